Context: an optimization exercise on an open-source flow, tuned for small area and a short achievable clock period. The choices shown serve that exercise and are no tape-out recipe.
At most, simulation tests tie the RTL to the original design; equivalence was not proved.
Runs are listed by start time; runs that overlapped did not see each other's results, and the first one shown may already differ from the original design.
Not every run is shown, and edits may drop behaviour that the tests do not exercise.
The RTL of runs 5, 6, 8, 9, 13, 14, 16 to 22, 25, 26, 28, 30, 33, 34, 36, 39, 40, 43, 44, 46 and 50 was laid out without a check of its function.
No activity file was given, so power comes from the tool's default toggle rates.

==> design/flow/design.v <==
module pipeline_sum #(DATA_WIDTH = 16) (
    input clk,
    input [DATA_WIDTH-1:0] a, b,
    output [2*DATA_WIDTH-1:0] r
);
logic [DATA_WIDTH-1:0] r_or, r_xor, r_div, r_slb;
assign r_or = a | b;
assign r_xor = a ^ b;
assign r_div = (b == '0) ? '1 : a / b;
assign r_slb = a << b;
logic [DATA_WIDTH-1:0] or_reg, xor_reg, div_reg, slb_reg;
always_ff @(posedge clk) begin
	  or_reg <= r_or;
	  xor_reg <= r_xor;
	  div_reg <= r_div;
	  slb_reg <= r_slb;
end
logic [2*DATA_WIDTH-1:0] partial_sum1, partial_sum2;
always_ff @(posedge clk) begin
	  partial_sum1 <= or_reg + div_reg;
	  partial_sum2 <= xor_reg + slb_reg;
end
logic [2*DATA_WIDTH-1:0] full_sum;
always_ff @(posedge clk) begin
     full_sum <= partial_sum1 + partial_sum2;
end
assign r = full_sum;
endmodule
==> design/flow/run.sh <==
#!/bin/bash
# synth_recipe.tcl (not shown) runs the flow's synth.tcl, then flattens the netlist and writes it again
# the make line also repeats each setting of config.mk as NAME=value (left out here)
make -C /OpenROAD-flow-scripts/flow DESIGN_CONFIG=/design/flow/config.mk WORK_HOME=/design/flow/orfs CLKGATE_MAP_FILE= SYNTH_SCRIPT=/design/flow/synth_recipe.tcl finish
==> design/flow/config.mk <==
export PLATFORM = sky130hd
export DESIGN_NAME = pipeline_sum
export DESIGN_NICKNAME = pipeline_sum
export VERILOG_FILES = /design/flow/design.v
export SDC_FILE = /design/flow/constraint.sdc
export NUM_CORES = 4
export LEC_CHECK = 0
export CAP_MARGIN = 20
export CORE_MARGIN = 2
export CORE_UTILIZATION = 40
export SLEW_MARGIN = 20
==> design/flow/constraint.sdc <==
create_clock -name core_clock -period 36.0 [get_ports {clk}]
set_input_delay 7.2000 -clock core_clock [delete_from_list [all_inputs] [get_ports {clk}]]
set_output_delay 7.2000 -clock core_clock [all_outputs]
set_load 0.01 [all_outputs]
==> results of run 1 <==
worst max path at each step:
| stage | end | start | slack, ns |
|---|---|---|---|
| 4_1_cts | div_reg[0] | b[15] | 0.22 |
| 2_1_floorplan | div_reg[0] | b[0] | 3.43 |
| 6_report | div_reg[0] | b[15] | 1.91 |
| 3_3_place_gp | div_reg[0] | b[15] | 0.06 |
| 5_1_grt | div_reg[0] | b[15] | -0.04 |
| 3_5_place_dp | div_reg[0] | b[15] | -0.58 |
final cells by class:
| cell class | count | share of cell area |
|---|---|---|
| Sequential cell | 116 | 0.162 |
| Tap cell | 396 | 0.0346 |
| Clock inverter | 9 | 0.00699 |
| Multi-Input combinational cell | 1309 | 0.687 |
| Inverter | 102 | 0.0267 |
| Timing Repair Buffer | 75 | 0.0480 |
| Clock buffer | 23 | 0.0348 |
repair_timing:
item / 4_1_cts / 5_1_grt
cloned: 0 / 1
resized for setup: 1 / 30
pin swaps: 0 / 2
endpoints found under the setup margin: 1 / 2
setup buffers: 0 / 3
hold buffers: 0 / 0
hold endpoints to repair: 0 / 0
worst max-delay path, delay by kind of cell:
kind	cells	cell delay [ns]
adders and majority gates	15	4.78
muxes	4	1.39
and+or+nand+nor	24	5.82
AOI/OAI and AO/OA	58	13.53
buffers and inverters	6	1.54
kinds of logic after synthesis:
kind of cell | count (synthesis) | share of synthesized area
muxes | 47 | 0.0457
buffers and inverters | 157 | 0.0520
xor gates and xnor gates | 94 | 0.0654
other | 1 | 0.000298
and+or+nand+nor | 473 | 0.186
adders and majority gates | 205 | 0.206
DFF | 116 | 0.185
AOI/OAI and AO/OA | 475 | 0.261
through the flow:
step	cell area [um2]	TNS [ns]	power [mW]	worst slack, ns	hold WS (ns)
finish	14300	0	0.566	1.91	0.445
global route	14300	-0.0381	0.602	-0.0381	0.473
CTS	14100	0	0.562	0.215	0.451
detailed placement	13500	-0.579	0.394	-0.579	0.432
global placement	13500	0	0.391	0.0564	0.437
floorplan	12600	0	0.329	3.43	0.420
cells in the final DEF (no fill, tap or decap), types with 50 or more instances in the layout:
| master | instances |
|---|---|
| ha_1 | 202 |
| dfxtp_1 | 116 |
| nor2_1 | 119 |
| a21oi_1 | 113 |
| nand2_1 | 128 |
| clkdlybuf4s50_1 | 50 |
| xnor2_1 | 63 |
| nor3_1 | 50 |
| o21ai_0 | 75 |
| inv_1 | 101 |
metal layers:
| layer | global-route usage | wire length (um) | vias up |
|---|---|---|---|
| met1 | 0.291 | 17400 | 5524 |
| met5 | 0 | 0 | - |
| met4 | 0.106 | 1790 | 0 |
| li1 | - | - | 5890 |
| met2 | 0.361 | 16700 | 364 |
| met3 | 0.0282 | 1620 | 95 |
where the power goes:
group | total, mW | internal [mW] | leakage [nW] | switching [mW]
logic | 0.246 | 0.111 | 5.12 | 0.135
clock network | 0.166 | 0.110 | 0.295 | 0.0555
registers | 0.154 | 0.149 | 0.964 | 0.00520
total | 0.566 | 0.370 | 6.38 | 0.196
==> flow_metrics.py, run 1 <==
metrics = {
    "run_status": {
        "run_status": "timing/DRC/antenna clean",
    },
    "global_route": {
        "grt_max_degree": 27,
        "grt_pass1_wl_mm": 58.2,
        "grt_pass1_vias": 11090,
        "grt-ovfl-total": 0,
        "grt_use_total": 0.222,
        "antenna_found_initial": 1,
    },
    "finish": {
        "fillers": 2981,
        "post-route-util": 0.466,
        "n_antenna_cell": 0,
        "largest_reg_flops": 18,
        "regArea_mm2": 0.00232,
        "drive_gt1_frac": 0.0924,
        "top_register": "full_sum",
        "area_growth_pct": 13.8,
        "final_cells": 2030,
        "finalNetCount": 1859,
        "multi_input_area_mm2": 0.00984,
        "reg_top3": "full_sum (18), partial_sum1 (17), partial_sum2 (17)",
    },
    "worst_setup_path": {
        "critPathSlowestCell": "or4_4",
        "ff2ff_setup_slack_ns": 33.04,
        "cp-end-kind": "register",
        "path_max_fanout": 20,
        "critical_path_arrival_ns": 34.35,
        "regToRegEndpoint": "partial_sum1[15]",
        "timing.rr.start": "or_reg[1]",
        "cpMostUsedCell": "ha_1",
        "r2r_cells": 9,
        "slowest_delay_ns": 0.73,
        "critPathKind": "input pin to register",
        "crit_path_start_kind": "input pin",
        "required_ns": 36.25,
    },
    "timing": {
        "slew_headroom": 0.352,
        "setup_violations": 0,
        "max_freq_ghz": 0.0293,
        "clock-skew-final_ns": 0.00722,
        "finalCriticalPeriod_ns": 34.09,
        "finalHoldViolations": 0,
        "period_share": 0.947,
        "drv_slew": 0,
        "tightest_slew_ns": 0.963,
    },
    "worst_hold_path": {
        "worst_hold_path.endpoint": "full_sum[0]",
        "whs_path_depth": 1,
        "min_from": "partial_sum2[0]",
        "hp-class": "register to register",
    },
    "synth": {
        "ys_ff_latch": 116,
        "ys.flop_type": "dfxtp_1",
        "ys_warn_count": 1,
        "netlist.area_leader.share": 0.201,
        "synthCells": 1568,
        "async_reset_ff_frac": 0,
        "synth-edff-count": 0,
        "synth.most_common_cell": "ha_1",
        "seq_area_frac_synth": 0.185,
        "synth.cell_area_mm2": 0.0126,
        "synthDistinctLibCells": 95,
        "avgSynthCellArea_um2": 8.02,
        "ys_top_cells_by_count": "ha_1 (202), nand2_1 (129), nor2_1 (120), a21oi_1 (117), dfxtp_1 (116)",
        "synthTopCellsByArea": "ha_1 (20%), dfxtp_1 (18%), a21oi_1 (4.7%)",
        "synth_top_area_cell": "ha_1",
    },
    "clock_network": {
        "tritoncts": "built",
        "cts_sinks": 116,
        "clock_path_buffers": 2,
        "htree_levels": 4,
        "cts_made_buffers": 17,
        "path_clk_slew_ns": 0.05,
        "cts_root_buffer": "clkbuf_16",
        "clock_latency_ns": 0.41,
    },
    "drt": {
        "drcViolationCount": 0,
        "via_count": 11873,
        "wire_per_inst_um": 18.5,
        "wirelength_mm": 37.6,
        "firstDrtPassIters": 5,
        "routed_via_density": 5.85,
        "drt_iter0_drc": 831,
        "final_antenna_net_count": 0,
    },
    "floorplan": {
        "chipWidth_um": 181,
        "die-area_mm2": 0.0329,
        "rows": 64,
        "die_y_um": 181,
        "start_util": 0.409,
        "core_mm2": 0.0307,
        "io-pin-count": 65,
    },
    "place": {
        "hpwlAfterDp_mm": 29.5,
        "routabilityCongestion": 0.937,
        "io_buffer_count": 50,
        "place_inst": 1994,
    },
    "power": {
        "pwr_density_cell_mw_per_mm2": 39.5,
        "ir_drop_v": 0.0000198,
        "power.leakage_nw": 6.38,
    },
    "run": {
        "drv_cap": 0,
    },
}
--- run 2: outline of the changes from run 1 ---
design/flow/design.v: 28 -> 462 lines; modules unchanged: 0
  pipeline_sum: edited, 28 -> 462 lines, shown in part
==> module pipeline_sum, changes in run 2, first 24 of 488 lines <==
@@ -1,28 +1,462 @@
-module pipeline_sum #(DATA_WIDTH = 16) (
+module pipeline_sum (
     input clk,
-    input [DATA_WIDTH-1:0] a, b,
-    output [2*DATA_WIDTH-1:0] r
+    input [15:0] a, b,
+    output [31:0] r
 );
-logic [DATA_WIDTH-1:0] r_or, r_xor, r_div, r_slb;
-assign r_or = a | b;
-assign r_xor = a ^ b;
-assign r_div = (b == '0) ? '1 : a / b;
-assign r_slb = a << b;
-logic [DATA_WIDTH-1:0] or_reg, xor_reg, div_reg, slb_reg;
-always_ff @(posedge clk) begin
-	  or_reg <= r_or;
-	  xor_reg <= r_xor;
-	  div_reg <= r_div;
-	  slb_reg <= r_slb;
-end
-logic [2*DATA_WIDTH-1:0] partial_sum1, partial_sum2;
-always_ff @(posedge clk) begin
-	  partial_sum1 <= or_reg + div_reg;
--- a/design/flow/config.mk
+++ b/design/flow/config.mk
@@ -7,2 +7,3 @@
 export LEC_CHECK = 0
+export ABC_AREA = 1
 export CAP_MARGIN = 20
==> flow_metrics.py, run 2 <==
metrics = {
    "finish": {
        "drive_gt1_frac": 0.116,
        "final_cell_mix": "nand2_1 (395), inv_1 (215), nand3_1 (123)",
        "finalNetCount": 1706,
        "area_growth_pct": 10.7,
        "fin_area_mm2": 0.0120,
        "mostFrequentLayoutCell": "nand2_1",
        "n_antenna_cell": 0,
        "multi_input_area_mm2": 0.00717,
        "regArea_mm2": 0.00232,
        "reg_top3": "y_c2 (18), y_c3 (18)",
        "fillers": 2760,
    },
    "drt": {
        "final_antenna_net_count": 0,
        "drt_iter0_drc": 586,
        "drcViolationCount": 0,
        "wirelength_mm": 27.0,
        "wire_per_inst_um": 13.7,
        "via_count": 9459,
        "firstDrtPassIters": 5,
        "routed_via_density": 4.82,
    },
    "clock_network": {
        "path_clk_slew_ns": 0.07,
        "ctsResizeCount": 0,
        "post_cts_buffers": 0,
        "clock_latency_ns": 0.42,
        "clock_path_buffers": 2,
        "cts_sinks": 116,
        "tritoncts": "built",
        "holdBufCountCts": 0,
        "cts_root_buffer": "clkbuf_16",
        "cts_made_buffers": 17,
        "htree_levels": 4,
    },
    "timing": {
        "clock-skew-final_ns": 0.0132,
        "finalHoldViolations": 0,
        "drv_slew": 0,
        "setup_violations": 0,
        "tightest_slew_ns": 0.959,
        "finalCriticalPeriod_ns": 13.23,
        "grt_setup_unrepaired": "no",
        "period_share": 0.368,
        "max_freq_ghz": 0.0756,
        "slew_headroom": 0.360,
        "timing.setup.tns_ns": 0,
    },
    "place": {
        "place_area_mm2": 0.0114,
        "routabilityCongestion": 0.863,
        "hpwlAfterDp_mm": 21.6,
        "io_buffer_count": 50,
    },
    "power": {
        "ir_drop_v": 0.0000282,
        "power.leakage_nw": 5.93,
        "pwr_density_cell_mw_per_mm2": 44.0,
        "total_power_mw": 0.527,
    },
    "synth": {
        "seq_area_frac_synth": 0.215,
        "netlist.area_leader.share": 0.215,
        "synth.most_common_cell": "nand2_1",
        "ys.flop_type": "dfxtp_1",
        "synthDistinctLibCells": 62,
        "synth-edff-count": 0,
        "avgSynthCellArea_um2": 6.88,
        "synth.cell_area_mm2": 0.0108,
        "synthCells": 1571,
        "ys_ff_latch": 116,
        "synthTopCellsByArea": "dfxtp_1 (21%), nand2_1 (14%), xor2_1 (9.2%)",
        "ys_warn_count": 1,
        "synth_top_area_cell": "dfxtp_1",
        "ys_top_cells_by_count": "nand2_1 (395), inv_1 (215), nand3_1 (123), dfxtp_1 (116), xor2_1 (113)",
        "async_reset_ff_frac": 0,
    },
    "run": {
        "drv_cap": 0,
    },
    "floorplan": {
        "io-pin-count": 65,
        "chipWidth_um": 168,
        "core_mm2": 0.0267,
        "start_util": 0.404,
        "die-area_mm2": 0.0283,
        "rows": 60,
        "die_y_um": 168,
    },
    "global_route": {
        "grt_max_degree": 28,
        "grt_pass1_wl_mm": 44.5,
        "grt-ovfl-total": 0,
        "grt_pass1_vias": 8941,
        "antenna_found_initial": 0,
        "grt_use_total": 0.195,
    },
    "worst_setup_path": {
        "crit_path_start_kind": "register",
        "cp.depth": 121,
        "cpMostUsedCell": "nand3_2",
        "crit_family": "simple AND/OR/NAND/NOR gates",
        "path_buf_inv": 7,
        "path_max_fanout": 19,
        "r2r_cells": 121,
        "critical_path_arrival_ns": 13.54,
        "critPathSlowestCell": "dfxtp_1",
        "slowest_delay_ns": 0.95,
        "cp-end-kind": "register",
        "required_ns": 36.31,
        "critPathKind": "register to register",
    },
    "worst_hold_path": {
        "whs_path_depth": 0,
        "hp-class": "register to register",
    },
    "run_status": {
        "run_status": "timing/DRC/antenna clean",
    },
}
## run 2: cell types whose count changed after synthesis, sizes merged, moves of 34 or more
| cell | delta |
|---|---|
| xor2 | +91 |
| inv | +135 |
| o21a | -34 |
| nand2 | +310 |
| nor3 | -50 |
| a21oi | -69 |
| nand3 | +143 |
| ha | -154 |
## run 2: area by class of cell
class                   count  area share
multi-input cells        1165       0.599
flip-flops and latches    116       0.194
inverters                 254      0.0806
repair buffers             53      0.0437
well taps                 341      0.0357
clock buffers              17      0.0356
clock inverters            15      0.0113
## run 2: layer usage
| layer | global-route usage | up-vias | share of wire |
|---|---|---|---|
| met5 | 0 | - | 0 |
| met4 | 0.0708 | 0 | 0.031 |
| met3 | 0.0249 | 44 | 0.026 |
| met2 | 0.343 | 168 | 0.48 |
| met1 | 0.245 | 4295 | 0.46 |
| li1 | - | 4952 | - |
## run 2: power by group
group	internal, mW	total [mW]	switching (mW)
Sequential	0.151	0.168	0.0166
Clock	0.0910	0.163	0.0715
Combinational	0.0842	0.196	0.112
## run 2: metrics by stage
step | setup slack (ns) | instances | utilization | hold WS (ns)
floorplan | 25.57 | 1584 | - | 0.310
global placement | 23.07 | 1929 | 0.427 | 0.312
detailed placement | 22.79 | 1929 | 0.427 | 0.312
CTS | 22.73 | 1961 | 0.448 | 0.323
global route | 21.04 | 1961 | 0.448 | 0.329
finish | 22.77 | 1961 | 0.448 | 0.322
## run 2: worst paths after layout
check | to | startpoint | slack (ns)
worst min-delay path | y_c3[1] | y_c2[1] | 0.32
worst max-delay path | q0_c3 | bb_c2[3] | 22.77
worst max register to register | q0_c3 | bb_c2[3] | 22.77
worst min register to register | y_c3[1] | y_c2[1] | 0.32
## run 2: kinds of logic after synthesis
group           synth area share
simple gates               0.335
buf+inv                    0.126
xor+xnor                   0.153
compound gates            0.0799
flops                      0.215
fa+ha+maj                 0.0889
mux                      0.00185
other cells             0.000347
## run 2: worst register-to-register path: cells and delay by family, from the launching register on
family / cells / cell delay (ns)
XOR/XNOR: 5 / 1.08
flip-flops: 1 / 0.95
AND/OR/NAND/NOR: 106 / 9.54
AO/OA/AOI/OAI: 3 / 0.60
buffers and inverters: 7 / 0.98
--- run 3: outline of the changes from run 2 ---
design/flow/design.v: 462 -> 436 lines; modules unchanged: 0
  pipeline_sum: edited, 462 -> 436 lines, not shown
--- a/design/flow/config.mk
+++ b/design/flow/config.mk
@@ -10,3 +10,3 @@
 export CORE_MARGIN = 2
-export CORE_UTILIZATION = 40
+export CORE_UTILIZATION = 65
 export SLEW_MARGIN = 20
==> flow_metrics.py, run 3 <==
metrics = {
    "clock_network": {
        "htree_levels": 4,
        "path_clk_slew_ns": 0.06,
        "tritoncts": "built",
        "clock_path_buffers": 2,
        "ctsResizeCount": 0,
        "cts_sinks": 114,
        "cts_made_buffers": 17,
        "clock_latency_ns": 0.42,
        "cts_root_buffer": "clkbuf_16",
        "post_cts_buffers": 0,
        "holdBufCountCts": 0,
    },
    "timing": {
        "finalHoldViolations": 0,
        "worst_slack_ns": 24.50,
        "slew_headroom": 0.386,
        "clock-skew-final_ns": 0.0102,
        "max_freq_ghz": 0.0870,
        "drv_slew": 0,
        "grt_setup_unrepaired": "no",
        "whs_ns": 0.326,
        "period_share": 0.319,
        "finalCriticalPeriod_ns": 11.50,
        "setup_violations": 0,
        "tightest_slew_ns": 0.920,
        "timing.setup.tns_ns": 0,
    },
    "floorplan": {
        "io-pin-count": 65,
        "core_mm2": 0.0165,
        "die-area_mm2": 0.0178,
        "start_util": 0.660,
        "rows": 47,
        "die_y_um": 133,
        "chipWidth_um": 133,
    },
    "finish": {
        "drive_gt1_frac": 0.0795,
        "n_antenna_cell": 0,
        "top_register": "y_c3",
        "final_cells": 1919,
        "final_cell_mix": "nand2_1 (484), inv_1 (274), nand3_1 (159)",
        "mostFrequentLayoutCell": "nand2_1",
        "largest_reg_flops": 18,
        "area_growth_pct": 9.16,
        "finalNetCount": 1790,
    },
    "drt": {
        "drcViolationCount": 0,
        "final_antenna_net_count": 0,
        "firstDrtPassIters": 5,
        "drt_iter0_drc": 639,
        "wire_per_inst_um": 13.1,
        "wirelength_mm": 25.1,
        "routed_via_density": 5.13,
        "via_count": 9841,
    },
    "power": {
        "p_int_mw": 0.325,
        "comb_power_share": 0.352,
        "p_sw_frac": 0.361,
        "p_switching_mw": 0.183,
        "power.leakage_nw": 6.23,
        "pwr-share-seq": 0.305,
        "ir_drop_v": 0.0000382,
        "pwr_density_cell_mw_per_mm2": 42.8,
        "clkPwrFrac": 0.342,
        "total_power_mw": 0.508,
    },
    "place": {
        "routabilityCongestion": 0.920,
        "io_buffer_count": 50,
        "dp_worst_setup_slack_ns": 24.62,
        "hpwlAfterDp_mm": 19.9,
        "place_inst": 1887,
    },
    "synth": {
        "synthCells": 1660,
        "synthTopCellsByArea": "dfxtp_1 (21%), nand2_1 (17%), xor2_1 (9.9%)",
        "synthDistinctLibCells": 55,
        "avgSynthCellArea_um2": 6.55,
        "async_reset_ff_frac": 0,
        "synth.cell_area_mm2": 0.0109,
        "synth_top_area_cell": "dfxtp_1",
        "synth.most_common_cell": "nand2_1",
        "seq_area_frac_synth": 0.210,
        "ys.flop_type": "dfxtp_1",
        "ys_warn_count": 1,
        "netlist.area_leader.share": 0.210,
        "ys_top_cells_by_count": "nand2_1 (484), inv_1 (274), nand3_1 (159), xor2_1 (123), dfxtp_1 (114)",
        "synth-edff-count": 0,
        "ys_ff_latch": 114,
    },
    "global_route": {
        "grt-ovfl-total": 0,
        "grt_max_degree": 30,
        "grt_use_total": 0.292,
        "antenna_found_initial": 0,
        "grt_pass1_vias": 9174,
        "grt_pass1_wl_mm": 41.9,
    },
    "worst_hold_path": {
        "hp-class": "register to register",
    },
    "worst_setup_path": {
        "critPathSlowestCell": "dfxtp_1",
        "cp-end-kind": "register",
        "critical_path_arrival_ns": 11.82,
        "critPathKind": "register to register",
        "crit_path_start_kind": "register",
        "cpMostUsedCell": "nand2_1",
        "slowest_delay_ns": 0.92,
        "required_ns": 36.32,
        "path_max_fanout": 29,
    },
    "run_status": {
        "run_status": "timing/DRC/antenna clean",
    },
    "run": {
        "drv_cap": 0,
    },
}
-- run 3: cell families (layout without fill, tap and decap cells) --
| kind of cell | count (synthesis) | count (layout) | share of synthesized area |
|---|---|---|---|
| and+or+nand+nor | 831 | 831 | 0.338 |
| adders and majority gates | 72 | 72 | 0.101 |
| AOI/OAI and AO/OA | 130 | 130 | 0.0740 |
| buffers and inverters | 355 | 381 | 0.144 |
| other | 1 | 14 | 0.000345 |
| xor gates and xnor gates | 156 | 156 | 0.131 |
| muxes | 1 | 1 | 0.000921 |
| DFF | 114 | 114 | 0.210 |
-- run 3: final timing paths --
kind	start	to	slack, ns	cells after the start
max	bb_c2[2]	q0_c3	24.50	105
min	ra_c1[0]	ra_c2[0]	0.33	0
max reg2reg	bb_c2[2]	q0_c3	24.50	105
min reg2reg	ra_c1[0]	ra_c2[0]	0.33	0
-- run 3: cell type report --
type / count / area [um2]
Clock inverter: 14 / 169
Fill cell: 1396 / 4600
Inverter: 297 / 1110
Timing Repair Buffer: 52 / 515
Sequential cell: 114 / 2280
Tap cell: 220 / 275
Clock buffer: 18 / 439
Multi-Input combinational cell: 1204 / 7070
-- run 3: through the flow --
| step | util | cell area, um2 |
|---|---|---|
| 6_report | 0.721 | 11900 |
| 5_1_grt | 0.721 | 11900 |
| 4_1_cts | 0.721 | 11900 |
| 3_5_place_dp | 0.684 | 11300 |
| 3_3_place_gp | 0.684 | 11300 |
| 2_1_floorplan | - | 10900 |
-- run 3: critical path: cells and delay by family, from the launching register on --
family	cells	cell delay, ns
simple gates	95	8.70
buf+inv	7	1.17
flops	1	0.92
xor+xnor	2	0.44
compound gates	1	0.14
-- run 3: per-layer routing --
layer | part of all wire | global-route usage | vias up
met5 | 0 | 0 | -
met4 | 0.036 | 0.126 | 0
met3 | 0.046 | 0.0586 | 55
met2 | 0.49 | 0.512 | 187
met1 | 0.43 | 0.347 | 4460
li1 | - | - | 5139
-- run 3: power groups by stage --
stage	combinational [mW]	clock, mW	sequential (mW)
after detailed placement	0.178	0	0.158
after global placement	0.175	0	0.158
after CTS	0.180	0.176	0.155
after global routing	0.203	0.182	0.157
final	0.179	0.174	0.155
after floorplan	0.136	0	0.151
==> inputs of run 4 (changes only) <==
--- a/design/flow/config.mk
+++ b/design/flow/config.mk
@@ -10,3 +10,3 @@
 export CORE_MARGIN = 2
-export CORE_UTILIZATION = 65
+export CORE_UTILIZATION = 40
 export SLEW_MARGIN = 20
==> flow_metrics.py, run 4 <==
metrics = {
    "run_status": {
        "run_status": "timing/DRC/antenna clean",
    },
    "timing": {
        "finalCriticalPeriod_ns": 11.06,
        "tightest_slew_ns": 0.853,
        "timing.setup.tns_ns": 0,
        "setup_violations": 0,
        "period_share": 0.307,
        "finalHoldViolations": 0,
        "drv_slew": 0,
        "slew_headroom": 0.431,
        "whs_ns": 0.326,
        "grt_setup_unrepaired": "no",
        "max_freq_ghz": 0.0904,
        "clock-skew-final_ns": 0.0144,
    },
    "clock_network": {
        "holdBufCountCts": 0,
        "cts_sinks": 114,
        "cts_made_buffers": 17,
        "clock_latency_ns": 0.43,
        "path_clk_slew_ns": 0.06,
        "post_cts_buffers": 0,
        "ctsResizeCount": 0,
        "cts_root_buffer": "clkbuf_16",
        "clock_path_buffers": 2,
        "tritoncts": "built",
        "htree_levels": 4,
    },
    "worst_setup_path": {
        "critPathSlowestCell": "dfxtp_1",
        "path_buf_inv": 8,
        "cpMostUsedCell": "nand2_1",
        "slowest_delay_ns": 0.87,
        "critPathKind": "register to register",
        "crit_path_start_kind": "register",
        "timing.rr.start": "bb_c2[1]",
        "crit_family": "simple AND/OR/NAND/NOR gates",
        "cp-end-kind": "register",
        "critical_path_arrival_ns": 11.37,
        "path_max_fanout": 24,
        "crit_start": "bb_c2[1]",
        "required_ns": 36.31,
    },
    "finish": {
        "top_register": "y_c3",
        "area_growth_pct": 10.3,
        "drive_gt1_frac": 0.0795,
        "largest_reg_flops": 18,
        "finalNetCount": 1790,
        "final_cells": 2040,
        "n_antenna_cell": 0,
        "final_cell_mix": "nand2_1 (484), inv_1 (274), nand3_1 (159)",
        "mostFrequentLayoutCell": "nand2_1",
        "fin_area_mm2": 0.0120,
    },
    "synth": {
        "ys_ff_latch": 114,
        "synth.cell_area_mm2": 0.0109,
        "netlist.area_leader.share": 0.210,
        "synth-edff-count": 0,
        "synth.most_common_cell": "nand2_1",
        "seq_area_frac_synth": 0.210,
        "ys_warn_count": 1,
        "ys_top_cells_by_count": "nand2_1 (484), inv_1 (274), nand3_1 (159), xor2_1 (123), dfxtp_1 (114)",
        "ys.flop_type": "dfxtp_1",
        "synth_top_area_cell": "dfxtp_1",
        "async_reset_ff_frac": 0,
        "synthCells": 1660,
        "synthDistinctLibCells": 55,
        "synthTopCellsByArea": "dfxtp_1 (21%), nand2_1 (17%), xor2_1 (9.9%)",
        "avgSynthCellArea_um2": 6.55,
    },
    "power": {
        "pwr_density_cell_mw_per_mm2": 41.6,
        "ir_drop_v": 0.0000333,
        "power.leakage_nw": 6.21,
    },
    "global_route": {
        "antenna_found_initial": 0,
        "grtUsageMet1": 0.238,
        "grt_pass1_vias": 9121,
        "globalRouteMet2Util": 0.324,
        "grt_pass1_wl_mm": 43.3,
        "grt_use_total": 0.188,
        "grt-ovfl-total": 0,
        "grt_most_used_layer": "met2",
        "grt_max_degree": 29,
        "met3_usage": 0.0276,
    },
    "run": {
        "drv_cap": 0,
    },
    "drt": {
        "via_count": 9640,
        "firstDrtPassIters": 6,
        "drt_iter0_drc": 563,
        "drcViolationCount": 0,
        "wire_per_inst_um": 12.6,
        "routed_via_density": 4.73,
        "final_antenna_net_count": 0,
        "wirelength_mm": 25.7,
    },
    "place": {
        "place_inst": 2008,
        "hpwlAfterDp_mm": 20.8,
        "io_buffer_count": 50,
        "routabilityCongestion": 0.891,
        "place_area_mm2": 0.0114,
    },
    "floorplan": {
        "die_y_um": 169,
        "start_util": 0.406,
        "die-area_mm2": 0.0285,
        "rows": 60,
        "chipWidth_um": 169,
        "core_mm2": 0.0268,
        "io-pin-count": 65,
    },
    "worst_hold_path": {
        "min_from": "ra_c1[5]",
        "hp-class": "register to register",
    },
}
run 4: kinds of logic after synthesis:
family          after synthesis  share of synthesized area
simple gates                831                      0.338
fa+ha+maj                    72                      0.101
xor+xnor                    156                      0.131
mux                           1                   0.000921
flops                       114                      0.210
buf+inv                     355                      0.144
compound gates              130                     0.0740
other cells                   1                   0.000345
run 4: area by class of cell:
class,instances,area (um2)
fillers,2793,14800
well taps,341,427
repair buffers,52,515
flip-flops and latches,114,2280
inverters,297,1110
clock buffers,17,425
clock inverters,15,151
multi-input cells,1204,7070
run 4: stage by stage:
stage	total power [mW]	utilization	setup WS (ns)
detailed placement	0.337	0.426	24.96
finish	0.499	0.447	24.94
global route	0.537	0.447	23.09
floorplan	0.287	-	26.51
CTS	0.506	0.447	24.90
global placement	0.335	0.426	25.16
run 4: final timing paths:
kind              cells past startpoint  endpoint  slack, ns
setup / recovery                    102     q0_c3      24.94
hold / removal                        0  ra_c2[5]       0.33
setup reg to reg                    102     q0_c3      24.94
hold reg to reg                       0  ra_c2[5]       0.33
run 4: power by group:
group,leakage (nW),switching [mW],total [mW],internal [mW]
clock,0.284,0.0696,0.167,0.0970
sequential,0.955,0.0139,0.155,0.141
combinational,4.98,0.0999,0.177,0.0776
total,6.21,0.183,0.499,0.316
run 4: layer usage:
layer | wire length, um | part of all wire
met5 | 0 | 0
met4 | 709 | 0.028
met3 | 888 | 0.035
met1 | 12000 | 0.46
met2 | 12200 | 0.47
run 4: worst reg2reg max path: cells and delay by family, from the launching register on:
| kind | cells | cell delay, ns |
|---|---|---|
| simple gates | 87 | 7.82 |
| buf+inv | 8 | 0.88 |
| flops | 1 | 0.87 |
| xor+xnor | 4 | 0.84 |
| compound gates | 3 | 0.54 |
--- run 5: outline of the changes from run 4 ---
design/flow/design.v: 436 -> 436 lines; modules unchanged: 0
  pipeline_sum: edited, 436 -> 436 lines, not shown
--- a/design/flow/config.mk
+++ b/design/flow/config.mk
@@ -10,3 +10,4 @@
 export CORE_MARGIN = 2
-export CORE_UTILIZATION = 40
+export CORE_UTILIZATION = 55
+export CTS_BUF_LIST = sky130_fd_sc_hd__clkbuf_8
 export SLEW_MARGIN = 20
==> flow_metrics.py, run 5 <==
metrics = {
    "timing": {
        "finalCriticalPeriod_ns": 10.75,
        "slew_headroom": 0.414,
        "setup_violations": 0,
        "finalHoldViolations": 0,
        "timing.setup.tns_ns": 0,
        "grt_setup_unrepaired": "no",
        "period_share": 0.299,
        "tightest_slew_ns": 0.876,
        "clock-skew-final_ns": 0.0125,
        "drv_slew": 0,
        "whs_ns": 0.340,
        "max_freq_ghz": 0.0930,
    },
    "run": {
        "drv_cap": 0,
    },
    "clock_network": {
        "htree_levels": 3,
        "ctsResizeCount": 0,
        "clock_path_buffers": 2,
        "cts_sinks": 110,
        "cts_root_buffer": "clkbuf_8",
        "tritoncts": "built",
        "path_clk_slew_ns": 0.12,
        "clock_latency_ns": 0.40,
        "post_cts_buffers": 0,
        "cts_made_buffers": 9,
        "holdBufCountCts": 0,
    },
    "synth": {
        "synthDistinctLibCells": 67,
        "async_reset_ff_frac": 0,
        "avgSynthCellArea_um2": 6.72,
        "netlist.area_leader.share": 0.190,
        "synth_top_area_cell": "dfxtp_1",
        "ys_top_cells_by_count": "nand2_1 (479), inv_1 (260), nand3_1 (132), xor2_1 (126), dfxtp_1 (110)",
        "synth.most_common_cell": "nand2_1",
        "synthCells": 1724,
        "synthTopCellsByArea": "dfxtp_1 (19%), nand2_1 (16%), xor2_1 (9.5%)",
        "synth.cell_area_mm2": 0.0116,
        "ys_ff_latch": 110,
        "ys.flop_type": "dfxtp_1",
        "seq_area_frac_synth": 0.190,
        "ys_warn_count": 1,
        "synth-edff-count": 0,
    },
    "worst_setup_path": {
        "cpMostUsedCell": "nand2_1",
        "slowest_delay_ns": 0.83,
        "critPathSlowestCell": "dfxtp_1",
        "crit_path_start_kind": "register",
        "critPathKind": "register to register",
        "cp-end-kind": "register",
        "path_max_fanout": 22,
        "critical_path_arrival_ns": 11.11,
        "required_ns": 36.35,
    },
    "power": {
        "p_int_mw": 0.260,
        "power.leakage_nw": 6.29,
        "p_sw_frac": 0.416,
        "pwr-share-seq": 0.332,
        "comb_power_share": 0.478,
        "pwr_density_cell_mw_per_mm2": 36.2,
        "ir_drop_v": 0.0000203,
        "clkPwrFrac": 0.190,
        "p_switching_mw": 0.185,
    },
    "global_route": {
        "grt_max_degree": 32,
        "antenna_found_initial": 0,
        "grt_use_total": 0.256,
        "grt-ovfl-total": 0,
        "grt_pass1_wl_mm": 45.3,
        "grt_pass1_vias": 9295,
    },
    "finish": {
        "final_cell_mix": "nand2_1 (479), inv_1 (260), nand3_1 (132)",
        "drive_gt1_frac": 0.115,
        "area_growth_pct": 6.05,
        "finalNetCount": 1852,
        "top_register": "rr_c3",
        "mostFrequentLayoutCell": "nand2_1",
        "post-route-util": 0.590,
        "fin_area_mm2": 0.0123,
        "largest_reg_flops": 18,
        "n_antenna_cell": 0,
    },
    "place": {
        "hpwlAfterDp_mm": 22.8,
        "io_buffer_count": 50,
        "place_area_mm2": 0.0121,
        "routabilityCongestion": 0.946,
    },
    "worst_hold_path": {
        "hp-class": "register to register",
    },
    "drt": {
        "wirelength_mm": 27.5,
        "drt_iter0_drc": 474,
        "routed_via_density": 4.95,
        "drcViolationCount": 0,
        "via_count": 10027,
        "final_antenna_net_count": 0,
        "firstDrtPassIters": 5,
        "wire_per_inst_um": 13.6,
    },
    "floorplan": {
        "rows": 53,
        "io-pin-count": 65,
        "chipWidth_um": 149,
        "die-area_mm2": 0.0222,
        "start_util": 0.556,
        "core_mm2": 0.0208,
        "die_y_um": 149,
    },
    "run_status": {
        "run_status": "timing/DRC/antenna clean",
    },
}
-- run 5: changes by cell type after synthesis, moves of 5 or more --
cell / change
inv_1: -14
a21oi_1: -8
nand3_2: +13
a31oi_1: -6
buf_6: -9
nand3_1: -27
or2_2: +10
xor2_2: +5
clkbuf_8: +9
nand2_1: -5
nor2_1: +16
nand2_2: +32
-- run 5: stage by stage --
stage                     instances  worst slack, ns  power, mW
after global routing           2027            23.81      0.483
final                          2027            25.25      0.444
after global placement         2011            25.64      0.363
after CTS                      2027            25.33      0.449
after detailed placement       2011            25.38      0.364
after floorplan                1737            26.93      0.310
-- run 5: cell type report --
type / instances / area, um2
Fill cell: 2088 / 8540
Multi-Input combinational cell: 1280 / 7860
Sequential cell: 110 / 2200
Inverter: 292 / 1120
Timing Repair Buffer: 54 / 531
Tap cell: 275 / 344
Clock buffer: 9 / 124
Clock inverter: 7 / 106
-- run 5: layer usage --
layer	vias up	part of all wire	wire length (um)	track usage
met3	42	0.044	1210	0.0343
met2	206	0.46	12500	0.425
met1	4445	0.47	12900	0.342
met4	0	0.029	803	0.0895
li1	5334	-	-	-
met5	-	0	0	0
-- run 5: cells by family (layout without fill, tap and decap cells) --
| logic type | after synthesis | in the layout | share of synthesized area |
|---|---|---|---|
| fa+ha+maj | 72 | 72 | 0.0959 |
| other cells | 1 | 14 | 0.000324 |
| flops | 110 | 110 | 0.190 |
| mux | 2 | 2 | 0.00173 |
| compound gates | 130 | 130 | 0.0722 |
| simple gates | 890 | 890 | 0.359 |
| buf+inv | 347 | 362 | 0.136 |
| xor+xnor | 172 | 172 | 0.145 |
-- run 5: power groups by stage --
stage                     Clock (mW)  Combinational [mW]  Sequential, mW
after floorplan                    0               0.159           0.151
after global placement             0               0.212           0.151
after detailed placement           0               0.213           0.151
after CTS                     0.0869               0.214           0.148
after global routing          0.0908               0.243           0.149
final                         0.0843               0.213           0.148
-- run 5: path summary, 6_finish.rpt --
kind | startpoint | to | slack [ns] | cells past startpoint
worst max register to register | bb_c2[2] | rr_c3[7] | 25.25 | 84
worst max-delay path | bb_c2[2] | rr_c3[7] | 25.25 | 84
worst min-delay path | q14_c1 | q14_c2 | 0.34 | 0
worst min register to register | q14_c1 | q14_c2 | 0.34 | 0
-- run 5: worst max-delay path: cells and delay by family (launching register included) --
kind | cells | cell delay [ns]
XOR/XNOR | 3 | 0.53
flip-flops | 1 | 0.83
adder cells (fa/ha/maj) | 2 | 0.67
buffers and inverters | 7 | 1.15
AND/OR/NAND/NOR | 67 | 6.54
AO/OA/AOI/OAI | 5 | 0.97
==> inputs of run 6 (changes only) <==
--- a/design/flow/design.v
+++ b/design/flow/design.v
@@ -38,5 +38,20 @@
   wire [15:0] s0_r13_ra = {s0_r13_d, s0_r14_ra[12:0]};
+  wire [3:0] s0_r12_t = s0_r13_ra[15:12];
+  wire s0_r12_hz = ~(|b[15:4]);
+  wire [4:0] s0_r12_bo;
+  assign s0_r12_bo[0] = 1'b0;
+  assign s0_r12_bo[1] = (s0_r12_t[0] ^ b[0]) ? b[0] : s0_r12_bo[0];
+  assign s0_r12_bo[2] = (s0_r12_t[1] ^ b[1]) ? b[1] : s0_r12_bo[1];
+  assign s0_r12_bo[3] = (s0_r12_t[2] ^ b[2]) ? b[2] : s0_r12_bo[2];
+  assign s0_r12_bo[4] = (s0_r12_t[3] ^ b[3]) ? b[3] : s0_r12_bo[3];
+  wire s0_r12_q = s0_r12_hz & ~s0_r12_bo[4];
+  wire [3:0] s0_r12_d;
+  assign s0_r12_d[0] = s0_r12_t[0] ^ (s0_r12_q & (b[0] ^ s0_r12_bo[0]));
+  assign s0_r12_d[1] = s0_r12_t[1] ^ (s0_r12_q & (b[1] ^ s0_r12_bo[1]));
+  assign s0_r12_d[2] = s0_r12_t[2] ^ (s0_r12_q & (b[2] ^ s0_r12_bo[2]));
+  assign s0_r12_d[3] = s0_r12_t[3] ^ (s0_r12_q & (b[3] ^ s0_r12_bo[3]));
+  wire [15:0] s0_r12_ra = {s0_r12_d, s0_r13_ra[11:0]};
   reg [15:0] ra_c1;
   reg [15:0] bb_c1;
-  reg [2:0] ah_c1;
+  reg [3:0] ah_c1;
   reg q15_c1;
@@ -44,6 +59,7 @@
   reg q13_c1;
+  reg q12_c1;
   always_ff @(posedge clk) begin
-    ra_c1 <= s0_r13_ra;
+    ra_c1 <= s0_r12_ra;
     bb_c1 <= b;
-    ah_c1 <= a[15:13];
+    ah_c1 <= a[15:12];
     q15_c1 <= s0_r15_q;
@@ -51,19 +67,5 @@
     q13_c1 <= s0_r13_q;
+    q12_c1 <= s0_r12_q;
   end
-  wire [3:0] s1_r12_t = ra_c1[15:12];
-  wire s1_r12_hz = ~(|bb_c1[15:4]);
-  wire [4:0] s1_r12_bo;
-  assign s1_r12_bo[0] = 1'b0;
-  assign s1_r12_bo[1] = (s1_r12_t[0] ^ bb_c1[0]) ? bb_c1[0] : s1_r12_bo[0];
-  assign s1_r12_bo[2] = (s1_r12_t[1] ^ bb_c1[1]) ? bb_c1[1] : s1_r12_bo[1];
-  assign s1_r12_bo[3] = (s1_r12_t[2] ^ bb_c1[2]) ? bb_c1[2] : s1_r12_bo[2];
-  assign s1_r12_bo[4] = (s1_r12_t[3] ^ bb_c1[3]) ? bb_c1[3] : s1_r12_bo[3];
-  wire s1_r12_q = s1_r12_hz & ~s1_r12_bo[4];
-  wire [3:0] s1_r12_d;
-  assign s1_r12_d[0] = s1_r12_t[0] ^ (s1_r12_q & (bb_c1[0] ^ s1_r12_bo[0]));
-  assign s1_r12_d[1] = s1_r12_t[1] ^ (s1_r12_q & (bb_c1[1] ^ s1_r12_bo[1]));
-  assign s1_r12_d[2] = s1_r12_t[2] ^ (s1_r12_q & (bb_c1[2] ^ s1_r12_bo[2]));
-  assign s1_r12_d[3] = s1_r12_t[3] ^ (s1_r12_q & (bb_c1[3] ^ s1_r12_bo[3]));
-  wire [15:0] s1_r12_ra = {s1_r12_d, ra_c1[11:0]};
-  wire [4:0] s1_r11_t = s1_r12_ra[15:11];
+  wire [4:0] s1_r11_t = ra_c1[15:11];
   wire s1_r11_hz = ~(|bb_c1[15:5]);
@@ -83,3 +85,3 @@
   assign s1_r11_d[4] = s1_r11_t[4] ^ (s1_r11_q & (bb_c1[4] ^ s1_r11_bo[4]));
-  wire [15:0] s1_r11_ra = {s1_r11_d, s1_r12_ra[10:0]};
+  wire [15:0] s1_r11_ra = {s1_r11_d, ra_c1[10:0]};
   wire [5:0] s1_r10_t = s1_r11_ra[15:10];
@@ -245,3 +247,3 @@
     bb_c2 <= bb_c1;
-    ah_c2 <= {ah_c1, ra_c1[12:5]};
+    ah_c2 <= {ah_c1, ra_c1[11:5]};
     q15_c2 <= q15_c1;
@@ -249,3 +251,3 @@
     q13_c2 <= q13_c1;
-    q12_c2 <= s1_r12_q;
+    q12_c2 <= q12_c1;
     q11_c2 <= s1_r11_q;
==> flow_metrics.py, run 6 <==
metrics = {
    "worst_setup_path": {
        "crit_path_start_kind": "input pin",
        "required_ns": 36.30,
        "critPathKind": "input pin to register",
        "cp-end-kind": "register",
        "path_max_fanout": 5,
        "critical_path_arrival_ns": 11.95,
    },
    "finish": {
        "drive_gt1_frac": 0.120,
        "top_register": "rr_c3",
        "mostFrequentLayoutCell": "nand2_1",
        "finalNetCount": 1895,
        "area_growth_pct": 5.11,
        "largest_reg_flops": 18,
        "fin_area_mm2": 0.0125,
        "final_cell_mix": "nand2_1 (500), inv_1 (275), nand3_1 (165)",
        "n_antenna_cell": 0,
    },
    "place": {
        "routabilityCongestion": 0.886,
        "io_buffer_count": 50,
        "dp_worst_setup_slack_ns": 23.95,
        "hpwlAfterDp_mm": 22.2,
        "place_area_mm2": 0.0123,
    },
    "timing": {
        "tightest_slew_ns": 0.857,
        "setup_violations": 0,
        "finalCriticalPeriod_ns": 11.65,
        "timing.setup.tns_ns": 0,
        "period_share": 0.324,
        "grt_setup_unrepaired": "no",
        "max_freq_ghz": 0.0859,
        "slew_headroom": 0.427,
        "finalHoldViolations": 0,
        "clock-skew-final_ns": 0.0215,
        "worst_slack_ns": 24.35,
        "drv_slew": 0,
    },
    "clock_network": {
        "htree_levels": 3,
        "cts_made_buffers": 9,
        "holdBufCountCts": 0,
        "path_clk_slew_ns": 0.12,
        "clock_path_buffers": 2,
        "ctsResizeCount": 0,
        "clock_latency_ns": 0.41,
        "tritoncts": "built",
        "cts_sinks": 112,
        "post_cts_buffers": 0,
        "cts_root_buffer": "clkbuf_8",
    },
    "drt": {
        "top_layer_used": "met4",
        "firstDrtPassIters": 5,
        "final_antenna_net_count": 0,
        "drcViolationCount": 0,
        "via_count": 10347,
        "routed_via_density": 5.00,
        "route.met2.wl_mm": 12.5,
        "route.met3.wl_um": 826,
        "wl_met1_mm": 12.8,
        "wirelength_mm": 26.6,
        "wire_per_inst_um": 12.8,
        "drt_iter0_drc": 418,
    },
    "worst_hold_path": {
        "hp-class": "register to register",
    },
    "global_route": {
        "antenna_found_initial": 0,
        "grt-ovfl-total": 0,
        "grt_max_degree": 33,
        "grt_use_total": 0.242,
        "grt_pass1_wl_mm": 44.2,
        "grt_pass1_vias": 9262,
    },
    "synth": {
        "synthTopCellsByArea": "dfxtp_1 (19%), nand2_1 (16%), inv_1 (8.7%)",
        "synthDistinctLibCells": 59,
        "ys_top_cells_by_count": "nand2_1 (500), inv_1 (275), nand3_1 (165), dfxtp_1 (112), xor2_1 (112)",
        "ys_warn_count": 1,
        "ys.flop_type": "dfxtp_1",
        "async_reset_ff_frac": 0,
        "ys_ff_latch": 112,
        "avgSynthCellArea_um2": 6.69,
        "synthCells": 1777,
        "synth-edff-count": 0,
        "netlist.area_leader.share": 0.189,
        "seq_area_frac_synth": 0.189,
        "synth.most_common_cell": "nand2_1",
        "synth.cell_area_mm2": 0.0119,
        "synth_top_area_cell": "dfxtp_1",
    },
    "power": {
        "power.leakage_nw": 6.51,
        "total_power_mw": 0.440,
        "ir_drop_v": 0.0000212,
        "pwr_density_cell_mw_per_mm2": 35.3,
    },
    "floorplan": {
        "die-area_mm2": 0.0228,
        "die_y_um": 151,
        "chipWidth_um": 151,
        "rows": 53,
        "start_util": 0.564,
        "io-pin-count": 65,
        "core_mm2": 0.0211,
    },
    "run": {
        "drv_cap": 0,
    },
    "run_status": {
        "run_status": "timing/DRC/antenna clean",
    },
}
## run 6: changes by cell type after synthesis, moves of 9 or more
cell	delta
inv_1	+15
nand2_1	+21
buf_4	+9
o21ai_0	+9
nor2_1	-24
nand2_4	+15
xor2_1	-14
nand3_1	+33
## run 6: logic make-up after synthesis
family,Yosys count,synth area share
AO/OA/AOI/OAI,118,0.0594
XOR/XNOR,160,0.129
buffers and inverters,371,0.143
multiplexers,2,0.00168
other,1,0.000316
adder cells (fa/ha/maj),71,0.0924
flip-flops,112,0.189
AND/OR/NAND/NOR,942,0.385
## run 6: final timing paths
| check | from | cells past startpoint | to | slack [ns] |
|---|---|---|---|---|
| worst min-delay path | ah_c1[0] | 0 | ah_c2[7] | 0.34 |
| worst max-delay path | b[4] | 27 | ra_c1[14] | 24.35 |
| worst max register to register | bb_c2[3] | 80 | rr_c3[7] | 25.27 |
| worst min register to register | ah_c1[0] | 0 | ah_c2[7] | 0.34 |
## run 6: critical path: stages
cell             delay, ns
clkdlybuf4s50_1       0.41
nor4_1                0.53
nand3_1               0.13
nor3_1                0.52
inv_1                 0.08
nor2_1                0.14
inv_1                 0.08
nor2_1                0.13
nand2_1               0.08
o21ai_0               0.22
a21boi_0              0.19
nand2_1               0.09
nand2_1               0.08
a21oi_1               0.17
o21ai_0               0.13
a21oi_1               0.26
nand2_1               0.10
xor2_1                0.17
nand2_1               0.06
nand2_1               0.05
inv_1                 0.07
nand2_1               0.06
a21oi_1               0.18
nand2_1               0.10
a22oi_1               0.39
nand3b_1              0.15
xor2_1                0.17
## run 6: cell type report
cell class	count	area, um2
Tap cell	275	344
Fill cell	2141	8600
Multi-Input combinational cell	1307	7990
Clock buffer	10	138
Sequential cell	112	2240
Inverter	306	1170
Timing Repair Buffer	55	538
Clock inverter	6	68.8
## run 6: power by group
| group | switching, mW | total, mW | internal (mW) |
|---|---|---|---|
| sequential | 0.00983 | 0.149 | 0.139 |
| clock | 0.0487 | 0.0783 | 0.0296 |
| combinational | 0.125 | 0.213 | 0.0876 |
## run 6: layer usage
| metal | GRT usage | up-vias |
|---|---|---|
| li1 | - | 5473 |
| met1 | 0.326 | 4677 |
| met2 | 0.415 | 168 |
| met3 | 0.0271 | 29 |
| met4 | 0.0593 | 0 |
| met5 | 0 | - |
## run 6: per-stage QoR
| stage | utilization | hold slack, ns | std cells |
|---|---|---|---|
| global placement | 0.583 | 0.312 | 2055 |
| floorplan | - | 0.310 | 1790 |
| CTS | 0.592 | 0.340 | 2071 |
| finish | 0.592 | 0.335 | 2071 |
| global route | 0.592 | 0.341 | 2071 |
| detailed placement | 0.583 | 0.314 | 2055 |
==> inputs of run 7 (changes only) <==
==> design/flow/design.v: back to that of run 3 <==
==> flow_metrics.py, run 7 <==
metrics = {
    "power": {
        "power.leakage_nw": 6.14,
        "ir_drop_v": 0.0000241,
        "pwr_density_cell_mw_per_mm2": 39.0,
    },
    "timing": {
        "grt_setup_unrepaired": "no",
        "drv_slew": 0,
        "max_freq_ghz": 0.0908,
        "finalCriticalPeriod_ns": 11.01,
        "worst_slack_ns": 24.99,
        "finalHoldViolations": 0,
        "period_share": 0.306,
        "slew_headroom": 0.499,
        "setup_violations": 0,
        "tightest_slew_ns": 0.750,
        "timing.setup.tns_ns": 0,
        "clock-skew-final_ns": 0.0143,
    },
    "worst_setup_path": {
        "crit_start": "bb_c2[3]",
        "critical_path_arrival_ns": 11.37,
        "r2r_cells": 105,
        "slowest_delay_ns": 0.77,
        "critPathKind": "register to register",
        "critPathSlowestCell": "dfxtp_1",
        "timing.rr.start": "bb_c2[3]",
        "crit_path_end": "q0_c3",
        "regToRegEndpoint": "q0_c3",
        "cpMostUsedCell": "nand2_1",
        "required_ns": 36.36,
        "crit_path_start_kind": "register",
        "ff2ff_setup_slack_ns": 24.99,
        "cp-end-kind": "register",
        "path_max_fanout": 14,
    },
    "place": {
        "dp_worst_setup_slack_ns": 24.94,
        "hpwlAfterDp_mm": 20.8,
        "io_buffer_count": 50,
        "routabilityCongestion": 0.932,
    },
    "clock_network": {
        "htree_levels": 4,
        "cts_made_buffers": 17,
        "tritoncts": "built",
        "ctsResizeCount": 0,
        "path_clk_slew_ns": 0.08,
        "clock_path_buffers": 2,
        "post_cts_buffers": 0,
        "clock_latency_ns": 0.46,
        "cts_root_buffer": "clkbuf_8",
        "cts_sinks": 114,
        "holdBufCountCts": 0,
    },
    "finish": {
        "largest_reg_flops": 18,
        "drive_gt1_frac": 0.0805,
        "area_growth_pct": 7.84,
        "final_cell_mix": "nand2_1 (484), inv_1 (274), nand3_1 (159)",
        "n_antenna_cell": 0,
        "fillers": 1980,
        "top_register": "y_c3",
        "finalNetCount": 1792,
        "post-route-util": 0.604,
        "mostFrequentLayoutCell": "nand2_1",
    },
    "drt": {
        "final_antenna_net_count": 0,
        "firstDrtPassIters": 5,
        "routed_via_density": 4.95,
        "drt_iter0_drc": 344,
        "wirelength_mm": 25.8,
        "wire_per_inst_um": 13.1,
        "drcViolationCount": 0,
        "via_count": 9731,
    },
    "synth": {
        "synth-edff-count": 0,
        "seq_area_frac_synth": 0.210,
        "ys.flop_type": "dfxtp_1",
        "netlist.area_leader.share": 0.210,
        "synthTopCellsByArea": "dfxtp_1 (21%), nand2_1 (17%), xor2_1 (9.9%)",
        "synth.most_common_cell": "nand2_1",
        "ys_ff_latch": 114,
        "ys_warn_count": 1,
        "synth.cell_area_mm2": 0.0109,
        "avgSynthCellArea_um2": 6.55,
        "synth_top_area_cell": "dfxtp_1",
        "ys_top_cells_by_count": "nand2_1 (484), inv_1 (274), nand3_1 (159), xor2_1 (123), dfxtp_1 (114)",
        "synthCells": 1660,
        "synthDistinctLibCells": 55,
        "async_reset_ff_frac": 0,
    },
    "global_route": {
        "antenna_found_initial": 0,
        "grt_pass1_wl_mm": 42.6,
        "grt_max_degree": 29,
        "grt_use_total": 0.260,
        "grt_pass1_vias": 9032,
        "grt-ovfl-total": 0,
    },
    "floorplan": {
        "core_mm2": 0.0194,
        "start_util": 0.560,
        "die_y_um": 145,
        "rows": 51,
        "chipWidth_um": 145,
        "io-pin-count": 65,
        "die-area_mm2": 0.0209,
    },
    "worst_hold_path": {
        "hp-class": "register to register",
        "min_from": "ra_c1[1]",
    },
    "run_status": {
        "run_status": "timing/DRC/antenna clean",
    },
    "run": {
        "drv_cap": 0,
    },
}
==> run 7: cell count changes after synthesis, moves of 8 or more <==
cell | before | now
nand2_2 | 61 | 33
nand2_4 | 24 | 6
or2_2 | 16 | 8
o21ai_0 | 58 | 49
nand2_1 | 500 | 484
a21oi_1 | 28 | 36
buf_6 | 11 | 20
nand4_1 | 28 | 19
nor2_1 | 76 | 84
nand3_2 | 35 | 16
buf_4 | 27 | 16
xor2_1 | 112 | 123
clkbuf_8 | 9 | 0
==> run 7: per-stage QoR <==
stage	total power [mW]	std cells	hold slack, ns	instance area [um2]
3_5_place_dp	0.337	1934	0.312	11300
2_1_floorplan	0.287	1673	0.310	10900
3_3_place_gp	0.335	1934	0.311	11300
4_1_cts	0.461	1966	0.332	11700
6_report	0.457	1966	0.331	11700
5_1_grt	0.492	1966	0.339	11700
==> run 7: worst min path at each step <==
stage	to	slack, ns	cells past startpoint
detailed placement	q13_c2	0.31	0
finish	ra_c2[1]	0.33	0
CTS	ra_c2[5]	0.33	0
global route	ra_c2[0]	0.34	0
global placement	q13_c2	0.31	0
floorplan	ah_c2[7]	0.31	0
==> run 7: routing by layer <==
layer	vias to the layer above	global-route usage	part of all wire
met4	0	0.0899	0.023
met5	-	0	0
met3	37	0.0328	0.031
met1	4387	0.326	0.46
met2	164	0.459	0.49
li1	5143	-	-
==> run 7: cells by family (layout without fill, tap and decap cells) <==
family | Yosys count | after routing | share of synthesized area
compound gates | 130 | 130 | 0.0740
xor+xnor | 156 | 156 | 0.131
fa+ha+maj | 72 | 72 | 0.101
buf+inv | 355 | 383 | 0.144
flops | 114 | 114 | 0.210
mux | 1 | 1 | 0.000921
other cells | 1 | 14 | 0.000345
simple gates | 831 | 831 | 0.338
==> run 7: final cells by class <==
cell class,count,area (um2),share of cell area
timing repair buffer,54,531,0.0453
sequential,114,2280,0.195
clock inverter,15,159,0.0136
clock buffer,17,234,0.0200
inverter,297,1110,0.0951
multi-input combinational,1204,7070,0.603
tap,265,332,0.0283
==> run 7: power breakdown <==
group	internal, mW	total [mW]	leakage [nW]	switching [mW]
Clock	0.0576	0.124	0.199	0.0660
Sequential	0.141	0.154	0.955	0.0133
Combinational	0.0776	0.179	4.99	0.101
==> run 7: worst max-delay path, delay by kind of cell (launching register included) <==
kind                      cells  cell delay [ns]
buffers and inverters         7             0.85
xor gates and xnor gates      1             0.31
DFF                           1             0.77
and+or+nand+nor              97             8.98
==> inputs of run 8 (changes only) <==
--- a/design/flow/design.v
+++ b/design/flow/design.v
@@ -38,5 +38,20 @@
   wire [15:0] s0_r13_ra = {s0_r13_d, s0_r14_ra[12:0]};
+  wire [3:0] s0_r12_t = s0_r13_ra[15:12];
+  wire s0_r12_hz = ~(|b[15:4]);
+  wire [4:0] s0_r12_bo;
+  assign s0_r12_bo[0] = 1'b0;
+  assign s0_r12_bo[1] = (s0_r12_t[0] ^ b[0]) ? b[0] : s0_r12_bo[0];
+  assign s0_r12_bo[2] = (s0_r12_t[1] ^ b[1]) ? b[1] : s0_r12_bo[1];
+  assign s0_r12_bo[3] = (s0_r12_t[2] ^ b[2]) ? b[2] : s0_r12_bo[2];
+  assign s0_r12_bo[4] = (s0_r12_t[3] ^ b[3]) ? b[3] : s0_r12_bo[3];
+  wire s0_r12_q = s0_r12_hz & ~s0_r12_bo[4];
+  wire [3:0] s0_r12_d;
+  assign s0_r12_d[0] = s0_r12_t[0] ^ (s0_r12_q & (b[0] ^ s0_r12_bo[0]));
+  assign s0_r12_d[1] = s0_r12_t[1] ^ (s0_r12_q & (b[1] ^ s0_r12_bo[1]));
+  assign s0_r12_d[2] = s0_r12_t[2] ^ (s0_r12_q & (b[2] ^ s0_r12_bo[2]));
+  assign s0_r12_d[3] = s0_r12_t[3] ^ (s0_r12_q & (b[3] ^ s0_r12_bo[3]));
+  wire [15:0] s0_r12_ra = {s0_r12_d, s0_r13_ra[11:0]};
   reg [15:0] ra_c1;
   reg [15:0] bb_c1;
-  reg [2:0] ah_c1;
+  reg [3:0] ah_c1;
   reg q15_c1;
@@ -44,6 +59,7 @@
   reg q13_c1;
+  reg q12_c1;
   always_ff @(posedge clk) begin
-    ra_c1 <= s0_r13_ra;
+    ra_c1 <= s0_r12_ra;
     bb_c1 <= b;
-    ah_c1 <= a[15:13];
+    ah_c1 <= a[15:12];
     q15_c1 <= s0_r15_q;
@@ -51,19 +67,5 @@
     q13_c1 <= s0_r13_q;
+    q12_c1 <= s0_r12_q;
   end
-  wire [3:0] s1_r12_t = ra_c1[15:12];
-  wire s1_r12_hz = ~(|bb_c1[15:4]);
-  wire [4:0] s1_r12_bo;
-  assign s1_r12_bo[0] = 1'b0;
-  assign s1_r12_bo[1] = (s1_r12_t[0] ^ bb_c1[0]) ? bb_c1[0] : s1_r12_bo[0];
-  assign s1_r12_bo[2] = (s1_r12_t[1] ^ bb_c1[1]) ? bb_c1[1] : s1_r12_bo[1];
-  assign s1_r12_bo[3] = (s1_r12_t[2] ^ bb_c1[2]) ? bb_c1[2] : s1_r12_bo[2];
-  assign s1_r12_bo[4] = (s1_r12_t[3] ^ bb_c1[3]) ? bb_c1[3] : s1_r12_bo[3];
-  wire s1_r12_q = s1_r12_hz & ~s1_r12_bo[4];
-  wire [3:0] s1_r12_d;
-  assign s1_r12_d[0] = s1_r12_t[0] ^ (s1_r12_q & (bb_c1[0] ^ s1_r12_bo[0]));
-  assign s1_r12_d[1] = s1_r12_t[1] ^ (s1_r12_q & (bb_c1[1] ^ s1_r12_bo[1]));
-  assign s1_r12_d[2] = s1_r12_t[2] ^ (s1_r12_q & (bb_c1[2] ^ s1_r12_bo[2]));
-  assign s1_r12_d[3] = s1_r12_t[3] ^ (s1_r12_q & (bb_c1[3] ^ s1_r12_bo[3]));
-  wire [15:0] s1_r12_ra = {s1_r12_d, ra_c1[11:0]};
-  wire [4:0] s1_r11_t = s1_r12_ra[15:11];
+  wire [4:0] s1_r11_t = ra_c1[15:11];
   wire s1_r11_hz = ~(|bb_c1[15:5]);
@@ -83,3 +85,3 @@
   assign s1_r11_d[4] = s1_r11_t[4] ^ (s1_r11_q & (bb_c1[4] ^ s1_r11_bo[4]));
-  wire [15:0] s1_r11_ra = {s1_r11_d, s1_r12_ra[10:0]};
+  wire [15:0] s1_r11_ra = {s1_r11_d, ra_c1[10:0]};
   wire [5:0] s1_r10_t = s1_r11_ra[15:10];
@@ -215,3 +217,3 @@
     bb_c2 <= bb_c1;
-    ah_c2 <= {ah_c1, ra_c1[12:6]};
+    ah_c2 <= {ah_c1, ra_c1[11:6]};
     q15_c2 <= q15_c1;
@@ -219,3 +221,3 @@
     q13_c2 <= q13_c1;
-    q12_c2 <= s1_r12_q;
+    q12_c2 <= q12_c1;
     q11_c2 <= s1_r11_q;
==> flow_metrics.py, run 8 <==
metrics = {
    "run_status": {
        "run_status": "timing/DRC/antenna clean",
    },
    "global_route": {
        "grt_pass1_vias": 8666,
        "grt_pass1_wl_mm": 40.1,
        "antenna_found_initial": 0,
        "grt_use_total": 0.245,
        "grt-ovfl-total": 0,
        "grt_max_degree": 31,
    },
    "synth": {
        "avgSynthCellArea_um2": 6.57,
        "synth-edff-count": 0,
        "seq_area_frac_synth": 0.220,
        "async_reset_ff_frac": 0,
        "synthTopCellsByArea": "dfxtp_1 (22%), nand2_1 (16%), xor2_1 (10%)",
        "synthDistinctLibCells": 58,
        "synth_top_family_by_area": "simple AND/OR/NAND/NOR gates",
        "ys.flop_type": "dfxtp_1",
        "ys_warn_count": 1,
        "synth.most_common_cell": "nand2_1",
        "synth.cell_area_mm2": 0.0106,
        "netlist.area_leader.share": 0.220,
        "synth_mux_area_frac": 0.000948,
        "synthCells": 1608,
        "ys_ff_latch": 116,
        "synthAdderAreaFrac": 0.105,
        "synthSimpleGateAreaFrac": 0.334,
        "synth_compound_area_frac": 0.0802,
        "synth_top_area_cell": "dfxtp_1",
        "synth_xor_area_frac": 0.129,
        "ys_top_cells_by_count": "nand2_1 (457), inv_1 (270), nand3_1 (149), xor2_1 (124), dfxtp_1 (116)",
    },
    "clock_network": {
        "ctsResizeCount": 0,
        "clock_path_buffers": 2,
        "cts_root_buffer": "clkbuf_8",
        "path_clk_slew_ns": 0.07,
        "htree_levels": 4,
        "tritoncts": "built",
        "post_cts_buffers": 0,
        "holdBufCountCts": 0,
        "cts_sinks": 116,
        "cts_made_buffers": 17,
        "clock_latency_ns": 0.44,
    },
    "finish": {
        "area_growth_pct": 9.23,
        "drive_gt1_frac": 0.0773,
        "final_cell_mix": "nand2_1 (457), inv_1 (271), nand3_1 (149)",
        "n_antenna_cell": 0,
        "post-route-util": 0.615,
        "largest_reg_flops": 18,
        "mostFrequentLayoutCell": "nand2_1",
        "finalNetCount": 1746,
        "final_cells": 1889,
        "top_register": "y_c3",
        "fin_area_mm2": 0.0115,
    },
    "timing": {
        "worst_slack_ns": 24.67,
        "tightest_slew_ns": 0.808,
        "timing.setup.tns_ns": 0,
        "setup_violations": 0,
        "clock-skew-final_ns": 0.0104,
        "whs_ns": 0.325,
        "grt_setup_unrepaired": "no",
        "period_share": 0.315,
        "finalHoldViolations": 0,
        "slew_headroom": 0.460,
        "max_freq_ghz": 0.0882,
        "drv_slew": 0,
        "finalCriticalPeriod_ns": 11.33,
    },
    "power": {
        "pwr-share-seq": 0.346,
        "p_sw_frac": 0.375,
        "power.leakage_nw": 6.01,
        "clkPwrFrac": 0.270,
        "ir_drop_v": 0.0000287,
        "p_int_mw": 0.284,
        "p_switching_mw": 0.170,
        "comb_power_share": 0.385,
        "pwr_density_cell_mw_per_mm2": 39.3,
        "total_power_mw": 0.454,
    },
    "floorplan": {
        "rows": 50,
        "start_util": 0.563,
        "die_y_um": 143,
        "chipWidth_um": 143,
        "die-area_mm2": 0.0203,
        "core_mm2": 0.0188,
        "io-pin-count": 65,
    },
    "worst_hold_path": {
        "min_from": "ra_c1[4]",
        "hp-class": "register to register",
    },
    "drt": {
        "via_count": 9378,
        "wirelength_mm": 23.5,
        "firstDrtPassIters": 5,
        "routed_via_density": 4.96,
        "drt_iter0_drc": 342,
        "final_antenna_net_count": 0,
        "drcViolationCount": 0,
        "wire_per_inst_um": 12.4,
    },
    "worst_setup_path": {
        "required_ns": 36.32,
        "critical_path_arrival_ns": 11.66,
        "crit_path_start_kind": "input pin",
        "path_max_fanout": 5,
        "critPathSlowestCell": "nor3_1",
        "slowest_delay_ns": 0.54,
        "cpMostUsedCell": "nand2_1",
        "cp-end-kind": "register",
        "crit_start": "b[10]",
        "timing.rr.start": "bb_c2[2]",
        "critPathKind": "input pin to register",
    },
    "place": {
        "place_area_mm2": 0.0111,
        "routabilityCongestion": 0.863,
        "io_buffer_count": 50,
        "dp_worst_setup_slack_ns": 24.22,
        "hpwlAfterDp_mm": 19.2,
        "place_inst": 1857,
    },
    "run": {
        "drv_cap": 0,
    },
}
-- run 8: cell type report --
cell class,instances,area (um2)
clock inverter,15,170
sequential,116,2320
tap,234,293
fill,1844,7230
clock buffer,17,234
timing repair buffer,53,523
multi-input combinational,1168,6920
inverter,286,1080
-- run 8: logic make-up (layout without fill, tap and decap cells) --
family,count (synthesis),count (layout)
DFF,116,116
adders and majority gates,73,73
other,1,14
muxes,1,1
buffers and inverters,337,371
xor gates and xnor gates,152,152
and+or+nand+nor,790,790
AOI/OAI and AO/OA,138,138
-- run 8: path summary, 6_finish.rpt --
check / endpoint / slack [ns] / depth (start not counted)
worst max-delay path: ra_c1[14] / 24.67 / 27
worst min-delay path: ra_c2[4] / 0.32 / 0
worst max register to register: q0_c3 / 24.78 / 99
worst min register to register: ra_c2[4] / 0.32 / 0
-- run 8: per-layer routing --
layer	track usage	share of wire	vias to the layer above
met2	0.427	0.48	125
met1	0.314	0.47	4200
met4	0.0578	0.017	0
met5	0	0	-
li1	-	-	5026
met3	0.0464	0.032	27
-- run 8: power groups by stage --
| stage | logic, mW | registers [mW] | clock network [mW] |
|---|---|---|---|
| after global placement | 0.173 | 0.159 | 0 |
| after global routing | 0.199 | 0.159 | 0.132 |
| after CTS | 0.176 | 0.157 | 0.126 |
| final | 0.175 | 0.157 | 0.122 |
| after detailed placement | 0.175 | 0.160 | 0 |
| after floorplan | 0.131 | 0.154 | 0 |
-- run 8: critical path, delay by kind of cell --
kind / cells / cell delay, ns
buffers and inverters: 4 / 0.64
AO/OA/AOI/OAI: 7 / 1.40
AND/OR/NAND/NOR: 14 / 2.08
XOR/XNOR: 2 / 0.34
--- run 9: outline of the changes from run 8 ---
design/flow/design.v: 438 -> 438 lines; modules unchanged: 0
  pipeline_sum: edited, 438 -> 438 lines, not shown
==> flow_metrics.py, run 9 <==
metrics = {
    "power": {
        "power.leakage_nw": 6.16,
        "ir_drop_v": 0.0000208,
        "clkPwrFrac": 0.258,
        "pwr-share-seq": 0.346,
        "p_sw_frac": 0.397,
        "pwr_density_cell_mw_per_mm2": 38.1,
        "p_int_mw": 0.277,
        "comb_power_share": 0.397,
        "p_switching_mw": 0.183,
    },
    "floorplan": {
        "rows": 51,
        "start_util": 0.565,
        "die-area_mm2": 0.0213,
        "die_y_um": 146,
        "core_mm2": 0.0196,
        "io-pin-count": 65,
        "chipWidth_um": 146,
    },
    "finish": {
        "drive_gt1_frac": 0.101,
        "multi_input_area_mm2": 0.00746,
        "area_growth_pct": 9.02,
        "finalNetCount": 1792,
        "final_cell_mix": "nand2_1 (467), inv_1 (240), nand3_1 (150)",
        "mostFrequentLayoutCell": "nand2_1",
        "regArea_mm2": 0.00234,
        "top_register": "y_c3",
        "fillers": 1904,
        "largest_reg_flops": 18,
    },
    "drt": {
        "final_antenna_net_count": 0,
        "drt_iter0_drc": 458,
        "drcViolationCount": 0,
        "via_count": 9833,
        "firstDrtPassIters": 7,
        "wire_per_inst_um": 13.1,
        "wirelength_mm": 25.8,
        "routed_via_density": 5.00,
    },
    "timing": {
        "period_share": 0.318,
        "clock-skew-final_ns": 0.0235,
        "finalHoldViolations": 0,
        "whs_ns": 0.325,
        "tightest_slew_ns": 0.892,
        "grt_setup_unrepaired": "no",
        "timing.setup.tns_ns": 0,
        "setup_violations": 0,
        "max_freq_ghz": 0.0873,
        "worst_slack_ns": 24.55,
        "slew_headroom": 0.404,
        "finalCriticalPeriod_ns": 11.45,
        "drv_slew": 0,
    },
    "worst_setup_path": {
        "path_max_fanout": 4,
        "ff2ff_setup_slack_ns": 25.58,
        "cp-end-kind": "register",
        "crit_family": "simple AND/OR/NAND/NOR gates",
        "r2r_cells": 90,
        "critPathKind": "input pin to register",
        "critical_path_arrival_ns": 11.79,
        "required_ns": 36.33,
        "regToRegEndpoint": "q0_c3",
        "crit_path_start_kind": "input pin",
        "cpMostUsedCell": "nand2_1",
        "critPathSlowestCell": "nor3_1",
        "path_buf_inv": 4,
        "slowest_delay_ns": 0.49,
        "timing.rr.start": "bb_c2[1]",
    },
    "synth": {
        "seq_area_frac_synth": 0.212,
        "netlist.area_leader.share": 0.212,
        "synth_xor_area_frac": 0.158,
        "synth_compound_area_frac": 0.0643,
        "ys.flop_type": "dfxtp_1",
        "ys_ff_latch": 117,
        "ys_warn_count": 1,
        "ys_top_cells_by_count": "nand2_1 (467), inv_1 (240), nand3_1 (150), xor2_1 (126), dfxtp_1 (117)",
        "synth.cell_area_mm2": 0.0111,
        "async_reset_ff_frac": 0,
        "synthCells": 1654,
        "avgSynthCellArea_um2": 6.69,
        "synth-edff-count": 0,
        "synthDistinctLibCells": 57,
        "synth_top_family_by_area": "simple AND/OR/NAND/NOR gates",
        "synth.most_common_cell": "nand2_1",
        "synthSimpleGateAreaFrac": 0.347,
        "synth_mux_area_frac": 0.00181,
        "synthAdderAreaFrac": 0.0981,
        "synthTopCellsByArea": "dfxtp_1 (21%), nand2_1 (16%), xor2_1 (10%)",
        "synth_top_area_cell": "dfxtp_1",
    },
    "clock_network": {
        "holdBufCountCts": 0,
        "ctsResizeCount": 0,
        "tritoncts": "built",
        "cts_sinks": 117,
        "post_cts_buffers": 0,
        "cts_root_buffer": "clkbuf_8",
        "path_clk_slew_ns": 0.09,
        "cts_made_buffers": 17,
        "clock_path_buffers": 2,
        "htree_levels": 4,
        "clock_latency_ns": 0.45,
    },
    "global_route": {
        "antenna_found_initial": 1,
        "grt_max_degree": 33,
        "grt_pass1_wl_mm": 43.0,
        "grt_use_total": 0.246,
        "grt_pass1_vias": 9117,
        "grt-ovfl-total": 0,
    },
    "worst_hold_path": {
        "hp-class": "register to register",
        "worst_hold_path.endpoint": "q13_c2",
        "whs_path_depth": 0,
        "min_from": "q13_c1",
    },
    "run_status": {
        "run_status": "timing/DRC/antenna clean",
    },
    "run": {
        "drv_cap": 0,
    },
    "place": {
        "hpwlAfterDp_mm": 20.8,
        "dp_worst_setup_slack_ns": 24.09,
        "io_buffer_count": 50,
        "routabilityCongestion": 0.905,
    },
}
-- run 9: cell count changes after synthesis, sizes merged, moves of 7 or more --
cell and change:
inv -23, xor2 +7, nand2 +30, a31oi -8, nor2 +7, xnor2 +19, nand4 +11
-- run 9: final cells by class --
cell class / count / area share
Tap cell: 265 / 0.0275
Antenna cell: 1 / 0.000207
Inverter: 269 / 0.0841
Clock inverter: 14 / 0.0114
Multi-Input combinational cell: 1229 / 0.618
Timing Repair Buffer: 55 / 0.0446
Sequential cell: 117 / 0.194
Clock buffer: 18 / 0.0205
-- run 9: layer usage --
metal / wire length [um] / GRT usage
met3: 822 / 0.0348
met4: 532 / 0.0770
met2: 12300 / 0.426
met1: 12100 / 0.318
met5: 0 / 0
-- run 9: power by group through the flow --
stage	Clock, mW	Combinational (mW)	Sequential, mW
floorplan	0	0.138	0.156
global placement	0	0.180	0.162
detailed placement	0	0.183	0.162
CTS	0.121	0.184	0.159
global route	0.127	0.207	0.161
finish	0.119	0.182	0.159
-- run 9: cells by family (layout without fill, tap and decap cells) --
kind of cell	after synthesis	in the layout
xor gates and xnor gates	182	182
DFF	117	117
and+or+nand+nor	840	840
adders and majority gates	70	70
AOI/OAI and AO/OA	121	121
other	1	15
muxes	2	2
buffers and inverters	321	356
-- run 9: worst register-to-register path, delay by kind of cell, from the launching register on --
family,cells,cell delay [ns]
DFF,1,0.85
buffers and inverters,5,0.75
xor gates and xnor gates,5,1.08
and+or+nand+nor,78,6.84
AOI/OAI and AO/OA,2,0.81
-- run 9: through the flow --
step	util	cell area [um2]	power [mW]	instances
floorplan	-	11100	0.294	1667
finish	0.616	12100	0.460	1968
CTS	0.616	12100	0.464	1967
global route	0.616	12100	0.496	1967
detailed placement	0.596	11700	0.345	1935
global placement	0.596	11700	0.342	1935
-- run 9: worst max path at each step --
stage / startpoint / to / slack [ns] / cells past startpoint
6_report: b[10] / ra_c1[14] / 24.55 / 28
5_1_grt: b[5] / ra_c1[14] / 23.92 / 28
4_1_cts: b[11] / ra_c1[14] / 24.52 / 28
2_1_floorplan: b[10] / ra_c1[14] / 25.59 / 27
3_3_place_gp: b[10] / ra_c1[14] / 24.20 / 28
3_5_place_dp: b[11] / ra_c1[14] / 24.09 / 28
==> run 10: too many edits to list; what changed since run 9 <==
design/flow/design.v: 438 -> 443 lines; modules unchanged: 0
  pipeline_sum: edited, 438 -> 443 lines, not shown
removed: design/flow/run.sh
==> design/flow/flow/run.sh (new file) <==
#!/bin/bash
# Own layout flow: the standard ORFS flow (standard.sh, unchanged synthesis),
# with the timing repair steps asked to reach a setup slack of SETUP_SLACK_MARGIN
# ns (against the design's own clock and constraints) using gate sizing and pin
# swaps only, so that the few high-fanout drivers on the critical paths are sized
# for their real wire load.
set -euo pipefail
MARGIN=25
bash standard.sh SETUP_SLACK_MARGIN=$MARGIN SETUP_MOVE_SEQUENCE=sizeup,swap SKIP_GATE_CLONING=1 finish > make_finish.log 2>&1
==> design/flow/standard.sh (new file) <==
#!/bin/bash
# synth_recipe.tcl (not shown) runs the flow's synth.tcl, then flattens the netlist and writes it again
# the make line also repeats each setting of config.mk as NAME=value (left out here)
make -C /OpenROAD-flow-scripts/flow DESIGN_CONFIG=/design/flow/config.mk WORK_HOME=/design/flow/orfs CLKGATE_MAP_FILE= SYNTH_SCRIPT=/design/flow/synth_recipe.tcl "${@:-finish}"
--- a/design/flow/config.mk
+++ b/design/flow/config.mk
@@ -11,3 +11,2 @@
 export CORE_UTILIZATION = 55
-export CTS_BUF_LIST = sky130_fd_sc_hd__clkbuf_8
 export SLEW_MARGIN = 20
==> flow_metrics.py, run 10 <==
metrics = {
    "timing": {
        "slew_headroom": 0.556,
        "setup_violations": 0,
        "grt_setup_unrepaired": "no",
        "tightest_slew_ns": 0.665,
        "finalHoldViolations": 0,
        "clock-skew-final_ns": 0.0123,
        "timing.setup.tns_ns": 0,
        "max_freq_ghz": 0.100,
        "drv_slew": 0,
        "whs_ns": 0.326,
        "period_share": 0.277,
        "finalCriticalPeriod_ns": 9.98,
    },
    "finish": {
        "area_growth_pct": 10.2,
        "n_antenna_cell": 0,
        "final_cell_mix": "nand2_1 (495), inv_1 (274), nand3_1 (171)",
        "drive_gt1_frac": 0.101,
        "finalNetCount": 1928,
        "mostFrequentLayoutCell": "nand2_1",
    },
    "power": {
        "pwr_density_cell_mw_per_mm2": 35.1,
        "ir_drop_v": 0.0000259,
        "power.leakage_nw": 6.69,
    },
    "drt": {
        "wire_per_inst_um": 14.0,
        "drt_iter0_drc": 475,
        "wirelength_mm": 29.0,
        "via_count": 10707,
        "firstDrtPassIters": 5,
        "final_antenna_net_count": 0,
        "drcViolationCount": 0,
        "routed_via_density": 5.17,
    },
    "run_status": {
        "run_status": "timing/DRC/antenna clean",
    },
    "floorplan": {
        "die-area_mm2": 0.0221,
        "rows": 52,
        "die_y_um": 149,
        "io-pin-count": 65,
        "chipWidth_um": 149,
        "start_util": 0.564,
        "core_mm2": 0.0204,
    },
    "clock_network": {
        "cts_made_buffers": 9,
        "cts_root_buffer": "clkbuf_16",
        "clock_path_buffers": 2,
        "tritoncts": "built",
        "cts_sinks": 109,
        "ctsResizeCount": 0,
        "htree_levels": 3,
        "holdBufCountCts": 0,
        "post_cts_buffers": 0,
        "path_clk_slew_ns": 0.08,
        "clock_latency_ns": 0.37,
    },
    "synth": {
        "async_reset_ff_frac": 0,
        "synthDistinctLibCells": 59,
        "synth.most_common_cell": "nand2_1",
        "synthTopCellsByArea": "dfxtp_1 (19%), nand2_1 (17%), inv_1 (9.0%)",
        "seq_area_frac_synth": 0.190,
        "synth_top_area_cell": "dfxtp_1",
        "synth.cell_area_mm2": 0.0115,
        "ys_top_cells_by_count": "nand2_1 (506), inv_1 (276), nand3_1 (180), dfxtp_1 (109), xor2_1 (100)",
        "avgSynthCellArea_um2": 6.46,
        "netlist.area_leader.share": 0.190,
        "ys_warn_count": 1,
        "synth-edff-count": 0,
        "ys.flop_type": "dfxtp_1",
        "synthCells": 1778,
        "ys_ff_latch": 109,
    },
    "worst_hold_path": {
        "hp-class": "register to register",
        "min_from": "q15_c1",
        "worst_hold_path.endpoint": "q15_c2",
        "whs_path_depth": 0,
    },
    "global_route": {
        "antenna_found_initial": 0,
        "grt_pass1_wl_mm": 47.6,
        "grt_use_total": 0.269,
        "grt_pass1_vias": 9978,
        "grt_max_degree": 32,
        "grt-ovfl-total": 0,
    },
    "worst_setup_path": {
        "crit_family": "simple AND/OR/NAND/NOR gates",
        "ff2ff_setup_slack_ns": 26.02,
        "r2r_cells": 93,
        "cp-end-kind": "register",
        "critical_path_arrival_ns": 10.22,
        "timing.rr.start": "bb_c2[3]",
        "regToRegEndpoint": "lo_c3[5]",
        "slowest_delay_ns": 0.59,
        "critPathSlowestCell": "dfxtp_2",
        "crit_path_start_kind": "register",
        "path_max_fanout": 15,
        "critPathKind": "register to register",
        "cpMostUsedCell": "nand2_1",
        "required_ns": 36.24,
        "path_buf_inv": 4,
    },
    "place": {
        "routabilityCongestion": 0.910,
        "io_buffer_count": 50,
        "hpwlAfterDp_mm": 23.4,
    },
    "run": {
        "drv_cap": 0,
    },
}
-- run 10: changes by cell type in the layout (fill, tap and decap cells not counted), moves of 10 or more --
cell,before,now
o22ai_1,4,18
xor2_1,126,92
nand3_1,150,171
ha_1,42,71
a21oi_1,33,57
nand2_1,467,495
clkbuf_8,18,0
xnor2_1,41,23
o21ai_0,55,69
nand2_4,2,13
nor2_1,81,58
dfxtp_1,117,107
inv_1,240,274
-- run 10: power by group --
group / switching (mW) / total, mW / leakage, nW / internal [mW]
logic: 0.112 / 0.193 / 5.63 / 0.0805
registers: 0.0131 / 0.149 / 0.914 / 0.136
clock network: 0.0534 / 0.103 / 0.148 / 0.0494
-- run 10: kinds of logic after synthesis --
group,synth area share
and+or+nand+nor,0.346
xor gates and xnor gates,0.112
AOI/OAI and AO/OA,0.0905
DFF,0.190
muxes,0.00174
other,0.000327
buffers and inverters,0.130
adders and majority gates,0.129
-- run 10: stage by stage --
stage               instance area (um2)  power (mW)   util  cells  worst slack, ns
finish                            12700       0.444  0.622   2070            26.02
global placement                  12100       0.337  0.593   2054            25.50
detailed placement                12100       0.338  0.593   2054            25.27
CTS                               12400       0.441  0.608   2070            25.20
global route                      12700       0.478  0.622   2070            24.91
floorplan                         11500       0.287      -   1791            26.92
-- run 10: worst max-delay path by stage --
stage / startpoint / endpoint / depth (start not counted)
2_1_floorplan: b[9] / ra_c1[14] / 14
3_3_place_gp: bb_c2[4] / lo_c3[6] / 84
3_5_place_dp: bb_c2[4] / lo_c3[6] / 83
4_1_cts: bb_c2[2] / lo_c3[6] / 92
5_1_grt: bb_c2[0] / lo_c3[5] / 93
6_report: bb_c2[3] / lo_c3[5] / 93
-- run 10: area by class of cell --
cell class,instances,area [um2]
clock inverters,7,75.1
fillers,2017,7700
multi-input cells,1310,8080
clock buffers,9,225
repair buffers,53,556
flip-flops and latches,109,2180
inverters,312,1200
well taps,270,338
-- run 10: layer usage --
| layer | part of all wire | wire [um] | GRT usage | up-vias |
|---|---|---|---|---|
| met5 | 0 | 0 | 0 | - |
| met4 | 0.030 | 872 | 0.0919 | 0 |
| met3 | 0.042 | 1220 | 0.0334 | 52 |
| met2 | 0.49 | 14200 | 0.485 | 225 |
| met1 | 0.44 | 12700 | 0.330 | 4865 |
| li1 | - | - | - | 5565 |
==> inputs of run 11 (changes only) <==
==> design/flow/flow/run.sh (replaced) <==
#!/bin/bash
set -euo pipefail
MARGIN=25
bash standard.sh SETUP_SLACK_MARGIN=$MARGIN SETUP_MOVE_SEQUENCE=sizeup,swap SKIP_GATE_CLONING=1 \
  "BUFFER_PORTS_ARGS=-buffer_cell sky130_fd_sc_hd__buf_1" finish > make_finish.log 2>&1
==> flow_metrics.py, run 11 <==
metrics = {
    "floorplan": {
        "die-area_mm2": 0.0221,
        "chipWidth_um": 149,
        "io-pin-count": 65,
        "start_util": 0.564,
        "die_y_um": 149,
        "rows": 52,
        "core_mm2": 0.0204,
    },
    "finish": {
        "post-route-util": 0.606,
        "drive_gt1_frac": 0.103,
        "finalNetCount": 1928,
        "final_cell_mix": "nand2_1 (495), inv_1 (274), nand3_1 (169)",
        "fillers": 2003,
        "mostFrequentLayoutCell": "nand2_1",
        "n_antenna_cell": 0,
        "area_growth_pct": 7.44,
    },
    "global_route": {
        "grt_max_degree": 32,
        "antenna_found_initial": 0,
        "grt_pass1_wl_mm": 46.3,
        "grt_pass1_vias": 9824,
        "grt_use_total": 0.262,
        "grt-ovfl-total": 0,
    },
    "synth": {
        "synthDistinctLibCells": 59,
        "synthCells": 1778,
        "ys_ff_latch": 109,
        "synth.most_common_cell": "nand2_1",
        "seq_area_frac_synth": 0.190,
        "synth-edff-count": 0,
        "avgSynthCellArea_um2": 6.46,
        "ys.flop_type": "dfxtp_1",
        "synth.cell_area_mm2": 0.0115,
        "ys_warn_count": 1,
        "synthTopCellsByArea": "dfxtp_1 (19%), nand2_1 (17%), inv_1 (9.0%)",
        "async_reset_ff_frac": 0,
        "synth_top_area_cell": "dfxtp_1",
        "netlist.area_leader.share": 0.190,
        "ys_top_cells_by_count": "nand2_1 (506), inv_1 (276), nand3_1 (180), dfxtp_1 (109), xor2_1 (100)",
    },
    "timing": {
        "period_share": 0.277,
        "finalHoldViolations": 0,
        "slew_headroom": 0.561,
        "clock-skew-final_ns": 0.0110,
        "finalCriticalPeriod_ns": 9.97,
        "grt_setup_unrepaired": "no",
        "drv_slew": 0,
        "setup_violations": 0,
        "timing.setup.tns_ns": 0,
        "tightest_slew_ns": 0.657,
        "max_freq_ghz": 0.100,
    },
    "drt": {
        "route.met3.wl_mm": 1.13,
        "drcViolationCount": 0,
        "drt_iter0_drc": 544,
        "firstDrtPassIters": 5,
        "wirelength_mm": 28.7,
        "via_count": 10665,
        "routed_via_density": 5.15,
        "final_antenna_net_count": 0,
        "wire_per_inst_um": 13.8,
        "route.met2.wl_mm": 14.0,
        "top_layer_used": "met4",
        "wl_met1_mm": 12.4,
    },
    "run_status": {
        "run_status": "timing/DRC/antenna clean",
    },
    "worst_setup_path": {
        "required_ns": 36.23,
        "cp-end-kind": "register",
        "path_max_fanout": 26,
        "critPathSlowestCell": "a21boi_4",
        "critPathKind": "register to register",
        "critical_path_arrival_ns": 10.20,
        "slowest_delay_ns": 0.40,
        "crit_path_start_kind": "register",
        "cpMostUsedCell": "nand2_1",
    },
    "clock_network": {
        "htree_levels": 3,
        "cts_made_buffers": 9,
        "clock_latency_ns": 0.36,
        "cts_sinks": 109,
        "cts_root_buffer": "clkbuf_16",
        "post_cts_buffers": 0,
        "clock_path_buffers": 2,
        "path_clk_slew_ns": 0.08,
        "tritoncts": "built",
        "holdBufCountCts": 0,
    },
    "power": {
        "pwr_density_cell_mw_per_mm2": 34.7,
        "power.leakage_nw": 6.56,
        "ir_drop_v": 0.0000222,
    },
    "run": {
        "drv_cap": 0,
    },
    "place": {
        "io_buffer_count": 50,
        "routabilityCongestion": 0.910,
        "hpwlAfterDp_mm": 23.2,
    },
    "worst_hold_path": {
        "hp-class": "register to register",
    },
}
-- run 11: changes by cell type in the layout (fill, tap and decap cells not counted), sizes merged --
cell | before | now
buf | 3 | 53
clkdlybuf4s50 | 50 | 0
-- run 11: final cells by class --
class                           instances  area [um2]  share of cell area
Tap cell                              270         338              0.0274
Sequential cell                       109        2190               0.177
Timing Repair Buffer                   53         243              0.0197
Clock inverter                          7        80.1             0.00649
Clock buffer                            9         225              0.0183
Inverter                              312        1190              0.0968
Multi-Input combinational cell       1310        8070               0.654
-- run 11: repair_timing --
item | in CTS | in global routing
setup endpoints to repair | 0 | 7
resized for setup | 0 | 66
hold endpoints to repair | 0 | 0
-- run 11: per-stage QoR --
stage               hold slack [ns]  instances  power (mW)  worst slack (ns)  cell area [um2]
floorplan                     0.310       1791       0.287             26.92            11500
global placement              0.310       2054       0.321             25.37            11800
detailed placement            0.312       2054       0.324             25.11            11800
CTS                           0.324       2070       0.427             25.08            12100
global route                  0.338       2070       0.461             24.96            12300
finish                        0.330       2070       0.428             26.03            12300
-- run 11: kinds of logic (layout without fill, tap and decap cells) --
family	count (synthesis)	count (layout)	share of synthesized area
fa+ha+maj	101	101	0.129
buf+inv	372	381	0.130
other cells	1	14	0.000327
simple gates	877	877	0.346
flops	109	109	0.190
compound gates	180	180	0.0905
mux	2	2	0.00174
xor+xnor	136	136	0.112
-- run 11: worst paths after layout --
kind | slack, ns | endpoint | start | cells after the start
hold / removal | 0.33 | ah_c2[7] | ah_c1[0] | 0
setup reg to reg | 26.03 | lo_c3[6] | bb_c2[1] | 95
setup / recovery | 26.03 | lo_c3[6] | bb_c2[1] | 95
hold reg to reg | 0.33 | ah_c2[7] | ah_c1[0] | 0
-- run 11: layer usage --
metal,vias up,GRT usage
met5,-,0
met4,0,0.109
met3,46,0.0304
met2,189,0.465
met1,4869,0.322
li1,5561,-
-- run 11: worst max-delay path, delay by kind of cell, from the launching register on --
| kind | cells | cell delay [ns] |
|---|---|---|
| xor gates and xnor gates | 3 | 0.54 |
| AOI/OAI and AO/OA | 4 | 0.94 |
| adders and majority gates | 2 | 0.36 |
| DFF | 1 | 0.36 |
| and+or+nand+nor | 80 | 6.91 |
| buffers and inverters | 6 | 0.67 |
-- run 11: power by group --
group / switching [mW] / leakage [nW] / internal, mW / total [mW]
Combinational: 0.111 / 5.49 / 0.0658 / 0.177
Clock: 0.0530 / 0.149 / 0.0495 / 0.103
Sequential: 0.0129 / 0.914 / 0.136 / 0.149
--- run 12: outline of the changes from run 11 ---
design/flow/design.v: 443 -> 445 lines; modules unchanged: 0
  pipeline_sum: edited, 443 -> 445 lines, not shown
==> flow_metrics.py, run 12 <==
metrics = {
    "floorplan": {
        "start_util": 0.559,
        "core_mm2": 0.0210,
        "die_y_um": 150,
        "rows": 53,
        "io-pin-count": 65,
        "chipWidth_um": 150,
        "die-area_mm2": 0.0225,
    },
    "synth": {
        "async_reset_ff_frac": 0,
        "ys_warn_count": 1,
        "synth.cell_area_mm2": 0.0117,
        "synthDistinctLibCells": 63,
        "synthTopCellsByArea": "dfxtp_1 (19%), nand2_1 (14%), inv_1 (7.7%)",
        "netlist.area_leader.share": 0.190,
        "synth_top_area_cell": "dfxtp_1",
        "avgSynthCellArea_um2": 6.84,
        "synth-edff-count": 0,
        "synth.most_common_cell": "nand2_1",
        "ys_top_cells_by_count": "nand2_1 (432), inv_1 (241), nand3_1 (140), dfxtp_1 (111), xor2_1 (97)",
        "synthCells": 1712,
        "ys.flop_type": "dfxtp_1",
        "ys_ff_latch": 111,
        "seq_area_frac_synth": 0.190,
    },
    "worst_setup_path": {
        "crit_start": "b[4]",
        "r2r_cells": 91,
        "crit_path_start_kind": "input pin",
        "timing.rr.start": "bb_c2[2]",
        "ff2ff_setup_slack_ns": 26.03,
        "required_ns": 36.25,
        "path_max_fanout": 3,
        "critical_path_arrival_ns": 10.24,
        "crit_path_end": "ra_c1[14]",
        "cp-end-kind": "register",
        "critPathKind": "input pin to register",
        "regToRegEndpoint": "lo_c3[5]",
    },
    "clock_network": {
        "cts_root_buffer": "clkbuf_16",
        "tritoncts": "built",
        "clock_path_buffers": 2,
        "path_clk_slew_ns": 0.08,
        "cts_made_buffers": 9,
        "htree_levels": 3,
        "cts_sinks": 111,
        "post_cts_buffers": 0,
        "clock_latency_ns": 0.36,
    },
    "power": {
        "ir_drop_v": 0.0000241,
        "pwr_density_cell_mw_per_mm2": 34.4,
        "p_sw_frac": 0.407,
        "pwr-share-seq": 0.355,
        "clkPwrFrac": 0.237,
        "comb_power_share": 0.407,
        "p_int_mw": 0.252,
        "power.leakage_nw": 6.29,
        "p_switching_mw": 0.173,
        "total_power_mw": 0.426,
    },
    "drt": {
        "wire_per_inst_um": 13.9,
        "via_count": 10169,
        "firstDrtPassIters": 5,
        "drt_iter0_drc": 462,
        "wirelength_mm": 28.1,
        "routed_via_density": 5.05,
        "drcViolationCount": 0,
        "final_antenna_net_count": 0,
    },
    "place": {
        "place_inst": 1997,
        "routabilityCongestion": 0.924,
        "hpwlAfterDp_mm": 22.8,
        "dp_worst_setup_slack_ns": 25.36,
        "io_buffer_count": 50,
    },
    "finish": {
        "post-route-util": 0.590,
        "drive_gt1_frac": 0.145,
        "regArea_mm2": 0.00223,
        "area_growth_pct": 5.53,
        "multi_input_area_mm2": 0.00814,
        "fillers": 2115,
        "final_cell_mix": "nand2_1 (421), inv_1 (239), nand3_1 (136)",
        "n_antenna_cell": 0,
        "mostFrequentLayoutCell": "nand2_1",
        "final_cells": 2013,
        "finalNetCount": 1864,
    },
    "timing": {
        "worst_slack_ns": 26.01,
        "finalHoldViolations": 0,
        "tightest_slew_ns": 0.789,
        "drv_slew": 0,
        "clock-skew-final_ns": 0.0122,
        "finalCriticalPeriod_ns": 9.99,
        "grt_setup_unrepaired": "no",
        "setup_violations": 0,
        "timing.setup.tns_ns": 0,
        "max_freq_ghz": 0.100,
        "slew_headroom": 0.473,
        "period_share": 0.278,
    },
    "global_route": {
        "antenna_found_initial": 0,
        "grt_use_total": 0.254,
        "grt_max_degree": 32,
        "grt_pass1_vias": 9224,
        "grt-ovfl-total": 0,
        "grt_pass1_wl_mm": 45.1,
    },
    "worst_hold_path": {
        "hp-class": "register to register",
    },
    "run_status": {
        "run_status": "timing/DRC/antenna clean",
    },
    "run": {
        "drv_cap": 0,
    },
}
run 12: changes by cell type after synthesis, moves of 6 or more:
cell,previous run,this run
buf_2,3,9
xor2_2,5,12
nand3_1,180,140
nor2_1,62,73
buf_6,1,7
clkbuf_1,32,6
nor3_1,2,9
nand2_1,506,432
nand3_2,13,26
a21oi_1,58,44
inv_1,276,241
nand2_2,39,80
xnor2_1,25,17
run 12: logic make-up after synthesis:
logic type,synth area share
flip-flops,0.190
multiplexers,0.00171
other,0.000320
adder cells (fa/ha/maj),0.126
AO/OA/AOI/OAI,0.0818
AND/OR/NAND/NOR,0.355
buffers and inverters,0.132
XOR/XNOR,0.114
run 12: layer usage:
| layer | GRT usage | wire length [um] | up-vias |
|---|---|---|---|
| li1 | - | - | 5366 |
| met5 | 0 | 0 | - |
| met1 | 0.325 | 12800 | 4597 |
| met2 | 0.451 | 13700 | 165 |
| met4 | 0.0769 | 729 | 0 |
| met3 | 0.0256 | 869 | 41 |
run 12: power groups by stage:
stage	Clock, mW	Combinational, mW	Sequential [mW]
floorplan	0	0.145	0.148
global placement	0	0.169	0.154
detailed placement	0	0.171	0.154
CTS	0.103	0.172	0.151
global route	0.107	0.197	0.153
finish	0.101	0.173	0.151
run 12: how the worst min path moves through the flow:
stage                      to  cells past startpoint  slack, ns      from
floorplan           ah_c2[10]                      0       0.31  ah_c1[2]
global placement     ra_c2[1]                      0       0.31  ra_c1[1]
detailed placement   ah_c2[8]                      0       0.31  ah_c1[0]
CTS                    q13_c2                      0       0.32    q13_c1
global route           q13_c2                      0       0.33    q13_c1
finish                 q13_c2                      0       0.33    q13_c1
run 12: repair_timing:
item | CTS | global route
endpoints found under the setup margin | 0 | 7
hold buffers | 0 | 0
resized for setup | 0 | 47
run 12: final cells by class:
cell class | instances | area share
repair buffers | 52 | 0.0174
clock inverters | 6 | 0.00587
inverters | 289 | 0.0912
well taps | 275 | 0.0278
flip-flops and latches | 111 | 0.180
multi-input cells | 1270 | 0.659
clock buffers | 10 | 0.0185
run 12: metrics by stage:
step	hold slack (ns)	instance area, um2
2_1_floorplan	0.310	11800
3_3_place_gp	0.310	11900
3_5_place_dp	0.312	11900
4_1_cts	0.323	12200
5_1_grt	0.331	12400
6_report	0.330	12400
run 12: critical path: stages:
cell and delay [ns]:
buf_1 0.08, nor3_1 0.57, nand4_1 0.46, nor2_1 0.26
nand2_1 0.10, o21ai_0 0.15, inv_1 0.07, nor2_1 0.08
nor2_1 0.06, nand2_1 0.06, nand2_1 0.08, a21oi_1 0.13
inv_1 0.06, or2_2 0.28, a21boi_0 0.30, nand3b_1 0.13
xor2_1 0.16
==> inputs of run 13 (changes only) <==
--- a/design/flow/design.v
+++ b/design/flow/design.v
@@ -25,30 +25,28 @@
   wire [15:0] s0_r14_ra = {s0_r14_d, s0_r15_ra[13:0]};
-  wire [2:0] s0_r13_t = s0_r14_ra[15:13];
-  wire s0_r13_hz = ~(|b[15:3]);
-  wire [3:0] s0_r13_bo;
-  assign s0_r13_bo[0] = 1'b0;
-  assign s0_r13_bo[1] = (s0_r13_t[0] ^ b[0]) ? b[0] : s0_r13_bo[0];
-  assign s0_r13_bo[2] = (s0_r13_t[1] ^ b[1]) ? b[1] : s0_r13_bo[1];
-  assign s0_r13_bo[3] = (s0_r13_t[2] ^ b[2]) ? b[2] : s0_r13_bo[2];
-  wire s0_r13_q = s0_r13_hz & ~s0_r13_bo[3];
-  wire [2:0] s0_r13_d;
-  assign s0_r13_d[0] = s0_r13_t[0] ^ (s0_r13_q & (b[0] ^ s0_r13_bo[0]));
-  assign s0_r13_d[1] = s0_r13_t[1] ^ (s0_r13_q & (b[1] ^ s0_r13_bo[1]));
-  assign s0_r13_d[2] = s0_r13_t[2] ^ (s0_r13_q & (b[2] ^ s0_r13_bo[2]));
-  wire [15:0] s0_r13_ra = {s0_r13_d, s0_r14_ra[12:0]};
   reg [15:0] ra_c1;
   reg [15:0] bb_c1;
-  reg [2:0] ah_c1;
+  reg [1:0] ah_c1;
   reg q15_c1;
   reg q14_c1;
-  reg q13_c1;
   always_ff @(posedge clk) begin
-    ra_c1 <= s0_r13_ra;
+    ra_c1 <= s0_r14_ra;
     bb_c1 <= b;
-    ah_c1 <= a[15:13];
+    ah_c1 <= a[15:14];
     q15_c1 <= s0_r15_q;
     q14_c1 <= s0_r14_q;
-    q13_c1 <= s0_r13_q;
   end
-  wire [3:0] s1_r12_t = ra_c1[15:12];
+  wire [2:0] s1_r13_t = ra_c1[15:13];
+  wire s1_r13_hz = ~(|bb_c1[15:3]);
+  wire [3:0] s1_r13_bo;
+  assign s1_r13_bo[0] = 1'b0;
+  assign s1_r13_bo[1] = (s1_r13_t[0] ^ bb_c1[0]) ? bb_c1[0] : s1_r13_bo[0];
+  assign s1_r13_bo[2] = (s1_r13_t[1] ^ bb_c1[1]) ? bb_c1[1] : s1_r13_bo[1];
+  assign s1_r13_bo[3] = (s1_r13_t[2] ^ bb_c1[2]) ? bb_c1[2] : s1_r13_bo[2];
+  wire s1_r13_q = s1_r13_hz & ~s1_r13_bo[3];
+  wire [2:0] s1_r13_d;
+  assign s1_r13_d[0] = s1_r13_t[0] ^ (s1_r13_q & (bb_c1[0] ^ s1_r13_bo[0]));
+  assign s1_r13_d[1] = s1_r13_t[1] ^ (s1_r13_q & (bb_c1[1] ^ s1_r13_bo[1]));
+  assign s1_r13_d[2] = s1_r13_t[2] ^ (s1_r13_q & (bb_c1[2] ^ s1_r13_bo[2]));
+  wire [15:0] s1_r13_ra = {s1_r13_d, ra_c1[12:0]};
+  wire [3:0] s1_r12_t = s1_r13_ra[15:12];
   wire s1_r12_hz = ~(|bb_c1[15:4]);
@@ -66,3 +64,3 @@
   assign s1_r12_d[3] = s1_r12_t[3] ^ (s1_r12_q & (bb_c1[3] ^ s1_r12_bo[3]));
-  wire [15:0] s1_r12_ra = {s1_r12_d, ra_c1[11:0]};
+  wire [15:0] s1_r12_ra = {s1_r12_d, s1_r13_ra[11:0]};
   wire [4:0] s1_r11_t = s1_r12_ra[15:11];
@@ -245,6 +243,6 @@
     bb_c2 <= bb_c1;
-    ah_c2 <= {ah_c1, ra_c1[12:5]};
+    ah_c2 <= {ah_c1, ra_c1[13:5]};
     q15_c2 <= q15_c1;
     q14_c2 <= q14_c1;
-    q13_c2 <= q13_c1;
+    q13_c2 <= s1_r13_q;
     q12_c2 <= s1_r12_q;
==> flow_metrics.py, run 13 <==
metrics = {
    "run_status": {
        "run_status": "timing/DRC/antenna clean",
    },
    "global_route": {
        "grt_use_total": 0.263,
        "antenna_found_initial": 0,
        "grt_pass1_vias": 9410,
        "grt_max_degree": 31,
        "grt_pass1_wl_mm": 46.9,
        "grt-ovfl-total": 0,
    },
    "worst_setup_path": {
        "cpMostUsedCell": "nand2_2",
        "cp.depth": 102,
        "critPathSlowestCell": "dfxtp_4",
        "r2r_cells": 102,
        "timing.rr.start": "bb_c2[1]",
        "regToRegEndpoint": "lo_c3[5]",
        "path_buf_inv": 7,
        "critPathKind": "register to register",
        "slowest_delay_ns": 0.44,
        "crit_path_start_kind": "register",
        "crit_family": "simple AND/OR/NAND/NOR gates",
        "cp-end-kind": "register",
        "critical_path_arrival_ns": 10.85,
        "crit_start": "bb_c2[1]",
        "path_max_fanout": 22,
        "crit_path_end": "lo_c3[5]",
        "required_ns": 36.24,
        "ff2ff_setup_slack_ns": 25.39,
    },
    "finish": {
        "final_cell_mix": "nand2_1 (373), inv_1 (203), nand3_1 (117)",
        "finalNetCount": 1854,
        "mostFrequentLayoutCell": "nand2_1",
        "area_growth_pct": 9.71,
        "post-route-util": 0.615,
        "drive_gt1_frac": 0.216,
        "n_antenna_cell": 0,
    },
    "drt": {
        "drcViolationCount": 0,
        "routed_via_density": 5.13,
        "drt_iter0_drc": 548,
        "wirelength_mm": 29.5,
        "firstDrtPassIters": 5,
        "final_antenna_net_count": 0,
        "via_count": 10270,
        "wire_per_inst_um": 14.7,
    },
    "timing": {
        "period_share": 0.295,
        "slew_headroom": 0.549,
        "drv_slew": 0,
        "clock-skew-final_ns": 0.0154,
        "max_freq_ghz": 0.0943,
        "tightest_slew_ns": 0.673,
        "finalCriticalPeriod_ns": 10.61,
        "timing.setup.tns_ns": 0,
        "finalHoldViolations": 0,
        "grt_setup_unrepaired": "yes",
        "setup_violations": 0,
    },
    "synth": {
        "ys_ff_latch": 109,
        "netlist.area_leader.share": 0.185,
        "synthTopCellsByArea": "dfxtp_1 (18%), nand2_1 (13%), ha_1 (7.2%)",
        "ys_warn_count": 1,
        "synth_top_area_cell": "dfxtp_1",
        "seq_area_frac_synth": 0.185,
        "avgSynthCellArea_um2": 6.97,
        "synth.most_common_cell": "nand2_1",
        "ys.flop_type": "dfxtp_1",
        "async_reset_ff_frac": 0,
        "ys_top_cells_by_count": "nand2_1 (420), inv_1 (211), nand3_1 (127), dfxtp_1 (109), xor2_1 (94)",
        "synthCells": 1695,
        "synth-edff-count": 0,
        "synthDistinctLibCells": 67,
        "synth.cell_area_mm2": 0.0118,
    },
    "power": {
        "total_power_mw": 0.446,
        "ir_drop_v": 0.0000240,
        "pwr_density_cell_mw_per_mm2": 34.4,
        "power.leakage_nw": 6.37,
    },
    "floorplan": {
        "core_mm2": 0.0211,
        "io-pin-count": 65,
        "chipWidth_um": 151,
        "die-area_mm2": 0.0227,
        "rows": 53,
        "start_util": 0.561,
        "die_y_um": 151,
    },
    "worst_hold_path": {
        "min_from": "ra_c1[4]",
        "hp-class": "register to register",
    },
    "clock_network": {
        "clock_path_buffers": 2,
        "post_cts_buffers": 0,
        "cts_made_buffers": 9,
        "tritoncts": "built",
        "clock_latency_ns": 0.37,
        "cts_root_buffer": "clkbuf_16",
        "path_clk_slew_ns": 0.09,
        "htree_levels": 3,
        "cts_sinks": 109,
        "holdBufCountCts": 0,
    },
    "place": {
        "hpwlAfterDp_mm": 23.7,
        "io_buffer_count": 50,
        "routabilityCongestion": 0.940,
    },
    "run": {
        "drv_cap": 0,
    },
}
-- run 13: cell types whose count changed in the layout (fill, tap and decap cells not counted), sizes merged, moves of 4 or more --
cell / before / now
xor2: 109 / 114
buf: 52 / 56
nor2: 86 / 100
nor3: 10 / 6
a21oi: 50 / 55
nand2: 528 / 513
o21ai: 81 / 75
nand3: 170 / 161
nand3b: 10 / 15
xnor2: 17 / 11
o22ai: 15 / 20
-- run 13: worst min-delay path by stage --
stage	end	slack (ns)	cells past startpoint
final	ra_c2[4]	0.33	0
after global routing	ra_c2[4]	0.34	0
after CTS	ra_c2[4]	0.33	0
after detailed placement	ah_c2[10]	0.31	0
after global placement	ah_c2[10]	0.31	0
after floorplan	ah_c2[10]	0.31	0
-- run 13: logic make-up after synthesis --
kind of cell               Yosys count  share of synthesized area
AOI/OAI and AO/OA                  173                     0.0866
xor gates and xnor gates           130                      0.115
adders and majority gates           99                      0.124
buffers and inverters              339                      0.132
DFF                                109                      0.185
muxes                                2                    0.00169
other                                1                   0.000317
and+or+nand+nor                    842                      0.356
-- run 13: layout make-up --
class	count	area (um2)
clock buffers	9	225
well taps	275	344
inverters	287	1190
clock inverters	7	103
flip-flops and latches	109	2200
fillers	2102	8120
multi-input cells	1260	8680
repair buffers	56	236
-- run 13: layer usage --
layer	share of wire	global-route usage
met4	0.012	0.0477
met2	0.50	0.473
met1	0.46	0.344
met3	0.030	0.0264
met5	0	0
-- run 13: where the power goes --
part / switching, mW / total [mW] / leakage, nW / internal, mW
Combinational: 0.119 / 0.189 / 5.30 / 0.0702
Sequential: 0.0123 / 0.148 / 0.915 / 0.136
Clock: 0.0571 / 0.109 / 0.160 / 0.0520
Total: 0.188 / 0.446 / 6.37 / 0.258
-- run 13: worst reg2reg max path: cells and delay by family, from the launching register on --
| family | cells | cell delay (ns) |
|---|---|---|
| compound gates | 15 | 2.32 |
| xor+xnor | 4 | 0.75 |
| fa+ha+maj | 2 | 0.56 |
| buf+inv | 7 | 0.55 |
| flops | 1 | 0.44 |
| simple gates | 74 | 5.88 |
-- run 13: timing repair --
action | CTS | global route
gates resized for setup | 1 | 162
endpoints found under the setup margin | 1 | 19
pin swaps | 0 | 63
cloned | 0 | 0
-- run 13: through the flow --
step	area, um2	setup WS [ns]	hold slack [ns]	cells
final	13000	25.39	0.332	2003
after floorplan	11900	26.70	0.310	1708
after global routing	13000	24.48	0.336	2003
after detailed placement	12000	25.03	0.312	1987
after CTS	12300	25.01	0.335	2003
after global placement	12000	25.31	0.313	1987
--- run 14: outline of the changes from run 13 ---
design/flow/design.v: 443 -> 441 lines; modules unchanged: 0
  pipeline_sum: edited, 443 -> 441 lines, not shown
==> flow_metrics.py, run 14 <==
metrics = {
    "drt": {
        "via_count": 10469,
        "drt_iter0_drc": 582,
        "firstDrtPassIters": 5,
        "routed_via_density": 5.16,
        "final_antenna_net_count": 0,
        "wirelength_mm": 29.7,
        "drcViolationCount": 0,
        "wire_per_inst_um": 14.6,
    },
    "clock_network": {
        "clock_latency_ns": 0.38,
        "htree_levels": 3,
        "tritoncts": "built",
        "cts_made_buffers": 9,
        "cts_root_buffer": "clkbuf_16",
        "clock_path_buffers": 2,
        "cts_sinks": 107,
        "holdBufCountCts": 0,
        "post_cts_buffers": 0,
        "path_clk_slew_ns": 0.09,
    },
    "finish": {
        "area_growth_pct": 7.18,
        "regArea_mm2": 0.00215,
        "final_cell_mix": "nand2_1 (452), inv_1 (254), nand3_1 (141)",
        "post-route-util": 0.600,
        "n_antenna_cell": 0,
        "multi_input_area_mm2": 0.00837,
        "mostFrequentLayoutCell": "nand2_1",
        "fin_area_mm2": 0.0126,
        "finalNetCount": 1882,
        "fillers": 2068,
        "drive_gt1_frac": 0.125,
    },
    "timing": {
        "setup_violations": 0,
        "finalHoldViolations": 0,
        "grt_setup_unrepaired": "no",
        "clock-skew-final_ns": 0.0162,
        "max_freq_ghz": 0.101,
        "timing.setup.tns_ns": 0,
        "drv_slew": 0,
        "tightest_slew_ns": 0.868,
        "slew_headroom": 0.416,
        "period_share": 0.275,
        "finalCriticalPeriod_ns": 9.91,
    },
    "global_route": {
        "grt_use_total": 0.271,
        "grt_pass1_wl_mm": 47.9,
        "grt_pass1_vias": 9806,
        "grt_max_degree": 32,
        "grt-ovfl-total": 0,
        "antenna_found_initial": 0,
    },
    "worst_setup_path": {
        "critical_path_arrival_ns": 10.15,
        "regToRegEndpoint": "lo_c3[5]",
        "slowest_delay_ns": 0.71,
        "cp-end-kind": "register",
        "ff2ff_setup_slack_ns": 26.09,
        "path_buf_inv": 5,
        "cpMostUsedCell": "nand2_1",
        "critPathKind": "register to register",
        "required_ns": 36.24,
        "r2r_cells": 76,
        "crit_start": "bb_c2[7]",
        "critPathSlowestCell": "dfxtp_1",
        "timing.rr.start": "bb_c2[7]",
        "crit_family": "simple AND/OR/NAND/NOR gates",
        "path_max_fanout": 12,
        "crit_path_start_kind": "register",
    },
    "synth": {
        "synth.cell_area_mm2": 0.0117,
        "ys_ff_latch": 107,
        "async_reset_ff_frac": 0,
        "synth.most_common_cell": "nand2_1",
        "synthCells": 1726,
        "synthTopCellsByArea": "dfxtp_1 (18%), nand2_1 (15%), xor2_1 (8.3%)",
        "netlist.area_leader.share": 0.182,
        "synthDistinctLibCells": 68,
        "ys.flop_type": "dfxtp_1",
        "synth_top_area_cell": "dfxtp_1",
        "ys_warn_count": 1,
        "avgSynthCellArea_um2": 6.80,
        "seq_area_frac_synth": 0.182,
        "ys_top_cells_by_count": "nand2_1 (465), inv_1 (254), nand3_1 (157), xor2_1 (111), dfxtp_1 (107)",
        "synth-edff-count": 0,
    },
    "power": {
        "power.leakage_nw": 6.47,
        "pwr_density_cell_mw_per_mm2": 34.5,
        "ir_drop_v": 0.0000227,
    },
    "floorplan": {
        "io-pin-count": 65,
        "start_util": 0.560,
        "rows": 53,
        "core_mm2": 0.0210,
        "chipWidth_um": 150,
        "die-area_mm2": 0.0225,
        "die_y_um": 150,
    },
    "worst_hold_path": {
        "min_from": "ah_c1[1]",
        "whs_path_depth": 0,
        "worst_hold_path.endpoint": "ah_c2[9]",
        "hp-class": "register to register",
    },
    "run": {
        "drv_cap": 0,
    },
    "run_status": {
        "run_status": "timing/DRC/antenna clean",
    },
    "place": {
        "routabilityCongestion": 0.910,
        "hpwlAfterDp_mm": 24.0,
        "io_buffer_count": 50,
        "place_area_mm2": 0.0120,
    },
}
[run 14: power breakdown]
group	switching [mW]	internal, mW	leakage (nW)
combinational	0.113	0.0678	5.42
sequential	0.0134	0.134	0.898
clock	0.0551	0.0507	0.154
total	0.182	0.252	6.47
[run 14: routing by layer]
| metal | wire length [um] | vias up | global-route usage |
|---|---|---|---|
| li1 | - | 5441 | - |
| met3 | 1140 | 48 | 0.0315 |
| met2 | 14900 | 205 | 0.495 |
| met5 | 0 | - | 0 |
| met4 | 720 | 0 | 0.0844 |
| met1 | 12900 | 4775 | 0.332 |
[run 14: logic make-up after synthesis]
group	count (synthesis)	synth area share
AO/OA/AOI/OAI	170	0.0847
adder cells (fa/ha/maj)	101	0.126
other	1	0.000319
XOR/XNOR	159	0.137
flip-flops	107	0.182
buffers and inverters	341	0.129
multiplexers	1	0.000853
AND/OR/NAND/NOR	846	0.340
[run 14: layout make-up]
type / instances / area share
inverters: 284 / 0.0902
clock buffers: 9 / 0.0179
multi-input cells: 1291 / 0.665
repair buffers: 56 / 0.0211
well taps: 275 / 0.0273
flip-flops and latches: 107 / 0.171
clock inverters: 7 / 0.00746
[run 14: worst register-to-register path, delay by kind of cell (launching register included)]
family | cells | cell delay [ns]
and+or+nand+nor | 61 | 5.87
AOI/OAI and AO/OA | 5 | 1.15
adders and majority gates | 2 | 0.53
xor gates and xnor gates | 3 | 0.77
DFF | 1 | 0.71
buffers and inverters | 5 | 0.76
[run 14: through the flow]
step,cells,power (mW),hold slack [ns],setup slack (ns)
2_1_floorplan,1739,0.289,0.310,27.35
3_3_place_gp,2013,0.324,0.310,24.96
3_5_place_dp,2013,0.326,0.312,24.65
4_1_cts,2029,0.432,0.335,25.02
5_1_grt,2029,0.468,0.337,24.90
6_report,2029,0.434,0.334,26.09
[run 14: timing repair]
action / 4_1_cts / 5_1_grt
gates cloned: 0 / 0
gates resized for setup: 2 / 73
pin swaps: 0 / 10
endpoints found under the setup margin: 6 / 7
[run 14: worst max path at each step]
stage / endpoint / slack [ns] / cells after the start
after global placement: lo_c3[5] / 24.96 / 87
after global routing: lo_c3[5] / 24.90 / 98
after detailed placement: lo_c3[5] / 24.65 / 85
after CTS: lo_c3[5] / 25.02 / 85
after floorplan: lo_c3[5] / 27.35 / 94
final: lo_c3[5] / 26.09 / 76
==> run 15: too many edits to list; what changed since run 14 <==
design/flow/design.v: 441 -> 510 lines; modules unchanged: 0
  pipeline_sum: edited, 441 -> 510 lines, not shown
==> flow_metrics.py, run 15 <==
metrics = {
    "run_status": {
        "run_status": "timing/DRC/antenna clean",
    },
    "timing": {
        "clock-skew-final_ns": 0.0101,
        "period_share": 0.277,
        "max_freq_ghz": 0.100,
        "tightest_slew_ns": 0.647,
        "grt_setup_unrepaired": "no",
        "drv_slew": 0,
        "timing.setup.tns_ns": 0,
        "finalCriticalPeriod_ns": 9.97,
        "setup_violations": 0,
        "slew_headroom": 0.567,
        "finalHoldViolations": 0,
    },
    "synth": {
        "netlist.area_leader.share": 0.199,
        "synthCells": 1646,
        "ys_top_cells_by_count": "nand2_1 (381), inv_1 (234), nor2_1 (124), nand3_1 (116), xor2_1 (113)",
        "synthDistinctLibCells": 64,
        "synth_top_area_cell": "dfxtp_1",
        "ys.flop_type": "dfxtp_1",
        "synthTopCellsByArea": "dfxtp_1 (20%), nand2_1 (13%), xor2_1 (8.8%)",
        "avgSynthCellArea_um2": 6.80,
        "async_reset_ff_frac": 0,
        "ys_warn_count": 1,
        "synth.most_common_cell": "nand2_1",
        "seq_area_frac_synth": 0.199,
        "synth.cell_area_mm2": 0.0112,
        "synth-edff-count": 0,
        "ys_ff_latch": 111,
    },
    "clock_network": {
        "path_clk_slew_ns": 0.08,
        "tritoncts": "built",
        "htree_levels": 3,
        "clock_path_buffers": 2,
        "cts_made_buffers": 9,
        "holdBufCountCts": 0,
        "cts_sinks": 111,
        "ctsResizeCount": 0,
        "clock_latency_ns": 0.37,
        "cts_root_buffer": "clkbuf_16",
        "post_cts_buffers": 0,
    },
    "floorplan": {
        "start_util": 0.557,
        "die_y_um": 147,
        "rows": 52,
        "chipWidth_um": 147,
        "core_mm2": 0.0201,
        "die-area_mm2": 0.0215,
        "io-pin-count": 65,
    },
    "finish": {
        "final_cell_mix": "nand2_1 (378), inv_1 (232), nor2_1 (124)",
        "drive_gt1_frac": 0.0961,
        "fin_area_mm2": 0.0119,
        "n_antenna_cell": 0,
        "area_growth_pct": 5.90,
        "regArea_mm2": 0.00223,
        "finalNetCount": 1808,
        "fillers": 1980,
        "multi_input_area_mm2": 0.00778,
        "mostFrequentLayoutCell": "nand2_1",
    },
    "global_route": {
        "grt-ovfl-total": 0,
        "grt_pass1_wl_mm": 45.7,
        "grt_pass1_vias": 9353,
        "grt_max_degree": 34,
        "antenna_found_initial": 0,
        "grt_use_total": 0.267,
    },
    "power": {
        "power.leakage_nw": 5.87,
        "clkPwrFrac": 0.241,
        "pwr-share-seq": 0.360,
        "p_switching_mw": 0.170,
        "p_sw_frac": 0.403,
        "pwr_density_cell_mw_per_mm2": 35.5,
        "ir_drop_v": 0.0000267,
        "p_int_mw": 0.251,
        "comb_power_share": 0.399,
    },
    "worst_hold_path": {
        "whs_path_depth": 0,
        "worst_hold_path.endpoint": "q15_c2",
        "min_from": "q15_c1",
        "hp-class": "register to register",
    },
    "worst_setup_path": {
        "crit_path_end": "lo_c3[5]",
        "path_max_fanout": 25,
        "cpMostUsedCell": "nand2_1",
        "crit_start": "bb_c2[2]",
        "ff2ff_setup_slack_ns": 26.03,
        "timing.rr.start": "bb_c2[2]",
        "regToRegEndpoint": "lo_c3[5]",
        "critPathSlowestCell": "or4_1",
        "r2r_cells": 64,
        "critical_path_arrival_ns": 10.23,
        "crit_path_start_kind": "register",
        "required_ns": 36.26,
        "critPathKind": "register to register",
        "slowest_delay_ns": 0.54,
        "cp-end-kind": "register",
    },
    "place": {
        "routabilityCongestion": 0.930,
        "hpwlAfterDp_mm": 22.6,
        "place_area_mm2": 0.0115,
        "io_buffer_count": 50,
    },
    "drt": {
        "drt_iter0_drc": 551,
        "via_count": 10000,
        "wire_per_inst_um": 14.3,
        "drcViolationCount": 0,
        "firstDrtPassIters": 6,
        "routed_via_density": 5.14,
        "wirelength_mm": 27.8,
        "final_antenna_net_count": 0,
    },
    "run": {
        "drv_cap": 0,
    },
}
-- run 15: cell types whose count changed in the layout (fill, tap and decap cells not counted), moves of 11 or more --
cell,previous run,this run
nor2_1,75,124
nand3_2,33,13
a21oi_1,50,61
nand2_1,452,378
inv_1,254,232
nand3_1,141,114
-- run 15: kinds of logic after synthesis --
family	share of synthesized area
and+or+nand+nor	0.318
buffers and inverters	0.117
AOI/OAI and AO/OA	0.100
xor gates and xnor gates	0.125
DFF	0.199
adders and majority gates	0.140
muxes	0.00179
other	0.000335
-- run 15: layer usage --
| metal | vias to the layer above | GRT usage | share of wire |
|---|---|---|---|
| met5 | - | 0 | 0 |
| met4 | 0 | 0.102 | 0.030 |
| met3 | 39 | 0.0344 | 0.040 |
| met2 | 199 | 0.445 | 0.45 |
| met1 | 4534 | 0.352 | 0.48 |
| li1 | 5228 | - | - |
-- run 15: through the flow --
stage          hold WS [ns]  std cells  power [mW]   util  setup slack [ns]
4_1_cts               0.331       1946       0.423  0.585             25.23
6_report              0.327       1946       0.421  0.590             26.03
2_1_floorplan         0.310       1659       0.287      -             26.93
5_1_grt               0.338       1946       0.454  0.590             24.97
3_3_place_gp          0.311       1930       0.319  0.571             25.56
3_5_place_dp          0.313       1930       0.320  0.571             25.28
-- run 15: area by class of cell --
type                            instances  area share
Inverter                              261      0.0845
Clock buffer                           10      0.0193
Sequential cell                       111       0.188
Clock inverter                          6     0.00517
Timing Repair Buffer                   54      0.0184
Multi-Input combinational cell       1234       0.656
Tap cell                              270      0.0285
-- run 15: critical path, delay by kind of cell (launching register included) --
kind | cells | cell delay (ns)
adders and majority gates | 5 | 1.79
DFF | 1 | 0.49
and+or+nand+nor | 39 | 4.13
xor gates and xnor gates | 3 | 0.59
AOI/OAI and AO/OA | 13 | 1.95
buffers and inverters | 4 | 0.89
-- run 15: power by group through the flow --
| stage | logic (mW) | registers (mW) | clock network [mW] |
|---|---|---|---|
| 3_3_place_gp | 0.164 | 0.154 | 0 |
| 6_report | 0.168 | 0.151 | 0.101 |
| 2_1_floorplan | 0.138 | 0.149 | 0 |
| 5_1_grt | 0.192 | 0.154 | 0.108 |
| 3_5_place_dp | 0.166 | 0.155 | 0 |
| 4_1_cts | 0.167 | 0.152 | 0.104 |
## Run 16: large edit since run 15, in outline
design/flow/design.v: 510 -> 441 lines; modules unchanged: 0
  pipeline_sum: edited, 510 -> 441 lines, not shown
==> flow_metrics.py, run 16 <==
metrics = {
    "run_status": {
        "run_status": "timing/DRC/antenna clean",
    },
    "clock_network": {
        "cts_sinks": 107,
        "path_clk_slew_ns": 0.08,
        "htree_levels": 3,
        "clock_latency_ns": 0.36,
        "clock_path_buffers": 2,
        "holdBufCountCts": 0,
        "tritoncts": "built",
        "cts_made_buffers": 9,
        "cts_root_buffer": "clkbuf_16",
    },
    "timing": {
        "period_share": 0.306,
        "whs_ns": 0.325,
        "drv_slew": 0,
        "tightest_slew_ns": 0.814,
        "setup_violations": 0,
        "finalCriticalPeriod_ns": 11.01,
        "finalHoldViolations": 0,
        "slew_headroom": 0.458,
        "max_freq_ghz": 0.0909,
        "clock-skew-final_ns": 0.0137,
        "timing.setup.tns_ns": 0,
        "worst_slack_ns": 24.99,
        "grt_setup_unrepaired": "yes",
    },
    "worst_setup_path": {
        "critical_path_arrival_ns": 11.25,
        "slowest_delay_ns": 0.45,
        "cp-end-kind": "register",
        "crit_path_start_kind": "register",
        "path_max_fanout": 12,
        "critPathSlowestCell": "inv_1",
        "critPathKind": "register to register",
        "r2r_cells": 89,
        "required_ns": 36.24,
    },
    "finish": {
        "finalNetCount": 1823,
        "final_cells": 1962,
        "area_growth_pct": 12.6,
        "mostFrequentLayoutCell": "nand2_1",
        "fin_area_mm2": 0.0126,
        "n_antenna_cell": 0,
        "drive_gt1_frac": 0.160,
        "final_cell_mix": "nand2_1 (367), inv_1 (264), xor2_1 (115)",
        "post-route-util": 0.628,
    },
    "place": {
        "dp_worst_setup_slack_ns": 23.68,
        "place_inst": 1947,
        "hpwlAfterDp_mm": 22.2,
        "place_area_mm2": 0.0113,
        "routabilityCongestion": 0.861,
        "io_buffer_count": 50,
    },
    "drt": {
        "drt_iter0_drc": 635,
        "drcViolationCount": 0,
        "routed_via_density": 5.13,
        "final_antenna_net_count": 0,
        "via_count": 10068,
        "wire_per_inst_um": 14.3,
        "firstDrtPassIters": 5,
        "wirelength_mm": 28.0,
    },
    "synth": {
        "async_reset_ff_frac": 0,
        "ys_ff_latch": 107,
        "synth_top_area_cell": "dfxtp_1",
        "netlist.area_leader.share": 0.191,
        "synthTopCellsByArea": "dfxtp_1 (19%), nand2_1 (15%), xor2_1 (10%)",
        "seq_area_frac_synth": 0.191,
        "ys_warn_count": 1,
        "synth.most_common_cell": "nand2_1",
        "synthCells": 1664,
        "synth-edff-count": 0,
        "ys.flop_type": "dfxtp_1",
        "synthDistinctLibCells": 61,
        "avgSynthCellArea_um2": 6.73,
        "synth.cell_area_mm2": 0.0112,
        "ys_top_cells_by_count": "nand2_1 (441), inv_1 (270), nand3_1 (134), xor2_1 (128), dfxtp_1 (107)",
    },
    "global_route": {
        "grt_use_total": 0.260,
        "grt-ovfl-total": 0,
        "grt_max_degree": 31,
        "antenna_found_initial": 0,
        "grt_pass1_wl_mm": 45.1,
        "grt_pass1_vias": 9359,
    },
    "power": {
        "ir_drop_v": 0.0000247,
        "total_power_mw": 0.448,
        "power.leakage_nw": 6.28,
        "pwr_density_cell_mw_per_mm2": 35.5,
    },
    "floorplan": {
        "start_util": 0.557,
        "rows": 52,
        "die-area_mm2": 0.0215,
        "io-pin-count": 65,
        "die_y_um": 147,
        "chipWidth_um": 147,
        "core_mm2": 0.0201,
    },
    "worst_hold_path": {
        "whs_path_depth": 0,
        "hp-class": "register to register",
    },
    "run": {
        "drv_cap": 0,
    },
}
[run 16: changes by cell type in the layout (fill, tap and decap cells not counted), sizes merged, moves of 8 or more]
| cell | before | now |
|---|---|---|
| nor2 | 130 | 93 |
| xor2 | 120 | 129 |
| o211ai | 11 | 1 |
| inv | 253 | 282 |
| xnor2 | 18 | 32 |
| o22ai | 8 | 17 |
| nor3 | 13 | 4 |
| o221ai | 8 | 0 |
| nand2 | 438 | 457 |
| nand3 | 130 | 152 |
[run 16: per-layer routing]
metal / up-vias / global-route usage / part of all wire
met1: 4601 / 0.331 / 0.44
li1: 5217 / - / -
met5: - / 0 / 0
met2: 203 / 0.462 / 0.50
met3: 47 / 0.0323 / 0.035
met4: 0 / 0.0738 / 0.027
[run 16: area by class of cell]
| class | instances | area (um2) |
|---|---|---|
| clock buffer | 10 | 239 |
| clock inverter | 5 | 67.6 |
| fill | 1940 | 7480 |
| inverter | 284 | 1080 |
| multi-input combinational | 1231 | 8510 |
| sequential | 107 | 2150 |
| tap | 270 | 338 |
| timing repair buffer | 55 | 238 |
[run 16: power breakdown]
| group | internal (mW) | switching (mW) |
|---|---|---|
| registers | 0.134 | 0.0125 |
| clock network | 0.0566 | 0.0466 |
| logic | 0.0752 | 0.124 |
| total | 0.265 | 0.183 |
[run 16: critical path: cells and delay by family (launching register included)]
kind	cells	cell delay [ns]
buf+inv	6	0.92
simple gates	72	6.89
xor+xnor	4	0.86
fa+ha+maj	3	0.65
compound gates	4	1.12
flops	1	0.43
[run 16: worst paths after layout]
| kind | end | startpoint | slack, ns |
|---|---|---|---|
| max | lo_c3[6] | bb_c2[15] | 24.99 |
| min | q13_c2 | q13_c1 | 0.32 |
| max reg2reg | lo_c3[6] | bb_c2[15] | 24.99 |
| min reg2reg | q13_c2 | q13_c1 | 0.32 |
[run 16: logic make-up after synthesis]
| kind of cell | after synthesis | synth area share |
|---|---|---|
| other cells | 1 | 0.000335 |
| flops | 107 | 0.191 |
| compound gates | 189 | 0.101 |
| buf+inv | 339 | 0.139 |
| xor+xnor | 163 | 0.131 |
| mux | 1 | 0.000893 |
| fa+ha+maj | 104 | 0.135 |
| simple gates | 760 | 0.303 |
[run 16: timing repair]
| item | CTS | global route |
|---|---|---|
| gates resized for setup | 57 | 178 |
| pin swaps | 13 | 82 |
| endpoints found under the setup margin | 7 | 17 |
| setup buffers | 0 | 0 |
## Run 17: large edit since run 16, in outline
design/flow/design.v: 441 -> 546 lines; modules unchanged: 0
  pipeline_sum: edited, 441 -> 546 lines, not shown
==> flow_metrics.py, run 17 <==
metrics = {
    "clock_network": {
        "post_cts_buffers": 0,
        "htree_levels": 3,
        "clock_path_buffers": 2,
        "tritoncts": "built",
        "cts_root_buffer": "clkbuf_16",
        "clock_latency_ns": 0.37,
        "cts_made_buffers": 9,
        "cts_sinks": 111,
        "path_clk_slew_ns": 0.10,
    },
    "finish": {
        "fin_area_mm2": 0.0130,
        "finalNetCount": 2047,
        "area_growth_pct": 4.57,
        "drive_gt1_frac": 0.113,
        "final_cell_mix": "nand2_1 (482), inv_1 (267), nand3_1 (183)",
        "mostFrequentLayoutCell": "nand2_1",
        "n_antenna_cell": 0,
        "post-route-util": 0.591,
    },
    "timing": {
        "tightest_slew_ns": 0.750,
        "finalHoldViolations": 0,
        "drv_slew": 0,
        "grt_setup_unrepaired": "no",
        "finalCriticalPeriod_ns": 9.91,
        "clock-skew-final_ns": 0.0223,
        "worst_slack_ns": 26.09,
        "max_freq_ghz": 0.101,
        "timing.setup.tns_ns": 0,
        "period_share": 0.275,
        "setup_violations": 0,
        "slew_headroom": 0.498,
        "whs_ns": 0.329,
    },
    "floorplan": {
        "chipWidth_um": 154,
        "start_util": 0.565,
        "die-area_mm2": 0.0238,
        "core_mm2": 0.0220,
        "io-pin-count": 65,
        "rows": 54,
        "die_y_um": 154,
    },
    "drt": {
        "drcViolationCount": 0,
        "firstDrtPassIters": 7,
        "drt_iter0_drc": 648,
        "final_antenna_net_count": 0,
        "wire_per_inst_um": 14.5,
        "routed_via_density": 5.24,
        "via_count": 11481,
        "wirelength_mm": 31.7,
    },
    "worst_hold_path": {
        "worst_hold_path.endpoint": "q13_c2",
        "hp-class": "register to register",
        "min_from": "q13_c1",
        "whs_path_depth": 0,
    },
    "synth": {
        "netlist.area_leader.share": 0.179,
        "synthDistinctLibCells": 72,
        "synthCells": 1887,
        "synth_top_area_cell": "dfxtp_1",
        "synth.most_common_cell": "nand2_1",
        "seq_area_frac_synth": 0.179,
        "ys_warn_count": 1,
        "avgSynthCellArea_um2": 6.57,
        "ys_top_cells_by_count": "nand2_1 (482), inv_1 (270), nand3_1 (184), nor2_1 (116), dfxtp_1 (111)",
        "ys_ff_latch": 111,
        "ys.flop_type": "dfxtp_1",
        "async_reset_ff_frac": 0,
        "synth.cell_area_mm2": 0.0124,
        "synth-edff-count": 0,
        "synthTopCellsByArea": "dfxtp_1 (18%), nand2_1 (15%), inv_1 (8.2%)",
    },
    "place": {
        "io_buffer_count": 50,
        "routabilityCongestion": 0.927,
        "dp_worst_setup_slack_ns": 25.08,
        "hpwlAfterDp_mm": 25.6,
        "place_area_mm2": 0.0126,
    },
    "global_route": {
        "grt-ovfl-total": 0,
        "grt_max_degree": 30,
        "grt_pass1_wl_mm": 52.6,
        "antenna_found_initial": 0,
        "grt_pass1_vias": 10725,
        "grt_use_total": 0.272,
        "grt_most_used_layer": "met2",
        "globalRouteMet2Util": 0.462,
        "met3_usage": 0.0261,
        "grtUsageMet1": 0.365,
    },
    "worst_setup_path": {
        "regToRegEndpoint": "lo_c3[5]",
        "ff2ff_setup_slack_ns": 26.09,
        "cpMostUsedCell": "nand2_1",
        "cp.depth": 66,
        "cp-end-kind": "register",
        "crit_path_start_kind": "register",
        "required_ns": 36.23,
        "critical_path_arrival_ns": 10.15,
        "r2r_cells": 66,
        "critPathKind": "register to register",
        "path_max_fanout": 21,
        "slowest_delay_ns": 0.51,
        "critPathSlowestCell": "dfxtp_4",
        "path_buf_inv": 6,
        "timing.rr.start": "bb_c2[1]",
        "crit_family": "simple AND/OR/NAND/NOR gates",
    },
    "power": {
        "pwr_density_cell_mw_per_mm2": 33.5,
        "power.leakage_nw": 6.63,
        "ir_drop_v": 0.0000208,
    },
    "run_status": {
        "run_status": "timing/DRC/antenna clean",
    },
    "run": {
        "drv_cap": 0,
    },
}
[run 17: metrics by stage]
stage               total power, mW  cells
finish                        0.435   2191
global route                  0.471   2191
CTS                           0.436   2191
detailed placement            0.334   2175
global placement              0.332   2175
floorplan                     0.300   1900
[run 17: final cells by class]
cell class                      count  area (um2)
Timing Repair Buffer               54         218
Sequential cell                   111        2240
Clock inverter                      6        60.1
Inverter                          303        1180
Tap cell                          280         350
Clock buffer                       10         229
Multi-Input combinational cell   1427        8700
Fill cell                        2191        8980
[run 17: worst max-delay path by stage]
stage / startpoint / endpoint
after floorplan: b[10] / ra_c1[14]
after global placement: bb_c2[1] / lo_c3[6]
after detailed placement: bb_c2[1] / lo_c3[6]
after CTS: bb_c2[1] / lo_c3[6]
after global routing: bb_c2[1] / lo_c3[5]
final: bb_c2[1] / lo_c3[5]
[run 17: logic make-up (layout without fill, tap and decap cells)]
group,count (synthesis),count (layout),synth area share
DFF,111,111,0.179
xor gates and xnor gates,120,120,0.0923
AOI/OAI and AO/OA,189,189,0.0879
adders and majority gates,112,112,0.130
and+or+nand+nor,990,990,0.381
buffers and inverters,362,373,0.128
muxes,2,2,0.00161
other,1,14,0.000302
[run 17: layer usage]
metal  wire [um]  part of all wire
met4         815             0.026
met5           0                 0
met3        1450             0.046
met1       14800              0.47
met2       14600              0.46
[run 17: power by group]
group / internal (mW) / switching [mW]
combinational: 0.0675 / 0.114
sequential: 0.138 / 0.0132
clock: 0.0491 / 0.0530
total: 0.255 / 0.180
[run 17: what timing repair did]
item	in CTS	in global routing
pin swaps	0	3
gates cloned	0	0
resized for setup	1	25
endpoints found under the setup margin	1	19
hold buffers	0	0
==> run 18: too many edits to list; what changed since run 17 <==
design/flow/design.v: 546 -> 459 lines; modules unchanged: 0
  pipeline_sum: edited, 546 -> 459 lines, not shown
==> flow_metrics.py, run 18 <==
metrics = {
    "synth": {
        "synthTopCellsByArea": "dfxtp_1 (20%), nand2_1 (15%), ha_1 (9.3%)",
        "seq_area_frac_synth": 0.201,
        "ys_ff_latch": 111,
        "synth.most_common_cell": "nand2_1",
        "ys_warn_count": 1,
        "synthCells": 1675,
        "synth_top_area_cell": "dfxtp_1",
        "synth.cell_area_mm2": 0.0111,
        "synthDistinctLibCells": 56,
        "synth-edff-count": 0,
        "ys.flop_type": "dfxtp_1",
        "ys_top_cells_by_count": "nand2_1 (449), inv_1 (238), nand3_1 (178), dfxtp_1 (111), o21ai_0 (100)",
        "async_reset_ff_frac": 0,
        "netlist.area_leader.share": 0.201,
        "avgSynthCellArea_um2": 6.61,
    },
    "drt": {
        "final_antenna_net_count": 0,
        "routed_via_density": 5.21,
        "firstDrtPassIters": 7,
        "drt_iter0_drc": 691,
        "via_count": 10287,
        "drcViolationCount": 0,
        "wire_per_inst_um": 14.5,
        "wirelength_mm": 28.6,
    },
    "worst_setup_path": {
        "critPathSlowestCell": "fa_2",
        "ff2ff_setup_slack_ns": 25.46,
        "crit_path_start_kind": "register",
        "timing.rr.start": "bb_c2[0]",
        "r2r_cells": 104,
        "path_max_fanout": 34,
        "slowest_delay_ns": 0.44,
        "critPathKind": "register to register",
        "crit_start": "bb_c2[0]",
        "cpMostUsedCell": "nand2_2",
        "required_ns": 36.25,
        "cp-end-kind": "register",
        "critical_path_arrival_ns": 10.79,
        "regToRegEndpoint": "lo_c3[3]",
    },
    "timing": {
        "whs_ns": 0.329,
        "worst_slack_ns": 25.46,
        "tightest_slew_ns": 0.763,
        "drv_slew": 0,
        "max_freq_ghz": 0.0949,
        "period_share": 0.293,
        "setup_violations": 0,
        "finalCriticalPeriod_ns": 10.54,
        "clock-skew-final_ns": 0.00771,
        "finalHoldViolations": 0,
        "timing.setup.tns_ns": 0,
        "slew_headroom": 0.490,
        "grt_setup_unrepaired": "yes",
    },
    "power": {
        "total_power_mw": 0.437,
        "ir_drop_v": 0.0000233,
        "pwr_density_cell_mw_per_mm2": 33.8,
        "power.leakage_nw": 6.50,
    },
    "clock_network": {
        "tritoncts": "built",
        "path_clk_slew_ns": 0.08,
        "cts_made_buffers": 9,
        "htree_levels": 3,
        "clock_path_buffers": 2,
        "post_cts_buffers": 0,
        "cts_sinks": 111,
        "holdBufCountCts": 0,
        "clock_latency_ns": 0.37,
        "cts_root_buffer": "clkbuf_16",
    },
    "finish": {
        "multi_input_area_mm2": 0.00872,
        "area_growth_pct": 16.7,
        "final_cells": 1973,
        "fillers": 1839,
        "n_antenna_cell": 0,
        "fin_area_mm2": 0.0129,
        "post-route-util": 0.660,
        "finalNetCount": 1848,
        "drive_gt1_frac": 0.217,
        "final_cell_mix": "nand2_1 (336), inv_1 (227), nand3_1 (149)",
        "mostFrequentLayoutCell": "nand2_1",
        "regArea_mm2": 0.00225,
    },
    "global_route": {
        "grt_pass1_wl_mm": 44.1,
        "antenna_found_initial": 0,
        "grt_max_degree": 35,
        "grt_pass1_vias": 9088,
        "grt-ovfl-total": 0,
        "grt_use_total": 0.256,
    },
    "worst_hold_path": {
        "min_from": "q14_c1",
        "hp-class": "register to register",
        "whs_path_depth": 0,
        "worst_hold_path.endpoint": "q14_c2",
    },
    "floorplan": {
        "io-pin-count": 65,
        "die_y_um": 146,
        "rows": 51,
        "chipWidth_um": 146,
        "core_mm2": 0.0196,
        "start_util": 0.566,
        "die-area_mm2": 0.0213,
    },
    "place": {
        "place_area_mm2": 0.0114,
        "hpwlAfterDp_mm": 22.6,
        "dp_worst_setup_slack_ns": 23.76,
        "place_inst": 1957,
        "io_buffer_count": 50,
        "routabilityCongestion": 0.911,
    },
    "run": {
        "drv_cap": 0,
    },
    "run_status": {
        "run_status": "timing/DRC/antenna clean",
    },
}
run 18: cell types whose count changed after synthesis, moves of 9 or more:
cell	previous run	this run
o21ai_0	89	100
nor2_2	16	0
xor2_1	95	49
nand2_2	57	46
nor2_1	116	52
or2_2	16	35
nand2_1	482	449
nand4_1	37	11
o21ai_1	1	10
inv_1	270	238
run 18: worst max path at each step:
| stage | end | slack, ns |
|---|---|---|
| finish | lo_c3[3] | 25.46 |
| global route | lo_c3[5] | 24.33 |
| CTS | lo_c3[5] | 25.01 |
| detailed placement | lo_c3[5] | 23.76 |
| global placement | lo_c3[5] | 24.30 |
| floorplan | ra_c1[13] | 26.31 |
run 18: timing repair:
item | in CTS | in global routing
setup endpoints to repair | 7 | 19
gates resized for setup | 25 | 323
pin swaps | 6 | 124
run 18: critical path, delay by kind of cell, from the launching register on:
family / cells / cell delay, ns
xor+xnor: 1 / 0.15
flops: 1 / 0.34
compound gates: 22 / 2.25
simple gates: 70 / 5.75
fa+ha+maj: 4 / 0.95
buf+inv: 7 / 0.90
run 18: kinds of logic after synthesis:
kind of cell | Yosys count | share of synthesized area
buf+inv | 317 | 0.118
xor+xnor | 71 | 0.0561
mux | 8 | 0.00723
fa+ha+maj | 114 | 0.149
compound gates | 216 | 0.111
simple gates | 837 | 0.358
other cells | 1 | 0.000338
flops | 111 | 0.201
run 18: layer usage:
layer	vias up	wire length, um	global-route usage
met5	-	0	0
met4	0	803	0.0848
met3	44	1230	0.0270
met2	247	13500	0.435
met1	4607	13100	0.341
li1	5389	-	-
run 18: where the power goes:
part / switching (mW) / internal [mW] / total (mW)
Sequential: 0.0130 / 0.138 / 0.151
Combinational: 0.114 / 0.0703 / 0.184
Clock: 0.0524 / 0.0498 / 0.102
run 18: area by class of cell:
class,instances,area share
Tap cell,265,0.0256
Sequential cell,111,0.174
Inverter,270,0.0856
Clock buffer,9,0.0174
Multi-Input combinational cell,1260,0.674
Timing Repair Buffer,51,0.0161
Clock inverter,7,0.00677
==> run 19: too many edits to list; what changed since run 18 <==
design/flow/design.v: 459 -> 527 lines; modules unchanged: 0
  pipeline_sum: edited, 459 -> 527 lines, not shown
==> flow_metrics.py, run 19 <==
metrics = {
    "run_status": {
        "run_status": "timing/DRC/antenna clean",
    },
    "drt": {
        "drcViolationCount": 0,
        "drt_iter0_drc": 718,
        "routed_via_density": 5.18,
        "wire_per_inst_um": 13.9,
        "via_count": 10954,
        "firstDrtPassIters": 6,
        "final_antenna_net_count": 0,
        "wirelength_mm": 29.4,
    },
    "synth": {
        "synth-edff-count": 0,
        "ys_top_cells_by_count": "nand2_1 (515), inv_1 (256), nand3_1 (170), xor2_1 (112), dfxtp_1 (109)",
        "netlist.area_leader.share": 0.183,
        "seq_area_frac_synth": 0.183,
        "synth.cell_area_mm2": 0.0119,
        "synthCells": 1818,
        "synthDistinctLibCells": 60,
        "ys.flop_type": "dfxtp_1",
        "ys_ff_latch": 109,
        "async_reset_ff_frac": 0,
        "avgSynthCellArea_um2": 6.55,
        "ys_warn_count": 1,
        "synth_top_area_cell": "dfxtp_1",
        "synth.most_common_cell": "nand2_1",
        "synthTopCellsByArea": "dfxtp_1 (18%), nand2_1 (16%), ha_1 (8.3%)",
    },
    "timing": {
        "grt_setup_unrepaired": "no",
        "slew_headroom": 0.283,
        "clock-skew-final_ns": 0.0148,
        "finalCriticalPeriod_ns": 9.92,
        "period_share": 0.276,
        "finalHoldViolations": 0,
        "timing.setup.tns_ns": 0,
        "max_freq_ghz": 0.101,
        "tightest_slew_ns": 1.07,
        "worst_slack_ns": 26.08,
        "drv_slew": 0,
        "setup_violations": 0,
        "whs_ns": 0.329,
    },
    "power": {
        "power.leakage_nw": 6.44,
        "ir_drop_v": 0.0000219,
        "total_power_mw": 0.436,
        "pwr_density_cell_mw_per_mm2": 35.0,
    },
    "floorplan": {
        "rows": 53,
        "chipWidth_um": 151,
        "io-pin-count": 65,
        "start_util": 0.563,
        "core_mm2": 0.0212,
        "die-area_mm2": 0.0228,
        "die_y_um": 151,
    },
    "worst_setup_path": {
        "slowest_delay_ns": 0.51,
        "crit_family": "simple AND/OR/NAND/NOR gates",
        "cpMostUsedCell": "nand2_1",
        "cp-end-kind": "register",
        "r2r_cells": 67,
        "critPathKind": "register to register",
        "regToRegEndpoint": "lo_c3[5]",
        "path_max_fanout": 24,
        "critical_path_arrival_ns": 10.16,
        "crit_path_start_kind": "register",
        "required_ns": 36.24,
        "ff2ff_setup_slack_ns": 26.08,
        "critPathSlowestCell": "dfxtp_4",
        "path_buf_inv": 7,
        "timing.rr.start": "bb_c2[1]",
    },
    "global_route": {
        "antenna_found_initial": 0,
        "grt_use_total": 0.266,
        "grt_pass1_vias": 9782,
        "grt-ovfl-total": 0,
        "grt_pass1_wl_mm": 47.8,
        "grt_max_degree": 30,
    },
    "place": {
        "hpwlAfterDp_mm": 24.0,
        "routabilityCongestion": 0.905,
        "place_area_mm2": 0.0121,
        "dp_worst_setup_slack_ns": 25.54,
        "io_buffer_count": 50,
        "place_inst": 2097,
    },
    "clock_network": {
        "cts_sinks": 109,
        "cts_made_buffers": 9,
        "tritoncts": "built",
        "clock_latency_ns": 0.38,
        "htree_levels": 3,
        "post_cts_buffers": 0,
        "clock_path_buffers": 2,
        "cts_root_buffer": "clkbuf_16",
        "path_clk_slew_ns": 0.09,
    },
    "worst_hold_path": {
        "worst_hold_path.endpoint": "q15_c2",
        "min_from": "q15_c1",
        "whs_path_depth": 0,
        "hp-class": "register to register",
    },
    "finish": {
        "fin_area_mm2": 0.0125,
        "post-route-util": 0.589,
        "finalNetCount": 1974,
        "n_antenna_cell": 0,
        "final_cell_mix": "nand2_1 (510), inv_1 (254), nand3_1 (168)",
        "area_growth_pct": 4.65,
        "mostFrequentLayoutCell": "nand2_1",
        "final_cells": 2113,
        "drive_gt1_frac": 0.0827,
    },
    "run": {
        "drv_cap": 0,
    },
}
[run 19: what timing repair did]
action / CTS / global route
setup endpoints to repair: 0 / 6
gates resized for setup: 0 / 20
hold buffers: 0 / 0
endpoints found under the hold margin: 0 / 0
[run 19: final cells by class]
cell class                      count  area, um2
Tap cell                          275        344
Timing Repair Buffer               52        203
Fill cell                        2122       8690
Multi-Input combinational cell   1378       8330
Clock buffer                        9        225
Clock inverter                      7       93.8
Inverter                          283       1080
Sequential cell                   109       2190
[run 19: report_power, final]
| part | internal [mW] | total [mW] | switching, mW | leakage, nW |
|---|---|---|---|---|
| logic | 0.0665 | 0.180 | 0.114 | 5.37 |
| clock network | 0.0508 | 0.107 | 0.0564 | 0.154 |
| registers | 0.136 | 0.149 | 0.0133 | 0.915 |
[run 19: cells by family after synthesis]
kind of cell	count (synthesis)	synth area share
adder cells (fa/ha/maj)	111	0.134
other	1	0.000315
XOR/XNOR	142	0.116
flip-flops	109	0.183
AO/OA/AOI/OAI	160	0.0760
multiplexers	1	0.000840
buffers and inverters	344	0.127
AND/OR/NAND/NOR	950	0.362
[run 19: per-layer routing]
metal | part of all wire | up-vias | GRT usage
met2 | 0.48 | 208 | 0.470
met3 | 0.033 | 37 | 0.0325
li1 | - | 5740 | -
met1 | 0.46 | 4969 | 0.344
met4 | 0.019 | 0 | 0.0664
met5 | 0 | - | 0
[run 19: how the worst max path moves through the flow]
stage          slack (ns)      from  cells after the start        end
3_5_place_dp        25.54  bb_c2[1]                     67   lo_c3[5]
2_1_floorplan       26.92      b[9]                     14  ra_c1[14]
5_1_grt             25.00  bb_c2[1]                     79   lo_c3[6]
4_1_cts             25.50  bb_c2[1]                     67   lo_c3[5]
6_report            26.08  bb_c2[1]                     67   lo_c3[5]
3_3_place_gp        25.76  bb_c2[1]                     67   lo_c3[5]
--- run 20: outline of the changes from run 19 ---
design/flow/design.v: 527 -> 447 lines; modules unchanged: 0
  pipeline_sum: edited, 527 -> 447 lines, not shown
--- a/design/flow/flow/run.sh
+++ b/design/flow/flow/run.sh
@@ -2,3 +2,3 @@
 set -euo pipefail
-MARGIN=25
+MARGIN=${MARGIN:-25}
 bash standard.sh SETUP_SLACK_MARGIN=$MARGIN SETUP_MOVE_SEQUENCE=sizeup,swap SKIP_GATE_CLONING=1 \
==> flow_metrics.py, run 20 <==
metrics = {
    "synth": {
        "synth_top_area_cell": "dfxtp_1",
        "netlist.area_leader.share": 0.190,
        "synth-edff-count": 0,
        "seq_area_frac_synth": 0.190,
        "ys_top_cells_by_count": "nand2_1 (441), inv_1 (244), nand3_1 (143), dfxtp_1 (111), xor2_1 (98)",
        "ys_ff_latch": 111,
        "synth.cell_area_mm2": 0.0117,
        "ys_warn_count": 1,
        "synthTopCellsByArea": "dfxtp_1 (19%), nand2_1 (14%), inv_1 (7.8%)",
        "avgSynthCellArea_um2": 6.83,
        "synth.most_common_cell": "nand2_1",
        "ys.flop_type": "dfxtp_1",
        "synthDistinctLibCells": 68,
        "async_reset_ff_frac": 0,
        "synthCells": 1710,
    },
    "run_status": {
        "run_status": "timing/DRC/antenna clean",
    },
    "worst_setup_path": {
        "regToRegEndpoint": "lo_c3[8]",
        "crit_start": "bb_c2[0]",
        "critPathKind": "register to register",
        "critical_path_arrival_ns": 10.25,
        "required_ns": 36.27,
        "timing.rr.start": "bb_c2[0]",
        "cp-end-kind": "register",
        "critPathSlowestCell": "xor2_1",
        "path_max_fanout": 33,
        "slowest_delay_ns": 0.36,
        "crit_path_end": "lo_c3[8]",
        "crit_path_start_kind": "register",
        "r2r_cells": 101,
        "cpMostUsedCell": "nand2_2",
        "ff2ff_setup_slack_ns": 26.02,
    },
    "finish": {
        "fillers": 2074,
        "regArea_mm2": 0.00223,
        "area_growth_pct": 6.71,
        "multi_input_area_mm2": 0.00819,
        "final_cell_mix": "nand2_1 (425), inv_1 (244), nand3_1 (139)",
        "n_antenna_cell": 0,
        "mostFrequentLayoutCell": "nand2_1",
        "finalNetCount": 1865,
        "drive_gt1_frac": 0.143,
        "final_cells": 2014,
    },
    "global_route": {
        "grt_use_total": 0.255,
        "grt_max_degree": 34,
        "grt_pass1_wl_mm": 45.5,
        "grt-ovfl-total": 0,
        "grt_pass1_vias": 9459,
        "antenna_found_initial": 1,
    },
    "timing": {
        "finalHoldViolations": 0,
        "slew_headroom": 0.495,
        "timing.setup.tns_ns": 0,
        "max_freq_ghz": 0.100,
        "grt_setup_unrepaired": "no",
        "period_share": 0.277,
        "drv_slew": 0,
        "finalCriticalPeriod_ns": 9.98,
        "clock-skew-final_ns": 0.0135,
        "setup_violations": 0,
        "tightest_slew_ns": 0.755,
    },
    "floorplan": {
        "chipWidth_um": 150,
        "core_mm2": 0.0210,
        "io-pin-count": 65,
        "die-area_mm2": 0.0224,
        "rows": 53,
        "die_y_um": 150,
        "start_util": 0.557,
    },
    "power": {
        "clkPwrFrac": 0.250,
        "p_switching_mw": 0.178,
        "comb_power_share": 0.408,
        "power.leakage_nw": 6.34,
        "total_power_mw": 0.435,
        "p_sw_frac": 0.410,
        "ir_drop_v": 0.0000223,
        "pwr-share-seq": 0.342,
        "pwr_density_cell_mw_per_mm2": 34.9,
        "p_int_mw": 0.256,
    },
    "drt": {
        "firstDrtPassIters": 5,
        "drcViolationCount": 0,
        "wire_per_inst_um": 13.7,
        "routed_via_density": 5.03,
        "wirelength_mm": 27.6,
        "drt_iter0_drc": 403,
        "via_count": 10132,
        "final_antenna_net_count": 0,
    },
    "clock_network": {
        "cts_root_buffer": "clkbuf_16",
        "path_clk_slew_ns": 0.09,
        "cts_sinks": 111,
        "htree_levels": 3,
        "tritoncts": "built",
        "cts_made_buffers": 9,
        "clock_path_buffers": 2,
        "clock_latency_ns": 0.37,
    },
    "run": {
        "drv_cap": 0,
    },
    "place": {
        "routabilityCongestion": 0.903,
        "io_buffer_count": 50,
        "hpwlAfterDp_mm": 22.7,
        "place_inst": 1998,
    },
    "worst_hold_path": {
        "hp-class": "register to register",
    },
}
[run 20: metrics by stage]
| stage | setup slack, ns | util | hold slack [ns] | cell area, um2 |
|---|---|---|---|---|
| floorplan | 26.92 | - | 0.310 | 11700 |
| global placement | 25.55 | 0.567 | 0.309 | 11900 |
| detailed placement | 25.28 | 0.567 | 0.312 | 11900 |
| CTS | 25.23 | 0.583 | 0.335 | 12200 |
| global route | 24.97 | 0.595 | 0.338 | 12500 |
| finish | 26.02 | 0.595 | 0.333 | 12500 |
[run 20: cell type report]
cell class | count | area share
Tap cell | 275 | 0.0276
Inverter | 289 | 0.0907
Sequential cell | 111 | 0.179
Multi-Input combinational cell | 1268 | 0.657
Clock inverter | 7 | 0.00823
Clock buffer | 9 | 0.0181
Timing Repair Buffer | 55 | 0.0194
[run 20: worst max-delay path, delay by kind of cell, from the launching register on]
kind | cells | cell delay (ns)
flip-flops | 1 | 0.33
XOR/XNOR | 2 | 0.46
AND/OR/NAND/NOR | 76 | 5.95
buffers and inverters | 8 | 0.69
AO/OA/AOI/OAI | 12 | 1.84
adder cells (fa/ha/maj) | 3 | 0.58
[run 20: power by group through the flow]
| stage | Combinational, mW | Sequential (mW) | Clock, mW |
|---|---|---|---|
| after detailed placement | 0.174 | 0.152 | 0 |
| after global routing | 0.202 | 0.151 | 0.117 |
| after CTS | 0.174 | 0.149 | 0.111 |
| after floorplan | 0.147 | 0.147 | 0 |
| after global placement | 0.172 | 0.152 | 0 |
| final | 0.177 | 0.149 | 0.109 |
[run 20: worst min-delay path by stage]
| stage | startpoint | endpoint | cells past startpoint |
|---|---|---|---|
| floorplan | ah_c1[2] | ah_c2[10] | 0 |
| global placement | ra_c1[0] | ra_c2[0] | 0 |
| detailed placement | ah_c1[0] | ah_c2[8] | 0 |
| CTS | ah_c1[0] | ah_c2[8] | 0 |
| global route | ra_c1[0] | ra_c2[0] | 0 |
| finish | ra_c1[4] | ra_c2[4] | 0 |
[run 20: what timing repair did]
action                                  CTS  global route
endpoints found under the setup margin    0             9
hold buffers                              0             0
setup buffers                             0             0
resized for setup                         0            68
[run 20: logic make-up after synthesis]
logic type,Yosys count,share of synthesized area
fa+ha+maj,100,0.126
compound gates,165,0.0824
other cells,1,0.000321
mux,5,0.00429
buf+inv,344,0.129
simple gates,851,0.353
flops,111,0.190
xor+xnor,133,0.115
[run 20: routing by layer]
layer / GRT usage / up-vias / part of all wire
li1: - / 5363 / -
met2: 0.452 / 116 / 0.48
met3: 0.0302 / 38 / 0.028
met1: 0.322 / 4613 / 0.46
met4: 0.0863 / 2 / 0.026
met5: 0 / - / 0.00043
--- run 21: outline of the changes from run 20 ---
design/flow/design.v: 447 -> 544 lines; modules unchanged: 0
  pipeline_sum: edited, 447 -> 544 lines, not shown
==> flow_metrics.py, run 21 <==
metrics = {
    "run_status": {
        "run_status": "timing/DRC/antenna clean",
    },
    "worst_hold_path": {
        "hp-class": "register to register",
    },
    "drt": {
        "wire_per_inst_um": 13.2,
        "wirelength_mm": 30.4,
        "final_antenna_net_count": 0,
        "routed_via_density": 5.20,
        "drt_iter0_drc": 621,
        "drcViolationCount": 0,
        "via_count": 11975,
        "firstDrtPassIters": 5,
    },
    "power": {
        "p_int_mw": 0.254,
        "ir_drop_v": 0.0000247,
        "power.leakage_nw": 7.03,
        "clkPwrFrac": 0.239,
        "pwr_density_cell_mw_per_mm2": 33.7,
        "p_switching_mw": 0.182,
        "pwr-share-seq": 0.341,
        "p_sw_frac": 0.418,
        "comb_power_share": 0.420,
    },
    "global_route": {
        "grt-ovfl-total": 0,
        "grt_pass1_vias": 11108,
        "grt_pass1_wl_mm": 51.3,
        "antenna_found_initial": 2,
        "grt_max_degree": 31,
        "grt_use_total": 0.262,
    },
    "worst_setup_path": {
        "critPathSlowestCell": "nor2b_4",
        "required_ns": 36.24,
        "path_max_fanout": 23,
        "cpMostUsedCell": "nand2_1",
        "path_buf_inv": 10,
        "cp-end-kind": "register",
        "crit_family": "simple AND/OR/NAND/NOR gates",
        "critical_path_arrival_ns": 9.99,
        "crit_path_start_kind": "register",
        "critPathKind": "register to register",
        "slowest_delay_ns": 0.41,
    },
    "timing": {
        "drv_slew": 0,
        "finalHoldViolations": 0,
        "setup_violations": 0,
        "max_freq_ghz": 0.103,
        "grt_setup_unrepaired": "no",
        "tightest_slew_ns": 0.779,
        "finalCriticalPeriod_ns": 9.75,
        "timing.setup.tns_ns": 0,
        "whs_ns": 0.332,
        "slew_headroom": 0.480,
        "clock-skew-final_ns": 0.0187,
        "period_share": 0.271,
    },
    "synth": {
        "synth.cell_area_mm2": 0.0124,
        "seq_area_frac_synth": 0.176,
        "ys_warn_count": 1,
        "ys_top_cells_by_count": "nand2_1 (652), inv_1 (284), nand3_1 (218), dfxtp_1 (109), nor2_1 (106)",
        "synthCells": 2003,
        "synth.most_common_cell": "nand2_1",
        "synthDistinctLibCells": 62,
        "ys_ff_latch": 109,
        "synthTopCellsByArea": "nand2_1 (20%), dfxtp_1 (18%), nand3_1 (8.8%)",
        "ys.flop_type": "dfxtp_1",
        "synth_top_area_cell": "nand2_1",
        "synth-edff-count": 0,
        "netlist.area_leader.share": 0.198,
        "avgSynthCellArea_um2": 6.18,
        "async_reset_ff_frac": 0,
    },
    "finish": {
        "drive_gt1_frac": 0.0678,
        "area_growth_pct": 4.44,
        "final_cell_mix": "nand2_1 (652), inv_1 (284), nand3_1 (218)",
        "n_antenna_cell": 0,
        "finalNetCount": 2160,
        "mostFrequentLayoutCell": "nand2_1",
    },
    "clock_network": {
        "clock_path_buffers": 2,
        "post_cts_buffers": 0,
        "holdBufCountCts": 0,
        "ctsResizeCount": 0,
        "cts_root_buffer": "clkbuf_16",
        "tritoncts": "built",
        "path_clk_slew_ns": 0.09,
        "clock_latency_ns": 0.37,
        "htree_levels": 3,
        "cts_sinks": 109,
        "cts_made_buffers": 9,
    },
    "floorplan": {
        "core_mm2": 0.0220,
        "die_y_um": 154,
        "io-pin-count": 65,
        "start_util": 0.564,
        "rows": 54,
        "die-area_mm2": 0.0237,
        "chipWidth_um": 154,
    },
    "place": {
        "io_buffer_count": 50,
        "hpwlAfterDp_mm": 25.1,
        "routabilityCongestion": 0.898,
    },
    "run": {
        "drv_cap": 0,
    },
}
## run 21: cell count changes in the layout (fill, tap and decap cells not counted), moves of 19 or more
| cell | change |
|---|---|
| nand4_1 | +36 |
| nand2_1 | +227 |
| xor2_1 | -19 |
| inv_1 | +40 |
| nor2_1 | +33 |
| nand2_2 | -56 |
| nand3_1 | +79 |
## run 21: layout make-up
class / count / area [um2]
Clock inverter: 7 / 93.8
Tap cell: 280 / 350
Clock buffer: 9 / 225
Multi-Input combinational cell: 1528 / 8680
Sequential cell: 109 / 2180
Fill cell: 2239 / 9020
Inverter: 315 / 1190
Timing Repair Buffer: 54 / 218
## run 21: power groups by stage
| stage | combinational, mW | clock (mW) | sequential (mW) |
|---|---|---|---|
| 5_1_grt | 0.212 | 0.111 | 0.151 |
| 3_5_place_dp | 0.182 | 0 | 0.151 |
| 2_1_floorplan | 0.153 | 0 | 0.146 |
| 3_3_place_gp | 0.180 | 0 | 0.151 |
| 4_1_cts | 0.184 | 0.108 | 0.149 |
| 6_report | 0.183 | 0.104 | 0.149 |
## run 21: path summary, 6_finish.rpt
path	start	end	slack, ns	cells past startpoint
setup / recovery	bb_c2[1]	lo_c3[5]	26.25	70
hold / removal	q13_c1	q13_c2	0.33	0
hold reg to reg	q13_c1	q13_c2	0.33	0
setup reg to reg	bb_c2[1]	lo_c3[5]	26.25	70
## run 21: logic make-up after synthesis
kind of cell               share of synthesized area
and+or+nand+nor                                0.406
DFF                                            0.176
other                                       0.000303
muxes                                        0.00162
buffers and inverters                          0.127
adders and majority gates                      0.131
AOI/OAI and AO/OA                             0.0751
xor gates and xnor gates                      0.0825
## run 21: worst reg2reg max path, delay by kind of cell, from the launching register on
family,cells,cell delay (ns)
AOI/OAI and AO/OA,4,0.52
xor gates and xnor gates,4,0.83
adders and majority gates,6,1.76
buffers and inverters,10,1.31
DFF,1,0.31
and+or+nand+nor,46,4.94
## run 21: stage by stage
step | cell area [um2] | instances | util | setup WS [ns] | power, mW
after global placement | 12600 | 2286 | 0.575 | 26.34 | 0.331
after detailed placement | 12600 | 2286 | 0.575 | 26.28 | 0.334
after CTS | 12900 | 2302 | 0.589 | 26.24 | 0.440
after floorplan | 12400 | 2016 | - | 26.93 | 0.299
after global routing | 12900 | 2302 | 0.589 | 25.14 | 0.474
final | 12900 | 2302 | 0.589 | 26.25 | 0.436
## run 21: metal layers
metal  vias up  track usage  part of all wire
met5         -            0           0.00076
met4         4       0.0961             0.032
met3        55       0.0310             0.040
met2       228        0.464              0.47
met1      5358        0.327              0.46
li1       6330            -                 -
--- run 22: outline of the changes from run 21 ---
design/flow/design.v: 544 -> 447 lines; modules unchanged: 0
  pipeline_sum: edited, 544 -> 447 lines, not shown
==> flow_metrics.py, run 22 <==
metrics = {
    "finish": {
        "mostFrequentLayoutCell": "nand2_1",
        "area_growth_pct": 6.93,
        "final_cell_mix": "nand2_1 (427), inv_1 (235), nand3_1 (126)",
        "final_cells": 2052,
        "post-route-util": 0.594,
        "drive_gt1_frac": 0.167,
        "finalNetCount": 1889,
    },
    "synth": {
        "synthTopCellsByArea": "dfxtp_1 (19%), nand2_1 (13%), inv_1 (7.4%)",
        "ys_ff_latch": 113,
        "ys_warn_count": 1,
        "synth.cell_area_mm2": 0.0120,
        "synth_top_area_cell": "dfxtp_1",
        "ys_top_cells_by_count": "nand2_1 (427), inv_1 (236), nand3_1 (127), dfxtp_1 (113), xor2_1 (96)",
        "avgSynthCellArea_um2": 6.98,
        "netlist.area_leader.share": 0.188,
        "synthDistinctLibCells": 74,
        "seq_area_frac_synth": 0.188,
        "ys.flop_type": "dfxtp_1",
        "async_reset_ff_frac": 0,
        "synth.most_common_cell": "nand2_1",
        "synthCells": 1725,
        "synth-edff-count": 0,
    },
    "timing": {
        "setup_violations": 0,
        "finalHoldViolations": 0,
        "max_freq_ghz": 0.0947,
        "grt_setup_unrepaired": "no",
        "period_share": 0.293,
        "tightest_slew_ns": 0.770,
        "clock-skew-final_ns": 0.0117,
        "finalCriticalPeriod_ns": 10.56,
        "slew_headroom": 0.485,
        "drv_slew": 0,
        "whs_ns": 0.328,
        "timing.setup.tns_ns": 0,
    },
    "drt": {
        "routed_via_density": 4.97,
        "final_antenna_net_count": 0,
        "wirelength_mm": 27.3,
        "wire_per_inst_um": 13.3,
        "firstDrtPassIters": 5,
        "drt_iter0_drc": 424,
        "drcViolationCount": 0,
        "via_count": 10204,
    },
    "clock_network": {
        "cts_made_buffers": 17,
        "clock_latency_ns": 0.43,
        "htree_levels": 4,
        "tritoncts": "built",
        "cts_root_buffer": "clkbuf_16",
        "cts_sinks": 113,
        "path_clk_slew_ns": 0.06,
        "clock_path_buffers": 2,
    },
    "run": {
        "drv_cap": 0,
    },
    "place": {
        "place_inst": 2019,
        "routabilityCongestion": 0.881,
        "hpwlAfterDp_mm": 22.2,
        "io_buffer_count": 50,
    },
    "worst_setup_path": {
        "critPathKind": "input pin to register",
        "path_max_fanout": 4,
        "required_ns": 36.31,
        "cp-end-kind": "register",
        "crit_path_start_kind": "input pin",
        "critical_path_arrival_ns": 10.87,
    },
    "worst_hold_path": {
        "hp-class": "register to register",
    },
    "power": {
        "power.leakage_nw": 6.57,
        "ir_drop_v": 0.0000261,
        "total_power_mw": 0.496,
        "pwr_density_cell_mw_per_mm2": 38.5,
    },
    "global_route": {
        "grt_use_total": 0.247,
        "grt_max_degree": 32,
        "antenna_found_initial": 2,
        "grt_pass1_wl_mm": 46.9,
        "grt_pass1_vias": 9769,
        "grt-ovfl-total": 0,
    },
    "floorplan": {
        "start_util": 0.555,
        "chipWidth_um": 152,
        "rows": 54,
        "die_y_um": 152,
        "io-pin-count": 65,
        "core_mm2": 0.0217,
        "die-area_mm2": 0.0231,
    },
    "run_status": {
        "run_status": "timing/DRC/antenna clean",
    },
}
[run 22: final timing paths]
kind / slack [ns] / endpoint / start / cells past startpoint
min reg2reg: 0.33 / ra_c2[4] / ra_c1[4] / 0
max: 25.44 / ra_c1[14] / b[13] / 28
min: 0.33 / ra_c2[4] / ra_c1[4] / 0
max reg2reg: 26.24 / lo_c3[5] / bb_c2[1] / 98
[run 22: logic make-up (layout without fill, tap and decap cells)]
kind of cell	Yosys count	in the layout	synth area share
xor gates and xnor gates	134	134	0.115
DFF	113	113	0.188
AOI/OAI and AO/OA	177	177	0.0865
other	1	15	0.000311
buffers and inverters	361	394	0.139
and+or+nand+nor	838	838	0.349
muxes	2	2	0.00166
adders and majority gates	99	99	0.121
[run 22: final cells by class]
class | instances | area (um2)
well taps | 280 | 350
flip-flops and latches | 113 | 2260
fillers | 2127 | 8810
diodes | 1 | 2.50
clock inverters | 15 | 160
clock buffers | 17 | 425
multi-input cells | 1264 | 8240
repair buffers | 56 | 240
inverters | 306 | 1200
[run 22: power by group]
| group | internal [mW] | switching, mW |
|---|---|---|
| logic | 0.0649 | 0.109 |
| clock network | 0.0983 | 0.0725 |
| registers | 0.141 | 0.0112 |
| total | 0.304 | 0.192 |
[run 22: routing by layer]
layer / up-vias / track usage / share of wire
met5: - / 0 / 0.00037
met1: 4613 / 0.315 / 0.46
met4: 2 / 0.0739 / 0.020
met2: 155 / 0.427 / 0.48
li1: 5405 / - / -
met3: 29 / 0.0431 / 0.039
[run 22: repair_timing]
| item | CTS | global route |
|---|---|---|
| setup buffers | 0 | 0 |
| setup endpoints to repair | 4 | 9 |
| resized for setup | 4 | 19 |
| pin swaps | 0 | 4 |
| hold buffers | 0 | 0 |
[run 22: through the flow]
stage	instance area, um2	worst slack [ns]
after floorplan	12100	25.59
after global placement	12200	24.34
after detailed placement	12200	24.21
after CTS	12800	25.09
after global routing	12900	25.03
final	12900	25.44
[run 22: critical path, cell delays in order]
cell	delay, ns
buf_1	0.11
nor4_4	0.39
nand3_2	0.14
nor3_4	0.27
inv_1	0.11
nor2_1	0.13
inv_1	0.07
nor2_1	0.14
nand2_1	0.09
o21ai_1	0.16
a21boi_1	0.10
nand2_1	0.06
nand2_1	0.09
a21oi_2	0.15
o21ai_0	0.12
a21oi_2	0.17
nand2_1	0.08
xor2_1	0.17
nand2_1	0.07
nand2_1	0.04
inv_1	0.06
nand2_1	0.06
nand2_1	0.06
nand2_1	0.06
or2_2	0.29
a21boi_2	0.21
nand3_1	0.11
xor2_1	0.15
==> inputs of run 23 (changes only) <==
==> design/flow/design.v: back to that of run 15 <==
==> design/flow/flow/run.sh (replaced) <==
#!/bin/bash
set -euo pipefail
MARGIN=26
bash standard.sh SETUP_SLACK_MARGIN=$MARGIN SETUP_MOVE_SEQUENCE=sizeup,swap SKIP_GATE_CLONING=1 \
  "BUFFER_PORTS_ARGS=-buffer_cell sky130_fd_sc_hd__buf_1" finish > make_finish.log 2>&1
==> flow_metrics.py, run 23 <==
metrics = {
    "worst_hold_path": {
        "hp-class": "register to register",
    },
    "global_route": {
        "grt_pass1_wl_mm": 45.8,
        "grtUsageMet1": 0.356,
        "grt-ovfl-total": 0,
        "grt_max_degree": 34,
        "met3_usage": 0.0313,
        "antenna_found_initial": 0,
        "grt_most_used_layer": "met2",
        "globalRouteMet2Util": 0.445,
        "grt_use_total": 0.267,
        "grt_pass1_vias": 9383,
    },
    "place": {
        "routabilityCongestion": 0.930,
        "place_inst": 1930,
        "hpwlAfterDp_mm": 22.6,
        "io_buffer_count": 50,
        "dp_worst_setup_slack_ns": 25.28,
        "place_area_mm2": 0.0115,
    },
    "clock_network": {
        "post_cts_buffers": 0,
        "path_clk_slew_ns": 0.08,
        "clock_latency_ns": 0.37,
        "cts_made_buffers": 9,
        "htree_levels": 3,
        "clock_path_buffers": 2,
        "cts_sinks": 111,
        "tritoncts": "built",
        "cts_root_buffer": "clkbuf_16",
    },
    "finish": {
        "area_growth_pct": 11.0,
        "final_cells": 1946,
        "n_antenna_cell": 0,
        "final_cell_mix": "nand2_1 (347), inv_1 (230), nor2_1 (116)",
        "fillers": 1910,
        "finalNetCount": 1808,
        "post-route-util": 0.618,
        "mostFrequentLayoutCell": "nand2_1",
        "drive_gt1_frac": 0.153,
        "fin_area_mm2": 0.0124,
    },
    "synth": {
        "synth_mux_area_frac": 0.00179,
        "synthCells": 1646,
        "synthTopCellsByArea": "dfxtp_1 (20%), nand2_1 (13%), xor2_1 (8.8%)",
        "synth_xor_area_frac": 0.125,
        "ys.flop_type": "dfxtp_1",
        "ys_top_cells_by_count": "nand2_1 (381), inv_1 (234), nor2_1 (124), nand3_1 (116), xor2_1 (113)",
        "ys_ff_latch": 111,
        "synth_top_area_cell": "dfxtp_1",
        "synth-edff-count": 0,
        "avgSynthCellArea_um2": 6.80,
        "seq_area_frac_synth": 0.199,
        "netlist.area_leader.share": 0.199,
        "synthAdderAreaFrac": 0.140,
        "synth.cell_area_mm2": 0.0112,
        "synth_compound_area_frac": 0.100,
        "synthDistinctLibCells": 64,
        "synth.most_common_cell": "nand2_1",
        "ys_warn_count": 1,
        "synthSimpleGateAreaFrac": 0.318,
        "synth_top_family_by_area": "simple AND/OR/NAND/NOR gates",
        "async_reset_ff_frac": 0,
    },
    "run": {
        "drv_cap": 0,
    },
    "worst_setup_path": {
        "path_max_fanout": 3,
        "slowest_delay_ns": 0.45,
        "critPathSlowestCell": "nor4_1",
        "crit_chain": "buf_1 > nor4_1 > nand4_1 > nor2_1 > nand2_1 > o21ai_0 > a21boi_0 > nand2_1 > nand2_1 > a21oi_1 > inv_1 > a21o_1 > o21ba_2 > nand3b_1 > xor2_1",
        "cpMostUsedCell": "nand2_1",
        "crit_path_start_kind": "input pin",
        "critPathKind": "input pin to register",
        "cp-end-kind": "register",
        "critical_path_arrival_ns": 9.92,
        "required_ns": 36.25,
    },
    "timing": {
        "slew_headroom": 0.556,
        "worst_slack_ns": 26.34,
        "period_share": 0.268,
        "finalHoldViolations": 0,
        "tightest_slew_ns": 0.663,
        "max_freq_ghz": 0.103,
        "whs_ns": 0.325,
        "grt_setup_unrepaired": "yes",
        "finalCriticalPeriod_ns": 9.66,
        "timing.setup.tns_ns": 0,
        "setup_violations": 0,
        "drv_slew": 0,
        "clock-skew-final_ns": 0.00974,
    },
    "drt": {
        "wirelength_mm": 28.5,
        "firstDrtPassIters": 5,
        "final_antenna_net_count": 0,
        "drcViolationCount": 0,
        "routed_via_density": 5.19,
        "via_count": 10107,
        "drt_iter0_drc": 603,
        "wire_per_inst_um": 14.6,
    },
    "power": {
        "ir_drop_v": 0.0000262,
        "power.leakage_nw": 6.02,
        "total_power_mw": 0.429,
        "pwr_density_cell_mw_per_mm2": 34.5,
    },
    "floorplan": {
        "chipWidth_um": 147,
        "die-area_mm2": 0.0215,
        "io-pin-count": 65,
        "core_mm2": 0.0201,
        "die_y_um": 147,
        "start_util": 0.557,
        "rows": 52,
    },
    "run_status": {
        "run_status": "timing/DRC/antenna clean",
    },
}
## run 23: changes by cell type after synthesis, sizes merged, moves of 9 or more
cell / previous run / this run
nand3: 154 / 130
nor2: 88 / 130
a21oi: 51 / 63
o211ai: 2 / 11
clkinv: 20 / 9
nand2: 534 / 438
xor2: 111 / 120
inv: 285 / 252
## run 23: what timing repair did
action / in CTS / in global routing
setup endpoints to repair: 7 / 19
hold buffers: 0 / 0
gates resized for setup: 18 / 147
pin swaps: 6 / 65
endpoints found under the hold margin: 0 / 0
## run 23: power by group
group / switching [mW] / total (mW) / internal [mW] / leakage [nW]
sequential: 0.0138 / 0.152 / 0.138 / 0.934
clock: 0.0524 / 0.101 / 0.0488 / 0.138
combinational: 0.109 / 0.176 / 0.0672 / 4.94
total: 0.175 / 0.429 / 0.254 / 6.02
## run 23: critical path: cells and delay by family
kind	cells	cell delay, ns
buffers and inverters	2	0.14
XOR/XNOR	1	0.16
AO/OA/AOI/OAI	5	0.94
AND/OR/NAND/NOR	7	1.46
## run 23: final timing paths
check	from	endpoint	slack [ns]	cells after the start
worst max-delay path	b[10]	ra_c1[14]	26.34	15
worst min-delay path	q15_c1	q15_c2	0.33	0
worst max register to register	bb_c2[2]	lo_c3[5]	26.39	64
worst min register to register	q15_c1	q15_c2	0.33	0
## run 23: layout make-up
class | instances | area (um2) | share of cell area
timing repair buffer | 54 | 221 | 0.0178
clock inverter | 6 | 61.3 | 0.00494
multi-input combinational | 1234 | 8280 | 0.667
sequential | 111 | 2260 | 0.182
inverter | 261 | 1030 | 0.0832
clock buffer | 10 | 229 | 0.0184
tap | 270 | 338 | 0.0272
## run 23: cells by family (layout without fill, tap and decap cells)
logic type / count (synthesis) / count (layout)
XOR/XNOR: 144 / 144
flip-flops: 111 / 111
multiplexers: 2 / 2
other: 1 / 14
AND/OR/NAND/NOR: 771 / 771
AO/OA/AOI/OAI: 195 / 195
adder cells (fa/ha/maj): 108 / 108
buffers and inverters: 314 / 331
## run 23: layer usage
layer	routed length (um)	vias to the layer above
li1	-	5214
met1	13500	4640
met5	0	-
met4	928	0
met2	13000	204
met3	1100	49
==> inputs of run 24 (changes only) <==
--- a/design/flow/flow/run.sh
+++ b/design/flow/flow/run.sh
@@ -2,3 +2,3 @@
 set -euo pipefail
-MARGIN=26
+MARGIN=25.5
 bash standard.sh SETUP_SLACK_MARGIN=$MARGIN SETUP_MOVE_SEQUENCE=sizeup,swap SKIP_GATE_CLONING=1 \
==> flow_metrics.py, run 24 <==
metrics = {
    "global_route": {
        "grt_pass1_vias": 9353,
        "grt-ovfl-total": 0,
        "antenna_found_initial": 0,
        "grt_max_degree": 34,
        "grt_pass1_wl_mm": 45.7,
        "grt_use_total": 0.267,
    },
    "drt": {
        "final_antenna_net_count": 0,
        "route.met3.wl_mm": 1.19,
        "wirelength_mm": 27.9,
        "via_count": 9997,
        "firstDrtPassIters": 5,
        "drcViolationCount": 0,
        "wl_met1_mm": 13.3,
        "wire_per_inst_um": 14.3,
        "drt_iter0_drc": 594,
        "routed_via_density": 5.14,
        "route.met2.wl_mm": 12.6,
        "top_layer_used": "met4",
    },
    "run_status": {
        "run_status": "timing/DRC/antenna clean",
    },
    "synth": {
        "synth_top_family_by_area": "simple AND/OR/NAND/NOR gates",
        "synthDistinctLibCells": 64,
        "ys_ff_latch": 111,
        "synth_compound_area_frac": 0.100,
        "synth.most_common_cell": "nand2_1",
        "synthAdderAreaFrac": 0.140,
        "synth_xor_area_frac": 0.125,
        "synth.cell_area_mm2": 0.0112,
        "synthTopCellsByArea": "dfxtp_1 (20%), nand2_1 (13%), xor2_1 (8.8%)",
        "ys_top_cells_by_count": "nand2_1 (381), inv_1 (234), nor2_1 (124), nand3_1 (116), xor2_1 (113)",
        "synthCells": 1646,
        "synthSimpleGateAreaFrac": 0.318,
        "ys_warn_count": 1,
        "netlist.area_leader.share": 0.199,
        "async_reset_ff_frac": 0,
        "synth_top_area_cell": "dfxtp_1",
        "synth-edff-count": 0,
        "ys.flop_type": "dfxtp_1",
        "seq_area_frac_synth": 0.199,
        "avgSynthCellArea_um2": 6.80,
        "synth_mux_area_frac": 0.00179,
    },
    "clock_network": {
        "clock_latency_ns": 0.37,
        "clock_path_buffers": 2,
        "tritoncts": "built",
        "holdBufCountCts": 0,
        "cts_root_buffer": "clkbuf_16",
        "cts_made_buffers": 9,
        "cts_sinks": 111,
        "path_clk_slew_ns": 0.08,
        "htree_levels": 3,
    },
    "worst_setup_path": {
        "critical_path_arrival_ns": 9.90,
        "timing.rr.start": "bb_c2[2]",
        "cp-end-kind": "register",
        "ff2ff_setup_slack_ns": 26.36,
        "r2r_cells": 66,
        "required_ns": 36.25,
        "critPathKind": "input pin to register",
        "path_max_fanout": 3,
        "regToRegEndpoint": "lo_c3[5]",
        "crit_path_start_kind": "input pin",
    },
    "floorplan": {
        "die_y_um": 147,
        "chipWidth_um": 147,
        "rows": 52,
        "start_util": 0.557,
        "die-area_mm2": 0.0215,
        "core_mm2": 0.0201,
        "io-pin-count": 65,
    },
    "place": {
        "place_inst": 1930,
        "io_buffer_count": 50,
        "routabilityCongestion": 0.930,
        "hpwlAfterDp_mm": 22.6,
        "place_area_mm2": 0.0115,
    },
    "timing": {
        "finalCriticalPeriod_ns": 9.65,
        "slew_headroom": 0.548,
        "timing.setup.tns_ns": 0,
        "finalHoldViolations": 0,
        "max_freq_ghz": 0.104,
        "clock-skew-final_ns": 0.0111,
        "period_share": 0.268,
        "tightest_slew_ns": 0.676,
        "whs_ns": 0.327,
        "drv_slew": 0,
        "setup_violations": 0,
        "grt_setup_unrepaired": "no",
    },
    "power": {
        "power.leakage_nw": 5.90,
        "pwr_density_cell_mw_per_mm2": 35.3,
        "ir_drop_v": 0.0000263,
    },
    "run": {
        "drv_cap": 0,
    },
    "worst_hold_path": {
        "min_from": "q15_c1",
        "worst_hold_path.endpoint": "q15_c2",
        "hp-class": "register to register",
        "whs_path_depth": 0,
    },
    "finish": {
        "final_cell_mix": "nand2_1 (364), inv_1 (232), nor2_1 (121)",
        "fin_area_mm2": 0.0120,
        "n_antenna_cell": 0,
        "final_cells": 1946,
        "drive_gt1_frac": 0.116,
        "mostFrequentLayoutCell": "nand2_1",
        "area_growth_pct": 7.40,
        "finalNetCount": 1808,
    },
}
[run 24: cell count changes in the layout (fill, tap and decap cells not counted), moves of 3 or more]
cell     change
xor2_2       -6
nor2_1       +5
nand2_2      -7
dfxtp_4      -6
xor2_1       +7
nand3_2     -17
nand2_1     +17
nand3_1     +20
nand2_4      -9
nor2_2       -3
dfxtp_1      +6
nand3_4      -3
[run 24: final cells by class]
| class | count | area [um2] |
|---|---|---|
| Sequential cell | 111 | 2230 |
| Inverter | 261 | 1010 |
| Multi-Input combinational cell | 1234 | 7930 |
| Tap cell | 270 | 338 |
| Clock inverter | 6 | 61.3 |
| Timing Repair Buffer | 54 | 218 |
| Fill cell | 1947 | 8080 |
| Clock buffer | 10 | 229 |
[run 24: cells by family after synthesis]
logic type      after synthesis
compound gates              195
xor+xnor                    144
fa+ha+maj                   108
buf+inv                     314
flops                       111
mux                           2
other cells                   1
simple gates                771
[run 24: what timing repair did]
action,4_1_cts,5_1_grt
hold endpoints to repair,0,0
pin swaps,0,24
endpoints found under the setup margin,5,18
resized for setup,3,65
buffers inserted,0,0
[run 24: how the worst max path moves through the flow]
stage | from | end | slack (ns)
2_1_floorplan | b[10] | ra_c1[14] | 26.93
3_3_place_gp | bb_c2[2] | lo_c3[5] | 25.56
3_5_place_dp | bb_c2[2] | lo_c3[5] | 25.28
4_1_cts | bb_c2[2] | lo_c3[5] | 25.52
5_1_grt | bb_c2[2] | lo_c3[5] | 25.50
6_report | b[10] | ra_c1[14] | 26.35
[run 24: power breakdown]
part	internal [mW]	total, mW	switching, mW
Clock	0.0488	0.101	0.0525
Combinational	0.0652	0.171	0.106
Sequential	0.138	0.152	0.0134
Total	0.252	0.424	0.171
[run 24: critical path, cell delays in order]
cell and delay, ns:
buf_1 0.08, nor4_1 0.45, nand4_1 0.40, nor2_1 0.27, nand2_1 0.10, o21ai_0 0.22, a21boi_0 0.16, nand2_1 0.08
nand2_1 0.07, a21oi_1 0.13, inv_1 0.06, a21o_1 0.16, o21ba_2 0.26, nand3b_1 0.10, xor2_1 0.16
[run 24: per-stage QoR]
| step | setup slack (ns) | utilization | power (mW) |
|---|---|---|---|
| floorplan | 26.93 | - | 0.287 |
| global placement | 25.56 | 0.571 | 0.319 |
| detailed placement | 25.28 | 0.571 | 0.320 |
| CTS | 25.52 | 0.586 | 0.423 |
| global route | 25.50 | 0.598 | 0.457 |
| finish | 26.35 | 0.598 | 0.424 |
[run 24: per-layer routing]
layer / vias to the layer above / GRT usage
met3: 43 / 0.0344
li1: 5228 / -
met2: 199 / 0.445
met5: - / 0
met4: 0 / 0.102
met1: 4527 / 0.352
--- run 25: outline of the changes from run 24 ---
design/flow/design.v: 510 -> 508 lines; modules unchanged: 0
  pipeline_sum: edited, 510 -> 508 lines, not shown
==> flow_metrics.py, run 25 <==
metrics = {
    "floorplan": {
        "rows": 54,
        "die_y_um": 152,
        "core_mm2": 0.0216,
        "start_util": 0.557,
        "die-area_mm2": 0.0231,
        "io-pin-count": 65,
        "chipWidth_um": 152,
    },
    "global_route": {
        "grt_use_total": 0.267,
        "grt_max_degree": 29,
        "grt_pass1_vias": 10441,
        "antenna_found_initial": 0,
        "grt_pass1_wl_mm": 51.1,
        "grt-ovfl-total": 0,
    },
    "synth": {
        "synth-edff-count": 0,
        "ys_ff_latch": 109,
        "synthCells": 1844,
        "synthDistinctLibCells": 61,
        "avgSynthCellArea_um2": 6.53,
        "ys.flop_type": "dfxtp_1",
        "async_reset_ff_frac": 0,
        "seq_area_frac_synth": 0.181,
        "synth.most_common_cell": "nand2_1",
        "netlist.area_leader.share": 0.181,
        "synth_top_area_cell": "dfxtp_1",
        "ys_top_cells_by_count": "nand2_1 (548), inv_1 (238), nand3_1 (202), dfxtp_1 (109), nor2_1 (91)",
        "ys_warn_count": 1,
        "synthTopCellsByArea": "dfxtp_1 (18%), nand2_1 (17%), nand3_1 (8.4%)",
        "synth.cell_area_mm2": 0.0120,
    },
    "drt": {
        "drt_iter0_drc": 656,
        "final_antenna_net_count": 0,
        "routed_via_density": 5.25,
        "firstDrtPassIters": 5,
        "drcViolationCount": 0,
        "wirelength_mm": 31.2,
        "wire_per_inst_um": 14.5,
        "via_count": 11298,
    },
    "worst_hold_path": {
        "whs_path_depth": 0,
        "hp-class": "register to register",
    },
    "clock_network": {
        "cts_sinks": 109,
        "ctsResizeCount": 0,
        "path_clk_slew_ns": 0.08,
        "tritoncts": "built",
        "clock_latency_ns": 0.36,
        "htree_levels": 3,
        "holdBufCountCts": 0,
        "cts_made_buffers": 9,
        "cts_root_buffer": "clkbuf_16",
        "clock_path_buffers": 2,
        "post_cts_buffers": 0,
    },
    "finish": {
        "final_cell_mix": "nand2_1 (536), inv_1 (236), nand3_1 (192)",
        "finalNetCount": 2007,
        "area_growth_pct": 7.59,
        "n_antenna_cell": 0,
        "mostFrequentLayoutCell": "nand2_1",
        "drive_gt1_frac": 0.122,
    },
    "power": {
        "p_switching_mw": 0.186,
        "p_sw_frac": 0.414,
        "pwr_density_cell_mw_per_mm2": 34.6,
        "pwr-share-seq": 0.332,
        "power.leakage_nw": 6.62,
        "clkPwrFrac": 0.239,
        "comb_power_share": 0.429,
        "ir_drop_v": 0.0000295,
        "p_int_mw": 0.263,
    },
    "place": {
        "io_buffer_count": 50,
        "hpwlAfterDp_mm": 25.1,
        "routabilityCongestion": 0.939,
        "dp_worst_setup_slack_ns": 25.68,
    },
    "worst_setup_path": {
        "critical_path_arrival_ns": 10.09,
        "r2r_cells": 77,
        "cpMostUsedCell": "nand2_1",
        "required_ns": 36.23,
        "slowest_delay_ns": 0.72,
        "path_max_fanout": 19,
        "critPathSlowestCell": "dfxtp_1",
        "critPathKind": "register to register",
        "crit_path_start_kind": "register",
        "cp-end-kind": "register",
    },
    "timing": {
        "drv_slew": 0,
        "finalCriticalPeriod_ns": 9.86,
        "finalHoldViolations": 0,
        "timing.setup.tns_ns": 0,
        "period_share": 0.274,
        "slew_headroom": 0.400,
        "clock-skew-final_ns": 0.0109,
        "max_freq_ghz": 0.101,
        "tightest_slew_ns": 0.896,
        "setup_violations": 0,
        "grt_setup_unrepaired": "yes",
        "worst_slack_ns": 26.14,
    },
    "run": {
        "drv_cap": 0,
    },
    "run_status": {
        "run_status": "timing/DRC/antenna clean",
    },
}
-- run 25: cell type report --
| cell class | count | area (um2) |
|---|---|---|
| clock buffers | 10 | 229 |
| clock inverters | 6 | 88.8 |
| fillers | 2150 | 8670 |
| inverters | 274 | 1080 |
| multi-input cells | 1419 | 8770 |
| flip-flops and latches | 109 | 2180 |
| well taps | 280 | 350 |
| repair buffers | 55 | 241 |
-- run 25: worst max-delay path, delay by kind of cell (launching register included) --
family          cells  cell delay (ns)
simple gates       52             4.95
fa+ha+maj           5             1.33
buf+inv             9             1.15
compound gates      7             0.82
xor+xnor            4             0.72
flops               1             0.72
-- run 25: logic make-up (layout without fill, tap and decap cells) --
kind of cell             after synthesis  count (layout)  synth area share
AO/OA/AOI/OAI                        154             154            0.0741
XOR/XNOR                             120             120             0.101
adder cells (fa/ha/maj)              107             107             0.129
buffers and inverters                329             345             0.119
flip-flops                           109             109             0.181
multiplexers                           2               2           0.00166
other                                  1              14          0.000312
AND/OR/NAND/NOR                     1022            1022             0.394
-- run 25: through the flow --
| step | std cells | hold slack [ns] | util | power (mW) | area [um2] |
|---|---|---|---|---|---|
| floorplan | 1857 | 0.310 | - | 0.298 | 12100 |
| global placement | 2137 | 0.310 | 0.568 | 0.334 | 12300 |
| detailed placement | 2137 | 0.312 | 0.568 | 0.336 | 12300 |
| CTS | 2153 | 0.332 | 0.582 | 0.445 | 12600 |
| global route | 2153 | 0.335 | 0.599 | 0.484 | 12900 |
| finish | 2153 | 0.327 | 0.599 | 0.448 | 12900 |
-- run 25: worst paths after layout --
| path | endpoint | slack (ns) | from |
|---|---|---|---|
| max | lo_c3[5] | 26.14 | bb_c2[3] |
| min | ah_c2[7] | 0.33 | ah_c1[0] |
| max reg2reg | lo_c3[5] | 26.14 | bb_c2[3] |
| min reg2reg | ah_c2[7] | 0.33 | ah_c1[0] |
-- run 25: routing by layer --
layer  wire [um]  up-vias  track usage  part of all wire
li1            -     5858            -                 -
met1       14100     5210        0.336              0.45
met2       15500      193        0.486              0.49
met3         949       37       0.0268             0.030
met4         711        0       0.0708             0.023
met5           0        -            0                 0
-- run 25: power groups by stage --
stage | Clock (mW) | Sequential (mW) | Combinational [mW]
after floorplan | 0 | 0.146 | 0.152
after global placement | 0 | 0.151 | 0.183
after detailed placement | 0 | 0.151 | 0.185
after CTS | 0.110 | 0.148 | 0.186
after global routing | 0.115 | 0.151 | 0.219
final | 0.107 | 0.149 | 0.192
--- run 26: outline of the changes from run 25 ---
design/flow/design.v: 508 -> 489 lines; modules unchanged: 0
  pipeline_sum: edited, 508 -> 489 lines, not shown
==> flow_metrics.py, run 26 <==
metrics = {
    "synth": {
        "ys_warn_count": 1,
        "synthDistinctLibCells": 61,
        "ys.flop_type": "dfxtp_1",
        "ys_ff_latch": 111,
        "synth-edff-count": 0,
        "seq_area_frac_synth": 0.191,
        "synth_top_area_cell": "dfxtp_1",
        "synth.most_common_cell": "nand2_1",
        "synth.cell_area_mm2": 0.0116,
        "avgSynthCellArea_um2": 6.85,
        "ys_top_cells_by_count": "nand2_1 (433), inv_1 (221), nand3_1 (143), dfxtp_1 (111), xor2_1 (98)",
        "async_reset_ff_frac": 0,
        "synthCells": 1701,
        "netlist.area_leader.share": 0.191,
        "synthTopCellsByArea": "dfxtp_1 (19%), nand2_1 (14%), ha_1 (7.7%)",
    },
    "worst_hold_path": {
        "hp-class": "register to register",
    },
    "global_route": {
        "grt_pass1_vias": 9349,
        "antenna_found_initial": 0,
        "grt-ovfl-total": 0,
        "grt_pass1_wl_mm": 45.3,
        "grt_max_degree": 30,
        "grt_use_total": 0.255,
    },
    "drt": {
        "final_antenna_net_count": 0,
        "routed_via_density": 5.09,
        "firstDrtPassIters": 8,
        "wire_per_inst_um": 13.9,
        "drt_iter0_drc": 470,
        "drcViolationCount": 0,
        "wirelength_mm": 27.9,
        "via_count": 10207,
    },
    "clock_network": {
        "cts_root_buffer": "clkbuf_16",
        "cts_made_buffers": 9,
        "path_clk_slew_ns": 0.09,
        "htree_levels": 3,
        "clock_latency_ns": 0.37,
        "tritoncts": "built",
        "clock_path_buffers": 2,
        "cts_sinks": 111,
        "holdBufCountCts": 0,
    },
    "place": {
        "dp_worst_setup_slack_ns": 24.31,
        "io_buffer_count": 50,
        "routabilityCongestion": 0.914,
        "place_inst": 1990,
        "hpwlAfterDp_mm": 22.6,
    },
    "timing": {
        "finalCriticalPeriod_ns": 10.43,
        "finalHoldViolations": 0,
        "timing.setup.tns_ns": 0,
        "setup_violations": 0,
        "slew_headroom": 0.462,
        "whs_ns": 0.333,
        "worst_slack_ns": 25.57,
        "period_share": 0.290,
        "clock-skew-final_ns": 0.0162,
        "drv_slew": 0,
        "grt_setup_unrepaired": "yes",
        "max_freq_ghz": 0.0959,
        "tightest_slew_ns": 0.804,
    },
    "finish": {
        "area_growth_pct": 7.15,
        "fillers": 2090,
        "n_antenna_cell": 0,
        "finalNetCount": 1861,
        "final_cell_mix": "nand2_1 (413), inv_1 (218), nand3_1 (134)",
        "drive_gt1_frac": 0.151,
        "mostFrequentLayoutCell": "nand2_1",
        "final_cells": 2006,
    },
    "floorplan": {
        "die_y_um": 150,
        "start_util": 0.558,
        "die-area_mm2": 0.0224,
        "chipWidth_um": 150,
        "core_mm2": 0.0209,
        "io-pin-count": 65,
        "rows": 53,
    },
    "power": {
        "ir_drop_v": 0.0000321,
        "clkPwrFrac": 0.248,
        "p_int_mw": 0.256,
        "pwr_density_cell_mw_per_mm2": 35.0,
        "power.leakage_nw": 6.21,
        "pwr-share-seq": 0.344,
        "p_sw_frac": 0.413,
        "p_switching_mw": 0.180,
        "comb_power_share": 0.409,
    },
    "worst_setup_path": {
        "cpMostUsedCell": "nand2_2",
        "path_buf_inv": 4,
        "critical_path_arrival_ns": 10.69,
        "crit_path_start_kind": "register",
        "critPathKind": "register to register",
        "crit_family": "simple AND/OR/NAND/NOR gates",
        "cp-end-kind": "register",
        "required_ns": 36.26,
        "path_max_fanout": 23,
        "slowest_delay_ns": 0.44,
        "critPathSlowestCell": "dfxtp_4",
    },
    "run_status": {
        "run_status": "timing/DRC/antenna clean",
    },
    "run": {
        "drv_cap": 0,
    },
}
[run 26: final timing paths]
path / end / depth (start not counted) / start / slack [ns]
worst max register to register: lo_c3[5] / 83 / bb_c2[1] / 25.57
worst min-delay path: ah_c2[8] / 0 / ah_c1[0] / 0.33
worst min register to register: ah_c2[8] / 0 / ah_c1[0] / 0.33
worst max-delay path: lo_c3[5] / 83 / bb_c2[1] / 25.57
[run 26: kinds of logic (layout without fill, tap and decap cells)]
group / count (synthesis) / after routing / share of synthesized area
XOR/XNOR: 130 / 130 / 0.111
multiplexers: 2 / 2 / 0.00172
buffers and inverters: 319 / 336 / 0.126
adder cells (fa/ha/maj): 104 / 104 / 0.131
AND/OR/NAND/NOR: 865 / 865 / 0.357
flip-flops: 111 / 111 / 0.191
AO/OA/AOI/OAI: 169 / 169 / 0.0832
other: 1 / 14 / 0.000322
[run 26: per-stage QoR]
stage / power, mW / util / area [um2]
2_1_floorplan: 0.293 / - / 11700
3_3_place_gp: 0.322 / 0.565 / 11800
3_5_place_dp: 0.324 / 0.565 / 11800
4_1_cts: 0.435 / 0.587 / 12300
5_1_grt: 0.471 / 0.598 / 12500
6_report: 0.437 / 0.598 / 12500
[run 26: final cells by class]
type	instances	area [um2]	share of cell area
tap	275	344	0.0276
sequential	111	2230	0.179
multi-input combinational	1284	8320	0.667
timing repair buffer	55	225	0.0180
inverter	265	1040	0.0834
clock inverter	7	96.3	0.00772
clock buffer	9	225	0.0180
[run 26: timing repair]
| item | CTS | global route |
|---|---|---|
| pin swaps | 4 | 13 |
| setup endpoints to repair | 7 | 18 |
| buffers inserted | 0 | 0 |
| resized for setup | 29 | 56 |
[run 26: power groups by stage]
stage	clock, mW	combinational [mW]	sequential, mW
2_1_floorplan	0	0.145	0.148
5_1_grt	0.116	0.203	0.152
6_report	0.108	0.178	0.150
4_1_cts	0.111	0.174	0.150
3_3_place_gp	0	0.169	0.153
3_5_place_dp	0	0.171	0.153
[run 26: per-layer routing]
| metal | part of all wire | vias up | track usage |
|---|---|---|---|
| li1 | - | 5393 | - |
| met1 | 0.46 | 4570 | 0.327 |
| met2 | 0.48 | 204 | 0.449 |
| met3 | 0.043 | 40 | 0.0345 |
| met4 | 0.025 | 0 | 0.0695 |
| met5 | 0 | - | 0 |
==> inputs of run 27 (changes only) <==
--- a/design/flow/design.v
+++ b/design/flow/design.v
@@ -278,3 +278,13 @@
   assign s2_r4_bo[12] = (s2_r4_t[11] ^ bb_c2[11]) ? bb_c2[11] : s2_r4_bo[11];
-  wire s2_r4_q = s2_r4_hz & ~s2_r4_bo[12];
+  wire [12:6] s2_r4_s_gu;
+  assign s2_r4_s_gu[6] = 1'b0;
+  assign s2_r4_s_gu[7] = (s2_r4_t[6] ^ bb_c2[6]) ? bb_c2[6] : s2_r4_s_gu[6];
+  assign s2_r4_s_gu[8] = (s2_r4_t[7] ^ bb_c2[7]) ? bb_c2[7] : s2_r4_s_gu[7];
+  assign s2_r4_s_gu[9] = (s2_r4_t[8] ^ bb_c2[8]) ? bb_c2[8] : s2_r4_s_gu[8];
+  assign s2_r4_s_gu[10] = (s2_r4_t[9] ^ bb_c2[9]) ? bb_c2[9] : s2_r4_s_gu[9];
+  assign s2_r4_s_gu[11] = (s2_r4_t[10] ^ bb_c2[10]) ? bb_c2[10] : s2_r4_s_gu[10];
+  assign s2_r4_s_gu[12] = (s2_r4_t[11] ^ bb_c2[11]) ? bb_c2[11] : s2_r4_s_gu[11];
+  wire s2_r4_s_pu = ~(|(s2_r4_t[11:6] ^ {bb_c2[11], bb_c2[10], bb_c2[9], bb_c2[8], bb_c2[7], bb_c2[6]}));
+  wire s2_r4_bf = s2_r4_s_gu[12] | (s2_r4_s_pu & s2_r4_bo[6]);
+  wire s2_r4_q = s2_r4_hz & ~s2_r4_bf;
   wire [11:0] s2_r4_d;
@@ -310,3 +320,14 @@
   assign s2_r3_bo[13] = (s2_r3_t[12] ^ bb_c2[12]) ? bb_c2[12] : s2_r3_bo[12];
-  wire s2_r3_q = s2_r3_hz & ~s2_r3_bo[13];
+  wire [13:6] s2_r3_s_gu;
+  assign s2_r3_s_gu[6] = 1'b0;
+  assign s2_r3_s_gu[7] = (s2_r3_t[6] ^ bb_c2[6]) ? bb_c2[6] : s2_r3_s_gu[6];
+  assign s2_r3_s_gu[8] = (s2_r3_t[7] ^ bb_c2[7]) ? bb_c2[7] : s2_r3_s_gu[7];
+  assign s2_r3_s_gu[9] = (s2_r3_t[8] ^ bb_c2[8]) ? bb_c2[8] : s2_r3_s_gu[8];
+  assign s2_r3_s_gu[10] = (s2_r3_t[9] ^ bb_c2[9]) ? bb_c2[9] : s2_r3_s_gu[9];
+  assign s2_r3_s_gu[11] = (s2_r3_t[10] ^ bb_c2[10]) ? bb_c2[10] : s2_r3_s_gu[10];
+  assign s2_r3_s_gu[12] = (s2_r3_t[11] ^ bb_c2[11]) ? bb_c2[11] : s2_r3_s_gu[11];
+  assign s2_r3_s_gu[13] = (s2_r3_t[12] ^ bb_c2[12]) ? bb_c2[12] : s2_r3_s_gu[12];
+  wire s2_r3_s_pu = ~(|(s2_r3_t[12:6] ^ {bb_c2[12], bb_c2[11], bb_c2[10], bb_c2[9], bb_c2[8], bb_c2[7], bb_c2[6]}));
+  wire s2_r3_bf = s2_r3_s_gu[13] | (s2_r3_s_pu & s2_r3_bo[6]);
+  wire s2_r3_q = s2_r3_hz & ~s2_r3_bf;
   wire [12:0] s2_r3_d;
@@ -468,6 +489,6 @@
   wire s2_x4_q0 = s2_x4_q1 ? s2_x4_ge3 : s2_x4_ge1;
-  wire [6:0] ml = {1'b0, ym2[5:0]} + {1'b0, 1'b0, s2_r4_q, s2_r3_q, s2_r2_q, 1'b0, 1'b0};
+  wire [8:0] ml = {1'b0, ym2[7:0]} + {1'b0, 1'b0, 1'b0, 1'b0, s2_r4_q, s2_r3_q, s2_r2_q, 1'b0, 1'b0};
   wire lc1 = ml[0] & s2_x4_q0;
   wire lc2 = (ml[1] & s2_x4_q1) | ((ml[1] | s2_x4_q1) & lc1);
-  wire [6:0] lo7;
+  wire [8:0] lo7;
   assign lo7[0] = ml[0] ^ s2_x4_q0;
@@ -479,5 +500,7 @@
   assign lo7[6] = ml[6] ^ (lc2 & (&ml[5:2]));
-  wire [11:0] h0 = ym2[17:6];
-  reg [6:0] lo_c3;
-  reg [11:0] hi_c3;
+  assign lo7[7] = ml[7] ^ (lc2 & (&ml[6:2]));
+  assign lo7[8] = ml[8] ^ (lc2 & (&ml[7:2]));
+  wire [9:0] h0 = ym2[17:8];
+  reg [8:0] lo_c3;
+  reg [9:0] hi_c3;
   always_ff @(posedge clk) begin
@@ -486,4 +509,4 @@
   end
-  wire [11:0] hs = hi_c3 + {11'd0, lo_c3[6]};
-  assign r = {14'd0, hs, lo_c3[5:0]};
+  wire [9:0] hs = hi_c3 + {9'd0, lo_c3[8]};
+  assign r = {14'd0, hs, lo_c3[7:0]};
 endmodule
==> flow_metrics.py, run 27 <==
metrics = {
    "drt": {
        "drt_iter0_drc": 462,
        "wire_per_inst_um": 14.3,
        "drcViolationCount": 0,
        "firstDrtPassIters": 5,
        "routed_via_density": 5.20,
        "via_count": 10186,
        "wirelength_mm": 27.9,
        "final_antenna_net_count": 0,
    },
    "worst_setup_path": {
        "critPathKind": "register to register",
        "required_ns": 36.30,
        "slowest_delay_ns": 0.54,
        "critPathSlowestCell": "dfxtp_4",
        "timing.rr.start": "bb_c2[2]",
        "crit_path_start_kind": "register",
        "path_buf_inv": 6,
        "critical_path_arrival_ns": 10.12,
        "crit_family": "simple AND/OR/NAND/NOR gates",
        "cpMostUsedCell": "nand2_2",
        "crit_start": "bb_c2[2]",
        "path_max_fanout": 24,
        "cp-end-kind": "register",
    },
    "finish": {
        "finalNetCount": 1819,
        "drive_gt1_frac": 0.120,
        "mostFrequentLayoutCell": "nand2_1",
        "final_cell_mix": "nand2_1 (369), inv_1 (226), nor2_1 (114), nand3_1 (114), dfxtp_1 (106)",
        "n_antenna_cell": 0,
        "area_growth_pct": 7.76,
    },
    "place": {
        "io_buffer_count": 50,
        "routabilityCongestion": 0.898,
        "dp_worst_setup_slack_ns": 24.85,
        "hpwlAfterDp_mm": 22.5,
    },
    "synth": {
        "ys_ff_latch": 111,
        "synth_top_family_by_area": "simple AND/OR/NAND/NOR gates",
        "synth-edff-count": 0,
        "ys_warn_count": 1,
        "ys_top_cells_by_count": "nand2_1 (388), inv_1 (230), nand3_1 (124), nor2_1 (117), dfxtp_1 (111)",
        "netlist.area_leader.share": 0.197,
        "synth_top_area_cell": "dfxtp_1",
        "synth_compound_area_frac": 0.108,
        "synth.most_common_cell": "nand2_1",
        "synthTopCellsByArea": "dfxtp_1 (20%), nand2_1 (13%), xor2_1 (8.4%)",
        "synth_mux_area_frac": 0.00177,
        "synthDistinctLibCells": 64,
        "synth_xor_area_frac": 0.121,
        "synthCells": 1658,
        "synth.cell_area_mm2": 0.0113,
        "synthAdderAreaFrac": 0.140,
        "async_reset_ff_frac": 0,
        "ys.flop_type": "dfxtp_1",
        "synthSimpleGateAreaFrac": 0.311,
        "seq_area_frac_synth": 0.197,
        "avgSynthCellArea_um2": 6.81,
    },
    "floorplan": {
        "io-pin-count": 65,
        "die_y_um": 147,
        "die-area_mm2": 0.0217,
        "chipWidth_um": 147,
        "rows": 52,
        "start_util": 0.560,
        "core_mm2": 0.0202,
    },
    "global_route": {
        "grt_max_degree": 30,
        "antenna_found_initial": 1,
        "grt-ovfl-total": 0,
        "grt_use_total": 0.260,
        "grt_pass1_vias": 9435,
        "grt_pass1_wl_mm": 45.2,
    },
    "timing": {
        "tightest_slew_ns": 0.715,
        "finalCriticalPeriod_ns": 9.82,
        "whs_ns": 0.323,
        "setup_violations": 0,
        "drv_slew": 0,
        "period_share": 0.273,
        "grt_setup_unrepaired": "yes",
        "finalHoldViolations": 0,
        "slew_headroom": 0.524,
        "clock-skew-final_ns": 0.0209,
        "worst_slack_ns": 26.18,
        "max_freq_ghz": 0.102,
        "timing.setup.tns_ns": 0,
    },
    "clock_network": {
        "cts_root_buffer": "clkbuf_16",
        "post_cts_buffers": 0,
        "cts_made_buffers": 9,
        "htree_levels": 3,
        "path_clk_slew_ns": 0.10,
        "tritoncts": "built",
        "clock_path_buffers": 2,
        "holdBufCountCts": 0,
        "cts_sinks": 111,
        "clock_latency_ns": 0.37,
    },
    "worst_hold_path": {
        "hp-class": "register to register",
        "min_from": "ra_c1[1]",
    },
    "run_status": {
        "run_status": "timing/DRC/antenna clean",
    },
    "power": {
        "total_power_mw": 0.435,
        "power.leakage_nw": 5.93,
        "pwr_density_cell_mw_per_mm2": 35.7,
        "ir_drop_v": 0.0000227,
    },
    "run": {
        "drv_cap": 0,
    },
}
[run 27: cell count changes after synthesis, sizes merged, moves of 6 or more]
cell,change
or2,+8
o221ai,+7
nand3b,-13
xor2,+9
o22ai,+6
nand4,-9
inv,+6
nand2,-89
nand3,-24
buf,-6
o21ai,+7
clkbuf,+7
nor2,+26
[run 27: worst paths after layout]
kind | cells after the start | slack (ns) | end
setup reg to reg | 61 | 26.18 | lo_c3[7]
hold reg to reg | 0 | 0.32 | ra_c2[1]
hold / removal | 0 | 0.32 | ra_c2[1]
setup / recovery | 61 | 26.18 | lo_c3[7]
[run 27: where the power goes]
part / internal (mW) / switching (mW) / leakage [nW] / total, mW
Sequential: 0.138 / 0.0115 / 0.931 / 0.150
Clock: 0.0525 / 0.0581 / 0.162 / 0.111
Combinational: 0.0658 / 0.109 / 4.84 / 0.175
Total: 0.256 / 0.178 / 5.93 / 0.435
[run 27: stage by stage]
| step | cell area, um2 | utilization | instances |
|---|---|---|---|
| after floorplan | 11300 | - | 1671 |
| after global placement | 11600 | 0.573 | 1941 |
| after detailed placement | 11600 | 0.573 | 1941 |
| after CTS | 11900 | 0.591 | 1957 |
| after global routing | 12200 | 0.603 | 1957 |
| final | 12200 | 0.603 | 1957 |
[run 27: per-layer routing]
metal | track usage | wire (um)
met2 | 0.448 | 13100
met3 | 0.0339 | 1030
met1 | 0.332 | 12800
met5 | 0 | 12
met4 | 0.0981 | 1030
[run 27: cell families after synthesis]
family	after synthesis
AND/OR/NAND/NOR	762
adder cells (fa/ha/maj)	109
multiplexers	2
flip-flops	111
XOR/XNOR	140
AO/OA/AOI/OAI	210
other	1
buffers and inverters	323
[run 27: area by class of cell]
| cell class | instances | area [um2] |
|---|---|---|
| Sequential cell | 111 | 2230 |
| Fill cell | 1978 | 8000 |
| Tap cell | 270 | 338 |
| Timing Repair Buffer | 55 | 225 |
| Clock buffer | 9 | 225 |
| Clock inverter | 7 | 113 |
| Inverter | 268 | 1040 |
| Multi-Input combinational cell | 1237 | 8000 |
[run 27: worst register-to-register path, delay by kind of cell (launching register included)]
| kind | cells | cell delay (ns) |
|---|---|---|
| buffers and inverters | 6 | 1.12 |
| adders and majority gates | 7 | 2.14 |
| DFF | 1 | 0.54 |
| AOI/OAI and AO/OA | 11 | 1.90 |
| xor gates and xnor gates | 4 | 0.58 |
| and+or+nand+nor | 33 | 3.47 |
[run 27: repair_timing]
item,CTS,global route
endpoints found under the setup margin,8,21
pin swaps,0,27
gates resized for setup,7,74
--- run 28: outline of the changes from run 27 ---
design/flow/design.v: 512 -> 478 lines; modules unchanged: 0
  pipeline_sum: edited, 512 -> 478 lines, not shown
==> flow_metrics.py, run 28 <==
metrics = {
    "place": {
        "io_buffer_count": 50,
        "place_area_mm2": 0.0124,
        "dp_worst_setup_slack_ns": 24.85,
        "hpwlAfterDp_mm": 24.1,
        "place_inst": 2068,
        "routabilityCongestion": 0.912,
    },
    "timing": {
        "tightest_slew_ns": 0.838,
        "finalHoldViolations": 0,
        "max_freq_ghz": 0.0965,
        "grt_setup_unrepaired": "yes",
        "whs_ns": 0.335,
        "finalCriticalPeriod_ns": 10.36,
        "drv_slew": 0,
        "period_share": 0.288,
        "timing.setup.tns_ns": 0,
        "clock-skew-final_ns": 0.0203,
        "slew_headroom": 0.439,
        "setup_violations": 0,
        "worst_slack_ns": 25.64,
    },
    "synth": {
        "ys_ff_latch": 111,
        "synth-edff-count": 0,
        "ys.flop_type": "dfxtp_1",
        "synthCells": 1774,
        "synthDistinctLibCells": 71,
        "avgSynthCellArea_um2": 6.89,
        "synth_compound_area_frac": 0.0766,
        "seq_area_frac_synth": 0.182,
        "async_reset_ff_frac": 0,
        "netlist.area_leader.share": 0.182,
        "ys_warn_count": 1,
        "synth.cell_area_mm2": 0.0122,
        "synth_top_family_by_area": "simple AND/OR/NAND/NOR gates",
        "synthTopCellsByArea": "dfxtp_1 (18%), nand2_1 (14%), xor2_1 (7.5%)",
        "synth_xor_area_frac": 0.108,
        "synth_top_area_cell": "dfxtp_1",
        "ys_top_cells_by_count": "nand2_1 (455), inv_1 (232), nand3_1 (123), dfxtp_1 (111), xor2_1 (104)",
        "synthAdderAreaFrac": 0.124,
        "synthSimpleGateAreaFrac": 0.378,
        "synth.most_common_cell": "nand2_1",
        "synth_mux_area_frac": 0.00164,
    },
    "finish": {
        "drive_gt1_frac": 0.180,
        "regArea_mm2": 0.00223,
        "finalNetCount": 1933,
        "fin_area_mm2": 0.0131,
        "fillers": 2110,
        "post-route-util": 0.598,
        "multi_input_area_mm2": 0.00874,
        "mostFrequentLayoutCell": "nand2_1",
        "final_cells": 2085,
        "area_growth_pct": 6.80,
        "final_cell_mix": "nand2_1 (442), inv_1 (231), nand3_1 (122)",
    },
    "global_route": {
        "grt-ovfl-total": 0,
        "antenna_found_initial": 2,
        "grt_use_total": 0.258,
        "grt_pass1_wl_mm": 49.3,
        "grt_max_degree": 30,
        "grt_pass1_vias": 10034,
    },
    "floorplan": {
        "die_y_um": 153,
        "io-pin-count": 65,
        "core_mm2": 0.0218,
        "chipWidth_um": 153,
        "die-area_mm2": 0.0234,
        "start_util": 0.560,
        "rows": 54,
    },
    "power": {
        "pwr_density_cell_mw_per_mm2": 34.5,
        "total_power_mw": 0.450,
        "power.leakage_nw": 6.61,
        "ir_drop_v": 0.0000223,
    },
    "clock_network": {
        "clock_path_buffers": 2,
        "path_clk_slew_ns": 0.09,
        "cts_root_buffer": "clkbuf_16",
        "cts_made_buffers": 9,
        "cts_sinks": 111,
        "clock_latency_ns": 0.37,
        "htree_levels": 3,
        "holdBufCountCts": 0,
        "tritoncts": "built",
    },
    "worst_setup_path": {
        "cp-end-kind": "register",
        "slowest_delay_ns": 0.40,
        "critPathSlowestCell": "fa_2",
        "path_max_fanout": 22,
        "required_ns": 36.25,
        "crit_path_start_kind": "register",
        "cpMostUsedCell": "nand2_2",
        "r2r_cells": 103,
        "ff2ff_setup_slack_ns": 25.64,
        "regToRegEndpoint": "lo_c3[5]",
        "critPathKind": "register to register",
        "critical_path_arrival_ns": 10.61,
        "timing.rr.start": "bb_c2[1]",
    },
    "drt": {
        "wl_met1_mm": 13.2,
        "route.met3.wl_mm": 1.25,
        "route.met2.wl_mm": 14.1,
        "via_count": 10510,
        "top_layer_used": "met5",
        "drcViolationCount": 0,
        "routed_via_density": 5.04,
        "final_antenna_net_count": 0,
        "wire_per_inst_um": 14.0,
        "firstDrtPassIters": 5,
        "wirelength_mm": 29.3,
        "drt_iter0_drc": 470,
    },
    "run": {
        "drv_cap": 0,
    },
    "run_status": {
        "run_status": "timing/DRC/antenna clean",
    },
    "worst_hold_path": {
        "worst_hold_path.endpoint": "ra_c2[4]",
        "hp-class": "register to register",
        "whs_path_depth": 0,
        "min_from": "ra_c1[4]",
    },
}
[run 28: cell count changes in the layout (fill, tap and decap cells not counted), sizes merged, moves of 9 or more]
cell    delta
inv       +15
nand3      +9
nand3b    +15
nand2    +157
nor2      -10
o22ai      -9
[run 28: repair_timing]
action,4_1_cts,5_1_grt
setup endpoints to repair,6,18
resized for setup,8,72
pin swaps,1,35
setup buffers,0,0
[run 28: routing by layer]
| layer | vias to the layer above | track usage |
|---|---|---|
| met5 | - | 0 |
| met2 | 195 | 0.455 |
| met4 | 2 | 0.0802 |
| met3 | 32 | 0.0403 |
| li1 | 5536 | - |
| met1 | 4745 | 0.323 |
[run 28: power by group]
| group | switching (mW) | total [mW] | internal [mW] |
|---|---|---|---|
| Sequential | 0.0122 | 0.150 | 0.138 |
| Combinational | 0.119 | 0.190 | 0.0711 |
| Clock | 0.0574 | 0.109 | 0.0516 |
[run 28: how the worst max path moves through the flow]
| stage | slack, ns | to | depth (start not counted) | startpoint |
|---|---|---|---|---|
| after floorplan | 26.69 | lo_c3[5] | 103 | bb_c2[1] |
| after global placement | 25.19 | lo_c3[5] | 100 | bb_c2[2] |
| after detailed placement | 24.85 | lo_c3[5] | 100 | bb_c2[2] |
| after CTS | 25.53 | lo_c3[5] | 103 | bb_c2[1] |
| after global routing | 24.77 | lo_c3[5] | 100 | bb_c2[2] |
| final | 25.64 | lo_c3[5] | 103 | bb_c2[1] |
[run 28: logic make-up (layout without fill, tap and decap cells)]
logic type                 Yosys count  after routing
and+or+nand+nor                    921            921
adders and majority gates          103            103
xor gates and xnor gates           134            134
muxes                                2              2
other                                1             15
AOI/OAI and AO/OA                  161            161
buffers and inverters              341            358
DFF                                111            111
[run 28: cell type report]
type,count,area share
multi-input combinational,1335,0.669
timing repair buffer,54,0.0186
antenna,1,0.000192
inverter,288,0.0888
clock buffer,9,0.0173
sequential,111,0.171
clock inverter,7,0.00777
tap,280,0.0268
[run 28: critical path, delay by kind of cell, from the launching register on]
family | cells | cell delay (ns)
DFF | 1 | 0.34
and+or+nand+nor | 75 | 5.57
adders and majority gates | 4 | 1.01
buffers and inverters | 9 | 0.70
xor gates and xnor gates | 3 | 0.48
AOI/OAI and AO/OA | 12 | 2.04
==> inputs of run 29 (changes only) <==
==> design/flow/design.v: back to that of run 15 <==
==> design/flow/flow/run.sh (replaced) <==
#!/bin/bash
set -euo pipefail
MARGIN=25.5
PLAT="$FLOW_HOME/platforms/sky130hd/config.mk"
BASE=$(sed -n '/^export DONT_USE_CELLS += /,/^#/p' "$PLAT" | grep -o 'sky130_fd_sc_hd__[a-z0-9_]*' | tr '\n' ' ')
EXTRA=""
for c in maj3_1 maj3_2 maj3_4 fa_1 fa_2 fa_4 fah_1 fahcin_1 fahcon_1 ha_1 ha_2 ha_4; do
  EXTRA="$EXTRA sky130_fd_sc_hd__$c"
done
bash standard.sh SETUP_SLACK_MARGIN=$MARGIN SETUP_MOVE_SEQUENCE=sizeup,swap SKIP_GATE_CLONING=1 \
  "BUFFER_PORTS_ARGS=-buffer_cell sky130_fd_sc_hd__buf_1" \
  "DONT_USE_CELLS=$BASE$EXTRA" finish > make_finish.log 2>&1
==> flow_metrics.py, run 29 <==
metrics = {
    "worst_setup_path": {
        "slowest_delay_ns": 0.60,
        "crit_chain": "buf_1 > nor4_1 > nand4_1 > nor2_1 > nand2_1 > o21ai_0 > inv_1 > nor2_1 > nor2_1 > nand2_1 > nand2_1 > a21oi_1 > inv_1 > or2_2 > a21boi_0 > nand3b_1 > xor2_1",
        "critPathKind": "input pin to register",
        "crit_family": "simple AND/OR/NAND/NOR gates",
        "crit_start": "b[10]",
        "critical_path_arrival_ns": 10.05,
        "cp-end-kind": "register",
        "required_ns": 36.26,
        "path_buf_inv": 3,
        "crit_path_start_kind": "input pin",
        "path_max_fanout": 3,
        "timing.rr.start": "bb_c2[1]",
        "cp.depth": 17,
        "r2r_cells": 71,
        "critPathSlowestCell": "nor4_1",
    },
    "drt": {
        "wire_per_inst_um": 12.7,
        "drt_iter0_drc": 665,
        "final_antenna_net_count": 0,
        "routed_via_density": 5.02,
        "drcViolationCount": 0,
        "wirelength_mm": 26.4,
        "firstDrtPassIters": 5,
        "via_count": 10464,
    },
    "global_route": {
        "grt-ovfl-total": 0,
        "grt_pass1_vias": 9143,
        "grt_pass1_wl_mm": 43.4,
        "antenna_found_initial": 0,
        "grt_use_total": 0.247,
        "grt_max_degree": 25,
    },
    "synth": {
        "synth.most_common_cell": "nand2_1",
        "synthCells": 1798,
        "seq_area_frac_synth": 0.199,
        "synth_top_area_cell": "dfxtp_1",
        "ys_top_cells_by_count": "nand2_1 (494), inv_1 (217), nor2_1 (205), nand3_1 (141), xor2_1 (115)",
        "synth.cell_area_mm2": 0.0112,
        "ys_warn_count": 1,
        "netlist.area_leader.share": 0.199,
        "synthDistinctLibCells": 64,
        "synth-edff-count": 0,
        "synthTopCellsByArea": "dfxtp_1 (20%), nand2_1 (17%), xor2_1 (9.0%)",
        "ys.flop_type": "dfxtp_1",
        "async_reset_ff_frac": 0,
        "ys_ff_latch": 111,
        "avgSynthCellArea_um2": 6.21,
    },
    "power": {
        "power.leakage_nw": 5.85,
        "pwr_density_cell_mw_per_mm2": 34.0,
        "total_power_mw": 0.398,
        "ir_drop_v": 0.0000220,
    },
    "floorplan": {
        "chipWidth_um": 146,
        "start_util": 0.555,
        "io-pin-count": 65,
        "die-area_mm2": 0.0215,
        "rows": 52,
        "core_mm2": 0.0201,
        "die_y_um": 146,
    },
    "clock_network": {
        "clock_latency_ns": 0.37,
        "htree_levels": 3,
        "holdBufCountCts": 0,
        "path_clk_slew_ns": 0.09,
        "tritoncts": "built",
        "cts_sinks": 111,
        "clock_path_buffers": 2,
        "cts_root_buffer": "clkbuf_16",
        "cts_made_buffers": 9,
    },
    "place": {
        "routabilityCongestion": 0.924,
        "hpwlAfterDp_mm": 21.7,
        "io_buffer_count": 50,
    },
    "worst_hold_path": {
        "hp-class": "register to register",
        "whs_path_depth": 0,
        "min_from": "ah_c1[1]",
    },
    "timing": {
        "period_share": 0.272,
        "tightest_slew_ns": 0.785,
        "grt_setup_unrepaired": "yes",
        "setup_violations": 0,
        "drv_slew": 0,
        "clock-skew-final_ns": 0.0143,
        "slew_headroom": 0.475,
        "finalHoldViolations": 0,
        "whs_ns": 0.333,
        "timing.setup.tns_ns": 0,
        "finalCriticalPeriod_ns": 9.80,
        "max_freq_ghz": 0.102,
    },
    "run": {
        "drv_cap": 0,
    },
    "finish": {
        "finalNetCount": 1844,
        "area_growth_pct": 4.66,
        "n_antenna_cell": 0,
        "mostFrequentLayoutCell": "nand2_1",
        "final_cell_mix": "nand2_1 (492), inv_1 (214), nor2_1 (202)",
        "drive_gt1_frac": 0.110,
    },
    "run_status": {
        "run_status": "timing/DRC/antenna clean",
    },
}
run 29: cell types whose count changed in the layout (fill, tap and decap cells not counted), moves of 12 or more:
| cell | before | now |
|---|---|---|
| nor2_1 | 87 | 202 |
| ha_1 | 69 | 0 |
| nand2_2 | 109 | 41 |
| nand2_1 | 442 | 492 |
| fa_1 | 29 | 0 |
| xnor2_1 | 15 | 37 |
| nand2_4 | 31 | 12 |
| nand3_1 | 122 | 141 |
| or2_2 | 7 | 25 |
| inv_1 | 231 | 214 |
| inv_2 | 32 | 19 |
| o221ai_1 | 0 | 13 |
| xor2_1 | 98 | 110 |
run 29: layout make-up:
type	count	area (um2)
fill	2049	8420
sequential	111	2240
clock buffer	9	225
timing repair buffer	54	218
inverter	249	965
clock inverter	7	97.6
tap	270	338
multi-input combinational	1386	7600
run 29: timing repair:
action / CTS / global route
endpoints found under the setup margin: 0 / 19
gates resized for setup: 0 / 34
buffers inserted: 0 / 0
run 29: logic make-up (layout without fill, tap and decap cells):
logic type             after synthesis  count (layout)  share of synthesized area
flip-flops                         111             111                      0.199
AND/OR/NAND/NOR                   1017            1017                      0.413
buffers and inverters              314             319                      0.132
AO/OA/AOI/OAI                      183             183                      0.103
other                                1              14                   0.000336
XOR/XNOR                           170             170                      0.150
multiplexers                         2               2                    0.00179
run 29: final timing paths:
check / end / slack, ns
max: ra_c1[14] / 26.20
min: ah_c2[9] / 0.33
max reg2reg: lo_c3[3] / 26.67
min reg2reg: ah_c2[9] / 0.33
run 29: layer usage:
| layer | GRT usage | part of all wire | vias up |
|---|---|---|---|
| met5 | 0 | 0 | - |
| met4 | 0.0791 | 0.027 | 0 |
| met3 | 0.0303 | 0.037 | 26 |
| met2 | 0.415 | 0.46 | 187 |
| met1 | 0.331 | 0.48 | 4608 |
| li1 | - | - | 5643 |
run 29: through the flow:
stage / worst slack, ns / utilization / cell area, um2 / std cells
2_1_floorplan: 26.75 / - / 11200 / 1811
3_3_place_gp: 25.81 / 0.559 / 11200 / 2070
3_5_place_dp: 25.77 / 0.559 / 11200 / 2070
4_1_cts: 25.80 / 0.575 / 11600 / 2086
5_1_grt: 25.49 / 0.581 / 11700 / 2086
6_report: 26.20 / 0.581 / 11700 / 2086
run 29: where the power goes:
part           switching (mW)  internal (mW)
combinational          0.0887         0.0533
sequential             0.0132          0.135
clock                  0.0557         0.0515
==> inputs of run 30 (changes only) <==
--- a/design/flow/design.v
+++ b/design/flow/design.v
@@ -214,3 +214,13 @@
   assign s1_r5_bo[11] = (s1_r5_t[10] ^ bb_c1[10]) ? bb_c1[10] : s1_r5_bo[10];
-  wire s1_r5_q = s1_r5_hz & ~s1_r5_bo[11];
+  wire [11:5] s1_r5_s_gu;
+  assign s1_r5_s_gu[5] = 1'b0;
+  assign s1_r5_s_gu[6] = (s1_r5_t[5] ^ bb_c1[5]) ? bb_c1[5] : s1_r5_s_gu[5];
+  assign s1_r5_s_gu[7] = (s1_r5_t[6] ^ bb_c1[6]) ? bb_c1[6] : s1_r5_s_gu[6];
+  assign s1_r5_s_gu[8] = (s1_r5_t[7] ^ bb_c1[7]) ? bb_c1[7] : s1_r5_s_gu[7];
+  assign s1_r5_s_gu[9] = (s1_r5_t[8] ^ bb_c1[8]) ? bb_c1[8] : s1_r5_s_gu[8];
+  assign s1_r5_s_gu[10] = (s1_r5_t[9] ^ bb_c1[9]) ? bb_c1[9] : s1_r5_s_gu[9];
+  assign s1_r5_s_gu[11] = (s1_r5_t[10] ^ bb_c1[10]) ? bb_c1[10] : s1_r5_s_gu[10];
+  wire s1_r5_s_pu = ~(|(s1_r5_t[10:5] ^ {bb_c1[10], bb_c1[9], bb_c1[8], bb_c1[7], bb_c1[6], bb_c1[5]}));
+  wire s1_r5_bf = s1_r5_s_gu[11] | (s1_r5_s_pu & s1_r5_bo[5]);
+  wire s1_r5_q = s1_r5_hz & ~s1_r5_bf;
   wire [10:0] s1_r5_d;
==> design/flow/flow/run.sh (replaced) <==
#!/bin/bash
set -euo pipefail
MARGIN=25.5
bash standard.sh SETUP_SLACK_MARGIN=$MARGIN SETUP_MOVE_SEQUENCE=sizeup,swap SKIP_GATE_CLONING=1 \
  "BUFFER_PORTS_ARGS=-buffer_cell sky130_fd_sc_hd__buf_1" finish > make_finish.log 2>&1
==> flow_metrics.py, run 30 <==
metrics = {
    "finish": {
        "multi_input_area_mm2": 0.00800,
        "mostFrequentLayoutCell": "nand2_1",
        "fillers": 1984,
        "finalNetCount": 1802,
        "final_cells": 1940,
        "drive_gt1_frac": 0.113,
        "post-route-util": 0.600,
        "final_cell_mix": "nand2_1 (353), inv_1 (231), nand3_1 (128)",
        "regArea_mm2": 0.00223,
        "area_growth_pct": 6.70,
    },
    "worst_setup_path": {
        "critPathSlowestCell": "a21boi_4",
        "crit_family": "compound AO/OA/AOI/OAI gates",
        "required_ns": 36.25,
        "cp-end-kind": "register",
        "ff2ff_setup_slack_ns": 26.43,
        "path_buf_inv": 7,
        "r2r_cells": 59,
        "timing.rr.start": "bb_c2[1]",
        "crit_path_start_kind": "register",
        "path_max_fanout": 23,
        "regToRegEndpoint": "lo_c3[5]",
        "cpMostUsedCell": "nand2_1",
        "slowest_delay_ns": 0.41,
        "critical_path_arrival_ns": 9.82,
        "cp.depth": 59,
        "critPathKind": "register to register",
    },
    "synth": {
        "synth_top_area_cell": "dfxtp_1",
        "synthDistinctLibCells": 67,
        "synthTopCellsByArea": "dfxtp_1 (19%), nand2_1 (12%), xor2_1 (8.4%)",
        "ys_ff_latch": 111,
        "synth-edff-count": 0,
        "ys_top_cells_by_count": "nand2_1 (355), inv_1 (232), nand3_1 (128), nor2_1 (124), dfxtp_1 (111)",
        "async_reset_ff_frac": 0,
        "synthCells": 1637,
        "seq_area_frac_synth": 0.195,
        "avgSynthCellArea_um2": 6.97,
        "ys.flop_type": "dfxtp_1",
        "ys_warn_count": 1,
        "netlist.area_leader.share": 0.195,
        "synth.most_common_cell": "nand2_1",
        "synth.cell_area_mm2": 0.0114,
    },
    "power": {
        "p_switching_mw": 0.176,
        "power.leakage_nw": 5.88,
        "pwr_density_cell_mw_per_mm2": 35.5,
        "clkPwrFrac": 0.252,
        "comb_power_share": 0.397,
        "ir_drop_v": 0.0000228,
        "pwr-share-seq": 0.351,
        "p_int_mw": 0.255,
        "p_sw_frac": 0.408,
    },
    "place": {
        "routabilityCongestion": 0.914,
        "place_inst": 1923,
        "dp_worst_setup_slack_ns": 24.40,
        "hpwlAfterDp_mm": 22.5,
        "io_buffer_count": 50,
    },
    "timing": {
        "setup_violations": 0,
        "finalHoldViolations": 0,
        "period_share": 0.266,
        "drv_slew": 0,
        "timing.setup.tns_ns": 0,
        "grt_setup_unrepaired": "no",
        "worst_slack_ns": 26.43,
        "finalCriticalPeriod_ns": 9.57,
        "tightest_slew_ns": 0.867,
        "max_freq_ghz": 0.104,
        "whs_ns": 0.335,
        "slew_headroom": 0.420,
        "clock-skew-final_ns": 0.0183,
    },
    "clock_network": {
        "clock_latency_ns": 0.37,
        "holdBufCountCts": 0,
        "tritoncts": "built",
        "clock_path_buffers": 2,
        "cts_sinks": 111,
        "cts_made_buffers": 9,
        "cts_root_buffer": "clkbuf_16",
        "path_clk_slew_ns": 0.09,
        "htree_levels": 3,
    },
    "worst_hold_path": {
        "hp-class": "register to register",
        "whs_path_depth": 0,
        "min_from": "ra_c1[0]",
        "worst_hold_path.endpoint": "ra_c2[0]",
    },
    "drt": {
        "final_antenna_net_count": 0,
        "routed_via_density": 5.16,
        "firstDrtPassIters": 5,
        "wirelength_mm": 27.8,
        "wire_per_inst_um": 14.3,
        "drt_iter0_drc": 647,
        "drcViolationCount": 0,
        "via_count": 10005,
    },
    "global_route": {
        "grt_use_total": 0.259,
        "grt_pass1_wl_mm": 45.6,
        "grt-ovfl-total": 0,
        "grt_pass1_vias": 9313,
        "antenna_found_initial": 1,
        "grt_max_degree": 31,
    },
    "floorplan": {
        "die-area_mm2": 0.0219,
        "io-pin-count": 65,
        "die_y_um": 148,
        "rows": 52,
        "start_util": 0.562,
        "core_mm2": 0.0203,
        "chipWidth_um": 148,
    },
    "run": {
        "drv_cap": 0,
    },
    "run_status": {
        "run_status": "timing/DRC/antenna clean",
    },
}
run 30: cell type report:
| type | count | area share |
|---|---|---|
| antenna | 1 | 0.000206 |
| clock buffer | 9 | 0.0185 |
| clock inverter | 7 | 0.00894 |
| inverter | 266 | 0.0855 |
| multi-input combinational | 1222 | 0.657 |
| sequential | 111 | 0.183 |
| tap | 270 | 0.0278 |
| timing repair buffer | 54 | 0.0189 |
run 30: metal layers:
layer | vias up | share of wire | GRT usage | wire length [um]
met1 | 4495 | 0.45 | 0.330 | 12500
met3 | 49 | 0.046 | 0.0420 | 1280
li1 | 5220 | - | - | -
met4 | 0 | 0.025 | 0.0733 | 699
met5 | - | 0 | 0 | 0
met2 | 241 | 0.48 | 0.452 | 13300
run 30: per-stage QoR:
stage / instance area (um2) / total power [mW]
detailed placement: 11700 / 0.321
floorplan: 11500 / 0.289
global route: 12200 / 0.466
CTS: 12000 / 0.431
finish: 12200 / 0.432
global placement: 11700 / 0.320
run 30: cells by family after synthesis:
family / after synthesis / synth area share
fa+ha+maj: 110 / 0.139
other cells: 1 / 0.000329
mux: 2 / 0.00176
simple gates: 749 / 0.311
flops: 111 / 0.195
xor+xnor: 148 / 0.130
compound gates: 199 / 0.101
buf+inv: 317 / 0.122
run 30: worst max-delay path by stage:
| stage | startpoint | to | slack [ns] |
|---|---|---|---|
| after floorplan | b[9] | ra_c1[14] | 26.92 |
| after global routing | bb_c2[1] | lo_c3[5] | 25.42 |
| final | bb_c2[1] | lo_c3[5] | 26.43 |
| after global placement | bb_c2[2] | lo_c3[5] | 24.76 |
| after detailed placement | bb_c2[2] | lo_c3[5] | 24.40 |
| after CTS | bb_c2[2] | lo_c3[5] | 25.50 |
run 30: repair_timing:
action / in CTS / in global routing
endpoints found under the setup margin: 7 / 17
setup buffers: 0 / 0
hold endpoints to repair: 0 / 0
pin swaps: 0 / 6
resized for setup: 4 / 42
run 30: power groups by stage:
| stage | Sequential (mW) | Clock (mW) | Combinational (mW) |
|---|---|---|---|
| final | 0.151 | 0.109 | 0.172 |
| after global routing | 0.154 | 0.117 | 0.195 |
| after CTS | 0.151 | 0.112 | 0.168 |
| after detailed placement | 0.154 | 0 | 0.167 |
| after global placement | 0.154 | 0 | 0.166 |
| after floorplan | 0.149 | 0 | 0.140 |
==> inputs of run 31 (changes only) <==
--- a/design/flow/design.v
+++ b/design/flow/design.v
@@ -214,13 +214,3 @@
   assign s1_r5_bo[11] = (s1_r5_t[10] ^ bb_c1[10]) ? bb_c1[10] : s1_r5_bo[10];
-  wire [11:5] s1_r5_s_gu;
-  assign s1_r5_s_gu[5] = 1'b0;
-  assign s1_r5_s_gu[6] = (s1_r5_t[5] ^ bb_c1[5]) ? bb_c1[5] : s1_r5_s_gu[5];
-  assign s1_r5_s_gu[7] = (s1_r5_t[6] ^ bb_c1[6]) ? bb_c1[6] : s1_r5_s_gu[6];
-  assign s1_r5_s_gu[8] = (s1_r5_t[7] ^ bb_c1[7]) ? bb_c1[7] : s1_r5_s_gu[7];
-  assign s1_r5_s_gu[9] = (s1_r5_t[8] ^ bb_c1[8]) ? bb_c1[8] : s1_r5_s_gu[8];
-  assign s1_r5_s_gu[10] = (s1_r5_t[9] ^ bb_c1[9]) ? bb_c1[9] : s1_r5_s_gu[9];
-  assign s1_r5_s_gu[11] = (s1_r5_t[10] ^ bb_c1[10]) ? bb_c1[10] : s1_r5_s_gu[10];
-  wire s1_r5_s_pu = ~(|(s1_r5_t[10:5] ^ {bb_c1[10], bb_c1[9], bb_c1[8], bb_c1[7], bb_c1[6], bb_c1[5]}));
-  wire s1_r5_bf = s1_r5_s_gu[11] | (s1_r5_s_pu & s1_r5_bo[5]);
-  wire s1_r5_q = s1_r5_hz & ~s1_r5_bf;
+  wire s1_r5_q = s1_r5_hz & ~s1_r5_bo[11];
   wire [10:0] s1_r5_d;
@@ -499,6 +489,6 @@
   wire s2_x4_q0 = s2_x4_q1 ? s2_x4_ge3 : s2_x4_ge1;
-  wire [6:0] ml = {1'b0, ym2[5:0]} + {1'b0, 1'b0, s2_r4_q, s2_r3_q, s2_r2_q, 1'b0, 1'b0};
+  wire [8:0] ml = {1'b0, ym2[7:0]} + {1'b0, 1'b0, 1'b0, 1'b0, s2_r4_q, s2_r3_q, s2_r2_q, 1'b0, 1'b0};
   wire lc1 = ml[0] & s2_x4_q0;
   wire lc2 = (ml[1] & s2_x4_q1) | ((ml[1] | s2_x4_q1) & lc1);
-  wire [6:0] lo7;
+  wire [8:0] lo7;
   assign lo7[0] = ml[0] ^ s2_x4_q0;
@@ -510,5 +500,7 @@
   assign lo7[6] = ml[6] ^ (lc2 & (&ml[5:2]));
-  wire [11:0] h0 = ym2[17:6];
-  reg [6:0] lo_c3;
-  reg [11:0] hi_c3;
+  assign lo7[7] = ml[7] ^ (lc2 & (&ml[6:2]));
+  assign lo7[8] = ml[8] ^ (lc2 & (&ml[7:2]));
+  wire [9:0] h0 = ym2[17:8];
+  reg [8:0] lo_c3;
+  reg [9:0] hi_c3;
   always_ff @(posedge clk) begin
@@ -517,4 +509,4 @@
   end
-  wire [11:0] hs = hi_c3 + {11'd0, lo_c3[6]};
-  assign r = {14'd0, hs, lo_c3[5:0]};
+  wire [9:0] hs = hi_c3 + {9'd0, lo_c3[8]};
+  assign r = {14'd0, hs, lo_c3[7:0]};
 endmodule
==> design/flow/flow/run.sh (replaced) <==
#!/bin/bash
set -euo pipefail
MARGIN=25.5
PLAT="$FLOW_HOME/platforms/sky130hd/config.mk"
BASE=$(sed -n '/^export DONT_USE_CELLS += /,/^#/p' "$PLAT" | grep -o 'sky130_fd_sc_hd__[a-z0-9_]*' | tr '\n' ' ')
EXTRA=""
for c in maj3_1 maj3_2 maj3_4 fa_1 fa_2 fa_4 fah_1 fahcin_1 fahcon_1 ha_1 ha_2 ha_4; do
  EXTRA="$EXTRA sky130_fd_sc_hd__$c"
done
bash standard.sh SETUP_SLACK_MARGIN=$MARGIN SETUP_MOVE_SEQUENCE=sizeup,swap SKIP_GATE_CLONING=1 \
  "BUFFER_PORTS_ARGS=-buffer_cell sky130_fd_sc_hd__buf_1" \
  "DONT_USE_CELLS=$BASE$EXTRA" finish > make_finish.log 2>&1
==> flow_metrics.py, run 31 <==
metrics = {
    "run_status": {
        "run_status": "timing/DRC/antenna clean",
    },
    "floorplan": {
        "rows": 52,
        "die-area_mm2": 0.0215,
        "chipWidth_um": 146,
        "start_util": 0.555,
        "io-pin-count": 65,
        "die_y_um": 146,
        "core_mm2": 0.0201,
    },
    "worst_setup_path": {
        "regToRegEndpoint": "ra_c2[12]",
        "crit_path_start_kind": "input pin",
        "crit_start": "b[10]",
        "timing.rr.start": "bb_c1[0]",
        "critPathKind": "input pin to register",
        "cpMostUsedCell": "nand2_1",
        "critical_path_arrival_ns": 9.87,
        "crit_chain": "buf_1 > nor4_1 > nand4_1 > nor2_1 > nand2_1 > o21ai_0 > a21boi_0 > nand2_1 > nand2_1 > a21oi_1 > inv_1 > a21o_1 > o21ba_2 > nand3b_1 > xor2_1",
        "ff2ff_setup_slack_ns": 26.50,
        "cp-end-kind": "register",
        "path_max_fanout": 3,
        "critPathSlowestCell": "nor4_1",
        "crit_path_end": "ra_c1[14]",
        "r2r_cells": 86,
        "slowest_delay_ns": 0.64,
        "required_ns": 36.25,
    },
    "global_route": {
        "grt_use_total": 0.265,
        "grt_max_degree": 27,
        "antenna_found_initial": 0,
        "grt_pass1_wl_mm": 46.5,
        "grt-ovfl-total": 0,
        "grt_pass1_vias": 9682,
    },
    "drt": {
        "final_antenna_net_count": 0,
        "firstDrtPassIters": 5,
        "via_count": 10796,
        "wirelength_mm": 28.1,
        "routed_via_density": 5.13,
        "drt_iter0_drc": 669,
        "drcViolationCount": 0,
        "wire_per_inst_um": 13.3,
    },
    "finish": {
        "area_growth_pct": 5.14,
        "post-route-util": 0.584,
        "drive_gt1_frac": 0.103,
        "n_antenna_cell": 0,
        "finalNetCount": 1862,
        "final_cell_mix": "nand2_1 (503), inv_1 (212), nor2_1 (194)",
        "mostFrequentLayoutCell": "nand2_1",
    },
    "synth": {
        "synth_top_area_cell": "dfxtp_1",
        "async_reset_ff_frac": 0,
        "netlist.area_leader.share": 0.199,
        "synthTopCellsByArea": "dfxtp_1 (20%), nand2_1 (17%), xor2_1 (8.7%)",
        "synthAdderAreaFrac": 0,
        "synth_xor_area_frac": 0.147,
        "ys_warn_count": 1,
        "synth_top_family_by_area": "simple AND/OR/NAND/NOR gates",
        "synth_mux_area_frac": 0.00179,
        "synthSimpleGateAreaFrac": 0.419,
        "synthCells": 1814,
        "seq_area_frac_synth": 0.199,
        "synth_compound_area_frac": 0.110,
        "synth.cell_area_mm2": 0.0112,
        "synth-edff-count": 0,
        "ys.flop_type": "dfxtp_1",
        "avgSynthCellArea_um2": 6.16,
        "ys_top_cells_by_count": "nand2_1 (503), inv_1 (213), nor2_1 (194), nand3_1 (151)",
        "ys_ff_latch": 111,
        "synthDistinctLibCells": 65,
        "synth.most_common_cell": "nand2_1",
    },
    "clock_network": {
        "tritoncts": "built",
        "post_cts_buffers": 0,
        "htree_levels": 3,
        "clock_latency_ns": 0.36,
        "cts_sinks": 111,
        "cts_root_buffer": "clkbuf_16",
        "clock_path_buffers": 2,
        "cts_made_buffers": 9,
        "path_clk_slew_ns": 0.08,
    },
    "timing": {
        "timing.setup.tns_ns": 0,
        "drv_slew": 0,
        "max_freq_ghz": 0.104,
        "period_share": 0.267,
        "slew_headroom": 0.464,
        "worst_slack_ns": 26.38,
        "setup_violations": 0,
        "clock-skew-final_ns": 0.0130,
        "finalHoldViolations": 0,
        "finalCriticalPeriod_ns": 9.62,
        "tightest_slew_ns": 0.803,
        "grt_setup_unrepaired": "no",
    },
    "place": {
        "hpwlAfterDp_mm": 23.0,
        "dp_worst_setup_slack_ns": 26.00,
        "io_buffer_count": 50,
        "routabilityCongestion": 0.919,
    },
    "power": {
        "power.leakage_nw": 5.90,
        "ir_drop_v": 0.0000243,
        "pwr_density_cell_mw_per_mm2": 34.9,
    },
    "run": {
        "drv_cap": 0,
    },
    "worst_hold_path": {
        "hp-class": "register to register",
    },
}
-- run 31: cell families (layout without fill, tap and decap cells) --
logic type / after synthesis / count (layout)
and+or+nand+nor: 1016 / 1016
buffers and inverters: 316 / 323
AOI/OAI and AO/OA: 198 / 198
xor gates and xnor gates: 170 / 170
DFF: 111 / 111
muxes: 2 / 2
other: 1 / 14
-- run 31: critical path: cells and delay by family --
kind                   cells  cell delay (ns)
XOR/XNOR                   1             0.15
AND/OR/NAND/NOR            7             1.46
AO/OA/AOI/OAI              5             0.89
buffers and inverters      2             0.15
-- run 31: area by class of cell --
cell class	instances	area (um2)
inverter	251	971
multi-input combinational	1400	7630
fill	2064	8360
clock inverter	6	108
timing repair buffer	56	233
clock buffer	10	229
sequential	111	2230
tap	270	338
-- run 31: how the worst min path moves through the flow --
stage / startpoint / to / slack (ns) / depth (start not counted)
after floorplan: ah_c1[2] / ah_c2[10] / 0.31 / 0
after global placement: ah_c1[2] / ah_c2[10] / 0.31 / 0
after detailed placement: ah_c1[2] / ah_c2[10] / 0.31 / 0
after CTS: ah_c1[2] / ah_c2[10] / 0.33 / 0
after global routing: ah_c1[1] / ah_c2[9] / 0.34 / 0
final: ah_c1[2] / ah_c2[10] / 0.33 / 0
-- run 31: timing repair --
| action | CTS | global route |
|---|---|---|
| setup endpoints to repair | 0 | 20 |
| hold buffers | 0 | 0 |
| resized for setup | 0 | 10 |
-- run 31: metrics by stage --
step	hold slack, ns	std cells	power [mW]	instance area, um2
final	0.331	2104	0.410	11700
after global placement	0.311	2088	0.297	11400
after detailed placement	0.312	2088	0.298	11400
after floorplan	0.310	1827	0.273	11200
after CTS	0.331	2104	0.410	11700
after global routing	0.337	2104	0.439	11700
-- run 31: power breakdown --
| group | switching [mW] | leakage [nW] | internal (mW) |
|---|---|---|---|
| Sequential | 0.0120 | 0.931 | 0.135 |
| Combinational | 0.0952 | 4.81 | 0.0541 |
| Clock | 0.0500 | 0.164 | 0.0630 |
| Total | 0.157 | 5.90 | 0.252 |
-- run 31: metal layers --
layer | share of wire | global-route usage | routed length, um
met5 | 0 | 0 | 0
met4 | 0.023 | 0.0830 | 641
met3 | 0.044 | 0.0319 | 1230
met2 | 0.46 | 0.447 | 12900
met1 | 0.47 | 0.354 | 13200
==> inputs of run 32 (changes only) <==
==> design/flow/design.v: back to that of run 12 <==
==> flow_metrics.py, run 32 <==
metrics = {
    "run_status": {
        "run_status": "timing/DRC/antenna clean",
    },
    "synth": {
        "ys_ff_latch": 111,
        "synth_top_family_by_area": "simple AND/OR/NAND/NOR gates",
        "synthAdderAreaFrac": 0,
        "synthCells": 1915,
        "ys_warn_count": 1,
        "synth_compound_area_frac": 0.0903,
        "synth_top_area_cell": "dfxtp_1",
        "netlist.area_leader.share": 0.196,
        "ys_top_cells_by_count": "nand2_1 (586), inv_1 (281), nand3_1 (179), nor2_1 (163), xor2_1 (123)",
        "synth_xor_area_frac": 0.138,
        "async_reset_ff_frac": 0,
        "synthSimpleGateAreaFrac": 0.434,
        "synth.most_common_cell": "nand2_1",
        "seq_area_frac_synth": 0.196,
        "synth-edff-count": 0,
        "synth_mux_area_frac": 0.00176,
        "synth.cell_area_mm2": 0.0113,
        "ys.flop_type": "dfxtp_1",
        "synthTopCellsByArea": "dfxtp_1 (20%), nand2_1 (19%), xor2_1 (9.5%)",
        "synthDistinctLibCells": 58,
        "avgSynthCellArea_um2": 5.92,
    },
    "drt": {
        "route.met2.wl_mm": 14.1,
        "routed_via_density": 5.12,
        "firstDrtPassIters": 6,
        "drcViolationCount": 0,
        "drt_iter0_drc": 588,
        "wire_per_inst_um": 13.4,
        "via_count": 11285,
        "top_layer_used": "met4",
        "final_antenna_net_count": 0,
        "wl_met1_mm": 13.0,
        "route.met3.wl_mm": 1.48,
        "wirelength_mm": 29.6,
    },
    "finish": {
        "fin_area_mm2": 0.0122,
        "regArea_mm2": 0.00225,
        "drive_gt1_frac": 0.114,
        "multi_input_area_mm2": 0.00780,
        "fillers": 2071,
        "post-route-util": 0.603,
        "mostFrequentLayoutCell": "nand2_1",
        "n_antenna_cell": 0,
        "final_cell_mix": "nand2_1 (579), inv_1 (280), nand3_1 (169)",
        "finalNetCount": 1964,
        "area_growth_pct": 7.57,
    },
    "worst_setup_path": {
        "path_max_fanout": 3,
        "timing.rr.start": "bb_c1[7]",
        "path_buf_inv": 4,
        "crit_family": "simple AND/OR/NAND/NOR gates",
        "critPathSlowestCell": "dfxtp_1",
        "r2r_cells": 86,
        "required_ns": 28.80,
        "critPathKind": "register to output port",
        "cp-end-kind": "output port",
        "slowest_delay_ns": 0.38,
        "cp.depth": 15,
        "critical_path_arrival_ns": 2.59,
        "regToRegEndpoint": "ra_c2[14]",
        "cpMostUsedCell": "nor2_1",
        "crit_path_start_kind": "register",
        "ff2ff_setup_slack_ns": 26.47,
        "crit_path_end": "r[17]",
        "crit_chain": "nand2_1 > nor2_1 > nand2_1 > inv_1 > nand2_1 > nor2_1 > inv_1 > nor2_1 > inv_1 > nor2_1 > and2_1 > nand2_1 > nor2_1 > xor2_1 > buf_1",
        "crit_start": "lo_c3[6]",
    },
    "power": {
        "ir_drop_v": 0.0000232,
        "pwr_density_cell_mw_per_mm2": 33.8,
        "power.leakage_nw": 6.38,
        "total_power_mw": 0.412,
    },
    "run": {
        "drv_cap": 0,
    },
    "floorplan": {
        "start_util": 0.561,
        "die_y_um": 148,
        "io-pin-count": 65,
        "rows": 52,
        "die-area_mm2": 0.0218,
        "core_mm2": 0.0202,
        "chipWidth_um": 148,
    },
    "global_route": {
        "grt_use_total": 0.275,
        "grt_pass1_wl_mm": 48.6,
        "grt-ovfl-total": 0,
        "grt_max_degree": 31,
        "grt_pass1_vias": 10165,
        "antenna_found_initial": 0,
    },
    "clock_network": {
        "tritoncts": "built",
        "cts_root_buffer": "clkbuf_16",
        "cts_sinks": 111,
        "path_clk_slew_ns": 0.08,
        "clock_latency_ns": 0.37,
        "post_cts_buffers": 0,
        "htree_levels": 3,
        "cts_made_buffers": 9,
        "clock_path_buffers": 2,
    },
    "timing": {
        "timing.setup.tns_ns": 0,
        "max_freq_ghz": 0.102,
        "tightest_slew_ns": 1.10,
        "clock-skew-final_ns": 0.0164,
        "period_share": 0.272,
        "worst_slack_ns": 26.21,
        "drv_slew": 0,
        "setup_violations": 0,
        "slew_headroom": 0.260,
        "finalHoldViolations": 0,
        "finalCriticalPeriod_ns": 9.79,
        "grt_setup_unrepaired": "no",
    },
    "worst_hold_path": {
        "hp-class": "register to register",
        "whs_path_depth": 0,
    },
    "place": {
        "hpwlAfterDp_mm": 23.5,
        "io_buffer_count": 50,
        "routabilityCongestion": 0.927,
        "place_area_mm2": 0.0116,
        "dp_worst_setup_slack_ns": 26.02,
    },
}
run 32: changes by cell type after synthesis, sizes merged, moves of 6 or more:
cell and change:
o22ai +8, nor2 -35, xnor2 -22, xor2 +12, nor3 -6, nand2 +92, or2 -13, inv +60
a21oi -15, nand3 +36
run 32: logic make-up (layout without fill, tap and decap cells):
| logic type | Yosys count | in the layout |
|---|---|---|
| xor+xnor | 160 | 160 |
| mux | 2 | 2 |
| simple gates | 1094 | 1094 |
| other cells | 1 | 14 |
| buf+inv | 379 | 387 |
| flops | 111 | 111 |
| compound gates | 168 | 168 |
run 32: final cells by class:
class	count	area share
Tap cell	270	0.0277
Timing Repair Buffer	55	0.0188
Multi-Input combinational cell	1438	0.640
Inverter	316	0.102
Clock inverter	7	0.00882
Clock buffer	9	0.0185
Sequential cell	111	0.185
run 32: how the worst min path moves through the flow:
stage	end	from
3_3_place_gp	ah_c2[10]	ah_c1[2]
2_1_floorplan	ah_c2[10]	ah_c1[2]
3_5_place_dp	ra_c2[3]	ra_c1[3]
4_1_cts	ra_c2[3]	ra_c1[3]
6_report	ra_c2[3]	ra_c1[3]
5_1_grt	ra_c2[3]	ra_c1[3]
run 32: routing by layer:
metal,up-vias,global-route usage
met1,5040,0.334
met5,-,0
met3,54,0.0448
met4,0,0.109
li1,5954,-
met2,237,0.485
run 32: power by group:
part           total (mW)  internal, mW  switching (mW)
sequential          0.149         0.135          0.0134
combinational       0.152        0.0534          0.0983
clock               0.112        0.0572          0.0546
total               0.412         0.246           0.166
run 32: worst reg2reg max path: cells and delay by family (launching register included):
family	cells	cell delay [ns]
buffers and inverters	6	0.57
XOR/XNOR	6	1.45
flip-flops	1	0.42
AO/OA/AOI/OAI	1	0.33
AND/OR/NAND/NOR	73	6.61
run 32: repair_timing:
item | in CTS | in global routing
endpoints found under the setup margin | 0 | 19
resized for setup | 0 | 72
hold buffers | 0 | 0
run 32: per-stage QoR:
step,std cells,hold WS (ns)
2_1_floorplan,1928,0.310
3_3_place_gp,2190,0.311
3_5_place_dp,2190,0.312
4_1_cts,2206,0.331
5_1_grt,2206,0.338
6_report,2206,0.330
==> run 33: too many edits to list; what changed since run 32 <==
design/flow/design.v: 445 -> 473 lines; modules unchanged: 0
  pipeline_sum: edited, 445 -> 473 lines, not shown
==> flow_metrics.py, run 33 <==
metrics = {
    "run_status": {
        "run_status": "timing/DRC/antenna clean",
    },
    "worst_setup_path": {
        "regToRegEndpoint": "ra_c2[15]",
        "critPathKind": "register to output port",
        "crit_path_end": "r[17]",
        "ff2ff_setup_slack_ns": 26.81,
        "crit_path_start_kind": "register",
        "required_ns": 28.80,
        "cpMostUsedCell": "nand2_1",
        "crit_chain": "and3_1 > nand2_1 > inv_1 > nand2_1 > inv_1 > nand2_1 > nor2_1 > inv_1 > nor2_1 > and2_1 > and3_1 > nand2_1 > xnor2_1 > buf_1",
        "crit_start": "lo_c3[6]",
        "slowest_delay_ns": 0.36,
        "path_max_fanout": 4,
        "r2r_cells": 67,
        "timing.rr.start": "bb_c1[3]",
        "cp-end-kind": "output port",
        "critPathSlowestCell": "dfxtp_1",
        "critical_path_arrival_ns": 2.65,
    },
    "drt": {
        "wire_per_inst_um": 13.2,
        "via_count": 12874,
        "final_antenna_net_count": 0,
        "drcViolationCount": 0,
        "drt_iter0_drc": 732,
        "firstDrtPassIters": 5,
        "routed_via_density": 5.16,
        "wirelength_mm": 33.0,
    },
    "synth": {
        "synth-edff-count": 0,
        "ys.flop_type": "dfxtp_1",
        "synth_top_area_cell": "nand2_1",
        "synth.cell_area_mm2": 0.0123,
        "ys_warn_count": 1,
        "netlist.area_leader.share": 0.223,
        "ys_top_cells_by_count": "nand2_1 (728), inv_1 (282), nor2_1 (221), nand3_1 (219), dfxtp_1 (111)",
        "seq_area_frac_synth": 0.181,
        "synthCells": 2195,
        "synthTopCellsByArea": "nand2_1 (22%), dfxtp_1 (18%), nand3_1 (8.9%)",
        "synthDistinctLibCells": 59,
        "async_reset_ff_frac": 0,
        "avgSynthCellArea_um2": 5.59,
        "ys_ff_latch": 111,
        "synth.most_common_cell": "nand2_1",
    },
    "timing": {
        "setup_violations": 0,
        "clock-skew-final_ns": 0.0145,
        "timing.setup.tns_ns": 0,
        "tightest_slew_ns": 0.870,
        "max_freq_ghz": 0.102,
        "drv_slew": 0,
        "finalHoldViolations": 0,
        "worst_slack_ns": 26.15,
        "grt_setup_unrepaired": "no",
        "slew_headroom": 0.418,
        "period_share": 0.274,
        "finalCriticalPeriod_ns": 9.85,
    },
    "finish": {
        "mostFrequentLayoutCell": "nand2_1",
        "final_cell_mix": "nand2_1 (728), inv_1 (282), nor2_1 (221)",
        "fillers": 2341,
        "drive_gt1_frac": 0.0813,
        "area_growth_pct": 4.54,
        "n_antenna_cell": 0,
        "finalNetCount": 2242,
        "fin_area_mm2": 0.0128,
    },
    "place": {
        "hpwlAfterDp_mm": 27.1,
        "routabilityCongestion": 0.925,
        "place_area_mm2": 0.0125,
        "dp_worst_setup_slack_ns": 26.36,
        "io_buffer_count": 50,
    },
    "global_route": {
        "grt_pass1_wl_mm": 55.0,
        "grt_max_degree": 28,
        "grt_pass1_vias": 11606,
        "grt_use_total": 0.282,
        "grt-ovfl-total": 0,
        "antenna_found_initial": 0,
    },
    "power": {
        "total_power_mw": 0.436,
        "clkPwrFrac": 0.252,
        "p_int_mw": 0.260,
        "power.leakage_nw": 7.08,
        "pwr_density_cell_mw_per_mm2": 34.0,
        "p_sw_frac": 0.404,
        "ir_drop_v": 0.0000255,
        "comb_power_share": 0.404,
        "pwr-share-seq": 0.345,
        "p_switching_mw": 0.176,
    },
    "floorplan": {
        "die_y_um": 153,
        "start_util": 0.561,
        "rows": 54,
        "die-area_mm2": 0.0235,
        "core_mm2": 0.0219,
        "chipWidth_um": 153,
        "io-pin-count": 65,
    },
    "worst_hold_path": {
        "hp-class": "register to register",
    },
    "clock_network": {
        "cts_made_buffers": 9,
        "path_clk_slew_ns": 0.08,
        "clock_path_buffers": 2,
        "post_cts_buffers": 0,
        "tritoncts": "built",
        "htree_levels": 3,
        "clock_latency_ns": 0.36,
        "cts_sinks": 111,
        "cts_root_buffer": "clkbuf_16",
        "holdBufCountCts": 0,
    },
    "run": {
        "drv_cap": 0,
    },
}
## run 33: routing by layer
layer / share of wire / vias up / GRT usage
li1: - / 6871 / -
met1: 0.46 / 5660 / 0.364
met2: 0.47 / 282 / 0.489
met3: 0.039 / 61 / 0.0264
met4: 0.035 / 0 / 0.103
met5: 0 / - / 0
## run 33: worst max-delay path, delay by kind of cell, from the launching register on
family                    cells  cell delay (ns)
xor gates and xnor gates      1             0.14
and+or+nand+nor               9             1.40
DFF                           1             0.36
buffers and inverters         4             0.38
## run 33: layout make-up
class	count	area [um2]	share of cell area
repair buffers	55	225	0.0176
well taps	280	350	0.0273
inverters	321	1220	0.0955
clock inverters	7	103	0.00800
clock buffers	9	225	0.0176
multi-input cells	1711	8480	0.661
flip-flops and latches	111	2220	0.173
## run 33: worst min-delay path by stage
stage / from / to / depth (start not counted)
after floorplan: ah_c1[2] / ah_c2[10] / 0
after global placement: ra_c1[4] / ra_c2[4] / 0
after detailed placement: q14_c1 / q14_c2 / 0
after CTS: q14_c1 / q14_c2 / 0
after global routing: q14_c1 / q14_c2 / 0
final: q14_c1 / q14_c2 / 0
## run 33: power by group through the flow
stage / clock [mW] / sequential [mW] / combinational (mW)
floorplan: 0 / 0.145 / 0.148
global placement: 0 / 0.153 / 0.173
detailed placement: 0 / 0.153 / 0.175
CTS: 0.112 / 0.151 / 0.176
global route: 0.116 / 0.152 / 0.202
finish: 0.110 / 0.150 / 0.176
## run 33: cells by family (layout without fill, tap and decap cells)
logic type / count (synthesis) / count (layout) / share of synthesized area
xor gates and xnor gates: 135 / 135 / 0.0964
muxes: 5 / 5 / 0.00408
other: 1 / 14 / 0.000306
DFF: 111 / 111 / 0.181
buffers and inverters: 386 / 392 / 0.132
and+or+nand+nor: 1327 / 1327 / 0.474
AOI/OAI and AO/OA: 230 / 230 / 0.112
## run 33: stage by stage
| stage | std cells | utilization | hold WS (ns) |
|---|---|---|---|
| global placement | 2478 | 0.571 | 0.311 |
| finish | 2494 | 0.586 | 0.328 |
| floorplan | 2208 | - | 0.310 |
| detailed placement | 2478 | 0.571 | 0.312 |
| global route | 2494 | 0.586 | 0.334 |
| CTS | 2494 | 0.586 | 0.328 |
## run 33: timing repair
action,CTS,global route
setup endpoints to repair,0,5
endpoints found under the hold margin,0,0
gates resized for setup,0,1
--- run 34: outline of the changes from run 33 ---
design/flow/design.v: 473 -> 508 lines; modules unchanged: 0
  pipeline_sum: edited, 473 -> 508 lines, not shown
==> flow_metrics.py, run 34 <==
metrics = {
    "clock_network": {
        "htree_levels": 3,
        "cts_sinks": 109,
        "post_cts_buffers": 0,
        "cts_made_buffers": 9,
        "holdBufCountCts": 0,
        "path_clk_slew_ns": 0.08,
        "clock_latency_ns": 0.36,
        "tritoncts": "built",
        "clock_path_buffers": 2,
        "cts_root_buffer": "clkbuf_16",
    },
    "finish": {
        "area_growth_pct": 8.21,
        "fillers": 1920,
        "final_cell_mix": "nand2_1 (474), inv_1 (207), nor2_1 (187)",
        "multi_input_area_mm2": 0.00787,
        "post-route-util": 0.609,
        "finalNetCount": 1838,
        "regArea_mm2": 0.00222,
        "mostFrequentLayoutCell": "nand2_1",
        "n_antenna_cell": 0,
        "fin_area_mm2": 0.0119,
        "drive_gt1_frac": 0.145,
        "final_cells": 2074,
    },
    "run_status": {
        "run_status": "timing/DRC/antenna clean",
    },
    "synth": {
        "ys_warn_count": 1,
        "seq_area_frac_synth": 0.198,
        "ys_ff_latch": 109,
        "ys.flop_type": "dfxtp_1",
        "synth_top_area_cell": "dfxtp_1",
        "synth.cell_area_mm2": 0.0110,
        "ys_top_cells_by_count": "nand2_1 (492), inv_1 (209), nor2_1 (190), nand3_1 (140), xor2_1 (110)",
        "synth-edff-count": 0,
        "async_reset_ff_frac": 0,
        "synthCells": 1792,
        "netlist.area_leader.share": 0.198,
        "synthDistinctLibCells": 66,
        "avgSynthCellArea_um2": 6.15,
        "synthTopCellsByArea": "dfxtp_1 (20%), nand2_1 (17%), xor2_1 (8.7%)",
        "synth.most_common_cell": "nand2_1",
    },
    "global_route": {
        "grt_pass1_vias": 9355,
        "grt_max_degree": 28,
        "grt-ovfl-total": 0,
        "antenna_found_initial": 0,
        "grt_pass1_wl_mm": 45.9,
        "grt_use_total": 0.264,
    },
    "worst_setup_path": {
        "path_max_fanout": 4,
        "required_ns": 28.80,
        "critPathKind": "register to output port",
        "critical_path_arrival_ns": 2.51,
        "r2r_cells": 91,
        "cp-end-kind": "output port",
        "crit_path_start_kind": "register",
    },
    "worst_hold_path": {
        "whs_path_depth": 0,
        "hp-class": "register to register",
    },
    "place": {
        "routabilityCongestion": 0.911,
        "dp_worst_setup_slack_ns": 25.66,
        "io_buffer_count": 50,
        "hpwlAfterDp_mm": 22.9,
        "place_inst": 2059,
        "place_area_mm2": 0.0112,
    },
    "drt": {
        "wirelength_mm": 28.7,
        "routed_via_density": 5.18,
        "drt_iter0_drc": 812,
        "via_count": 10733,
        "firstDrtPassIters": 5,
        "final_antenna_net_count": 0,
        "wire_per_inst_um": 13.8,
        "drcViolationCount": 0,
    },
    "floorplan": {
        "core_mm2": 0.0196,
        "die-area_mm2": 0.0212,
        "io-pin-count": 65,
        "chipWidth_um": 146,
        "die_y_um": 146,
        "start_util": 0.562,
        "rows": 51,
    },
    "power": {
        "total_power_mw": 0.394,
        "p_int_mw": 0.236,
        "ir_drop_v": 0.0000218,
        "power.leakage_nw": 5.89,
        "pwr_density_cell_mw_per_mm2": 33.0,
        "clkPwrFrac": 0.246,
        "p_switching_mw": 0.158,
        "pwr-share-seq": 0.376,
        "p_sw_frac": 0.400,
        "comb_power_share": 0.378,
    },
    "timing": {
        "drv_slew": 0,
        "worst_slack_ns": 26.29,
        "grt_setup_unrepaired": "no",
        "finalHoldViolations": 0,
        "whs_ns": 0.326,
        "slew_headroom": 0.460,
        "clock-skew-final_ns": 0.0104,
        "max_freq_ghz": 0.103,
        "setup_violations": 0,
        "tightest_slew_ns": 0.808,
        "timing.setup.tns_ns": 0,
        "finalCriticalPeriod_ns": 9.71,
        "period_share": 0.270,
    },
    "run": {
        "drv_cap": 0,
    },
}
-- run 34: changes by cell type after synthesis, moves of 17 or more --
cell,previous run,this run
nand3_1,219,140
o21ai_0,87,66
nand2_2,58,41
nand2_1,728,492
inv_1,282,209
nor2_1,221,190
xor2_1,91,110
-- run 34: worst paths after layout --
check,start,endpoint,slack [ns]
worst max-delay path,lo_c3[6],r[17],26.29
worst min-delay path,ah_c1[1],ah_c2[10],0.33
worst min register to register,ah_c1[1],ah_c2[10],0.33
worst max register to register,bb_c1[3],ra_c2[15],26.41
-- run 34: power groups by stage --
| stage | combinational [mW] | clock (mW) | sequential, mW |
|---|---|---|---|
| after global routing | 0.168 | 0.104 | 0.150 |
| after global placement | 0.140 | 0 | 0.150 |
| after detailed placement | 0.141 | 0 | 0.150 |
| after floorplan | 0.125 | 0 | 0.142 |
| final | 0.149 | 0.0968 | 0.148 |
| after CTS | 0.142 | 0.0985 | 0.148 |
-- run 34: cell type report --
class,instances,area share
sequential,109,0.186
inverter,254,0.0853
multi-input combinational,1379,0.660
tap,265,0.0278
timing repair buffer,52,0.0180
clock buffer,9,0.0189
clock inverter,6,0.00409
-- run 34: logic make-up (layout without fill, tap and decap cells) --
kind of cell           count (synthesis)  count (layout)  share of synthesized area
multiplexers                           1               1                   0.000908
AND/OR/NAND/NOR                      990             990                      0.414
other                                  1              14                   0.000340
buffers and inverters                317             321                      0.122
flip-flops                           109             109                      0.198
XOR/XNOR                             166             166                      0.149
AO/OA/AOI/OAI                        208             208                      0.116
-- run 34: layer usage --
| metal | wire, um | vias up | global-route usage | share of wire |
|---|---|---|---|---|
| li1 | - | 5640 | - | - |
| met1 | 13600 | 4790 | 0.364 | 0.47 |
| met2 | 13200 | 261 | 0.439 | 0.46 |
| met3 | 1270 | 42 | 0.0241 | 0.044 |
| met4 | 672 | 0 | 0.0784 | 0.023 |
| met5 | 0 | - | 0 | 0 |
-- run 34: worst max-delay path: stages, from the launching register on --
cell and delay [ns]:
dfxtp_1 0.33, nand2_1 0.07, nor2_1 0.20, nand2_1 0.08, inv_1 0.07, nand2_1 0.08, inv_1 0.10, nand2_1 0.05
nor2_1 0.16, inv_1 0.06, nor2_1 0.14, and2_1 0.22, and3_1 0.22, nand2_1 0.08, xnor2_1 0.13, buf_1 0.16
-- run 34: repair_timing --
action	4_1_cts	5_1_grt
hold endpoints to repair	0	0
resized for setup	0	108
endpoints found under the setup margin	0	19
==> inputs of run 35 (changes only) <==
==> design/flow/design.v: back to that of run 27 <==
--- a/design/flow/flow/run.sh
+++ b/design/flow/flow/run.sh
@@ -2,3 +2,3 @@
 set -euo pipefail
-MARGIN=25.5
+MARGIN=26
 PLAT="$FLOW_HOME/platforms/sky130hd/config.mk"
==> flow_metrics.py, run 35 <==
metrics = {
    "timing": {
        "slew_headroom": 0.481,
        "period_share": 0.267,
        "grt_setup_unrepaired": "yes",
        "max_freq_ghz": 0.104,
        "drv_slew": 0,
        "clock-skew-final_ns": 0.0117,
        "timing.setup.tns_ns": 0,
        "finalCriticalPeriod_ns": 9.62,
        "tightest_slew_ns": 0.775,
        "finalHoldViolations": 0,
        "setup_violations": 0,
    },
    "finish": {
        "mostFrequentLayoutCell": "nand2_1",
        "fillers": 2044,
        "drive_gt1_frac": 0.124,
        "final_cell_mix": "nand2_1 (497), inv_1 (212), nor2_1 (187)",
        "n_antenna_cell": 0,
        "area_growth_pct": 6.92,
        "final_cells": 2104,
        "regArea_mm2": 0.00226,
        "finalNetCount": 1862,
        "multi_input_area_mm2": 0.00778,
    },
    "synth": {
        "async_reset_ff_frac": 0,
        "avgSynthCellArea_um2": 6.16,
        "ys.flop_type": "dfxtp_1",
        "ys_warn_count": 1,
        "synthCells": 1814,
        "netlist.area_leader.share": 0.199,
        "synth.cell_area_mm2": 0.0112,
        "ys_ff_latch": 111,
        "seq_area_frac_synth": 0.199,
        "synth-edff-count": 0,
        "ys_top_cells_by_count": "nand2_1 (503), inv_1 (213), nor2_1 (194), nand3_1 (151)",
        "synth.most_common_cell": "nand2_1",
        "synthTopCellsByArea": "dfxtp_1 (20%), nand2_1 (17%), xor2_1 (8.7%)",
        "synth_top_area_cell": "dfxtp_1",
        "synthDistinctLibCells": 65,
    },
    "global_route": {
        "globalRouteMet2Util": 0.447,
        "antenna_found_initial": 0,
        "grt_most_used_layer": "met2",
        "grt_pass1_vias": 9682,
        "grtUsageMet1": 0.354,
        "grt_pass1_wl_mm": 46.5,
        "grt-ovfl-total": 0,
        "grt_use_total": 0.265,
        "grt_max_degree": 27,
        "met3_usage": 0.0319,
    },
    "drt": {
        "drcViolationCount": 0,
        "via_count": 10839,
        "firstDrtPassIters": 5,
        "drt_iter0_drc": 632,
        "wire_per_inst_um": 13.4,
        "final_antenna_net_count": 0,
        "routed_via_density": 5.15,
        "wirelength_mm": 28.3,
    },
    "power": {
        "p_switching_mw": 0.159,
        "comb_power_share": 0.369,
        "pwr_density_cell_mw_per_mm2": 34.5,
        "pwr-share-seq": 0.358,
        "clkPwrFrac": 0.273,
        "ir_drop_v": 0.0000246,
        "p_sw_frac": 0.385,
        "power.leakage_nw": 5.93,
        "p_int_mw": 0.253,
    },
    "worst_setup_path": {
        "crit_chain": "buf_1 > nor4_1 > nand4_1 > nor2_1 > nand2_1 > o21ai_0 > a21boi_0 > nand2_1 > nand2_1 > a21oi_1 > inv_1 > a21o_1 > o21ba_2 > nand3b_1 > xor2_1",
        "regToRegEndpoint": "ra_c2[11]",
        "crit_family": "simple AND/OR/NAND/NOR gates",
        "cp-end-kind": "register",
        "critPathKind": "input pin to register",
        "slowest_delay_ns": 0.64,
        "ff2ff_setup_slack_ns": 26.93,
        "timing.rr.start": "bb_c1[8]",
        "critical_path_arrival_ns": 9.86,
        "critPathSlowestCell": "nor4_1",
        "cpMostUsedCell": "nand2_1",
        "path_max_fanout": 3,
        "crit_path_start_kind": "input pin",
        "required_ns": 36.25,
        "path_buf_inv": 2,
        "r2r_cells": 87,
    },
    "clock_network": {
        "tritoncts": "built",
        "clock_path_buffers": 2,
        "cts_made_buffers": 9,
        "cts_root_buffer": "clkbuf_16",
        "cts_sinks": 111,
        "path_clk_slew_ns": 0.08,
        "htree_levels": 3,
        "holdBufCountCts": 0,
        "clock_latency_ns": 0.36,
    },
    "run": {
        "drv_cap": 0,
    },
    "floorplan": {
        "chipWidth_um": 146,
        "die-area_mm2": 0.0215,
        "start_util": 0.555,
        "core_mm2": 0.0201,
        "io-pin-count": 65,
        "die_y_um": 146,
        "rows": 52,
    },
    "worst_hold_path": {
        "worst_hold_path.endpoint": "ah_c2[8]",
        "whs_path_depth": 0,
        "min_from": "ah_c1[0]",
        "hp-class": "register to register",
    },
    "place": {
        "place_inst": 2088,
        "routabilityCongestion": 0.919,
        "io_buffer_count": 50,
        "hpwlAfterDp_mm": 23.0,
    },
    "run_status": {
        "run_status": "timing/DRC/antenna clean",
    },
}
[run 35: metrics by stage]
step,power (mW),utilization,instance area (um2),setup WS [ns],hold WS (ns)
3_5_place_dp,0.298,0.566,11400,26.00,0.312
6_report,0.412,0.594,11900,26.38,0.330
4_1_cts,0.410,0.583,11700,26.27,0.331
2_1_floorplan,0.273,-,11200,26.93,0.310
3_3_place_gp,0.297,0.566,11400,26.01,0.311
5_1_grt,0.442,0.594,11900,25.89,0.337
[run 35: cells by family after synthesis]
logic type | Yosys count | share of synthesized area
AOI/OAI and AO/OA | 198 | 0.110
xor gates and xnor gates | 170 | 0.147
buffers and inverters | 316 | 0.123
DFF | 111 | 0.199
muxes | 2 | 0.00179
other | 1 | 0.000336
and+or+nand+nor | 1016 | 0.419
[run 35: what timing repair did]
action,4_1_cts,5_1_grt
setup endpoints to repair,0,21
setup buffers,0,0
gates resized for setup,0,67
[run 35: power by group through the flow]
stage | Clock (mW) | Combinational (mW) | Sequential, mW
final | 0.113 | 0.152 | 0.147
after global routing | 0.119 | 0.173 | 0.149
after CTS | 0.114 | 0.149 | 0.147
after detailed placement | 0 | 0.148 | 0.150
after global placement | 0 | 0.147 | 0.150
after floorplan | 0 | 0.129 | 0.144
[run 35: layout make-up]
class / instances / area share
sequential: 111 / 0.189
clock buffer: 10 / 0.0192
tap: 270 / 0.0283
multi-input combinational: 1400 / 0.652
timing repair buffer: 56 / 0.0198
inverter: 251 / 0.0831
clock inverter: 6 / 0.00901
[run 35: worst max path at each step]
stage / endpoint / slack, ns / start / cells after the start
floorplan: ra_c1[14] / 26.93 / b[10] / 14
global placement: ra_c1[14] / 26.01 / b[10] / 15
detailed placement: ra_c1[14] / 26.00 / b[10] / 15
CTS: ra_c2[11] / 26.27 / bb_c1[2] / 84
global route: lo_c3[7] / 25.89 / bb_c2[1] / 66
finish: ra_c1[14] / 26.38 / b[10] / 15
[run 35: per-layer routing]
metal / routed length (um) / vias to the layer above
met5: 0 / -
met4: 690 / 0
met3: 1250 / 39
met2: 13100 / 272
met1: 13300 / 4789
li1: - / 5739
--- run 36: outline of the changes from run 35 ---
design/flow/design.v: 512 -> 514 lines; modules unchanged: 0
  pipeline_sum: edited, 512 -> 514 lines, not shown
--- a/design/flow/flow/run.sh
+++ b/design/flow/flow/run.sh
@@ -2,3 +2,3 @@
 set -euo pipefail
-MARGIN=26
+MARGIN=25.5
 PLAT="$FLOW_HOME/platforms/sky130hd/config.mk"
==> flow_metrics.py, run 36 <==
metrics = {
    "run_status": {
        "run_status": "timing/DRC/antenna clean",
    },
    "synth": {
        "netlist.area_leader.share": 0.204,
        "synthDistinctLibCells": 70,
        "ys_top_cells_by_count": "nand2_1 (471), inv_1 (219), nor2_1 (217), xor2_1 (124), nand3_1 (123)",
        "ys.flop_type": "dfxtp_1",
        "synth.cell_area_mm2": 0.0111,
        "async_reset_ff_frac": 0,
        "avgSynthCellArea_um2": 6.16,
        "ys_warn_count": 1,
        "synth.most_common_cell": "nand2_1",
        "synth_top_area_cell": "dfxtp_1",
        "seq_area_frac_synth": 0.204,
        "synthTopCellsByArea": "dfxtp_1 (20%), nand2_1 (16%), xor2_1 (9.8%)",
        "ys_ff_latch": 113,
        "synthCells": 1798,
        "synth-edff-count": 0,
    },
    "worst_setup_path": {
        "slowest_delay_ns": 0.47,
        "path_max_fanout": 12,
        "crit_family": "simple AND/OR/NAND/NOR gates",
        "cpMostUsedCell": "nand2_2",
        "cp-end-kind": "register",
        "crit_path_start_kind": "register",
        "required_ns": 36.29,
        "critPathKind": "register to register",
        "critical_path_arrival_ns": 10.70,
        "path_buf_inv": 5,
        "critPathSlowestCell": "dfxtp_4",
    },
    "power": {
        "ir_drop_v": 0.0000313,
        "power.leakage_nw": 6.09,
        "pwr_density_cell_mw_per_mm2": 38.7,
    },
    "global_route": {
        "grt_use_total": 0.267,
        "grt_pass1_vias": 9646,
        "grt_max_degree": 29,
        "antenna_found_initial": 0,
        "grt-ovfl-total": 0,
        "grt_pass1_wl_mm": 46.5,
    },
    "timing": {
        "drv_slew": 0,
        "worst_slack_ns": 25.58,
        "setup_violations": 0,
        "finalHoldViolations": 0,
        "max_freq_ghz": 0.0960,
        "slew_headroom": 0.427,
        "period_share": 0.289,
        "grt_setup_unrepaired": "yes",
        "tightest_slew_ns": 0.857,
        "clock-skew-final_ns": 0.0139,
        "timing.setup.tns_ns": 0,
        "finalCriticalPeriod_ns": 10.42,
    },
    "drt": {
        "wl_met1_mm": 13.2,
        "routed_via_density": 5.18,
        "via_count": 10869,
        "top_layer_used": "met4",
        "wirelength_mm": 29.0,
        "firstDrtPassIters": 7,
        "route.met2.wl_mm": 13.5,
        "wire_per_inst_um": 13.8,
        "drt_iter0_drc": 778,
        "drcViolationCount": 0,
        "final_antenna_net_count": 0,
        "route.met3.wl_mm": 1.40,
    },
    "worst_hold_path": {
        "hp-class": "register to register",
    },
    "finish": {
        "drive_gt1_frac": 0.152,
        "fillers": 1888,
        "multi_input_area_mm2": 0.00810,
        "final_cell_mix": "nand2_1 (429), inv_1 (213), nor2_1 (212)",
        "n_antenna_cell": 0,
        "mostFrequentLayoutCell": "nand2_1",
        "regArea_mm2": 0.00228,
        "fin_area_mm2": 0.0126,
        "finalNetCount": 1855,
        "area_growth_pct": 14.0,
    },
    "clock_network": {
        "holdBufCountCts": 0,
        "cts_root_buffer": "clkbuf_16",
        "cts_sinks": 113,
        "htree_levels": 4,
        "post_cts_buffers": 0,
        "tritoncts": "built",
        "clock_path_buffers": 2,
        "cts_made_buffers": 17,
        "path_clk_slew_ns": 0.06,
        "clock_latency_ns": 0.43,
    },
    "place": {
        "hpwlAfterDp_mm": 22.5,
        "place_area_mm2": 0.0113,
        "dp_worst_setup_slack_ns": 25.27,
        "routabilityCongestion": 0.922,
        "io_buffer_count": 50,
    },
    "floorplan": {
        "core_mm2": 0.0196,
        "chipWidth_um": 146,
        "start_util": 0.565,
        "rows": 51,
        "io-pin-count": 65,
        "die_y_um": 146,
        "die-area_mm2": 0.0213,
    },
    "run": {
        "drv_cap": 0,
    },
}
==> run 36: cell types whose count changed in the layout (fill, tap and decap cells not counted), sizes merged, moves of 16 or more <==
cell    previous run  this run
o21ai             69        96
clkinv             5        21
nor2             204       223
xor2             120       138
nand2            559       507
==> run 36: worst paths after layout <==
check	from	end	slack [ns]	cells past startpoint
hold / removal	q14_c1	q14_c2	0.32	0
setup reg to reg	bb_c1[2]	ra_c2[9]	25.58	90
hold reg to reg	q14_c1	q14_c2	0.32	0
setup / recovery	bb_c1[2]	ra_c2[9]	25.58	90
==> run 36: cells by family after synthesis <==
group | share of synthesized area
XOR/XNOR | 0.160
multiplexers | 0.00181
AO/OA/AOI/OAI | 0.120
AND/OR/NAND/NOR | 0.395
other | 0.000339
flip-flops | 0.204
buffers and inverters | 0.119
==> run 36: metal layers <==
metal  up-vias  GRT usage
li1       5689          -
met3        57     0.0370
met2       286      0.444
met4         0      0.101
met5         -          0
met1      4837      0.352
==> run 36: cell type report <==
cell class / count / area share
multi-input cells: 1381 / 0.642
flip-flops and latches: 113 / 0.181
inverters: 253 / 0.0809
clock buffers: 21 / 0.0365
well taps: 265 / 0.0263
repair buffers: 56 / 0.0194
clock inverters: 11 / 0.0146
==> run 36: repair_timing <==
action / 4_1_cts / 5_1_grt
pin swaps: 0 / 55
gates resized for setup: 4 / 154
endpoints found under the setup margin: 13 / 17
cloned: 0 / 0
==> run 36: per-stage QoR <==
| stage | hold slack [ns] | total power [mW] | util | std cells |
|---|---|---|---|---|
| floorplan | 0.310 | 0.271 | - | 1811 |
| global placement | 0.311 | 0.294 | 0.578 | 2068 |
| detailed placement | 0.312 | 0.296 | 0.578 | 2068 |
| CTS | 0.322 | 0.482 | 0.611 | 2100 |
| global route | 0.331 | 0.518 | 0.645 | 2100 |
| finish | 0.320 | 0.488 | 0.645 | 2100 |
==> run 36: where the power goes <==
part / switching (mW) / internal (mW) / total, mW
combinational: 0.0951 / 0.0555 / 0.151
clock: 0.0597 / 0.126 / 0.185
sequential: 0.0134 / 0.139 / 0.152
total: 0.168 / 0.320 / 0.488
==> inputs of run 37 (changes only) <==
==> design/flow/design.v: back to that of run 27 <==
--- a/design/flow/flow/run.sh
+++ b/design/flow/flow/run.sh
@@ -2,3 +2,3 @@
 set -euo pipefail
-MARGIN=25.5
+MARGIN=25
 PLAT="$FLOW_HOME/platforms/sky130hd/config.mk"
==> flow_metrics.py, run 37 <==
metrics = {
    "clock_network": {
        "cts_sinks": 111,
        "ctsResizeCount": 0,
        "cts_root_buffer": "clkbuf_16",
        "clock_path_buffers": 2,
        "holdBufCountCts": 0,
        "cts_made_buffers": 9,
        "htree_levels": 3,
        "path_clk_slew_ns": 0.08,
        "post_cts_buffers": 0,
        "clock_latency_ns": 0.36,
        "tritoncts": "built",
    },
    "drt": {
        "wire_per_inst_um": 13.3,
        "routed_via_density": 5.13,
        "drt_iter0_drc": 636,
        "firstDrtPassIters": 5,
        "drcViolationCount": 0,
        "via_count": 10788,
        "wirelength_mm": 28.1,
        "final_antenna_net_count": 0,
    },
    "synth": {
        "ys_top_cells_by_count": "nand2_1 (503), inv_1 (213), nor2_1 (194), nand3_1 (151)",
        "ys_ff_latch": 111,
        "ys_warn_count": 1,
        "synth_top_area_cell": "dfxtp_1",
        "avgSynthCellArea_um2": 6.16,
        "synthAdderAreaFrac": 0,
        "synthCells": 1814,
        "seq_area_frac_synth": 0.199,
        "async_reset_ff_frac": 0,
        "synth.cell_area_mm2": 0.0112,
        "synthSimpleGateAreaFrac": 0.419,
        "synth_mux_area_frac": 0.00179,
        "synthDistinctLibCells": 65,
        "synthTopCellsByArea": "dfxtp_1 (20%), nand2_1 (17%), xor2_1 (8.7%)",
        "synth_top_family_by_area": "simple AND/OR/NAND/NOR gates",
        "ys.flop_type": "dfxtp_1",
        "synth.most_common_cell": "nand2_1",
        "synth_compound_area_frac": 0.110,
        "synth-edff-count": 0,
        "synth_xor_area_frac": 0.147,
        "netlist.area_leader.share": 0.199,
    },
    "global_route": {
        "globalRouteMet2Util": 0.447,
        "grt_most_used_layer": "met2",
        "grt_use_total": 0.265,
        "antenna_found_initial": 0,
        "grt_pass1_vias": 9682,
        "grtUsageMet1": 0.354,
        "met3_usage": 0.0319,
        "grt-ovfl-total": 0,
        "grt_pass1_wl_mm": 46.5,
        "grt_max_degree": 27,
    },
    "worst_setup_path": {
        "r2r_cells": 84,
        "critPathKind": "register to register",
        "critPathSlowestCell": "dfxtp_1",
        "cp-end-kind": "register",
        "cpMostUsedCell": "nand2_2",
        "critical_path_arrival_ns": 9.84,
        "slowest_delay_ns": 0.66,
        "timing.rr.start": "bb_c1[2]",
        "crit_start": "bb_c1[2]",
        "required_ns": 36.24,
        "ff2ff_setup_slack_ns": 26.40,
        "path_buf_inv": 7,
        "regToRegEndpoint": "ra_c2[12]",
        "crit_family": "simple AND/OR/NAND/NOR gates",
        "crit_path_start_kind": "register",
        "path_max_fanout": 21,
    },
    "timing": {
        "timing.setup.tns_ns": 0,
        "drv_slew": 0,
        "slew_headroom": 0.449,
        "whs_ns": 0.327,
        "period_share": 0.267,
        "finalHoldViolations": 0,
        "setup_violations": 0,
        "max_freq_ghz": 0.104,
        "clock-skew-final_ns": 0.0128,
        "tightest_slew_ns": 0.825,
        "finalCriticalPeriod_ns": 9.60,
        "grt_setup_unrepaired": "no",
    },
    "power": {
        "ir_drop_v": 0.0000244,
        "pwr_density_cell_mw_per_mm2": 34.9,
        "total_power_mw": 0.409,
        "power.leakage_nw": 5.91,
    },
    "floorplan": {
        "die_y_um": 146,
        "core_mm2": 0.0201,
        "rows": 52,
        "die-area_mm2": 0.0215,
        "chipWidth_um": 146,
        "start_util": 0.555,
        "io-pin-count": 65,
    },
    "finish": {
        "n_antenna_cell": 0,
        "drive_gt1_frac": 0.101,
        "final_cells": 2104,
        "fillers": 2065,
        "area_growth_pct": 4.95,
        "final_cell_mix": "nand2_1 (503), inv_1 (213), nor2_1 (194)",
        "finalNetCount": 1862,
        "mostFrequentLayoutCell": "nand2_1",
        "fin_area_mm2": 0.0117,
    },
    "worst_hold_path": {
        "whs_path_depth": 0,
        "min_from": "ah_c1[1]",
        "hp-class": "register to register",
        "worst_hold_path.endpoint": "ah_c2[9]",
    },
    "place": {
        "place_area_mm2": 0.0114,
        "place_inst": 2088,
        "hpwlAfterDp_mm": 23.0,
        "routabilityCongestion": 0.919,
        "io_buffer_count": 50,
    },
    "run_status": {
        "run_status": "timing/DRC/antenna clean",
    },
    "run": {
        "drv_cap": 0,
    },
}
## run 37: cell types whose count changed in the layout (fill, tap and decap cells not counted), sizes merged, moves of 16 or more
cell and delta:
nand2 +52, o21ai -27, nor2 -19, xor2 -18, clkinv -16
## run 37: layout make-up
cell class,instances,area (um2),share of cell area
multi-input combinational,1400,7620,0.650
sequential,111,2220,0.190
inverter,251,967,0.0825
tap,270,338,0.0288
timing repair buffer,56,233,0.0199
clock buffer,10,229,0.0195
clock inverter,6,108,0.00918
## run 37: kinds of logic after synthesis
group           after synthesis
simple gates               1016
flops                       111
compound gates              198
xor+xnor                    170
other cells                   1
mux                           2
buf+inv                     316
## run 37: report_power, final
part           switching (mW)  total, mW  internal [mW]  leakage, nW
combinational          0.0952      0.149         0.0540         4.81
clock                  0.0492      0.112         0.0629        0.164
sequential             0.0120      0.147          0.135        0.931
## run 37: worst reg2reg max path: cells and delay by family, from the launching register on
kind                      cells  cell delay, ns
AOI/OAI and AO/OA             1            0.17
buffers and inverters         7            0.80
and+or+nand+nor              70            6.22
DFF                           1            0.66
xor gates and xnor gates      6            1.62
## run 37: worst max-delay path by stage
| stage | end | slack, ns | cells past startpoint |
|---|---|---|---|
| CTS | ra_c2[11] | 26.27 | 84 |
| finish | ra_c2[12] | 26.40 | 84 |
| detailed placement | ra_c1[14] | 26.00 | 15 |
| global route | lo_c3[7] | 25.15 | 69 |
| floorplan | ra_c1[14] | 26.93 | 14 |
| global placement | ra_c1[14] | 26.01 | 15 |
## run 37: routing by layer
layer / part of all wire / wire length [um]
met5: 0 / 0
met4: 0.022 / 620
met3: 0.042 / 1180
met2: 0.46 / 12800
met1: 0.48 / 13400
## run 37: stage by stage
step,util,setup WS (ns)
floorplan,-,26.93
global placement,0.566,26.01
detailed placement,0.566,26.00
CTS,0.583,26.27
global route,0.583,25.15
finish,0.583,26.40
==> inputs of run 38 (changes only) <==
--- a/design/flow/flow/run.sh
+++ b/design/flow/flow/run.sh
@@ -2,3 +2,3 @@
 set -euo pipefail
-MARGIN=25
+MARGIN=25.5
 PLAT="$FLOW_HOME/platforms/sky130hd/config.mk"
--- a/design/flow/config.mk
+++ b/design/flow/config.mk
@@ -10,3 +10,3 @@
 export CORE_MARGIN = 2
-export CORE_UTILIZATION = 55
+export CORE_UTILIZATION = 65
 export SLEW_MARGIN = 20
==> flow_metrics.py, run 38 <==
metrics = {
    "run_status": {
        "run_status": "timing/DRC/antenna clean",
    },
    "worst_setup_path": {
        "timing.rr.start": "bb_c1[3]",
        "path_max_fanout": 3,
        "required_ns": 36.25,
        "regToRegEndpoint": "ra_c2[14]",
        "crit_path_start_kind": "input pin",
        "r2r_cells": 85,
        "cp-end-kind": "register",
        "critical_path_arrival_ns": 9.90,
        "critPathKind": "input pin to register",
        "ff2ff_setup_slack_ns": 26.41,
    },
    "finish": {
        "drive_gt1_frac": 0.105,
        "post-route-util": 0.699,
        "final_cell_mix": "nand2_1 (503), inv_1 (212), nor2_1 (194)",
        "mostFrequentLayoutCell": "nand2_1",
        "n_antenna_cell": 0,
        "final_cells": 2052,
        "finalNetCount": 1860,
        "fin_area_mm2": 0.0117,
        "area_growth_pct": 4.53,
    },
    "place": {
        "dp_worst_setup_slack_ns": 26.10,
        "io_buffer_count": 50,
        "routabilityCongestion": 0.999,
        "hpwlAfterDp_mm": 22.1,
        "place_inst": 2036,
        "place_area_mm2": 0.0113,
    },
    "worst_hold_path": {
        "worst_hold_path.endpoint": "ra_c2[2]",
        "hp-class": "register to register",
        "whs_path_depth": 0,
        "min_from": "ra_c1[2]",
    },
    "timing": {
        "grt_setup_unrepaired": "no",
        "tightest_slew_ns": 0.795,
        "clock-skew-final_ns": 0.0115,
        "worst_slack_ns": 26.36,
        "drv_slew": 0,
        "finalHoldViolations": 0,
        "period_share": 0.268,
        "finalCriticalPeriod_ns": 9.64,
        "slew_headroom": 0.470,
        "max_freq_ghz": 0.104,
        "setup_violations": 0,
        "whs_ns": 0.321,
        "timing.setup.tns_ns": 0,
    },
    "synth": {
        "synth.most_common_cell": "nand2_1",
        "ys.flop_type": "dfxtp_1",
        "ys_top_cells_by_count": "nand2_1 (503), inv_1 (213), nor2_1 (194), nand3_1 (151)",
        "async_reset_ff_frac": 0,
        "ys_ff_latch": 111,
        "synthDistinctLibCells": 65,
        "avgSynthCellArea_um2": 6.16,
        "ys_warn_count": 1,
        "netlist.area_leader.share": 0.199,
        "seq_area_frac_synth": 0.199,
        "synth.cell_area_mm2": 0.0112,
        "synth-edff-count": 0,
        "synth_top_area_cell": "dfxtp_1",
        "synthTopCellsByArea": "dfxtp_1 (20%), nand2_1 (17%), xor2_1 (8.7%)",
        "synthCells": 1814,
    },
    "drt": {
        "firstDrtPassIters": 5,
        "drt_iter0_drc": 660,
        "final_antenna_net_count": 0,
        "wirelength_mm": 27.6,
        "wire_per_inst_um": 13.4,
        "routed_via_density": 5.34,
        "via_count": 10957,
        "drcViolationCount": 0,
    },
    "floorplan": {
        "rows": 47,
        "chipWidth_um": 135,
        "die-area_mm2": 0.0182,
        "io-pin-count": 65,
        "start_util": 0.669,
        "die_y_um": 135,
        "core_mm2": 0.0167,
    },
    "clock_network": {
        "clock_latency_ns": 0.36,
        "holdBufCountCts": 0,
        "path_clk_slew_ns": 0.09,
        "tritoncts": "built",
        "clock_path_buffers": 2,
        "htree_levels": 3,
        "post_cts_buffers": 0,
        "cts_made_buffers": 9,
        "cts_sinks": 111,
        "cts_root_buffer": "clkbuf_16",
    },
    "global_route": {
        "antenna_found_initial": 0,
        "grt_max_degree": 27,
        "grt_pass1_vias": 9768,
        "grt_use_total": 0.305,
        "grt_pass1_wl_mm": 45.2,
        "grt-ovfl-total": 0,
    },
    "power": {
        "p_int_mw": 0.248,
        "ir_drop_v": 0.0000223,
        "p_switching_mw": 0.160,
        "total_power_mw": 0.408,
        "power.leakage_nw": 5.89,
        "comb_power_share": 0.366,
        "p_sw_frac": 0.391,
        "clkPwrFrac": 0.271,
        "pwr-share-seq": 0.363,
        "pwr_density_cell_mw_per_mm2": 34.9,
    },
    "run": {
        "drv_cap": 0,
    },
}
-- run 38: repair_timing --
action	4_1_cts	5_1_grt
endpoints found under the setup margin	0	20
gates resized for setup	0	13
endpoints found under the hold margin	0	0
-- run 38: layer usage --
metal  vias up  track usage  share of wire
li1       5714            -              -
met3        54       0.0330          0.060
met2       342        0.510           0.46
met5         -            0              0
met4         0        0.130          0.037
met1      4847        0.401           0.45
-- run 38: critical path, cell delays in order --
cell	delay [ns]
buf_1	0.10
nor4_1	0.62
nand4_1	0.32
nor2_1	0.22
nand2_1	0.08
o21ai_0	0.20
a21boi_0	0.15
nand2_1	0.08
nand2_1	0.07
a21oi_1	0.13
inv_1	0.07
a21o_1	0.16
o21ba_2	0.26
nand3b_1	0.09
xor2_1	0.14
-- run 38: area by class of cell --
| cell class | instances | area (um2) |
|---|---|---|
| well taps | 220 | 275 |
| fillers | 1553 | 5030 |
| inverters | 251 | 971 |
| clock buffers | 10 | 239 |
| clock inverters | 6 | 98.8 |
| multi-input cells | 1400 | 7640 |
| repair buffers | 54 | 218 |
| flip-flops and latches | 111 | 2230 |
-- run 38: kinds of logic (layout without fill, tap and decap cells) --
kind of cell,count (synthesis),after routing,synth area share
AOI/OAI and AO/OA,198,198,0.110
xor gates and xnor gates,170,170,0.147
buffers and inverters,316,321,0.123
DFF,111,111,0.199
muxes,2,2,0.00179
other,1,14,0.000336
and+or+nand+nor,1016,1016,0.419
-- run 38: power groups by stage --
stage	Sequential (mW)	Clock, mW	Combinational [mW]
after floorplan	0.144	0	0.129
after global placement	0.150	0	0.145
after detailed placement	0.151	0	0.147
after CTS	0.148	0.111	0.148
after global routing	0.149	0.117	0.169
final	0.148	0.111	0.149
-- run 38: how the worst max path moves through the flow --
| stage | start | endpoint | slack, ns | cells past startpoint |
|---|---|---|---|---|
| 2_1_floorplan | b[10] | ra_c1[14] | 26.93 | 14 |
| 3_3_place_gp | b[10] | ra_c1[14] | 26.18 | 15 |
| 3_5_place_dp | b[10] | ra_c1[14] | 26.10 | 15 |
| 4_1_cts | bb_c1[2] | ra_c2[14] | 26.17 | 84 |
| 5_1_grt | bb_c1[6] | ra_c2[6] | 25.50 | 86 |
| 6_report | b[9] | ra_c1[14] | 26.36 | 15 |
==> inputs of run 39 (changes only) <==
--- a/design/flow/design.v
+++ b/design/flow/design.v
@@ -278,13 +278,3 @@
   assign s2_r4_bo[12] = (s2_r4_t[11] ^ bb_c2[11]) ? bb_c2[11] : s2_r4_bo[11];
-  wire [12:6] s2_r4_s_gu;
-  assign s2_r4_s_gu[6] = 1'b0;
-  assign s2_r4_s_gu[7] = (s2_r4_t[6] ^ bb_c2[6]) ? bb_c2[6] : s2_r4_s_gu[6];
-  assign s2_r4_s_gu[8] = (s2_r4_t[7] ^ bb_c2[7]) ? bb_c2[7] : s2_r4_s_gu[7];
-  assign s2_r4_s_gu[9] = (s2_r4_t[8] ^ bb_c2[8]) ? bb_c2[8] : s2_r4_s_gu[8];
-  assign s2_r4_s_gu[10] = (s2_r4_t[9] ^ bb_c2[9]) ? bb_c2[9] : s2_r4_s_gu[9];
-  assign s2_r4_s_gu[11] = (s2_r4_t[10] ^ bb_c2[10]) ? bb_c2[10] : s2_r4_s_gu[10];
-  assign s2_r4_s_gu[12] = (s2_r4_t[11] ^ bb_c2[11]) ? bb_c2[11] : s2_r4_s_gu[11];
-  wire s2_r4_s_pu = ~(|(s2_r4_t[11:6] ^ {bb_c2[11], bb_c2[10], bb_c2[9], bb_c2[8], bb_c2[7], bb_c2[6]}));
-  wire s2_r4_bf = s2_r4_s_gu[12] | (s2_r4_s_pu & s2_r4_bo[6]);
-  wire s2_r4_q = s2_r4_hz & ~s2_r4_bf;
+  wire s2_r4_q = s2_r4_hz & ~s2_r4_bo[12];
   wire [11:0] s2_r4_d;
--- a/design/flow/config.mk
+++ b/design/flow/config.mk
@@ -10,3 +10,3 @@
 export CORE_MARGIN = 2
-export CORE_UTILIZATION = 65
+export CORE_UTILIZATION = 55
 export SLEW_MARGIN = 20
==> flow_metrics.py, run 39 <==
metrics = {
    "floorplan": {
        "die_y_um": 148,
        "io-pin-count": 65,
        "rows": 52,
        "die-area_mm2": 0.0220,
        "core_mm2": 0.0204,
        "chipWidth_um": 148,
        "start_util": 0.563,
    },
    "timing": {
        "clock-skew-final_ns": 0.00907,
        "tightest_slew_ns": 0.833,
        "finalHoldViolations": 0,
        "drv_slew": 0,
        "period_share": 0.262,
        "slew_headroom": 0.443,
        "setup_violations": 0,
        "finalCriticalPeriod_ns": 9.44,
        "grt_setup_unrepaired": "yes",
        "timing.setup.tns_ns": 0,
        "max_freq_ghz": 0.106,
    },
    "drt": {
        "wirelength_mm": 28.6,
        "via_count": 10939,
        "drcViolationCount": 0,
        "final_antenna_net_count": 0,
        "drt_iter0_drc": 474,
        "firstDrtPassIters": 6,
        "wire_per_inst_um": 13.3,
        "routed_via_density": 5.10,
    },
    "worst_setup_path": {
        "critPathSlowestCell": "dfxtp_1",
        "crit_family": "simple AND/OR/NAND/NOR gates",
        "slowest_delay_ns": 0.59,
        "required_ns": 36.26,
        "cp-end-kind": "register",
        "path_max_fanout": 20,
        "cpMostUsedCell": "nand2_2",
        "path_buf_inv": 12,
        "critical_path_arrival_ns": 9.71,
        "critPathKind": "register to register",
        "crit_path_start_kind": "register",
    },
    "clock_network": {
        "tritoncts": "built",
        "cts_root_buffer": "clkbuf_16",
        "htree_levels": 3,
        "cts_sinks": 111,
        "cts_made_buffers": 9,
        "clock_path_buffers": 2,
        "path_clk_slew_ns": 0.08,
        "post_cts_buffers": 0,
        "holdBufCountCts": 0,
        "clock_latency_ns": 0.36,
    },
    "finish": {
        "mostFrequentLayoutCell": "nand2_1",
        "final_cell_mix": "nand2_1 (518), inv_1 (225), nor2_1 (175)",
        "finalNetCount": 1904,
        "area_growth_pct": 4.34,
        "fillers": 2108,
        "final_cells": 2146,
        "drive_gt1_frac": 0.122,
        "n_antenna_cell": 0,
    },
    "synth": {
        "synth.cell_area_mm2": 0.0115,
        "ys_ff_latch": 111,
        "seq_area_frac_synth": 0.194,
        "synthCells": 1854,
        "async_reset_ff_frac": 0,
        "synthTopCellsByArea": "dfxtp_1 (19%), nand2_1 (17%), xor2_1 (9.2%)",
        "avgSynthCellArea_um2": 6.18,
        "ys_warn_count": 1,
        "ys_top_cells_by_count": "nand2_1 (518), inv_1 (227), nor2_1 (175), nand3_1 (164), xor2_1 (121)",
        "synth_top_area_cell": "dfxtp_1",
        "synth.most_common_cell": "nand2_1",
        "synthDistinctLibCells": 68,
        "netlist.area_leader.share": 0.194,
        "ys.flop_type": "dfxtp_1",
        "synth-edff-count": 0,
    },
    "worst_hold_path": {
        "hp-class": "register to register",
    },
    "place": {
        "io_buffer_count": 50,
        "hpwlAfterDp_mm": 23.5,
        "routabilityCongestion": 0.949,
        "place_inst": 2130,
    },
    "global_route": {
        "grt_pass1_vias": 9854,
        "grt_use_total": 0.265,
        "antenna_found_initial": 0,
        "grt_pass1_wl_mm": 47.7,
        "grt-ovfl-total": 0,
        "grt_max_degree": 31,
    },
    "power": {
        "p_sw_frac": 0.396,
        "ir_drop_v": 0.0000213,
        "pwr-share-seq": 0.370,
        "p_int_mw": 0.240,
        "power.leakage_nw": 6.05,
        "clkPwrFrac": 0.240,
        "comb_power_share": 0.390,
        "p_switching_mw": 0.158,
        "pwr_density_cell_mw_per_mm2": 33.3,
    },
    "run_status": {
        "run_status": "timing/DRC/antenna clean",
    },
    "run": {
        "drv_cap": 0,
    },
}
-- run 39: final timing paths --
check / from / to / slack [ns] / cells after the start
hold reg to reg: ra_c1[1] / ra_c2[1] / 0.33 / 0
hold / removal: ra_c1[1] / ra_c2[1] / 0.33 / 0
setup / recovery: bb_c1[1] / ra_c2[5] / 26.56 / 86
setup reg to reg: bb_c1[1] / ra_c2[5] / 26.56 / 86
-- run 39: final cells by class --
cell class / instances / area (um2) / area share
multi-input combinational: 1425 / 7840 / 0.655
clock buffer: 10 / 229 / 0.0191
inverter: 264 / 1010 / 0.0842
clock inverter: 6 / 62.6 / 0.00523
timing repair buffer: 60 / 263 / 0.0220
sequential: 111 / 2230 / 0.186
tap: 270 / 338 / 0.0282
-- run 39: logic make-up after synthesis --
group                  Yosys count  share of synthesized area
flip-flops                     111                      0.194
AND/OR/NAND/NOR               1058                      0.430
multiplexers                     2                    0.00175
other                            1                   0.000327
XOR/XNOR                       167                      0.139
AO/OA/AOI/OAI                  184                      0.102
buffers and inverters          331                      0.132
-- run 39: repair_timing --
| action | in CTS | in global routing |
|---|---|---|
| hold endpoints to repair | 0 | 0 |
| resized for setup | 0 | 15 |
| endpoints found under the setup margin | 0 | 20 |
-- run 39: routing by layer --
| layer | share of wire | up-vias | GRT usage |
|---|---|---|---|
| li1 | - | 5844 | - |
| met3 | 0.046 | 25 | 0.0209 |
| met5 | 0 | - | 0 |
| met4 | 0.013 | 0 | 0.0629 |
| met1 | 0.47 | 4807 | 0.358 |
| met2 | 0.47 | 263 | 0.461 |
-- run 39: through the flow --
| stage | total power, mW | setup WS (ns) | cell area (um2) | utilization | hold WS (ns) |
|---|---|---|---|---|---|
| floorplan | 0.279 | 26.92 | 11500 | - | 0.310 |
| global placement | 0.301 | 26.15 | 11600 | 0.570 | 0.310 |
| detailed placement | 0.303 | 26.13 | 11600 | 0.570 | 0.314 |
| CTS | 0.399 | 26.11 | 11900 | 0.584 | 0.329 |
| global route | 0.430 | 25.48 | 12000 | 0.587 | 0.335 |
| finish | 0.398 | 26.56 | 12000 | 0.587 | 0.327 |
-- run 39: power by group through the flow --
stage	Sequential [mW]	Clock [mW]	Combinational, mW
2_1_floorplan	0.144	0	0.134
5_1_grt	0.149	0.104	0.177
4_1_cts	0.147	0.0985	0.154
3_5_place_dp	0.150	0	0.153
3_3_place_gp	0.150	0	0.152
6_report	0.147	0.0957	0.155
==> inputs of run 40 (changes only) <==
--- a/design/flow/design.v
+++ b/design/flow/design.v
@@ -25,30 +25,28 @@
   wire [15:0] s0_r14_ra = {s0_r14_d, s0_r15_ra[13:0]};
-  wire [2:0] s0_r13_t = s0_r14_ra[15:13];
-  wire s0_r13_hz = ~(|b[15:3]);
-  wire [3:0] s0_r13_bo;
-  assign s0_r13_bo[0] = 1'b0;
-  assign s0_r13_bo[1] = (s0_r13_t[0] ^ b[0]) ? b[0] : s0_r13_bo[0];
-  assign s0_r13_bo[2] = (s0_r13_t[1] ^ b[1]) ? b[1] : s0_r13_bo[1];
-  assign s0_r13_bo[3] = (s0_r13_t[2] ^ b[2]) ? b[2] : s0_r13_bo[2];
-  wire s0_r13_q = s0_r13_hz & ~s0_r13_bo[3];
-  wire [2:0] s0_r13_d;
-  assign s0_r13_d[0] = s0_r13_t[0] ^ (s0_r13_q & (b[0] ^ s0_r13_bo[0]));
-  assign s0_r13_d[1] = s0_r13_t[1] ^ (s0_r13_q & (b[1] ^ s0_r13_bo[1]));
-  assign s0_r13_d[2] = s0_r13_t[2] ^ (s0_r13_q & (b[2] ^ s0_r13_bo[2]));
-  wire [15:0] s0_r13_ra = {s0_r13_d, s0_r14_ra[12:0]};
   reg [15:0] ra_c1;
   reg [15:0] bb_c1;
-  reg [2:0] ah_c1;
+  reg [1:0] ah_c1;
   reg q15_c1;
   reg q14_c1;
-  reg q13_c1;
   always_ff @(posedge clk) begin
-    ra_c1 <= s0_r13_ra;
+    ra_c1 <= s0_r14_ra;
     bb_c1 <= b;
-    ah_c1 <= a[15:13];
+    ah_c1 <= a[15:14];
     q15_c1 <= s0_r15_q;
     q14_c1 <= s0_r14_q;
-    q13_c1 <= s0_r13_q;
   end
-  wire [3:0] s1_r12_t = ra_c1[15:12];
+  wire [2:0] s1_r13_t = ra_c1[15:13];
+  wire s1_r13_hz = ~(|bb_c1[15:3]);
+  wire [3:0] s1_r13_bo;
+  assign s1_r13_bo[0] = 1'b0;
+  assign s1_r13_bo[1] = (s1_r13_t[0] ^ bb_c1[0]) ? bb_c1[0] : s1_r13_bo[0];
+  assign s1_r13_bo[2] = (s1_r13_t[1] ^ bb_c1[1]) ? bb_c1[1] : s1_r13_bo[1];
+  assign s1_r13_bo[3] = (s1_r13_t[2] ^ bb_c1[2]) ? bb_c1[2] : s1_r13_bo[2];
+  wire s1_r13_q = s1_r13_hz & ~s1_r13_bo[3];
+  wire [2:0] s1_r13_d;
+  assign s1_r13_d[0] = s1_r13_t[0] ^ (s1_r13_q & (bb_c1[0] ^ s1_r13_bo[0]));
+  assign s1_r13_d[1] = s1_r13_t[1] ^ (s1_r13_q & (bb_c1[1] ^ s1_r13_bo[1]));
+  assign s1_r13_d[2] = s1_r13_t[2] ^ (s1_r13_q & (bb_c1[2] ^ s1_r13_bo[2]));
+  wire [15:0] s1_r13_ra = {s1_r13_d, ra_c1[12:0]};
+  wire [3:0] s1_r12_t = s1_r13_ra[15:12];
   wire s1_r12_hz = ~(|bb_c1[15:4]);
@@ -66,3 +64,3 @@
   assign s1_r12_d[3] = s1_r12_t[3] ^ (s1_r12_q & (bb_c1[3] ^ s1_r12_bo[3]));
-  wire [15:0] s1_r12_ra = {s1_r12_d, ra_c1[11:0]};
+  wire [15:0] s1_r12_ra = {s1_r12_d, s1_r13_ra[11:0]};
   wire [4:0] s1_r11_t = s1_r12_ra[15:11];
@@ -245,6 +243,6 @@
     bb_c2 <= bb_c1;
-    ah_c2 <= {ah_c1, ra_c1[12:5]};
+    ah_c2 <= {ah_c1, ra_c1[13:5]};
     q15_c2 <= q15_c1;
     q14_c2 <= q14_c1;
-    q13_c2 <= q13_c1;
+    q13_c2 <= s1_r13_q;
     q12_c2 <= s1_r12_q;
@@ -278,3 +276,13 @@
   assign s2_r4_bo[12] = (s2_r4_t[11] ^ bb_c2[11]) ? bb_c2[11] : s2_r4_bo[11];
-  wire s2_r4_q = s2_r4_hz & ~s2_r4_bo[12];
+  wire [12:6] s2_r4_s_gu;
+  assign s2_r4_s_gu[6] = 1'b0;
+  assign s2_r4_s_gu[7] = (s2_r4_t[6] ^ bb_c2[6]) ? bb_c2[6] : s2_r4_s_gu[6];
+  assign s2_r4_s_gu[8] = (s2_r4_t[7] ^ bb_c2[7]) ? bb_c2[7] : s2_r4_s_gu[7];
+  assign s2_r4_s_gu[9] = (s2_r4_t[8] ^ bb_c2[8]) ? bb_c2[8] : s2_r4_s_gu[8];
+  assign s2_r4_s_gu[10] = (s2_r4_t[9] ^ bb_c2[9]) ? bb_c2[9] : s2_r4_s_gu[9];
+  assign s2_r4_s_gu[11] = (s2_r4_t[10] ^ bb_c2[10]) ? bb_c2[10] : s2_r4_s_gu[10];
+  assign s2_r4_s_gu[12] = (s2_r4_t[11] ^ bb_c2[11]) ? bb_c2[11] : s2_r4_s_gu[11];
+  wire s2_r4_s_pu = ~(|(s2_r4_t[11:6] ^ {bb_c2[11], bb_c2[10], bb_c2[9], bb_c2[8], bb_c2[7], bb_c2[6]}));
+  wire s2_r4_bf = s2_r4_s_gu[12] | (s2_r4_s_pu & s2_r4_bo[6]);
+  wire s2_r4_q = s2_r4_hz & ~s2_r4_bf;
   wire [11:0] s2_r4_d;
==> flow_metrics.py, run 40 <==
metrics = {
    "floorplan": {
        "rows": 52,
        "start_util": 0.556,
        "die-area_mm2": 0.0214,
        "chipWidth_um": 146,
        "core_mm2": 0.0200,
        "io-pin-count": 65,
        "die_y_um": 146,
    },
    "finish": {
        "regArea_mm2": 0.00222,
        "post-route-util": 0.619,
        "drive_gt1_frac": 0.163,
        "fin_area_mm2": 0.0124,
        "fillers": 1995,
        "final_cells": 2122,
        "area_growth_pct": 11.2,
        "final_cell_mix": "nand2_1 (471), inv_1 (222), nor2_1 (192)",
        "mostFrequentLayoutCell": "nand2_1",
        "finalNetCount": 1879,
        "multi_input_area_mm2": 0.00819,
    },
    "worst_setup_path": {
        "critPathSlowestCell": "a211oi_1",
        "ff2ff_setup_slack_ns": 26.22,
        "critical_path_arrival_ns": 10.03,
        "timing.rr.start": "bb_c1[7]",
        "path_max_fanout": 20,
        "required_ns": 36.25,
        "critPathKind": "register to register",
        "r2r_cells": 84,
        "cpMostUsedCell": "nand2_2",
        "slowest_delay_ns": 0.94,
        "crit_path_start_kind": "register",
        "cp-end-kind": "register",
        "regToRegEndpoint": "ra_c2[15]",
        "crit_start": "bb_c1[7]",
    },
    "timing": {
        "drv_slew": 0,
        "slew_headroom": 0.234,
        "clock-skew-final_ns": 0.0120,
        "timing.setup.tns_ns": 0,
        "grt_setup_unrepaired": "no",
        "finalHoldViolations": 0,
        "setup_violations": 0,
        "max_freq_ghz": 0.102,
        "whs_ns": 0.333,
        "finalCriticalPeriod_ns": 9.78,
        "period_share": 0.272,
        "tightest_slew_ns": 1.14,
        "worst_slack_ns": 26.22,
    },
    "synth": {
        "synth.most_common_cell": "nand2_1",
        "synth_top_area_cell": "dfxtp_1",
        "avgSynthCellArea_um2": 6.08,
        "synthCells": 1834,
        "netlist.area_leader.share": 0.196,
        "ys.flop_type": "dfxtp_1",
        "ys_warn_count": 1,
        "ys_ff_latch": 109,
        "synth.cell_area_mm2": 0.0112,
        "synthDistinctLibCells": 67,
        "synth-edff-count": 0,
        "seq_area_frac_synth": 0.196,
        "ys_top_cells_by_count": "nand2_1 (507), inv_1 (230), nor2_1 (205), nand3_1 (127), xor2_1 (121)",
        "async_reset_ff_frac": 0,
        "synthTopCellsByArea": "dfxtp_1 (20%), nand2_1 (17%), xor2_1 (9.5%)",
    },
    "drt": {
        "final_antenna_net_count": 0,
        "firstDrtPassIters": 7,
        "routed_via_density": 5.16,
        "drt_iter0_drc": 697,
        "wire_per_inst_um": 13.9,
        "wirelength_mm": 29.6,
        "via_count": 10942,
        "drcViolationCount": 0,
    },
    "global_route": {
        "grt_max_degree": 25,
        "grt_use_total": 0.274,
        "grt_pass1_wl_mm": 48.1,
        "antenna_found_initial": 0,
        "grt-ovfl-total": 0,
        "grt_pass1_vias": 9977,
    },
    "worst_hold_path": {
        "min_from": "ah_c1[0]",
        "whs_path_depth": 0,
        "hp-class": "register to register",
        "worst_hold_path.endpoint": "ah_c2[9]",
    },
    "clock_network": {
        "cts_made_buffers": 9,
        "post_cts_buffers": 0,
        "cts_root_buffer": "clkbuf_16",
        "tritoncts": "built",
        "clock_path_buffers": 2,
        "path_clk_slew_ns": 0.09,
        "holdBufCountCts": 0,
        "clock_latency_ns": 0.36,
        "htree_levels": 3,
        "cts_sinks": 109,
    },
    "power": {
        "pwr_density_cell_mw_per_mm2": 33.0,
        "ir_drop_v": 0.0000205,
        "power.leakage_nw": 6.10,
        "total_power_mw": 0.409,
    },
    "run": {
        "drv_cap": 0,
    },
    "place": {
        "hpwlAfterDp_mm": 23.4,
        "routabilityCongestion": 0.936,
        "io_buffer_count": 50,
        "dp_worst_setup_slack_ns": 24.94,
        "place_inst": 2105,
        "place_area_mm2": 0.0113,
    },
    "run_status": {
        "run_status": "timing/DRC/antenna clean",
    },
}
[run 40: changes by cell type after synthesis, moves of 6 or more]
cell      previous run  this run
a211oi_1             1         7
a21oi_1             36        59
a21oi_2              8         0
clkbuf_1            14        26
nand2_1            518       507
nand2_2             62        43
nand3_1            164       127
nor2_1             175       205
o21ai_0             50        70
o21ai_1             19        10
[run 40: critical path, delay by kind of cell, from the launching register on]
| family | cells | cell delay, ns |
|---|---|---|
| AO/OA/AOI/OAI | 3 | 1.23 |
| AND/OR/NAND/NOR | 70 | 6.25 |
| XOR/XNOR | 5 | 1.17 |
| buffers and inverters | 6 | 0.52 |
| flip-flops | 1 | 0.41 |
[run 40: what timing repair did]
| item | in CTS | in global routing |
|---|---|---|
| resized for setup | 9 | 191 |
| pin swaps | 1 | 57 |
| endpoints found under the setup margin | 9 | 21 |
[run 40: final cells by class]
class                   count  share of cell area
flip-flops and latches    109               0.179
multi-input cells        1404               0.661
well taps                 270              0.0272
diodes                      1            0.000202
clock inverters             7             0.00696
repair buffers             56              0.0198
clock buffers               9              0.0182
inverters                 266              0.0877
[run 40: worst max path at each step]
stage                            to  slack (ns)  cells after the start
after floorplan               r[17]       27.22                      9
after global placement     lo_c3[7]       25.11                     71
after detailed placement   lo_c3[7]       24.94                     72
after CTS                  lo_c3[7]       25.62                     71
after global routing       lo_c3[4]       25.41                     75
final                     ra_c2[15]       26.22                     84
[run 40: cells by family (layout without fill, tap and decap cells)]
family | Yosys count | after routing | share of synthesized area
compound gates | 212 | 212 | 0.114
xor+xnor | 170 | 170 | 0.148
buf+inv | 334 | 338 | 0.133
flops | 109 | 109 | 0.196
mux | 2 | 2 | 0.00180
other cells | 1 | 15 | 0.000336
simple gates | 1006 | 1006 | 0.408
[run 40: routing by layer]
metal | global-route usage | vias to the layer above | share of wire
met2 | 0.459 | 220 | 0.46
met5 | 0 | - | 0
met1 | 0.367 | 4913 | 0.46
met3 | 0.0300 | 48 | 0.040
li1 | - | 5761 | -
met4 | 0.0956 | 0 | 0.034
[run 40: where the power goes]
part           total [mW]  internal (mW)  switching (mW)  leakage [nW]
Clock               0.105         0.0502          0.0543         0.151
Combinational       0.158         0.0581           0.100          5.04
Sequential          0.146          0.133          0.0131         0.917
Total               0.409          0.241           0.167          6.10
==> inputs of run 41 (changes only) <==
--- a/design/flow/design.v
+++ b/design/flow/design.v
@@ -25,28 +25,30 @@
   wire [15:0] s0_r14_ra = {s0_r14_d, s0_r15_ra[13:0]};
+  wire [2:0] s0_r13_t = s0_r14_ra[15:13];
+  wire s0_r13_hz = ~(|b[15:3]);
+  wire [3:0] s0_r13_bo;
+  assign s0_r13_bo[0] = 1'b0;
+  assign s0_r13_bo[1] = (s0_r13_t[0] ^ b[0]) ? b[0] : s0_r13_bo[0];
+  assign s0_r13_bo[2] = (s0_r13_t[1] ^ b[1]) ? b[1] : s0_r13_bo[1];
+  assign s0_r13_bo[3] = (s0_r13_t[2] ^ b[2]) ? b[2] : s0_r13_bo[2];
+  wire s0_r13_q = s0_r13_hz & ~s0_r13_bo[3];
+  wire [2:0] s0_r13_d;
+  assign s0_r13_d[0] = s0_r13_t[0] ^ (s0_r13_q & (b[0] ^ s0_r13_bo[0]));
+  assign s0_r13_d[1] = s0_r13_t[1] ^ (s0_r13_q & (b[1] ^ s0_r13_bo[1]));
+  assign s0_r13_d[2] = s0_r13_t[2] ^ (s0_r13_q & (b[2] ^ s0_r13_bo[2]));
+  wire [15:0] s0_r13_ra = {s0_r13_d, s0_r14_ra[12:0]};
   reg [15:0] ra_c1;
   reg [15:0] bb_c1;
-  reg [1:0] ah_c1;
+  reg [2:0] ah_c1;
   reg q15_c1;
   reg q14_c1;
+  reg q13_c1;
   always_ff @(posedge clk) begin
-    ra_c1 <= s0_r14_ra;
+    ra_c1 <= s0_r13_ra;
     bb_c1 <= b;
-    ah_c1 <= a[15:14];
+    ah_c1 <= a[15:13];
     q15_c1 <= s0_r15_q;
     q14_c1 <= s0_r14_q;
+    q13_c1 <= s0_r13_q;
   end
-  wire [2:0] s1_r13_t = ra_c1[15:13];
-  wire s1_r13_hz = ~(|bb_c1[15:3]);
-  wire [3:0] s1_r13_bo;
-  assign s1_r13_bo[0] = 1'b0;
-  assign s1_r13_bo[1] = (s1_r13_t[0] ^ bb_c1[0]) ? bb_c1[0] : s1_r13_bo[0];
-  assign s1_r13_bo[2] = (s1_r13_t[1] ^ bb_c1[1]) ? bb_c1[1] : s1_r13_bo[1];
-  assign s1_r13_bo[3] = (s1_r13_t[2] ^ bb_c1[2]) ? bb_c1[2] : s1_r13_bo[2];
-  wire s1_r13_q = s1_r13_hz & ~s1_r13_bo[3];
-  wire [2:0] s1_r13_d;
-  assign s1_r13_d[0] = s1_r13_t[0] ^ (s1_r13_q & (bb_c1[0] ^ s1_r13_bo[0]));
-  assign s1_r13_d[1] = s1_r13_t[1] ^ (s1_r13_q & (bb_c1[1] ^ s1_r13_bo[1]));
-  assign s1_r13_d[2] = s1_r13_t[2] ^ (s1_r13_q & (bb_c1[2] ^ s1_r13_bo[2]));
-  wire [15:0] s1_r13_ra = {s1_r13_d, ra_c1[12:0]};
-  wire [3:0] s1_r12_t = s1_r13_ra[15:12];
+  wire [3:0] s1_r12_t = ra_c1[15:12];
   wire s1_r12_hz = ~(|bb_c1[15:4]);
@@ -64,3 +66,3 @@
   assign s1_r12_d[3] = s1_r12_t[3] ^ (s1_r12_q & (bb_c1[3] ^ s1_r12_bo[3]));
-  wire [15:0] s1_r12_ra = {s1_r12_d, s1_r13_ra[11:0]};
+  wire [15:0] s1_r12_ra = {s1_r12_d, ra_c1[11:0]};
   wire [4:0] s1_r11_t = s1_r12_ra[15:11];
@@ -243,6 +245,6 @@
     bb_c2 <= bb_c1;
-    ah_c2 <= {ah_c1, ra_c1[13:5]};
+    ah_c2 <= {ah_c1, ra_c1[12:5]};
     q15_c2 <= q15_c1;
     q14_c2 <= q14_c1;
-    q13_c2 <= s1_r13_q;
+    q13_c2 <= q13_c1;
     q12_c2 <= s1_r12_q;
--- a/design/flow/config.mk
+++ b/design/flow/config.mk
@@ -10,3 +10,3 @@
 export CORE_MARGIN = 2
-export CORE_UTILIZATION = 55
+export CORE_UTILIZATION = 45
 export SLEW_MARGIN = 20
==> flow_metrics.py, run 41 <==
metrics = {
    "run_status": {
        "run_status": "timing/DRC/antenna clean",
    },
    "finish": {
        "mostFrequentLayoutCell": "nand2_1",
        "finalNetCount": 1862,
        "fillers": 2565,
        "n_antenna_cell": 0,
        "area_growth_pct": 5.59,
        "final_cell_mix": "nand2_1 (503), inv_1 (212), nor2_1 (194)",
        "fin_area_mm2": 0.0118,
        "drive_gt1_frac": 0.105,
    },
    "worst_setup_path": {
        "crit_path_start_kind": "input pin",
        "r2r_cells": 88,
        "critPathKind": "input pin to register",
        "critical_path_arrival_ns": 9.75,
        "required_ns": 36.27,
        "path_max_fanout": 3,
        "cp-end-kind": "register",
    },
    "global_route": {
        "grt_use_total": 0.224,
        "grt_pass1_vias": 9644,
        "grt_max_degree": 27,
        "grt_pass1_wl_mm": 47.4,
        "grt-ovfl-total": 0,
        "antenna_found_initial": 0,
    },
    "synth": {
        "synth-edff-count": 0,
        "ys_top_cells_by_count": "nand2_1 (503), inv_1 (213), nor2_1 (194), nand3_1 (151)",
        "synth.cell_area_mm2": 0.0112,
        "synth_xor_area_frac": 0.147,
        "synth_top_family_by_area": "simple AND/OR/NAND/NOR gates",
        "synth_mux_area_frac": 0.00179,
        "async_reset_ff_frac": 0,
        "seq_area_frac_synth": 0.199,
        "synthSimpleGateAreaFrac": 0.419,
        "synth.most_common_cell": "nand2_1",
        "netlist.area_leader.share": 0.199,
        "synth_compound_area_frac": 0.110,
        "ys_warn_count": 1,
        "avgSynthCellArea_um2": 6.16,
        "synthCells": 1814,
        "ys_ff_latch": 111,
        "synthAdderAreaFrac": 0,
        "synthDistinctLibCells": 65,
        "synthTopCellsByArea": "dfxtp_1 (20%), nand2_1 (17%), xor2_1 (8.7%)",
        "ys.flop_type": "dfxtp_1",
        "synth_top_area_cell": "dfxtp_1",
    },
    "place": {
        "place_area_mm2": 0.0114,
        "hpwlAfterDp_mm": 23.5,
        "io_buffer_count": 50,
        "routabilityCongestion": 0.939,
    },
    "floorplan": {
        "die_y_um": 162,
        "chipWidth_um": 162,
        "die-area_mm2": 0.0261,
        "start_util": 0.459,
        "io-pin-count": 65,
        "rows": 57,
        "core_mm2": 0.0243,
    },
    "timing": {
        "finalHoldViolations": 0,
        "period_share": 0.264,
        "slew_headroom": 0.438,
        "timing.setup.tns_ns": 0,
        "drv_slew": 0,
        "tightest_slew_ns": 0.839,
        "finalCriticalPeriod_ns": 9.49,
        "setup_violations": 0,
        "clock-skew-final_ns": 0.00643,
        "grt_setup_unrepaired": "no",
        "max_freq_ghz": 0.105,
    },
    "drt": {
        "wirelength_mm": 28.9,
        "routed_via_density": 4.99,
        "wire_per_inst_um": 13.4,
        "final_antenna_net_count": 0,
        "drcViolationCount": 0,
        "via_count": 10769,
        "drt_iter0_drc": 731,
        "firstDrtPassIters": 7,
    },
    "clock_network": {
        "cts_root_buffer": "clkbuf_16",
        "cts_made_buffers": 9,
        "clock_path_buffers": 2,
        "cts_sinks": 111,
        "htree_levels": 3,
        "clock_latency_ns": 0.37,
        "tritoncts": "built",
        "path_clk_slew_ns": 0.08,
    },
    "worst_hold_path": {
        "whs_path_depth": 0,
        "hp-class": "register to register",
    },
    "run": {
        "drv_cap": 0,
    },
    "power": {
        "pwr_density_cell_mw_per_mm2": 34.3,
        "ir_drop_v": 0.0000217,
        "power.leakage_nw": 5.89,
    },
}
-- run 41: changes by cell type after synthesis, moves of 5 or more --
cell / change
nand3_1: +24
inv_1: -17
o21ai_0: -12
a21oi_1: -11
nor2_1: -11
xnor2_1: +11
xor2_1: -10
nand2_4: +7
nand3_2: -7
nand3_4: +6
clkbuf_1: -5
inv_2: +5
nand4_1: -5
-- run 41: stage by stage --
| step | setup WS (ns) | power [mW] | cells | util | hold slack, ns |
|---|---|---|---|---|---|
| final | 26.51 | 0.405 | 2158 | 0.485 | 0.331 |
| after global routing | 25.51 | 0.435 | 2158 | 0.485 | 0.343 |
| after global placement | 26.09 | 0.299 | 2142 | 0.471 | 0.312 |
| after CTS | 26.24 | 0.407 | 2158 | 0.484 | 0.331 |
| after floorplan | 26.93 | 0.273 | 1827 | - | 0.310 |
| after detailed placement | 26.04 | 0.300 | 2142 | 0.471 | 0.313 |
-- run 41: path summary, 6_finish.rpt --
check | slack (ns) | from | end
worst min register to register | 0.33 | ah_c1[1] | ah_c2[9]
worst max-delay path | 26.51 | b[10] | ra_c1[14]
worst min-delay path | 0.33 | ah_c1[1] | ah_c2[9]
worst max register to register | 26.62 | bb_c1[6] | ra_c2[13]
-- run 41: layout make-up --
cell class | count | area (um2) | share of cell area
well taps | 324 | 405 | 0.0344
flip-flops and latches | 111 | 2230 | 0.189
clock inverters | 7 | 90.1 | 0.00764
inverters | 251 | 971 | 0.0823
clock buffers | 9 | 225 | 0.0191
repair buffers | 56 | 233 | 0.0197
multi-input cells | 1400 | 7640 | 0.648
-- run 41: power by group --
group / switching [mW] / leakage [nW] / total [mW] / internal (mW)
combinational: 0.0954 / 4.81 / 0.150 / 0.0541
clock: 0.0523 / 0.152 / 0.108 / 0.0557
sequential: 0.0122 / 0.931 / 0.148 / 0.135
-- run 41: worst max-delay path, stage by stage --
cell	delay [ns]
buf_1	0.08
nor4_1	0.52
nand4_1	0.32
nor2_1	0.22
nand2_1	0.08
o21ai_0	0.20
a21boi_0	0.14
nand2_1	0.08
nand2_1	0.07
a21oi_1	0.13
inv_1	0.07
a21o_1	0.15
o21ba_2	0.25
nand3b_1	0.09
xor2_1	0.14
-- run 41: routing by layer --
metal  GRT usage  up-vias  part of all wire
met3      0.0270       27             0.044
li1            -     5721                 -
met4      0.0702        0             0.025
met2       0.374      231              0.46
met5           0        -                 0
met1       0.302     4790              0.48
-- run 41: timing repair --
item / CTS / global route
resized for setup: 0 / 10
setup endpoints to repair: 0 / 21
hold buffers: 0 / 0
buffers inserted: 0 / 0
==> inputs of run 42 (changes only) <==
--- a/design/flow/design.v
+++ b/design/flow/design.v
@@ -489,6 +489,6 @@
   wire s2_x4_q0 = s2_x4_q1 ? s2_x4_ge3 : s2_x4_ge1;
-  wire [8:0] ml = {1'b0, ym2[7:0]} + {1'b0, 1'b0, 1'b0, 1'b0, s2_r4_q, s2_r3_q, s2_r2_q, 1'b0, 1'b0};
+  wire [10:0] ml = {1'b0, ym2[9:0]} + {1'b0, 1'b0, 1'b0, 1'b0, 1'b0, 1'b0, s2_r4_q, s2_r3_q, s2_r2_q, 1'b0, 1'b0};
   wire lc1 = ml[0] & s2_x4_q0;
   wire lc2 = (ml[1] & s2_x4_q1) | ((ml[1] | s2_x4_q1) & lc1);
-  wire [8:0] lo7;
+  wire [10:0] lo7;
   assign lo7[0] = ml[0] ^ s2_x4_q0;
@@ -502,5 +502,7 @@
   assign lo7[8] = ml[8] ^ (lc2 & (&ml[7:2]));
-  wire [9:0] h0 = ym2[17:8];
-  reg [8:0] lo_c3;
-  reg [9:0] hi_c3;
+  assign lo7[9] = ml[9] ^ (lc2 & (&ml[8:2]));
+  assign lo7[10] = ml[10] ^ (lc2 & (&ml[9:2]));
+  wire [7:0] h0 = ym2[17:10];
+  reg [10:0] lo_c3;
+  reg [7:0] hi_c3;
   always_ff @(posedge clk) begin
@@ -509,4 +511,4 @@
   end
-  wire [9:0] hs = hi_c3 + {9'd0, lo_c3[8]};
-  assign r = {14'd0, hs, lo_c3[7:0]};
+  wire [7:0] hs = hi_c3 + {7'd0, lo_c3[10]};
+  assign r = {14'd0, hs, lo_c3[9:0]};
 endmodule
--- a/design/flow/config.mk
+++ b/design/flow/config.mk
@@ -10,3 +10,3 @@
 export CORE_MARGIN = 2
-export CORE_UTILIZATION = 45
+export CORE_UTILIZATION = 55
 export SLEW_MARGIN = 20
==> flow_metrics.py, run 42 <==
metrics = {
    "run_status": {
        "run_status": "timing/DRC/antenna clean",
    },
    "synth": {
        "synth.most_common_cell": "nand2_1",
        "synth-edff-count": 0,
        "ys.flop_type": "dfxtp_1",
        "avgSynthCellArea_um2": 6.15,
        "seq_area_frac_synth": 0.198,
        "synth_top_area_cell": "dfxtp_1",
        "ys_top_cells_by_count": "nand2_1 (493), inv_1 (216), nor2_1 (208), nand3_1 (145), xor2_1 (113)",
        "synthCells": 1824,
        "ys_ff_latch": 111,
        "async_reset_ff_frac": 0,
        "netlist.area_leader.share": 0.198,
        "synthTopCellsByArea": "dfxtp_1 (20%), nand2_1 (17%), xor2_1 (8.8%)",
        "ys_warn_count": 1,
        "synth.cell_area_mm2": 0.0112,
        "synthDistinctLibCells": 71,
    },
    "finish": {
        "post-route-util": 0.586,
        "n_antenna_cell": 0,
        "final_cell_mix": "nand2_1 (491), inv_1 (215), nor2_1 (208)",
        "fin_area_mm2": 0.0118,
        "area_growth_pct": 5.02,
        "finalNetCount": 1870,
        "mostFrequentLayoutCell": "nand2_1",
        "drive_gt1_frac": 0.105,
    },
    "drt": {
        "wire_per_inst_um": 13.0,
        "drt_iter0_drc": 608,
        "firstDrtPassIters": 5,
        "drcViolationCount": 0,
        "wirelength_mm": 27.5,
        "via_count": 10750,
        "routed_via_density": 5.09,
        "final_antenna_net_count": 0,
    },
    "floorplan": {
        "die-area_mm2": 0.0215,
        "chipWidth_um": 147,
        "start_util": 0.558,
        "core_mm2": 0.0201,
        "die_y_um": 147,
        "rows": 52,
        "io-pin-count": 65,
    },
    "clock_network": {
        "post_cts_buffers": 0,
        "clock_path_buffers": 2,
        "cts_sinks": 111,
        "holdBufCountCts": 0,
        "htree_levels": 3,
        "path_clk_slew_ns": 0.09,
        "clock_latency_ns": 0.36,
        "cts_made_buffers": 9,
        "cts_root_buffer": "clkbuf_16",
        "tritoncts": "built",
    },
    "worst_setup_path": {
        "crit_path_start_kind": "input pin",
        "cp.depth": 15,
        "path_max_fanout": 3,
        "r2r_cells": 86,
        "crit_chain": "buf_1 > nor4_1 > nand4_1 > nor2_1 > nand2_1 > o21ai_0 > a21boi_0 > nand2_1 > nand2_1 > a21oi_1 > inv_1 > a21o_1 > o21ba_2 > nand3b_1 > xor2_1",
        "required_ns": 36.26,
        "ff2ff_setup_slack_ns": 26.63,
        "path_buf_inv": 2,
        "crit_family": "simple AND/OR/NAND/NOR gates",
        "slowest_delay_ns": 0.38,
        "cpMostUsedCell": "nand2_1",
        "critPathKind": "input pin to register",
        "critPathSlowestCell": "nand4_1",
        "critical_path_arrival_ns": 9.68,
        "cp-end-kind": "register",
    },
    "timing": {
        "slew_headroom": 0.470,
        "timing.setup.tns_ns": 0,
        "grt_setup_unrepaired": "no",
        "period_share": 0.262,
        "max_freq_ghz": 0.106,
        "clock-skew-final_ns": 0.0172,
        "tightest_slew_ns": 0.794,
        "whs_ns": 0.332,
        "drv_slew": 0,
        "finalHoldViolations": 0,
        "setup_violations": 0,
        "finalCriticalPeriod_ns": 9.42,
    },
    "place": {
        "place_area_mm2": 0.0114,
        "io_buffer_count": 50,
        "hpwlAfterDp_mm": 22.4,
        "routabilityCongestion": 0.926,
    },
    "global_route": {
        "globalRouteMet2Util": 0.457,
        "grt_pass1_wl_mm": 45.8,
        "grt-ovfl-total": 0,
        "grt_max_degree": 28,
        "antenna_found_initial": 0,
        "grt_most_used_layer": "met2",
        "grt_pass1_vias": 9600,
        "grtUsageMet1": 0.334,
        "grt_use_total": 0.259,
        "met3_usage": 0.0295,
    },
    "power": {
        "ir_drop_v": 0.0000235,
        "pwr_density_cell_mw_per_mm2": 34.0,
        "power.leakage_nw": 5.91,
    },
    "worst_hold_path": {
        "hp-class": "register to register",
        "whs_path_depth": 0,
    },
    "run": {
        "drv_cap": 0,
    },
}
-- run 42: final cells by class --
type / instances / area, um2
well taps: 270 / 338
clock buffers: 9 / 225
multi-input cells: 1408 / 7680
fillers: 2056 / 8330
repair buffers: 60 / 263
clock inverters: 7 / 91.3
inverters: 247 / 948
flip-flops and latches: 111 / 2230
-- run 42: final timing paths --
path,startpoint,to
max,b[9],ra_c1[14]
min,q14_c1,q14_c2
max reg2reg,bb_c1[6],ra_c2[13]
min reg2reg,q14_c1,q14_c2
-- run 42: per-stage QoR --
stage | setup WS [ns] | total power, mW | cells
floorplan | 26.92 | 0.276 | 1837
global placement | 26.17 | 0.298 | 2096
detailed placement | 26.03 | 0.300 | 2096
CTS | 26.02 | 0.402 | 2112
global route | 25.48 | 0.431 | 2112
finish | 26.58 | 0.400 | 2112
-- run 42: report_power, final --
group / internal [mW] / total, mW / switching (mW)
clock network: 0.0503 / 0.102 / 0.0517
registers: 0.135 / 0.147 / 0.0117
logic: 0.0547 / 0.151 / 0.0965
total: 0.240 / 0.400 / 0.160
-- run 42: cell families after synthesis --
family                    share of synthesized area
muxes                                       0.00179
xor gates and xnor gates                      0.142
AOI/OAI and AO/OA                             0.112
buffers and inverters                         0.125
and+or+nand+nor                               0.421
DFF                                           0.198
other                                      0.000334
-- run 42: layer usage --
metal / routed length, um / vias up
li1: - / 5774
met1: 12800 / 4740
met2: 13100 / 203
met3: 999 / 33
met4: 592 / 0
met5: 0 / -
-- run 42: what timing repair did --
| action | in CTS | in global routing |
|---|---|---|
| gates resized for setup | 0 | 14 |
| hold endpoints to repair | 0 | 0 |
| endpoints found under the setup margin | 0 | 11 |
==> inputs of run 43 (changes only) <==
--- a/design/flow/design.v
+++ b/design/flow/design.v
@@ -489,6 +489,6 @@
   wire s2_x4_q0 = s2_x4_q1 ? s2_x4_ge3 : s2_x4_ge1;
-  wire [10:0] ml = {1'b0, ym2[9:0]} + {1'b0, 1'b0, 1'b0, 1'b0, 1'b0, 1'b0, s2_r4_q, s2_r3_q, s2_r2_q, 1'b0, 1'b0};
+  wire [12:0] ml = {1'b0, ym2[11:0]} + {1'b0, 1'b0, 1'b0, 1'b0, 1'b0, 1'b0, 1'b0, 1'b0, s2_r4_q, s2_r3_q, s2_r2_q, 1'b0, 1'b0};
   wire lc1 = ml[0] & s2_x4_q0;
   wire lc2 = (ml[1] & s2_x4_q1) | ((ml[1] | s2_x4_q1) & lc1);
-  wire [10:0] lo7;
+  wire [12:0] lo7;
   assign lo7[0] = ml[0] ^ s2_x4_q0;
@@ -504,5 +504,7 @@
   assign lo7[10] = ml[10] ^ (lc2 & (&ml[9:2]));
-  wire [7:0] h0 = ym2[17:10];
-  reg [10:0] lo_c3;
-  reg [7:0] hi_c3;
+  assign lo7[11] = ml[11] ^ (lc2 & (&ml[10:2]));
+  assign lo7[12] = ml[12] ^ (lc2 & (&ml[11:2]));
+  wire [5:0] h0 = ym2[17:12];
+  reg [12:0] lo_c3;
+  reg [5:0] hi_c3;
   always_ff @(posedge clk) begin
@@ -511,4 +513,4 @@
   end
-  wire [7:0] hs = hi_c3 + {7'd0, lo_c3[10]};
-  assign r = {14'd0, hs, lo_c3[9:0]};
+  wire [5:0] hs = hi_c3 + {5'd0, lo_c3[12]};
+  assign r = {14'd0, hs, lo_c3[11:0]};
 endmodule
==> flow_metrics.py, run 43 <==
metrics = {
    "drt": {
        "wire_per_inst_um": 13.3,
        "drt_iter0_drc": 570,
        "drcViolationCount": 0,
        "routed_via_density": 5.06,
        "final_antenna_net_count": 0,
        "via_count": 10879,
        "firstDrtPassIters": 7,
        "wirelength_mm": 28.5,
    },
    "clock_network": {
        "ctsResizeCount": 0,
        "path_clk_slew_ns": 0.08,
        "cts_sinks": 111,
        "htree_levels": 3,
        "holdBufCountCts": 0,
        "clock_path_buffers": 2,
        "cts_made_buffers": 9,
        "post_cts_buffers": 0,
        "cts_root_buffer": "clkbuf_16",
        "tritoncts": "built",
        "clock_latency_ns": 0.37,
    },
    "timing": {
        "setup_violations": 0,
        "drv_slew": 0,
        "clock-skew-final_ns": 0.0101,
        "period_share": 0.265,
        "tightest_slew_ns": 0.888,
        "timing.setup.tns_ns": 0,
        "max_freq_ghz": 0.105,
        "finalCriticalPeriod_ns": 9.53,
        "grt_setup_unrepaired": "no",
        "finalHoldViolations": 0,
        "slew_headroom": 0.403,
    },
    "floorplan": {
        "start_util": 0.561,
        "chipWidth_um": 148,
        "die_y_um": 148,
        "rows": 52,
        "core_mm2": 0.0203,
        "io-pin-count": 65,
        "die-area_mm2": 0.0219,
    },
    "worst_setup_path": {
        "critPathKind": "input pin to register",
        "r2r_cells": 86,
        "regToRegEndpoint": "ra_c2[5]",
        "cp-end-kind": "register",
        "critical_path_arrival_ns": 9.81,
        "required_ns": 36.28,
        "path_max_fanout": 3,
        "crit_path_start_kind": "input pin",
        "timing.rr.start": "bb_c1[7]",
        "ff2ff_setup_slack_ns": 26.52,
    },
    "synth": {
        "ys_ff_latch": 111,
        "synthCells": 1867,
        "synth_top_area_cell": "dfxtp_1",
        "ys.flop_type": "dfxtp_1",
        "seq_area_frac_synth": 0.195,
        "netlist.area_leader.share": 0.195,
        "avgSynthCellArea_um2": 6.10,
        "synthTopCellsByArea": "dfxtp_1 (20%), nand2_1 (18%), xor2_1 (8.8%)",
        "synth-edff-count": 0,
        "async_reset_ff_frac": 0,
        "synth.cell_area_mm2": 0.0114,
        "ys_top_cells_by_count": "nand2_1 (534), inv_1 (219), nor2_1 (205), nand3_1 (138), xor2_1 (115)",
        "ys_warn_count": 1,
        "synthDistinctLibCells": 69,
        "synth.most_common_cell": "nand2_1",
    },
    "finish": {
        "regArea_mm2": 0.00223,
        "mostFrequentLayoutCell": "nand2_1",
        "area_growth_pct": 4.17,
        "fillers": 2053,
        "final_cells": 2148,
        "finalNetCount": 1906,
        "drive_gt1_frac": 0.111,
        "multi_input_area_mm2": 0.00778,
        "final_cell_mix": "nand2_1 (534), inv_1 (218), nor2_1 (205)",
        "n_antenna_cell": 0,
    },
    "place": {
        "routabilityCongestion": 0.945,
        "hpwlAfterDp_mm": 23.2,
        "io_buffer_count": 50,
        "place_inst": 2132,
    },
    "global_route": {
        "grt_pass1_wl_mm": 46.5,
        "grt_max_degree": 30,
        "grt-ovfl-total": 0,
        "antenna_found_initial": 0,
        "grt_pass1_vias": 9650,
        "grt_use_total": 0.263,
    },
    "power": {
        "pwr_density_cell_mw_per_mm2": 33.9,
        "power.leakage_nw": 5.99,
        "ir_drop_v": 0.0000213,
    },
    "worst_hold_path": {
        "min_from": "ra_c1[0]",
        "worst_hold_path.endpoint": "ra_c2[0]",
        "whs_path_depth": 0,
        "hp-class": "register to register",
    },
    "run": {
        "drv_cap": 0,
    },
    "run_status": {
        "run_status": "timing/DRC/antenna clean",
    },
}
==> run 43: cell count changes after synthesis, moves of 6 or more <==
cell,change
nand2_1,+41
o21ai_0,+8
or2_2,+8
buf_2,-7
inv_2,+7
nand3_1,-7
nand3_2,+7
o221ai_1,-7
a21oi_1,-6
==> run 43: cells by family (layout without fill, tap and decap cells) <==
logic type	after synthesis	count (layout)	synth area share
and+or+nand+nor	1059	1059	0.422
buffers and inverters	331	329	0.130
AOI/OAI and AO/OA	198	198	0.107
xor gates and xnor gates	166	166	0.145
DFF	111	111	0.195
other	1	14	0.000329
muxes	1	1	0.000878
==> run 43: worst max path at each step <==
| stage | from | cells after the start | to | slack, ns |
|---|---|---|---|---|
| floorplan | b[9] | 16 | ra_c1[14] | 26.74 |
| global placement | b[9] | 17 | ra_c1[14] | 26.09 |
| detailed placement | b[9] | 17 | ra_c1[14] | 26.05 |
| CTS | bb_c1[6] | 86 | ra_c2[5] | 26.09 |
| global route | bb_c2[1] | 75 | lo_c3[9] | 25.54 |
| finish | b[9] | 17 | ra_c1[13] | 26.47 |
==> run 43: layer usage <==
layer,GRT usage,vias up,part of all wire
li1,-,5835,-
met5,0,-,0
met1,0.343,4763,0.46
met2,0.451,239,0.46
met3,0.0373,42,0.050
met4,0.0810,0,0.024
==> run 43: worst max-delay path, cell delays in order <==
cell,delay [ns]
buf_1,0.08
nor4_1,0.34
nand4_1,0.30
nor2_1,0.22
nand2_1,0.09
o21ai_0,0.14
inv_1,0.06
nor2_1,0.08
nor2_1,0.06
nand2_1,0.05
nand2_1,0.07
a21oi_1,0.13
inv_1,0.06
or2_2,0.28
a21boi_0,0.33
nand2_1,0.11
xnor2_1,0.21
==> run 43: power breakdown <==
part | leakage (nW) | switching (mW) | internal [mW] | total (mW)
Clock | 0.151 | 0.0525 | 0.0513 | 0.104
Sequential | 0.931 | 0.0117 | 0.135 | 0.147
Combinational | 4.91 | 0.0976 | 0.0544 | 0.152
==> run 43: per-stage QoR <==
step                      hold slack, ns  area [um2]  power (mW)   util  setup WS (ns)
final                              0.329       11900       0.403  0.585          26.47
after global routing               0.338       11900       0.434  0.585          25.54
after CTS                          0.331       11800       0.404  0.582          26.09
after detailed placement           0.312       11500       0.300  0.567          26.05
after global placement             0.310       11500       0.299  0.567          26.09
after floorplan                    0.310       11400       0.278      -          26.74
==> run 43: cell type report <==
class / instances / share of cell area
repair buffers: 57 / 0.0202
clock buffers: 10 / 0.0201
well taps: 270 / 0.0285
multi-input cells: 1438 / 0.656
flip-flops and latches: 111 / 0.188
inverters: 256 / 0.0824
clock inverters: 6 / 0.00548
==> inputs of run 44 (changes only) <==
--- a/design/flow/design.v
+++ b/design/flow/design.v
@@ -214,3 +214,13 @@
   assign s1_r5_bo[11] = (s1_r5_t[10] ^ bb_c1[10]) ? bb_c1[10] : s1_r5_bo[10];
-  wire s1_r5_q = s1_r5_hz & ~s1_r5_bo[11];
+  wire [11:5] s1_r5_s_gu;
+  assign s1_r5_s_gu[5] = 1'b0;
+  assign s1_r5_s_gu[6] = (s1_r5_t[5] ^ bb_c1[5]) ? bb_c1[5] : s1_r5_s_gu[5];
+  assign s1_r5_s_gu[7] = (s1_r5_t[6] ^ bb_c1[6]) ? bb_c1[6] : s1_r5_s_gu[6];
+  assign s1_r5_s_gu[8] = (s1_r5_t[7] ^ bb_c1[7]) ? bb_c1[7] : s1_r5_s_gu[7];
+  assign s1_r5_s_gu[9] = (s1_r5_t[8] ^ bb_c1[8]) ? bb_c1[8] : s1_r5_s_gu[8];
+  assign s1_r5_s_gu[10] = (s1_r5_t[9] ^ bb_c1[9]) ? bb_c1[9] : s1_r5_s_gu[9];
+  assign s1_r5_s_gu[11] = (s1_r5_t[10] ^ bb_c1[10]) ? bb_c1[10] : s1_r5_s_gu[10];
+  wire s1_r5_s_pu = ~(|(s1_r5_t[10:5] ^ {bb_c1[10], bb_c1[9], bb_c1[8], bb_c1[7], bb_c1[6], bb_c1[5]}));
+  wire s1_r5_bf = s1_r5_s_gu[11] | (s1_r5_s_pu & s1_r5_bo[5]);
+  wire s1_r5_q = s1_r5_hz & ~s1_r5_bf;
   wire [10:0] s1_r5_d;
@@ -489,6 +499,6 @@
   wire s2_x4_q0 = s2_x4_q1 ? s2_x4_ge3 : s2_x4_ge1;
-  wire [12:0] ml = {1'b0, ym2[11:0]} + {1'b0, 1'b0, 1'b0, 1'b0, 1'b0, 1'b0, 1'b0, 1'b0, s2_r4_q, s2_r3_q, s2_r2_q, 1'b0, 1'b0};
+  wire [8:0] ml = {1'b0, ym2[7:0]} + {1'b0, 1'b0, 1'b0, 1'b0, s2_r4_q, s2_r3_q, s2_r2_q, 1'b0, 1'b0};
   wire lc1 = ml[0] & s2_x4_q0;
   wire lc2 = (ml[1] & s2_x4_q1) | ((ml[1] | s2_x4_q1) & lc1);
-  wire [12:0] lo7;
+  wire [8:0] lo7;
   assign lo7[0] = ml[0] ^ s2_x4_q0;
@@ -502,9 +512,5 @@
   assign lo7[8] = ml[8] ^ (lc2 & (&ml[7:2]));
-  assign lo7[9] = ml[9] ^ (lc2 & (&ml[8:2]));
-  assign lo7[10] = ml[10] ^ (lc2 & (&ml[9:2]));
-  assign lo7[11] = ml[11] ^ (lc2 & (&ml[10:2]));
-  assign lo7[12] = ml[12] ^ (lc2 & (&ml[11:2]));
-  wire [5:0] h0 = ym2[17:12];
-  reg [12:0] lo_c3;
-  reg [5:0] hi_c3;
+  wire [9:0] h0 = ym2[17:8];
+  reg [8:0] lo_c3;
+  reg [9:0] hi_c3;
   always_ff @(posedge clk) begin
@@ -513,4 +519,4 @@
   end
-  wire [5:0] hs = hi_c3 + {5'd0, lo_c3[12]};
-  assign r = {14'd0, hs, lo_c3[11:0]};
+  wire [9:0] hs = hi_c3 + {9'd0, lo_c3[8]};
+  assign r = {14'd0, hs, lo_c3[7:0]};
 endmodule
==> flow_metrics.py, run 44 <==
metrics = {
    "worst_setup_path": {
        "crit_path_start_kind": "register",
        "critPathSlowestCell": "dfxtp_1",
        "r2r_cells": 79,
        "path_buf_inv": 3,
        "cpMostUsedCell": "nand2_1",
        "cp-end-kind": "output port",
        "ff2ff_setup_slack_ns": 26.68,
        "required_ns": 28.80,
        "regToRegEndpoint": "ra_c2[11]",
        "timing.rr.start": "bb_c1[8]",
        "slowest_delay_ns": 0.33,
        "crit_family": "simple AND/OR/NAND/NOR gates",
        "critical_path_arrival_ns": 2.18,
        "crit_chain": "nand2_1 > nor2_1 > nand2_1 > inv_1 > nand2_1 > inv_1 > nand2_1 > nor2_1 > and2_1 > nand2_1 > nor2_1 > xor2_1 > buf_1",
        "path_max_fanout": 4,
        "critPathKind": "register to output port",
    },
    "clock_network": {
        "clock_path_buffers": 2,
        "cts_root_buffer": "clkbuf_16",
        "cts_sinks": 111,
        "holdBufCountCts": 0,
        "tritoncts": "built",
        "cts_made_buffers": 9,
        "path_clk_slew_ns": 0.08,
        "clock_latency_ns": 0.36,
        "htree_levels": 3,
    },
    "finish": {
        "mostFrequentLayoutCell": "nand2_1",
        "n_antenna_cell": 0,
        "area_growth_pct": 3.87,
        "finalNetCount": 1858,
        "post-route-util": 0.578,
        "final_cell_mix": "nand2_1 (501), nor2_1 (222), inv_1 (211)",
        "drive_gt1_frac": 0.103,
    },
    "timing": {
        "finalHoldViolations": 0,
        "finalCriticalPeriod_ns": 9.38,
        "clock-skew-final_ns": 0.00938,
        "setup_violations": 0,
        "grt_setup_unrepaired": "no",
        "timing.setup.tns_ns": 0,
        "tightest_slew_ns": 0.852,
        "max_freq_ghz": 0.107,
        "slew_headroom": 0.431,
        "drv_slew": 0,
        "period_share": 0.261,
    },
    "drt": {
        "final_antenna_net_count": 0,
        "wirelength_mm": 28.2,
        "wire_per_inst_um": 13.4,
        "via_count": 10634,
        "drcViolationCount": 0,
        "drt_iter0_drc": 519,
        "firstDrtPassIters": 5,
        "routed_via_density": 5.06,
    },
    "floorplan": {
        "io-pin-count": 65,
        "die_y_um": 147,
        "core_mm2": 0.0201,
        "chipWidth_um": 147,
        "rows": 52,
        "die-area_mm2": 0.0215,
        "start_util": 0.556,
    },
    "place": {
        "routabilityCongestion": 0.923,
        "io_buffer_count": 50,
        "hpwlAfterDp_mm": 23.0,
    },
    "power": {
        "ir_drop_v": 0.0000254,
        "power.leakage_nw": 5.87,
        "pwr_density_cell_mw_per_mm2": 35.1,
    },
    "synth": {
        "synthDistinctLibCells": 71,
        "ys_warn_count": 1,
        "async_reset_ff_frac": 0,
        "synthTopCellsByArea": "dfxtp_1 (20%), nand2_1 (17%), xor2_1 (9.4%)",
        "avgSynthCellArea_um2": 6.17,
        "seq_area_frac_synth": 0.199,
        "synth-edff-count": 0,
        "synthCells": 1813,
        "ys_top_cells_by_count": "nand2_1 (501), nor2_1 (222), inv_1 (211), nand3_1 (154), xor2_1 (120)",
        "synth.most_common_cell": "nand2_1",
        "synth.cell_area_mm2": 0.0112,
        "ys_ff_latch": 111,
        "netlist.area_leader.share": 0.199,
        "synth_top_area_cell": "dfxtp_1",
        "ys.flop_type": "dfxtp_1",
    },
    "worst_hold_path": {
        "min_from": "q14_c1",
        "worst_hold_path.endpoint": "q14_c2",
        "whs_path_depth": 0,
        "hp-class": "register to register",
    },
    "global_route": {
        "grt-ovfl-total": 0,
        "grt_use_total": 0.264,
        "grt_pass1_wl_mm": 46.3,
        "grt_max_degree": 25,
        "antenna_found_initial": 0,
        "grt_pass1_vias": 9384,
    },
    "run": {
        "drv_cap": 0,
    },
    "run_status": {
        "run_status": "timing/DRC/antenna clean",
    },
}
==> run 44: cell count changes in the layout (fill, tap and decap cells not counted), sizes merged, moves of 6 or more <==
| cell | previous run | this run |
|---|---|---|
| nand2 | 587 | 542 |
| nor2 | 215 | 231 |
| o21ai | 83 | 70 |
| nand4 | 23 | 15 |
| nand3 | 161 | 171 |
| o211ai | 13 | 5 |
| xnor2 | 34 | 40 |
| or2 | 38 | 28 |
| o22ai | 5 | 14 |
| inv | 251 | 241 |
==> run 44: layer usage <==
layer | routed length [um] | track usage | vias up
met2 | 12800 | 0.436 | 257
met3 | 1350 | 0.0353 | 34
li1 | - | - | 5694
met1 | 13300 | 0.358 | 4649
met4 | 737 | 0.0816 | 0
met5 | 0 | 0 | -
==> run 44: final cells by class <==
cell class / instances / area (um2)
multi-input cells: 1402 / 7540
fillers: 2054 / 8490
well taps: 270 / 338
repair buffers: 54 / 218
flip-flops and latches: 111 / 2230
inverters: 247 / 943
clock inverters: 6 / 108
clock buffers: 10 / 229
==> run 44: cell families (layout without fill, tap and decap cells) <==
logic type / Yosys count / in the layout / synth area share
compound gates: 187 / 187 / 0.108
xor+xnor: 174 / 174 / 0.151
buf+inv: 313 / 317 / 0.133
flops: 111 / 111 / 0.199
mux: 3 / 3 / 0.00269
other cells: 1 / 14 / 0.000335
simple gates: 1024 / 1024 / 0.407
==> run 44: worst max path at each step <==
stage | startpoint | cells past startpoint | slack [ns] | endpoint
floorplan | b[9] | 14 | 26.92 | ra_c1[14]
global placement | b[9] | 15 | 26.25 | ra_c1[14]
detailed placement | b[6] | 15 | 26.24 | ra_c1[14]
CTS | bb_c1[6] | 76 | 26.28 | ra_c2[11]
global route | bb_c2[0] | 70 | 25.55 | lo_c3[7]
finish | lo_c3[8] | 13 | 26.62 | r[17]
==> run 44: timing repair <==
item / in CTS / in global routing
endpoints found under the hold margin: 0 / 0
setup endpoints to repair: 0 / 21
gates resized for setup: 0 / 14
buffers inserted: 0 / 0
==> run 44: through the flow <==
stage          hold slack, ns  setup slack, ns  cell area, um2  std cells  power, mW
6_report                0.330            26.62           11600       2100      0.408
5_1_grt                 0.337            25.55           11600       2100      0.436
4_1_cts                 0.331            26.28           11600       2100      0.409
3_5_place_dp            0.312            26.24           11200       2084      0.295
3_3_place_gp            0.311            26.25           11200       2084      0.294
2_1_floorplan           0.310            26.92           11200       1826      0.272
==> run 44: report_power, final <==
group          leakage (nW)  switching (mW)  internal, mW
sequential            0.931          0.0128         0.135
clock                 0.164          0.0511        0.0630
combinational          4.78          0.0920        0.0533
==> inputs of run 45 (changes only) <==
--- a/design/flow/design.v
+++ b/design/flow/design.v
@@ -214,13 +214,3 @@
   assign s1_r5_bo[11] = (s1_r5_t[10] ^ bb_c1[10]) ? bb_c1[10] : s1_r5_bo[10];
-  wire [11:5] s1_r5_s_gu;
-  assign s1_r5_s_gu[5] = 1'b0;
-  assign s1_r5_s_gu[6] = (s1_r5_t[5] ^ bb_c1[5]) ? bb_c1[5] : s1_r5_s_gu[5];
-  assign s1_r5_s_gu[7] = (s1_r5_t[6] ^ bb_c1[6]) ? bb_c1[6] : s1_r5_s_gu[6];
-  assign s1_r5_s_gu[8] = (s1_r5_t[7] ^ bb_c1[7]) ? bb_c1[7] : s1_r5_s_gu[7];
-  assign s1_r5_s_gu[9] = (s1_r5_t[8] ^ bb_c1[8]) ? bb_c1[8] : s1_r5_s_gu[8];
-  assign s1_r5_s_gu[10] = (s1_r5_t[9] ^ bb_c1[9]) ? bb_c1[9] : s1_r5_s_gu[9];
-  assign s1_r5_s_gu[11] = (s1_r5_t[10] ^ bb_c1[10]) ? bb_c1[10] : s1_r5_s_gu[10];
-  wire s1_r5_s_pu = ~(|(s1_r5_t[10:5] ^ {bb_c1[10], bb_c1[9], bb_c1[8], bb_c1[7], bb_c1[6], bb_c1[5]}));
-  wire s1_r5_bf = s1_r5_s_gu[11] | (s1_r5_s_pu & s1_r5_bo[5]);
-  wire s1_r5_q = s1_r5_hz & ~s1_r5_bf;
+  wire s1_r5_q = s1_r5_hz & ~s1_r5_bo[11];
   wire [10:0] s1_r5_d;
@@ -499,6 +489,6 @@
   wire s2_x4_q0 = s2_x4_q1 ? s2_x4_ge3 : s2_x4_ge1;
-  wire [8:0] ml = {1'b0, ym2[7:0]} + {1'b0, 1'b0, 1'b0, 1'b0, s2_r4_q, s2_r3_q, s2_r2_q, 1'b0, 1'b0};
+  wire [10:0] ml = {1'b0, ym2[9:0]} + {1'b0, 1'b0, 1'b0, 1'b0, 1'b0, 1'b0, s2_r4_q, s2_r3_q, s2_r2_q, 1'b0, 1'b0};
   wire lc1 = ml[0] & s2_x4_q0;
   wire lc2 = (ml[1] & s2_x4_q1) | ((ml[1] | s2_x4_q1) & lc1);
-  wire [8:0] lo7;
+  wire [10:0] lo7;
   assign lo7[0] = ml[0] ^ s2_x4_q0;
@@ -512,5 +502,7 @@
   assign lo7[8] = ml[8] ^ (lc2 & (&ml[7:2]));
-  wire [9:0] h0 = ym2[17:8];
-  reg [8:0] lo_c3;
-  reg [9:0] hi_c3;
+  assign lo7[9] = ml[9] ^ (lc2 & (&ml[8:2]));
+  assign lo7[10] = ml[10] ^ (lc2 & (&ml[9:2]));
+  wire [7:0] h0 = ym2[17:10];
+  reg [10:0] lo_c3;
+  reg [7:0] hi_c3;
   always_ff @(posedge clk) begin
@@ -519,4 +511,4 @@
   end
-  wire [9:0] hs = hi_c3 + {9'd0, lo_c3[8]};
-  assign r = {14'd0, hs, lo_c3[7:0]};
+  wire [7:0] hs = hi_c3 + {7'd0, lo_c3[10]};
+  assign r = {14'd0, hs, lo_c3[9:0]};
 endmodule
--- a/design/flow/flow/run.sh
+++ b/design/flow/flow/run.sh
@@ -2,3 +2,3 @@
 set -euo pipefail
-MARGIN=25.5
+MARGIN=26
 PLAT="$FLOW_HOME/platforms/sky130hd/config.mk"
==> flow_metrics.py, run 45 <==
metrics = {
    "synth": {
        "ys_ff_latch": 111,
        "async_reset_ff_frac": 0,
        "synth_top_area_cell": "dfxtp_1",
        "synthDistinctLibCells": 71,
        "synthTopCellsByArea": "dfxtp_1 (20%), nand2_1 (17%), xor2_1 (8.8%)",
        "avgSynthCellArea_um2": 6.15,
        "synth-edff-count": 0,
        "synthCells": 1824,
        "seq_area_frac_synth": 0.198,
        "ys.flop_type": "dfxtp_1",
        "synth.cell_area_mm2": 0.0112,
        "synth.most_common_cell": "nand2_1",
        "ys_top_cells_by_count": "nand2_1 (493), inv_1 (216), nor2_1 (208), nand3_1 (145), xor2_1 (113)",
        "netlist.area_leader.share": 0.198,
        "ys_warn_count": 1,
    },
    "drt": {
        "drcViolationCount": 0,
        "via_count": 10739,
        "wire_per_inst_um": 13.1,
        "drt_iter0_drc": 570,
        "final_antenna_net_count": 0,
        "routed_via_density": 5.08,
        "wirelength_mm": 27.6,
        "firstDrtPassIters": 5,
    },
    "place": {
        "routabilityCongestion": 0.926,
        "hpwlAfterDp_mm": 22.4,
        "dp_worst_setup_slack_ns": 26.03,
        "io_buffer_count": 50,
        "place_area_mm2": 0.0114,
        "place_inst": 2096,
    },
    "worst_setup_path": {
        "crit_chain": "buf_1 > nor4_1 > nand4_1 > nor2_1 > nand2_1 > o21ai_0 > a21boi_0 > nand2_1 > nand2_1 > a21oi_1 > inv_1 > a21o_1 > o21ba_2 > nand3b_1 > xor2_1",
        "cp-end-kind": "register",
        "crit_family": "simple AND/OR/NAND/NOR gates",
        "slowest_delay_ns": 0.38,
        "cpMostUsedCell": "nand2_1",
        "crit_path_start_kind": "input pin",
        "critPathSlowestCell": "nand4_1",
        "critPathKind": "input pin to register",
        "path_max_fanout": 3,
        "critical_path_arrival_ns": 9.68,
        "required_ns": 36.26,
        "path_buf_inv": 2,
    },
    "power": {
        "power.leakage_nw": 5.94,
        "pwr-share-seq": 0.366,
        "ir_drop_v": 0.0000235,
        "p_sw_frac": 0.400,
        "clkPwrFrac": 0.254,
        "p_int_mw": 0.241,
        "total_power_mw": 0.402,
        "comb_power_share": 0.380,
        "pwr_density_cell_mw_per_mm2": 33.7,
        "p_switching_mw": 0.161,
    },
    "timing": {
        "grt_setup_unrepaired": "no",
        "finalHoldViolations": 0,
        "period_share": 0.261,
        "setup_violations": 0,
        "max_freq_ghz": 0.106,
        "finalCriticalPeriod_ns": 9.41,
        "clock-skew-final_ns": 0.0178,
        "worst_slack_ns": 26.59,
        "drv_slew": 0,
        "tightest_slew_ns": 0.771,
        "slew_headroom": 0.484,
        "timing.setup.tns_ns": 0,
    },
    "clock_network": {
        "cts_made_buffers": 9,
        "path_clk_slew_ns": 0.09,
        "cts_sinks": 111,
        "tritoncts": "built",
        "clock_path_buffers": 2,
        "cts_root_buffer": "clkbuf_16",
        "htree_levels": 3,
        "clock_latency_ns": 0.36,
    },
    "floorplan": {
        "chipWidth_um": 147,
        "die_y_um": 147,
        "io-pin-count": 65,
        "die-area_mm2": 0.0215,
        "core_mm2": 0.0201,
        "start_util": 0.558,
        "rows": 52,
    },
    "run": {
        "drv_cap": 0,
    },
    "worst_hold_path": {
        "hp-class": "register to register",
    },
    "finish": {
        "fillers": 2024,
        "finalNetCount": 1870,
        "drive_gt1_frac": 0.121,
        "final_cells": 2112,
        "area_growth_pct": 6.49,
        "mostFrequentLayoutCell": "nand2_1",
        "fin_area_mm2": 0.0119,
        "n_antenna_cell": 0,
        "final_cell_mix": "nand2_1 (489), inv_1 (215), nor2_1 (203)",
    },
    "global_route": {
        "grt-ovfl-total": 0,
        "grt_max_degree": 28,
        "antenna_found_initial": 0,
        "grt_use_total": 0.259,
        "grt_pass1_vias": 9600,
        "grt_pass1_wl_mm": 45.8,
    },
    "run_status": {
        "run_status": "timing/DRC/antenna clean",
    },
}
==> run 45: routing by layer <==
layer	vias up	GRT usage	part of all wire
met5	-	0	0
met4	0	0.0699	0.022
met1	4753	0.334	0.46
li1	5767	-	-
met3	34	0.0295	0.038
met2	185	0.457	0.48
==> run 45: logic make-up (layout without fill, tap and decap cells) <==
logic type,count (synthesis),count (layout),synth area share
AND/OR/NAND/NOR,1028,1028,0.421
multiplexers,2,2,0.00179
XOR/XNOR,163,163,0.142
other,1,14,0.000334
buffers and inverters,318,323,0.125
flip-flops,111,111,0.198
AO/OA/AOI/OAI,201,201,0.112
==> run 45: area by class of cell <==
type	instances	area [um2]	area share
timing repair buffer	60	270	0.0226
clock inverter	7	91.3	0.00765
sequential	111	2250	0.188
tap	270	338	0.0283
multi-input combinational	1408	7810	0.654
clock buffer	9	225	0.0189
inverter	247	957	0.0802
==> run 45: worst paths after layout <==
check	start	endpoint	slack, ns	cells after the start
min reg2reg	q14_c1	q14_c2	0.33	0
max	b[9]	ra_c1[14]	26.59	15
max reg2reg	bb_c1[6]	ra_c2[13]	26.91	84
min	q14_c1	q14_c2	0.33	0
==> run 45: timing repair <==
action,4_1_cts,5_1_grt
endpoints found under the setup margin,0,23
gates resized for setup,0,58
hold buffers,0,0
buffers inserted,0,0
==> run 45: per-stage QoR <==
stage	hold slack [ns]	util
after floorplan	0.310	-
after global placement	0.310	0.567
after detailed placement	0.312	0.567
after CTS	0.334	0.583
after global routing	0.337	0.594
final	0.332	0.594
==> run 45: power by group through the flow <==
stage               Sequential, mW  Combinational, mW  Clock (mW)
floorplan                    0.144              0.132           0
global placement             0.150              0.148           0
detailed placement           0.150              0.150           0
CTS                          0.147              0.151       0.105
global route                 0.149              0.175       0.109
finish                       0.147              0.153       0.102
==> run 45: worst reg2reg max path, delay by kind of cell, from the launching register on <==
| family | cells | cell delay [ns] |
|---|---|---|
| buffers and inverters | 5 | 0.39 |
| xor gates and xnor gates | 5 | 1.33 |
| and+or+nand+nor | 74 | 6.85 |
| DFF | 1 | 0.41 |
==> inputs of run 46 (changes only) <==
--- a/design/flow/design.v
+++ b/design/flow/design.v
@@ -214,3 +214,13 @@
   assign s1_r5_bo[11] = (s1_r5_t[10] ^ bb_c1[10]) ? bb_c1[10] : s1_r5_bo[10];
-  wire s1_r5_q = s1_r5_hz & ~s1_r5_bo[11];
+  wire [11:5] s1_r5_s_gu;
+  assign s1_r5_s_gu[5] = 1'b0;
+  assign s1_r5_s_gu[6] = (s1_r5_t[5] ^ bb_c1[5]) ? bb_c1[5] : s1_r5_s_gu[5];
+  assign s1_r5_s_gu[7] = (s1_r5_t[6] ^ bb_c1[6]) ? bb_c1[6] : s1_r5_s_gu[6];
+  assign s1_r5_s_gu[8] = (s1_r5_t[7] ^ bb_c1[7]) ? bb_c1[7] : s1_r5_s_gu[7];
+  assign s1_r5_s_gu[9] = (s1_r5_t[8] ^ bb_c1[8]) ? bb_c1[8] : s1_r5_s_gu[8];
+  assign s1_r5_s_gu[10] = (s1_r5_t[9] ^ bb_c1[9]) ? bb_c1[9] : s1_r5_s_gu[9];
+  assign s1_r5_s_gu[11] = (s1_r5_t[10] ^ bb_c1[10]) ? bb_c1[10] : s1_r5_s_gu[10];
+  wire s1_r5_s_pu = ~(|(s1_r5_t[10:5] ^ {bb_c1[10], bb_c1[9], bb_c1[8], bb_c1[7], bb_c1[6], bb_c1[5]}));
+  wire s1_r5_bf = s1_r5_s_gu[11] | (s1_r5_s_pu & s1_r5_bo[5]);
+  wire s1_r5_q = s1_r5_hz & ~s1_r5_bf;
   wire [10:0] s1_r5_d;
--- a/design/flow/flow/run.sh
+++ b/design/flow/flow/run.sh
@@ -2,3 +2,3 @@
 set -euo pipefail
-MARGIN=26
+MARGIN=25.5
 PLAT="$FLOW_HOME/platforms/sky130hd/config.mk"
==> flow_metrics.py, run 46 <==
metrics = {
    "run_status": {
        "run_status": "timing/DRC/antenna clean",
    },
    "floorplan": {
        "start_util": 0.565,
        "die-area_mm2": 0.0213,
        "io-pin-count": 65,
        "chipWidth_um": 146,
        "rows": 51,
        "core_mm2": 0.0196,
        "die_y_um": 146,
    },
    "worst_setup_path": {
        "timing.rr.start": "bb_c1[6]",
        "crit_path_start_kind": "input pin",
        "ff2ff_setup_slack_ns": 26.52,
        "critical_path_arrival_ns": 9.93,
        "r2r_cells": 81,
        "critPathKind": "input pin to register",
        "cp-end-kind": "register",
        "regToRegEndpoint": "ra_c2[13]",
        "required_ns": 36.26,
        "crit_path_end": "ra_c1[14]",
        "path_max_fanout": 3,
        "crit_start": "b[4]",
    },
    "synth": {
        "netlist.area_leader.share": 0.201,
        "synth-edff-count": 0,
        "synthTopCellsByArea": "dfxtp_1 (20%), nand2_1 (17%), xor2_1 (9.5%)",
        "ys_warn_count": 1,
        "synth.most_common_cell": "nand2_1",
        "seq_area_frac_synth": 0.201,
        "synth_top_area_cell": "dfxtp_1",
        "ys.flop_type": "dfxtp_1",
        "synthDistinctLibCells": 66,
        "async_reset_ff_frac": 0,
        "avgSynthCellArea_um2": 6.04,
        "ys_top_cells_by_count": "nand2_1 (515), nor2_1 (218), inv_1 (209), nand3_1 (153), xor2_1 (120)",
        "synthCells": 1832,
        "ys_ff_latch": 111,
        "synth.cell_area_mm2": 0.0111,
    },
    "place": {
        "io_buffer_count": 50,
        "routabilityCongestion": 0.978,
        "place_inst": 2102,
        "place_area_mm2": 0.0113,
        "dp_worst_setup_slack_ns": 25.99,
        "hpwlAfterDp_mm": 23.5,
    },
    "global_route": {
        "grt_max_degree": 24,
        "grt_use_total": 0.264,
        "antenna_found_initial": 0,
        "grt_pass1_wl_mm": 46.2,
        "grt_pass1_vias": 9766,
        "grt-ovfl-total": 0,
    },
    "timing": {
        "whs_ns": 0.330,
        "worst_slack_ns": 26.32,
        "drv_slew": 0,
        "tightest_slew_ns": 0.879,
        "finalCriticalPeriod_ns": 9.68,
        "grt_setup_unrepaired": "no",
        "max_freq_ghz": 0.103,
        "setup_violations": 0,
        "clock-skew-final_ns": 0.0126,
        "slew_headroom": 0.413,
        "timing.setup.tns_ns": 0,
        "finalHoldViolations": 0,
        "period_share": 0.269,
    },
    "drt": {
        "final_antenna_net_count": 0,
        "wire_per_inst_um": 13.6,
        "routed_via_density": 5.14,
        "drcViolationCount": 0,
        "wirelength_mm": 28.7,
        "firstDrtPassIters": 5,
        "drt_iter0_drc": 559,
        "via_count": 10885,
    },
    "finish": {
        "final_cell_mix": "nand2_1 (515), nor2_1 (218), inv_1 (208)",
        "n_antenna_cell": 0,
        "drive_gt1_frac": 0.0934,
        "final_cells": 2118,
        "fin_area_mm2": 0.0116,
        "mostFrequentLayoutCell": "nand2_1",
        "area_growth_pct": 5.20,
        "finalNetCount": 1881,
        "post-route-util": 0.594,
    },
    "run": {
        "drv_cap": 0,
    },
    "power": {
        "ir_drop_v": 0.0000219,
        "comb_power_share": 0.372,
        "total_power_mw": 0.405,
        "pwr_density_cell_mw_per_mm2": 34.8,
        "p_int_mw": 0.247,
        "pwr-share-seq": 0.365,
        "p_switching_mw": 0.158,
        "clkPwrFrac": 0.263,
        "p_sw_frac": 0.390,
        "power.leakage_nw": 5.87,
    },
    "clock_network": {
        "holdBufCountCts": 0,
        "cts_sinks": 111,
        "post_cts_buffers": 0,
        "clock_path_buffers": 2,
        "cts_made_buffers": 9,
        "cts_root_buffer": "clkbuf_16",
        "tritoncts": "built",
        "path_clk_slew_ns": 0.08,
        "clock_latency_ns": 0.36,
        "htree_levels": 3,
    },
    "worst_hold_path": {
        "hp-class": "register to register",
    },
}
run 46: cell count changes in the layout (fill, tap and decap cells not counted), sizes merged, moves of 6 or more:
cell,change
nor2,+10
inv,+9
nand3,+7
xor2,+9
clkinv,-6
run 46: how the worst min path moves through the flow:
| stage | startpoint | to | slack [ns] | depth (start not counted) |
|---|---|---|---|---|
| 6_report | ra_c1[0] | ra_c2[0] | 0.33 | 0 |
| 2_1_floorplan | ah_c1[2] | ah_c2[10] | 0.31 | 0 |
| 4_1_cts | ra_c1[0] | ra_c2[0] | 0.33 | 0 |
| 5_1_grt | ra_c1[2] | ra_c2[2] | 0.33 | 0 |
| 3_5_place_dp | ah_c1[2] | ah_c2[10] | 0.31 | 0 |
| 3_3_place_gp | q15_c1 | q15_c2 | 0.31 | 0 |
run 46: layer usage:
metal,share of wire,vias to the layer above,GRT usage
met5,0,-,0
met4,0.034,0,0.102
met3,0.052,56,0.0426
met2,0.46,270,0.453
met1,0.45,4800,0.332
li1,-,5759,-
run 46: power by group through the flow:
stage                     logic, mW  clock network, mW  registers (mW)
after floorplan               0.130                  0           0.144
after global placement        0.148                  0           0.151
after detailed placement      0.149                  0           0.150
after CTS                     0.150              0.109           0.148
after global routing          0.171              0.113           0.149
final                         0.151              0.106           0.148
run 46: worst max-delay path, cell delays in order:
cell and delay (ns):
buf_1 0.08, nor3_1 0.47, nand4_1 0.40, nor2_1 0.23, nand2_1 0.09, o21ai_0 0.21, a21boi_0 0.17, nand2_1 0.09
nand2_1 0.07, a21oi_1 0.16, inv_1 0.07, a21o_1 0.16, o21ba_2 0.28, nand3b_1 0.10, xor2_1 0.15
run 46: kinds of logic (layout without fill, tap and decap cells):
kind of cell / after synthesis / in the layout / share of synthesized area
and+or+nand+nor: 1037 / 1037 / 0.417
AOI/OAI and AO/OA: 195 / 195 / 0.109
muxes: 1 / 1 / 0.000905
other: 1 / 14 / 0.000339
buffers and inverters: 315 / 323 / 0.121
xor gates and xnor gates: 172 / 172 / 0.151
DFF: 111 / 111 / 0.201
run 46: area by class of cell:
| cell class | count | area (um2) |
|---|---|---|
| inverter | 251 | 961 |
| sequential | 111 | 2220 |
| clock inverter | 6 | 86.3 |
| multi-input combinational | 1419 | 7560 |
| tap | 265 | 332 |
| timing repair buffer | 56 | 233 |
| clock buffer | 10 | 239 |
| fill | 2025 | 7960 |
run 46: what timing repair did:
item | 4_1_cts | 5_1_grt
resized for setup | 0 | 4
setup endpoints to repair | 0 | 11
hold endpoints to repair | 0 | 0
==> inputs of run 47 (changes only) <==
--- a/design/flow/design.v
+++ b/design/flow/design.v
@@ -214,13 +214,3 @@
   assign s1_r5_bo[11] = (s1_r5_t[10] ^ bb_c1[10]) ? bb_c1[10] : s1_r5_bo[10];
-  wire [11:5] s1_r5_s_gu;
-  assign s1_r5_s_gu[5] = 1'b0;
-  assign s1_r5_s_gu[6] = (s1_r5_t[5] ^ bb_c1[5]) ? bb_c1[5] : s1_r5_s_gu[5];
-  assign s1_r5_s_gu[7] = (s1_r5_t[6] ^ bb_c1[6]) ? bb_c1[6] : s1_r5_s_gu[6];
-  assign s1_r5_s_gu[8] = (s1_r5_t[7] ^ bb_c1[7]) ? bb_c1[7] : s1_r5_s_gu[7];
-  assign s1_r5_s_gu[9] = (s1_r5_t[8] ^ bb_c1[8]) ? bb_c1[8] : s1_r5_s_gu[8];
-  assign s1_r5_s_gu[10] = (s1_r5_t[9] ^ bb_c1[9]) ? bb_c1[9] : s1_r5_s_gu[9];
-  assign s1_r5_s_gu[11] = (s1_r5_t[10] ^ bb_c1[10]) ? bb_c1[10] : s1_r5_s_gu[10];
-  wire s1_r5_s_pu = ~(|(s1_r5_t[10:5] ^ {bb_c1[10], bb_c1[9], bb_c1[8], bb_c1[7], bb_c1[6], bb_c1[5]}));
-  wire s1_r5_bf = s1_r5_s_gu[11] | (s1_r5_s_pu & s1_r5_bo[5]);
-  wire s1_r5_q = s1_r5_hz & ~s1_r5_bf;
+  wire s1_r5_q = s1_r5_hz & ~s1_r5_bo[11];
   wire [10:0] s1_r5_d;
--- a/design/flow/flow/run.sh
+++ b/design/flow/flow/run.sh
@@ -6,3 +6,3 @@
 EXTRA=""
-for c in maj3_1 maj3_2 maj3_4 fa_1 fa_2 fa_4 fah_1 fahcin_1 fahcon_1 ha_1 ha_2 ha_4; do
+for c in  maj3_1 maj3_2 maj3_4 fa_1 fa_2 fa_4 fah_1 fahcin_1 fahcon_1 ha_1 ha_2 ha_4; do
   EXTRA="$EXTRA sky130_fd_sc_hd__$c"
--- a/design/flow/config.mk
+++ b/design/flow/config.mk
@@ -11,2 +11,3 @@
 export CORE_UTILIZATION = 55
+export CTS_BUF_LIST = sky130_fd_sc_hd__clkbuf_8 sky130_fd_sc_hd__clkbuf_16
 export SLEW_MARGIN = 20
==> flow_metrics.py, run 47 <==
metrics = {
    "drt": {
        "drt_iter0_drc": 608,
        "firstDrtPassIters": 5,
        "final_antenna_net_count": 0,
        "wire_per_inst_um": 13.0,
        "via_count": 10750,
        "wirelength_mm": 27.5,
        "routed_via_density": 5.09,
        "drcViolationCount": 0,
    },
    "power": {
        "pwr_density_cell_mw_per_mm2": 34.0,
        "ir_drop_v": 0.0000235,
        "power.leakage_nw": 5.91,
    },
    "run": {
        "drv_cap": 0,
    },
    "finish": {
        "n_antenna_cell": 0,
        "mostFrequentLayoutCell": "nand2_1",
        "finalNetCount": 1870,
        "fillers": 2056,
        "multi_input_area_mm2": 0.00768,
        "final_cell_mix": "nand2_1 (491), inv_1 (215), nor2_1 (208)",
        "post-route-util": 0.586,
        "regArea_mm2": 0.00223,
        "area_growth_pct": 5.02,
        "drive_gt1_frac": 0.105,
    },
    "worst_setup_path": {
        "critPathSlowestCell": "nand4_1",
        "required_ns": 36.26,
        "crit_family": "simple AND/OR/NAND/NOR gates",
        "cpMostUsedCell": "nand2_1",
        "cp-end-kind": "register",
        "crit_start": "b[9]",
        "critical_path_arrival_ns": 9.68,
        "timing.rr.start": "bb_c1[6]",
        "critPathKind": "input pin to register",
        "path_buf_inv": 2,
        "path_max_fanout": 3,
        "slowest_delay_ns": 0.38,
        "regToRegEndpoint": "ra_c2[13]",
        "crit_chain": "buf_1 > nor4_1 > nand4_1 > nor2_1 > nand2_1 > o21ai_0 > a21boi_0 > nand2_1 > nand2_1 > a21oi_1 > inv_1 > a21o_1 > o21ba_2 > nand3b_1 > xor2_1",
        "cp.depth": 15,
        "ff2ff_setup_slack_ns": 26.63,
        "crit_path_start_kind": "input pin",
        "r2r_cells": 86,
        "crit_path_end": "ra_c1[14]",
    },
    "timing": {
        "drv_slew": 0,
        "slew_headroom": 0.470,
        "grt_setup_unrepaired": "no",
        "period_share": 0.262,
        "finalHoldViolations": 0,
        "clock-skew-final_ns": 0.0172,
        "timing.setup.tns_ns": 0,
        "finalCriticalPeriod_ns": 9.42,
        "max_freq_ghz": 0.106,
        "tightest_slew_ns": 0.794,
        "worst_slack_ns": 26.58,
        "setup_violations": 0,
    },
    "clock_network": {
        "cts_root_buffer": "clkbuf_16",
        "tritoncts": "built",
        "cts_sinks": 111,
        "clock_path_buffers": 2,
        "htree_levels": 3,
        "post_cts_buffers": 0,
        "cts_made_buffers": 9,
        "path_clk_slew_ns": 0.09,
        "clock_latency_ns": 0.36,
    },
    "synth": {
        "avgSynthCellArea_um2": 6.15,
        "seq_area_frac_synth": 0.198,
        "synthCells": 1824,
        "synth-edff-count": 0,
        "ys_ff_latch": 111,
        "ys_top_cells_by_count": "nand2_1 (493), inv_1 (216), nor2_1 (208), nand3_1 (145), xor2_1 (113)",
        "ys_warn_count": 1,
        "async_reset_ff_frac": 0,
        "synth_top_area_cell": "dfxtp_1",
        "synth.most_common_cell": "nand2_1",
        "synthTopCellsByArea": "dfxtp_1 (20%), nand2_1 (17%), xor2_1 (8.8%)",
        "synth.cell_area_mm2": 0.0112,
        "netlist.area_leader.share": 0.198,
        "synthDistinctLibCells": 71,
        "ys.flop_type": "dfxtp_1",
    },
    "floorplan": {
        "die_y_um": 147,
        "die-area_mm2": 0.0215,
        "rows": 52,
        "io-pin-count": 65,
        "chipWidth_um": 147,
        "core_mm2": 0.0201,
        "start_util": 0.558,
    },
    "global_route": {
        "grt_max_degree": 28,
        "grt_pass1_vias": 9600,
        "grt_pass1_wl_mm": 45.8,
        "grt_use_total": 0.259,
        "grt-ovfl-total": 0,
        "antenna_found_initial": 0,
    },
    "place": {
        "routabilityCongestion": 0.926,
        "io_buffer_count": 50,
        "dp_worst_setup_slack_ns": 26.03,
        "hpwlAfterDp_mm": 22.4,
    },
    "run_status": {
        "run_status": "timing/DRC/antenna clean",
    },
    "worst_hold_path": {
        "hp-class": "register to register",
    },
}
==> run 47: cell types whose count changed after synthesis, sizes merged, moves of 4 or more <==
cell    change
buf        +11
nor2       -10
inv         -9
xor2        -9
nand3       -7
clkinv      +5
nand2       -5
nand4       +5
a21oi       +4
a31oi       -4
clkbuf      -4
nor3        -4
o221ai      +4
==> run 47: repair_timing <==
action / in CTS / in global routing
gates resized for setup: 0 / 14
setup endpoints to repair: 0 / 11
hold buffers: 0 / 0
==> run 47: cells by family (layout without fill, tap and decap cells) <==
group,after synthesis,in the layout,share of synthesized area
simple gates,1028,1028,0.421
buf+inv,318,323,0.125
compound gates,201,201,0.112
xor+xnor,163,163,0.142
flops,111,111,0.198
mux,2,2,0.00179
other cells,1,14,0.000334
==> run 47: metrics by stage <==
stage	total power [mW]	instances	area, um2	hold slack, ns
finish	0.400	2112	11800	0.332
global route	0.431	2112	11800	0.337
CTS	0.402	2112	11700	0.334
detailed placement	0.300	2096	11400	0.312
global placement	0.298	2096	11400	0.310
floorplan	0.276	1837	11300	0.310
==> run 47: metal layers <==
| layer | routed length (um) | vias up | track usage |
|---|---|---|---|
| li1 | - | 5774 | - |
| met1 | 12800 | 4740 | 0.334 |
| met2 | 13100 | 203 | 0.457 |
| met3 | 999 | 33 | 0.0295 |
| met4 | 592 | 0 | 0.0699 |
| met5 | 0 | - | 0 |
==> run 47: how the worst min path moves through the flow <==
| stage | depth (start not counted) | from | slack, ns | to |
|---|---|---|---|---|
| after detailed placement | 0 | ra_c1[0] | 0.31 | ra_c2[0] |
| after floorplan | 0 | ah_c1[2] | 0.31 | ah_c2[10] |
| after global placement | 0 | ra_c1[0] | 0.31 | ra_c2[0] |
| final | 0 | q14_c1 | 0.33 | q14_c2 |
| after CTS | 0 | ra_c1[0] | 0.33 | ra_c2[0] |
| after global routing | 0 | q14_c1 | 0.34 | q14_c2 |
==> run 47: cell type report <==
| type | count | share of cell area |
|---|---|---|
| sequential | 111 | 0.189 |
| tap | 270 | 0.0287 |
| clock buffer | 9 | 0.0191 |
| inverter | 247 | 0.0805 |
| multi-input combinational | 1408 | 0.652 |
| clock inverter | 7 | 0.00776 |
| timing repair buffer | 60 | 0.0223 |
==> run 47: where the power goes <==
group / internal (mW) / total, mW / switching, mW / leakage [nW]
clock: 0.0503 / 0.102 / 0.0517 / 0.152
combinational: 0.0547 / 0.151 / 0.0965 / 4.82
sequential: 0.135 / 0.147 / 0.0117 / 0.931
==> inputs of run 48 (changes only) <==
--- a/design/flow/flow/run.sh
+++ b/design/flow/flow/run.sh
@@ -6,3 +6,3 @@
 EXTRA=""
-for c in  maj3_1 maj3_2 maj3_4 fa_1 fa_2 fa_4 fah_1 fahcin_1 fahcon_1 ha_1 ha_2 ha_4; do
+for c in xor3_1 xor3_2 xor3_4 xnor3_1 xnor3_2 xnor3_4 maj3_1 maj3_2 maj3_4 fa_1 fa_2 fa_4 fah_1 fahcin_1 fahcon_1 ha_1 ha_2 ha_4; do
   EXTRA="$EXTRA sky130_fd_sc_hd__$c"
--- a/design/flow/config.mk
+++ b/design/flow/config.mk
@@ -11,3 +11,2 @@
 export CORE_UTILIZATION = 55
-export CTS_BUF_LIST = sky130_fd_sc_hd__clkbuf_8 sky130_fd_sc_hd__clkbuf_16
 export SLEW_MARGIN = 20
==> flow_metrics.py, run 48 <==
metrics = {
    "run_status": {
        "run_status": "timing/DRC/antenna clean",
    },
    "finish": {
        "finalNetCount": 1883,
        "drive_gt1_frac": 0.107,
        "mostFrequentLayoutCell": "nand2_1",
        "n_antenna_cell": 0,
        "final_cell_mix": "nand2_1 (510), inv_1 (225), nor2_1 (208)",
        "area_growth_pct": 4.53,
    },
    "timing": {
        "finalHoldViolations": 0,
        "drv_slew": 0,
        "grt_setup_unrepaired": "no",
        "timing.setup.tns_ns": 0,
        "tightest_slew_ns": 0.779,
        "period_share": 0.263,
        "finalCriticalPeriod_ns": 9.47,
        "clock-skew-final_ns": 0.0160,
        "setup_violations": 0,
        "max_freq_ghz": 0.106,
        "slew_headroom": 0.478,
    },
    "worst_setup_path": {
        "r2r_cells": 70,
        "crit_path_start_kind": "input pin",
        "path_max_fanout": 3,
        "timing.rr.start": "bb_c2[2]",
        "crit_start": "b[12]",
        "required_ns": 36.26,
        "crit_path_end": "ra_c1[14]",
        "ff2ff_setup_slack_ns": 26.69,
        "cp-end-kind": "register",
        "critPathKind": "input pin to register",
        "regToRegEndpoint": "lo_c3[9]",
        "critical_path_arrival_ns": 9.73,
    },
    "drt": {
        "wirelength_mm": 27.8,
        "drcViolationCount": 0,
        "wire_per_inst_um": 13.1,
        "firstDrtPassIters": 6,
        "via_count": 10767,
        "final_antenna_net_count": 0,
        "drt_iter0_drc": 493,
        "routed_via_density": 5.07,
    },
    "synth": {
        "netlist.area_leader.share": 0.198,
        "avgSynthCellArea_um2": 6.11,
        "ys_warn_count": 1,
        "ys.flop_type": "dfxtp_1",
        "synth.most_common_cell": "nand2_1",
        "async_reset_ff_frac": 0,
        "synth.cell_area_mm2": 0.0112,
        "synth_top_area_cell": "dfxtp_1",
        "ys_ff_latch": 111,
        "ys_top_cells_by_count": "nand2_1 (514), inv_1 (228), nor2_1 (208), nand3_1 (144), xor2_1 (114)",
        "synthTopCellsByArea": "dfxtp_1 (20%), nand2_1 (17%), xor2_1 (8.9%)",
        "synthDistinctLibCells": 70,
        "synthCells": 1836,
        "seq_area_frac_synth": 0.198,
        "synth-edff-count": 0,
    },
    "clock_network": {
        "cts_sinks": 111,
        "path_clk_slew_ns": 0.08,
        "htree_levels": 3,
        "holdBufCountCts": 0,
        "post_cts_buffers": 0,
        "ctsResizeCount": 0,
        "clock_path_buffers": 2,
        "clock_latency_ns": 0.36,
        "cts_root_buffer": "clkbuf_16",
        "cts_made_buffers": 9,
        "tritoncts": "built",
    },
    "global_route": {
        "antenna_found_initial": 0,
        "grt_use_total": 0.260,
        "grt_max_degree": 28,
        "grt-ovfl-total": 0,
        "grt_pass1_wl_mm": 45.9,
        "grt_pass1_vias": 9594,
    },
    "worst_hold_path": {
        "whs_path_depth": 0,
        "hp-class": "register to register",
    },
    "floorplan": {
        "rows": 52,
        "io-pin-count": 65,
        "die-area_mm2": 0.0216,
        "die_y_um": 147,
        "start_util": 0.558,
        "core_mm2": 0.0201,
        "chipWidth_um": 147,
    },
    "power": {
        "p_sw_frac": 0.401,
        "p_switching_mw": 0.160,
        "pwr_density_cell_mw_per_mm2": 34.1,
        "p_int_mw": 0.240,
        "power.leakage_nw": 5.85,
        "pwr-share-seq": 0.366,
        "total_power_mw": 0.400,
        "comb_power_share": 0.375,
        "ir_drop_v": 0.0000233,
        "clkPwrFrac": 0.259,
    },
    "place": {
        "hpwlAfterDp_mm": 22.6,
        "io_buffer_count": 50,
        "routabilityCongestion": 0.947,
    },
    "run": {
        "drv_cap": 0,
    },
}
-- run 48: worst min path at each step --
stage,start,end,slack (ns)
after floorplan,ah_c1[2],ah_c2[10],0.31
after global placement,q15_c1,q15_c2,0.31
after detailed placement,q14_c1,q14_c2,0.31
after CTS,q14_c1,q14_c2,0.33
after global routing,ra_c1[2],ra_c2[2],0.34
final,ah_c1[2],ah_c2[10],0.33
-- run 48: layout make-up --
cell class | instances | area (um2)
timing repair buffer | 62 | 278
inverter | 248 | 955
clock inverter | 7 | 91.3
multi-input combinational | 1418 | 7600
clock buffer | 9 | 225
sequential | 111 | 2240
fill | 2068 | 8380
tap | 270 | 338
-- run 48: kinds of logic (layout without fill, tap and decap cells) --
group           count (synthesis)  count (layout)  synth area share
mux                             2               2           0.00178
xor+xnor                      156             156             0.124
buf+inv                       320             326             0.139
compound gates                209             209             0.117
other cells                     1              14          0.000334
simple gates                 1037            1037             0.419
flops                         111             111             0.198
-- run 48: critical path, cell delays in order --
cell      delay (ns)
buf_1           0.09
nor4_1          0.31
nand4_1         0.40
nor2_1          0.25
nand2_1         0.09
o21ai_0         0.22
a21boi_0        0.15
nand2_1         0.08
nand2_1         0.09
a21oi_1         0.14
inv_1           0.07
a21o_1          0.16
o21ba_2         0.24
nand3b_1        0.09
xor2_1          0.14
-- run 48: power groups by stage --
stage | Combinational, mW | Clock [mW] | Sequential, mW
5_1_grt | 0.173 | 0.111 | 0.148
3_3_place_gp | 0.147 | 0 | 0.149
4_1_cts | 0.149 | 0.106 | 0.146
2_1_floorplan | 0.132 | 0 | 0.144
6_report | 0.150 | 0.104 | 0.146
3_5_place_dp | 0.148 | 0 | 0.149
-- run 48: metal layers --
metal  up-vias  wire length, um  GRT usage
met5         -                0          0
met4         0              884     0.0966
met3        38             1000     0.0264
met2       190            13000      0.450
met1      4745            12900      0.335
li1       5794                -          -
-- run 48: metrics by stage --
step	setup slack, ns	std cells	hold slack, ns	area (um2)	utilization
floorplan	26.92	1849	0.310	11300	-
global route	25.44	2125	0.341	11700	0.583
detailed placement	25.97	2109	0.312	11300	0.560
CTS	25.91	2125	0.333	11600	0.576
finish	26.53	2125	0.333	11700	0.583
global placement	26.17	2109	0.312	11300	0.560
==> inputs of run 49 (changes only) <==
--- a/design/flow/config.mk
+++ b/design/flow/config.mk
@@ -10,3 +10,3 @@
 export CORE_MARGIN = 2
-export CORE_UTILIZATION = 55
+export CORE_UTILIZATION = 60
 export SLEW_MARGIN = 20
==> flow_metrics.py, run 49 <==
metrics = {
    "run_status": {
        "run_status": "timing/DRC/antenna clean",
    },
    "worst_setup_path": {
        "critPathKind": "input pin to register",
        "timing.rr.start": "bb_c1[8]",
        "critical_path_arrival_ns": 9.69,
        "path_max_fanout": 3,
        "crit_path_start_kind": "input pin",
        "cp-end-kind": "register",
        "required_ns": 36.26,
        "crit_start": "b[4]",
    },
    "timing": {
        "drv_slew": 0,
        "timing.setup.tns_ns": 0,
        "worst_slack_ns": 26.57,
        "period_share": 0.262,
        "setup_violations": 0,
        "grt_setup_unrepaired": "no",
        "slew_headroom": 0.462,
        "finalCriticalPeriod_ns": 9.43,
        "clock-skew-final_ns": 0.0242,
        "tightest_slew_ns": 0.803,
        "finalHoldViolations": 0,
        "max_freq_ghz": 0.106,
    },
    "global_route": {
        "grt_max_degree": 28,
        "antenna_found_initial": 0,
        "grt_pass1_vias": 9491,
        "grt_pass1_wl_mm": 46.3,
        "grt_use_total": 0.285,
        "grt-ovfl-total": 0,
    },
    "synth": {
        "synthCells": 1836,
        "synth.cell_area_mm2": 0.0112,
        "synth.most_common_cell": "nand2_1",
        "netlist.area_leader.share": 0.198,
        "ys.flop_type": "dfxtp_1",
        "async_reset_ff_frac": 0,
        "ys_top_cells_by_count": "nand2_1 (514), inv_1 (228), nor2_1 (208), nand3_1 (144), xor2_1 (114)",
        "synth_top_area_cell": "dfxtp_1",
        "synthDistinctLibCells": 70,
        "avgSynthCellArea_um2": 6.11,
        "ys_warn_count": 1,
        "ys_ff_latch": 111,
        "synthTopCellsByArea": "dfxtp_1 (20%), nand2_1 (17%), xor2_1 (8.9%)",
        "synth-edff-count": 0,
        "seq_area_frac_synth": 0.198,
    },
    "clock_network": {
        "path_clk_slew_ns": 0.08,
        "clock_path_buffers": 2,
        "clock_latency_ns": 0.38,
        "post_cts_buffers": 0,
        "cts_made_buffers": 9,
        "tritoncts": "built",
        "cts_sinks": 111,
        "cts_root_buffer": "clkbuf_16",
        "htree_levels": 3,
    },
    "floorplan": {
        "die_y_um": 141,
        "chipWidth_um": 141,
        "io-pin-count": 65,
        "start_util": 0.606,
        "rows": 50,
        "core_mm2": 0.0185,
        "die-area_mm2": 0.0198,
    },
    "finish": {
        "final_cell_mix": "nand2_1 (511), inv_1 (226), nor2_1 (208)",
        "n_antenna_cell": 0,
        "post-route-util": 0.630,
        "drive_gt1_frac": 0.104,
        "fin_area_mm2": 0.0117,
        "mostFrequentLayoutCell": "nand2_1",
        "area_growth_pct": 4.03,
        "finalNetCount": 1881,
    },
    "power": {
        "ir_drop_v": 0.0000346,
        "total_power_mw": 0.403,
        "power.leakage_nw": 5.84,
        "pwr_density_cell_mw_per_mm2": 34.5,
    },
    "worst_hold_path": {
        "min_from": "q14_c1",
        "hp-class": "register to register",
    },
    "drt": {
        "final_antenna_net_count": 0,
        "routed_via_density": 5.16,
        "wirelength_mm": 27.8,
        "via_count": 10762,
        "drt_iter0_drc": 570,
        "wire_per_inst_um": 13.3,
        "drcViolationCount": 0,
        "firstDrtPassIters": 5,
    },
    "place": {
        "routabilityCongestion": 0.945,
        "place_area_mm2": 0.0112,
        "io_buffer_count": 50,
        "hpwlAfterDp_mm": 22.5,
        "dp_worst_setup_slack_ns": 25.86,
    },
    "run": {
        "drv_cap": 0,
    },
}
-- run 49: cell counts after synthesis --
Identical to the previous run, type by type.
-- run 49: metrics by stage --
| step | instances | hold WS, ns |
|---|---|---|
| 2_1_floorplan | 1849 | 0.310 |
| 3_3_place_gp | 2071 | 0.310 |
| 3_5_place_dp | 2071 | 0.313 |
| 4_1_cts | 2087 | 0.334 |
| 5_1_grt | 2087 | 0.336 |
| 6_report | 2087 | 0.332 |
-- run 49: path summary, 6_finish.rpt --
check,end,slack (ns),cells past startpoint
worst max-delay path,ra_c1[14],26.57,15
worst min-delay path,q14_c2,0.33,0
worst max register to register,ra_c2[12],26.57,93
worst min register to register,q14_c2,0.33,0
-- run 49: critical path: stages --
cell and delay, ns:
buf_1 0.08, nor2_1 0.31, nand4_1 0.38, nor2_1 0.26, nand2_1 0.09, o21ai_0 0.22, a21boi_0 0.15, nand2_1 0.08
nand2_1 0.07, a21oi_1 0.13, inv_1 0.07, a21o_1 0.16, o21ba_2 0.25, nand3b_1 0.09, xor2_1 0.14
-- run 49: routing by layer --
| metal | global-route usage | share of wire | wire length (um) | up-vias |
|---|---|---|---|---|
| met5 | 0 | 0 | 0 | - |
| met4 | 0.0805 | 0.021 | 574 | 0 |
| met3 | 0.0204 | 0.026 | 731 | 37 |
| met2 | 0.498 | 0.48 | 13400 | 183 |
| met1 | 0.380 | 0.47 | 13200 | 4737 |
| li1 | - | - | - | 5805 |
-- run 49: cell families after synthesis --
group           synth area share
buf+inv                    0.139
xor+xnor                   0.124
compound gates             0.117
other cells             0.000334
flops                      0.198
simple gates               0.419
mux                      0.00178
-- run 49: cell type report --
cell class,instances,area (um2)
Clock inverter,7,91.3
Sequential cell,111,2240
Inverter,248,955
Clock buffer,9,225
Multi-Input combinational cell,1418,7600
Tap cell,234,293
Timing Repair Buffer,60,263
Fill cell,1869,6850
-- run 49: timing repair --
item,CTS,global route
gates resized for setup,0,38
setup endpoints to repair,0,23
hold endpoints to repair,0,0
hold buffers,0,0
-- run 49: power breakdown --
part,total [mW],switching [mW],internal [mW]
logic,0.150,0.0959,0.0538
clock network,0.106,0.0550,0.0509
registers,0.147,0.0119,0.135
total,0.403,0.163,0.240
==> inputs of run 50 (changes only) <==
--- a/design/flow/design.v
+++ b/design/flow/design.v
@@ -214,3 +214,13 @@
   assign s1_r5_bo[11] = (s1_r5_t[10] ^ bb_c1[10]) ? bb_c1[10] : s1_r5_bo[10];
-  wire s1_r5_q = s1_r5_hz & ~s1_r5_bo[11];
+  wire [11:5] s1_r5_s_gu;
+  assign s1_r5_s_gu[5] = 1'b0;
+  assign s1_r5_s_gu[6] = (s1_r5_t[5] ^ bb_c1[5]) ? bb_c1[5] : s1_r5_s_gu[5];
+  assign s1_r5_s_gu[7] = (s1_r5_t[6] ^ bb_c1[6]) ? bb_c1[6] : s1_r5_s_gu[6];
+  assign s1_r5_s_gu[8] = (s1_r5_t[7] ^ bb_c1[7]) ? bb_c1[7] : s1_r5_s_gu[7];
+  assign s1_r5_s_gu[9] = (s1_r5_t[8] ^ bb_c1[8]) ? bb_c1[8] : s1_r5_s_gu[8];
+  assign s1_r5_s_gu[10] = (s1_r5_t[9] ^ bb_c1[9]) ? bb_c1[9] : s1_r5_s_gu[9];
+  assign s1_r5_s_gu[11] = (s1_r5_t[10] ^ bb_c1[10]) ? bb_c1[10] : s1_r5_s_gu[10];
+  wire s1_r5_s_pu = ~(|(s1_r5_t[10:5] ^ {bb_c1[10], bb_c1[9], bb_c1[8], bb_c1[7], bb_c1[6], bb_c1[5]}));
+  wire s1_r5_bf = s1_r5_s_gu[11] | (s1_r5_s_pu & s1_r5_bo[5]);
+  wire s1_r5_q = s1_r5_hz & ~s1_r5_bf;
   wire [10:0] s1_r5_d;
--- a/design/flow/config.mk
+++ b/design/flow/config.mk
@@ -10,3 +10,3 @@
 export CORE_MARGIN = 2
-export CORE_UTILIZATION = 60
+export CORE_UTILIZATION = 55
 export SLEW_MARGIN = 20
==> flow_metrics.py, run 50 <==
metrics = {
    "power": {
        "ir_drop_v": 0.0000271,
        "pwr_density_cell_mw_per_mm2": 34.6,
        "power.leakage_nw": 5.85,
        "total_power_mw": 0.405,
    },
    "floorplan": {
        "die_y_um": 145,
        "start_util": 0.562,
        "core_mm2": 0.0195,
        "die-area_mm2": 0.0211,
        "io-pin-count": 65,
        "chipWidth_um": 145,
        "rows": 51,
    },
    "timing": {
        "whs_ns": 0.332,
        "max_freq_ghz": 0.103,
        "slew_headroom": 0.363,
        "setup_violations": 0,
        "timing.setup.tns_ns": 0,
        "clock-skew-final_ns": 0.0170,
        "tightest_slew_ns": 0.953,
        "finalHoldViolations": 0,
        "period_share": 0.269,
        "finalCriticalPeriod_ns": 9.69,
        "drv_slew": 0,
        "grt_setup_unrepaired": "no",
    },
    "drt": {
        "wirelength_mm": 29.9,
        "firstDrtPassIters": 5,
        "wire_per_inst_um": 14.0,
        "drt_iter0_drc": 677,
        "routed_via_density": 5.15,
        "drcViolationCount": 0,
        "final_antenna_net_count": 0,
        "via_count": 11025,
    },
    "synth": {
        "ys_ff_latch": 111,
        "synth-edff-count": 0,
        "synthDistinctLibCells": 68,
        "synth_top_area_cell": "dfxtp_1",
        "ys.flop_type": "dfxtp_1",
        "synthTopCellsByArea": "dfxtp_1 (20%), nand2_1 (18%), xor2_1 (9.3%)",
        "netlist.area_leader.share": 0.202,
        "ys_top_cells_by_count": "nand2_1 (538), inv_1 (225), nor2_1 (216), nand3_1 (155), xor2_1 (116)",
        "synth.cell_area_mm2": 0.0110,
        "seq_area_frac_synth": 0.202,
        "async_reset_ff_frac": 0,
        "ys_warn_count": 1,
        "synthCells": 1851,
        "synth.most_common_cell": "nand2_1",
        "avgSynthCellArea_um2": 5.93,
    },
    "clock_network": {
        "clock_latency_ns": 0.37,
        "cts_made_buffers": 9,
        "clock_path_buffers": 2,
        "path_clk_slew_ns": 0.09,
        "cts_sinks": 111,
        "cts_root_buffer": "clkbuf_16",
        "tritoncts": "built",
        "htree_levels": 3,
    },
    "worst_hold_path": {
        "min_from": "ra_c1[1]",
        "whs_path_depth": 0,
        "worst_hold_path.endpoint": "ra_c2[1]",
        "hp-class": "register to register",
    },
    "worst_setup_path": {
        "required_ns": 36.26,
        "ff2ff_setup_slack_ns": 26.56,
        "critPathKind": "input pin to register",
        "regToRegEndpoint": "ra_c2[12]",
        "r2r_cells": 89,
        "critical_path_arrival_ns": 9.95,
        "timing.rr.start": "bb_c1[3]",
        "crit_path_start_kind": "input pin",
        "path_max_fanout": 3,
        "cp-end-kind": "register",
    },
    "run_status": {
        "run_status": "timing/DRC/antenna clean",
    },
    "finish": {
        "area_growth_pct": 6.69,
        "finalNetCount": 1902,
        "n_antenna_cell": 0,
        "mostFrequentLayoutCell": "nand2_1",
        "drive_gt1_frac": 0.0977,
        "final_cell_mix": "nand2_1 (532), inv_1 (222), nor2_1 (215)",
        "fillers": 1958,
    },
    "place": {
        "io_buffer_count": 50,
        "hpwlAfterDp_mm": 23.8,
        "routabilityCongestion": 0.969,
    },
    "run": {
        "drv_cap": 0,
    },
    "global_route": {
        "grt_pass1_vias": 9972,
        "antenna_found_initial": 0,
        "grt_use_total": 0.279,
        "grt_pass1_wl_mm": 48.5,
        "grt_max_degree": 25,
        "grt-ovfl-total": 0,
    },
}
## run 50: changes by cell type after synthesis, sizes merged, moves of 5 or more
cell,change
nor3,+7
nand4,-6
nand3,+10
nand2,+11
clkinv,+5
clkbuf,-8
xor2,+6
nor2,+6
## run 50: cells by family after synthesis
group	count (synthesis)	share of synthesized area
buf+inv	318	0.126
xor+xnor	164	0.136
simple gates	1053	0.420
other cells	1	0.000342
flops	111	0.202
mux	1	0.000912
compound gates	203	0.115
## run 50: how the worst max path moves through the flow
stage | slack [ns] | start | end
2_1_floorplan | 26.93 | b[10] | ra_c1[14]
3_5_place_dp | 25.76 | bb_c1[3] | ra_c2[12]
6_report | 26.31 | b[4] | ra_c1[14]
3_3_place_gp | 25.88 | b[4] | ra_c1[14]
5_1_grt | 25.44 | bb_c1[3] | ra_c2[14]
4_1_cts | 25.69 | bb_c1[3] | ra_c2[12]
## run 50: what timing repair did
action,4_1_cts,5_1_grt
hold endpoints to repair,0,0
gates resized for setup,0,42
endpoints found under the setup margin,0,23
buffers inserted,0,0
hold buffers,0,0
## run 50: area by class of cell
cell class,instances,area [um2],area share
inverters,255,995,0.0849
flip-flops and latches,111,2240,0.191
repair buffers,57,240,0.0205
well taps,265,332,0.0283
multi-input cells,1435,7580,0.647
clock inverters,7,98.8,0.00844
clock buffers,9,225,0.0192
## run 50: layer usage
layer	global-route usage	vias up	routed length (um)
met5	0	-	0
met4	0.0686	0	544
met3	0.0333	38	1280
met2	0.500	265	14400
met1	0.356	4889	13600
li1	-	5833	-
## run 50: critical path, stage by stage
cell and delay (ns):
buf_1 0.08, nor3_1 0.54, nand4_1 0.44, nor2_1 0.25
nand2_1 0.08, o21ai_0 0.20, a21boi_0 0.15, nand2_1 0.08
nand2_1 0.08, a21oi_1 0.13, inv_1 0.06, a21o_1 0.16
o21ba_2 0.25, nand3b_1 0.09, xor2_1 0.15
## run 50: stage by stage
step / std cells / cell area [um2] / setup WS [ns] / utilization
2_1_floorplan: 1864 / 11000 / 26.93 / -
3_3_place_gp: 2123 / 11200 / 25.88 / 0.574
3_5_place_dp: 2123 / 11200 / 25.76 / 0.574
4_1_cts: 2139 / 11500 / 25.69 / 0.590
5_1_grt: 2139 / 11700 / 25.44 / 0.600
6_report: 2139 / 11700 / 26.31 / 0.600
## run 50: report_power, final
part,internal (mW),switching [mW]
Clock,0.0512,0.0544
Sequential,0.136,0.0125
Combinational,0.0527,0.0984
Total,0.239,0.165
==> inputs of run 51 (changes only) <==
--- a/design/flow/design.v
+++ b/design/flow/design.v
@@ -214,13 +214,3 @@
   assign s1_r5_bo[11] = (s1_r5_t[10] ^ bb_c1[10]) ? bb_c1[10] : s1_r5_bo[10];
-  wire [11:5] s1_r5_s_gu;
-  assign s1_r5_s_gu[5] = 1'b0;
-  assign s1_r5_s_gu[6] = (s1_r5_t[5] ^ bb_c1[5]) ? bb_c1[5] : s1_r5_s_gu[5];
-  assign s1_r5_s_gu[7] = (s1_r5_t[6] ^ bb_c1[6]) ? bb_c1[6] : s1_r5_s_gu[6];
-  assign s1_r5_s_gu[8] = (s1_r5_t[7] ^ bb_c1[7]) ? bb_c1[7] : s1_r5_s_gu[7];
-  assign s1_r5_s_gu[9] = (s1_r5_t[8] ^ bb_c1[8]) ? bb_c1[8] : s1_r5_s_gu[8];
-  assign s1_r5_s_gu[10] = (s1_r5_t[9] ^ bb_c1[9]) ? bb_c1[9] : s1_r5_s_gu[9];
-  assign s1_r5_s_gu[11] = (s1_r5_t[10] ^ bb_c1[10]) ? bb_c1[10] : s1_r5_s_gu[10];
-  wire s1_r5_s_pu = ~(|(s1_r5_t[10:5] ^ {bb_c1[10], bb_c1[9], bb_c1[8], bb_c1[7], bb_c1[6], bb_c1[5]}));
-  wire s1_r5_bf = s1_r5_s_gu[11] | (s1_r5_s_pu & s1_r5_bo[5]);
-  wire s1_r5_q = s1_r5_hz & ~s1_r5_bf;
+  wire s1_r5_q = s1_r5_hz & ~s1_r5_bo[11];
   wire [10:0] s1_r5_d;
==> flow_metrics.py, run 51 <==
metrics = {
    "finish": {
        "final_cell_mix": "nand2_1 (510), inv_1 (225), nor2_1 (208)",
        "fin_area_mm2": 0.0117,
        "post-route-util": 0.583,
        "area_growth_pct": 4.53,
        "n_antenna_cell": 0,
        "fillers": 2068,
        "mostFrequentLayoutCell": "nand2_1",
        "regArea_mm2": 0.00224,
        "drive_gt1_frac": 0.107,
        "multi_input_area_mm2": 0.00760,
        "finalNetCount": 1883,
    },
    "power": {
        "pwr_density_cell_mw_per_mm2": 34.1,
        "ir_drop_v": 0.0000233,
        "comb_power_share": 0.375,
        "pwr-share-seq": 0.366,
        "p_switching_mw": 0.160,
        "p_sw_frac": 0.401,
        "clkPwrFrac": 0.259,
        "power.leakage_nw": 5.85,
        "p_int_mw": 0.240,
    },
    "worst_setup_path": {
        "crit_chain": "buf_1 > nor4_1 > nand4_1 > nor2_1 > nand2_1 > o21ai_0 > a21boi_0 > nand2_1 > nand2_1 > a21oi_1 > inv_1 > a21o_1 > o21ba_2 > nand3b_1 > xor2_1",
        "crit_start": "b[12]",
        "regToRegEndpoint": "lo_c3[9]",
        "ff2ff_setup_slack_ns": 26.69,
        "slowest_delay_ns": 0.40,
        "crit_path_start_kind": "input pin",
        "r2r_cells": 70,
        "required_ns": 36.26,
        "path_max_fanout": 3,
        "critical_path_arrival_ns": 9.73,
        "cp-end-kind": "register",
        "cpMostUsedCell": "nand2_1",
        "critPathSlowestCell": "nand4_1",
        "critPathKind": "input pin to register",
        "crit_path_end": "ra_c1[14]",
        "timing.rr.start": "bb_c2[2]",
    },
    "clock_network": {
        "clock_latency_ns": 0.36,
        "ctsResizeCount": 0,
        "clock_path_buffers": 2,
        "tritoncts": "built",
        "htree_levels": 3,
        "cts_root_buffer": "clkbuf_16",
        "cts_sinks": 111,
        "path_clk_slew_ns": 0.08,
        "holdBufCountCts": 0,
        "cts_made_buffers": 9,
        "post_cts_buffers": 0,
    },
    "drt": {
        "drt_iter0_drc": 493,
        "via_count": 10767,
        "final_antenna_net_count": 0,
        "firstDrtPassIters": 6,
        "wire_per_inst_um": 13.1,
        "wirelength_mm": 27.8,
        "drcViolationCount": 0,
        "routed_via_density": 5.07,
    },
    "synth": {
        "ys.flop_type": "dfxtp_1",
        "synthTopCellsByArea": "dfxtp_1 (20%), nand2_1 (17%), xor2_1 (8.9%)",
        "netlist.area_leader.share": 0.198,
        "synth_top_area_cell": "dfxtp_1",
        "synth.cell_area_mm2": 0.0112,
        "synthDistinctLibCells": 70,
        "synth-edff-count": 0,
        "synth.most_common_cell": "nand2_1",
        "ys_ff_latch": 111,
        "synthCells": 1836,
        "seq_area_frac_synth": 0.198,
        "async_reset_ff_frac": 0,
        "avgSynthCellArea_um2": 6.11,
        "ys_warn_count": 1,
        "ys_top_cells_by_count": "nand2_1 (514), inv_1 (228), nor2_1 (208), nand3_1 (144), xor2_1 (114)",
    },
    "timing": {
        "clock-skew-final_ns": 0.0160,
        "setup_violations": 0,
        "drv_slew": 0,
        "tightest_slew_ns": 0.779,
        "timing.setup.tns_ns": 0,
        "grt_setup_unrepaired": "no",
        "finalHoldViolations": 0,
        "period_share": 0.263,
        "worst_slack_ns": 26.53,
        "finalCriticalPeriod_ns": 9.47,
        "slew_headroom": 0.478,
        "max_freq_ghz": 0.106,
    },
    "floorplan": {
        "core_mm2": 0.0201,
        "die-area_mm2": 0.0216,
        "start_util": 0.558,
        "io-pin-count": 65,
        "chipWidth_um": 147,
        "die_y_um": 147,
        "rows": 52,
    },
    "global_route": {
        "grt-ovfl-total": 0,
        "grt_most_used_layer": "met2",
        "grt_pass1_vias": 9594,
        "grt_max_degree": 28,
        "grt_pass1_wl_mm": 45.9,
        "met3_usage": 0.0264,
        "grtUsageMet1": 0.335,
        "globalRouteMet2Util": 0.450,
        "grt_use_total": 0.260,
        "antenna_found_initial": 0,
    },
    "place": {
        "hpwlAfterDp_mm": 22.6,
        "dp_worst_setup_slack_ns": 25.97,
        "routabilityCongestion": 0.947,
        "place_area_mm2": 0.0113,
        "io_buffer_count": 50,
    },
    "worst_hold_path": {
        "whs_path_depth": 0,
        "hp-class": "register to register",
    },
    "run_status": {
        "run_status": "timing/DRC/antenna clean",
    },
    "run": {
        "drv_cap": 0,
    },
}
[run 51: cell count changes in the layout (fill, tap and decap cells not counted), moves of 5 or more]
| cell | previous run | this run |
|---|---|---|
| buf_4 | 7 | 12 |
| nand2_1 | 532 | 510 |
| nand2_4 | 4 | 15 |
| nand3_1 | 155 | 144 |
| nand4_1 | 21 | 27 |
| nor2_1 | 215 | 208 |
| nor3_1 | 19 | 11 |
| o21ai_2 | 2 | 7 |
[run 51: how the worst min path moves through the flow]
stage / from / endpoint / slack, ns
after detailed placement: q14_c1 / q14_c2 / 0.31
final: ah_c1[2] / ah_c2[10] / 0.33
after global routing: ra_c1[2] / ra_c2[2] / 0.34
after global placement: q15_c1 / q15_c2 / 0.31
after CTS: q14_c1 / q14_c2 / 0.33
after floorplan: ah_c1[2] / ah_c2[10] / 0.31
[run 51: final cells by class]
type / count / share of cell area
sequential: 111 / 0.191
clock inverter: 7 / 0.00779
multi-input combinational: 1418 / 0.648
clock buffer: 9 / 0.0192
tap: 270 / 0.0288
timing repair buffer: 62 / 0.0237
inverter: 248 / 0.0814
[run 51: stage by stage]
step	hold slack, ns	cells	total power [mW]
after global routing	0.341	2125	0.432
after CTS	0.333	2125	0.401
after floorplan	0.310	1849	0.276
after detailed placement	0.312	2109	0.297
final	0.333	2125	0.400
after global placement	0.312	2109	0.296
[run 51: power groups by stage]
stage	sequential, mW	combinational (mW)	clock (mW)
2_1_floorplan	0.144	0.132	0
3_3_place_gp	0.149	0.147	0
3_5_place_dp	0.149	0.148	0
4_1_cts	0.146	0.149	0.106
5_1_grt	0.148	0.173	0.111
6_report	0.146	0.150	0.104
[run 51: worst max-delay path: cells and delay by family]
kind	cells	cell delay (ns)
XOR/XNOR	1	0.14
AND/OR/NAND/NOR	7	1.31
buffers and inverters	2	0.16
AO/OA/AOI/OAI	5	0.91
[run 51: cells by family (layout without fill, tap and decap cells)]
group | Yosys count | after routing | synth area share
muxes | 2 | 2 | 0.00178
and+or+nand+nor | 1037 | 1037 | 0.419
DFF | 111 | 111 | 0.198
AOI/OAI and AO/OA | 209 | 209 | 0.117
buffers and inverters | 320 | 326 | 0.139
other | 1 | 14 | 0.000334
xor gates and xnor gates | 156 | 156 | 0.124
[run 51: metal layers]
metal / wire [um] / vias up
met5: 0 / -
met4: 884 / 0
met3: 1000 / 38
met2: 13000 / 190
met1: 12900 / 4745
li1: - / 5794

==> static timing again, ports no longer ideal <==
In the flow no input, the clock included, has a driving cell. The finished layouts below were timed again as built, in two steps. Step 1 sets driving cells, clkbuf_16 on the clock port and buf_2 on the other inputs (assumed; they add their load-dependent delay and slew). Step 2 times the ports against the registers' clock, not the clock port: input delays grow and output delays shrink by t, the midpoint of the rising clock arrivals with the driver on. Three values: ideal, step 1, step 2; two values: the first two.
| run | t, ns | slack for setup (ns) | hold WS [ns] | clock arrival spread, ns |
|---|---|---|---|---|
| run 1 | 0.442 | 1.908 / 1.917 / 1.475 | 0.445 / 0.445 / 0.445 | 0.011 / 0.010 |
| run 2 | 0.457 | 22.767 / 22.767 / 22.767 | 0.322 / 0.322 / 0.322 | 0.014 / 0.015 |
| run 3 | 0.467 | 24.500 / 24.500 / 24.500 | 0.326 / 0.326 / 0.326 | 0.010 / 0.011 |
| run 4 | 0.469 | 24.937 / 24.937 / 24.937 | 0.326 / 0.326 / 0.326 | 0.015 / 0.015 |
| run 5 | 0.446 | 25.248 / 25.248 / 25.248 | 0.340 / 0.340 / 0.340 | 0.014 / 0.014 |
| run 6 | 0.437 | 24.352 / 24.370 / 23.933 | 0.335 / 0.335 / 0.335 | 0.022 / 0.022 |
| run 7 | 0.494 | 24.986 / 24.986 / 24.986 | 0.331 / 0.331 / 0.331 | 0.014 / 0.014 |
| run 8 | 0.480 | 24.667 / 24.681 / 24.201 | 0.325 / 0.325 / 0.325 | 0.010 / 0.010 |
| run 9 | 0.479 | 24.546 / 24.561 / 24.083 | 0.325 / 0.325 / 0.325 | 0.029 / 0.029 |
| run 10 | 0.412 | 26.023 / 26.023 / 25.757 | 0.326 / 0.326 / 0.326 | 0.013 / 0.012 |
| run 11 | 0.406 | 26.034 / 26.034 / 26.034 | 0.330 / 0.330 / 0.330 | 0.011 / 0.011 |
| run 12 | 0.400 | 26.010 / 26.033 / 25.636 | 0.330 / 0.330 / 0.330 | 0.013 / 0.013 |
| run 13 | 0.416 | 25.392 / 25.392 / 25.392 | 0.332 / 0.332 / 0.332 | 0.017 / 0.017 |
| run 14 | 0.419 | 26.088 / 26.088 / 26.088 | 0.334 / 0.334 / 0.334 | 0.016 / 0.016 |
| run 15 | 0.409 | 26.032 / 26.032 / 25.916 | 0.327 / 0.327 / 0.327 | 0.010 / 0.011 |
| run 16 | 0.402 | 24.995 / 24.995 / 24.995 | 0.325 / 0.325 / 0.325 | 0.014 / 0.014 |
| run 17 | 0.397 | 26.088 / 26.088 / 25.900 | 0.329 / 0.329 / 0.329 | 0.023 / 0.023 |
| run 18 | 0.406 | 25.465 / 25.465 / 25.443 | 0.329 / 0.329 / 0.329 | 0.009 / 0.009 |
| run 19 | 0.419 | 26.078 / 26.078 / 26.078 | 0.329 / 0.329 / 0.329 | 0.016 / 0.015 |
| run 20 | 0.409 | 26.018 / 26.018 / 26.018 | 0.333 / 0.333 / 0.333 | 0.014 / 0.013 |
| run 21 | 0.410 | 26.250 / 26.250 / 26.250 | 0.332 / 0.332 / 0.332 | 0.019 / 0.019 |
| run 22 | 0.474 | 25.435 / 25.464 / 24.990 | 0.328 / 0.328 / 0.328 | 0.012 / 0.012 |
| run 23 | 0.409 | 26.337 / 26.361 / 25.951 | 0.325 / 0.325 / 0.325 | 0.010 / 0.011 |
| run 24 | 0.410 | 26.354 / 26.358 / 25.967 | 0.327 / 0.327 / 0.327 | 0.012 / 0.012 |
| run 25 | 0.402 | 26.141 / 26.141 / 26.078 | 0.327 / 0.327 / 0.327 | 0.011 / 0.011 |
| run 26 | 0.418 | 25.571 / 25.571 / 25.571 | 0.333 / 0.333 / 0.333 | 0.016 / 0.016 |
| run 27 | 0.412 | 26.182 / 26.182 / 26.182 | 0.323 / 0.323 / 0.323 | 0.021 / 0.021 |
| run 28 | 0.413 | 25.638 / 25.638 / 25.638 | 0.335 / 0.335 / 0.335 | 0.020 / 0.020 |
| run 29 | 0.406 | 26.201 / 26.227 / 25.820 | 0.333 / 0.333 / 0.333 | 0.015 / 0.015 |
| run 30 | 0.411 | 26.428 / 26.428 / 26.174 | 0.335 / 0.335 / 0.335 | 0.018 / 0.018 |
| run 31 | 0.396 | 26.381 / 26.402 / 26.007 | 0.331 / 0.331 / 0.331 | 0.013 / 0.013 |
| run 32 | 0.412 | 26.210 / 26.161 / 26.250 | 0.330 / 0.330 / 0.330 | 0.017 / 0.016 |
| run 33 | 0.395 | 26.151 / 26.111 / 26.427 | 0.328 / 0.328 / 0.328 | 0.014 / 0.015 |
| run 34 | 0.404 | 26.293 / 26.248 / 26.406 | 0.326 / 0.326 / 0.326 | 0.011 / 0.010 |
| run 35 | 0.395 | 26.383 / 26.403 / 26.008 | 0.330 / 0.330 / 0.330 | 0.012 / 0.012 |
| run 36 | 0.457 | 25.585 / 25.585 / 25.585 | 0.320 / 0.320 / 0.320 | 0.014 / 0.014 |
| run 37 | 0.397 | 26.403 / 26.403 / 26.076 | 0.327 / 0.327 / 0.327 | 0.013 / 0.013 |
| run 38 | 0.393 | 26.357 / 26.363 / 25.971 | 0.321 / 0.321 / 0.321 | 0.011 / 0.011 |
| run 39 | 0.395 | 26.555 / 26.525 / 26.218 | 0.327 / 0.327 / 0.327 | 0.009 / 0.009 |
| run 40 | 0.404 | 26.220 / 26.220 / 26.220 | 0.333 / 0.333 / 0.333 | 0.016 / 0.016 |
| run 41 | 0.411 | 26.514 / 26.535 / 26.123 | 0.331 / 0.331 / 0.331 | 0.007 / 0.007 |
| run 42 | 0.401 | 26.584 / 26.609 / 26.208 | 0.332 / 0.332 / 0.332 | 0.017 / 0.017 |
| run 43 | 0.406 | 26.470 / 26.495 / 26.088 | 0.329 / 0.329 / 0.329 | 0.012 / 0.013 |
| run 44 | 0.407 | 26.621 / 26.570 / 26.249 | 0.330 / 0.330 / 0.330 | 0.010 / 0.010 |
| run 45 | 0.402 | 26.588 / 26.614 / 26.211 | 0.332 / 0.332 / 0.332 | 0.018 / 0.017 |
| run 46 | 0.399 | 26.324 / 26.347 / 25.948 | 0.330 / 0.330 / 0.330 | 0.013 / 0.013 |
| run 47 | 0.401 | 26.584 / 26.609 / 26.208 | 0.332 / 0.332 / 0.332 | 0.017 / 0.017 |
| run 48 | 0.406 | 26.535 / 26.564 / 26.158 | 0.333 / 0.333 / 0.333 | 0.017 / 0.016 |
| run 49 | 0.413 | 26.566 / 26.569 / 26.183 | 0.332 / 0.332 / 0.332 | 0.024 / 0.024 |
| run 50 | 0.405 | 26.308 / 26.333 / 25.927 | 0.332 / 0.332 / 0.332 | 0.017 / 0.017 |
| run 51 | 0.406 | 26.535 / 26.564 / 26.158 | 0.333 / 0.333 / 0.333 | 0.017 / 0.016 |
After both steps setup and hold are still met in every run listed. For run 8, which loses most, drivers alone change the setup slack by +0.014 ns; drivers and shift together by -0.466 ns.
